What follows belongs to an exercise in optimizing a design on an open flow for small area; a production flow would make more cautious choices.
At most, simulation tests tie the RTL to the original design; equivalence was not proved.
The runs stand in the order in which they began. Some may have run side by side, so a run need not build on the results above it, and the first need not be the original design.
Some runs may be left out. An edit can pass the tests and still lose a function that they never use.
For runs 1 to 9, only the layout was checked, not whether the RTL still works.
In runs 20 to 35 the design's own scripts or RTL, not TritonCTS, make the clock network.
The clock port is modelled as an ideal driver, which makes a skipped or thinned clock tree look cheaper than it is; a real chip needs a root buffer or a tree.
Power is estimated from default activity; no workload was simulated.

## design.v

```verilog
`timescale 1ns / 1ps
module fifo_one_clk (rst,clk, write_data,write_req, read_data,read_data_valid, read_req, fifo_of, fifo_uf, fifo_empty, fifo_full);
parameter DATA = 8;
parameter ADDR = 10; 
     input  			rst,clk;
     input [7:0] 		write_data;
     input 				write_req, read_req;  
     output reg [7:0] 	read_data;
	 output reg			read_data_valid;
	 output reg 		fifo_of, fifo_uf;
	 output				fifo_empty, fifo_full;
   	reg [DATA-1:0] my_fifo [0:2**ADDR-1];
	reg  [ADDR-1:0] read_pointer, write_pointer;	
 assign	fifo_empty	= (read_pointer == write_pointer);
 wire	fifo_full2	= (read_pointer - write_pointer == 2'b1);
 wire	fifo_full3	= (read_pointer == write_pointer + 2'b1);
 wire [ADDR-1:0] diff = read_pointer - write_pointer;
 wire 		 fifo_full =   (diff == 1);
 wire	write_to_fifo = write_req & !fifo_full;
 wire	read_from_fifo = read_req & !fifo_empty;
   always @ (posedge clk or negedge rst)
    if (!rst)
  	 	write_pointer <= 0;
	 else if (write_to_fifo)
    	write_pointer <= write_pointer + 1;
always @ (posedge clk)
	if (write_to_fifo)
		my_fifo[write_pointer] <= write_data[7:0];
always @ (posedge clk or negedge rst) 
 	if (!rst)
  	 	fifo_of <= 0;
	 else
	   	fifo_of <= write_req & fifo_full;       		  
  always @ (posedge clk or negedge rst)
    if (!rst) 
		begin
		read_pointer 	<= 0;
 		read_data		<= 0;
		read_data_valid	<= 0;
		end
	else
	 if (read_from_fifo)
			begin
			read_data<= my_fifo[read_pointer];
			read_data_valid <= 1;
			read_pointer <=read_pointer +1;
			end
		else
			read_data_valid <= 0;
always @ (posedge clk or negedge rst) 
 	if (!rst)
  	 	fifo_uf <= 0;
	 else	  	
	 	fifo_uf <= read_req & fifo_empty; 
endmodule
`timescale 1ns / 1ps
module switch(rst,clk,write_data_0, write_data_1,dest_0,dest_1,write_req_0, write_req_1,  
data_ack_0, data_ack_1, read_data_0, read_data_1,read_data_valid_0, read_data_valid_1,source_add_0, source_add_1,
 configuration_address,configuration_data,configuration_data_valid);
parameter DATA_SWITCH  = 8;
parameter ADDR_SWITCH  = 4;
input  				rst,clk;			 
input 		[7:0] 	write_data_0, write_data_1;			 
input		[2:0]	dest_0, dest_1;  
input 				write_req_0, write_req_1; 
output				data_ack_0, data_ack_1;  
output  	[7:0] 	read_data_0, read_data_1;			 
output 				read_data_valid_0, read_data_valid_1;	 
output				source_add_0, source_add_1;
input	[3:0]		configuration_address;
input	[7:0]		configuration_data;
input				configuration_data_valid;
reg [7:0] map;
reg 	strict_rount, prioritized, write_req_0_s, write_req_1_s;
wire 	fifo_dest_0, fifo_dest_1;
reg		next_read_to_out_0, next_read_to_out_1;
wire 	fifo_of_0_0, fifo_of_0_1, fifo_of_1_0, fifo_of_1_1;
wire 	read_data_valid_0_0, read_data_valid_0_1, read_data_valid_1_0, read_data_valid_1_1;
wire 	[7:0] read_data_0_0, read_data_0_1, read_data_1_0, read_data_1_1;
reg		read_req_0_0, read_req_0_1, read_req_1_0, read_req_1_1;
wire 	fifo_empty_0_0, fifo_empty_0_1, fifo_empty_1_0, fifo_empty_1_1;
assign fifo_dest_0 = map[dest_0];
assign fifo_dest_1 = map[dest_1];
assign data_ack_0 = write_req_0_s & !(fifo_of_0_0 | fifo_of_0_1);
assign data_ack_1 = write_req_1_s & !(fifo_of_1_0 | fifo_of_1_1);
assign read_data_valid_0 = read_data_valid_0_0 | read_data_valid_1_0;
assign read_data_valid_1 = read_data_valid_0_1 | read_data_valid_1_1;
assign read_data_0 = read_data_valid_0_0 ? read_data_0_0 : read_data_1_0;
assign read_data_1 = read_data_valid_0_1 ? read_data_0_1 : read_data_1_1;
assign source_add_0 = (read_data_valid_0_0) ? 0 : 1;
assign source_add_1 = (read_data_valid_1_1) ? 1 : 0;
reg last_read_out_0, last_read_out_1;
always @ (posedge clk or negedge rst)
    if (!rst) 
		begin
		write_req_0_s <= 0;
		write_req_1_s <= 0;
		end
	else
		begin
		write_req_0_s <= write_req_0;
		write_req_1_s <= write_req_1;
		end
always @ (posedge clk or negedge rst)
    if (!rst) 
		begin
		map 			<= 8'b1111_0000;
		strict_rount 	<= 1;
		prioritized		<= 0;
		end
	else
		if (configuration_data_valid)
			case (configuration_address)
					0 : 	map <= configuration_data;
					1:		{strict_rount, prioritized} <= configuration_data[1:0];
			endcase
always @(*)
	begin
	next_read_to_out_0 = 0;  
	next_read_to_out_1 = 0;  
	if(strict_rount)
		begin
		next_read_to_out_0 = prioritized;
		next_read_to_out_1 = prioritized;
		end
	else
		begin
		next_read_to_out_0 = !last_read_out_0;
		next_read_to_out_1 = !last_read_out_1;
		end
	end
always @ (posedge clk or negedge rst)
    if (!rst) 
		begin
		last_read_out_0	<= 0; 
		last_read_out_1	<= 0;
		end
	else
		begin
		if(read_data_valid_0_0)
			last_read_out_0 <= 0;
		if(read_data_valid_1_0)
			last_read_out_0 <= 1;
		if(read_data_valid_0_1)
			last_read_out_1 <= 0;
		if(read_data_valid_1_1)
			last_read_out_1 <= 1;
		end
always @(*)
	begin
	read_req_0_0 = 0;
	read_req_1_0 = 0;
	case ({fifo_empty_0_0, fifo_empty_1_0})
		2'b11:
			begin
			read_req_0_0 = 0;
			read_req_1_0 = 0;
			end
		2'b10:
			begin
			read_req_0_0 = 0;
			read_req_1_0 = 1;
			end
		2'b01:
			begin
			read_req_0_0 = 1;
			read_req_1_0 = 0;
			end
		2'b00:
			begin
			read_req_0_0 = !next_read_to_out_0;
			read_req_1_0 = next_read_to_out_0;
			end
	default:
			begin
			read_req_0_0 = 0;
			read_req_1_0 = 0;
			end
	endcase
	end
always @(*)
	begin
	read_req_0_1 = 0;
	read_req_1_1 = 0;
	case ({fifo_empty_0_1, fifo_empty_1_1})
		2'b11:
			begin
			read_req_0_1 = 0;
			read_req_1_1 = 0;
			end
		2'b10:
			begin
			read_req_0_1 = 0;
			read_req_1_1 = 1;
			end
		2'b01:
			begin
			read_req_0_1 = 1;
			read_req_1_1 = 0;
			end
		2'b00:
			begin
			read_req_0_1 = !next_read_to_out_1;
			read_req_1_1 = next_read_to_out_1;
			end
	default:
			begin
			read_req_0_1 = 0;
			read_req_1_1 = 0;
			end
	endcase
	end		
fifo_one_clk FIFO_IN0_OUT0 (.rst			(rst),
							.clk			(clk), 
							.write_data		(write_data_0),
							.write_req		(write_req_0& !fifo_dest_0), 
							.read_data		(read_data_0_0),
							.read_data_valid(read_data_valid_0_0), 
							.read_req		(read_req_0_0), 
							.fifo_of		(fifo_of_0_0), 
							.fifo_uf		(), 
							.fifo_empty		(fifo_empty_0_0), 
							.fifo_full		());
defparam FIFO_IN0_OUT0.DATA=DATA_SWITCH,FIFO_IN0_OUT0.ADDR = ADDR_SWITCH; 
fifo_one_clk FIFO_IN0_OUT1 (.rst			(rst),
							.clk			(clk), 
							.write_data		(write_data_0),
							.write_req		(write_req_0& fifo_dest_0), 
							.read_data		(read_data_0_1),
							.read_data_valid(read_data_valid_0_1), 
							.read_req		(read_req_0_1), 
							.fifo_of		(fifo_of_0_1), 
							.fifo_uf		(), 
							.fifo_empty		(fifo_empty_0_1), 
							.fifo_full		());
defparam FIFO_IN0_OUT1.DATA=DATA_SWITCH,FIFO_IN0_OUT1.ADDR = ADDR_SWITCH; 
fifo_one_clk FIFO_IN1_OUT0 (.rst			(rst),
							.clk			(clk), 
							.write_data		(write_data_1),
							.write_req		(write_req_1 & !fifo_dest_1), 
							.read_data		(read_data_1_0),
							.read_data_valid(read_data_valid_1_0), 
							.read_req		(read_req_1_0), 
							.fifo_of		(fifo_of_1_0), 
							.fifo_uf		(), 
							.fifo_empty		(fifo_empty_1_0), 
							.fifo_full		());
defparam FIFO_IN1_OUT0.DATA=DATA_SWITCH,FIFO_IN1_OUT0.ADDR = ADDR_SWITCH; 
fifo_one_clk FIFO_IN1_OUT1 (.rst			(rst),
							.clk			(clk), 
							.write_data		(write_data_1),
							.write_req		(write_req_1 & fifo_dest_1), 
							.read_data		(read_data_1_1),  
							.read_data_valid(read_data_valid_1_1), 
							.read_req		(read_req_1_1), 
							.fifo_of		(fifo_of_1_1), 
							.fifo_uf		(), 
							.fifo_empty		(fifo_empty_1_1), 
							.fifo_full		());
defparam FIFO_IN1_OUT1.DATA=DATA_SWITCH,FIFO_IN1_OUT1.ADDR = ADDR_SWITCH; 
endmodule
```

## run.sh

```bash
#!/bin/bash
# synth_recipe.tcl (not shown) runs the flow's synth.tcl, then flattens the netlist and writes it again
# the make line also repeats each setting of config.mk as NAME=value (left out here)
make -C /OpenROAD-flow-scripts/flow DESIGN_CONFIG=/design/flow/config.mk WORK_HOME=/design/flow/orfs CLKGATE_MAP_FILE= SYNTH_SCRIPT=/design/flow/synth_recipe.tcl finish
```

## config.mk

```make
export PLATFORM = sky130hd
export DESIGN_NAME = switch
export DESIGN_NICKNAME = switch
export VERILOG_FILES = /design/flow/design.v
export SDC_FILE = /design/flow/constraint.sdc
export NUM_CORES = 4
export LEC_CHECK = 0
export CAP_MARGIN = 20
export CORE_MARGIN = 2
export CORE_UTILIZATION = 40
export SLEW_MARGIN = 20
```

## constraint.sdc

```tcl
create_clock -name core_clock -period 5.0 [get_ports {clk}]
set_input_delay 1.0000 -clock core_clock [delete_from_list [all_inputs] [get_ports {clk}]]
set_output_delay 1.0000 -clock core_clock [all_outputs]
set_load 0.01 [all_outputs]
```

==> results.yml, run 1 <==
global_route:
  grt_pass1_vias: 12620
  grt.overflow.total: 0
  grt_pass1_wl_um: 79730
  antenna_found_initial: 0
  grt_max_degree: 52
  grt_usage: 0.1681
timing:
  finalHoldViolations: 0
  fmax_ghz: 0.2849
  fin_setup_tns_ps: 0
  max_slew_margin: 0.3594
  fin_crit_sh: 0.7021
  skew_ps: 29.06
  finalCriticalPeriod_ps: 3510
  setup_viol: 0
  worst_slew_pin_slew_ps: 960.9
  slew_viol_final: 0
  rsz0062_at_grt: "false"
worst_setup_path:
  critPathBufInv: 1
  critPathMaxStageDelay_ps: 820
  critical_path_class: "reg2reg"
  start_kind: "flop"
  end_kind: "flop"
  cp_common_cell: "a21oi_1"
  path_cells: "clkinv_1 > ha_1 > a21oi_1 > a21o_1 > a21oi_1 > or2_1 > nor4b_2"
  worstPathArrival_ps: 3740
  crit_family: "simple AND/OR/NAND/NOR gates"
  worst_path_max_delay_cell: "nor4b_2"
  cp_data_required_time_ps: 5230
  cp_max_fo: 13
yosys:
  syn_area_um2: 24860
  synth-main-ff-cell: "edfxtp_1"
  synth-edff-count: 512
  synth_area_leaders: "edfxtp_1, mux4_2, dfrtp_1, mux2_2, mux4_1"
  yosysSeqAreaShare: 0.7052
  ys.warnings.count: 2
  ys_seq_elements: 598
  synth_cell_types: 58
  synth_top_area_share: 0.6184
  synth.largest_area_cell: "edfxtp_1"
  syn_avg_cell_area_um2: 19.59
  synthArstFlopShare: 0.1438
  syn_inst: 1269
  syn-num-nets: 1344
drt:
  dr.first_iter.drc_count: 914
  drt_pass1_iterations: 4
  vias: 11950
  wl_um: 52580
  drcViolationCount: 0
  wire_per_inst_um: 23.23
  drt-vias-per-instance: 5.280
  drtAntennaViolNets: 0
die:
  die-width_um: 253.3
  die_h_um: 253.3
  num_rows: 91
  num_io_pins: 61
  coreArea_um2: 61600
  start_util: 0.4036
  die_area_um2: 64160
power:
  leakage_nw: 9.739
  finalPower_mw: 16.77
  power_density_nw_per_um2: 590.3
  ir_worst_vdd_mv: 0.2353
clock_network:
  clk_pin_slew_ps: 60
  worstSkewPairLatency_ps: 600
  cts_root_buf: "clkbuf_16"
  cts.repair.resized: 0
  cts_buffers: 66
  cts_sinks: 598
  cts_max_level: 3
  cts_buffer_depth: 3
  postCtsSetupBuffers: 0
  cts-hold-fix-buffers: 0
  cts_tree: "built"
hold_path:
  hold_path.class: "reg2reg"
placed_design:
  port_buffers: 60
  hpwl_um: 33820
  gp_congestion: 0.7981
  place_inst: 2145
layout:
  syn2layout_area_growth_pct: 14.27
  layout-drive-gt1-share: 0.2328
  fin_nets: 1451
  diodes: 0
  finalNonFillerCells: 2263
job:
  drv_cap: 0
run_status:
  outcome: "no timing/DRC/antenna violations"
stage by stage:
step	setup slack, ps	utilization	hold slack (ps)	cell area [um2]
global route	1148	0.4612	494.1	28410
CTS	1518	0.4612	471.7	28410
detailed placement	1070	0.4254	440.4	26200
floorplan	1598	-	419.8	24860
finish	1490	0.4612	471.9	28410
global placement	1104	0.4254	430.1	26200
cell usage after synthesis (17+ instances only):
cell	number
inv_1	22
xnor2_1	17
edfxtp_1	512
and2_1	18
mux4_2	102
mux2i_1	38
a21oi_1	33
mux4_1	26
and3_1	42
dfrtp_1	81
mux2_2	61
nor2b_1	28
nand2_1	29
a211oi_1	25
ha_1	32
clkbuf_8	18
power by group:
group | total (mW) | internal [mW] | switching [mW]
registers | 6.47 | 6.04 | 0.427
clock network | 4.90 | 2.95 | 1.95
logic | 5.40 | 2.54 | 2.86
layout make-up:
type,instances,area [um2]
fill,5182,33190
inverter,23,86.33
multi-input combinational,585,6618
clock buffer,87,1824
timing repair buffer,102,913.4
sequential,598,17540
tap,837,1047
clock inverter,31,382.9
layout by cell type, fill, tap and decap left out, types with 6 or more instances in the layout:
cell type        count
and2_1              18
mux4_2             102
edfxtp_1           512
nor3_1              15
clkdlybuf4s50_1     59
bufinv_16            7
dfrtp_1             77
a21oi_1             33
nor2b_1             28
a211oi_1            25
and3_1              42
o21ai_0             16
nand2_1             29
xor2_1              15
clkbuf_16           69
nor3b_1              6
xnor2_1             17
nor2_1              16
nand3_1             11
clkbuf_1            15
inv_1               22
mux4_1              26
mux2i_1             38
ha_1                32
mux2_2              61
mux2_4               8
clkinv_1             9
buf_4               43
logic make-up after synthesis:
group	after synthesis	share of synthesized area
compound gates	88	0.02270
xor+xnor	32	0.01127
fa+ha+maj	36	0.01933
buf+inv	86	0.02884
flops	598	0.7052
mux	235	0.1676
simple gates	194	0.04499
worst reg2reg max path: cells and delay by family, from the launching register on:
family                     cells  cell delay, ps
and+or+nand+nor                2            1260
DFF                            1             610
AOI/OAI and AO/OA              3             480
adders and majority gates      1             440
buffers and inverters          1             360
registers in the layout (all words and copies together) (netlist names), 4 cells and up:
signal	count
FIFO_IN1_OUT0.read_pointer	4
FIFO_IN1_OUT1.write_pointer	4
FIFO_IN0_OUT0.read_data	8
FIFO_IN0_OUT0.write_pointer	4
FIFO_IN1_OUT1.read_data	8
FIFO_IN1_OUT0.my_fifo	128
FIFO_IN0_OUT1.read_pointer	4
map	8
FIFO_IN1_OUT0.read_data	8
FIFO_IN0_OUT0.my_fifo	128
FIFO_IN0_OUT1.read_data	8
FIFO_IN1_OUT1.read_pointer	4
FIFO_IN1_OUT0.write_pointer	4
FIFO_IN0_OUT1.write_pointer	4
FIFO_IN1_OUT1.my_fifo	128
FIFO_IN0_OUT0.read_pointer	4
FIFO_IN0_OUT1.my_fifo	128
per-layer routing:
layer  part of all wire  wire length, um  global-route usage  up-vias
met5                  0                0                   0        -
met1               0.44            23140              0.2349     6231
met3              0.055             2874             0.03218       72
met2               0.49            25550              0.2708      336
li1                   -                -                   -     5310
met4              0.019             1006             0.04429        0
final timing paths:
| check | from | endpoint | slack [ps] | cells past startpoint |
|---|---|---|---|---|
| max in group asynchronous | rst | FIFO_IN0_OUT0.read_pointer[0]$_DFFE_PN0P_ | 3490 | 2 |
| worst max-delay path | FIFO_IN0_OUT1.write_pointer[2]$_DFFE_PN0P_ | FIFO_IN0_OUT1.my_fifo[2][3]$_DFFE_PP_ | 1490 | 7 |
| worst min-delay path | FIFO_IN1_OUT0.read_data_valid$_DFF_PN0_ | last_read_out_0$_DFFE_PN0P_ | 470 | 1 |
| worst max register to register | FIFO_IN0_OUT1.write_pointer[2]$_DFFE_PN0P_ | FIFO_IN0_OUT1.my_fifo[2][3]$_DFFE_PP_ | 1490 | 7 |
| worst min register to register | FIFO_IN1_OUT0.read_data_valid$_DFF_PN0_ | last_read_out_0$_DFFE_PN0P_ | 470 | 1 |
| min in group asynchronous | rst | map[2]$_DFFE_PN0P_ | 480 | 1 |
==> run 2, diff against run 1 <==
==> design.v (replaced) <==
module fifo_one_clk (rst, clk, write_data, write_req, read_req, fifo_empty, fifo_full, last);
input         rst, clk;
input  [7:0]  write_data;
input         write_req;    
input         read_req;     
output        fifo_empty, fifo_full;
output [7:0]  last;         
reg [119:0] mem;
reg [3:0]   cnt;
assign fifo_empty = (cnt == 4'd0);
assign fifo_full  = (cnt == 4'd15);
wire write_to_fifo = write_req & !fifo_full;
always @(posedge clk or negedge rst)
	if (!rst)
		cnt <= 4'd0;
	else
		cnt <= cnt + {3'b000, write_to_fifo} - {3'b000, read_req};
always @(posedge clk)
	if (write_to_fifo)
		mem <= {mem[111:0], write_data};
assign last = mem[cnt*8 +: 8];
endmodule
module switch(rst,clk,write_data_0, write_data_1,dest_0,dest_1,write_req_0, write_req_1,
data_ack_0, data_ack_1, read_data_0, read_data_1,read_data_valid_0, read_data_valid_1,source_add_0, source_add_1,
 configuration_address,configuration_data,configuration_data_valid);
input               rst,clk;
input       [7:0]   write_data_0, write_data_1;
input       [2:0]   dest_0, dest_1;
input               write_req_0, write_req_1;
output reg          data_ack_0, data_ack_1;
output      [7:0]   read_data_0, read_data_1;
output reg          read_data_valid_0, read_data_valid_1;
output reg          source_add_0, source_add_1;
input       [3:0]   configuration_address;
input       [7:0]   configuration_data;
input               configuration_data_valid;
reg [7:0] map;
reg       strict_rount, prioritized;
reg       last_read_out_0, last_read_out_1;
wire fifo_dest_0 = map[dest_0];
wire fifo_dest_1 = map[dest_1];
wire empty_0_0, empty_0_1, empty_1_0, empty_1_1;
wire full_0_0, full_0_1, full_1_0, full_1_1;
wire [7:0] last_0_0, last_0_1, last_1_0, last_1_1;
always @(posedge clk or negedge rst)
	if (!rst) begin
		map          <= 8'b1111_0000;
		strict_rount <= 1'b1;
		prioritized  <= 1'b0;
	end else if (configuration_data_valid)
		case (configuration_address)
			0 : map <= configuration_data;
			1: {strict_rount, prioritized} <= configuration_data[1:0];
		endcase
always @(posedge clk or negedge rst)
	if (!rst) begin
		data_ack_0 <= 1'b0;
		data_ack_1 <= 1'b0;
	end else begin
		data_ack_0 <= write_req_0 & !(fifo_dest_0 ? full_0_1 : full_0_0);
		data_ack_1 <= write_req_1 & !(fifo_dest_1 ? full_1_1 : full_1_0);
	end
wire next_0 = strict_rount ? prioritized : !last_read_out_0;
wire next_1 = strict_rount ? prioritized : !last_read_out_1;
wire rd_0_0 = !empty_0_0 & (empty_1_0 | !next_0);
wire rd_1_0 = !empty_1_0 & (empty_0_0 |  next_0);
wire rd_0_1 = !empty_0_1 & (empty_1_1 | !next_1);
wire rd_1_1 = !empty_1_1 & (empty_0_1 |  next_1);
always @(posedge clk or negedge rst)
	if (!rst) begin
		read_data_valid_0 <= 1'b0;
		read_data_valid_1 <= 1'b0;
		last_read_out_0   <= 1'b0;
		last_read_out_1   <= 1'b0;
	end else begin
		read_data_valid_0 <= rd_0_0 | rd_1_0;
		read_data_valid_1 <= rd_0_1 | rd_1_1;
		if (read_data_valid_0) last_read_out_0 <= source_add_0;
		if (read_data_valid_1) last_read_out_1 <= source_add_1;
	end
always @(posedge clk) begin
	source_add_0 <= rd_1_0;
	source_add_1 <= rd_1_1;
end
assign read_data_0 = source_add_0 ? last_1_0 : last_0_0;
assign read_data_1 = source_add_1 ? last_1_1 : last_0_1;
fifo_one_clk FIFO_IN0_OUT0 (.rst(rst), .clk(clk), .write_data(write_data_0),
	.write_req(write_req_0 & !fifo_dest_0), .read_req(rd_0_0),
	.fifo_empty(empty_0_0), .fifo_full(full_0_0), .last(last_0_0));
fifo_one_clk FIFO_IN0_OUT1 (.rst(rst), .clk(clk), .write_data(write_data_0),
	.write_req(write_req_0 & fifo_dest_0), .read_req(rd_0_1),
	.fifo_empty(empty_0_1), .fifo_full(full_0_1), .last(last_0_1));
fifo_one_clk FIFO_IN1_OUT0 (.rst(rst), .clk(clk), .write_data(write_data_1),
	.write_req(write_req_1 & !fifo_dest_1), .read_req(rd_1_0),
	.fifo_empty(empty_1_0), .fifo_full(full_1_0), .last(last_1_0));
fifo_one_clk FIFO_IN1_OUT1 (.rst(rst), .clk(clk), .write_data(write_data_1),
	.write_req(write_req_1 & fifo_dest_1), .read_req(rd_1_1),
	.fifo_empty(empty_1_1), .fifo_full(full_1_1), .last(last_1_1));
endmodule
==> run 2 against run 1 <==
Net effect: critical path type is now reg2out; wire length down 25%; critical path depth down 1; design area fell by 17%; synthesized cell count is 18% lower; first-iteration DRC count grew 2.6%; clock-buffer cell count fell by 9; still clean; clock skew fell by 11 ps; clock power decreased by 18%; register-to-register slack improved by 340 ps; sequential share of layout area increased by 3.0 points; highest routed layer unchanged; worst hold slack worse by 37 ps; via count fell by 18%.
==> results.yml, run 2 <==
run_status:
  outcome: "no timing/DRC/antenna violations"
worst_setup_path:
  worst-r2r-setup-slack_ps: 1830
  critical_path_class: "reg2out"
  worstPathArrival_ps: 3640
  start_kind: "flop"
  cp_max_fo: 25
  end_kind: "output port"
  cp_data_required_time_ps: 4000
timing:
  setup_ws_ps: 355.0
  worst_slew_pin_slew_ps: 1063
  fmax_ghz: 0.2153
  slew_viol_final: 0
  hold_slack_ps: 435.4
  finalCriticalPeriod_ps: 4645
  skew_ps: 18.00
  fin_crit_sh: 0.9290
  setup_viol: 0
  finalHoldViolations: 0
  rsz0062_at_grt: "false"
  max_slew_margin: 0.2900
  fin_setup_tns_ps: 0
yosys:
  syn-num-nets: 1102
  synth_area_leaders: "edfxtp_1, mux4_2, mux2i_1, dfrtp_1, mux2_2"
  syn_avg_cell_area_um2: 19.77
  synth-main-ff-cell: "edfxtp_1"
  synth_cell_types: 48
  syn_area_um2: 20470
  synth_top_area_share: 0.7043
  yosysSeqAreaShare: 0.7457
  ys.warnings.count: 2
  yosysMostFrequentCell: "edfxtp_1"
  synthArstFlopShare: 0.06226
  ys_seq_elements: 514
  synth.largest_area_cell: "edfxtp_1"
  syn_inst: 1035
  synth-edff-count: 480
  synth_top_cells_by_count: "edfxtp_1, mux4_2, mux2i_1"
power:
  power_density_nw_per_um2: 626.7
  ir_worst_vdd_mv: 0.2796
  pwr-share-seq: 0.448
  leakage_nw: 7.956
  p_int_mw: 10.22
  comb_power_share: 0.281
  p_switching_mw: 4.573
  p_clk_frac: 0.271
  switching_share: 0.3092
clock_network:
  worstSkewPairLatency_ps: 600
  cts_buffer_depth: 3
  postCtsSetupBuffers: 0
  cts_root_buf: "clkbuf_16"
  cts_sinks: 514
  clk_pin_slew_ps: 60
  cts_max_level: 2
  cts_buffers: 54
  cts.repair.resized: 0
  cts_tree: "built"
  cts-hold-fix-buffers: 0
die:
  start_util: 0.4063
  coreArea_um2: 50380
  die_h_um: 230.2
  die-width_um: 230.2
  die_area_um2: 52990
  num_rows: 82
  num_io_pins: 61
layout:
  seqCellArea_um2: 15270
  n_fill_cell: 4154
  diodes: 0
  final_core_util: 0.4684
  layout-drive-gt1-share: 0.1959
  multi_input_area_um2: 4792
  fin_nets: 1186
  final_cell_mix: "edfxtp_1, mux4_2, mux2i_1"
  syn2layout_area_growth_pct: 15.30
  final_common_cell: "edfxtp_1"
global_route:
  grt_pass1_wl_um: 61200
  antenna_found_initial: 1
  grt_pass1_vias: 9906
  grt_max_degree: 93
  grt.overflow.total: 0
  grt_usage: 0.1494
drt:
  dr.first_iter.drc_count: 938
  drt-vias-per-instance: 5.355
  wire_per_inst_um: 21.48
  wl_um: 39450
  drtAntennaViolNets: 0
  drt_pass1_iterations: 5
  drcViolationCount: 0
  vias: 9832
job:
  drv_cap: 0
placed_design:
  port_buffers: 60
  gp_congestion: 0.7552
  dp_slack_ps: 874.0
  hpwl_um: 23990
hold_path:
  hold_path.class: "reg2reg"
## run 2: critical path, cell delays in order (launching register included)
cell             delay (ps)
dfrtp_1                 780
buf_12                  280
mux4_2                  520
a2bb2oi_1               140
a221oi_1                660
a31oi_1                 130
clkdlybuf4s50_1         540
## run 2: layout make-up
cell class,count,share of cell area
sequential,514,0.6470
multi-input combinational,438,0.2031
clock buffer,78,0.06448
tap,672,0.03563
timing repair buffer,83,0.03468
clock inverter,23,0.01066
inverter,28,0.004454
## run 2: per-stage QoR
step                total power, mW  cell area, um2  cells
detailed placement            10.92           21820   1735
CTS                           14.98           23590   1836
global route                  15.55           23600   1836
global placement              10.86           21820   1735
floorplan                     9.440           20470   1035
finish                        14.79           23600   1836
## run 2: worst paths after layout
path,startpoint,endpoint,cells past startpoint
setup / recovery,FIFO_IN0_OUT0.cnt[1]$_DFF_PN0_,read_data_0[4],6
hold / removal,FIFO_IN1_OUT1.mem[95]$_DFFE_PP_,FIFO_IN1_OUT1.mem[103]$_DFFE_PP_,0
setup reg to reg,FIFO_IN1_OUT0.cnt[0]$_DFF_PN0_,FIFO_IN1_OUT0.cnt[2]$_DFF_PN0_,10
hold reg to reg,FIFO_IN1_OUT1.mem[95]$_DFFE_PP_,FIFO_IN1_OUT1.mem[103]$_DFFE_PP_,0
max in group asynchronous,rst,FIFO_IN1_OUT1.cnt[0]$_DFF_PN0_,1
min in group asynchronous,rst,data_ack_1$_DFF_PN0_,1
## run 2: kinds of logic (layout without fill, tap and decap cells)
group           count (synthesis)  in the layout  share of synthesized area
xor+xnor                        8              8                   0.003424
flops                         514            514                     0.7457
simple gates                   72             72                    0.01950
buf+inv                        83            212                    0.02152
fa+ha+maj                      28             28                    0.01859
compound gates                142            142                    0.05001
mux                           188            188                     0.1413
## run 2: power by group through the flow
stage,clock [mW],sequential [mW],combinational [mW]
final,4.01,6.62,4.16
after global routing,4.26,6.77,4.52
after detailed placement,0,6.72,4.20
after global placement,0,6.70,4.16
after floorplan,0,6.13,3.31
after CTS,4.11,6.65,4.22
## run 2: metal layers
metal	global-route usage	routed length, um
met3	0.03137	1986
met1	0.2301	19350
met4	0.03690	755
met5	0	0
met2	0.2163	17350
==> run 3, diff against run 2 <==
--- a/config.mk
+++ b/config.mk
@@ -9,3 +9,5 @@
 export CORE_MARGIN = 2
 export CORE_UTILIZATION = 40
+export CTS_BUF_LIST = sky130_fd_sc_hd__clkbuf_8
+export CTS_CLUSTER_SIZE = 30
 export SLEW_MARGIN = 20
==> run 3 against run 2 <==
Net effect: sequential share of layout area up 0.66 points; via count increased by 1.9%; combinational power about the same; critical endpoint unchanged; non-clock buffer count is the same; sequential power barely moved; critical path depth did not move; synthesized area unchanged; first-iteration DRC count shrank 15%; clock-buffer cell count is 10 higher; still clean on timing, DRC and antenna.
==> results.yml, run 3 <==
power:
  p_clk_frac: 0.238
  leakage_nw: 8.006
  comb_power_share: 0.294
  switching_share: 0.3252
  p_switching_mw: 4.596
  p_int_mw: 9.538
  pwr-share-seq: 0.468
  ir_worst_vdd_mv: 0.2394
  power_density_nw_per_um2: 605.1
global_route:
  grt.overflow.total: 0
  grt_pass1_wl_um: 62210
  antenna_found_initial: 1
  grt_usage: 0.1529
  grt_max_degree: 93
  grt_pass1_vias: 10240
yosys:
  synth_top_area_share: 0.7043
  syn-num-nets: 1102
  yosysSeqAreaShare: 0.7457
  synth_top_cells_by_count: "edfxtp_1, mux4_2, mux2i_1"
  yosysMostFrequentCell: "edfxtp_1"
  ys_seq_elements: 514
  synth_area_leaders: "edfxtp_1, mux4_2, mux2i_1, dfrtp_1, mux2_2"
  syn_inst: 1035
  syn_avg_cell_area_um2: 19.77
  ys.warnings.count: 2
  synth-main-ff-cell: "edfxtp_1"
  syn_area_um2: 20470
  synth.largest_area_cell: "edfxtp_1"
  synth_cell_types: 48
  synth-edff-count: 480
  synthArstFlopShare: 0.06226
timing:
  fin_crit_sh: 0.9304
  finalHoldViolations: 0
  finalCriticalPeriod_ps: 4652
  worst_slew_pin_slew_ps: 1027
  rsz0062_at_grt: "false"
  max_slew_margin: 0.3147
  slew_viol_final: 0
  fmax_ghz: 0.2150
  skew_ps: 25.88
  setup_viol: 0
  hold_slack_ps: 428.4
worst_setup_path:
  crit_family: "compound AO/OA/AOI/OAI gates"
  critical_path_class: "reg2out"
  end_kind: "output port"
  worst_path_max_delay_cell: "dfrtp_1"
  critPathMaxStageDelay_ps: 760
  worstPathArrival_ps: 3650
  path_cells: "buf_12 > mux4_2 > a2bb2oi_1 > a221oi_1 > a31oi_1 > clkdlybuf4s50_1"
  cp_max_fo: 25
  cp_data_required_time_ps: 4000
  critPathBufInv: 2
  start_kind: "flop"
drt:
  vias: 10020
  dr.first_iter.drc_count: 801
  wl_met1_um: 19270
  wire_per_inst_um: 21.17
  met3_length_um: 2059
  wl_um: 40090
  drt-vias-per-instance: 5.291
  top_layer: "met4"
  drt_pass1_iterations: 5
  drtAntennaViolNets: 0
  drcViolationCount: 0
  met2WireLength_um: 17850
clock_network:
  cts_buffer_depth: 3
  cts_tree: "built"
  worstSkewPairLatency_ps: 650
  cts_buffers: 84
  cts.repair.resized: 0
  cts-hold-fix-buffers: 0
  cts_sinks: 514
  clk_pin_slew_ps: 60
  cts_max_level: 3
  cts_root_buf: "clkbuf_8"
  postCtsSetupBuffers: 0
die:
  start_util: 0.4063
  coreArea_um2: 50380
  num_rows: 82
  num_io_pins: 61
  die-width_um: 230.2
  die_h_um: 230.2
  die_area_um2: 52990
placed_design:
  gp_congestion: 0.7552
  port_buffers: 60
  place_inst: 1735
  hpwl_um: 23990
layout:
  final_common_cell: "edfxtp_1"
  fin_nets: 1216
  final_cell_mix: "edfxtp_1, clkbuf_8, mux4_2"
  syn2layout_area_growth_pct: 14.13
  final_core_util: 0.4637
  layout-drive-gt1-share: 0.2088
  finalNonFillerCells: 1894
hold_path:
  hold_path.class: "reg2reg"
run_status:
  outcome: "no timing/DRC/antenna violations"
job:
  drv_cap: 0
-- run 3: cell counts after synthesis --
No cell type changed its count.
-- run 3: per-layer routing --
metal  GRT usage  vias to the layer above
met1      0.2299                     5205
met4     0.04839                        0
met5           0                        -
met2      0.2205                      240
li1            -                     4497
met3     0.03460                       79
-- run 3: path summary, 6_finish.rpt --
check	depth (start not counted)	slack (ps)	start	to
max reg2reg	10	1820	FIFO_IN1_OUT0.cnt[0]$_DFF_PN0_	FIFO_IN1_OUT0.cnt[2]$_DFF_PN0_
min	0	430	FIFO_IN0_OUT1.mem[53]$_DFFE_PP_	FIFO_IN0_OUT1.mem[61]$_DFFE_PP_
min in group asynchronous	1	460	rst	FIFO_IN1_OUT0.cnt[2]$_DFF_PN0_
max	6	350	FIFO_IN0_OUT0.cnt[1]$_DFF_PN0_	read_data_0[4]
min reg2reg	0	430	FIFO_IN0_OUT1.mem[53]$_DFFE_PP_	FIFO_IN0_OUT1.mem[61]$_DFFE_PP_
max in group asynchronous	1	3910	rst	FIFO_IN1_OUT1.cnt[0]$_DFF_PN0_
-- run 3: cells by family (layout without fill, tap and decap cells) --
family,Yosys count,in the layout,share of synthesized area
other cells,0,1,0
fa+ha+maj,28,28,0.01859
compound gates,142,142,0.05001
mux,188,188,0.1413
buf+inv,83,269,0.02152
simple gates,72,72,0.01950
flops,514,514,0.7457
xor+xnor,8,8,0.003424
-- run 3: cell type report --
type	count	area, um2
Sequential cell	514	15270
Clock inverter	70	320.3
Tap cell	672	840.8
Timing Repair Buffer	83	818.3
Antenna cell	1	2.502
Inverter	28	105.1
Clock buffer	88	1211
Fill cell	4234	27020
Multi-Input combinational cell	438	4792
-- run 3: power groups by stage --
stage | Sequential, mW | Combinational [mW] | Clock [mW]
final | 6.62 | 4.16 | 3.36
after global routing | 6.78 | 4.52 | 3.64
after global placement | 6.70 | 4.16 | 0
after detailed placement | 6.72 | 4.20 | 0
after CTS | 6.65 | 4.22 | 3.48
after floorplan | 6.13 | 3.31 | 0
-- run 3: per-stage QoR --
step           power (mW)  worst slack [ps]  cell area, um2  setup TNS (ps)
6_report            14.13             347.9           23360               0
5_1_grt             14.94             181.0           23350               0
4_1_cts             14.36             233.9           23350               0
3_5_place_dp        10.92             874.0           21820               0
3_3_place_gp        10.86             913.0           21820               0
2_1_floorplan       9.440            -771.3           20470          -14180
==> run 4, diff against run 3 <==
--- a/config.mk
+++ b/config.mk
@@ -9,5 +9,5 @@
 export CORE_MARGIN = 2
 export CORE_UTILIZATION = 40
-export CTS_BUF_LIST = sky130_fd_sc_hd__clkbuf_8
-export CTS_CLUSTER_SIZE = 30
+export CTS_BUF_LIST = sky130_fd_sc_hd__clkbuf_4
+export CTS_CLUSTER_SIZE = 20
 export SLEW_MARGIN = 20
==> run 4 against run 3 <==
Net effect: still clean on timing, DRC and antenna; wire length up 0.26%; sequential power about the same; synthesized area is the same; combinational power barely moved; critical path type unchanged; highest routed layer unchanged.
==> results.yml, run 4 <==
worst_setup_path:
  crit_family: "compound AO/OA/AOI/OAI gates"
  worstPathArrival_ps: 3660
  worst-r2r-setup-slack_ps: 1830
  cp_data_required_time_ps: 4000
  critPathBufInv: 1
  rr_endpoint: "FIFO_IN1_OUT1.mem[42]$_DFFE_PP_"
  critical_path_class: "reg2out"
  start_kind: "flop"
  reg2reg_from: "FIFO_IN1_OUT1.cnt[2]$_DFF_PN0_"
  cp_max_fo: 31
  end_kind: "output port"
  worst_path_max_delay_cell: "dfrtp_2"
  rr_worst_depth: 6
  path_cells: "mux4_2 > a2bb2oi_1 > a221oi_1 > a31oi_1 > clkdlybuf4s50_1"
  critPathMaxStageDelay_ps: 910
global_route:
  grt_max_degree: 93
  antenna_found_initial: 2
  grt_pass1_vias: 10710
  grt.overflow.total: 0
  grt_pass1_wl_um: 62880
  grt_usage: 0.1545
drt:
  wl_um: 40200
  wire_per_inst_um: 20.37
  dr.first_iter.drc_count: 885
  drcViolationCount: 0
  vias: 10360
  drtAntennaViolNets: 0
  drt_pass1_iterations: 4
  drt-vias-per-instance: 5.250
clock_network:
  cts_max_level: 4
  cts_sinks: 514
  cts_root_buf: "clkbuf_4"
  cts_buffer_depth: 3
  worstSkewPairLatency_ps: 800
  cts_buffers: 136
  clk_pin_slew_ps: 70
  cts_tree: "built"
  postCtsSetupBuffers: 0
hold_path:
  hold_path.class: "in2async"
power:
  p_switching_mw: 4.623
  comb_power_share: 0.288
  p_int_mw: 9.814
  pwr-share-seq: 0.458
  p_clk_frac: 0.254
  finalPower_mw: 14.44
  ir_worst_vdd_mv: 0.2093
  switching_share: 0.3202
  power_density_nw_per_um2: 613.2
  leakage_nw: 8.120
layout:
  seqCellArea_um2: 15270
  layout-drive-gt1-share: 0.2777
  n_fill_cell: 4252
  final_cell_mix: "edfxtp_1, clkbuf_4, mux4_2"
  finalNonFillerCells: 1973
  final_common_cell: "edfxtp_1"
  multi_input_area_um2: 4792
  syn2layout_area_growth_pct: 15.03
  fin_nets: 1268
  final_core_util: 0.4673
  design_area_um2: 23540
yosys:
  synth_top_area_share: 0.7043
  synthArstFlopShare: 0.06226
  ys_seq_elements: 514
  synth_area_leaders: "edfxtp_1, mux4_2, mux2i_1, dfrtp_1, mux2_2"
  synth.largest_area_cell: "edfxtp_1"
  syn-num-nets: 1102
  yosysMostFrequentCell: "edfxtp_1"
  yosysSeqAreaShare: 0.7457
  synth-main-ff-cell: "edfxtp_1"
  synth-edff-count: 480
  syn_area_um2: 20470
  synth_top_cells_by_count: "edfxtp_1, mux4_2, mux2i_1"
  syn_inst: 1035
  ys.warnings.count: 2
  synth_cell_types: 48
  syn_avg_cell_area_um2: 19.77
die:
  die-width_um: 230.2
  num_rows: 82
  coreArea_um2: 50380
  start_util: 0.4063
  num_io_pins: 61
  die_area_um2: 52990
  die_h_um: 230.2
timing:
  finalHoldViolations: 0
  fin_setup_tns_ps: 0
  setup_viol: 0
  skew_ps: 39.17
  setup_ws_ps: 342.5
  rsz0062_at_grt: "false"
  fmax_ghz: 0.2147
  hold_slack_ps: 303.5
  max_slew_margin: 0.3096
  fin_crit_sh: 0.9315
  slew_viol_final: 0
  worst_slew_pin_slew_ps: 1034
  finalCriticalPeriod_ps: 4657
placed_design:
  dp_slack_ps: 874.0
  placed_cell_area_um2: 21820
  gp_congestion: 0.7552
  place_inst: 1735
  port_buffers: 60
  hpwl_um: 23990
run_status:
  outcome: "no timing/DRC/antenna violations"
job:
  drv_cap: 0
## run 4: cell counts after synthesis
No cell type changed its count.
## run 4: area by class of cell
| type | instances | share of cell area |
|---|---|---|
| well taps | 672 | 0.03571 |
| flip-flops and latches | 514 | 0.6485 |
| inverters | 28 | 0.004464 |
| clock buffers | 198 | 0.06314 |
| clock inverters | 39 | 0.009726 |
| multi-input cells | 438 | 0.2036 |
| repair buffers | 83 | 0.03476 |
| diodes | 1 | 0.0001063 |
## run 4: worst max path at each step
| stage | cells after the start | from | endpoint |
|---|---|---|---|
| 2_1_floorplan | 7 | dest_0[0] | FIFO_IN0_OUT1.cnt[2]$_DFF_PN0_ |
| 6_report | 5 | FIFO_IN0_OUT0.cnt[2]$_DFF_PN0_ | read_data_0[2] |
| 3_5_place_dp | 5 | dest_0[0] | FIFO_IN0_OUT0.mem[119]$_DFFE_PP_ |
| 5_1_grt | 6 | FIFO_IN1_OUT1.cnt[2]$_DFF_PN0_ | read_data_1[0] |
| 3_3_place_gp | 5 | dest_0[0] | FIFO_IN0_OUT0.mem[87]$_DFFE_PP_ |
| 4_1_cts | 6 | FIFO_IN0_OUT0.cnt[1]$_DFF_PN0_ | read_data_0[4] |
## run 4: cells by family after synthesis
family / Yosys count / synth area share
adders and majority gates: 28 / 0.01859
and+or+nand+nor: 72 / 0.01950
DFF: 514 / 0.7457
AOI/OAI and AO/OA: 142 / 0.05001
buffers and inverters: 83 / 0.02152
muxes: 188 / 0.1413
xor gates and xnor gates: 8 / 0.003424
## run 4: timing repair
item,4_1_cts,5_1_grt
hold buffers,0,0
setup endpoints to repair,0,1
hold endpoints to repair,0,0
gates resized for setup,0,1
## run 4: power by group through the flow
stage	logic [mW]	clock network, mW	registers (mW)
floorplan	3.31	0	6.13
global placement	4.16	0	6.70
detailed placement	4.20	0	6.72
CTS	4.22	3.81	6.65
global route	4.52	4.02	6.77
finish	4.15	3.67	6.61
## run 4: per-layer routing
layer / part of all wire / routed length (um) / global-route usage / vias to the layer above
met5: 0 / 0 / 0 / -
met4: 0.017 / 700 / 0.05081 / 0
met3: 0.063 / 2527 / 0.04576 / 69
met2: 0.45 / 17910 / 0.2194 / 314
met1: 0.47 / 19060 / 0.2273 / 5308
li1: - / - / - / 4668
==> run 5, diff against run 4 <==
==> flow/run.sh (new file) <==
#!/bin/bash
# Standard ORFS layout with area-oriented tweaks:
#  - clock tree without dummy loads, from small clock buffers
#  - port buffers of the smallest buffer cell
#  - power (and so area) recovery after global routing
export CTS_ARGS="-sink_clustering_enable -repair_clock_nets -dont_use_dummy_load ${CTS_EXTRA:-}"
export BUFFER_PORTS_ARGS="-buffer_cell sky130_fd_sc_hd__buf_1"
export RECOVER_POWER=100
bash standard.sh > standard.log 2>&1
==> standard.sh (new file) <==
#!/bin/bash
# synth_recipe.tcl (not shown) runs the flow's synth.tcl, then flattens the netlist and writes it again
# the make line also repeats each setting of config.mk as NAME=value (left out here)
make -C /OpenROAD-flow-scripts/flow DESIGN_CONFIG=/design/flow/config.mk WORK_HOME=/design/flow/orfs CLKGATE_MAP_FILE= SYNTH_SCRIPT=/design/flow/synth_recipe.tcl "${@:-finish}"
--- a/config.mk
+++ b/config.mk
@@ -6,8 +6,7 @@
 export NUM_CORES = 4
 export LEC_CHECK = 0
+export ABC_AREA = 1
 export CAP_MARGIN = 20
 export CORE_MARGIN = 2
 export CORE_UTILIZATION = 40
-export CTS_BUF_LIST = sky130_fd_sc_hd__clkbuf_4
-export CTS_CLUSTER_SIZE = 20
 export SLEW_MARGIN = 20
removed: run.sh
==> run 5 against run 4 <==
Net effect: now fails the layout checks on max-capacitance violations, max-slew violations; non-clock buffer count fell by 4; die area rose by 9.4%; setup slack improved by 520 ps; fmax rose by 13%; highest routed layer is now met5.
==> results.yml, run 5 <==
run_status:
  outcome: "failed layout checks"
  so_faults: "max-capacitance violations, max-slew violations"
clock_network:
  cts.repair.resized: 0
  cts-hold-fix-buffers: 0
  cts_buffers: 54
  cts_sinks: 514
  cts_buffer_depth: 3
  clk_pin_slew_ps: 60
  cts_root_buf: "clkbuf_16"
  postCtsSetupBuffers: 0
  worstSkewPairLatency_ps: 610
  cts_max_level: 2
  cts_tree: "built"
yosys:
  synth.largest_area_cell: "edfxtp_1"
  synth-edff-count: 480
  synth_cell_types: 29
  yosysMostFrequentCell: "nand2_1"
  syn_area_um2: 22420
  synth_top_area_share: 0.6430
  synthArstFlopShare: 0.06226
  syn_avg_cell_area_um2: 10.60
  syn_inst: 2115
  ys.warnings.count: 2
  synth-main-ff-cell: "edfxtp_1"
  synth_top_cells_by_count: "nand2_1, edfxtp_1, nand3_1"
  synth_area_leaders: "edfxtp_1, nand2_1, nand3_1, inv_1, dfrtp_1"
  yosysSeqAreaShare: 0.6808
  syn-num-nets: 2182
  ys_seq_elements: 514
layout:
  finalNonFillerCells: 2901
  fin_nets: 2222
  diodes: 0
  layout-drive-gt1-share: 0.04923
  final_cell_mix: "nand2_1, edfxtp_1, nand3_1"
  design_area_um2: 24540
  syn2layout_area_growth_pct: 9.461
  final_common_cell: "nand2_1"
  n_fill_cell: 5159
  final_core_util: 0.4445
global_route:
  grt_pass1_wl_um: 76240
  antenna_found_initial: 1
  grt.overflow.total: 0
  grt_pass1_vias: 14050
  grt_max_degree: 121
  grt_usage: 0.1676
hold_path:
  hold_path.class: "reg2reg"
placed_design:
  port_buffers: 60
  hpwl_um: 27840
  placed_cell_area_um2: 23260
  dp_slack_ps: 1387
  gp_congestion: 0.7689
  place_inst: 2847
drt:
  drtAntennaViolNets: 0
  wire_per_inst_um: 16.29
  drcViolationCount: 0
  drt-vias-per-instance: 4.851
  vias: 14070
  wl_um: 47250
  drt_pass1_iterations: 5
  dr.first_iter.drc_count: 1300
die:
  start_util: 0.4061
  num_rows: 86
  die-width_um: 240.7
  num_io_pins: 61
  die_h_um: 240.7
  coreArea_um2: 55200
  die_area_um2: 57950
timing:
  fmax_ghz: 0.2420
  setup_viol: 0
  fin_crit_sh: 0.8265
  finalHoldViolations: 0
  fin_setup_tns_ps: 0
  max_slew_margin: -1.018
  skew_ps: 54.87
  finalCriticalPeriod_ps: 4133
  worst_slew_pin_slew_ps: 3027
  rsz0062_at_grt: "false"
  setup_ws_ps: 867.3
  slew_viol_final: 397
power:
  ir_worst_vdd_mv: 0.2686
  power_density_nw_per_um2: 573.7
  leakage_nw: 10.32
worst_setup_path:
  start_kind: "flop"
  cp_max_fo: 34
  worstPathArrival_ps: 3130
  cp_data_required_time_ps: 4000
  critical_path_class: "reg2out"
  end_kind: "output port"
job:
  drv_cap: 5
run 5: cell count changes in the layout (fill, tap and decap cells not counted), moves of 22 or more:
cell,change
a221oi_1,-24
buf_1,+56
clkbuf_16,+54
clkbuf_4,-197
clkdlybuf4s50_1,-59
clkinv_1,-22
inv_1,+318
mux2_2,-33
mux2i_1,-68
mux4_2,-75
nand2_1,+627
nand3_1,+350
nor2_1,+25
run 5: per-layer routing:
layer,GRT usage,routed length [um],vias to the layer above
met3,0.02814,2700,84
met5,0,11,-
met4,0.05665,1141,2
li1,-,-,6940
met2,0.2547,20620,344
met1,0.2442,22780,6704
run 5: power breakdown:
| part | internal (mW) | switching [mW] | leakage [nW] |
|---|---|---|---|
| Sequential | 5.48 | 0.434 | 4.87 |
| Clock | 1.88 | 1.51 | 0.665 |
| Combinational | 1.45 | 3.32 | 4.78 |
| Total | 8.81 | 5.27 | 10.3 |
run 5: final timing paths:
kind                                                  from                               to  slack, ps  cells past startpoint
min                        FIFO_IN0_OUT0.mem[65]$_DFFE_PP_  FIFO_IN0_OUT0.mem[73]$_DFFE_PP_        390                      0
max in group asynchronous                              rst   FIFO_IN0_OUT0.cnt[0]$_DFF_PN0_       2790                      1
min in group asynchronous                              rst             data_ack_0$_DFF_PN0_        930                      1
max                         FIFO_IN1_OUT1.cnt[1]$_DFF_PN0_                   read_data_1[3]        870                      8
min reg2reg                FIFO_IN0_OUT0.mem[65]$_DFFE_PP_  FIFO_IN0_OUT0.mem[73]$_DFFE_PP_        390                      0
max reg2reg                 FIFO_IN1_OUT0.cnt[0]$_DFF_PN0_  FIFO_IN1_OUT0.mem[78]$_DFFE_PP_        900                      5
run 5: cells by family (layout without fill, tap and decap cells):
family	count (synthesis)	in the layout	synth area share
AOI/OAI and AO/OA	41	41	0.01161
xor gates and xnor gates	8	8	0.003126
adders and majority gates	28	28	0.01697
buffers and inverters	458	496	0.08490
DFF	514	514	0.6808
and+or+nand+nor	1066	1066	0.2026
run 5: area by class of cell:
cell class              instances  area (um2)  area share
flip-flops and latches        514       15270      0.6222
multi-input cells            1143        5251      0.2140
inverters                     363        1375     0.05604
clock buffers                  54        1351     0.05507
well taps                     748       935.9     0.03814
repair buffers                 79       356.6     0.01453
run 5: worst max-delay path, cell delays in order, from the launching register on:
cell and delay [ps]:
dfrtp_1 570, inv_1 1020, nand3_1 170, nand3_1 140, nand3_1 140, nand2_1 170, nand2_1 70, nand2_1 80
buf_1 160
run 5: stage by stage:
| step | hold slack, ps | power (mW) |
|---|---|---|
| 2_1_floorplan | 417.4 | 9.431 |
| 3_3_place_gp | 422.6 | 10.72 |
| 3_5_place_dp | 427.9 | 10.81 |
| 4_1_cts | 394.5 | 14.24 |
| 5_1_grt | 396.2 | 15.07 |
| 6_report | 394.9 | 14.08 |
==> run 6, diff against run 5 <==
--- a/config.mk
+++ b/config.mk
@@ -6,5 +6,4 @@
 export NUM_CORES = 4
 export LEC_CHECK = 0
-export ABC_AREA = 1
 export CAP_MARGIN = 20
 export CORE_MARGIN = 2
==> run 6 against run 5 <==
Net effect: via count fell by 31%; clock-buffer cell count fell by 2; die area fell by 8.6%; largest cell class unchanged; total power fell by 2.0%; still fails the layout checks on max-capacitance violations, max-slew violations; first-iteration DRC count fell by 27%; flip-flop and latch count did not move; clock skew fell by 31 ps; worst hold slack improved by 32 ps; register-to-register slack improved by 110 ps.
==> results.yml, run 6 <==
run_status:
  outcome: "failed layout checks"
  so_faults: "max-capacitance violations, max-slew violations"
timing:
  max_slew_margin: -0.9504
  skew_ps: 23.51
  finalCriticalPeriod_ps: 4493
  worst_slew_pin_slew_ps: 2926
  finalHoldViolations: 0
  rsz0062_at_grt: "false"
  fmax_ghz: 0.2225
  fin_crit_sh: 0.8987
  setup_viol: 0
  slew_viol_final: 314
  hold_slack_ps: 427.1
  setup_ws_ps: 506.6
yosys:
  synth_cell_types: 48
  synth.largest_area_cell: "edfxtp_1"
  synth-main-ff-cell: "edfxtp_1"
  synth_xor_area_frac: 0.003424
  syn_area_um2: 20470
  syn_inst: 1035
  syn-num-nets: 1102
  yosysMostFrequentCell: "edfxtp_1"
  synth-compound-area-share: 0.05001
  synthMuxAreaShare: 0.1413
  synth_top_family_by_area: "multiplexers"
  synthArstFlopShare: 0.06226
  synthAdderAreaFrac: 0.01859
  yosysSeqAreaShare: 0.7457
  synth-edff-count: 480
  synth_top_area_share: 0.7043
  synth_top_cells_by_count: "edfxtp_1, mux4_2, mux2i_1"
  ys_seq_elements: 514
  synth-simple-area-share: 0.01950
  synth_area_leaders: "edfxtp_1, mux4_2, mux2i_1, dfrtp_1, mux2_2"
  ys.warnings.count: 2
  syn_avg_cell_area_um2: 19.77
die:
  num_io_pins: 61
  start_util: 0.4063
  die_h_um: 230.2
  die-width_um: 230.2
  die_area_um2: 52990
  coreArea_um2: 50380
  num_rows: 82
hold_path:
  hold_path.class: "reg2reg"
  hp-start: "FIFO_IN1_OUT1.mem[106]$_DFFE_PP_"
layout:
  finalNonFillerCells: 1786
  final_common_cell: "edfxtp_1"
  final_cell_mix: "edfxtp_1, mux4_2, mux2i_1"
  seqCellArea_um2: 15260
  n_fill_cell: 4239
  multi_input_area_um2: 4762
  fin_nets: 1182
  syn2layout_area_growth_pct: 10.78
  layout-drive-gt1-share: 0.1743
  design_area_um2: 22670
  final_core_util: 0.4501
worst_setup_path:
  cp_data_required_time_ps: 4000
  critical_path_class: "reg2out"
  startpoint: "FIFO_IN0_OUT1.cnt[2]$_DFF_PN0_"
  start_kind: "flop"
  cp_max_fo: 19
  end_kind: "output port"
  worstPathArrival_ps: 3490
  reg2reg_from: "map[3]$_DFFE_PN0P_"
placed_design:
  hpwl_um: 24170
  placed_cell_area_um2: 21420
  dp_slack_ps: 1159
  port_buffers: 60
  gp_congestion: 0.7546
  place_inst: 1733
clock_network:
  worstSkewPairLatency_ps: 570
  cts_max_level: 2
  postCtsSetupBuffers: 0
  cts_buffer_depth: 3
  cts_root_buf: "clkbuf_16"
  cts_tree: "built"
  cts_sinks: 514
  cts-hold-fix-buffers: 0
  clk_pin_slew_ps: 60
  cts_buffers: 52
  cts.repair.resized: 0
global_route:
  busiest_layer: "met1"
  grt_pass1_vias: 9922
  grt_pass1_wl_um: 60640
  grt_use_met3: 0.03013
  grt.overflow.total: 0
  grt_max_degree: 121
  antenna_found_initial: 1
  grt_use_met1: 0.2344
  grt_usage: 0.1487
  use_met2: 0.2083
drt:
  wl_um: 38810
  drcViolationCount: 0
  dr.first_iter.drc_count: 950
  drt-vias-per-instance: 5.463
  vias: 9757
  wire_per_inst_um: 21.73
  drtAntennaViolNets: 0
  drt_pass1_iterations: 5
job:
  drv_cap: 6
power:
  power_density_nw_per_um2: 608.1
  leakage_nw: 7.540
  ir_worst_vdd_mv: 0.2550
[run 6: critical path, stage by stage, from the launching register on]
cell	delay, ps
dfrtp_1	920
clkbuf_1	810
inv_2	330
a221oi_1	330
nor2_1	100
o31a_1	280
buf_1	140
[run 6: kinds of logic after synthesis]
kind of cell / Yosys count
DFF: 514
xor gates and xnor gates: 8
adders and majority gates: 28
muxes: 188
buffers and inverters: 83
AOI/OAI and AO/OA: 142
and+or+nand+nor: 72
[run 6: final timing paths]
path	cells past startpoint	slack, ps	endpoint
setup / recovery	6	510	read_data_1[5]
hold / removal	0	430	FIFO_IN1_OUT1.mem[114]$_DFFE_PP_
setup reg to reg	5	1010	FIFO_IN1_OUT0.cnt[1]$_DFF_PN0_
hold reg to reg	0	430	FIFO_IN1_OUT1.mem[114]$_DFFE_PP_
max in group asynchronous	1	2580	FIFO_IN0_OUT0.cnt[2]$_DFF_PN0_
min in group asynchronous	1	1050	data_ack_1$_DFF_PN0_
[run 6: metal layers]
layer / wire length [um] / part of all wire / vias to the layer above
met3: 2246 / 0.058 / 57
met4: 692 / 0.018 / 0
met5: 0 / 0 / -
met2: 16890 / 0.44 / 257
li1: - / - / 4368
met1: 18980 / 0.49 / 5075
[run 6: report_power, final]
group | internal, mW | switching [mW]
Combinational | 1.81 | 2.05
Sequential | 5.80 | 0.862
Clock | 1.81 | 1.45
[run 6: final cells by class]
class,instances,share of cell area
Antenna cell,1,0.0001104
Clock buffer,52,0.05739
Inverter,28,0.004636
Multi-Input combinational cell,438,0.2100
Sequential cell,514,0.6733
Tap cell,672,0.03708
Timing Repair Buffer,81,0.01749
[run 6: metrics by stage]
stage	setup TNS, ps	total power [mW]
finish	0	13.79
global route	0	14.56
CTS	0	13.96
detailed placement	0	10.66
global placement	0	10.61
floorplan	-14180	9.440
==> run 7, diff against run 6 <==
--- a/flow/run.sh
+++ b/flow/run.sh
@@ -6,4 +6,4 @@
 export CTS_ARGS="-sink_clustering_enable -repair_clock_nets -dont_use_dummy_load ${CTS_EXTRA:-}"
 export BUFFER_PORTS_ARGS="-buffer_cell sky130_fd_sc_hd__buf_1"
-export RECOVER_POWER=100
+#export RECOVER_POWER=100
 bash standard.sh > standard.log 2>&1
==> run 7 against run 6 <==
Net effect: largest cell class unchanged; flip-flop and latch count stayed put; synthesized cell count unchanged; highest routed layer unchanged; setup slack improved by 140 ps; now clean on timing, DRC and antenna.
==> results.yml, run 7 <==
die:
  die_h_um: 230.2
  num_rows: 82
  die-width_um: 230.2
  start_util: 0.4063
  coreArea_um2: 50380
  num_io_pins: 61
  die_area_um2: 52990
power:
  ir_worst_vdd_mv: 0.2549
  switching_share: 0.3171
  leakage_nw: 7.553
  p_int_mw: 9.415
  power_density_nw_per_um2: 606.7
  comb_power_share: 0.282
  p_switching_mw: 4.373
  pwr-share-seq: 0.481
  p_clk_frac: 0.237
  finalPower_mw: 13.79
yosys:
  synth_area_leaders: "edfxtp_1, mux4_2, mux2i_1, dfrtp_1, mux2_2"
  synth-edff-count: 480
  ys.warnings.count: 2
  synthArstFlopShare: 0.06226
  syn_inst: 1035
  synth_cell_types: 48
  syn-num-nets: 1102
  synth.largest_area_cell: "edfxtp_1"
  synth-main-ff-cell: "edfxtp_1"
  yosysMostFrequentCell: "edfxtp_1"
  yosysSeqAreaShare: 0.7457
  syn_avg_cell_area_um2: 19.77
  syn_area_um2: 20470
  ys_seq_elements: 514
  synth_top_area_share: 0.7043
  synth_top_cells_by_count: "edfxtp_1, mux4_2, mux2i_1"
worst_setup_path:
  cp_data_required_time_ps: 4000
  critPathBufInv: 2
  worst_path_max_delay_cell: "dfrtp_1"
  worstPathArrival_ps: 3360
  worstSetupPathDepth: 6
  critPathMaxStageDelay_ps: 930
  critical_path_class: "reg2out"
  end_kind: "output port"
  start_kind: "flop"
  path_cells: "buf_4 > mux4_2 > a2bb2oi_1 > a221oi_1 > a31oi_1 > buf_1"
  rr_worst_depth: 11
  cp_max_fo: 19
  crit_family: "flip-flops"
global_route:
  grt.overflow.total: 0
  grt_max_degree: 121
  grt_pass1_vias: 9922
  antenna_found_initial: 1
  grt_usage: 0.1487
  grt_pass1_wl_um: 60640
hold_path:
  hold_path_depth: 0
  hold_path.class: "reg2reg"
layout:
  layout-drive-gt1-share: 0.1797
  fin_nets: 1182
  final_cell_mix: "edfxtp_1, mux4_2, mux2i_1"
  syn2layout_area_growth_pct: 11.04
  design_area_um2: 22730
  final_common_cell: "edfxtp_1"
run_status:
  outcome: "no timing/DRC/antenna violations"
clock_network:
  cts_sinks: 514
  cts_root_buf: "clkbuf_16"
  cts_tree: "built"
  cts_max_level: 2
  worstSkewPairLatency_ps: 570
  postCtsSetupBuffers: 0
  cts_buffer_depth: 3
  cts_buffers: 52
  clk_pin_slew_ps: 50
  cts-hold-fix-buffers: 0
  cts.repair.resized: 0
drt:
  wire_per_inst_um: 21.70
  dr.first_iter.drc_count: 989
  wl_um: 38760
  drt-vias-per-instance: 5.451
  drtAntennaViolNets: 0
  vias: 9736
  drcViolationCount: 0
  drt_pass1_iterations: 5
timing:
  max_slew_margin: 0.3451
  fin_crit_sh: 0.8715
  setup_viol: 0
  hold_slack_ps: 427.7
  fmax_ghz: 0.2295
  setup_ws_ps: 642.6
  finalHoldViolations: 0
  worst_slew_pin_slew_ps: 982.4
  finalCriticalPeriod_ps: 4357
  skew_ps: 23.81
  rsz0062_at_grt: "false"
  slew_viol_final: 0
placed_design:
  placed_cell_area_um2: 21420
  dp_slack_ps: 1159
  gp_congestion: 0.7546
  hpwl_um: 24170
  port_buffers: 60
job:
  drv_cap: 0
==> run 7: power by group through the flow <==
stage,Sequential (mW),Clock (mW),Combinational (mW)
after floorplan,6.13,0,3.31
after global placement,6.73,0,3.88
after detailed placement,6.74,0,3.92
after CTS,6.67,3.36,3.93
after global routing,6.80,3.51,4.24
final,6.64,3.27,3.88
==> run 7: worst register-to-register path, delay by kind of cell, from the launching register on <==
| family | cells | cell delay (ps) |
|---|---|---|
| XOR/XNOR | 1 | 140 |
| adder cells (fa/ha/maj) | 4 | 1140 |
| flip-flops | 1 | 920 |
| AO/OA/AOI/OAI | 2 | 240 |
| buffers and inverters | 4 | 730 |
==> run 7: per-stage QoR <==
stage / instances / util / TNS, ps
3_5_place_dp: 1733 / 0.4252 / 0
5_1_grt: 1785 / 0.4511 / 0
6_report: 1786 / 0.4511 / 0
4_1_cts: 1785 / 0.4511 / 0
2_1_floorplan: 1035 / - / -14180
3_3_place_gp: 1733 / 0.4252 / 0
==> run 7: layout make-up <==
| class | count | area (um2) |
|---|---|---|
| Antenna cell | 1 | 2.502 |
| Timing Repair Buffer | 81 | 421.7 |
| Clock buffer | 52 | 1301 |
| Multi-Input combinational cell | 438 | 4790 |
| Sequential cell | 514 | 15260 |
| Tap cell | 672 | 840.8 |
| Inverter | 28 | 105.1 |
| Fill cell | 4231 | 27650 |
==> run 7: cell families (layout without fill, tap and decap cells) <==
logic type / after synthesis / in the layout / synth area share
buffers and inverters: 83 / 161 / 0.02152
flip-flops: 514 / 514 / 0.7457
AO/OA/AOI/OAI: 142 / 142 / 0.05001
other: 0 / 1 / 0
XOR/XNOR: 8 / 8 / 0.003424
multiplexers: 188 / 188 / 0.1413
adder cells (fa/ha/maj): 28 / 28 / 0.01859
AND/OR/NAND/NOR: 72 / 72 / 0.01950
==> run 7: routing by layer <==
layer  part of all wire  global-route usage  wire length, um  up-vias
met5                  0                   0                0        -
met1               0.49              0.2344            19060     5057
met4              0.018             0.04032              696        0
li1                   -                   -                -     4376
met3              0.055             0.03013             2139       57
met2               0.44              0.2083            16870      246
==> run 7: worst paths after layout <==
check	start	endpoint	slack (ps)
setup / recovery	FIFO_IN0_OUT0.cnt[1]$_DFF_PN0_	read_data_0[4]	640
hold / removal	FIFO_IN1_OUT1.mem[106]$_DFFE_PP_	FIFO_IN1_OUT1.mem[114]$_DFFE_PP_	430
setup reg to reg	FIFO_IN0_OUT1.cnt[2]$_DFF_PN0_	FIFO_IN1_OUT1.cnt[2]$_DFF_PN0_	1730
hold reg to reg	FIFO_IN1_OUT1.mem[106]$_DFFE_PP_	FIFO_IN1_OUT1.mem[114]$_DFFE_PP_	430
max in group asynchronous	rst	FIFO_IN0_OUT0.cnt[2]$_DFF_PN0_	3830
min in group asynchronous	rst	data_ack_1$_DFF_PN0_	550
==> run 8, diff against run 7 <==
==> design.v (replaced) <==
module fifo_one_clk (rst, clk, write_data, write_req, read_req, ovf_data,
                     fifo_empty, fifo_full, head, ovf_write, ovf_read, ovf_alloc);
input         rst, clk;
input  [7:0]  write_data;
input         write_req;    
input         read_req;     
input  [7:0]  ovf_data;     
output        fifo_empty, fifo_full;
output [7:0]  head;         
output        ovf_write;    
output        ovf_read;     
output        ovf_alloc;    
reg [79:0]  mem;
reg [3:0]   cnt;
assign fifo_empty = (cnt == 4'd0);
assign fifo_full  = (cnt == 4'd15);
wire write_to_fifo = write_req & !fifo_full;
wire eq10 = (cnt == 4'd10);
wire gt10 = (cnt > 4'd10);
always @(posedge clk or negedge rst)
	if (!rst)
		cnt <= 4'd0;
	else if (write_to_fifo & !read_req)
		cnt <= cnt + 4'd1;
	else if (read_req & !write_to_fifo)
		cnt <= cnt - 4'd1;
assign ovf_write = write_to_fifo & (gt10 | (eq10 & !read_req));
assign ovf_read  = read_req & gt10;
assign ovf_alloc = write_to_fifo & eq10 & !read_req;
wire       insert = (write_to_fifo & !ovf_write) | ovf_read;
wire [7:0] din    = gt10 ? ovf_data : write_data;
always @(posedge clk)
	if (insert)
		mem <= {mem[71:0], din};
reg [7:0] rd;
integer k;
always @(*) begin
	rd = 8'd0;
	for (k = 0; k < 9; k = k + 1)
		rd = rd | (mem[k*8 +: 8] & {8{cnt == k + 1}});
	rd = rd | (mem[72 +: 8] & {8{cnt >= 4'd10}});
end
assign head = rd;
endmodule
module switch(rst,clk,write_data_0, write_data_1,dest_0,dest_1,write_req_0, write_req_1,
data_ack_0, data_ack_1, read_data_0, read_data_1,read_data_valid_0, read_data_valid_1,source_add_0, source_add_1,
 configuration_address,configuration_data,configuration_data_valid);
input               rst,clk;
input       [7:0]   write_data_0, write_data_1;
input       [2:0]   dest_0, dest_1;
input               write_req_0, write_req_1;
output reg          data_ack_0, data_ack_1;
output reg  [7:0]   read_data_0, read_data_1;
output reg          read_data_valid_0, read_data_valid_1;
output reg          source_add_0, source_add_1;
input       [3:0]   configuration_address;
input       [7:0]   configuration_data;
input               configuration_data_valid;
reg [7:0] map;
reg       strict_rount, prioritized;
reg       last_read_out_0, last_read_out_1;
wire fifo_dest_0 = map[dest_0];
wire fifo_dest_1 = map[dest_1];
wire [3:0] empty, full, rd, wreq, ovf_write, ovf_read, ovf_alloc;
wire [7:0] head0, head1, head2, head3;
wire [7:0] xdata0, xdata1, xdata2, xdata3;
assign wreq[0] = write_req_0 & !fifo_dest_0;
assign wreq[1] = write_req_0 &  fifo_dest_0;
assign wreq[2] = write_req_1 & !fifo_dest_1;
assign wreq[3] = write_req_1 &  fifo_dest_1;
always @(posedge clk or negedge rst)
	if (!rst) begin
		map          <= 8'b1111_0000;
		strict_rount <= 1'b1;
		prioritized  <= 1'b0;
	end else if (configuration_data_valid)
		case (configuration_address)
			0 : map <= configuration_data;
			1: {strict_rount, prioritized} <= configuration_data[1:0];
		endcase
always @(posedge clk or negedge rst)
	if (!rst) begin
		data_ack_0 <= 1'b0;
		data_ack_1 <= 1'b0;
	end else begin
		data_ack_0 <= write_req_0 & !(fifo_dest_0 ? full[1] : full[0]);
		data_ack_1 <= write_req_1 & !(fifo_dest_1 ? full[3] : full[2]);
	end
wire next_0 = strict_rount ? prioritized : !last_read_out_0;
wire next_1 = strict_rount ? prioritized : !last_read_out_1;
assign rd[0] = !empty[0] & (empty[2] | !next_0);
assign rd[2] = !empty[2] & (empty[0] |  next_0);
assign rd[1] = !empty[1] & (empty[3] | !next_1);
assign rd[3] = !empty[3] & (empty[1] |  next_1);
always @(posedge clk or negedge rst)
	if (!rst) begin
		read_data_valid_0 <= 1'b0;
		read_data_valid_1 <= 1'b0;
		last_read_out_0   <= 1'b0;
		last_read_out_1   <= 1'b0;
	end else begin
		read_data_valid_0 <= rd[0] | rd[2];
		read_data_valid_1 <= rd[1] | rd[3];
		if (read_data_valid_0) last_read_out_0 <= source_add_0;
		if (read_data_valid_1) last_read_out_1 <= source_add_1;
	end
always @(posedge clk) begin
	source_add_0 <= rd[2];
	source_add_1 <= rd[3];
	read_data_0  <= (head0 & {8{rd[0]}}) | (head2 & {8{rd[2]}});
	read_data_1  <= (head1 & {8{rd[1]}}) | (head3 & {8{rd[3]}});
end
reg  [39:0] mem_a, mem_b;
reg  [2:0]  cnt_a, cnt_b;
reg  [1:0]  own_a, own_b;
wire        busy_a = (cnt_a != 3'd0);
wire        busy_b = (cnt_b != 3'd0);
wire [3:0] grant_a, grant_b;
assign grant_a[0] = ovf_alloc[0] & !busy_a;
assign grant_a[1] = ovf_alloc[1] & !busy_a & !ovf_alloc[0];
assign grant_a[2] = ovf_alloc[2] & !busy_a & !(|ovf_alloc[1:0]);
assign grant_a[3] = ovf_alloc[3] & !busy_a & !(|ovf_alloc[2:0]);
assign grant_b    = ovf_alloc & ~grant_a;
wire [3:0] is_a = {busy_a & own_a == 2'd3, busy_a & own_a == 2'd2,
                   busy_a & own_a == 2'd1, busy_a & own_a == 2'd0};
wire [3:0] is_b = {busy_b & own_b == 2'd3, busy_b & own_b == 2'd2,
                   busy_b & own_b == 2'd1, busy_b & own_b == 2'd0};
wire [3:0] wr_a_q = ovf_write & (is_a | grant_a);
wire [3:0] wr_b_q = ovf_write & (is_b | grant_b);
wire wr_a = |wr_a_q;
wire wr_b = |wr_b_q;
wire rd_a = |(ovf_read & is_a);
wire rd_b = |(ovf_read & is_b);
wire [7:0] wd_a = (|wr_a_q[3:2]) ? write_data_1 : write_data_0;
wire [7:0] wd_b = (|wr_b_q[3:2]) ? write_data_1 : write_data_0;
always @(posedge clk or negedge rst)
	if (!rst) begin
		cnt_a <= 3'd0;
		cnt_b <= 3'd0;
	end else begin
		if (wr_a & !rd_a) cnt_a <= cnt_a + 3'd1;
		else if (rd_a & !wr_a) cnt_a <= cnt_a - 3'd1;
		if (wr_b & !rd_b) cnt_b <= cnt_b + 3'd1;
		else if (rd_b & !wr_b) cnt_b <= cnt_b - 3'd1;
	end
always @(posedge clk) begin
	if (|grant_a) own_a <= {grant_a[3] | grant_a[2], grant_a[3] | grant_a[1]};
	if (|grant_b) own_b <= {grant_b[3] | grant_b[2], grant_b[3] | grant_b[1]};
	if (wr_a) mem_a <= {mem_a[31:0], wd_a};
	if (wr_b) mem_b <= {mem_b[31:0], wd_b};
end
reg [7:0] head_a, head_b;
integer k;
always @(*) begin
	head_a = 8'd0;
	head_b = 8'd0;
	for (k = 0; k < 5; k = k + 1) begin
		head_a = head_a | (mem_a[k*8 +: 8] & {8{cnt_a == k + 1}});
		head_b = head_b | (mem_b[k*8 +: 8] & {8{cnt_b == k + 1}});
	end
end
assign xdata0 = is_a[0] ? head_a : head_b;
assign xdata1 = is_a[1] ? head_a : head_b;
assign xdata2 = is_a[2] ? head_a : head_b;
assign xdata3 = is_a[3] ? head_a : head_b;
fifo_one_clk FIFO_IN0_OUT0 (.rst(rst), .clk(clk), .write_data(write_data_0),
	.write_req(wreq[0]), .read_req(rd[0]), .ovf_data(xdata0),
	.fifo_empty(empty[0]), .fifo_full(full[0]), .head(head0),
	.ovf_write(ovf_write[0]), .ovf_read(ovf_read[0]), .ovf_alloc(ovf_alloc[0]));
fifo_one_clk FIFO_IN0_OUT1 (.rst(rst), .clk(clk), .write_data(write_data_0),
	.write_req(wreq[1]), .read_req(rd[1]), .ovf_data(xdata1),
	.fifo_empty(empty[1]), .fifo_full(full[1]), .head(head1),
	.ovf_write(ovf_write[1]), .ovf_read(ovf_read[1]), .ovf_alloc(ovf_alloc[1]));
fifo_one_clk FIFO_IN1_OUT0 (.rst(rst), .clk(clk), .write_data(write_data_1),
	.write_req(wreq[2]), .read_req(rd[2]), .ovf_data(xdata2),
	.fifo_empty(empty[2]), .fifo_full(full[2]), .head(head2),
	.ovf_write(ovf_write[2]), .ovf_read(ovf_read[2]), .ovf_alloc(ovf_alloc[2]));
fifo_one_clk FIFO_IN1_OUT1 (.rst(rst), .clk(clk), .write_data(write_data_1),
	.write_req(wreq[3]), .read_req(rd[3]), .ovf_data(xdata3),
	.fifo_empty(empty[3]), .fifo_full(full[3]), .head(head3),
	.ovf_write(ovf_write[3]), .ovf_read(ovf_read[3]), .ovf_alloc(ovf_alloc[3]));
endmodule
--- a/flow/run.sh
+++ b/flow/run.sh
@@ -4,5 +4,5 @@
 #  - port buffers of the smallest buffer cell
 #  - power (and so area) recovery after global routing
-export CTS_ARGS="-sink_clustering_enable -repair_clock_nets -dont_use_dummy_load ${CTS_EXTRA:-}"
+export CTS_ARGS="-sink_clustering_enable -repair_clock_nets -dont_use_dummy_load -sink_clustering_size 30 -sink_clustering_max_diameter 80"
 export BUFFER_PORTS_ARGS="-buffer_cell sky130_fd_sc_hd__buf_1"
 #export RECOVER_POWER=100
==> run 8 against run 7 <==
Net effect: still clean on timing, DRC and antenna; worst hold slack got worse by 36 ps; sequential power increased by 19%; clock power decreased by 35%; synthesized area decreased by 4.9%; setup slack improved by 500 ps; core utilization decreased by 1.1 points; sequential share of layout area decreased by 3.3 points; combinational power increased by 43%; critical endpoint is now mem_b[15]$_DFFE_PP_; highest routed layer is now met5.
==> results.yml, run 8 <==
layout:
  fin_nets: 1445
  final_cell_mix: "edfxtp_1, nand2_1, o21ai_0"
  final_common_cell: "edfxtp_1"
  syn2layout_area_growth_pct: 8.231
  diodes: 0
  layout-drive-gt1-share: 0.1105
yosys:
  synth_top_family_by_area: "compound AO/OA/AOI/OAI gates"
  syn-num-nets: 1413
  synth-compound-area-share: 0.1380
  synth_top_area_share: 0.6235
  synth_xor_area_frac: 0.009003
  syn_avg_cell_area_um2: 14.56
  syn_inst: 1336
  synth_area_leaders: "edfxtp_1, dfrtp_1, mux2_2, ha_1, nand2_1"
  synth.largest_area_cell: "edfxtp_1"
  synthArstFlopShare: 0.08261
  synth_top_cells_by_count: "edfxtp_1, nand2_1, o21ai_0"
  synth-main-ff-cell: "edfxtp_1"
  synthAdderAreaFrac: 0.02495
  yosysSeqAreaShare: 0.6912
  synthMuxAreaShare: 0.04643
  ys.warnings.count: 2
  synth_cell_types: 81
  yosysMostFrequentCell: "edfxtp_1"
  ys_seq_elements: 460
  syn_area_um2: 19460
  synth-edff-count: 404
  synth-simple-area-share: 0.06733
hold_path:
  hold_path.class: "reg2reg"
global_route:
  grt_max_degree: 81
  use_met2: 0.2537
  grt_pass1_vias: 11050
  antenna_found_initial: 2
  grt_use_met1: 0.2664
  grt_pass1_wl_um: 67410
  grt_use_met3: 0.02391
  busiest_layer: "met1"
  grt_usage: 0.1712
  grt.overflow.total: 0
job:
  drv_cap: 0
drt:
  wl_um: 43520
  drt_pass1_iterations: 5
  drcViolationCount: 0
  dr.first_iter.drc_count: 1189
  drtAntennaViolNets: 0
  vias: 11450
  drt-vias-per-instance: 5.779
  wire_per_inst_um: 21.97
power:
  ir_worst_vdd_mv: 0.5109
  finalPower_mw: 15.60
  leakage_nw: 7.060
  power_density_nw_per_um2: 740.9
clock_network:
  cts_max_level: 1
  cts_buffers: 27
  cts_root_buf: "clkbuf_16"
  worstSkewPairLatency_ps: 610
  postCtsSetupBuffers: 0
  cts_buffer_depth: 3
  cts.repair.resized: 0
  clk_pin_slew_ps: 90
  cts_tree: "built"
  cts-hold-fix-buffers: 0
  cts_sinks: 460
worst_setup_path:
  critical_path_class: "reg2reg"
  worstPathArrival_ps: 4080
  end_kind: "flop"
  start_kind: "flop"
  cp_data_required_time_ps: 5220
  cp_max_fo: 40
timing:
  setup_viol: 0
  finalHoldViolations: 0
  slew_viol_final: 0
  finalCriticalPeriod_ps: 3857
  rsz0062_at_grt: "false"
  fin_setup_tns_ps: 0
  worst_slew_pin_slew_ps: 1051
  skew_ps: 76.50
  max_slew_margin: 0.2953
  fin_crit_sh: 0.7714
  fmax_ghz: 0.2593
die:
  num_io_pins: 61
  start_util: 0.4067
  die_h_um: 224.6
  die_area_um2: 50420
  die-width_um: 224.6
  coreArea_um2: 47850
  num_rows: 80
run_status:
  outcome: "no timing/DRC/antenna violations"
placed_design:
  port_buffers: 60
  hpwl_um: 28200
  gp_congestion: 0.8129
==> run 8: worst paths after layout <==
| path | from | end | slack, ps | cells after the start |
|---|---|---|---|---|
| min reg2reg | mem_a[22]$_DFFE_PP_ | mem_a[30]$_DFFE_PP_ | 390 | 0 |
| min | mem_a[22]$_DFFE_PP_ | mem_a[30]$_DFFE_PP_ | 390 | 0 |
| max reg2reg | FIFO_IN1_OUT0.cnt[1]$_DFFE_PN0P_ | mem_b[15]$_DFFE_PP_ | 1140 | 9 |
| max in group asynchronous | rst | strict_rount$_DFFE_PN1P_ | 4070 | 2 |
| min in group asynchronous | rst | FIFO_IN1_OUT0.cnt[3]$_DFFE_PN0P_ | 460 | 2 |
| max | FIFO_IN1_OUT0.cnt[1]$_DFFE_PN0P_ | mem_b[15]$_DFFE_PP_ | 1140 | 9 |
==> run 8: cell families after synthesis <==
kind of cell	Yosys count
flops	460
simple gates	266
mux	79
fa+ha+maj	39
xor+xnor	20
compound gates	360
buf+inv	112
==> run 8: power by group <==
| part | switching [mW] | total (mW) | internal [mW] |
|---|---|---|---|
| Sequential | 0.988 | 7.92 | 6.93 |
| Clock | 1.18 | 2.14 | 0.956 |
| Combinational | 3.69 | 5.55 | 1.86 |
| Total | 5.85 | 15.6 | 9.75 |
==> run 8: cell type report <==
class	instances	area (um2)
sequential	460	13450
fill	4274	26790
tap	615	769.5
clock buffer	27	675.6
timing repair buffer	83	449.2
multi-input combinational	764	5595
inverter	32	120.1
==> run 8: stage by stage <==
step           hold slack, ps    util  worst slack, ps  cells  area, um2
2_1_floorplan           418.8       -            275.0   1336      19480
6_report                392.1  0.4401             1143   1981      21060
5_1_grt                 404.8  0.4401            880.9   1981      21060
3_5_place_dp            431.3  0.4260            803.3   1954      20380
3_3_place_gp            421.9  0.4260            931.5   1954      20380
4_1_cts                 394.2  0.4401             1160   1981      21060
==> run 8: per-layer routing <==
layer | routed length, um | vias up
met1 | 20820 | 5784
li1 | - | 5290
met2 | 19290 | 321
met4 | 954 | 2
met5 | 13 | -
met3 | 2429 | 51
==> run 8: critical path, stage by stage (launching register included) <==
cell      delay [ps]
dfrtp_1          460
inv_1            120
ha_1             470
nor3b_2          330
nor4_4           430
o211ai_2         250
and2_1           290
o221ai_4         440
a211o_1          250
buf_4            450
==> run 9, diff against run 8 <==
==> flow/run.sh (replaced) <==
#!/bin/bash
# Standard ORFS layout with area-oriented tweaks:
#  - clock tree without dummy loads, from small clock buffers
#  - port buffers of the smallest buffer cell
#  - power (and so area) recovery after global routing
export CTS_ARGS="-sink_clustering_enable -repair_clock_nets -dont_use_dummy_load -sink_clustering_size 24 -sink_clustering_max_diameter 60"
export BUFFER_PORTS_ARGS="-buffer_cell sky130_fd_sc_hd__buf_1"
#export RECOVER_POWER=100
bash standard.sh > standard.log 2>&1
==> run 9 against run 8 <==
Net effect: still clean on timing, DRC and antenna; clock-buffer cell count increased by 10; via count increased by 1.1%; worst hold slack improved by 10 ps; setup slack got worse by 54 ps; fmax decreased by 1.4%; wire length increased by 0.86%; critical endpoint is now mem_b[32]$_DFFE_PP_.
==> results.yml, run 9 <==
yosys:
  synth-main-ff-cell: "edfxtp_1"
  ys_seq_elements: 460
  ys.warnings.count: 2
  synth-edff-count: 404
  syn_inst: 1336
  synth_top_area_share: 0.6235
  synth.largest_area_cell: "edfxtp_1"
  syn-num-nets: 1413
  yosysSeqAreaShare: 0.6912
  synth_cell_types: 81
  syn_area_um2: 19460
  synth_area_leaders: "edfxtp_1, dfrtp_1, mux2_2, ha_1, nand2_1"
  syn_avg_cell_area_um2: 14.56
  synth_top_cells_by_count: "edfxtp_1, nand2_1, o21ai_0"
  yosysMostFrequentCell: "edfxtp_1"
  synthArstFlopShare: 0.08261
timing:
  rsz0062_at_grt: "false"
  max_slew_margin: 0.2975
  finalCriticalPeriod_ps: 3911
  fin_crit_sh: 0.7822
  fin_setup_tns_ps: 0
  skew_ps: 74.39
  finalHoldViolations: 0
  slew_viol_final: 0
  fmax_ghz: 0.2557
  worst_slew_pin_slew_ps: 1048
  setup_ws_ps: 1089
  hold_slack_ps: 402.6
  setup_viol: 0
power:
  ir_worst_vdd_mv: 0.5049
  p_clk_frac: 0.160
  p_switching_mw: 5.945
  p_int_mw: 10.11
  finalPower_mw: 16.05
  pwr-share-seq: 0.494
  switching_share: 0.3704
  leakage_nw: 7.183
  comb_power_share: 0.346
  power_density_nw_per_um2: 753.3
worst_setup_path:
  start_kind: "flop"
  startpoint: "FIFO_IN1_OUT0.cnt[0]$_DFFE_PN0P_"
  worst_path_max_delay_cell: "ha_1"
  crit_family: "simple AND/OR/NAND/NOR gates"
  end_kind: "flop"
  reg2reg_from: "FIFO_IN1_OUT0.cnt[0]$_DFFE_PN0P_"
  critPathMaxStageDelay_ps: 490
  rr_endpoint: "mem_b[32]$_DFFE_PP_"
  cp_max_fo: 40
  critPathCapture: "mem_b[32]$_DFFE_PP_"
  rr_worst_depth: 9
  cp_data_required_time_ps: 5160
  critPathBufInv: 2
  worstSetupPathDepth: 9
  worst-r2r-setup-slack_ps: 1090
  worstPathArrival_ps: 4070
  critical_path_class: "reg2reg"
  path_cells: "inv_1 > ha_1 > nor3b_2 > nor4_4 > o211ai_2 > and2_1 > o221ai_4 > a211o_1 > buf_4"
placed_design:
  place_inst: 1954
  gp_congestion: 0.8129
  hpwl_um: 28200
  dp_slack_ps: 803.3
  placed_cell_area_um2: 20380
  port_buffers: 60
layout:
  diodes: 0
  syn2layout_area_growth_pct: 9.517
  final_core_util: 0.4454
  n_fill_cell: 4253
  fin_nets: 1455
  layout-drive-gt1-share: 0.1170
  final_common_cell: "edfxtp_1"
  design_area_um2: 21310
  finalNonFillerCells: 1991
  final_cell_mix: "edfxtp_1, nand2_1, o21ai_0"
clock_network:
  cts_root_buf: "clkbuf_16"
  worstSkewPairLatency_ps: 570
  cts_tree: "built"
  cts_buffers: 37
  clk_pin_slew_ps: 90
  cts_max_level: 2
  cts_buffer_depth: 3
  cts-hold-fix-buffers: 0
  postCtsSetupBuffers: 0
  cts_sinks: 460
  cts.repair.resized: 0
die:
  die-width_um: 224.6
  die_area_um2: 50420
  num_rows: 80
  die_h_um: 224.6
  num_io_pins: 61
  coreArea_um2: 47850
  start_util: 0.4067
global_route:
  grt_pass1_wl_um: 67520
  grt.overflow.total: 0
  grt_usage: 0.1734
  grt_pass1_vias: 11100
  grt_max_degree: 81
  antenna_found_initial: 2
drt:
  drtAntennaViolNets: 0
  wl_um: 43890
  vias: 11570
  dr.first_iter.drc_count: 1275
  wire_per_inst_um: 22.05
  drcViolationCount: 0
  drt-vias-per-instance: 5.812
  drt_pass1_iterations: 5
job:
  drv_cap: 0
hold_path:
  hold_path.class: "reg2reg"
  hp-start: "mem_a[22]$_DFFE_PP_"
run_status:
  outcome: "no timing/DRC/antenna violations"
[run 9: worst min-delay path by stage]
stage | endpoint | slack, ps | cells past startpoint
2_1_floorplan | FIFO_IN1_OUT0.mem[54]$_DFFE_PP_ | 420 | 0
3_3_place_gp | FIFO_IN0_OUT1.mem[54]$_DFFE_PP_ | 420 | 0
3_5_place_dp | FIFO_IN1_OUT1.mem[79]$_DFFE_PP_ | 430 | 0
4_1_cts | mem_a[30]$_DFFE_PP_ | 400 | 0
5_1_grt | mem_a[30]$_DFFE_PP_ | 420 | 0
6_report | mem_a[30]$_DFFE_PP_ | 400 | 0
[run 9: area by class of cell]
cell class                 instances  area (um2)  share of cell area
clock buffer                      37       925.9             0.04345
sequential                       460       13450              0.6311
inverter                          32       120.1            0.005637
tap                              615       769.5             0.03611
multi-input combinational        764        5595              0.2626
timing repair buffer              83       449.2             0.02108
[run 9: cells by family after synthesis]
| family | count (synthesis) | synth area share |
|---|---|---|
| DFF | 460 | 0.6912 |
| AOI/OAI and AO/OA | 360 | 0.1380 |
| and+or+nand+nor | 266 | 0.06733 |
| buffers and inverters | 112 | 0.02309 |
| muxes | 79 | 0.04643 |
| adders and majority gates | 39 | 0.02495 |
| xor gates and xnor gates | 20 | 0.009003 |
[run 9: power groups by stage]
stage / registers (mW) / logic [mW] / clock network (mW)
4_1_cts: 7.95 / 5.57 / 2.63
3_5_place_dp: 7.99 / 5.55 / 0
2_1_floorplan: 7.73 / 3.82 / 0
6_report: 7.93 / 5.56 / 2.57
5_1_grt: 8.16 / 6.10 / 2.75
3_3_place_gp: 7.93 / 5.50 / 0
[run 9: per-layer routing]
metal | wire length, um | share of wire | up-vias | global-route usage
li1 | - | - | 5310 | -
met1 | 20860 | 0.48 | 5828 | 0.2655
met2 | 19200 | 0.44 | 366 | 0.2508
met3 | 2891 | 0.066 | 66 | 0.03331
met4 | 934 | 0.021 | 2 | 0.04892
met5 | 13 | 0.00030 | - | 0
[run 9: worst reg2reg max path: cells and delay by family (launching register included)]
| family | cells | cell delay (ps) |
|---|---|---|
| flops | 1 | 450 |
| fa+ha+maj | 1 | 490 |
| compound gates | 3 | 940 |
| buf+inv | 2 | 570 |
| simple gates | 3 | 1050 |
==> run 10, diff against run 9 <==
--- a/design.v
+++ b/design.v
@@ -1,11 +1,12 @@
-module fifo_one_clk (rst, clk, write_data, write_req, read_req, ovf_data,
-                     fifo_empty, fifo_full, head, ovf_write, ovf_read, ovf_alloc);
+module fifo_one_clk (rst, clk, write_data, write_req, read_req,
+                     fifo_empty, fifo_full, more10, head, top, ovf_write, ovf_read, ovf_alloc);
 input         rst, clk;
 input  [7:0]  write_data;
 input         write_req;    
 input         read_req;     
-input  [7:0]  ovf_data;     
 output        fifo_empty, fifo_full;
+output        more10;       
 output [7:0]  head;         
+output [7:0]  top;          
 output        ovf_write;    
 output        ovf_read;     
@@ -17,5 +18,5 @@
 wire write_to_fifo = write_req & !fifo_full;
 wire eq10 = (cnt == 4'd10);
-wire gt10 = (cnt > 4'd10);
+assign more10 = (cnt > 4'd10);
 always @(posedge clk or negedge rst)
 	if (!rst)
@@ -25,19 +26,17 @@
 	else if (read_req & !write_to_fifo)
 		cnt <= cnt - 4'd1;
-assign ovf_write = write_to_fifo & (gt10 | (eq10 & !read_req));
-assign ovf_read  = read_req & gt10;
+assign ovf_write = write_to_fifo & (more10 | (eq10 & !read_req));
+assign ovf_read  = read_req & more10;
 assign ovf_alloc = write_to_fifo & eq10 & !read_req;
-wire       insert = (write_to_fifo & !ovf_write) | ovf_read;
-wire [7:0] din    = gt10 ? ovf_data : write_data;
 always @(posedge clk)
-	if (insert)
-		mem <= {mem[71:0], din};
+	if (write_to_fifo)
+		mem <= {mem[71:0], write_data};
+assign top = mem[72 +: 8];
 reg [7:0] rd;
 integer k;
 always @(*) begin
 	rd = 8'd0;
-	for (k = 0; k < 9; k = k + 1)
+	for (k = 0; k < 10; k = k + 1)
 		rd = rd | (mem[k*8 +: 8] & {8{cnt == k + 1}});
-	rd = rd | (mem[72 +: 8] & {8{cnt >= 4'd10}});
 end
 assign head = rd;
@@ -62,7 +61,7 @@
 wire fifo_dest_0 = map[dest_0];
 wire fifo_dest_1 = map[dest_1];
-wire [3:0] empty, full, rd, wreq, ovf_write, ovf_read, ovf_alloc;
+wire [3:0] empty, full, more10, rd, wreq, ovf_write, ovf_read, ovf_alloc;
 wire [7:0] head0, head1, head2, head3;
-wire [7:0] xdata0, xdata1, xdata2, xdata3;
+wire [7:0] top0, top1, top2, top3;
 assign wreq[0] = write_req_0 & !fifo_dest_0;
 assign wreq[1] = write_req_0 &  fifo_dest_0;
@@ -105,10 +104,4 @@
 		if (read_data_valid_1) last_read_out_1 <= source_add_1;
 	end
-always @(posedge clk) begin
-	source_add_0 <= rd[2];
-	source_add_1 <= rd[3];
-	read_data_0  <= (head0 & {8{rd[0]}}) | (head2 & {8{rd[2]}});
-	read_data_1  <= (head1 & {8{rd[1]}}) | (head3 & {8{rd[3]}});
-end
 reg  [39:0] mem_a, mem_b;
 reg  [2:0]  cnt_a, cnt_b;
@@ -132,6 +125,19 @@
 wire rd_a = |(ovf_read & is_a);
 wire rd_b = |(ovf_read & is_b);
-wire [7:0] wd_a = (|wr_a_q[3:2]) ? write_data_1 : write_data_0;
-wire [7:0] wd_b = (|wr_b_q[3:2]) ? write_data_1 : write_data_0;
+reg [7:0] wd_a, wd_b;
+always @(*) begin
+	case (busy_a ? own_a : {grant_a[3] | grant_a[2], grant_a[3] | grant_a[1]})
+		2'd0: wd_a = top0;
+		2'd1: wd_a = top1;
+		2'd2: wd_a = top2;
+		default: wd_a = top3;
+	endcase
+	case (busy_b ? own_b : {grant_b[3] | grant_b[2], grant_b[3] | grant_b[1]})
+		2'd0: wd_b = top0;
+		2'd1: wd_b = top1;
+		2'd2: wd_b = top2;
+		default: wd_b = top3;
+	endcase
+end
 always @(posedge clk or negedge rst)
 	if (!rst) begin
@@ -160,23 +166,32 @@
 	end
 end
-assign xdata0 = is_a[0] ? head_a : head_b;
-assign xdata1 = is_a[1] ? head_a : head_b;
-assign xdata2 = is_a[2] ? head_a : head_b;
-assign xdata3 = is_a[3] ? head_a : head_b;
+wire [3:0] rd_p  = rd & ~more10;
+wire       rd_a0 = rd_a & !own_a[0];
+wire       rd_a1 = rd_a &  own_a[0];
+wire       rd_b0 = rd_b & !own_b[0];
+wire       rd_b1 = rd_b &  own_b[0];
+always @(posedge clk) begin
+	source_add_0 <= rd[2];
+	source_add_1 <= rd[3];
+	read_data_0  <= (head0 & {8{rd_p[0]}}) | (head2 & {8{rd_p[2]}}) |
+	                (head_a & {8{rd_a0}}) | (head_b & {8{rd_b0}});
+	read_data_1  <= (head1 & {8{rd_p[1]}}) | (head3 & {8{rd_p[3]}}) |
+	                (head_a & {8{rd_a1}}) | (head_b & {8{rd_b1}});
+end
 fifo_one_clk FIFO_IN0_OUT0 (.rst(rst), .clk(clk), .write_data(write_data_0),
-	.write_req(wreq[0]), .read_req(rd[0]), .ovf_data(xdata0),
-	.fifo_empty(empty[0]), .fifo_full(full[0]), .head(head0),
+	.write_req(wreq[0]), .read_req(rd[0]),
+	.fifo_empty(empty[0]), .fifo_full(full[0]), .more10(more10[0]), .head(head0), .top(top0),
 	.ovf_write(ovf_write[0]), .ovf_read(ovf_read[0]), .ovf_alloc(ovf_alloc[0]));
 fifo_one_clk FIFO_IN0_OUT1 (.rst(rst), .clk(clk), .write_data(write_data_0),
-	.write_req(wreq[1]), .read_req(rd[1]), .ovf_data(xdata1),
-	.fifo_empty(empty[1]), .fifo_full(full[1]), .head(head1),
+	.write_req(wreq[1]), .read_req(rd[1]),
+	.fifo_empty(empty[1]), .fifo_full(full[1]), .more10(more10[1]), .head(head1), .top(top1),
 	.ovf_write(ovf_write[1]), .ovf_read(ovf_read[1]), .ovf_alloc(ovf_alloc[1]));
 fifo_one_clk FIFO_IN1_OUT0 (.rst(rst), .clk(clk), .write_data(write_data_1),
-	.write_req(wreq[2]), .read_req(rd[2]), .ovf_data(xdata2),
-	.fifo_empty(empty[2]), .fifo_full(full[2]), .head(head2),
+	.write_req(wreq[2]), .read_req(rd[2]),
+	.fifo_empty(empty[2]), .fifo_full(full[2]), .more10(more10[2]), .head(head2), .top(top2),
 	.ovf_write(ovf_write[2]), .ovf_read(ovf_read[2]), .ovf_alloc(ovf_alloc[2]));
 fifo_one_clk FIFO_IN1_OUT1 (.rst(rst), .clk(clk), .write_data(write_data_1),
-	.write_req(wreq[3]), .read_req(rd[3]), .ovf_data(xdata3),
-	.fifo_empty(empty[3]), .fifo_full(full[3]), .head(head3),
+	.write_req(wreq[3]), .read_req(rd[3]),
+	.fifo_empty(empty[3]), .fifo_full(full[3]), .more10(more10[3]), .head(head3), .top(top3),
 	.ovf_write(ovf_write[3]), .ovf_read(ovf_read[3]), .ovf_alloc(ovf_alloc[3]));
 endmodule
==> flow/run.sh (replaced) <==
#!/bin/bash
# Standard ORFS layout with area-oriented tweaks:
#  - clock tree without dummy loads, from small clock buffers
#  - port buffers of the smallest buffer cell
#  - power (and so area) recovery after global routing
export CTS_ARGS="-sink_clustering_enable -repair_clock_nets -dont_use_dummy_load -sink_clustering_size 30 -sink_clustering_max_diameter 80"
export BUFFER_PORTS_ARGS="-buffer_cell sky130_fd_sc_hd__buf_1"
#export RECOVER_POWER=100
bash standard.sh > standard.log 2>&1
==> run 10 against run 9 <==
Net effect: core utilization down 0.81 points; sequential power down 29%; clock-buffer cell count down 10.
==> results.yml, run 10 <==
run_status:
  outcome: "no timing/DRC/antenna violations"
layout:
  final_cell_mix: "edfxtp_1, nand2_1, buf_1"
  final_common_cell: "edfxtp_1"
  layout-drive-gt1-share: 0.1072
  final_core_util: 0.4373
  syn2layout_area_growth_pct: 8.777
  fin_nets: 1357
global_route:
  grt_pass1_vias: 10780
  grt_usage: 0.1784
  grt_pass1_wl_um: 68090
  grt_max_degree: 83
  grt.overflow.total: 0
  antenna_found_initial: 2
clock_network:
  cts_max_level: 1
  clk_pin_slew_ps: 110
  postCtsSetupBuffers: 0
  cts_root_buf: "clkbuf_16"
  cts_buffer_depth: 3
  cts.repair.resized: 0
  cts_tree: "built"
  cts_buffers: 27
  cts-hold-fix-buffers: 0
  cts_sinks: 460
  worstSkewPairLatency_ps: 600
timing:
  setup_viol: 0
  hold_slack_ps: 393.2
  skew_ps: 68.13
  max_slew_margin: 0.2932
  slew_viol_final: 0
  fmax_ghz: 0.2489
  worst_slew_pin_slew_ps: 1060
  finalHoldViolations: 0
  rsz0062_at_grt: "false"
  fin_crit_sh: 0.8034
  finalCriticalPeriod_ps: 4017
drt:
  drtAntennaViolNets: 0
  vias: 11130
  wire_per_inst_um: 23.90
  drcViolationCount: 0
  drt_pass1_iterations: 7
  wl_um: 45290
  drt-vias-per-instance: 5.875
  dr.first_iter.drc_count: 1596
yosys:
  ys.warnings.count: 2
  synth-edff-count: 404
  synth_top_area_share: 0.6361
  ys_seq_elements: 460
  yosysMostFrequentCell: "edfxtp_1"
  synth_top_cells_by_count: "edfxtp_1, nand2_1, a22oi_1"
  syn_area_um2: 19070
  synth_area_leaders: "edfxtp_1, dfrtp_1, a222oi_1, ha_1, a22oi_1"
  yosysSeqAreaShare: 0.7051
  synth-main-ff-cell: "edfxtp_1"
  synthArstFlopShare: 0.08261
  syn-num-nets: 1307
  synth.largest_area_cell: "edfxtp_1"
  syn_avg_cell_area_um2: 15.51
  syn_inst: 1230
  synth_cell_types: 76
die:
  coreArea_um2: 47450
  die_area_um2: 49450
  start_util: 0.4020
  die_h_um: 222.4
  die-width_um: 222.4
  num_rows: 80
  num_io_pins: 61
power:
  p_clk_frac: 0.178
  leakage_nw: 6.920
  pwr-share-seq: 0.468
  switching_share: 0.3722
  p_int_mw: 7.558
  ir_worst_vdd_mv: 0.3208
  power_density_nw_per_um2: 580.3
  finalPower_mw: 12.04
  comb_power_share: 0.354
  p_switching_mw: 4.481
hold_path:
  hp-start: "FIFO_IN1_OUT0.mem[15]$_DFFE_PP_"
  hold_path.class: "reg2reg"
  hold_path_depth: 0
  min_to: "FIFO_IN1_OUT0.mem[23]$_DFFE_PP_"
worst_setup_path:
  cp_data_required_time_ps: 5200
  cp_max_fo: 40
  worst-r2r-setup-slack_ps: 980
  worstPathArrival_ps: 4220
  rr_endpoint: "mem_a[36]$_DFFE_PP_"
  rr_worst_depth: 10
  end_kind: "flop"
  reg2reg_from: "FIFO_IN1_OUT0.cnt[1]$_DFFE_PN0P_"
  start_kind: "flop"
  critical_path_class: "reg2reg"
placed_design:
  port_buffers: 60
  gp_congestion: 0.9134
  hpwl_um: 30580
job:
  drv_cap: 0
run 10: cell count changes after synthesis, moves of 15 or more:
| cell | before | now |
|---|---|---|
| mux2_2 | 56 | 37 |
| o21ai_0 | 68 | 35 |
| nand2_1 | 120 | 74 |
| a22o_1 | 11 | 31 |
| a21oi_1 | 47 | 32 |
| a222oi_1 | 29 | 50 |
| a221oi_1 | 40 | 18 |
| mux2i_1 | 13 | 39 |
run 10: worst max path at each step:
stage,start,to,slack [ps]
floorplan,dest_1[0],cnt_a[2]$_DFFE_PN0P_,-520
global placement,dest_0[0],mem_a[36]$_DFFE_PP_,1060
detailed placement,dest_0[0],mem_a[38]$_DFFE_PP_,980
CTS,FIFO_IN1_OUT0.cnt[1]$_DFFE_PN0P_,mem_a[36]$_DFFE_PP_,1040
global route,FIFO_IN1_OUT0.cnt[1]$_DFFE_PN0P_,cnt_a[2]$_DFFE_PN0P_,840
finish,FIFO_IN1_OUT0.cnt[1]$_DFFE_PN0P_,mem_a[36]$_DFFE_PP_,980
run 10: cells by family after synthesis:
| kind of cell | synth area share |
|---|---|
| buffers and inverters | 0.01922 |
| multiplexers | 0.05235 |
| AO/OA/AOI/OAI | 0.1295 |
| flip-flops | 0.7051 |
| adder cells (fa/ha/maj) | 0.02545 |
| XOR/XNOR | 0.009184 |
| AND/OR/NAND/NOR | 0.05917 |
run 10: area by class of cell:
class,count,area [um2]
timing repair buffer,89,444.2
clock buffer,27,675.6
antenna,2,5.005
fill,4196,26700
sequential,460,13450
inverter,24,90.09
multi-input combinational,678,5314
tap,615,769.5
run 10: per-stage QoR:
step	setup TNS [ps]	worst slack (ps)	instance area, um2	cells
floorplan	-1312	-518.8	19120	1230
global placement	0	1058	20070	1866
CTS	0	1039	20740	1893
detailed placement	0	977.2	20070	1866
finish	0	983.0	20750	1895
global route	0	841.1	20740	1894
run 10: worst max-delay path, stage by stage (launching register included):
cell and delay [ps]:
dfrtp_1 460, inv_1 160, ha_1 490, nor3b_2 540, or4_4 240, a21o_4 110, nand3_1 200, o21ai_4 460
mux2i_1 140, o211ai_1 310, buf_4 520
run 10: power groups by stage:
stage	Combinational (mW)	Sequential (mW)	Clock, mW
after floorplan	2.93	5.45	0
after global placement	4.21	5.69	0
after detailed placement	4.24	5.72	0
after CTS	4.25	5.64	2.19
after global routing	4.62	5.73	2.31
final	4.26	5.64	2.14
run 10: per-layer routing:
layer  global-route usage  vias to the layer above  part of all wire
met1               0.2553                     5640              0.44
met4              0.05023                        0             0.025
met5                    0                        -                 0
li1                     -                     5034                 -
met3              0.02777                       68             0.064
met2               0.2835                      391              0.47
==> run 11, diff against run 10 <==
==> flow/run.sh (replaced) <==
#!/bin/bash
# Standard ORFS layout with area-oriented tweaks:
#  - clock tree without dummy loads, from small clock buffers
#  - port buffers of the smallest buffer cell
#  - power (and so area) recovery after global routing
export CTS_ARGS="-sink_clustering_enable -repair_clock_nets -dont_use_dummy_load -buf_list sky130_fd_sc_hd__clkbuf_8 -sink_clustering_size 20 -sink_clustering_max_diameter 60"
export BUFFER_PORTS_ARGS="-buffer_cell sky130_fd_sc_hd__buf_1"
#export RECOVER_POWER=100
bash standard.sh > standard.log 2>&1
==> run 11 against run 10 <==
Net effect: still clean; setup slack lost 28 ps; final cell count is 0.47% higher; non-clock buffer count stayed put; clock-buffer cell count grew 9; synthesized cell count is the same; die area is the same; worst hold slack better by 8.5 ps; synthesized area did not move; global-route usage rose by 0.32 points; critical path depth did not move; register-to-register slack got worse by 30 ps; clock power is 15% lower.
==> results.yml, run 11 <==
clock_network:
  cts-hold-fix-buffers: 0
  cts.repair.resized: 0
  clk_pin_slew_ps: 110
  worstSkewPairLatency_ps: 650
  cts_buffers: 36
  cts_root_buf: "clkbuf_8"
  postCtsSetupBuffers: 0
  cts_max_level: 2
  cts_sinks: 460
  cts_buffer_depth: 3
  cts_tree: "built"
layout:
  fin_nets: 1366
  seqCellArea_um2: 13450
  design_area_um2: 20570
  syn2layout_area_growth_pct: 7.832
  finalNonFillerCells: 1904
  final_common_cell: "edfxtp_1"
  multi_input_area_um2: 5314
  final_cell_mix: "edfxtp_1, nand2_1, buf_1"
  n_fill_cell: 4225
  layout-drive-gt1-share: 0.1134
  final_core_util: 0.4335
run_status:
  outcome: "no timing/DRC/antenna violations"
worst_setup_path:
  worst-r2r-setup-slack_ps: 960
  crit_family: "simple AND/OR/NAND/NOR gates"
  path_cells: "inv_1 > ha_1 > nor3b_2 > or4_4 > a21o_4 > nand3_1 > o21ai_4 > mux2i_1 > o211ai_1 > buf_4"
  worst_path_max_delay_cell: "nor3b_2"
  start_kind: "flop"
  critical_path_class: "reg2reg"
  cp_data_required_time_ps: 5200
  critPathMaxStageDelay_ps: 540
  end_kind: "flop"
  rr_endpoint: "mem_a[36]$_DFFE_PP_"
  rr_worst_depth: 10
  critPathBufInv: 2
  worstPathArrival_ps: 4250
  cp_max_fo: 40
  reg2reg_from: "FIFO_IN1_OUT0.cnt[1]$_DFFE_PN0P_"
yosys:
  yosysSeqAreaShare: 0.7051
  synthArstFlopShare: 0.08261
  synth.largest_area_cell: "edfxtp_1"
  syn_avg_cell_area_um2: 15.51
  synth_top_area_share: 0.6361
  ys.warnings.count: 2
  synth_top_cells_by_count: "edfxtp_1, nand2_1, a22oi_1"
  synth-main-ff-cell: "edfxtp_1"
  syn_inst: 1230
  synth_cell_types: 76
  synth-edff-count: 404
  yosysMostFrequentCell: "edfxtp_1"
  syn-num-nets: 1307
  synth_area_leaders: "edfxtp_1, dfrtp_1, a222oi_1, ha_1, a22oi_1"
  ys_seq_elements: 460
  syn_area_um2: 19070
die:
  num_rows: 80
  die_area_um2: 49450
  coreArea_um2: 47450
  num_io_pins: 61
  die_h_um: 222.4
  start_util: 0.4020
  die-width_um: 222.4
power:
  ir_worst_vdd_mv: 0.1906
  p_clk_frac: 0.155
  p_switching_mw: 4.461
  leakage_nw: 6.846
  switching_share: 0.3809
  comb_power_share: 0.364
  p_int_mw: 7.249
  power_density_nw_per_um2: 569.4
  pwr-share-seq: 0.481
drt:
  wire_per_inst_um: 23.98
  drt-vias-per-instance: 5.854
  dr.first_iter.drc_count: 1597
  wl_um: 45650
  vias: 11150
  drt_pass1_iterations: 6
  drtAntennaViolNets: 0
  drcViolationCount: 0
global_route:
  grt_pass1_wl_um: 68400
  grt_pass1_vias: 10900
  grt_max_degree: 83
  grt_usage: 0.1816
  antenna_found_initial: 1
  grt.overflow.total: 0
timing:
  max_slew_margin: 0.3005
  worst_slew_pin_slew_ps: 1049
  rsz0062_at_grt: "false"
  hold_slack_ps: 401.7
  fmax_ghz: 0.2472
  slew_viol_final: 0
  skew_ps: 90.42
  setup_viol: 0
  finalCriticalPeriod_ps: 4045
  fin_crit_sh: 0.8089
  finalHoldViolations: 0
placed_design:
  hpwl_um: 30580
  port_buffers: 60
  placed_cell_area_um2: 20070
  gp_congestion: 0.9134
  place_inst: 1866
hold_path:
  hp-start: "mem_a[12]$_DFFE_PP_"
  hold_path_depth: 0
  min_to: "mem_a[20]$_DFFE_PP_"
  hold_path.class: "reg2reg"
job:
  drv_cap: 0
run 11: cell types whose count changed in the layout (fill, tap and decap cells not counted), sizes merged:
cell    change
clkbuf      +9
run 11: metrics by stage:
step                      setup TNS, ps  power (mW)  worst slack, ps
after floorplan                   -1312       8.384           -518.8
after global placement                0       9.895             1058
after detailed placement              0       9.956            977.2
after CTS                             0       11.77             1016
after global routing                  0       12.33            834.1
final                                 0       11.71            955.4
run 11: layout make-up:
cell class,instances,share of cell area
tap,615,0.03741
sequential,460,0.6539
inverter,24,0.004380
timing repair buffer,89,0.02160
antenna,2,0.0002433
clock buffer,36,0.02409
multi-input combinational,678,0.2584
run 11: kinds of logic after synthesis:
group           Yosys count  share of synthesized area
mux                      85                    0.05235
xor+xnor                 20                   0.009184
buf+inv                  92                    0.01922
flops                   460                     0.7051
fa+ha+maj                39                    0.02545
compound gates          314                     0.1295
simple gates            220                    0.05917
run 11: worst max-delay path by stage:
| stage | start | to | slack [ps] | cells past startpoint |
|---|---|---|---|---|
| 2_1_floorplan | dest_1[0] | cnt_a[2]$_DFFE_PN0P_ | -520 | 10 |
| 3_3_place_gp | dest_0[0] | mem_a[36]$_DFFE_PP_ | 1060 | 9 |
| 3_5_place_dp | dest_0[0] | mem_a[38]$_DFFE_PP_ | 980 | 9 |
| 4_1_cts | FIFO_IN1_OUT0.cnt[1]$_DFFE_PN0P_ | mem_a[36]$_DFFE_PP_ | 1020 | 10 |
| 5_1_grt | FIFO_IN0_OUT1.cnt[1]$_DFFE_PN0P_ | cnt_b[2]$_DFFE_PN0P_ | 830 | 12 |
| 6_report | FIFO_IN1_OUT0.cnt[1]$_DFFE_PN0P_ | mem_a[36]$_DFFE_PP_ | 960 | 10 |
run 11: routing by layer:
layer / global-route usage / share of wire / vias to the layer above
li1: - / - / 5032
met4: 0.06820 / 0.032 / 0
met1: 0.2591 / 0.44 / 5625
met2: 0.2830 / 0.46 / 416
met3: 0.02618 / 0.063 / 73
met5: 0 / 0 / -
run 11: power groups by stage:
stage / Sequential (mW) / Combinational, mW / Clock, mW
2_1_floorplan: 5.45 / 2.93 / 0
3_3_place_gp: 5.69 / 4.21 / 0
3_5_place_dp: 5.72 / 4.24 / 0
4_1_cts: 5.64 / 4.25 / 1.88
5_1_grt: 5.72 / 4.61 / 1.99
6_report: 5.63 / 4.26 / 1.82
run 11: worst reg2reg max path, stage by stage, from the launching register on:
cell and delay, ps:
dfrtp_1 470, inv_1 160, ha_1 490, nor3b_2 550, or4_4 250, a21o_4 110
nand3_1 210, o21ai_4 460, mux2i_1 140, o211ai_1 290, buf_4 530
==> run 12, diff against run 11 <==
==> flow/run.sh (replaced) <==
#!/bin/bash
# ORFS layout as standard.sh does it, with these changes:
#  - synthesis maps the logic with an area-oriented ABC script
#  - clock tree without dummy loads, from larger sink clusters
#  - port buffers of the smallest buffer cell
# Each tool's output is in standard.log and in the ORFS logs under orfs/logs.
set -e
export AREA_ABC_SCRIPT=$PWD/flow/area.abc
export FLOW_SYNTH_TCL=$PWD/synth_recipe.tcl
export CTS_ARGS="-sink_clustering_enable -repair_clock_nets -dont_use_dummy_load -buf_list sky130_fd_sc_hd__clkbuf_8 -sink_clustering_size 16 -sink_clustering_max_diameter 50"
export BUFFER_PORTS_ARGS="-buffer_cell sky130_fd_sc_hd__buf_1"
sed "s#SYNTH_SCRIPT=[^ ]*#SYNTH_SCRIPT=$PWD/flow/synth_abc.tcl#" standard.sh > standard_area.sh
bash standard_area.sh > standard.log 2>&1
==> flow/area.abc (new file) <==
&get -n
&st
&dch
&nf -R 1000 -p
&st
&syn2
&dch
&nf -R 1000 -p
&st
&dch
&nf -R 1000 -p
&put
buffer -c
topo
stime -c
upsize -c
dnsize -c
==> flow/synth_abc.tcl (new file) <==
# The standard synthesis script, with Yosys's abc pass given an
# area-oriented ABC script (flow/area.abc) in place of ORFS's speed script.
# Only the combinational mapping changes; the registers are the same.
proc abc {args} {
  set i [lsearch $args -script]
  if {$i >= 0} { lset args [expr {$i+1}] $::env(AREA_ABC_SCRIPT) }
  puts "abc: $args"
  yosys abc {*}$args
}
source $::env(FLOW_SYNTH_TCL)
==> run 12 against run 11 <==
Net effect: still clean; register-to-register slack better by 50 ps; clock power up 9%; via count down 3.4%.
==> results.yml, run 12 <==
run_status:
  outcome: "no timing/DRC/antenna violations"
timing:
  worst_slew_pin_slew_ps: 1067
  finalHoldViolations: 0
  setup_viol: 0
  fmax_ghz: 0.2505
  skew_ps: 67.73
  fin_setup_tns_ps: 0
  fin_crit_sh: 0.7983
  rsz0062_at_grt: "false"
  max_slew_margin: 0.2871
  finalCriticalPeriod_ps: 3991
  slew_viol_final: 0
  setup_ws_ps: 1009
die:
  coreArea_um2: 45380
  die_area_um2: 47770
  die-width_um: 218.6
  die_h_um: 218.6
  num_rows: 78
  start_util: 0.4058
  num_io_pins: 61
yosys:
  syn_avg_cell_area_um2: 15.88
  synth_area_leaders: "edfxtp_1, dfrtp_1, a222oi_1, ha_1, dfxtp_1"
  synth_cell_types: 66
  synth_top_cells_by_count: "edfxtp_1, a222oi_1, o21ai_0"
  syn_inst: 1160
  yosysSeqAreaShare: 0.7303
  synth-main-ff-cell: "edfxtp_1"
  syn_area_um2: 18420
  ys.warnings.count: 2
  synth.largest_area_cell: "edfxtp_1"
  synth_top_area_share: 0.6588
  synth-edff-count: 404
  yosysMostFrequentCell: "edfxtp_1"
  synthArstFlopShare: 0.08261
  ys_seq_elements: 460
  syn-num-nets: 1237
clock_network:
  postCtsSetupBuffers: 0
  cts_root_buf: "clkbuf_8"
  cts-hold-fix-buffers: 0
  cts_buffer_depth: 3
  cts_sinks: 460
  cts_buffers: 44
  cts_tree: "built"
  cts_max_level: 2
  clk_pin_slew_ps: 100
  worstSkewPairLatency_ps: 650
  cts.repair.resized: 0
placed_design:
  place_inst: 1768
  gp_congestion: 0.9002
  hpwl_um: 31210
  port_buffers: 60
  dp_slack_ps: 508.7
layout:
  syn2layout_area_growth_pct: 7.902
  final_common_cell: "edfxtp_1"
  fin_nets: 1291
  final_core_util: 0.4379
  seqCellArea_um2: 13450
  final_cell_mix: "edfxtp_1, a222oi_1, nor2_1"
  n_fill_cell: 4001
  multi_input_area_um2: 4683
  finalNonFillerCells: 1813
  layout-drive-gt1-share: 0.08416
worst_setup_path:
  path_cells: "inv_1 > ha_1 > a31oi_1 > nand3_2 > nand3_2 > nor2_2 > nand2_1 > a31oi_1 > buf_4 > a21oi_1 > o21ai_1 > nand3_4 > ha_4 > nor2b_1 > a21oi_1 > o21ai_0"
  worst_path_max_delay_cell: "ha_1"
  cp_max_fo: 30
  cp_data_required_time_ps: 5480
  start_kind: "flop"
  worstPathArrival_ps: 4470
  critPathMaxStageDelay_ps: 570
  critical_path_class: "reg2reg"
  end_kind: "flop"
power:
  leakage_nw: 6.390
  p_clk_frac: 0.175
  ir_worst_vdd_mv: 0.1873
  pwr-share-seq: 0.508
  switching_share: 0.3660
  power_density_nw_per_um2: 573.3
  comb_power_share: 0.317
  p_int_mw: 7.221
  finalPower_mw: 11.39
  p_switching_mw: 4.169
drt:
  vias: 10770
  wire_per_inst_um: 25.19
  drcViolationCount: 0
  dr.first_iter.drc_count: 1516
  wl_um: 45670
  drtAntennaViolNets: 0
  drt-vias-per-instance: 5.938
  drt_pass1_iterations: 6
global_route:
  antenna_found_initial: 1
  grt_pass1_wl_um: 67160
  grt.overflow.total: 0
  grt_usage: 0.1904
  grt_pass1_vias: 10240
  grt_max_degree: 83
hold_path:
  hold_path.class: "reg2reg"
job:
  drv_cap: 0
-- run 12: path summary, 6_finish.rpt --
kind	from	to	slack, ps	cells past startpoint
max	FIFO_IN1_OUT0.cnt[1]$_DFFE_PN0P_	cnt_a[2]$_DFFE_PN0P_	1010	16
min reg2reg	mem_a[0]$_DFFE_PP_	mem_a[8]$_DFFE_PP_	400	0
min in group asynchronous	rst	cnt_b[2]$_DFFE_PN0P_	530	1
min	mem_a[0]$_DFFE_PP_	mem_a[8]$_DFFE_PP_	400	0
max reg2reg	FIFO_IN1_OUT0.cnt[1]$_DFFE_PN0P_	cnt_a[2]$_DFFE_PN0P_	1010	16
max in group asynchronous	rst	FIFO_IN0_OUT1.cnt[3]$_DFFE_PN0P_	3810	1
-- run 12: power groups by stage --
stage               logic, mW  registers [mW]  clock network (mW)
detailed placement       3.57            5.86                   0
floorplan                2.42            5.64                   0
CTS                      3.58            5.79                2.06
global placement         3.53            5.83                   0
finish                   3.61            5.79                1.99
global route             3.90            5.88                2.18
-- run 12: final cells by class --
class	instances	share of cell area
clock buffer	44	0.03048
tap	600	0.03778
antenna	1	0.0001259
inverter	21	0.004282
multi-input combinational	618	0.2357
timing repair buffer	69	0.01480
sequential	460	0.6768
-- run 12: cell families after synthesis --
logic type | count (synthesis) | synth area share
buffers and inverters | 82 | 0.01746
muxes | 23 | 0.02154
AOI/OAI and AO/OA | 337 | 0.1367
DFF | 460 | 0.7303
and+or+nand+nor | 200 | 0.05864
adders and majority gates | 38 | 0.02582
xor gates and xnor gates | 20 | 0.009512
-- run 12: metal layers --
| metal | share of wire | track usage | routed length [um] | up-vias |
|---|---|---|---|---|
| met3 | 0.078 | 0.03814 | 3576 | 92 |
| met5 | 0 | 0 | 0 | - |
| met4 | 0.038 | 0.08299 | 1739 | 0 |
| li1 | - | - | - | 4757 |
| met2 | 0.45 | 0.2832 | 20520 | 486 |
| met1 | 0.43 | 0.2712 | 19830 | 5431 |
-- run 12: metrics by stage --
stage / instance area [um2] / hold slack [ps]
after floorplan: 18460 / 420.7
after global placement: 19260 / 427.5
after detailed placement: 19260 / 430.0
after CTS: 19870 / 401.5
after global routing: 19870 / 400.7
final: 19870 / 404.4
-- run 12: critical path, delay by kind of cell (launching register included) --
| kind | cells | cell delay (ps) |
|---|---|---|
| buf+inv | 2 | 400 |
| fa+ha+maj | 2 | 910 |
| compound gates | 6 | 900 |
| flops | 1 | 430 |
| simple gates | 6 | 1180 |
==> run 13, diff against run 12 <==
==> flow/area.abc (replaced) <==
&get -n
&st
&dch
&nf -R 1000 -p
&put
topo
==> run 13 against run 12 <==
Net effect: critical endpoint is now mem_a[29]$_DFFE_PP_; first-iteration DRC count down 2.7%; still clean; setup slack worse by 110 ps; largest power group unchanged; critical path depth down 2; core utilization up 0.75 points; largest cell class unchanged; highest routed layer is now met5.
==> results.yml, run 13 <==
job:
  drv_cap: 0
layout:
  design_area_um2: 19740
  final_core_util: 0.4454
  final_common_cell: "edfxtp_1"
  final_cell_mix: "edfxtp_1, nand2_1, a222oi_1"
  syn2layout_area_growth_pct: 9.724
  layout-drive-gt1-share: 0.06245
  finalNonFillerCells: 1842
  fin_nets: 1328
yosys:
  synth.largest_area_cell: "edfxtp_1"
  syn_inst: 1131
  synth-edff-count: 404
  yosysSeqAreaShare: 0.7477
  ys_seq_elements: 460
  syn_area_um2: 17990
  synth_area_leaders: "edfxtp_1, a222oi_1, dfrtp_1, nand2_1, ha_1"
  syn_avg_cell_area_um2: 15.90
  synth_top_area_share: 0.6744
  synth-main-ff-cell: "edfxtp_1"
  syn-num-nets: 1208
  synth_top_cells_by_count: "edfxtp_1, nand2_1, a222oi_1"
  yosysMostFrequentCell: "edfxtp_1"
  ys.warnings.count: 2
  synth_cell_types: 40
  synthArstFlopShare: 0.08261
die:
  die-width_um: 216.1
  die_h_um: 216.1
  num_rows: 77
  start_util: 0.4059
  num_io_pins: 61
  die_area_um2: 46680
  coreArea_um2: 44320
placed_design:
  placed_cell_area_um2: 19120
  port_buffers: 60
  gp_congestion: 0.8954
  place_inst: 1796
  hpwl_um: 28760
timing:
  worst_slew_pin_slew_ps: 1035
  rsz0062_at_grt: "false"
  max_slew_margin: 0.3103
  finalHoldViolations: 0
  slew_viol_final: 0
  finalCriticalPeriod_ps: 4103
  hold_slack_ps: 404.0
  setup_viol: 0
  fmax_ghz: 0.2437
  fin_crit_sh: 0.8206
  skew_ps: 66.94
power:
  ir_worst_vdd_mv: 0.2616
  comb_power_share: 0.317
  p_int_mw: 7.297
  p_switching_mw: 4.079
  pwr-share-seq: 0.508
  power_density_nw_per_um2: 576.3
  leakage_nw: 6.552
  p_clk_frac: 0.175
  switching_share: 0.3586
  finalPower_mw: 11.38
worst_setup_path:
  critPathMaxStageDelay_ps: 510
  end_kind: "flop"
  path_cells: "buf_1 > mux4_2 > mux2i_1 > nand3_1 > clkinv_4 > nand3_1 > nand2_1 > or3_1 > o21ai_0 > nand2b_1 > nor2_1 > a221oi_1 > nand2_2 > buf_4"
  crit_family: "simple AND/OR/NAND/NOR gates"
  cp_data_required_time_ps: 5230
  start_kind: "primary input"
  critical_path_class: "in2reg"
  critPathBufInv: 3
  cp_common_cell: "nand3_1"
  cp_max_fo: 40
  worst_path_max_delay_cell: "mux4_2"
  worstPathArrival_ps: 4330
drt:
  drt-vias-per-instance: 5.721
  wl_um: 41290
  wire_per_inst_um: 22.42
  vias: 10540
  drtAntennaViolNets: 0
  dr.first_iter.drc_count: 1475
  drcViolationCount: 0
  drt_pass1_iterations: 7
global_route:
  grt_pass1_wl_um: 62220
  grt_max_degree: 83
  grt_usage: 0.1751
  antenna_found_initial: 1
  grt.overflow.total: 0
  grt_pass1_vias: 10240
clock_network:
  cts_sinks: 460
  cts_tree: "built"
  worstSkewPairLatency_ps: 650
  cts.repair.resized: 0
  cts_root_buf: "clkbuf_8"
  cts_buffer_depth: 3
  cts-hold-fix-buffers: 0
  cts_buffers: 45
  postCtsSetupBuffers: 0
  cts_max_level: 2
  clk_pin_slew_ps: 80
hold_path:
  hold_path.class: "reg2reg"
run_status:
  outcome: "no timing/DRC/antenna violations"
-- run 13: cell count changes after synthesis, sizes merged, moves of 20 or more --
cell	before	now
a221o	0	24
inv	20	0
a21oi	39	19
clkinv	1	27
o21ai	70	21
a21boi	22	0
clkbuf	47	0
a31oi	34	4
a22oi	13	35
nor2	68	28
nand2	24	165
-- run 13: worst paths after layout --
check | from | end | slack [ps] | cells past startpoint
hold / removal | mem_b[24]$_DFFE_PP_ | mem_b[32]$_DFFE_PP_ | 400 | 0
max in group asynchronous | rst | cnt_b[0]$_DFFE_PN0P_ | 4100 | 2
min in group asynchronous | rst | prioritized$_DFFE_PN0P_ | 440 | 2
setup / recovery | dest_0[0] | mem_a[29]$_DFFE_PP_ | 900 | 14
hold reg to reg | mem_b[24]$_DFFE_PP_ | mem_b[32]$_DFFE_PP_ | 400 | 0
setup reg to reg | FIFO_IN1_OUT1.cnt[2]$_DFFE_PN0P_ | mem_a[29]$_DFFE_PP_ | 1010 | 12
-- run 13: area by class of cell --
class                      count  area (um2)
antenna                        1       2.502
clock buffer                  45       619.3
fill                        3981       24580
inverter                      27       136.4
multi-input combinational    644        4468
sequential                   460       13450
tap                          592       740.7
timing repair buffer          73       321.6
-- run 13: logic make-up after synthesis --
family,after synthesis,synth area share
buffers and inverters,27,0.005634
multiplexers,20,0.01482
flip-flops,460,0.7477
adder cells (fa/ha/maj),38,0.02643
XOR/XNOR,22,0.01071
AND/OR/NAND/NOR,337,0.08931
AO/OA/AOI/OAI,227,0.1054
-- run 13: power groups by stage --
| stage | registers, mW | logic (mW) | clock network (mW) |
|---|---|---|---|
| after global routing | 5.88 | 3.95 | 2.18 |
| after CTS | 5.78 | 3.62 | 2.06 |
| after floorplan | 5.67 | 2.32 | 0 |
| final | 5.78 | 3.61 | 1.99 |
| after global placement | 5.83 | 3.57 | 0 |
| after detailed placement | 5.86 | 3.61 | 0 |
-- run 13: layer usage --
| layer | part of all wire | track usage | vias up |
|---|---|---|---|
| li1 | - | - | 4811 |
| met1 | 0.46 | 0.2576 | 5281 |
| met2 | 0.45 | 0.2649 | 373 |
| met3 | 0.061 | 0.02835 | 71 |
| met4 | 0.026 | 0.06096 | 2 |
| met5 | 0.00027 | 0 | - |
-- run 13: stage by stage --
| stage | setup WS (ps) | TNS (ps) |
|---|---|---|
| after global routing | 597.5 | 0 |
| after floorplan | -4.748 | -9.496 |
| after global placement | 415.3 | 0 |
| final | 896.8 | 0 |
| after CTS | 1027 | 0 |
| after detailed placement | 366.6 | 0 |
==> run 14, diff against run 13 <==
--- a/design.v
+++ b/design.v
@@ -19,11 +19,14 @@
 wire eq10 = (cnt == 4'd10);
 assign more10 = (cnt > 4'd10);
+wire [3:0] tg;
+assign tg[0] = write_to_fifo ^ read_req;
+assign tg[1] = tg[0] & (cnt[0] ~^ write_to_fifo);
+assign tg[2] = tg[1] & (cnt[1] ~^ write_to_fifo);
+assign tg[3] = tg[2] & (cnt[2] ~^ write_to_fifo);
 always @(posedge clk or negedge rst)
 	if (!rst)
 		cnt <= 4'd0;
-	else if (write_to_fifo & !read_req)
-		cnt <= cnt + 4'd1;
-	else if (read_req & !write_to_fifo)
-		cnt <= cnt - 4'd1;
+	else
+		cnt <= cnt ^ tg;
 assign ovf_write = write_to_fifo & (more10 | (eq10 & !read_req));
 assign ovf_read  = read_req & more10;
@@ -140,4 +143,11 @@
 	endcase
 end
+wire [2:0] tg_a, tg_b;
+assign tg_a[0] = wr_a ^ rd_a;
+assign tg_a[1] = tg_a[0] & (cnt_a[0] ~^ wr_a);
+assign tg_a[2] = tg_a[1] & (cnt_a[1] ~^ wr_a);
+assign tg_b[0] = wr_b ^ rd_b;
+assign tg_b[1] = tg_b[0] & (cnt_b[0] ~^ wr_b);
+assign tg_b[2] = tg_b[1] & (cnt_b[1] ~^ wr_b);
 always @(posedge clk or negedge rst)
 	if (!rst) begin
@@ -145,8 +155,6 @@
 		cnt_b <= 3'd0;
 	end else begin
-		if (wr_a & !rd_a) cnt_a <= cnt_a + 3'd1;
-		else if (rd_a & !wr_a) cnt_a <= cnt_a - 3'd1;
-		if (wr_b & !rd_b) cnt_b <= cnt_b + 3'd1;
-		else if (rd_b & !wr_b) cnt_b <= cnt_b - 3'd1;
+		cnt_a <= cnt_a ^ tg_a;
+		cnt_b <= cnt_b ^ tg_b;
 	end
 always @(posedge clk) begin
==> run 14 against run 13 <==
Net effect: via count is 1.4% higher; combinational power is 6.1% lower; total power is 1.4% lower; flip-flop and latch count stayed put; register-to-register slack better by 190 ps; largest power group unchanged; clock skew is 8.6 ps lower; worst hold slack worse by 2.2 ps.
==> results.yml, run 14 <==
drt:
  drt-vias-per-instance: 5.840
  drt_pass1_iterations: 9
  wire_per_inst_um: 23.64
  vias: 10690
  dr.first_iter.drc_count: 1799
  drcViolationCount: 0
  drtAntennaViolNets: 0
  wl_um: 43260
yosys:
  synth-simple-area-share: 0.09334
  syn_avg_cell_area_um2: 15.88
  ys.warnings.count: 2
  syn_inst: 1104
  synth-edff-count: 404
  synth_area_leaders: "edfxtp_1, a222oi_1, dfrtp_1, nand2_1, dfxtp_1"
  yosysSeqAreaShare: 0.7671
  yosysMostFrequentCell: "edfxtp_1"
  synthMuxAreaShare: 0.01513
  ys_seq_elements: 460
  synth_cell_types: 38
  syn_area_um2: 17530
  synth_top_cells_by_count: "edfxtp_1, nand2_1, a222oi_1"
  synth_xor_area_frac: 0.01549
  synth-compound-area-share: 0.1079
  synth_top_family_by_area: "compound AO/OA/AOI/OAI gates"
  syn-num-nets: 1143
  synth.largest_area_cell: "edfxtp_1"
  synthArstFlopShare: 0.08261
  synth-main-ff-cell: "edfxtp_1"
  synth_top_area_share: 0.6919
  synthAdderAreaFrac: 0
hold_path:
  hold_path.class: "reg2reg"
  min_to: "FIFO_IN0_OUT1.mem[77]$_DFFE_PP_"
  hp-start: "FIFO_IN0_OUT1.mem[69]$_DFFE_PP_"
  hold_path_depth: 0
layout:
  final_common_cell: "edfxtp_1"
  multi_input_area_um2: 4163
  fin_nets: 1286
  n_fill_cell: 3829
  layout-drive-gt1-share: 0.09076
  final_cell_mix: "edfxtp_1, nand2_1, a222oi_1"
  final_core_util: 0.4512
  design_area_um2: 19480
  diodes: 0
  syn2layout_area_growth_pct: 11.10
  seqCellArea_um2: 13450
global_route:
  grt.overflow.total: 0
  grt_pass1_vias: 10470
  antenna_found_initial: 0
  grt_usage: 0.1921
  grt_pass1_wl_um: 64930
  grt_max_degree: 84
clock_network:
  cts_root_buf: "clkbuf_8"
  cts_tree: "built"
  worstSkewPairLatency_ps: 630
  cts_buffer_depth: 3
  cts_max_level: 2
  postCtsSetupBuffers: 0
  cts_sinks: 460
  cts-hold-fix-buffers: 0
  cts.repair.resized: 0
  clk_pin_slew_ps: 100
  cts_buffers: 42
placed_design:
  port_buffers: 60
  placed_cell_area_um2: 18890
  hpwl_um: 30130
  gp_congestion: 0.9136
die:
  start_util: 0.4061
  num_rows: 76
  num_io_pins: 61
  coreArea_um2: 43170
  die_area_um2: 45520
  die-width_um: 213.4
  die_h_um: 213.4
worst_setup_path:
  reg2reg_from: "map[1]$_DFFE_PN0P_"
  worstPathArrival_ps: 4230
  cp_max_fo: 40
  cp_data_required_time_ps: 5220
  rr_worst_depth: 13
  worst-r2r-setup-slack_ps: 1200
  start_kind: "primary input"
  end_kind: "flop"
  rr_endpoint: "mem_a[21]$_DFFE_PN_"
  critical_path_class: "in2reg"
power:
  leakage_nw: 6.259
  power_density_nw_per_um2: 575.8
  finalPower_mw: 11.22
  ir_worst_vdd_mv: 0.1840
timing:
  max_slew_margin: 0.2580
  skew_ps: 58.32
  fin_setup_tns_ps: 0
  fmax_ghz: 0.2490
  finalHoldViolations: 0
  worst_slew_pin_slew_ps: 1104
  finalCriticalPeriod_ps: 4016
  rsz0062_at_grt: "false"
  setup_viol: 0
  fin_crit_sh: 0.8032
  hold_slack_ps: 401.8
  slew_viol_final: 0
run_status:
  outcome: "no timing/DRC/antenna violations"
job:
  drv_cap: 0
run 14: final cells by class:
class,instances,share of cell area
multi-input cells,639,0.2137
well taps,585,0.03757
inverters,5,0.001349
repair buffers,99,0.02730
clock buffers,42,0.02967
flip-flops and latches,460,0.6904
run 14: critical path, stage by stage:
cell      delay (ps)
buf_1            160
mux4_2           510
mux2i_1          160
buf_4            160
nand3_1          150
clkinv_2         100
o21ai_0          210
nor3_1           310
buf_4            170
nand3_1          110
and2_1           250
nand2_1          140
o32ai_2          130
nor3_4           260
clkinv_4         360
run 14: per-layer routing:
metal / global-route usage / wire length [um] / vias up
met5: 0 / 0 / -
met4: 0.09028 / 1895 / 0
met3: 0.03339 / 3480 / 88
met2: 0.2875 / 19310 / 474
met1: 0.2746 / 18570 / 5333
li1: - / - / 4792
run 14: logic make-up (layout without fill, tap and decap cells):
group                     Yosys count  after routing
AOI/OAI and AO/OA                 244            244
xor gates and xnor gates           31             31
buffers and inverters               5            146
DFF                               460            460
muxes                              20             20
and+or+nand+nor                   344            344
run 14: worst max path at each step:
stage                         start                   to  slack (ps)  depth (start not counted)
after CTS                 dest_0[0]  mem_a[32]$_DFFE_PN_         980                         14
after global routing      dest_0[0]  mem_a[21]$_DFFE_PN_         750                         14
after detailed placement  dest_0[0]  mem_a[21]$_DFFE_PN_         370                         14
final                     dest_1[0]  mem_a[21]$_DFFE_PN_         980                         15
after floorplan           dest_0[0]   cnt_b[2]$_DFF_PN0_       -1040                         15
after global placement    dest_0[0]  mem_a[37]$_DFFE_PN_         460                         14
run 14: metrics by stage:
| step | setup slack [ps] | cells |
|---|---|---|
| floorplan | -1037 | 1104 |
| global placement | 461.1 | 1788 |
| detailed placement | 365.3 | 1788 |
| CTS | 975.6 | 1830 |
| global route | 754.1 | 1830 |
| finish | 983.9 | 1830 |
run 14: report_power, final:
group / switching (mW) / internal (mW)
clock network: 1.18 / 0.751
logic: 2.25 / 1.14
registers: 0.637 / 5.26
total: 4.06 / 7.15
==> run 15, diff against run 14 <==
--- a/config.mk
+++ b/config.mk
@@ -8,4 +8,5 @@
 export CAP_MARGIN = 20
 export CORE_MARGIN = 2
-export CORE_UTILIZATION = 40
+export CORE_UTILIZATION = 65
+export PLACE_DENSITY = 0.75
 export SLEW_MARGIN = 20
==> run 15 against run 14 <==
Net effect: global-route usage increased by 11 points; combinational power about the same; critical endpoint is now cnt_b[2]$_DFF_PN0_; sequential power about the same; non-clock buffer count unchanged; largest power group unchanged; final cell count decreased by 13%; die area decreased by 38%; core utilization increased by 26 points; synthesized cell count unchanged.
==> results.yml, run 15 <==
clock_network:
  postCtsSetupBuffers: 0
  worstSkewPairLatency_ps: 570
  clk_pin_slew_ps: 100
  cts_root_buf: "clkbuf_8"
  cts-hold-fix-buffers: 0
  cts_sinks: 460
  cts.repair.resized: 0
  cts_max_level: 2
  cts_buffers: 39
  cts_buffer_depth: 3
  cts_tree: "built"
worst_setup_path:
  rr_worst_depth: 13
  rr_endpoint: "cnt_b[2]$_DFF_PN0_"
  critPathCapture: "cnt_b[2]$_DFF_PN0_"
  startpoint: "dest_0[0]"
  worstPathArrival_ps: 4460
  start_kind: "primary input"
  cp_max_fo: 84
  reg2reg_from: "map[2]$_DFFE_PN0P_"
  worst-r2r-setup-slack_ps: 1240
  cp_data_required_time_ps: 5450
  critical_path_class: "in2reg"
  end_kind: "flop"
global_route:
  grt_usage: 0.2976
  grt_pass1_wl_um: 62780
  grt_pass1_vias: 10270
  antenna_found_initial: 0
  grt_max_degree: 85
  grt.overflow.total: 0
power:
  leakage_nw: 6.233
  finalPower_mw: 11.09
  switching_share: 0.3592
  pwr-share-seq: 0.531
  p_clk_frac: 0.163
  ir_worst_vdd_mv: 0.3464
  comb_power_share: 0.305
  p_int_mw: 7.107
  power_density_nw_per_um2: 580.2
  p_switching_mw: 3.984
die:
  die_h_um: 168.2
  die-width_um: 168.2
  coreArea_um2: 26730
  num_io_pins: 61
  num_rows: 60
  die_area_um2: 28300
  start_util: 0.6560
hold_path:
  hold_path.class: "reg2reg"
timing:
  finalHoldViolations: 0
  finalCriticalPeriod_ps: 4014
  setup_ws_ps: 986.4
  skew_ps: 41.34
  fin_setup_tns_ps: 0
  max_slew_margin: 0.1608
  rsz0062_at_grt: "false"
  worst_slew_pin_slew_ps: 1249
  setup_viol: 0
  fin_crit_sh: 0.8027
  fmax_ghz: 0.2492
  slew_viol_final: 0
placed_design:
  port_buffers: 60
  hpwl_um: 29200
  gp_congestion: 0.9060
  dp_slack_ps: 419.4
layout:
  final_core_util: 0.7153
  final_cell_mix: "edfxtp_1, nand2_1, a222oi_1"
  seqCellArea_um2: 13450
  syn2layout_area_growth_pct: 9.027
  final_common_cell: "edfxtp_1"
  multi_input_area_um2: 4148
  fin_nets: 1283
  n_fill_cell: 1762
  layout-drive-gt1-share: 0.08615
  diodes: 0
drt:
  drcViolationCount: 0
  drtAntennaViolNets: 0
  drt_pass1_iterations: 9
  wire_per_inst_um: 26.29
  wl_um: 41610
  vias: 10950
  dr.first_iter.drc_count: 1870
  drt-vias-per-instance: 6.915
yosys:
  yosysSeqAreaShare: 0.7671
  synth_area_leaders: "edfxtp_1, a222oi_1, dfrtp_1, nand2_1, dfxtp_1"
  synth_cell_types: 38
  ys_seq_elements: 460
  synth_top_area_share: 0.6919
  syn-num-nets: 1143
  syn_avg_cell_area_um2: 15.88
  synth.largest_area_cell: "edfxtp_1"
  synthArstFlopShare: 0.08261
  yosysMostFrequentCell: "edfxtp_1"
  ys.warnings.count: 2
  synth_top_cells_by_count: "edfxtp_1, nand2_1, a222oi_1"
  syn_inst: 1104
  synth-main-ff-cell: "edfxtp_1"
  syn_area_um2: 17530
  synth-edff-count: 404
job:
  drv_cap: 0
run_status:
  outcome: "no timing/DRC/antenna violations"
run 15: cell types whose count changed in the layout (fill, tap and decap cells not counted):
cell,change
clkbuf_2,-1
o21ai_1,-1
buf_2,+2
o311ai_1,-1
clkbuf_8,-3
nor3_1,+3
nor3_2,-3
buf_4,-1
o21ai_0,+1
o311ai_0,+1
run 15: through the flow:
stage          hold WS [ps]  area, um2  instances
6_report              418.7      19120       1583
3_5_place_dp          433.5      18560       1543
2_1_floorplan         425.2      17610       1104
4_1_cts               420.9      19100       1582
5_1_grt               432.7      19120       1583
3_3_place_gp          428.0      18560       1543
run 15: worst min-delay path by stage:
stage | slack [ps] | endpoint | cells after the start | start
4_1_cts | 420 | FIFO_IN0_OUT0.mem[28]$_DFFE_PN_ | 0 | FIFO_IN0_OUT0.mem[20]$_DFFE_PN_
3_5_place_dp | 430 | FIFO_IN1_OUT1.mem[79]$_DFFE_PN_ | 0 | FIFO_IN1_OUT1.mem[71]$_DFFE_PN_
6_report | 420 | FIFO_IN0_OUT0.mem[31]$_DFFE_PN_ | 0 | FIFO_IN0_OUT0.mem[23]$_DFFE_PN_
3_3_place_gp | 430 | FIFO_IN0_OUT1.mem[71]$_DFFE_PP_ | 0 | FIFO_IN0_OUT1.mem[63]$_DFFE_PP_
2_1_floorplan | 430 | FIFO_IN0_OUT0.mem[10]$_DFFE_PN_ | 0 | FIFO_IN0_OUT0.mem[2]$_DFFE_PN_
5_1_grt | 430 | FIFO_IN0_OUT0.mem[28]$_DFFE_PN_ | 0 | FIFO_IN0_OUT0.mem[20]$_DFFE_PN_
run 15: area by class of cell:
type / instances / area share
flip-flops and latches: 460 / 0.7036
repair buffers: 99 / 0.02769
multi-input cells: 639 / 0.2170
inverters: 5 / 0.001375
clock buffers: 39 / 0.02808
well taps: 341 / 0.02232
run 15: critical path, cell delays in order:
cell and delay [ps]:
buf_1 150, mux4_2 510, mux2i_1 270, nand2_1 140
a41oi_4 190, buf_4 820, a21oi_1 290, nor4_1 250
nor4_1 80, nand3b_1 220, nand2b_1 180, or3_1 120
o21ai_0 100, xor2_1 150
run 15: routing by layer:
layer / track usage / vias up / routed length, um
li1: - / 4780 / -
met1: 0.4584 / 5402 / 17260
met2: 0.4337 / 672 / 18380
met3: 0.05078 / 92 / 4199
met4: 0.1147 / 0 / 1767
met5: 0 / - / 0
run 15: cell families (layout without fill, tap and decap cells):
| group | count (synthesis) | count (layout) | share of synthesized area |
|---|---|---|---|
| xor+xnor | 31 | 31 | 0.01549 |
| flops | 460 | 460 | 0.7671 |
| buf+inv | 5 | 143 | 0.001071 |
| mux | 20 | 20 | 0.01513 |
| compound gates | 244 | 244 | 0.1079 |
| simple gates | 344 | 344 | 0.09334 |
run 15: power groups by stage:
stage	Combinational, mW	Sequential, mW	Clock [mW]
after CTS	3.32	5.88	1.83
final	3.39	5.89	1.81
after global routing	3.62	5.99	1.96
after global placement	3.27	5.90	0
after detailed placement	3.31	5.96	0
after floorplan	2.02	5.78	0
==> run 16, diff against run 15 <==
--- a/config.mk
+++ b/config.mk
@@ -6,7 +6,7 @@
 export NUM_CORES = 4
 export LEC_CHECK = 0
-export CAP_MARGIN = 20
+export CAP_MARGIN = 0
 export CORE_MARGIN = 2
 export CORE_UTILIZATION = 65
 export PLACE_DENSITY = 0.75
-export SLEW_MARGIN = 20
+export SLEW_MARGIN = 0
==> run 16 against run 15 <==
Net effect: still clean; register-to-register slack worse by 20 ps; non-clock buffer count down 1; setup slack improved by 22 ps; first-iteration DRC count increased by 0.96%; design area shrank 0.10%; via count shrank 0.16%; clock skew down 1.6 ps; final cell count is essentially flat; worst hold slack gained 3.4 ps; sequential share of layout area increased by 0.074 points; die area unchanged; fmax grew 0.56%; largest cell class unchanged; highest routed layer unchanged.
==> results.yml, run 16 <==
power:
  p_int_mw: 7.102
  p_clk_frac: 0.163
  comb_power_share: 0.305
  power_density_nw_per_um2: 579.7
  p_switching_mw: 3.969
  ir_worst_vdd_mv: 0.3453
  leakage_nw: 6.222
  pwr-share-seq: 0.532
  switching_share: 0.3585
run_status:
  outcome: "no timing/DRC/antenna violations"
drt:
  wire_per_inst_um: 26.31
  drt-vias-per-instance: 6.908
  dr.first_iter.drc_count: 1888
  vias: 10930
  drcViolationCount: 0
  drtAntennaViolNets: 0
  drt_pass1_iterations: 12
  wl_um: 41630
yosys:
  synth-main-ff-cell: "edfxtp_1"
  synthAdderAreaFrac: 0
  ys_seq_elements: 460
  yosysMostFrequentCell: "edfxtp_1"
  syn_inst: 1104
  synth.largest_area_cell: "edfxtp_1"
  synthArstFlopShare: 0.08261
  synth_top_area_share: 0.6919
  synth-simple-area-share: 0.09334
  synth_xor_area_frac: 0.01549
  synth-compound-area-share: 0.1079
  synth_area_leaders: "edfxtp_1, a222oi_1, dfrtp_1, nand2_1, dfxtp_1"
  ys.warnings.count: 2
  syn-num-nets: 1143
  synthMuxAreaShare: 0.01513
  synth_cell_types: 38
  syn_area_um2: 17530
  yosysSeqAreaShare: 0.7671
  syn_avg_cell_area_um2: 15.88
  synth-edff-count: 404
  synth_top_cells_by_count: "edfxtp_1, nand2_1, a222oi_1"
  synth_top_family_by_area: "compound AO/OA/AOI/OAI gates"
timing:
  max_slew_margin: 0.1328
  skew_ps: 39.73
  hold_slack_ps: 422.1
  setup_ws_ps: 1009
  rsz0062_at_grt: "false"
  slew_viol_final: 0
  setup_viol: 0
  finalHoldViolations: 0
  fmax_ghz: 0.2506
  fin_crit_sh: 0.7982
  worst_slew_pin_slew_ps: 1287
  fin_setup_tns_ps: 0
  finalCriticalPeriod_ps: 3991
worst_setup_path:
  reg2reg_from: "FIFO_IN0_OUT0.cnt[2]$_DFF_PN0_"
  path_cells: "buf_1 > mux4_2 > mux2i_1 > nand2_1 > a41oi_4 > buf_4 > a21oi_1 > nor4_1 > nor4_1 > nand3b_1 > nand2b_1 > or3_1 > o21ai_0 > xor2_1"
  startpoint: "dest_0[0]"
  worst_path_max_delay_cell: "buf_4"
  end_kind: "flop"
  cp_common_cell: "nor4_1"
  critical_path_class: "in2reg"
  critPathMaxStageDelay_ps: 800
  start_kind: "primary input"
  cp_data_required_time_ps: 5440
  cp_max_fo: 84
  worstPathArrival_ps: 4430
hold_path:
  hold_path.class: "reg2reg"
  hp-start: "FIFO_IN1_OUT0.mem[70]$_DFFE_PN_"
die:
  coreArea_um2: 26730
  die_h_um: 168.2
  die_area_um2: 28300
  start_util: 0.6560
  die-width_um: 168.2
  num_rows: 60
  num_io_pins: 61
clock_network:
  cts_sinks: 460
  cts_tree: "built"
  postCtsSetupBuffers: 0
  cts_max_level: 2
  cts_root_buf: "clkbuf_8"
  worstSkewPairLatency_ps: 560
  cts.repair.resized: 0
  clk_pin_slew_ps: 100
  cts-hold-fix-buffers: 0
  cts_buffers: 39
  cts_buffer_depth: 3
global_route:
  grt_usage: 0.2976
  grt_max_degree: 85
  busiest_layer: "met1"
  grt_pass1_wl_um: 62780
  grt_pass1_vias: 10270
  antenna_found_initial: 0
  grt_use_met3: 0.05078
  use_met2: 0.4337
  grt_use_met1: 0.4584
  grt.overflow.total: 0
placed_design:
  hpwl_um: 29200
  gp_congestion: 0.9060
  port_buffers: 60
  dp_slack_ps: 419.4
job:
  drv_cap: 0
layout:
  diodes: 0
  syn2layout_area_growth_pct: 8.913
  final_cell_mix: "edfxtp_1, nand2_1, a222oi_1"
  fin_nets: 1282
  final_common_cell: "edfxtp_1"
  layout-drive-gt1-share: 0.08300
run 16: worst paths after layout:
check | endpoint | slack (ps) | cells after the start
hold reg to reg | FIFO_IN1_OUT0.mem[78]$_DFFE_PN_ | 420 | 0
setup reg to reg | read_data_1[3]$_DFF_P_ | 1220 | 10
min in group asynchronous | last_read_out_1$_DFFE_PN0P_ | 600 | 1
setup / recovery | cnt_b[2]$_DFF_PN0_ | 1010 | 14
max in group asynchronous | cnt_b[0]$_DFF_PN0_ | 3740 | 1
hold / removal | FIFO_IN1_OUT0.mem[78]$_DFFE_PN_ | 420 | 0
run 16: critical path: cells and delay by family:
family                 cells  cell delay, ps
AND/OR/NAND/NOR            6             980
multiplexers               2             780
AO/OA/AOI/OAI              3             570
buffers and inverters      2             950
XOR/XNOR                   1             150
run 16: power groups by stage:
stage | combinational, mW | sequential [mW] | clock [mW]
finish | 3.38 | 5.89 | 1.81
global route | 3.62 | 5.98 | 1.96
CTS | 3.31 | 5.88 | 1.83
detailed placement | 3.30 | 5.96 | 0
global placement | 3.27 | 5.90 | 0
floorplan | 2.02 | 5.78 | 0
run 16: final cells by class:
class,instances,area [um2]
Sequential cell,460,13450
Fill cell,1764,7630
Multi-Input combinational cell,639,4133
Clock buffer,39,536.8
Timing Repair Buffer,98,524.3
Tap cell,341,426.7
Inverter,5,26.28
run 16: logic make-up (layout without fill, tap and decap cells):
group           after synthesis  after routing
simple gates                344            344
xor+xnor                     31             31
flops                       460            460
compound gates              244            244
mux                          20             20
buf+inv                       5            142
run 16: layer usage:
metal / vias to the layer above / wire (um)
met4: 0 / 1817
met5: - / 0
met2: 703 / 18430
li1: 4782 / -
met3: 96 / 4273
met1: 5347 / 17110
run 16: stage by stage:
step                      instance area (um2)  utilization  power (mW)  instances
after floorplan                         17610            -       7.801       1104
after global routing                    19100       0.7145       11.56       1582
final                                   19100       0.7145       11.07       1582
after CTS                               19100       0.7145       11.03       1582
after global placement                  18560       0.6944       9.169       1543
after detailed placement                18560       0.6944       9.266       1543
==> run 17, diff against run 16 <==
--- a/flow/run.sh
+++ b/flow/run.sh
@@ -8,5 +8,5 @@
 export AREA_ABC_SCRIPT=$PWD/flow/area.abc
 export FLOW_SYNTH_TCL=$PWD/synth_recipe.tcl
-export CTS_ARGS="-sink_clustering_enable -repair_clock_nets -dont_use_dummy_load -buf_list sky130_fd_sc_hd__clkbuf_8 -sink_clustering_size 16 -sink_clustering_max_diameter 50"
+export CTS_ARGS="-sink_clustering_enable -repair_clock_nets -dont_use_dummy_load -buf_list sky130_fd_sc_hd__clkbuf_8 -sink_clustering_size 22 -sink_clustering_max_diameter 60"
 export BUFFER_PORTS_ARGS="-buffer_cell sky130_fd_sc_hd__buf_1"
 sed "s#SYNTH_SCRIPT=[^ ]*#SYNTH_SCRIPT=$PWD/flow/synth_abc.tcl#" standard.sh > standard_area.sh
--- a/config.mk
+++ b/config.mk
@@ -6,7 +6,7 @@
 export NUM_CORES = 4
 export LEC_CHECK = 0
-export CAP_MARGIN = 0
+export CAP_MARGIN = 20
 export CORE_MARGIN = 2
 export CORE_UTILIZATION = 65
 export PLACE_DENSITY = 0.75
-export SLEW_MARGIN = 0
+export SLEW_MARGIN = 20
==> run 17 against run 16 <==
Net effect: synthesized cell count did not move; register-to-register slack got worse by 20 ps; critical path depth fell by 1; synthesized area did not move; total power fell by 1.6%; final cell count fell by 0.44%; still clean; clock skew rose by 28 ps; setup slack improved by 31 ps; flip-flop and latch count did not move.
==> results.yml, run 17 <==
power:
  pwr-share-seq: 0.540
  ir_worst_vdd_mv: 0.3306
  power_density_nw_per_um2: 573.2
  comb_power_share: 0.310
  p_clk_frac: 0.149
  p_int_mw: 6.958
  finalPower_mw: 10.89
  switching_share: 0.3613
  p_switching_mw: 3.936
  leakage_nw: 6.175
layout:
  final_common_cell: "edfxtp_1"
  layout-drive-gt1-share: 0.08023
  finalNonFillerCells: 1575
  fin_nets: 1275
  final_core_util: 0.7111
  seqCellArea_um2: 13450
  final_cell_mix: "edfxtp_1, nand2_1, a222oi_1"
  design_area_um2: 19010
  multi_input_area_um2: 4148
  n_fill_cell: 1772
  syn2layout_area_growth_pct: 8.399
  diodes: 0
placed_design:
  place_inst: 1543
  gp_congestion: 0.9060
  hpwl_um: 29200
  dp_slack_ps: 419.4
  port_buffers: 60
  placed_cell_area_um2: 18560
worst_setup_path:
  end_kind: "flop"
  start_kind: "primary input"
  worstPathArrival_ps: 4190
  cp_common_cell: "nand3_1"
  cp_data_required_time_ps: 5230
  crit_family: "simple AND/OR/NAND/NOR gates"
  worst_path_max_delay_cell: "mux4_2"
  cp_max_fo: 40
  critPathBufInv: 3
  critical_path_class: "in2reg"
  critPathMaxStageDelay_ps: 510
  path_cells: "buf_1 > mux4_2 > mux2i_1 > nand3_1 > clkinv_2 > o21ai_0 > nor3_1 > nand3_1 > and2_1 > nand2_1 > o32ai_2 > nor3_4 > clkinv_4"
die:
  die_area_um2: 28300
  coreArea_um2: 26730
  die_h_um: 168.2
  start_util: 0.6560
  num_io_pins: 61
  num_rows: 60
  die-width_um: 168.2
timing:
  finalHoldViolations: 0
  skew_ps: 67.91
  worst_slew_pin_slew_ps: 1145
  setup_ws_ps: 1040
  hold_slack_ps: 406.3
  rsz0062_at_grt: "false"
  fmax_ghz: 0.2525
  max_slew_margin: 0.2307
  setup_viol: 0
  fin_crit_sh: 0.7921
  slew_viol_final: 0
  fin_setup_tns_ps: 0
  finalCriticalPeriod_ps: 3960
yosys:
  syn_avg_cell_area_um2: 15.88
  synth_top_cells_by_count: "edfxtp_1, nand2_1, a222oi_1"
  syn-num-nets: 1143
  synth_top_area_share: 0.6919
  syn_area_um2: 17530
  synth-main-ff-cell: "edfxtp_1"
  syn_inst: 1104
  yosysMostFrequentCell: "edfxtp_1"
  synth_area_leaders: "edfxtp_1, a222oi_1, dfrtp_1, nand2_1, dfxtp_1"
  ys.warnings.count: 2
  yosysSeqAreaShare: 0.7671
  synth_cell_types: 38
  synth.largest_area_cell: "edfxtp_1"
  ys_seq_elements: 460
  synth-edff-count: 404
  synthArstFlopShare: 0.08261
drt:
  drtAntennaViolNets: 0
  dr.first_iter.drc_count: 1952
  wire_per_inst_um: 26.26
  vias: 10840
  drt_pass1_iterations: 9
  drcViolationCount: 0
  drt-vias-per-instance: 6.880
  wl_um: 41360
clock_network:
  cts_tree: "built"
  cts_buffers: 31
  cts_max_level: 1
  cts_root_buf: "clkbuf_8"
  cts-hold-fix-buffers: 0
  cts_sinks: 460
  cts.repair.resized: 0
  postCtsSetupBuffers: 0
  worstSkewPairLatency_ps: 640
  clk_pin_slew_ps: 110
  cts_buffer_depth: 3
global_route:
  grt_pass1_wl_um: 62530
  antenna_found_initial: 0
  grt_usage: 0.2942
  grt_pass1_vias: 10120
  grt.overflow.total: 0
  grt_max_degree: 85
hold_path:
  hold_path.class: "reg2reg"
run_status:
  outcome: "no timing/DRC/antenna violations"
job:
  drv_cap: 0
## run 17: layout make-up
cell class	count	share of cell area
Clock buffer	31	0.02245
Timing Repair Buffer	99	0.02785
Inverter	5	0.001382
Tap cell	341	0.02245
Multi-Input combinational cell	639	0.2182
Sequential cell	460	0.7076
## run 17: final timing paths
check                                               start                        endpoint  cells past startpoint  slack (ps)
max reg2reg                FIFO_IN1_OUT0.cnt[1]$_DFF_PN0_              mem_a[5]$_DFFE_PN_                     12        1200
min in group asynchronous                             rst  FIFO_IN0_OUT1.cnt[2]$_DFF_PN0_                      1         520
max                                             dest_1[0]              mem_a[5]$_DFFE_PN_                     13        1040
min reg2reg                           mem_a[23]$_DFFE_PN_             mem_a[31]$_DFFE_PN_                      0         410
max in group asynchronous                             rst              cnt_b[0]$_DFF_PN0_                      1        3870
min                                   mem_a[23]$_DFFE_PN_             mem_a[31]$_DFFE_PN_                      0         410
## run 17: cells by family (layout without fill, tap and decap cells)
family          after synthesis  after routing  share of synthesized area
simple gates                344            344                    0.09334
mux                          20             20                    0.01513
compound gates              244            244                     0.1079
xor+xnor                     31             31                    0.01549
buf+inv                       5            135                   0.001071
flops                       460            460                     0.7671
## run 17: routing by layer
layer  track usage  up-vias  wire length (um)
li1              -     4768                 -
met1        0.4630     5317             16960
met2        0.4312      666             18440
met3       0.03879       85              4164
met5             0        -                 0
met4        0.1053        0              1803
## run 17: power groups by stage
| stage | Combinational (mW) | Sequential (mW) | Clock (mW) |
|---|---|---|---|
| floorplan | 2.02 | 5.78 | 0 |
| global placement | 3.27 | 5.90 | 0 |
| detailed placement | 3.31 | 5.96 | 0 |
| CTS | 3.31 | 5.88 | 1.64 |
| global route | 3.62 | 5.98 | 1.75 |
| finish | 3.38 | 5.89 | 1.63 |
==> run 18, diff against run 17 <==
--- a/flow/run.sh
+++ b/flow/run.sh
@@ -8,5 +8,5 @@
 export AREA_ABC_SCRIPT=$PWD/flow/area.abc
 export FLOW_SYNTH_TCL=$PWD/synth_recipe.tcl
-export CTS_ARGS="-sink_clustering_enable -repair_clock_nets -dont_use_dummy_load -buf_list sky130_fd_sc_hd__clkbuf_8 -sink_clustering_size 22 -sink_clustering_max_diameter 60"
+export CTS_ARGS="-sink_clustering_enable -repair_clock_nets -dont_use_dummy_load -buf_list sky130_fd_sc_hd__clkbuf_8 -sink_clustering_size 20 -sink_clustering_max_diameter 55"
 export BUFFER_PORTS_ARGS="-buffer_cell sky130_fd_sc_hd__buf_1"
 sed "s#SYNTH_SCRIPT=[^ ]*#SYNTH_SCRIPT=$PWD/flow/synth_abc.tcl#" standard.sh > standard_area.sh
==> flow/area.abc (replaced) <==
&get -n
&st
&dch
&nf -R 1000 -p -C 32 -F 10 -A 10
&put
topo
--- a/config.mk
+++ b/config.mk
@@ -8,5 +8,5 @@
 export CAP_MARGIN = 20
 export CORE_MARGIN = 2
-export CORE_UTILIZATION = 65
-export PLACE_DENSITY = 0.75
+export CORE_UTILIZATION = 70
+export PLACE_DENSITY = 0.8
 export SLEW_MARGIN = 20
==> run 18 against run 17 <==
Net effect: largest power group unchanged; synthesized area is 0.80% lower; design area fell by 0.63%; wire length up 0.14%; core utilization grew 6.3 points.
==> results.yml, run 18 <==
timing:
  fin_setup_tns_ps: 0
  max_slew_margin: 0.2022
  fin_crit_sh: 0.8405
  rsz0062_at_grt: "false"
  finalCriticalPeriod_ps: 4203
  slew_viol_final: 0
  setup_viol: 0
  finalHoldViolations: 0
  fmax_ghz: 0.2379
  skew_ps: 96.20
  worst_slew_pin_slew_ps: 1188
power:
  p_clk_frac: 0.157
  ir_worst_vdd_mv: 0.4993
  power_density_nw_per_um2: 578.1
  p_int_mw: 6.963
  leakage_nw: 6.163
  p_switching_mw: 3.956
  switching_share: 0.3623
  comb_power_share: 0.297
  pwr-share-seq: 0.546
placed_design:
  gp_congestion: 0.9622
  hpwl_um: 28830
  port_buffers: 60
drt:
  drtAntennaViolNets: 0
  drt-vias-per-instance: 7.371
  wl_um: 41420
  vias: 10940
  dr.first_iter.drc_count: 2403
  drt_pass1_iterations: 10
  drcViolationCount: 0
  wire_per_inst_um: 27.91
worst_setup_path:
  rr_worst_depth: 11
  cp_max_fo: 8
  reg2reg_from: "FIFO_IN0_OUT0.cnt[2]$_DFF_PN0_"
  worstPathArrival_ps: 4620
  end_kind: "flop"
  rr_endpoint: "cnt_b[2]$_DFF_PN0_"
  worst-r2r-setup-slack_ps: 880
  critical_path_class: "in2reg"
  start_kind: "primary input"
  cp_data_required_time_ps: 5420
die:
  start_util: 0.7131
  coreArea_um2: 24390
  die_area_um2: 26120
  num_io_pins: 61
  die-width_um: 161.6
  die_h_um: 161.6
  num_rows: 57
global_route:
  grt.overflow.total: 0
  grt_pass1_vias: 10220
  antenna_found_initial: 1
  grt_usage: 0.3169
  grt_max_degree: 84
  grt_pass1_wl_um: 61400
layout:
  diodes: 0
  final_cell_mix: "edfxtp_1, a222oi_1, nand2_1"
  final_core_util: 0.7743
  seqCellArea_um2: 13450
  n_fill_cell: 1418
  multi_input_area_um2: 4056
  fin_nets: 1201
  layout-drive-gt1-share: 0.08793
  final_common_cell: "edfxtp_1"
  syn2layout_area_growth_pct: 8.582
job:
  drv_cap: 0
hold_path:
  hold_path.class: "reg2reg"
  hold_path_depth: 0
  min_to: "FIFO_IN0_OUT1.mem[19]$_DFFE_PP_"
  hp-start: "FIFO_IN0_OUT1.mem[11]$_DFFE_PP_"
clock_network:
  cts_root_buf: "clkbuf_8"
  worstSkewPairLatency_ps: 570
  cts-hold-fix-buffers: 0
  cts_sinks: 460
  cts_buffers: 35
  cts_max_level: 2
  cts.repair.resized: 0
  postCtsSetupBuffers: 0
  cts_buffer_depth: 3
  cts_tree: "built"
  clk_pin_slew_ps: 110
yosys:
  syn-num-nets: 1078
  syn_area_um2: 17390
  synth_area_leaders: "edfxtp_1, a222oi_1, dfrtp_1, dfxtp_1, nand2_1"
  syn_avg_cell_area_um2: 16.74
  synthArstFlopShare: 0.08261
  yosysMostFrequentCell: "edfxtp_1"
  yosysSeqAreaShare: 0.7733
  synth_cell_types: 39
  syn_inst: 1039
  ys.warnings.count: 2
  ys_seq_elements: 460
  synth-main-ff-cell: "edfxtp_1"
  synth.largest_area_cell: "edfxtp_1"
  synth_top_area_share: 0.6975
  synth_top_cells_by_count: "edfxtp_1, a222oi_1, nand2_1"
  synth-edff-count: 404
run_status:
  outcome: "no timing/DRC/antenna violations"
==> run 18: cell type report <==
| cell class | count | share of cell area |
|---|---|---|
| Clock buffer | 35 | 0.02551 |
| Inverter | 10 | 0.002451 |
| Multi-Input combinational cell | 569 | 0.2148 |
| Sequential cell | 460 | 0.7121 |
| Tap cell | 324 | 0.02147 |
| Timing Repair Buffer | 86 | 0.02365 |
==> run 18: worst max path at each step <==
stage / from / endpoint / slack (ps)
floorplan: dest_0[0] / mem_b[2]$_DFFE_PP_ / -310
detailed placement: dest_0[0] / cnt_b[2]$_DFF_PN0_ / 290
global route: dest_0[0] / cnt_b[2]$_DFF_PN0_ / 580
global placement: dest_0[0] / cnt_b[2]$_DFF_PN0_ / 440
finish: dest_0[0] / cnt_b[2]$_DFF_PN0_ / 800
CTS: dest_0[0] / cnt_b[2]$_DFF_PN0_ / 840
==> run 18: worst max-delay path: stages <==
cell and delay, ps:
buf_1 150, mux4_2 530, mux2i_1 270, a311o_1 400, nor2_1 80, nand2_1 250
nor2_1 100, or4_1 520, nor4_1 630, and2_1 260, nor3b_1 210, a31oi_1 80
xnor2_1 150
==> run 18: cells by family (layout without fill, tap and decap cells) <==
group	count (synthesis)	count (layout)	share of synthesized area
DFF	460	460	0.7733
AOI/OAI and AO/OA	272	272	0.1259
and+or+nand+nor	245	245	0.06748
xor gates and xnor gates	34	34	0.01712
muxes	18	18	0.01410
buffers and inverters	10	131	0.002158
==> run 18: power by group through the flow <==
stage | Combinational [mW] | Clock, mW | Sequential, mW
floorplan | 1.94 | 0 | 5.79
global placement | 3.04 | 0 | 5.94
finish | 3.25 | 1.71 | 5.96
CTS | 3.14 | 1.72 | 5.93
global route | 3.42 | 1.84 | 6.05
detailed placement | 3.13 | 0 | 6.00
==> run 18: metrics by stage <==
step	hold WS, ps	power [mW]	instances	cell area, um2	setup WS (ps)
after floorplan	421.1	7.733	1039	17500	-314.0
after global placement	425.5	8.979	1449	18350	441.9
after detailed placement	432.7	9.138	1449	18360	292.5
after CTS	434.3	10.79	1484	18850	843.0
after global routing	423.0	11.31	1484	18890	583.3
final	426.5	10.92	1484	18890	797.3
==> run 18: routing by layer <==
layer | track usage | vias to the layer above | routed length [um]
met5 | 0 | - | 17
met4 | 0.1086 | 2 | 1575
met3 | 0.04931 | 107 | 4946
met2 | 0.4815 | 871 | 18990
met1 | 0.4831 | 5350 | 15890
li1 | - | 4609 | -
==> run 19, diff against run 18 <==
--- a/flow/run.sh
+++ b/flow/run.sh
@@ -8,5 +8,5 @@
 export AREA_ABC_SCRIPT=$PWD/flow/area.abc
 export FLOW_SYNTH_TCL=$PWD/synth_recipe.tcl
-export CTS_ARGS="-sink_clustering_enable -repair_clock_nets -dont_use_dummy_load -buf_list sky130_fd_sc_hd__clkbuf_8 -sink_clustering_size 20 -sink_clustering_max_diameter 55"
+export CTS_ARGS="-sink_clustering_enable -repair_clock_nets -dont_use_dummy_load -buf_list sky130_fd_sc_hd__clkbuf_4 -sink_clustering_size 10 -sink_clustering_max_diameter 40"
 export BUFFER_PORTS_ARGS="-buffer_cell sky130_fd_sc_hd__buf_1"
 sed "s#SYNTH_SCRIPT=[^ ]*#SYNTH_SCRIPT=$PWD/flow/synth_abc.tcl#" standard.sh > standard_area.sh
==> run 19 against run 18 <==
Net effect: critical endpoint unchanged; largest power group unchanged; register-to-register slack hardly changed; critical path type is now reg2reg; highest routed layer is now met4; core utilization is 0.23 points lower; sequential share of layout area is 0.21 points higher; still clean; setup slack better by 93 ps.
==> results.yml, run 19 <==
global_route:
  grt.overflow.total: 0
  grt_max_degree: 84
  grt_usage: 0.3202
  antenna_found_initial: 1
  grt_pass1_vias: 10460
  grt_pass1_wl_um: 62020
yosys:
  syn_inst: 1039
  ys.warnings.count: 2
  synth_cell_types: 39
  synth.largest_area_cell: "edfxtp_1"
  syn-num-nets: 1078
  yosysMostFrequentCell: "edfxtp_1"
  ys_seq_elements: 460
  synth_top_area_share: 0.6975
  synthArstFlopShare: 0.08261
  syn_area_um2: 17390
  synth_top_cells_by_count: "edfxtp_1, a222oi_1, nand2_1"
  synth_area_leaders: "edfxtp_1, a222oi_1, dfrtp_1, dfxtp_1, nand2_1"
  syn_avg_cell_area_um2: 16.74
  yosysSeqAreaShare: 0.7733
  synth-edff-count: 404
  synth-main-ff-cell: "edfxtp_1"
worst_setup_path:
  path_cells: "nand2b_1 > nor2_1 > nor2_1 > a22oi_1 > nor4_1 > or4_1 > nor4_1 > and2_1 > nor3b_1 > a31oi_1 > xnor2_1"
  worst-r2r-setup-slack_ps: 890
  start_kind: "flop"
  cp_data_required_time_ps: 5570
  rr_worst_depth: 11
  worstPathArrival_ps: 4680
  cp_max_fo: 12
  critical_path_class: "reg2reg"
  crit_family: "simple AND/OR/NAND/NOR gates"
  reg2reg_from: "FIFO_IN0_OUT0.cnt[2]$_DFF_PN0_"
  worst_path_max_delay_cell: "nor2_1"
  critPathBufInv: 0
  end_kind: "flop"
  critPathMaxStageDelay_ps: 760
  rr_endpoint: "cnt_b[2]$_DFF_PN0_"
power:
  leakage_nw: 6.169
  power_density_nw_per_um2: 573.7
  ir_worst_vdd_mv: 0.3001
layout:
  final_cell_mix: "edfxtp_1, a222oi_1, nand2_1"
  seqCellArea_um2: 13450
  final_common_cell: "edfxtp_1"
  finalNonFillerCells: 1507
  fin_nets: 1222
  n_fill_cell: 1455
  final_core_util: 0.7720
  syn2layout_area_growth_pct: 8.258
  layout-drive-gt1-share: 0.1041
  multi_input_area_um2: 4056
clock_network:
  cts.repair.resized: 0
  cts_buffer_depth: 3
  cts_root_buf: "clkbuf_4"
  cts_sinks: 460
  worstSkewPairLatency_ps: 750
  cts_max_level: 2
  clk_pin_slew_ps: 110
  cts_tree: "built"
  postCtsSetupBuffers: 0
  cts-hold-fix-buffers: 0
  cts_buffers: 56
die:
  num_rows: 57
  coreArea_um2: 24390
  num_io_pins: 61
  die-width_um: 161.6
  die_area_um2: 26120
  die_h_um: 161.6
  start_util: 0.7131
placed_design:
  hpwl_um: 28830
  dp_slack_ps: 292.5
  place_inst: 1449
  port_buffers: 60
  gp_congestion: 0.9622
drt:
  wire_per_inst_um: 27.57
  met2WireLength_um: 18910
  met3_length_um: 5105
  drt-vias-per-instance: 7.313
  dr.first_iter.drc_count: 2354
  drcViolationCount: 0
  top_layer: "met4"
  wl_met1_um: 15810
  vias: 11020
  drtAntennaViolNets: 0
  drt_pass1_iterations: 12
  wl_um: 41550
timing:
  fmax_ghz: 0.2433
  setup_viol: 0
  slew_viol_final: 0
  fin_crit_sh: 0.8220
  worst_slew_pin_slew_ps: 1169
  fin_setup_tns_ps: 0
  rsz0062_at_grt: "false"
  skew_ps: 105.8
  finalCriticalPeriod_ps: 4110
  setup_ws_ps: 890.2
  max_slew_margin: 0.2147
  finalHoldViolations: 0
  hold_slack_ps: 414.4
hold_path:
  min_to: "FIFO_IN0_OUT0.mem[65]$_DFFE_PN_"
  hold_path.class: "reg2reg"
  hold_path_depth: 0
  hp-start: "FIFO_IN0_OUT0.mem[57]$_DFFE_PN_"
job:
  drv_cap: 0
run_status:
  outcome: "no timing/DRC/antenna violations"
-- run 19: area by class of cell --
cell class                 count  area share
tap                          324     0.02153
inverter                      10    0.002459
clock buffer                  56     0.02233
sequential                   460      0.7143
multi-input combinational    569      0.2154
antenna                        2   0.0002658
timing repair buffer          86     0.02372
-- run 19: kinds of logic (layout without fill, tap and decap cells) --
logic type	count (synthesis)	after routing	share of synthesized area
flops	460	460	0.7733
compound gates	272	272	0.1259
buf+inv	10	152	0.002158
other cells	0	2	0
simple gates	245	245	0.06748
xor+xnor	34	34	0.01712
mux	18	18	0.01410
-- run 19: worst max path at each step --
stage	start	endpoint	slack (ps)	depth (start not counted)
final	FIFO_IN0_OUT0.cnt[2]$_DFF_PN0_	cnt_b[2]$_DFF_PN0_	890	11
after CTS	FIFO_IN1_OUT0.cnt[3]$_DFF_PN0_	cnt_b[2]$_DFF_PN0_	950	13
after detailed placement	dest_0[0]	cnt_b[2]$_DFF_PN0_	290	13
after floorplan	dest_0[0]	mem_b[2]$_DFFE_PP_	-310	15
after global routing	FIFO_IN1_OUT1.cnt[1]$_DFF_PN0_	cnt_b[2]$_DFF_PN0_	650	16
after global placement	dest_0[0]	cnt_b[2]$_DFF_PN0_	440	13
-- run 19: through the flow --
step	power, mW	instance area [um2]
2_1_floorplan	7.733	17500
3_3_place_gp	8.979	18350
3_5_place_dp	9.138	18360
4_1_cts	10.70	18780
5_1_grt	11.24	18830
6_report	10.80	18830
-- run 19: layer usage --
metal,vias to the layer above,global-route usage
li1,4699,-
met1,5384,0.4814
met2,822,0.4792
met3,116,0.05675
met4,0,0.1279
met5,-,0
-- run 19: power breakdown --
| group | switching, mW | internal, mW |
|---|---|---|
| Clock | 1.11 | 0.513 |
| Sequential | 0.674 | 5.28 |
| Combinational | 2.18 | 1.05 |
| Total | 3.96 | 6.84 |
==> run 20, diff against run 19 <==
==> flow/run.sh (replaced) <==
#!/bin/bash
# ORFS layout as standard.sh does it, with these changes:
#  - synthesis maps the logic with an area-oriented ABC script
#  - a plain two-level clock tree (flow/clock_tree.tcl) in place of TritonCTS
#  - port buffers of the smallest buffer cell
# Each tool's output is in standard.log and in the ORFS logs under orfs/logs.
set -e
export AREA_ABC_SCRIPT=$PWD/flow/area.abc
export FLOW_SYNTH_TCL=$PWD/synth_recipe.tcl
export PRE_CTS_TCL=$PWD/flow/clock_tree.tcl
export CLK_GROUP=16
export CLK_LEAF=sky130_fd_sc_hd__clkbuf_8
export CLK_ROOT=sky130_fd_sc_hd__clkbuf_16
export BUFFER_PORTS_ARGS="-buffer_cell sky130_fd_sc_hd__buf_1"
sed "s#SYNTH_SCRIPT=[^ ]*#SYNTH_SCRIPT=$PWD/flow/synth_abc.tcl#" standard.sh > standard_area.sh
bash standard_area.sh > standard.log 2>&1
==> flow/clock_tree.tcl (new file) <==
# Loaded by cts.tcl (PRE_CTS_TCL): replaces TritonCTS with a plain two-level
# clock tree, one leaf buffer per geographic group of sinks and one root buffer.
proc build_clock_tree {} {
  set group_size [expr {[info exists ::env(CLK_GROUP)] ? $::env(CLK_GROUP) : 24}]
  set leaf_cell  [expr {[info exists ::env(CLK_LEAF)] ? $::env(CLK_LEAF) : "sky130_fd_sc_hd__clkbuf_8"}]
  set root_cell  [expr {[info exists ::env(CLK_ROOT)] ? $::env(CLK_ROOT) : "sky130_fd_sc_hd__clkbuf_16"}]
  set db [ord::get_db]
  set block [ord::get_db_block]
  set clk_net [$block findNet clk]
  set sinks {}
  foreach it [$clk_net getITerms] {
    set inst [$it getInst]
    set bb [$inst getBBox]
    set x [expr {([$bb xMin] + [$bb xMax]) / 2}]
    set y [expr {([$bb yMin] + [$bb yMax]) / 2}]
    lappend sinks [list $x $y $it]
  }
  set n [llength $sinks]
  set ngroups [expr {int(ceil(double($n) / $group_size))}]
  # columns x rows of groups, about square
  set ncols [expr {int(ceil(sqrt($ngroups)))}]
  set nrows [expr {int(ceil(double($ngroups) / $ncols))}]
  set sinks [lsort -integer -index 0 $sinks]
  set per_col [expr {int(ceil(double($n) / $ncols))}]
  set groups {}
  for {set c 0} {$c < $ncols} {incr c} {
    set col [lrange $sinks [expr {$c * $per_col}] [expr {($c + 1) * $per_col - 1}]]
    if {[llength $col] == 0} continue
    set col [lsort -integer -index 1 $col]
    set nr [expr {int(ceil(double([llength $col]) / $group_size))}]
    set per_row [expr {int(ceil(double([llength $col]) / $nr))}]
    for {set r 0} {$r < $nr} {incr r} {
      set g [lrange $col [expr {$r * $per_row}] [expr {($r + 1) * $per_row - 1}]]
      if {[llength $g]} { lappend groups $g }
    }
  }
  set leaf_master [$db findMaster $leaf_cell]
  set root_master [$db findMaster $root_cell]
  set root_net [odb::dbNet_create $block clknet_root]
  $root_net setSigType CLOCK
  set i 0
  set sx 0; set sy 0
  foreach g $groups {
    set cx 0; set cy 0
    foreach s $g { incr cx [lindex $s 0]; incr cy [lindex $s 1] }
    set cx [expr {$cx / [llength $g]}]
    set cy [expr {$cy / [llength $g]}]
    set buf [odb::dbInst_create $block $leaf_master clkbuf_leaf_$i]
    set net [odb::dbNet_create $block clknet_leaf_$i]
    $net setSigType CLOCK
    foreach s $g {
      set it [lindex $s 2]
      $it disconnect
      $it connect $net
    }
    [$buf findITerm X] connect $net
    [$buf findITerm A] connect $root_net
    $buf setLocation $cx $cy
    $buf setPlacementStatus PLACED
    incr sx $cx; incr sy $cy
    incr i
  }
  set root [odb::dbInst_create $block $root_master clkbuf_root]
  [$root findITerm A] connect $clk_net
  [$root findITerm X] connect $root_net
  $root setLocation [expr {$sx / $i}] [expr {$sy / $i}]
  $root setPlacementStatus PLACED
  puts "clock tree: $n sinks, $i leaf buffers ($leaf_cell), root $root_cell"
}

rename clock_tree_synthesis ""
proc clock_tree_synthesis {args} {
  build_clock_tree
  set_propagated_clock [all_clocks]
}
==> run 20 against run 19 <==
Net effect: clock power is essentially flat; sequential power is essentially flat; register-to-register slack worse by 80 ps; design area about the same; final cell count fell by 1.8%; synthesized cell count is the same; synthesized area is the same; first-iteration DRC count fell by 8.6%; wire length is 0.89% lower; core utilization is 0.051 points higher; combinational power is essentially flat; largest power group unchanged.
==> results.yml, run 20 <==
yosys:
  syn-num-nets: 1078
  synth_top_area_share: 0.6975
  synth_top_cells_by_count: "edfxtp_1, a222oi_1, nand2_1"
  synth-compound-area-share: 0.1259
  synth_xor_area_frac: 0.01712
  yosysMostFrequentCell: "edfxtp_1"
  ys_seq_elements: 460
  synth-simple-area-share: 0.06748
  yosysSeqAreaShare: 0.7733
  syn_avg_cell_area_um2: 16.74
  synth_area_leaders: "edfxtp_1, a222oi_1, dfrtp_1, dfxtp_1, nand2_1"
  synth_top_family_by_area: "compound AO/OA/AOI/OAI gates"
  synthArstFlopShare: 0.08261
  synth-main-ff-cell: "edfxtp_1"
  synth_cell_types: 39
  syn_inst: 1039
  syn_area_um2: 17390
  synthAdderAreaFrac: 0
  synthMuxAreaShare: 0.01410
  synth-edff-count: 404
  synth.largest_area_cell: "edfxtp_1"
  ys.warnings.count: 2
job:
  drv_cap: 0
layout:
  diodes: 0
  n_fill_cell: 1428
  seqCellArea_um2: 13450
  layout-drive-gt1-share: 0.08478
  final_core_util: 0.7725
  syn2layout_area_growth_pct: 8.330
  final_cell_mix: "edfxtp_1, a222oi_1, nand2_1"
  multi_input_area_um2: 4056
  final_common_cell: "edfxtp_1"
  fin_nets: 1197
timing:
  worst_slew_pin_slew_ps: 1209
  finalCriticalPeriod_ps: 4189
  fmax_ghz: 0.2387
  finalHoldViolations: 0
  setup_ws_ps: 811.2
  fin_crit_sh: 0.8378
  rsz0062_at_grt: "false"
  slew_viol_final: 0
  skew_ps: 33.97
  setup_viol: 0
  fin_setup_tns_ps: 0
  max_slew_margin: 0.1878
worst_setup_path:
  rr_worst_depth: 13
  worstPathArrival_ps: 4620
  reg2reg_from: "FIFO_IN1_OUT0.cnt[0]$_DFF_PN0_"
  rr_endpoint: "cnt_b[2]$_DFF_PN0_"
  cp_data_required_time_ps: 5430
  critPathMaxStageDelay_ps: 800
  worst-r2r-setup-slack_ps: 810
  start_kind: "flop"
  cp_max_fo: 11
  critPathCapture: "cnt_b[2]$_DFF_PN0_"
  startpoint: "FIFO_IN1_OUT0.cnt[0]$_DFF_PN0_"
  end_kind: "flop"
  path_cells: "nor4_1 > nor3_1 > nor2_1 > buf_4 > nor2_1 > a22oi_1 > nor4_1 > or4_1 > nor4_1 > and2_1 > nor3b_1 > a31oi_1 > xnor2_1"
  cp_common_cell: "nor4_1"
  worst_path_max_delay_cell: "nor4_1"
  critical_path_class: "reg2reg"
clock_network:
  clk_pin_slew_ps: 110
  postCtsSetupBuffers: 0
  cts.repair.resized: 0
  worstSkewPairLatency_ps: 560
  cts-hold-fix-buffers: 0
drt:
  wl_um: 41180
  dr.first_iter.drc_count: 2151
  vias: 10830
  drt-vias-per-instance: 7.320
  wire_per_inst_um: 27.82
  drt_pass1_iterations: 10
  drtAntennaViolNets: 0
  drcViolationCount: 0
global_route:
  grt.overflow.total: 0
  grt_max_degree: 84
  grt_pass1_wl_um: 60620
  grt_usage: 0.3102
  grt_pass1_vias: 10190
  antenna_found_initial: 1
power:
  comb_power_share: 0.300
  power_density_nw_per_um2: 575.2
  pwr-share-seq: 0.550
  finalPower_mw: 10.84
  p_switching_mw: 3.941
  ir_worst_vdd_mv: 0.3686
  p_int_mw: 6.897
  leakage_nw: 6.139
  p_clk_frac: 0.150
  switching_share: 0.3636
die:
  die_area_um2: 26120
  die_h_um: 161.6
  die-width_um: 161.6
  num_io_pins: 61
  coreArea_um2: 24390
  num_rows: 57
  start_util: 0.7131
placed_design:
  dp_slack_ps: 292.5
  hpwl_um: 28830
  gp_congestion: 0.9622
  port_buffers: 60
run_status:
  outcome: "no timing/DRC/antenna violations"
hold_path:
  hold_path.class: "reg2reg"
run 20: area by class of cell:
cell class                      instances  area share
Inverter                               10    0.002457
Timing Repair Buffer                   86     0.02371
Buffer                                 31     0.02324
Sequential cell                       460      0.7138
Tap cell                              324     0.02152
Multi-Input combinational cell        569      0.2153
run 20: worst min path at each step:
stage	cells past startpoint	start	end
floorplan	0	FIFO_IN0_OUT0.mem[14]$_DFFE_PN_	FIFO_IN0_OUT0.mem[22]$_DFFE_PN_
global placement	0	FIFO_IN1_OUT1.mem[71]$_DFFE_PN_	FIFO_IN1_OUT1.mem[79]$_DFFE_PN_
detailed placement	0	FIFO_IN0_OUT0.mem[46]$_DFFE_PN_	FIFO_IN0_OUT0.mem[54]$_DFFE_PN_
CTS	0	FIFO_IN1_OUT0.mem[45]$_DFFE_PN_	FIFO_IN1_OUT0.mem[53]$_DFFE_PN_
global route	0	FIFO_IN1_OUT0.mem[67]$_DFFE_PN_	FIFO_IN1_OUT0.mem[75]$_DFFE_PN_
finish	0	FIFO_IN0_OUT0.mem[13]$_DFFE_PN_	FIFO_IN0_OUT0.mem[21]$_DFFE_PN_
run 20: kinds of logic (layout without fill, tap and decap cells):
family	Yosys count	count (layout)
DFF	460	460
AOI/OAI and AO/OA	272	272
and+or+nand+nor	245	245
muxes	18	18
xor gates and xnor gates	34	34
buffers and inverters	10	127
run 20: metrics by stage:
step                instances  cell area (um2)  hold WS, ps
floorplan                1039            17500        421.1
global placement         1449            18350        425.5
detailed placement       1449            18360        432.7
finish                   1480            18840        444.9
global route             1480            18840        446.7
CTS                      1480            18800        444.7
run 20: per-layer routing:
layer / wire length, um / global-route usage
met1: 15630 / 0.4637
met5: 16 / 0
met2: 18410 / 0.4639
met3: 4979 / 0.05675
met4: 2138 / 0.1279
run 20: worst max-delay path: cells and delay by family, from the launching register on:
kind            cells  cell delay (ps)
compound gates      2              410
xor+xnor            1              150
buf+inv             1              180
flops               1              520
simple gates        9             2790
run 20: power by group through the flow:
stage	sequential, mW	clock, mW	combinational [mW]
finish	5.96	1.63	3.25
global placement	5.94	0	3.04
floorplan	5.79	0	1.94
global route	6.05	1.74	3.43
detailed placement	6.00	0	3.13
CTS	5.93	1.64	3.14
==> run 21, diff against run 20 <==
--- a/flow/run.sh
+++ b/flow/run.sh
@@ -12,4 +12,5 @@
 export CLK_LEAF=sky130_fd_sc_hd__clkbuf_8
 export CLK_ROOT=sky130_fd_sc_hd__clkbuf_16
+export REMOVE_ABC_BUFFERS=1
 export BUFFER_PORTS_ARGS="-buffer_cell sky130_fd_sc_hd__buf_1"
 sed "s#SYNTH_SCRIPT=[^ ]*#SYNTH_SCRIPT=$PWD/flow/synth_abc.tcl#" standard.sh > standard_area.sh
==> run 21 against run 20 <==
Net effect: critical endpoint unchanged; global-route usage rose by 0.59 points; wire length rose by 0.32%; register-to-register slack improved by 170 ps; core utilization fell by 0.43 points; still clean; clock power barely moved; first-iteration DRC count rose by 6.5%; die area did not move; total power fell by 0.66%; synthesized area did not move; highest routed layer is now met4.
==> results.yml, run 21 <==
timing:
  rsz0062_at_grt: "false"
  worst_slew_pin_slew_ps: 1130
  fin_crit_sh: 0.8348
  finalHoldViolations: 0
  slew_viol_final: 0
  finalCriticalPeriod_ps: 4174
  max_slew_margin: 0.2410
  fmax_ghz: 0.2396
  skew_ps: 30.42
  setup_viol: 0
worst_setup_path:
  worstPathArrival_ps: 4620
  end_kind: "flop"
  cp_max_fo: 4
  rr_endpoint: "cnt_b[2]$_DFF_PN0_"
  start_kind: "primary input"
  worst-r2r-setup-slack_ps: 980
  cp_data_required_time_ps: 5450
  reg2reg_from: "FIFO_IN0_OUT0.cnt[0]$_DFF_PN0_"
  critical_path_class: "in2reg"
  rr_worst_depth: 11
drt:
  wl_um: 41310
  drt_pass1_iterations: 10
  drcViolationCount: 0
  wl_met1_um: 16250
  drtAntennaViolNets: 0
  top_layer: "met4"
  drt-vias-per-instance: 7.327
  wire_per_inst_um: 27.84
  met2WireLength_um: 18860
  met3_length_um: 4765
  vias: 10870
  dr.first_iter.drc_count: 2291
yosys:
  synthArstFlopShare: 0.08261
  syn_avg_cell_area_um2: 16.74
  syn_area_um2: 17390
  yosysMostFrequentCell: "edfxtp_1"
  synth_area_leaders: "edfxtp_1, a222oi_1, dfrtp_1, dfxtp_1, nand2_1"
  ys_seq_elements: 460
  synth_top_cells_by_count: "edfxtp_1, a222oi_1, nand2_1"
  syn_inst: 1039
  synth-edff-count: 404
  ys.warnings.count: 2
  yosysSeqAreaShare: 0.7733
  synth_top_area_share: 0.6975
  synth.largest_area_cell: "edfxtp_1"
  synth-main-ff-cell: "edfxtp_1"
  synth_cell_types: 39
hold_path:
  hold_path_depth: 0
  hp-start: "FIFO_IN1_OUT1.mem[60]$_DFFE_PN_"
  hold_path.class: "reg2reg"
  min_to: "FIFO_IN1_OUT1.mem[68]$_DFFE_PN_"
die:
  die-width_um: 161.6
  num_io_pins: 61
  die_area_um2: 26120
  die_h_um: 161.6
  num_rows: 57
  coreArea_um2: 24390
  start_util: 0.7131
placed_design:
  placed_cell_area_um2: 18280
  hpwl_um: 29350
  port_buffers: 60
  gp_congestion: 0.9500
layout:
  diodes: 0
  fin_nets: 1201
  layout-drive-gt1-share: 0.06724
  final_core_util: 0.7682
  syn2layout_area_growth_pct: 7.726
  design_area_um2: 18740
  final_common_cell: "edfxtp_1"
  final_cell_mix: "edfxtp_1, a222oi_1, nand2_1"
global_route:
  antenna_found_initial: 1
  grt_pass1_vias: 10130
  grt.overflow.total: 0
  grt_usage: 0.3161
  grt_pass1_wl_um: 62390
  grt_max_degree: 84
power:
  ir_worst_vdd_mv: 0.3820
  power_density_nw_per_um2: 574.6
  leakage_nw: 6.112
clock_network:
  postCtsSetupBuffers: 0
  clk_pin_slew_ps: 110
  cts.repair.resized: 0
  worstSkewPairLatency_ps: 550
  cts-hold-fix-buffers: 0
run_status:
  outcome: "no timing/DRC/antenna violations"
job:
  drv_cap: 0
[run 21: routing by layer]
layer  track usage  vias to the layer above
met5             0                        -
met4       0.08890                        0
met3       0.03801                       91
met2        0.4823                      790
met1        0.4971                     5378
li1              -                     4615
[run 21: report_power, final]
| group | switching, mW | leakage [nW] | total (mW) | internal (mW) |
|---|---|---|---|---|
| clock | 1.06 | 0.228 | 1.63 | 0.566 |
| sequential | 0.683 | 4.37 | 5.97 | 5.28 |
| combinational | 2.13 | 1.52 | 3.17 | 1.04 |
[run 21: cells by family (layout without fill, tap and decap cells)]
logic type,after synthesis,count (layout),synth area share
DFF,460,460,0.7733
AOI/OAI and AO/OA,272,272,0.1259
xor gates and xnor gates,34,34,0.01712
buffers and inverters,10,131,0.002158
and+or+nand+nor,245,245,0.06748
muxes,18,18,0.01410
[run 21: worst max path at each step]
stage | from | end | slack [ps] | cells after the start
2_1_floorplan | dest_0[0] | mem_a[0]$_DFFE_PN_ | -4450 | 12
3_3_place_gp | dest_1[0] | cnt_b[2]$_DFF_PN0_ | 400 | 16
3_5_place_dp | dest_1[0] | cnt_b[2]$_DFF_PN0_ | 250 | 16
4_1_cts | dest_1[0] | cnt_b[2]$_DFF_PN0_ | 840 | 16
5_1_grt | dest_1[0] | cnt_b[2]$_DFF_PN0_ | 440 | 16
6_report | dest_1[0] | cnt_b[2]$_DFF_PN0_ | 830 | 16
[run 21: cell type report]
| class | count | area (um2) |
|---|---|---|
| well taps | 324 | 405.4 |
| repair buffers | 90 | 466.7 |
| plain buffers | 31 | 437.9 |
| flip-flops and latches | 460 | 13450 |
| multi-input cells | 569 | 3940 |
| fillers | 1414 | 5654 |
| inverters | 10 | 37.54 |
[run 21: through the flow]
stage / total power, mW / setup TNS (ps) / instances / hold WS, ps / setup WS (ps)
2_1_floorplan: 7.716 / -558320 / 1039 / 421.1 / -4454
3_3_place_gp: 8.968 / 0 / 1449 / 423.4 / 399.1
3_5_place_dp: 9.094 / 0 / 1452 / 432.2 / 253.7
4_1_cts: 10.66 / 0 / 1483 / 451.4 / 835.4
5_1_grt: 11.18 / 0 / 1484 / 460.8 / 440.4
6_report: 10.77 / 0 / 1484 / 450.2 / 825.8
[run 21: worst max-delay path, cell delays in order]
cell and delay (ps):
buf_1 150, mux4_2 510, mux2i_1 380, nand3_1 220, inv_2 110, o21ai_0 160
nor3_1 240, buf_4 160, nand3_1 100, nand2_1 130, nand2_1 100, nor4_1 620
and2_0 260, nor3b_1 230, a31oi_1 90, xnor2_1 150
==> run 22, diff against run 21 <==
--- a/flow/run.sh
+++ b/flow/run.sh
@@ -3,4 +3,6 @@
 #  - synthesis maps the logic with an area-oriented ABC script
 #  - a plain two-level clock tree (flow/clock_tree.tcl) in place of TritonCTS
+#  - no timing repair at floorplan (REMOVE_ABC_BUFFERS): later stages repair
+#    timing with placement in hand
 #  - port buffers of the smallest buffer cell
 # Each tool's output is in standard.log and in the ORFS logs under orfs/logs.
==> run 22 against run 21 <==
Net effect: still clean on timing, DRC and antenna; synthesized area did not move; wire length did not move; clock skew did not move; die area did not move; register-to-register slack barely moved; final cell count did not move; clock power barely moved; via count did not move; core utilization did not move; critical path type unchanged; critical endpoint unchanged.
==> results.yml, run 22 <==
run_status:
  outcome: "no timing/DRC/antenna violations"
power:
  switching_share: 0.3604
  p_switching_mw: 3.880
  p_int_mw: 6.885
  p_clk_frac: 0.151
  ir_worst_vdd_mv: 0.3820
  comb_power_share: 0.294
  leakage_nw: 6.112
  pwr-share-seq: 0.554
  power_density_nw_per_um2: 574.6
yosys:
  synthAdderAreaFrac: 0
  synth_top_area_share: 0.6975
  yosysSeqAreaShare: 0.7733
  ys_seq_elements: 460
  synthArstFlopShare: 0.08261
  syn_avg_cell_area_um2: 16.74
  synth-edff-count: 404
  syn_area_um2: 17390
  yosysMostFrequentCell: "edfxtp_1"
  syn_inst: 1039
  synth_top_family_by_area: "compound AO/OA/AOI/OAI gates"
  synthMuxAreaShare: 0.01410
  ys.warnings.count: 2
  synth-main-ff-cell: "edfxtp_1"
  synth_top_cells_by_count: "edfxtp_1, a222oi_1, nand2_1"
  synth-compound-area-share: 0.1259
  synth_xor_area_frac: 0.01712
  synth_area_leaders: "edfxtp_1, a222oi_1, dfrtp_1, dfxtp_1, nand2_1"
  synth.largest_area_cell: "edfxtp_1"
  synth_cell_types: 39
  synth-simple-area-share: 0.06748
drt:
  drcViolationCount: 0
  drt-vias-per-instance: 7.327
  dr.first_iter.drc_count: 2291
  wire_per_inst_um: 27.84
  vias: 10870
  drt_pass1_iterations: 10
  drtAntennaViolNets: 0
  wl_um: 41310
die:
  num_rows: 57
  num_io_pins: 61
  start_util: 0.7131
  die_h_um: 161.6
  die-width_um: 161.6
  coreArea_um2: 24390
  die_area_um2: 26120
timing:
  hold_slack_ps: 450.2
  max_slew_margin: 0.2410
  slew_viol_final: 0
  rsz0062_at_grt: "false"
  fin_setup_tns_ps: 0
  setup_ws_ps: 825.8
  fmax_ghz: 0.2396
  skew_ps: 30.42
  worst_slew_pin_slew_ps: 1130
  setup_viol: 0
  fin_crit_sh: 0.8348
  finalCriticalPeriod_ps: 4174
  finalHoldViolations: 0
layout:
  final_common_cell: "edfxtp_1"
  final_cell_mix: "edfxtp_1, a222oi_1, nand2_1"
  finalNonFillerCells: 1484
  syn2layout_area_growth_pct: 7.726
  diodes: 0
  layout-drive-gt1-share: 0.06724
  fin_nets: 1201
placed_design:
  hpwl_um: 29350
  place_inst: 1452
  dp_slack_ps: 253.7
  port_buffers: 60
  gp_congestion: 0.9500
worst_setup_path:
  path_cells: "buf_1 > mux4_2 > mux2i_1 > nand3_1 > inv_2 > o21ai_0 > nor3_1 > buf_4 > nand3_1 > nand2_1 > nand2_1 > nor4_1 > and2_0 > nor3b_1 > a31oi_1 > xnor2_1"
  critPathMaxStageDelay_ps: 620
  critical_path_class: "in2reg"
  worstPathArrival_ps: 4620
  start_kind: "primary input"
  worst_path_max_delay_cell: "nor4_1"
  end_kind: "flop"
  cp_max_fo: 4
  cp_data_required_time_ps: 5450
global_route:
  grt_max_degree: 84
  grt.overflow.total: 0
  grt_usage: 0.3161
  antenna_found_initial: 1
  grt_pass1_wl_um: 62390
  grt_pass1_vias: 10130
clock_network:
  clk_pin_slew_ps: 110
  cts.repair.resized: 0
  cts-hold-fix-buffers: 0
  worstSkewPairLatency_ps: 550
  postCtsSetupBuffers: 0
hold_path:
  hold_path.class: "reg2reg"
job:
  drv_cap: 0
[run 22: cell counts after synthesis]
Identical to the previous run, type by type.
[run 22: critical path: cells and delay by family]
| family | cells | cell delay (ps) |
|---|---|---|
| simple gates | 8 | 1900 |
| mux | 2 | 890 |
| buf+inv | 3 | 420 |
| compound gates | 2 | 250 |
| xor+xnor | 1 | 150 |
[run 22: power by group through the flow]
stage	Clock [mW]	Combinational, mW	Sequential [mW]
floorplan	0	1.90	5.82
global placement	0	3.01	5.96
detailed placement	0	3.07	6.03
CTS	1.64	3.07	5.95
global route	1.75	3.36	6.06
finish	1.63	3.17	5.97
[run 22: kinds of logic (layout without fill, tap and decap cells)]
group,after synthesis,in the layout
flops,460,460
buf+inv,10,131
simple gates,245,245
xor+xnor,34,34
compound gates,272,272
mux,18,18
[run 22: worst paths after layout]
check                      cells past startpoint                               to                             from  slack (ps)
min                                            0  FIFO_IN1_OUT1.mem[68]$_DFFE_PN_  FIFO_IN1_OUT1.mem[60]$_DFFE_PN_         450
max                                           16               cnt_b[2]$_DFF_PN0_                        dest_1[0]         830
min reg2reg                                    0  FIFO_IN1_OUT1.mem[68]$_DFFE_PN_  FIFO_IN1_OUT1.mem[60]$_DFFE_PN_         450
max reg2reg                                   11               cnt_b[2]$_DFF_PN0_   FIFO_IN0_OUT0.cnt[0]$_DFF_PN0_         980
max in group asynchronous                      1   FIFO_IN1_OUT0.cnt[3]$_DFF_PN0_                              rst        3810
min in group asynchronous                      1   FIFO_IN0_OUT0.cnt[0]$_DFF_PN0_                              rst         580
[run 22: layout make-up]
class / count / area (um2)
flip-flops and latches: 460 / 13450
multi-input cells: 569 / 3940
inverters: 10 / 37.54
well taps: 324 / 405.4
fillers: 1414 / 5654
plain buffers: 31 / 437.9
repair buffers: 90 / 466.7
[run 22: metal layers]
layer / vias up / GRT usage / part of all wire / wire length, um
li1: 4615 / - / - / -
met1: 5378 / 0.4971 / 0.39 / 16250
met2: 790 / 0.4823 / 0.46 / 18860
met3: 91 / 0.03801 / 0.12 / 4765
met4: 0 / 0.08890 / 0.035 / 1437
met5: - / 0 / 0 / 0
[run 22: metrics by stage]
stage                 util  power (mW)  area (um2)
floorplan                -       7.716       17390
global placement    0.7488       8.968       18260
detailed placement  0.7496       9.094       18280
CTS                 0.7676       10.66       18720
global route        0.7682       11.18       18740
finish              0.7682       10.77       18740
==> run 23, diff against run 22 <==
--- a/config.mk
+++ b/config.mk
@@ -9,4 +9,5 @@
 export CORE_MARGIN = 2
 export CORE_UTILIZATION = 70
+export GPL_TIMING_DRIVEN = 0
 export PLACE_DENSITY = 0.8
 export SLEW_MARGIN = 20
==> run 23 against run 22 <==
Net effect: wire length is 1.4% lower; critical path depth shrank 7; synthesized area stayed put; final cell count is 1.4% lower; global-route usage is 0.79 points lower; critical endpoint is now mem_b[27]$_DFFE_PP_; first-iteration DRC count shrank 1.4%; combinational power about the same; total power down 0.32%.
==> results.yml, run 23 <==
run_status:
  outcome: "no timing/DRC/antenna violations"
placed_design:
  gp_congestion: 1.001
  port_buffers: 60
  hpwl_um: 28250
  place_inst: 1431
  dp_slack_ps: -1139
  placed_cell_area_um2: 18200
yosys:
  synth_top_cells_by_count: "edfxtp_1, a222oi_1, nand2_1"
  synthAdderAreaFrac: 0
  synth.largest_area_cell: "edfxtp_1"
  synth-simple-area-share: 0.06748
  syn_avg_cell_area_um2: 16.74
  yosysSeqAreaShare: 0.7733
  synth_top_family_by_area: "compound AO/OA/AOI/OAI gates"
  yosysMostFrequentCell: "edfxtp_1"
  syn_inst: 1039
  synth_top_area_share: 0.6975
  synth_cell_types: 39
  synth-compound-area-share: 0.1259
  synth_xor_area_frac: 0.01712
  ys.warnings.count: 2
  syn_area_um2: 17390
  synth_area_leaders: "edfxtp_1, a222oi_1, dfrtp_1, dfxtp_1, nand2_1"
  synth-main-ff-cell: "edfxtp_1"
  synthMuxAreaShare: 0.01410
  synthArstFlopShare: 0.08261
  synth-edff-count: 404
  ys_seq_elements: 460
layout:
  finalNonFillerCells: 1463
  final_common_cell: "edfxtp_1"
  final_core_util: 0.7702
  syn2layout_area_growth_pct: 8.014
  design_area_um2: 18790
  fin_nets: 1180
  layout-drive-gt1-share: 0.06848
  final_cell_mix: "edfxtp_1, a222oi_1, nand2_1"
  diodes: 0
die:
  die_h_um: 161.6
  num_io_pins: 61
  die-width_um: 161.6
  num_rows: 57
  die_area_um2: 26120
  start_util: 0.7131
  coreArea_um2: 24390
hold_path:
  hold_path.class: "reg2reg"
  hp-start: "FIFO_IN1_OUT0.mem[22]$_DFFE_PN_"
  min_to: "FIFO_IN1_OUT0.mem[30]$_DFFE_PN_"
  hold_path_depth: 0
drt:
  wire_per_inst_um: 27.85
  drcViolationCount: 0
  dr.first_iter.drc_count: 2259
  wl_um: 40750
  drtAntennaViolNets: 0
  drt-vias-per-instance: 7.321
  drt_pass1_iterations: 10
  vias: 10710
power:
  pwr-share-seq: 0.555
  comb_power_share: 0.294
  ir_worst_vdd_mv: 0.3620
  switching_share: 0.3628
  power_density_nw_per_um2: 571.2
  leakage_nw: 6.058
  finalPower_mw: 10.73
  p_clk_frac: 0.151
  p_int_mw: 6.837
  p_switching_mw: 3.894
timing:
  finalCriticalPeriod_ps: 4702
  max_slew_margin: 0.1908
  slew_viol_final: 0
  fin_setup_tns_ps: 0
  worst_slew_pin_slew_ps: 1205
  finalHoldViolations: 0
  setup_ws_ps: 297.7
  setup_viol: 0
  fin_crit_sh: 0.9405
  fmax_ghz: 0.2127
  skew_ps: 30.30
  hold_slack_ps: 438.4
clock_network:
  cts-hold-fix-buffers: 0
  clk_pin_slew_ps: 90
  postCtsSetupBuffers: 0
  worstSkewPairLatency_ps: 550
worst_setup_path:
  cp_max_fo: 83
  end_kind: "flop"
  startpoint: "dest_1[0]"
  rr_endpoint: "mem_b[3]$_DFFE_PP_"
  worst-r2r-setup-slack_ps: 480
  critical_path_class: "in2reg"
  worstPathArrival_ps: 4890
  rr_worst_depth: 12
  start_kind: "primary input"
  cp_data_required_time_ps: 5180
  reg2reg_from: "FIFO_IN1_OUT1.cnt[1]$_DFF_PN0_"
global_route:
  grt_usage: 0.3082
  grt_pass1_vias: 10080
  grt_max_degree: 84
  grt.overflow.total: 0
  antenna_found_initial: 0
  grt_pass1_wl_um: 60200
job:
  drv_cap: 0
==> run 23: cells by family after synthesis <==
logic type                Yosys count
AOI/OAI and AO/OA                 272
xor gates and xnor gates           34
buffers and inverters              10
DFF                               460
muxes                              18
and+or+nand+nor                   245
==> run 23: what timing repair did <==
item | CTS | global route
setup endpoints to repair | 92 | 94
resized for setup | 7 | 8
pin swaps | 0 | 0
gates cloned | 0 | 1
==> run 23: layout make-up <==
cell class,count,area (um2)
sequential,460,13450
fill,1408,5604
multi-input combinational,569,4038
buffer,31,437.9
tap,324,405.4
timing repair buffer,68,356.6
inverter,10,91.34
timing repair inverter,1,8.758
==> run 23: layer usage <==
metal,share of wire,wire [um],track usage,vias up
met1,0.38,15660,0.4665,5236
met2,0.45,18380,0.4610,779
met4,0.048,1946,0.1211,0
met3,0.12,4765,0.05265,118
met5,0,0,0,-
li1,-,-,-,4578
==> run 23: worst max-delay path, cell delays in order <==
cell and delay (ps):
buf_1 160, mux4_2 530, mux2i_2 400, nand3b_1 550, clkinv_8 480, and4b_1 380, or4_1 420, nor4_2 520
clkinv_4 420
==> run 23: worst max-delay path by stage <==
stage	to	slack, ps	cells past startpoint
2_1_floorplan	mem_a[0]$_DFFE_PN_	-4450	12
3_3_place_gp	mem_a[17]$_DFFE_PN_	-7400	13
3_5_place_dp	mem_b[27]$_DFFE_PP_	-1140	12
4_1_cts	cnt_a[2]$_DFF_PN0_	20	16
5_1_grt	cnt_a[2]$_DFF_PN0_	-9	16
6_report	mem_b[27]$_DFFE_PP_	300	9
==> run 23: power groups by stage <==
stage               clock network (mW)  registers, mW  logic (mW)
floorplan                            0           5.82        1.90
global placement                     0           5.98        2.86
detailed placement                   0           6.00        3.01
CTS                               1.62           5.92        3.03
global route                      1.75           6.05        3.35
finish                            1.62           5.95        3.16
==> run 24, diff against run 23 <==
--- a/flow/clock_tree.tcl
+++ b/flow/clock_tree.tcl
@@ -1,4 +1,4 @@
 # Loaded by cts.tcl (PRE_CTS_TCL): replaces TritonCTS with a plain two-level
-# clock tree, one leaf buffer per geographic group of sinks and one root buffer.
+# clock tree, one leaf buffer per compact group of sinks and one root buffer.
 proc build_clock_tree {} {
   set group_size [expr {[info exists ::env(CLK_GROUP)] ? $::env(CLK_GROUP) : 24}]
@@ -34,4 +34,53 @@
       if {[llength $g]} { lappend groups $g }
     }
+  }
+  # refine the groups: a few rounds of capacity-limited nearest-centre
+  # assignment (balanced k-means), so that each group is compact
+  set k [llength $groups]
+  set cap [expr {int(ceil(double($n) / $k)) + 1}]
+  set centres {}
+  foreach g $groups {
+    set cx 0; set cy 0
+    foreach s $g { set cx [expr {$cx + [lindex $s 0]}]; set cy [expr {$cy + [lindex $s 1]}] }
+    lappend centres [list [expr {$cx / [llength $g]}] [expr {$cy / [llength $g]}]]
+  }
+  for {set iter 0} {$iter < 12} {incr iter} {
+    set pairs {}
+    for {set si 0} {$si < $n} {incr si} {
+      set s [lindex $sinks $si]
+      for {set ci 0} {$ci < $k} {incr ci} {
+        set c [lindex $centres $ci]
+        lappend pairs [list [expr {abs([lindex $s 0] - [lindex $c 0]) + abs([lindex $s 1] - [lindex $c 1])}] $si $ci]
+      }
+    }
+    set pairs [lsort -integer -index 0 $pairs]
+    set assigned [lrepeat $n -1]
+    set counts [lrepeat $k 0]
+    set left $n
+    foreach p $pairs {
+      lassign $p d si ci
+      if {[lindex $assigned $si] >= 0 || [lindex $counts $ci] >= $cap} continue
+      lset assigned $si $ci
+      lset counts $ci [expr {[lindex $counts $ci] + 1}]
+      incr left -1
+      if {$left == 0} break
+    }
+    set groups {}
+    for {set ci 0} {$ci < $k} {incr ci} { lappend groups {} }
+    for {set si 0} {$si < $n} {incr si} {
+      set ci [lindex $assigned $si]
+      lset groups $ci [concat [lindex $groups $ci] [list [lindex $sinks $si]]]
+    }
+    set centres {}
+    set ng {}
+    foreach g $groups {
+      if {[llength $g] == 0} continue
+      lappend ng $g
+      set cx 0; set cy 0
+      foreach s $g { set cx [expr {$cx + [lindex $s 0]}]; set cy [expr {$cy + [lindex $s 1]}] }
+      lappend centres [list [expr {$cx / [llength $g]}] [expr {$cy / [llength $g]}]]
+    }
+    set groups $ng
+    set k [llength $groups]
   }
   set leaf_master [$db findMaster $leaf_cell]
--- a/config.mk
+++ b/config.mk
@@ -9,5 +9,4 @@
 export CORE_MARGIN = 2
 export CORE_UTILIZATION = 70
-export GPL_TIMING_DRIVEN = 0
 export PLACE_DENSITY = 0.8
 export SLEW_MARGIN = 20
==> run 24 against run 23 <==
Net effect: fmax is 10% higher; die area unchanged; register-to-register slack improved by 450 ps; clock power hardly changed; sequential share of layout area rose by 0.19 points; flip-flop and latch count unchanged; setup slack improved by 440 ps; largest power group unchanged.
==> results.yml, run 24 <==
hold_path:
  hp-start: "mem_b[11]$_DFFE_PP_"
  hold_path.class: "reg2reg"
  min_to: "mem_b[19]$_DFFE_PP_"
  hold_path_depth: 0
layout:
  seqCellArea_um2: 13450
  syn2layout_area_growth_pct: 7.726
  multi_input_area_um2: 3940
  diodes: 0
  final_common_cell: "edfxtp_1"
  fin_nets: 1201
  final_cell_mix: "edfxtp_1, a222oi_1, nand2_1"
  n_fill_cell: 1421
  layout-drive-gt1-share: 0.06724
die:
  num_io_pins: 61
  num_rows: 57
  coreArea_um2: 24390
  start_util: 0.7131
  die_area_um2: 26120
  die_h_um: 161.6
  die-width_um: 161.6
power:
  leakage_nw: 6.112
  ir_worst_vdd_mv: 0.3692
  power_density_nw_per_um2: 573.1
  finalPower_mw: 10.74
worst_setup_path:
  end_kind: "flop"
  start_kind: "primary input"
  rr_worst_depth: 11
  critical_path_class: "in2reg"
  cp_max_fo: 4
  worstPathArrival_ps: 4660
  rr_endpoint: "cnt_b[2]$_DFF_PN0_"
  cp_data_required_time_ps: 5400
  reg2reg_from: "FIFO_IN0_OUT0.cnt[0]$_DFF_PN0_"
  worst-r2r-setup-slack_ps: 930
clock_network:
  clk_pin_slew_ps: 100
  postCtsSetupBuffers: 0
  cts.repair.resized: 0
  cts-hold-fix-buffers: 0
  worstSkewPairLatency_ps: 550
timing:
  slew_viol_final: 0
  finalHoldViolations: 0
  fin_setup_tns_ps: 0
  rsz0062_at_grt: "false"
  setup_viol: 0
  finalCriticalPeriod_ps: 4258
  fmax_ghz: 0.2349
  skew_ps: 29.23
  worst_slew_pin_slew_ps: 1151
  max_slew_margin: 0.2269
  fin_crit_sh: 0.8515
yosys:
  yosysSeqAreaShare: 0.7733
  ys.warnings.count: 2
  syn_area_um2: 17390
  synth-edff-count: 404
  ys_seq_elements: 460
  synth.largest_area_cell: "edfxtp_1"
  synth_cell_types: 39
  synthArstFlopShare: 0.08261
  synth_top_area_share: 0.6975
  yosysMostFrequentCell: "edfxtp_1"
  synth_top_cells_by_count: "edfxtp_1, a222oi_1, nand2_1"
  syn_inst: 1039
  syn_avg_cell_area_um2: 16.74
  synth_area_leaders: "edfxtp_1, a222oi_1, dfrtp_1, dfxtp_1, nand2_1"
  synth-main-ff-cell: "edfxtp_1"
placed_design:
  port_buffers: 60
  gp_congestion: 0.9500
  hpwl_um: 29350
drt:
  wl_um: 41100
  drtAntennaViolNets: 0
  vias: 10810
  wire_per_inst_um: 27.69
  drt-vias-per-instance: 7.282
  dr.first_iter.drc_count: 2134
  drt_pass1_iterations: 9
  drcViolationCount: 0
global_route:
  grt_usage: 0.3150
  antenna_found_initial: 0
  grt_pass1_wl_um: 62180
  grt.overflow.total: 0
  grt_pass1_vias: 10140
  grt_max_degree: 84
job:
  drv_cap: 0
run_status:
  outcome: "no timing/DRC/antenna violations"
## run 24: worst max path at each step
stage	startpoint	end	cells past startpoint
2_1_floorplan	dest_0[0]	mem_a[0]$_DFFE_PN_	12
3_3_place_gp	dest_1[0]	cnt_b[2]$_DFF_PN0_	16
3_5_place_dp	dest_1[0]	cnt_b[2]$_DFF_PN0_	16
4_1_cts	dest_1[0]	cnt_b[2]$_DFF_PN0_	16
5_1_grt	dest_1[0]	cnt_b[2]$_DFF_PN0_	16
6_report	dest_1[0]	cnt_b[2]$_DFF_PN0_	16
## run 24: cells by family after synthesis
| family | share of synthesized area |
|---|---|
| AO/OA/AOI/OAI | 0.1259 |
| XOR/XNOR | 0.01712 |
| buffers and inverters | 0.002158 |
| flip-flops | 0.7733 |
| multiplexers | 0.01410 |
| AND/OR/NAND/NOR | 0.06748 |
## run 24: cell type report
cell class,count,area share
multi-input combinational,569,0.2103
tap,324,0.02164
inverter,10,0.002003
sequential,460,0.7178
timing repair buffer,90,0.02491
buffer,31,0.02337
## run 24: critical path: stages
cell,delay (ps)
buf_1,150
mux4_2,510
mux2i_1,380
nand3_1,230
inv_2,110
o21ai_0,160
nor3_1,240
buf_4,150
nand3_1,100
nand2_1,140
nand2_1,110
nor4_1,640
and2_0,260
nor3b_1,230
a31oi_1,90
xnor2_1,150
## run 24: power by group
part	switching [mW]	internal (mW)
registers	0.682	5.28
logic	2.13	1.04
clock network	1.04	0.566
## run 24: per-stage QoR
stage / setup WS, ps / utilization / hold WS, ps / area (um2) / std cells
2_1_floorplan: -4454 / - / 421.1 / 17390 / 1039
5_1_grt: 391.8 / 0.7682 / 453.5 / 18740 / 1484
3_3_place_gp: 399.1 / 0.7488 / 423.4 / 18260 / 1449
6_report: 742.3 / 0.7682 / 438.1 / 18740 / 1484
3_5_place_dp: 253.7 / 0.7496 / 432.2 / 18280 / 1452
4_1_cts: 786.6 / 0.7676 / 442.3 / 18720 / 1483
## run 24: routing by layer
layer	vias to the layer above	wire (um)	global-route usage
li1	4610	-	-
met1	5383	16410	0.4910
met2	736	18710	0.4841
met3	78	4621	0.04391
met4	0	1355	0.08126
met5	-	0	0
==> run 25, diff against run 24 <==
--- a/config.mk
+++ b/config.mk
@@ -8,5 +8,5 @@
 export CAP_MARGIN = 20
 export CORE_MARGIN = 2
-export CORE_UTILIZATION = 70
-export PLACE_DENSITY = 0.8
+export CORE_UTILIZATION = 60
+export PLACE_DENSITY = 0.7
 export SLEW_MARGIN = 20
==> run 25 against run 24 <==
Net effect: flip-flop and latch count did not move; critical endpoint is now mem_b[0]$_DFFE_PP_; critical path depth shrank 2; setup slack improved by 160 ps; total power up 0.33%; highest routed layer unchanged; sequential share of layout area is 0.56 points lower; worst hold slack got worse by 2.9 ps; final cell count is 4.6% higher; register-to-register slack improved by 140 ps.
==> results.yml, run 25 <==
run_status:
  outcome: "no timing/DRC/antenna violations"
timing:
  max_slew_margin: 0.2180
  finalCriticalPeriod_ps: 4095
  skew_ps: 22.43
  hold_slack_ps: 435.2
  slew_viol_final: 0
  rsz0062_at_grt: "false"
  finalHoldViolations: 0
  fmax_ghz: 0.2442
  setup_viol: 0
  fin_setup_tns_ps: 0
  fin_crit_sh: 0.8189
  worst_slew_pin_slew_ps: 1170
drt:
  drtAntennaViolNets: 0
  drt_pass1_iterations: 8
  wl_um: 42000
  dr.first_iter.drc_count: 1990
  drt-vias-per-instance: 6.955
  drcViolationCount: 0
  vias: 10790
  wire_per_inst_um: 27.06
yosys:
  syn_avg_cell_area_um2: 16.74
  synth-edff-count: 404
  synthMuxAreaShare: 0.01410
  ys.warnings.count: 2
  synth_top_cells_by_count: "edfxtp_1, a222oi_1, nand2_1"
  synth_cell_types: 39
  synth-main-ff-cell: "edfxtp_1"
  syn_area_um2: 17390
  synthArstFlopShare: 0.08261
  yosysMostFrequentCell: "edfxtp_1"
  synth_top_family_by_area: "compound AO/OA/AOI/OAI gates"
  synth-simple-area-share: 0.06748
  synth_top_area_share: 0.6975
  yosysSeqAreaShare: 0.7733
  synth_area_leaders: "edfxtp_1, a222oi_1, dfrtp_1, dfxtp_1, nand2_1"
  syn_inst: 1039
  synthAdderAreaFrac: 0
  ys_seq_elements: 460
  synth-compound-area-share: 0.1259
  synth.largest_area_cell: "edfxtp_1"
  synth_xor_area_frac: 0.01712
layout:
  n_fill_cell: 2025
  seqCellArea_um2: 13450
  final_common_cell: "edfxtp_1"
  multi_input_area_um2: 3935
  layout-drive-gt1-share: 0.07277
  fin_nets: 1209
  final_cell_mix: "edfxtp_1, a222oi_1, nand2_1"
  syn2layout_area_growth_pct: 8.575
  diodes: 0
die:
  num_io_pins: 61
  die_h_um: 174.3
  die_area_um2: 30370
  coreArea_um2: 28630
  start_util: 0.6076
  die-width_um: 174.3
  num_rows: 62
worst_setup_path:
  start_kind: "primary input"
  worst-r2r-setup-slack_ps: 1070
  critPathBufInv: 2
  crit_family: "simple AND/OR/NAND/NOR gates"
  path_cells: "buf_1 > mux4_2 > mux2i_1 > nand3_1 > inv_2 > o21ai_0 > nor3_1 > nand3_1 > nand2_1 > nand2_1 > a21boi_0 > nor2b_1 > a222oi_1 > nand2_1"
  critical_path_class: "in2reg"
  worst_path_max_delay_cell: "nor2b_1"
  worstPathArrival_ps: 4510
  cp_max_fo: 8
  critPathMaxStageDelay_ps: 610
  cp_common_cell: "nand2_1"
  end_kind: "flop"
  cp_data_required_time_ps: 5410
placed_design:
  hpwl_um: 29160
  port_buffers: 60
  gp_congestion: 0.8846
power:
  leakage_nw: 6.157
  power_density_nw_per_um2: 570.4
  ir_worst_vdd_mv: 0.3011
clock_network:
  clk_pin_slew_ps: 100
  postCtsSetupBuffers: 0
  cts.repair.resized: 0
  worstSkewPairLatency_ps: 560
  cts-hold-fix-buffers: 0
global_route:
  grt.overflow.total: 0
  grt_usage: 0.2710
  grt_max_degree: 84
  grt_pass1_vias: 10150
  grt_pass1_wl_um: 62630
  antenna_found_initial: 0
hold_path:
  hold_path.class: "reg2reg"
job:
  drv_cap: 0
-- run 25: cell counts after synthesis --
Identical to the previous run, type by type.
-- run 25: per-layer routing --
layer,wire length [um],up-vias,part of all wire,GRT usage
met3,4375,80,0.10,0.03871
met2,18900,650,0.45,0.4097
met5,0,-,0,0
met1,17470,5430,0.42,0.4214
met4,1250,0,0.030,0.07003
li1,-,4634,-,-
-- run 25: through the flow --
stage	setup WS, ps	power, mW	utilization	cells	instance area [um2]
after detailed placement	364.6	9.150	0.6441	1519	18440
after global placement	465.2	9.050	0.6437	1519	18430
final	905.5	10.77	0.6597	1552	18880
after floorplan	-4454	7.716	-	1039	17390
after global routing	541.0	11.25	0.6597	1552	18880
after CTS	897.8	10.74	0.6594	1550	18870
-- run 25: cell families (layout without fill, tap and decap cells) --
kind of cell | count (synthesis) | after routing
flops | 460 | 460
compound gates | 272 | 272
buf+inv | 10 | 139
simple gates | 245 | 245
mux | 18 | 18
xor+xnor | 34 | 34
-- run 25: worst paths after layout --
kind | cells after the start | endpoint | from
setup / recovery | 14 | mem_b[0]$_DFFE_PP_ | dest_1[0]
hold / removal | 0 | FIFO_IN1_OUT0.mem[38]$_DFFE_PN_ | FIFO_IN1_OUT0.mem[30]$_DFFE_PN_
setup reg to reg | 14 | mem_b[6]$_DFFE_PP_ | FIFO_IN1_OUT1.cnt[1]$_DFF_PN0_
hold reg to reg | 0 | FIFO_IN1_OUT0.mem[38]$_DFFE_PN_ | FIFO_IN1_OUT0.mem[30]$_DFFE_PN_
max in group asynchronous | 2 | FIFO_IN1_OUT0.cnt[2]$_DFF_PN0_ | rst
min in group asynchronous | 2 | map[3]$_DFFE_PN0P_ | rst
-- run 25: report_power, final --
part	switching, mW	internal (mW)
registers	0.664	5.28
clock network	1.06	0.566
logic	2.14	1.06
-- run 25: cell type report --
type                       instances  area share
buffer                            31     0.02319
inverter                          10    0.001988
multi-input combinational        569      0.2084
sequential                       460      0.7122
tap                              384     0.02544
timing repair buffer              98     0.02882
==> run 26, diff against run 25 <==
==> flow/area.abc (replaced) <==
&get -n
&st
&dch
&nf -R 100 -p -C 32 -F 10 -A 10
&put
topo
--- a/config.mk
+++ b/config.mk
@@ -8,5 +8,5 @@
 export CAP_MARGIN = 20
 export CORE_MARGIN = 2
-export CORE_UTILIZATION = 60
-export PLACE_DENSITY = 0.7
+export CORE_UTILIZATION = 70
+export PLACE_DENSITY = 0.8
 export SLEW_MARGIN = 20
==> run 26 against run 25 <==
Net effect: still clean; clock skew is 15 ps higher; via count grew 1.2%; core utilization rose by 11 points; largest power group unchanged.
==> results.yml, run 26 <==
power:
  power_density_nw_per_um2: 572.1
  ir_worst_vdd_mv: 0.3566
  leakage_nw: 6.132
clock_network:
  clk_pin_slew_ps: 100
  worstSkewPairLatency_ps: 560
  cts.repair.resized: 0
  postCtsSetupBuffers: 0
  cts-hold-fix-buffers: 0
die:
  num_rows: 57
  die_area_um2: 26120
  die_h_um: 161.6
  coreArea_um2: 24390
  start_util: 0.7130
  num_io_pins: 61
  die-width_um: 161.6
timing:
  finalCriticalPeriod_ps: 4194
  worst_slew_pin_slew_ps: 1134
  rsz0062_at_grt: "false"
  skew_ps: 37.26
  fin_crit_sh: 0.8387
  fin_setup_tns_ps: 0
  setup_viol: 0
  fmax_ghz: 0.2385
  finalHoldViolations: 0
  max_slew_margin: 0.2378
  slew_viol_final: 0
yosys:
  synth-main-ff-cell: "edfxtp_1"
  yosysMostFrequentCell: "edfxtp_1"
  syn_area_um2: 17390
  synth.largest_area_cell: "edfxtp_1"
  ys_seq_elements: 460
  synth-edff-count: 404
  synth_top_area_share: 0.6976
  syn_avg_cell_area_um2: 16.75
  syn_inst: 1038
  synth_top_cells_by_count: "edfxtp_1, a222oi_1, nand2_1"
  synth_cell_types: 39
  ys.warnings.count: 2
  yosysSeqAreaShare: 0.7733
  synthArstFlopShare: 0.08261
  synth_area_leaders: "edfxtp_1, a222oi_1, dfrtp_1, nand2_1, dfxtp_1"
layout:
  diodes: 0
  layout-drive-gt1-share: 0.06995
  final_core_util: 0.7696
  fin_nets: 1199
  syn2layout_area_growth_pct: 7.928
  n_fill_cell: 1449
  final_cell_mix: "edfxtp_1, a222oi_1, nand2_1"
  final_common_cell: "edfxtp_1"
global_route:
  grt.overflow.total: 0
  grt_usage: 0.3224
  grt_max_degree: 85
  grt_pass1_vias: 10120
  grt_pass1_wl_um: 62870
  antenna_found_initial: 0
job:
  drv_cap: 0
run_status:
  outcome: "no timing/DRC/antenna violations"
worst_setup_path:
  worst_path_max_delay_cell: "buf_4"
  critPathMaxStageDelay_ps: 820
  critical_path_class: "in2reg"
  cp_data_required_time_ps: 5450
  path_cells: "buf_1 > mux4_2 > mux2i_1 > nand2_1 > a41oi_4 > buf_4 > a21boi_0 > nor4_1 > or4_1 > nor4_1 > and2_0 > nor3b_1 > a31oi_1 > xnor2_1"
  cp_max_fo: 84
  cp_common_cell: "nor4_1"
  end_kind: "flop"
  worstPathArrival_ps: 4640
  start_kind: "primary input"
drt:
  drt_pass1_iterations: 10
  vias: 10920
  drt-vias-per-instance: 7.371
  drtAntennaViolNets: 0
  wire_per_inst_um: 28.73
  drcViolationCount: 0
  dr.first_iter.drc_count: 2383
  wl_um: 42580
placed_design:
  gp_congestion: 0.9729
  port_buffers: 60
  hpwl_um: 30050
hold_path:
  hold_path.class: "reg2reg"
## run 26: cell count changes after synthesis, moves of 2 or more
cell     previous run  this run
a21oi_1            34        36
nor2_1             42        38
xnor2_1            20        17
xor2_1             14        16
## run 26: power breakdown
part,total [mW],leakage (nW),internal [mW],switching (mW)
clock,1.61,0.228,0.566,1.04
sequential,5.98,4.37,5.28,0.703
combinational,3.15,1.53,1.03,2.13
## run 26: cell type report
class                           instances  area [um2]  share of cell area
Sequential cell                       460       13450              0.7165
Multi-Input combinational cell        568        3959              0.2109
Timing Repair Buffer                   89       481.7             0.02566
Buffer                                 31       437.9             0.02333
Tap cell                              324       405.4             0.02160
Inverter                               10       37.54            0.002000
## run 26: logic make-up (layout without fill, tap and decap cells)
| group | after synthesis | in the layout | synth area share |
|---|---|---|---|
| compound gates | 273 | 273 | 0.1261 |
| xor+xnor | 33 | 33 | 0.01662 |
| buf+inv | 10 | 130 | 0.002159 |
| flops | 460 | 460 | 0.7733 |
| mux | 19 | 19 | 0.01468 |
| simple gates | 243 | 243 | 0.06712 |
## run 26: routing by layer
metal | vias up | global-route usage | routed length [um]
li1 | 4611 | - | -
met1 | 5380 | 0.5031 | 16610
met2 | 812 | 0.4858 | 19330
met3 | 121 | 0.02979 | 4587
met4 | 0 | 0.1251 | 2052
met5 | - | 0 | 0
## run 26: critical path: cells and delay by family
family / cells / cell delay (ps)
multiplexers: 2 / 830
AND/OR/NAND/NOR: 6 / 970
buffers and inverters: 2 / 970
AO/OA/AOI/OAI: 3 / 730
XOR/XNOR: 1 / 130
## run 26: path summary, 6_finish.rpt
kind / start / end / slack [ps] / depth (start not counted)
setup / recovery: dest_0[0] / cnt_b[2]$_DFF_PN0_ / 810 / 14
hold / removal: FIFO_IN0_OUT1.mem[56]$_DFFE_PP_ / FIFO_IN0_OUT1.mem[64]$_DFFE_PP_ / 430 / 0
setup reg to reg: FIFO_IN1_OUT0.cnt[0]$_DFF_PN0_ / cnt_b[2]$_DFF_PN0_ / 820 / 12
hold reg to reg: FIFO_IN0_OUT1.mem[56]$_DFFE_PP_ / FIFO_IN0_OUT1.mem[64]$_DFFE_PP_ / 430 / 0
max in group asynchronous: rst / cnt_b[2]$_DFF_PN0_ / 3830 / 1
min in group asynchronous: rst / FIFO_IN0_OUT0.cnt[2]$_DFF_PN0_ / 580 / 1
## run 26: through the flow
| step | instances | setup slack, ps | hold slack (ps) | total power, mW | area [um2] |
|---|---|---|---|---|---|
| detailed placement | 1451 | 225.8 | 431.2 | 9.095 | 18310 |
| global placement | 1451 | 449.9 | 422.6 | 8.956 | 18300 |
| global route | 1482 | 477.2 | 438.4 | 11.12 | 18770 |
| finish | 1482 | 806.3 | 427.4 | 10.74 | 18770 |
| floorplan | 1038 | -4322 | 421.1 | 7.679 | 17390 |
| CTS | 1482 | 787.9 | 431.3 | 10.65 | 18750 |
==> run 27, diff against run 26 <==
==> flow/area.abc (replaced) <==
&get -n
&st
&dch
&nf -R 1000 -p -C 32 -F 10 -A 10
&put
topo
--- a/config.mk
+++ b/config.mk
@@ -6,7 +6,7 @@
 export NUM_CORES = 4
 export LEC_CHECK = 0
-export CAP_MARGIN = 20
+export CAP_MARGIN = 0
 export CORE_MARGIN = 2
 export CORE_UTILIZATION = 70
 export PLACE_DENSITY = 0.8
-export SLEW_MARGIN = 20
+export SLEW_MARGIN = 0
==> run 27 against run 26 <==
Net effect: still clean on timing, DRC and antenna; first-iteration DRC count shrank 3.9%; sequential share of layout area rose by 0.26 points; synthesized cell count is essentially flat; fmax is 1.6% lower; final cell count down 0.13%; via count shrank 1.1%; total power about the same; synthesized area about the same; worst hold slack improved by 12 ps; core utilization fell by 0.28 points; setup slack worse by 70 ps; highest routed layer unchanged.
==> results.yml, run 27 <==
run_status:
  outcome: "no timing/DRC/antenna violations"
yosys:
  synth_top_family_by_area: "compound AO/OA/AOI/OAI gates"
  synth_xor_area_frac: 0.01712
  synth-simple-area-share: 0.06748
  ys.warnings.count: 2
  synthAdderAreaFrac: 0
  yosysSeqAreaShare: 0.7733
  syn_avg_cell_area_um2: 16.74
  synth_top_cells_by_count: "edfxtp_1, a222oi_1, nand2_1"
  synth_area_leaders: "edfxtp_1, a222oi_1, dfrtp_1, dfxtp_1, nand2_1"
  syn_area_um2: 17390
  synth-edff-count: 404
  synth.largest_area_cell: "edfxtp_1"
  synthArstFlopShare: 0.08261
  synthMuxAreaShare: 0.01410
  synth_cell_types: 39
  yosysMostFrequentCell: "edfxtp_1"
  synth-compound-area-share: 0.1259
  synth_top_area_share: 0.6975
  syn_inst: 1039
  ys_seq_elements: 460
  synth-main-ff-cell: "edfxtp_1"
worst_setup_path:
  start_kind: "primary input"
  critPathBufInv: 3
  critPathMaxStageDelay_ps: 720
  end_kind: "flop"
  rr_worst_depth: 11
  worst_path_max_delay_cell: "nor4_1"
  critical_path_class: "in2reg"
  worstPathArrival_ps: 4680
  worst-r2r-setup-slack_ps: 850
  crit_family: "simple AND/OR/NAND/NOR gates"
  cp_max_fo: 4
  cp_data_required_time_ps: 5410
  path_cells: "buf_1 > mux4_2 > mux2i_1 > nand3_1 > inv_2 > o21ai_0 > nor3_1 > buf_4 > nand3_1 > nand2_1 > nand2_1 > nor4_1 > and2_0 > nor3b_1 > a31oi_1 > xnor2_1"
  rr_endpoint: "cnt_b[2]$_DFF_PN0_"
  reg2reg_from: "FIFO_IN0_OUT0.cnt[0]$_DFF_PN0_"
layout:
  syn2layout_area_growth_pct: 7.525
  diodes: 0
  fin_nets: 1197
  finalNonFillerCells: 1480
  final_common_cell: "edfxtp_1"
  final_cell_mix: "edfxtp_1, a222oi_1, nand2_1"
  layout-drive-gt1-share: 0.06142
  design_area_um2: 18700
die:
  start_util: 0.7131
  num_io_pins: 61
  die_area_um2: 26120
  coreArea_um2: 24390
  die-width_um: 161.6
  num_rows: 57
  die_h_um: 161.6
power:
  power_density_nw_per_um2: 574.6
  finalPower_mw: 10.75
  ir_worst_vdd_mv: 0.3613
  leakage_nw: 6.087
drt:
  wire_per_inst_um: 27.85
  wl_um: 41210
  drt_pass1_iterations: 10
  drcViolationCount: 0
  drtAntennaViolNets: 0
  dr.first_iter.drc_count: 2290
  drt-vias-per-instance: 7.299
  vias: 10800
placed_design:
  dp_slack_ps: 302.0
  placed_cell_area_um2: 18260
  gp_congestion: 0.9500
  place_inst: 1449
  hpwl_um: 29440
  port_buffers: 60
timing:
  fmax_ghz: 0.2345
  finalCriticalPeriod_ps: 4264
  rsz0062_at_grt: "false"
  skew_ps: 31.42
  slew_viol_final: 0
  fin_crit_sh: 0.8528
  max_slew_margin: 0.1195
  setup_ws_ps: 736.2
  finalHoldViolations: 0
  worst_slew_pin_slew_ps: 1311
  setup_viol: 0
  hold_slack_ps: 439.3
clock_network:
  postCtsSetupBuffers: 0
  worstSkewPairLatency_ps: 560
  clk_pin_slew_ps: 110
  cts.repair.resized: 0
  cts-hold-fix-buffers: 0
global_route:
  antenna_found_initial: 2
  grt_usage: 0.3168
  grt_pass1_vias: 10200
  grt.overflow.total: 0
  grt_pass1_wl_um: 62410
  grt_max_degree: 84
hold_path:
  hold_path_depth: 0
  hp-start: "FIFO_IN0_OUT0.mem[66]$_DFFE_PN_"
  hold_path.class: "reg2reg"
  min_to: "FIFO_IN0_OUT0.mem[74]$_DFFE_PN_"
job:
  drv_cap: 0
## run 27: final cells by class
| type | count | area [um2] |
|---|---|---|
| Fill cell | 1418 | 5689 |
| Tap cell | 324 | 405.4 |
| Sequential cell | 460 | 13450 |
| Timing Repair Buffer | 86 | 446.7 |
| Inverter | 10 | 37.54 |
| Buffer | 31 | 437.9 |
| Multi-Input combinational cell | 569 | 3925 |
## run 27: cell families (layout without fill, tap and decap cells)
kind of cell / count (synthesis) / in the layout
buf+inv: 10 / 127
flops: 460 / 460
mux: 18 / 18
xor+xnor: 34 / 34
simple gates: 245 / 245
compound gates: 272 / 272
## run 27: worst max-delay path by stage
stage	from	end	slack, ps	cells after the start
2_1_floorplan	dest_0[0]	mem_a[0]$_DFFE_PN_	-4450	12
3_3_place_gp	dest_1[0]	cnt_b[2]$_DFF_PN0_	400	16
3_5_place_dp	dest_1[0]	cnt_b[2]$_DFF_PN0_	300	16
4_1_cts	dest_1[0]	cnt_b[2]$_DFF_PN0_	840	16
5_1_grt	dest_1[0]	cnt_b[2]$_DFF_PN0_	470	16
6_report	dest_1[0]	cnt_b[2]$_DFF_PN0_	740	16
## run 27: power by group
| group | internal, mW | total (mW) | switching, mW |
|---|---|---|---|
| Clock | 0.566 | 1.63 | 1.06 |
| Combinational | 1.03 | 3.16 | 2.13 |
| Sequential | 5.28 | 5.96 | 0.673 |
## run 27: per-stage QoR
step                      TNS, ps    util
final                           0  0.7667
after floorplan           -558320       -
after global placement          0  0.7488
after detailed placement        0  0.7488
after global routing            0  0.7667
after CTS                       0  0.7667
## run 27: layer usage
metal | track usage | routed length (um)
met5 | 0 | 0
met4 | 0.08528 | 1368
met3 | 0.03955 | 4786
met2 | 0.4862 | 18800
met1 | 0.4963 | 16250
==> run 28, diff against run 27 <==
--- a/design.v
+++ b/design.v
@@ -1,4 +1,5 @@
 module fifo_one_clk (rst, clk, write_data, write_req, read_req,
-                     fifo_empty, fifo_full, more10, head, top, ovf_write, ovf_read, ovf_alloc);
+                     fifo_empty, fifo_full, more10, last, top,
+                     ovf_write, ovf_read, ovf_take, ovf_ghost);
 input         rst, clk;
 input  [7:0]  write_data;
@@ -7,9 +8,10 @@
 output        fifo_empty, fifo_full;
 output        more10;       
-output [7:0]  head;         
+output [7:0]  last;         
 output [7:0]  top;          
 output        ovf_write;    
 output        ovf_read;     
-output        ovf_alloc;    
+output        ovf_take;     
+output        ovf_ghost;    
 reg [79:0]  mem;
 reg [3:0]   cnt;
@@ -31,5 +33,6 @@
 assign ovf_write = write_to_fifo & (more10 | (eq10 & !read_req));
 assign ovf_read  = read_req & more10;
-assign ovf_alloc = write_to_fifo & eq10 & !read_req;
+assign ovf_take  = write_to_fifo & eq10;
+assign ovf_ghost = write_to_fifo & eq10 & read_req;
 always @(posedge clk)
 	if (write_to_fifo)
@@ -41,7 +44,7 @@
 	rd = 8'd0;
 	for (k = 0; k < 10; k = k + 1)
-		rd = rd | (mem[k*8 +: 8] & {8{cnt == k + 1}});
-end
-assign head = rd;
+		rd = rd | (mem[k*8 +: 8] & {8{cnt == k}});
+end
+assign last = rd;
 endmodule
 module switch(rst,clk,write_data_0, write_data_1,dest_0,dest_1,write_req_0, write_req_1,
@@ -53,5 +56,5 @@
 input               write_req_0, write_req_1;
 output reg          data_ack_0, data_ack_1;
-output reg  [7:0]   read_data_0, read_data_1;
+output      [7:0]   read_data_0, read_data_1;
 output reg          read_data_valid_0, read_data_valid_1;
 output reg          source_add_0, source_add_1;
@@ -64,6 +67,6 @@
 wire fifo_dest_0 = map[dest_0];
 wire fifo_dest_1 = map[dest_1];
-wire [3:0] empty, full, more10, rd, wreq, ovf_write, ovf_read, ovf_alloc;
-wire [7:0] head0, head1, head2, head3;
+wire [3:0] empty, full, more10, rd, wreq, ovf_write, ovf_read, ovf_take, ovf_ghost;
+wire [7:0] last0, last1, last2, last3;
 wire [7:0] top0, top1, top2, top3;
 assign wreq[0] = write_req_0 & !fifo_dest_0;
@@ -113,17 +116,17 @@
 wire        busy_b = (cnt_b != 3'd0);
 wire [3:0] grant_a, grant_b;
-assign grant_a[0] = ovf_alloc[0] & !busy_a;
-assign grant_a[1] = ovf_alloc[1] & !busy_a & !ovf_alloc[0];
-assign grant_a[2] = ovf_alloc[2] & !busy_a & !(|ovf_alloc[1:0]);
-assign grant_a[3] = ovf_alloc[3] & !busy_a & !(|ovf_alloc[2:0]);
-assign grant_b    = ovf_alloc & ~grant_a;
+assign grant_a[0] = ovf_take[0] & !busy_a;
+assign grant_a[1] = ovf_take[1] & !busy_a & !ovf_take[0];
+assign grant_a[2] = ovf_take[2] & !busy_a & !(|ovf_take[1:0]);
+assign grant_a[3] = ovf_take[3] & !busy_a & !(|ovf_take[2:0]);
+assign grant_b    = ovf_take & ~grant_a;
 wire [3:0] is_a = {busy_a & own_a == 2'd3, busy_a & own_a == 2'd2,
                    busy_a & own_a == 2'd1, busy_a & own_a == 2'd0};
 wire [3:0] is_b = {busy_b & own_b == 2'd3, busy_b & own_b == 2'd2,
                    busy_b & own_b == 2'd1, busy_b & own_b == 2'd0};
-wire [3:0] wr_a_q = ovf_write & (is_a | grant_a);
-wire [3:0] wr_b_q = ovf_write & (is_b | grant_b);
-wire wr_a = |wr_a_q;
-wire wr_b = |wr_b_q;
+wire wr_a = |(ovf_write & (is_a | grant_a));
+wire wr_b = |(ovf_write & (is_b | grant_b));
+wire sh_a = wr_a | (|(ovf_ghost & grant_a));
+wire sh_b = wr_b | (|(ovf_ghost & grant_b));
 wire rd_a = |(ovf_read & is_a);
 wire rd_b = |(ovf_read & is_b);
@@ -161,45 +164,55 @@
 	if (|grant_a) own_a <= {grant_a[3] | grant_a[2], grant_a[3] | grant_a[1]};
 	if (|grant_b) own_b <= {grant_b[3] | grant_b[2], grant_b[3] | grant_b[1]};
-	if (wr_a) mem_a <= {mem_a[31:0], wd_a};
-	if (wr_b) mem_b <= {mem_b[31:0], wd_b};
-end
-reg [7:0] head_a, head_b;
+	if (sh_a) mem_a <= {mem_a[31:0], wd_a};
+	if (sh_b) mem_b <= {mem_b[31:0], wd_b};
+end
+reg [7:0] last_a, last_b;
 integer k;
 always @(*) begin
-	head_a = 8'd0;
-	head_b = 8'd0;
+	last_a = 8'd0;
+	last_b = 8'd0;
 	for (k = 0; k < 5; k = k + 1) begin
-		head_a = head_a | (mem_a[k*8 +: 8] & {8{cnt_a == k + 1}});
-		head_b = head_b | (mem_b[k*8 +: 8] & {8{cnt_b == k + 1}});
-	end
-end
-wire [3:0] rd_p  = rd & ~more10;
-wire       rd_a0 = rd_a & !own_a[0];
-wire       rd_a1 = rd_a &  own_a[0];
-wire       rd_b0 = rd_b & !own_b[0];
-wire       rd_b1 = rd_b &  own_b[0];
+		last_a = last_a | (mem_a[k*8 +: 8] & {8{cnt_a == k}});
+		last_b = last_b | (mem_b[k*8 +: 8] & {8{cnt_b == k}});
+	end
+end
+wire gh_a0 = |(ovf_ghost & grant_a & 4'b0101);
+wire gh_a1 = |(ovf_ghost & grant_a & 4'b1010);
+wire gh_b0 = |(ovf_ghost & grant_b & 4'b0101);
+wire gh_b1 = |(ovf_ghost & grant_b & 4'b1010);
+wire rd_a0 = rd_a & !own_a[0];
+wire rd_a1 = rd_a &  own_a[0];
+wire rd_b0 = rd_b & !own_b[0];
+wire rd_b1 = rd_b &  own_b[0];
+reg  in_ovf_0, in_ovf_1, ovf_b_0, ovf_b_1;
 always @(posedge clk) begin
 	source_add_0 <= rd[2];
 	source_add_1 <= rd[3];
-	read_data_0  <= (head0 & {8{rd_p[0]}}) | (head2 & {8{rd_p[2]}}) |
-	                (head_a & {8{rd_a0}}) | (head_b & {8{rd_b0}});
-	read_data_1  <= (head1 & {8{rd_p[1]}}) | (head3 & {8{rd_p[3]}}) |
-	                (head_a & {8{rd_a1}}) | (head_b & {8{rd_b1}});
-end
+	in_ovf_0     <= rd_a0 | rd_b0 | gh_a0 | gh_b0;
+	in_ovf_1     <= rd_a1 | rd_b1 | gh_a1 | gh_b1;
+	ovf_b_0      <= rd_b0 | gh_b0;
+	ovf_b_1      <= rd_b1 | gh_b1;
+end
+assign read_data_0 = in_ovf_0 ? (ovf_b_0 ? last_b : last_a) : (source_add_0 ? last2 : last0);
+assign read_data_1 = in_ovf_1 ? (ovf_b_1 ? last_b : last_a) : (source_add_1 ? last3 : last1);
 fifo_one_clk FIFO_IN0_OUT0 (.rst(rst), .clk(clk), .write_data(write_data_0),
 	.write_req(wreq[0]), .read_req(rd[0]),
-	.fifo_empty(empty[0]), .fifo_full(full[0]), .more10(more10[0]), .head(head0), .top(top0),
-	.ovf_write(ovf_write[0]), .ovf_read(ovf_read[0]), .ovf_alloc(ovf_alloc[0]));
+	.fifo_empty(empty[0]), .fifo_full(full[0]), .more10(more10[0]), .last(last0), .top(top0),
+	.ovf_write(ovf_write[0]), .ovf_read(ovf_read[0]),
+	.ovf_take(ovf_take[0]), .ovf_ghost(ovf_ghost[0]));
 fifo_one_clk FIFO_IN0_OUT1 (.rst(rst), .clk(clk), .write_data(write_data_0),
 	.write_req(wreq[1]), .read_req(rd[1]),
-	.fifo_empty(empty[1]), .fifo_full(full[1]), .more10(more10[1]), .head(head1), .top(top1),
-	.ovf_write(ovf_write[1]), .ovf_read(ovf_read[1]), .ovf_alloc(ovf_alloc[1]));
+	.fifo_empty(empty[1]), .fifo_full(full[1]), .more10(more10[1]), .last(last1), .top(top1),
+	.ovf_write(ovf_write[1]), .ovf_read(ovf_read[1]),
+	.ovf_take(ovf_take[1]), .ovf_ghost(ovf_ghost[1]));
 fifo_one_clk FIFO_IN1_OUT0 (.rst(rst), .clk(clk), .write_data(write_data_1),
 	.write_req(wreq[2]), .read_req(rd[2]),
-	.fifo_empty(empty[2]), .fifo_full(full[2]), .more10(more10[2]), .head(head2), .top(top2),
-	.ovf_write(ovf_write[2]), .ovf_read(ovf_read[2]), .ovf_alloc(ovf_alloc[2]));
+	.fifo_empty(empty[2]), .fifo_full(full[2]), .more10(more10[2]), .last(last2), .top(top2),
+	.ovf_write(ovf_write[2]), .ovf_read(ovf_read[2]),
+	.ovf_take(ovf_take[2]), .ovf_ghost(ovf_ghost[2]));
 fifo_one_clk FIFO_IN1_OUT1 (.rst(rst), .clk(clk), .write_data(write_data_1),
 	.write_req(wreq[3]), .read_req(rd[3]),
-	.fifo_empty(empty[3]), .fifo_full(full[3]), .more10(more10[3]), .head(head3), .top(top3),
-	.ovf_write(ovf_write[3]), .ovf_read(ovf_read[3]), .ovf_alloc(ovf_alloc[3]));
+	.fifo_empty(empty[3]), .fifo_full(full[3]), .more10(more10[3]), .last(last3), .top(top3),
+	.ovf_write(ovf_write[3]), .ovf_read(ovf_read[3]),
+	.ovf_take(ovf_take[3]), .ovf_ghost(ovf_ghost[3]));
 endmodule
--- a/config.mk
+++ b/config.mk
@@ -6,7 +6,7 @@
 export NUM_CORES = 4
 export LEC_CHECK = 0
-export CAP_MARGIN = 0
+export CAP_MARGIN = 20
 export CORE_MARGIN = 2
 export CORE_UTILIZATION = 70
 export PLACE_DENSITY = 0.8
-export SLEW_MARGIN = 0
+export SLEW_MARGIN = 20
==> run 28 against run 27 <==
Net effect: first-iteration DRC count is 6.0% higher; register-to-register slack improved by 50 ps; setup slack lost 240 ps; synthesized area fell by 0.94%; sequential power down 2%; clock power decreased by 2%; die area down 0.92%; combinational power up 6%; total power up 0.24%; critical path type is now reg2out.
==> results.yml, run 28 <==
layout:
  syn2layout_area_growth_pct: 8.475
  fin_nets: 1231
  final_cell_mix: "edfxtp_1, nand2_1, a222oi_1"
  n_fill_cell: 1388
  seqCellArea_um2: 13210
  final_common_cell: "edfxtp_1"
  finalNonFillerCells: 1514
  layout-drive-gt1-share: 0.07815
  diodes: 0
  multi_input_area_um2: 4051
worst_setup_path:
  end_kind: "output port"
  worst-r2r-setup-slack_ps: 900
  start_kind: "flop"
  critPathCapture: "read_data_1[5]"
  worstPathArrival_ps: 3510
  reg2reg_from: "map[3]$_DFFE_PN0P_"
  startpoint: "cnt_a[1]$_DFF_PN0_"
  rr_endpoint: "mem_b[1]$_DFFE_PP_"
  critical_path_class: "reg2out"
  rr_worst_depth: 13
  cp_max_fo: 8
  cp_data_required_time_ps: 4000
hold_path:
  hold_path.class: "reg2reg"
power:
  ir_worst_vdd_mv: 0.3966
  power_density_nw_per_um2: 576.3
  leakage_nw: 6.056
yosys:
  synth-compound-area-share: 0.1150
  synth.largest_area_cell: "edfxtp_1"
  synth_top_cells_by_count: "edfxtp_1, nand2_1, a222oi_1"
  syn_inst: 1059
  syn_area_um2: 17230
  synth_top_family_by_area: "compound AO/OA/AOI/OAI gates"
  yosysSeqAreaShare: 0.7667
  synth-main-ff-cell: "edfxtp_1"
  syn_avg_cell_area_um2: 16.27
  synth_top_area_share: 0.7041
  synth_area_leaders: "edfxtp_1, a222oi_1, dfrtp_1, nand2_1, nor2_1"
  synthArstFlopShare: 0.08482
  synthMuxAreaShare: 0.01489
  synthAdderAreaFrac: 0
  synth-edff-count: 404
  ys_seq_elements: 448
  ys.warnings.count: 2
  synth_xor_area_frac: 0.01932
  synth-simple-area-share: 0.08214
  synth_cell_types: 41
  yosysMostFrequentCell: "edfxtp_1"
global_route:
  antenna_found_initial: 1
  grt_pass1_wl_um: 64120
  grt_max_degree: 85
  grt_pass1_vias: 10430
  grt_usage: 0.3299
  grt.overflow.total: 0
die:
  die_area_um2: 25880
  num_rows: 57
  num_io_pins: 61
  die-width_um: 160.9
  start_util: 0.7105
  coreArea_um2: 24250
  die_h_um: 160.9
timing:
  max_slew_margin: 0.2453
  fin_crit_sh: 0.9012
  finalHoldViolations: 0
  skew_ps: 21.50
  fin_setup_tns_ps: 0
  setup_viol: 0
  fmax_ghz: 0.2219
  rsz0062_at_grt: "false"
  slew_viol_final: 0
  finalCriticalPeriod_ps: 4506
  worst_slew_pin_slew_ps: 1130
placed_design:
  port_buffers: 60
  place_inst: 1483
  gp_congestion: 1.017
  hpwl_um: 30440
clock_network:
  worstSkewPairLatency_ps: 550
  clk_pin_slew_ps: 90
  cts-hold-fix-buffers: 0
  cts.repair.resized: 0
  postCtsSetupBuffers: 0
run_status:
  outcome: "no timing/DRC/antenna violations"
job:
  drv_cap: 0
drt:
  dr.first_iter.drc_count: 2428
  drt_pass1_iterations: 8
  drcViolationCount: 0
  drt-vias-per-instance: 7.279
  drtAntennaViolNets: 0
  wl_um: 42880
  wire_per_inst_um: 28.32
  vias: 11020
[run 28: worst min-delay path by stage]
stage,start,endpoint,slack [ps],depth (start not counted)
3_5_place_dp,mem_b[30]$_DFFE_PP_,mem_b[38]$_DFFE_PP_,430,0
3_3_place_gp,FIFO_IN0_OUT0.mem[39]$_DFFE_PN_,FIFO_IN0_OUT0.mem[47]$_DFFE_PN_,430,0
4_1_cts,mem_b[13]$_DFFE_PP_,mem_b[21]$_DFFE_PP_,440,0
6_report,mem_b[13]$_DFFE_PP_,mem_b[21]$_DFFE_PP_,440,0
5_1_grt,mem_b[13]$_DFFE_PP_,mem_b[21]$_DFFE_PP_,450,0
2_1_floorplan,FIFO_IN0_OUT0.mem[2]$_DFFE_PN_,FIFO_IN0_OUT0.mem[10]$_DFFE_PN_,430,0
[run 28: layout make-up]
type	count	area share
tap	324	0.02169
timing repair buffer	100	0.02952
buffer	31	0.02343
inverter	9	0.001808
sequential	448	0.7068
multi-input combinational	602	0.2168
[run 28: metrics by stage]
stage / hold slack, ps / total power [mW] / setup slack, ps / cell area [um2] / util
after global routing: 446.2 / 11.20 / 293.9 / 18690 / 0.7707
after global placement: 426.7 / 8.980 / 367.3 / 18240 / 0.7522
final: 439.4 / 10.77 / 493.9 / 18690 / 0.7707
after detailed placement: 433.5 / 9.143 / 292.7 / 18240 / 0.7522
after CTS: 438.3 / 10.68 / 605.7 / 18680 / 0.7703
after floorplan: 425.2 / 7.624 / -4017 / 17230 / -
[run 28: critical path, cell delays in order, from the launching register on]
cell      delay, ps
dfrtp_1         490
nor3b_1         860
a222oi_1        240
nand2_1         140
a21oi_1          90
o21ai_0         700
nand2_1         120
o21ai_0         130
buf_1           180
[run 28: kinds of logic after synthesis]
group	after synthesis
XOR/XNOR	38
buffers and inverters	9
multiplexers	19
flip-flops	448
AND/OR/NAND/NOR	305
AO/OA/AOI/OAI	240
[run 28: metal layers]
metal | part of all wire | track usage | vias up
li1 | - | - | 4695
met1 | 0.38 | 0.4911 | 5435
met2 | 0.47 | 0.5242 | 791
met3 | 0.11 | 0.04390 | 98
met4 | 0.035 | 0.1011 | 2
met5 | 0.00021 | 0 | -
[run 28: report_power, final]
| group | leakage, nW | total (mW) | switching (mW) | internal, mW |
|---|---|---|---|---|
| Combinational | 1.56 | 3.34 | 2.21 | 1.12 |
| Clock | 0.228 | 1.59 | 1.03 | 0.565 |
| Sequential | 4.27 | 5.84 | 0.745 | 5.10 |
==> run 29, diff against run 28 <==
--- a/config.mk
+++ b/config.mk
@@ -6,7 +6,8 @@
 export NUM_CORES = 4
 export LEC_CHECK = 0
-export CAP_MARGIN = 20
+export CAP_MARGIN = 0
 export CORE_MARGIN = 2
 export CORE_UTILIZATION = 70
+export GPL_TIMING_DRIVEN = 0
 export PLACE_DENSITY = 0.8
-export SLEW_MARGIN = 20
+export SLEW_MARGIN = 0
==> run 29 against run 28 <==
Net effect: clock power about the same; fmax decreased by 7.7%; first-iteration DRC count decreased by 10%; final cell count decreased by 1.7%; clock skew increased by 2.2 ps; highest routed layer is now met4.
==> results.yml, run 29 <==
yosys:
  yosysSeqAreaShare: 0.7667
  synth_cell_types: 41
  syn_area_um2: 17230
  syn_inst: 1059
  yosysMostFrequentCell: "edfxtp_1"
  synth_top_area_share: 0.7041
  synth-edff-count: 404
  syn_avg_cell_area_um2: 16.27
  synth_top_cells_by_count: "edfxtp_1, nand2_1, a222oi_1"
  ys.warnings.count: 2
  synth-main-ff-cell: "edfxtp_1"
  synth_area_leaders: "edfxtp_1, a222oi_1, dfrtp_1, nand2_1, nor2_1"
  ys_seq_elements: 448
  synthArstFlopShare: 0.08482
  synth.largest_area_cell: "edfxtp_1"
placed_design:
  hpwl_um: 28680
  dp_slack_ps: -1023
  gp_congestion: 0.9665
  port_buffers: 60
die:
  start_util: 0.7105
  coreArea_um2: 24250
  die_area_um2: 25880
  die_h_um: 160.9
  num_rows: 57
  die-width_um: 160.9
  num_io_pins: 61
timing:
  skew_ps: 23.69
  finalCriticalPeriod_ps: 4882
  fmax_ghz: 0.2048
  fin_crit_sh: 0.9764
  rsz0062_at_grt: "false"
  fin_setup_tns_ps: 0
  slew_viol_final: 0
  worst_slew_pin_slew_ps: 1454
  setup_ws_ps: 118.1
  finalHoldViolations: 0
  setup_viol: 0
  hold_slack_ps: 438.5
  max_slew_margin: 0.02318
worst_setup_path:
  cp_data_required_time_ps: 4000
  end_kind: "output port"
  cp_max_fo: 10
  startpoint: "FIFO_IN0_OUT1.cnt[2]$_DFF_PN0_"
  critical_path_class: "reg2out"
  reg2reg_from: "map[4]$_DFFE_PN1P_"
  start_kind: "flop"
  worst-r2r-setup-slack_ps: 500
  worstPathArrival_ps: 3880
layout:
  n_fill_cell: 1424
  syn2layout_area_growth_pct: 8.213
  fin_nets: 1206
  final_common_cell: "edfxtp_1"
  final_cell_mix: "edfxtp_1, nand2_1, a222oi_1"
  diodes: 0
  layout-drive-gt1-share: 0.06009
drt:
  drcViolationCount: 0
  wire_per_inst_um: 27.67
  drt-vias-per-instance: 7.255
  dr.first_iter.drc_count: 2174
  wl_um: 41200
  drt_pass1_iterations: 10
  drtAntennaViolNets: 0
  vias: 10800
power:
  leakage_nw: 5.966
  finalPower_mw: 10.69
  ir_worst_vdd_mv: 0.3557
  power_density_nw_per_um2: 573.5
global_route:
  grt_pass1_vias: 10100
  grt_max_degree: 60
  antenna_found_initial: 0
  grt.overflow.total: 0
  grt_pass1_wl_um: 60690
  grt_usage: 0.3120
clock_network:
  cts-hold-fix-buffers: 0
  worstSkewPairLatency_ps: 540
  clk_pin_slew_ps: 100
job:
  drv_cap: 0
hold_path:
  hold_path.class: "in2async"
run_status:
  outcome: "no timing/DRC/antenna violations"
==> run 29: layout make-up <==
type,count,area [um2],area share
buffer,31,437.9,0.02349
inverter,9,41.29,0.002215
multi-input combinational,602,4069,0.2182
sequential,448,13210,0.7085
tap,324,405.4,0.02174
timing repair buffer,75,481.7,0.02584
==> run 29: final timing paths <==
path                                                    to  cells past startpoint
max                                         read_data_1[2]                      7
min                                     cnt_b[2]$_DFF_PN0_                      2
max reg2reg                             mem_b[3]$_DFFE_PP_                     12
min reg2reg                FIFO_IN0_OUT0.mem[46]$_DFFE_PN_                      0
max in group asynchronous               map[4]$_DFFE_PN1P_                      2
min in group core_clock    FIFO_IN0_OUT0.mem[46]$_DFFE_PN_                      0
==> run 29: per-stage QoR <==
step                      instance area, um2  std cells    util
after floorplan                        17230       1059       -
after global placement                 17860       1443  0.7365
after detailed placement               18160       1456  0.7491
after CTS                              18610       1487  0.7676
after global routing                   18640       1489  0.7689
final                                  18640       1489  0.7689
==> run 29: routing by layer <==
metal  GRT usage  vias to the layer above  part of all wire
met5           0                        -                 0
met4      0.1112                        0             0.044
met3     0.04029                      105              0.11
met2      0.4795                      697              0.46
met1      0.4740                     5350              0.39
li1            -                     4650                 -
==> run 29: kinds of logic (layout without fill, tap and decap cells) <==
logic type / count (synthesis) / count (layout) / share of synthesized area
DFF: 448 / 448 / 0.7667
AOI/OAI and AO/OA: 240 / 240 / 0.1150
buffers and inverters: 9 / 115 / 0.001961
muxes: 19 / 19 / 0.01489
and+or+nand+nor: 305 / 305 / 0.08213
xor gates and xnor gates: 38 / 38 / 0.01932
==> run 29: power by group <==
group | internal (mW) | leakage [nW] | switching [mW]
sequential | 5.09 | 4.27 | 0.727
combinational | 1.10 | 1.47 | 2.19
clock | 0.565 | 0.228 | 1.02
total | 6.75 | 5.97 | 3.94
==> run 29: timing repair <==
action,in CTS,in global routing
pin swaps,0,1
resized for setup,3,3
endpoints found under the hold margin,0,0
endpoints found under the setup margin,80,71
buffers inserted,0,2
==> run 29: critical path, cell delays in order, from the launching register on <==
cell,delay [ps]
dfrtp_1,530
nand2b_1,290
nor3_1,1030
a222oi_1,340
a41oi_1,460
a21oi_1,120
o21ai_0,390
buf_1,200
==> run 30, diff against run 29 <==
==> flow/area.abc (replaced) <==
&get -n
&st
&dch
&nf -R 1000 -p -C 32 -F 10 -A 10
&put
topo
stime -c
upsize -c
dnsize -c
--- a/config.mk
+++ b/config.mk
@@ -9,5 +9,4 @@
 export CORE_MARGIN = 2
 export CORE_UTILIZATION = 70
-export GPL_TIMING_DRIVEN = 0
 export PLACE_DENSITY = 0.8
 export SLEW_MARGIN = 0
==> run 30 against run 29 <==
Net effect: still clean on timing, DRC and antenna; total power rose by 1.5%; global-route usage rose by 1.4 points; wire length rose by 3.4%; synthesized cell count did not move; fmax rose by 12%; register-to-register slack improved by 780 ps; critical path type unchanged.
==> results.yml, run 30 <==
run_status:
  outcome: "no timing/DRC/antenna violations"
placed_design:
  place_inst: 1483
  gp_congestion: 0.9935
  port_buffers: 60
  hpwl_um: 29590
worst_setup_path:
  crit_family: "compound AO/OA/AOI/OAI gates"
  critPathBufInv: 1
  cp_data_required_time_ps: 4000
  cp_max_fo: 10
  critPathMaxStageDelay_ps: 570
  path_cells: "nand2b_1 > nor2_1 > a222oi_1 > a41oi_1 > a21oi_1 > o21ai_0 > buf_1"
  critical_path_class: "reg2out"
  reg2reg_from: "FIFO_IN0_OUT1.cnt[2]$_DFF_PN0_"
  end_kind: "output port"
  worstPathArrival_ps: 3360
  worst_path_max_delay_cell: "dfrtp_1"
  start_kind: "flop"
  startpoint: "FIFO_IN0_OUT1.cnt[2]$_DFF_PN0_"
yosys:
  ys_seq_elements: 448
  synth_top_cells_by_count: "edfxtp_1, nand2_1, a222oi_1"
  synth.largest_area_cell: "edfxtp_1"
  ys.warnings.count: 2
  synth-main-ff-cell: "edfxtp_1"
  syn_avg_cell_area_um2: 16.51
  yosysSeqAreaShare: 0.7554
  syn_inst: 1059
  synth_area_leaders: "edfxtp_1, a222oi_1, dfrtp_1, nand2_1, xnor2_1"
  synth_cell_types: 62
  synth-edff-count: 404
  synthArstFlopShare: 0.08482
  syn_area_um2: 17490
  yosysMostFrequentCell: "edfxtp_1"
  synth_top_area_share: 0.6938
timing:
  setup_viol: 0
  rsz0062_at_grt: "false"
  max_slew_margin: 0.2891
  finalCriticalPeriod_ps: 4364
  slew_viol_final: 0
  fmax_ghz: 0.2291
  finalHoldViolations: 0
  fin_crit_sh: 0.8729
  skew_ps: 39.05
  worst_slew_pin_slew_ps: 1066
die:
  die-width_um: 162.1
  start_util: 0.7169
  num_io_pins: 61
  die_h_um: 162.1
  coreArea_um2: 24390
  num_rows: 57
  die_area_um2: 26260
drt:
  wire_per_inst_um: 28.12
  dr.first_iter.drc_count: 2301
  wl_um: 42580
  drt-vias-per-instance: 7.168
  drtAntennaViolNets: 0
  vias: 10850
  drt_pass1_iterations: 11
  drcViolationCount: 0
layout:
  fin_nets: 1231
  final_common_cell: "edfxtp_1"
  final_core_util: 0.7744
  final_cell_mix: "edfxtp_1, nand2_1, a222oi_1"
  syn2layout_area_growth_pct: 8.029
  diodes: 0
  finalNonFillerCells: 1514
  layout-drive-gt1-share: 0.1008
clock_network:
  worstSkewPairLatency_ps: 550
  clk_pin_slew_ps: 100
  cts-hold-fix-buffers: 0
  postCtsSetupBuffers: 0
  cts.repair.resized: 0
global_route:
  grt_pass1_wl_um: 63750
  grt.overflow.total: 0
  grt_usage: 0.3257
  antenna_found_initial: 2
  grt_pass1_vias: 10280
  grt_max_degree: 85
hold_path:
  hold_path.class: "reg2reg"
  hp-start: "FIFO_IN1_OUT0.mem[63]$_DFFE_PP_"
power:
  power_density_nw_per_um2: 574.4
  leakage_nw: 6.122
  ir_worst_vdd_mv: 0.3683
job:
  drv_cap: 0
## run 30: cell types whose count changed in the layout (fill, tap and decap cells not counted), moves of 3 or more
cell,change
and2_0,-3
buf_4,+33
o21ai_0,-3
a21oi_1,-3
inv_2,+3
nor4_2,-4
buf_16,-4
buf_12,-4
nor4_4,+4
## run 30: worst register-to-register path, cell delays in order (launching register included)
cell	delay, ps
dfrtp_1	570
nor4_4	340
buf_4	280
or2_1	320
nor2b_1	520
o22a_1	360
o221ai_2	130
a21oi_2	270
nand3_2	350
buf_12	300
## run 30: per-layer routing
metal	up-vias	part of all wire	GRT usage
li1	4696	-	-
met1	5303	0.39	0.4956
met2	775	0.47	0.5137
met3	79	0.11	0.04750
met4	0	0.027	0.07804
met5	-	0	0
## run 30: metrics by stage
step | hold slack [ps] | TNS, ps | area, um2 | total power, mW | setup WS (ps)
floorplan | 425.2 | -145340 | 17490 | 7.719 | -1838
global placement | 428.0 | 0 | 18450 | 9.086 | 740.8
detailed placement | 432.1 | 0 | 18450 | 9.222 | 676.1
CTS | 433.3 | 0 | 18890 | 10.76 | 631.9
global route | 445.0 | 0 | 18890 | 11.27 | 561.2
finish | 434.1 | 0 | 18890 | 10.85 | 635.5
## run 30: final timing paths
| kind | end | cells past startpoint | slack, ps |
|---|---|---|---|
| worst max-delay path | read_data_1[2] | 7 | 640 |
| worst min-delay path | FIFO_IN1_OUT0.mem[71]$_DFFE_PP_ | 0 | 430 |
| worst max register to register | mem_a[2]$_DFFE_PP_ | 9 | 1280 |
| worst min register to register | FIFO_IN1_OUT0.mem[71]$_DFFE_PP_ | 0 | 430 |
| max in group asynchronous | FIFO_IN1_OUT0.cnt[3]$_DFF_PN0_ | 1 | 3690 |
| min in group asynchronous | cnt_b[2]$_DFF_PN0_ | 1 | 630 |
## run 30: power by group
group          switching, mW  internal, mW  leakage [nW]  total (mW)
Sequential             0.731          5.10          4.27        5.83
Clock                   1.03         0.566         0.228        1.59
Combinational           2.26          1.17          1.63        3.43
Total                   4.02          6.83          6.12        10.8
## run 30: layout make-up
class | instances | area [um2]
buffer | 31 | 437.9
fill | 1407 | 5502
inverter | 9 | 38.79
multi-input combinational | 602 | 4259
sequential | 448 | 13210
tap | 324 | 405.4
timing repair buffer | 100 | 539.3
## run 30: kinds of logic (layout without fill, tap and decap cells)
| family | Yosys count | in the layout | synth area share |
|---|---|---|---|
| flops | 448 | 448 | 0.7554 |
| simple gates | 305 | 305 | 0.08937 |
| compound gates | 240 | 240 | 0.1184 |
| xor+xnor | 38 | 38 | 0.01903 |
| mux | 19 | 19 | 0.01560 |
| buf+inv | 9 | 140 | 0.002218 |
==> run 31, diff against run 30 <==
==> flow/area.abc (replaced) <==
&get -n
&st
&dch
&nf -R 1000 -p -C 32 -F 10 -A 10
&put
topo
==> run 31 against run 30 <==
Net effect: critical path depth increased by 1; register-to-register slack got worse by 380 ps; fmax decreased by 3.6%; setup slack got worse by 160 ps; critical endpoint is now read_data_1[5]; design area decreased by 1.1%; sequential power about the same; worst hold slack improved by 6.0 ps; synthesized cell count unchanged; synthesized area decreased by 1.5%; via count increased by 2.2%; core utilization decreased by 0.42 points.
==> results.yml, run 31 <==
run_status:
  outcome: "no timing/DRC/antenna violations"
placed_design:
  gp_congestion: 1.017
  port_buffers: 60
  place_inst: 1483
  hpwl_um: 30440
worst_setup_path:
  start_kind: "flop"
  worstPathArrival_ps: 3530
  end_kind: "output port"
  critical_path_class: "reg2out"
  cp_data_required_time_ps: 4000
  cp_max_fo: 8
global_route:
  grt.overflow.total: 0
  grt_max_degree: 85
  grt_usage: 0.3299
  grt_pass1_vias: 10430
  antenna_found_initial: 1
  grt_pass1_wl_um: 64120
job:
  drv_cap: 0
timing:
  rsz0062_at_grt: "false"
  finalCriticalPeriod_ps: 4526
  hold_slack_ps: 440.0
  max_slew_margin: 0.1588
  slew_viol_final: 0
  skew_ps: 21.09
  finalHoldViolations: 0
  setup_viol: 0
  worst_slew_pin_slew_ps: 1245
  fmax_ghz: 0.2210
  fin_setup_tns_ps: 0
  fin_crit_sh: 0.9051
layout:
  fin_nets: 1231
  final_cell_mix: "edfxtp_1, nand2_1, a222oi_1"
  final_common_cell: "edfxtp_1"
  diodes: 0
  layout-drive-gt1-share: 0.07647
  n_fill_cell: 1389
  finalNonFillerCells: 1514
  syn2layout_area_growth_pct: 8.410
  final_core_util: 0.7703
clock_network:
  worstSkewPairLatency_ps: 550
  cts-hold-fix-buffers: 0
  clk_pin_slew_ps: 90
  cts.repair.resized: 0
  postCtsSetupBuffers: 0
power:
  finalPower_mw: 10.77
  leakage_nw: 6.053
  power_density_nw_per_um2: 576.5
  ir_worst_vdd_mv: 0.3996
yosys:
  synth-simple-area-share: 0.08214
  ys_seq_elements: 448
  syn_avg_cell_area_um2: 16.27
  synth-compound-area-share: 0.1150
  synth_cell_types: 41
  synth_area_leaders: "edfxtp_1, a222oi_1, dfrtp_1, nand2_1, nor2_1"
  syn_inst: 1059
  synth_top_area_share: 0.7041
  yosysMostFrequentCell: "edfxtp_1"
  yosysSeqAreaShare: 0.7667
  synthAdderAreaFrac: 0
  synthMuxAreaShare: 0.01489
  ys.warnings.count: 2
  synth-main-ff-cell: "edfxtp_1"
  synth.largest_area_cell: "edfxtp_1"
  syn_area_um2: 17230
  synth_xor_area_frac: 0.01932
  synthArstFlopShare: 0.08482
  synth-edff-count: 404
  synth_top_family_by_area: "compound AO/OA/AOI/OAI gates"
  synth_top_cells_by_count: "edfxtp_1, nand2_1, a222oi_1"
drt:
  wl_um: 42790
  wire_per_inst_um: 28.26
  vias: 11100
  drcViolationCount: 0
  drt_pass1_iterations: 7
  drt-vias-per-instance: 7.328
  dr.first_iter.drc_count: 2435
  drtAntennaViolNets: 0
die:
  die-width_um: 160.9
  coreArea_um2: 24250
  die_area_um2: 25880
  start_util: 0.7105
  num_io_pins: 61
  die_h_um: 160.9
  num_rows: 57
hold_path:
  hold_path.class: "reg2reg"
-- run 31: cell count changes in the layout (fill, tap and decap cells not counted), moves of 3 or more --
cell     delta
nor4_4      -4
a21oi_1     +4
nor4_2      +4
and2_0      +3
a21oi_2     -3
o21ai_0     +4
-- run 31: cell families (layout without fill, tap and decap cells) --
family | count (synthesis) | after routing
buffers and inverters | 9 | 140
XOR/XNOR | 38 | 38
flip-flops | 448 | 448
AO/OA/AOI/OAI | 240 | 240
multiplexers | 19 | 19
AND/OR/NAND/NOR | 305 | 305
-- run 31: critical path, cell delays in order, from the launching register on --
cell and delay, ps:
dfrtp_1 500, nor3b_1 910, a222oi_1 200, nand2_1 150, a21oi_1 90, o21ai_0 690
nand2_1 120, o21ai_0 130, buf_1 180
-- run 31: area by class of cell --
type,instances,area [um2],share of cell area
Inverter,9,33.78,0.001809
Timing Repair Buffer,100,551.8,0.02954
Sequential cell,448,13210,0.7072
Buffer,31,437.9,0.02345
Multi-Input combinational cell,602,4040,0.2163
Tap cell,324,405.4,0.02170
-- run 31: path summary, 6_finish.rpt --
path / from / endpoint / slack [ps] / cells after the start
worst max-delay path: cnt_a[0]$_DFF_PN0_ / read_data_1[5] / 470 / 8
worst min register to register: mem_b[13]$_DFFE_PP_ / mem_b[21]$_DFFE_PP_ / 440 / 0
min in group asynchronous: rst / cnt_b[1]$_DFF_PN0_ / 520 / 2
worst max register to register: map[3]$_DFFE_PN0P_ / mem_b[1]$_DFFE_PP_ / 900 / 13
max in group asynchronous: rst / FIFO_IN0_OUT0.cnt[0]$_DFF_PN0_ / 4050 / 2
worst min-delay path: mem_b[13]$_DFFE_PP_ / mem_b[21]$_DFFE_PP_ / 440 / 0
-- run 31: power by group --
group          internal, mW  total (mW)  switching [mW]  leakage (nW)
logic                  1.12        3.33            2.21          1.56
clock network         0.566        1.60            1.04         0.228
registers              5.10        5.84           0.743          4.27
-- run 31: metal layers --
layer  global-route usage  vias up  routed length, um  share of wire
li1                     -     4697                  -              -
met1               0.4911     5517              16100           0.38
met2               0.5242      774              20310           0.47
met3              0.04390      105               4764           0.11
met4               0.1011        2               1606          0.038
met5                    0        -                  9        0.00021
-- run 31: per-stage QoR --
step / worst slack [ps] / cell area, um2
after floorplan: -4017 / 17230
after global placement: 367.3 / 18240
after detailed placement: 292.7 / 18240
after CTS: 605.7 / 18680
after global routing: 293.9 / 18680
final: 474.4 / 18680
==> run 32, diff against run 31 <==
--- a/design.v
+++ b/design.v
@@ -39,4 +39,15 @@
 		mem <= {mem[71:0], write_data};
 assign top = mem[72 +: 8];
+wire [9:0] at;
+assign at[0] = (cnt == 4'd0);
+assign at[1] = (cnt == 4'd1);
+assign at[2] = (cnt[2:0] == 3'd2);
+assign at[3] = (cnt[2:0] == 3'd3);
+assign at[4] = (cnt[2:0] == 3'd4);
+assign at[5] = (cnt[2:0] == 3'd5);
+assign at[6] = (cnt[2:0] == 3'd6);
+assign at[7] = (cnt[2:0] == 3'd7);
+assign at[8] = cnt[3] & !cnt[0];
+assign at[9] = cnt[3] &  cnt[0];
 reg [7:0] rd;
 integer k;
@@ -44,5 +55,5 @@
 	rd = 8'd0;
 	for (k = 0; k < 10; k = k + 1)
-		rd = rd | (mem[k*8 +: 8] & {8{cnt == k}});
+		rd = rd | (mem[k*8 +: 8] & {8{at[k]}});
 end
 assign last = rd;
@@ -167,4 +178,6 @@
 	if (sh_b) mem_b <= {mem_b[31:0], wd_b};
 end
+wire [4:0] at_a = {cnt_a[2], cnt_a[1:0] == 2'd3, cnt_a[1:0] == 2'd2, cnt_a[1:0] == 2'd1, cnt_a == 3'd0};
+wire [4:0] at_b = {cnt_b[2], cnt_b[1:0] == 2'd3, cnt_b[1:0] == 2'd2, cnt_b[1:0] == 2'd1, cnt_b == 3'd0};
 reg [7:0] last_a, last_b;
 integer k;
@@ -173,6 +186,6 @@
 	last_b = 8'd0;
 	for (k = 0; k < 5; k = k + 1) begin
-		last_a = last_a | (mem_a[k*8 +: 8] & {8{cnt_a == k}});
-		last_b = last_b | (mem_b[k*8 +: 8] & {8{cnt_b == k}});
+		last_a = last_a | (mem_a[k*8 +: 8] & {8{at_a[k]}});
+		last_b = last_b | (mem_b[k*8 +: 8] & {8{at_b[k]}});
 	end
 end
--- a/config.mk
+++ b/config.mk
@@ -9,4 +9,5 @@
 export CORE_MARGIN = 2
 export CORE_UTILIZATION = 70
+export GPL_TIMING_DRIVEN = 0
 export PLACE_DENSITY = 0.8
 export SLEW_MARGIN = 0
==> run 32 against run 31 <==
Net effect: sequential power about the same; combinational power increased by 6.6%; final cell count decreased by 3.3%; core utilization increased by 0.23 points; register-to-register slack got worse by 540 ps; wire length decreased by 8.0%; largest power group unchanged; highest routed layer is now met4.
==> results.yml, run 32 <==
run_status:
  outcome: "no timing/DRC/antenna violations"
drt:
  drtAntennaViolNets: 0
  drt-vias-per-instance: 7.221
  vias: 10570
  drcViolationCount: 0
  dr.first_iter.drc_count: 2005
  wl_um: 39380
  drt_pass1_iterations: 9
  wire_per_inst_um: 26.90
timing:
  setup_viol: 0
  finalHoldViolations: 0
  skew_ps: 27.42
  finalCriticalPeriod_ps: 4752
  fmax_ghz: 0.2104
  fin_crit_sh: 0.9505
  worst_slew_pin_slew_ps: 1382
  max_slew_margin: 0.07649
  fin_setup_tns_ps: 0
  hold_slack_ps: 412.5
  rsz0062_at_grt: "false"
  slew_viol_final: 0
  setup_ws_ps: 247.7
yosys:
  ys_seq_elements: 448
  syn_inst: 1026
  ys.warnings.count: 2
  synth_cell_types: 47
  synth_area_leaders: "edfxtp_1, a222oi_1, dfrtp_1, nand2_1, a22oi_1"
  syn_area_um2: 17200
  syn_avg_cell_area_um2: 16.77
  synth_top_area_share: 0.7052
  synthArstFlopShare: 0.08482
  synth_top_cells_by_count: "edfxtp_1, a222oi_1, nand2_1"
  synth.largest_area_cell: "edfxtp_1"
  yosysSeqAreaShare: 0.7678
  yosysMostFrequentCell: "edfxtp_1"
  synth-main-ff-cell: "edfxtp_1"
  synth-edff-count: 404
power:
  comb_power_share: 0.323
  power_density_nw_per_um2: 586.5
  leakage_nw: 6.032
  pwr-share-seq: 0.532
  p_switching_mw: 4.081
  ir_worst_vdd_mv: 0.3329
  p_int_mw: 6.907
  p_clk_frac: 0.145
  switching_share: 0.3714
hold_path:
  hold_path.class: "in2async"
clock_network:
  cts-hold-fix-buffers: 0
  clk_pin_slew_ps: 100
  worstSkewPairLatency_ps: 550
layout:
  diodes: 0
  fin_nets: 1181
  syn2layout_area_growth_pct: 8.894
  finalNonFillerCells: 1464
  final_cell_mix: "edfxtp_1, a222oi_1, nand2_1"
  layout-drive-gt1-share: 0.06667
  final_common_cell: "edfxtp_1"
  final_core_util: 0.7726
worst_setup_path:
  start_kind: "primary input"
  worst-r2r-setup-slack_ps: 360
  cp_data_required_time_ps: 5270
  worstPathArrival_ps: 5020
  cp_common_cell: "nand2b_1"
  critPathMaxStageDelay_ps: 560
  worst_path_max_delay_cell: "a21oi_4"
  end_kind: "flop"
  critPathBufInv: 5
  crit_family: "simple AND/OR/NAND/NOR gates"
  path_cells: "buf_1 > mux4_2 > mux2i_1 > nand2b_1 > a21oi_4 > buf_12 > nand3_1 > nor3_1 > nand2b_1 > clkinv_1 > o21ai_1 > nand3b_1 > buf_16 > buf_6"
  critical_path_class: "in2reg"
  cp_max_fo: 30
global_route:
  grt.overflow.total: 0
  grt_pass1_vias: 9909
  grt_max_degree: 60
  grt_usage: 0.3022
  grt_pass1_wl_um: 59570
  antenna_found_initial: 0
placed_design:
  gp_congestion: 0.9558
  dp_slack_ps: -927.4
  place_inst: 1427
  hpwl_um: 27910
  port_buffers: 60
die:
  start_util: 0.7095
  die-width_um: 160.8
  num_rows: 57
  die_area_um2: 25850
  num_io_pins: 61
  coreArea_um2: 24250
  die_h_um: 160.8
job:
  drv_cap: 0
run 32: path summary, 6_finish.rpt:
path	from	cells after the start	end
hold / removal	rst	1	FIFO_IN1_OUT1.cnt[2]$_DFF_PN0_
min in group core_clock	FIFO_IN0_OUT1.mem[56]$_DFFE_PN_	0	FIFO_IN0_OUT1.mem[64]$_DFFE_PN_
setup reg to reg	map[7]$_DFFE_PN1P_	13	mem_a[34]$_DFFE_PP_
setup / recovery	dest_1[0]	14	mem_a[34]$_DFFE_PP_
hold reg to reg	FIFO_IN0_OUT1.mem[56]$_DFFE_PN_	0	FIFO_IN0_OUT1.mem[64]$_DFFE_PN_
max in group asynchronous	rst	2	map[6]$_DFFE_PN1P_
run 32: cell families after synthesis:
family,count (synthesis),synth area share
compound gates,268,0.1250
xor+xnor,40,0.02036
buf+inv,9,0.001963
flops,448,0.7678
mux,17,0.01367
simple gates,244,0.07120
run 32: power groups by stage:
stage                     logic, mW  clock network (mW)  registers [mW]
after floorplan                2.16                   0            5.67
after global placement         3.24                   0            5.92
after detailed placement       3.47                   0            5.91
after CTS                      3.50                1.59            5.83
after global routing           3.78                1.71            5.95
final                          3.55                1.59            5.85
run 32: what timing repair did:
action | in CTS | in global routing
gates cloned | 1 | 0
endpoints found under the setup margin | 71 | 12
gates resized for setup | 0 | 1
buffers inserted | 3 | 0
run 32: metrics by stage:
step	total power, mW	instance area (um2)
final	10.99	18730
after floorplan	7.826	17200
after global routing	11.44	18730
after detailed placement	9.376	18260
after CTS	10.92	18720
after global placement	9.157	17830
run 32: layout make-up:
type                       instances  area, um2
multi-input combinational        570       4051
inverter                           9      35.03
sequential                       448      13210
timing repair buffer              82      595.6
buffer                            31      437.9
fill                            1394       5514
tap                              324      405.4
run 32: layer usage:
layer	vias to the layer above	GRT usage	wire (um)
li1	4590	-	-
met1	5307	0.4627	16050
met2	608	0.4841	18850
met3	66	0.03177	3414
met4	0	0.07265	1067
met5	-	0	0
run 32: worst reg2reg max path, stage by stage, from the launching register on:
cell and delay [ps]:
dfstp_2 560, mux4_2 240, mux2i_1 100, nand2b_1 300, a21oi_4 560, buf_12 270
nand3_1 220, nor3_1 550, nand2b_1 390, clkinv_1 110, o21ai_1 390, nand3b_1 290
buf_16 200, buf_6 180
==> run 33, diff against run 32 <==
--- a/config.mk
+++ b/config.mk
@@ -9,5 +9,4 @@
 export CORE_MARGIN = 2
 export CORE_UTILIZATION = 70
-export GPL_TIMING_DRIVEN = 0
 export PLACE_DENSITY = 0.8
 export SLEW_MARGIN = 0
==> run 33 against run 32 <==
Net effect: combinational power shrank 1%; total power shrank 0.40%; via count grew 1.1%; clock power is essentially flat; sequential power is essentially flat; critical path type is now reg2out; highest routed layer unchanged.
==> results.yml, run 33 <==
drt:
  drt-vias-per-instance: 7.266
  vias: 10690
  drtAntennaViolNets: 0
  wl_um: 39940
  drcViolationCount: 0
  wire_per_inst_um: 27.15
  drt_pass1_iterations: 10
  dr.first_iter.drc_count: 2294
worst_setup_path:
  start_kind: "flop"
  crit_family: "simple AND/OR/NAND/NOR gates"
  worst_path_max_delay_cell: "nor4_1"
  worstPathArrival_ps: 3270
  critPathMaxStageDelay_ps: 870
  path_cells: "nor4_1 > buf_4 > a222oi_1 > nand4_1 > o21ai_0 > o22ai_1 > buf_1"
  critPathBufInv: 2
  end_kind: "output port"
  reg2reg_from: "FIFO_IN0_OUT0.cnt[2]$_DFF_PN0_"
  rr_endpoint: "mem_b[4]$_DFFE_PP_"
  rr_worst_depth: 10
  critical_path_class: "reg2out"
  cp_max_fo: 11
  worst-r2r-setup-slack_ps: 1120
  cp_data_required_time_ps: 4000
die:
  num_io_pins: 61
  die_h_um: 160.8
  start_util: 0.7095
  num_rows: 57
  die_area_um2: 25850
  coreArea_um2: 24250
  die-width_um: 160.8
yosys:
  synthArstFlopShare: 0.08482
  yosysMostFrequentCell: "edfxtp_1"
  synth_xor_area_frac: 0.02036
  syn_area_um2: 17200
  synth_top_cells_by_count: "edfxtp_1, a222oi_1, nand2_1"
  syn_inst: 1026
  synth_top_area_share: 0.7052
  synth_area_leaders: "edfxtp_1, a222oi_1, dfrtp_1, nand2_1, a22oi_1"
  synth-simple-area-share: 0.07120
  synth-main-ff-cell: "edfxtp_1"
  synth_cell_types: 47
  synthMuxAreaShare: 0.01367
  synth-compound-area-share: 0.1250
  syn_avg_cell_area_um2: 16.77
  synth-edff-count: 404
  synthAdderAreaFrac: 0
  ys_seq_elements: 448
  synth.largest_area_cell: "edfxtp_1"
  synth_top_family_by_area: "compound AO/OA/AOI/OAI gates"
  ys.warnings.count: 2
  yosysSeqAreaShare: 0.7678
timing:
  worst_slew_pin_slew_ps: 1095
  fmax_ghz: 0.2341
  setup_ws_ps: 729.1
  hold_slack_ps: 446.2
  max_slew_margin: 0.2688
  finalHoldViolations: 0
  fin_crit_sh: 0.8542
  rsz0062_at_grt: "false"
  finalCriticalPeriod_ps: 4271
  skew_ps: 23.60
  slew_viol_final: 0
  setup_viol: 0
layout:
  design_area_um2: 18590
  fin_nets: 1188
  diodes: 0
  syn2layout_area_growth_pct: 8.043
  finalNonFillerCells: 1471
  final_cell_mix: "edfxtp_1, a222oi_1, nand2_1"
  final_common_cell: "edfxtp_1"
  layout-drive-gt1-share: 0.06975
global_route:
  grt_pass1_wl_um: 61110
  grt_max_degree: 85
  antenna_found_initial: 1
  grt_usage: 0.3109
  grt_pass1_vias: 10090
  grt.overflow.total: 0
hold_path:
  min_to: "FIFO_IN0_OUT1.mem[29]$_DFFE_PN_"
  hp-start: "FIFO_IN0_OUT1.mem[21]$_DFFE_PN_"
  hold_path.class: "reg2reg"
  hold_path_depth: 0
power:
  p_clk_frac: 0.143
  leakage_nw: 6.009
  comb_power_share: 0.319
  switching_share: 0.3714
  p_switching_mw: 4.064
  pwr-share-seq: 0.537
  finalPower_mw: 10.94
  power_density_nw_per_um2: 588.8
  ir_worst_vdd_mv: 0.4456
  p_int_mw: 6.879
placed_design:
  hpwl_um: 28650
  place_inst: 1440
  dp_slack_ps: 483.9
  placed_cell_area_um2: 18150
  port_buffers: 60
  gp_congestion: 0.9259
clock_network:
  cts.repair.resized: 0
  clk_pin_slew_ps: 100
  cts-hold-fix-buffers: 0
  postCtsSetupBuffers: 0
  worstSkewPairLatency_ps: 540
job:
  drv_cap: 0
run_status:
  outcome: "no timing/DRC/antenna violations"
run 33: cell types whose count changed in the layout (fill, tap and decap cells not counted), sizes merged:
cell	delta
clkbuf	-1
clkinv	-1
a21oi	-1
buf	+9
inv	+1
run 33: cell families (layout without fill, tap and decap cells):
family,after synthesis,in the layout
flip-flops,448,448
AO/OA/AOI/OAI,268,268
AND/OR/NAND/NOR,244,244
XOR/XNOR,40,40
multiplexers,17,17
buffers and inverters,9,130
run 33: how the worst max path moves through the flow:
stage | start | endpoint | slack (ps) | cells after the start
finish | FIFO_IN0_OUT0.cnt[2]$_DFF_PN0_ | read_data_0[1] | 730 | 7
detailed placement | dest_0[0] | mem_b[31]$_DFFE_PP_ | 480 | 15
floorplan | dest_1[0] | mem_b[0]$_DFFE_PP_ | -4220 | 13
global route | FIFO_IN0_OUT0.cnt[0]$_DFF_PN0_ | read_data_0[4] | 490 | 7
global placement | dest_0[0] | mem_b[31]$_DFFE_PP_ | 430 | 15
CTS | FIFO_IN0_OUT0.cnt[2]$_DFF_PN0_ | read_data_0[4] | 760 | 7
run 33: area by class of cell:
| class | instances | area (um2) |
|---|---|---|
| plain buffers | 31 | 437.9 |
| fillers | 1409 | 5660 |
| inverters | 9 | 33.78 |
| multi-input cells | 569 | 4025 |
| flip-flops and latches | 448 | 13210 |
| well taps | 324 | 405.4 |
| repair buffers | 90 | 476.7 |
run 33: worst reg2reg max path, cell delays in order, from the launching register on:
cell,delay [ps]
dfrtp_1,510
nor4_1,870
a21oi_1,120
buf_4,220
nor2_1,490
o21ai_0,290
o21ai_0,120
o21ai_0,100
a221o_1,350
nand3b_1,190
buf_4,300
run 33: routing by layer:
metal	wire, um	share of wire	vias to the layer above	track usage
met5	0	0	-	0
met4	1557	0.039	0	0.1071
met3	4154	0.10	86	0.04881
met2	18480	0.46	738	0.4777
met1	15740	0.39	5273	0.4684
li1	-	-	4592	-
run 33: power by group through the flow:
stage / sequential [mW] / clock (mW) / combinational, mW
finish: 5.88 / 1.57 / 3.50
global route: 5.98 / 1.71 / 3.74
CTS: 5.86 / 1.59 / 3.44
detailed placement: 5.93 / 0 / 3.43
global placement: 5.88 / 0 / 3.37
floorplan: 5.67 / 0 / 2.16
run 33: stage by stage:
stage,TNS (ps),utilization
2_1_floorplan,-758490,-
3_3_place_gp,0,0.7485
3_5_place_dp,0,0.7485
4_1_cts,0,0.7666
5_1_grt,0,0.7666
6_report,0,0.7666
==> run 34, diff against run 33 <==
--- a/flow/run.sh
+++ b/flow/run.sh
@@ -11,6 +11,6 @@
 export FLOW_SYNTH_TCL=$PWD/synth_recipe.tcl
 export PRE_CTS_TCL=$PWD/flow/clock_tree.tcl
-export CLK_GROUP=16
-export CLK_LEAF=sky130_fd_sc_hd__clkbuf_8
+export CLK_GROUP=10
+export CLK_LEAF=sky130_fd_sc_hd__clkbuf_4
 export CLK_ROOT=sky130_fd_sc_hd__clkbuf_16
 export REMOVE_ABC_BUFFERS=1
==> run 34 against run 33 <==
Net effect: still clean on timing, DRC and antenna; fmax increased by 0.13%; combinational power barely moved; synthesized area unchanged; sequential share of layout area rose by 0.16 points; critical endpoint is now read_data_0[2]; largest cell class unchanged.
==> results.yml, run 34 <==
yosys:
  yosysMostFrequentCell: "edfxtp_1"
  synth.largest_area_cell: "edfxtp_1"
  synth_top_area_share: 0.7052
  syn_inst: 1026
  synth_top_family_by_area: "compound AO/OA/AOI/OAI gates"
  synth-edff-count: 404
  synth_top_cells_by_count: "edfxtp_1, a222oi_1, nand2_1"
  synth_xor_area_frac: 0.02036
  synth-simple-area-share: 0.07120
  synthMuxAreaShare: 0.01367
  synth_area_leaders: "edfxtp_1, a222oi_1, dfrtp_1, nand2_1, a22oi_1"
  synthArstFlopShare: 0.08482
  syn_avg_cell_area_um2: 16.77
  synthAdderAreaFrac: 0
  synth_cell_types: 47
  ys.warnings.count: 2
  ys_seq_elements: 448
  synth-compound-area-share: 0.1250
  syn_area_um2: 17200
  yosysSeqAreaShare: 0.7678
  synth-main-ff-cell: "edfxtp_1"
drt:
  dr.first_iter.drc_count: 2425
  drt-vias-per-instance: 7.167
  wl_um: 39930
  drcViolationCount: 0
  drt_pass1_iterations: 9
  drtAntennaViolNets: 0
  vias: 10690
  wire_per_inst_um: 26.78
timing:
  slew_viol_final: 0
  rsz0062_at_grt: "false"
  hold_slack_ps: 424.9
  fmax_ghz: 0.2345
  max_slew_margin: 0.2922
  worst_slew_pin_slew_ps: 1060
  finalCriticalPeriod_ps: 4265
  setup_viol: 0
  finalHoldViolations: 0
  skew_ps: 37.12
  fin_crit_sh: 0.8530
global_route:
  grt_usage: 0.3119
  grt_use_met3: 0.05398
  antenna_found_initial: 3
  busiest_layer: "met2"
  grt_pass1_vias: 10270
  grt.overflow.total: 0
  use_met2: 0.4765
  grt_use_met1: 0.4681
  grt_max_degree: 85
  grt_pass1_wl_um: 61340
placed_design:
  placed_cell_area_um2: 18150
  gp_congestion: 0.9259
  hpwl_um: 28650
  place_inst: 1440
  port_buffers: 60
die:
  coreArea_um2: 24250
  num_rows: 57
  die_area_um2: 25850
  start_util: 0.7095
  die_h_um: 160.8
  die-width_um: 160.8
  num_io_pins: 61
hold_path:
  hold_path.class: "reg2reg"
layout:
  design_area_um2: 18550
  layout-drive-gt1-share: 0.08491
  multi_input_area_um2: 4025
  final_common_cell: "edfxtp_1"
  fin_nets: 1207
  syn2layout_area_growth_pct: 7.796
  n_fill_cell: 1438
  seqCellArea_um2: 13210
  final_cell_mix: "edfxtp_1, a222oi_1, nand2_1"
  finalNonFillerCells: 1491
worst_setup_path:
  worstPathArrival_ps: 3270
  worst-r2r-setup-slack_ps: 1120
  worst_path_max_delay_cell: "nor4_1"
  start_kind: "flop"
  critPathMaxStageDelay_ps: 840
  path_cells: "nor4_1 > buf_4 > a222oi_1 > a31oi_1 > a21oi_1 > o22ai_1 > buf_1"
  critical_path_class: "reg2out"
  crit_family: "compound AO/OA/AOI/OAI gates"
  cp_data_required_time_ps: 4000
  end_kind: "output port"
  critPathBufInv: 2
  cp_max_fo: 11
clock_network:
  cts.repair.resized: 0
  cts-hold-fix-buffers: 0
  postCtsSetupBuffers: 0
  clk_pin_slew_ps: 100
  worstSkewPairLatency_ps: 580
power:
  leakage_nw: 6.019
  ir_worst_vdd_mv: 0.4430
  power_density_nw_per_um2: 586.0
run_status:
  outcome: "no timing/DRC/antenna violations"
job:
  drv_cap: 0
[run 34: cell counts after synthesis]
Identical to the previous run, type by type.
[run 34: stage by stage]
| step | setup TNS [ps] | power [mW] | utilization | setup WS, ps |
|---|---|---|---|---|
| 6_report | 0 | 10.87 | 0.7648 | 734.8 |
| 5_1_grt | 0 | 11.37 | 0.7648 | 437.8 |
| 4_1_cts | 0 | 10.82 | 0.7647 | 710.0 |
| 3_5_place_dp | 0 | 9.364 | 0.7485 | 483.9 |
| 3_3_place_gp | 0 | 9.244 | 0.7485 | 434.0 |
| 2_1_floorplan | -758490 | 7.826 | - | -4219 |
[run 34: cell families after synthesis]
family                    after synthesis
xor gates and xnor gates               40
AOI/OAI and AO/OA                     268
muxes                                  17
buffers and inverters                   9
DFF                                   448
and+or+nand+nor                       244
[run 34: area by class of cell]
type | count | area share
buffer | 50 | 0.02118
multi-input combinational | 569 | 0.2170
inverter | 9 | 0.001822
tap | 324 | 0.02186
sequential | 448 | 0.7123
timing repair buffer | 90 | 0.02571
antenna | 1 | 0.0001349
[run 34: power breakdown]
| group | switching (mW) | internal [mW] |
|---|---|---|
| clock | 1.02 | 0.482 |
| sequential | 0.774 | 5.10 |
| combinational | 2.28 | 1.21 |
| total | 4.07 | 6.79 |
[run 34: worst register-to-register path, stage by stage (launching register included)]
cell,delay (ps)
dfrtp_1,510
nor4_1,840
a21oi_1,120
buf_4,220
nor2_1,500
o21ai_0,300
o21ai_0,130
o21ai_0,100
a221o_1,350
nand3b_1,190
buf_4,300
[run 34: final timing paths]
path	startpoint	to	cells after the start
min in group asynchronous	rst	FIFO_IN1_OUT1.cnt[0]$_DFF_PN0_	2
setup / recovery	FIFO_IN0_OUT0.cnt[2]$_DFF_PN0_	read_data_0[2]	7
hold / removal	mem_b[5]$_DFFE_PP_	mem_b[13]$_DFFE_PP_	0
max in group asynchronous	rst	FIFO_IN0_OUT0.cnt[3]$_DFF_PN0_	2
setup reg to reg	FIFO_IN0_OUT0.cnt[2]$_DFF_PN0_	mem_b[39]$_DFFE_PP_	10
hold reg to reg	mem_b[5]$_DFFE_PP_	mem_b[13]$_DFFE_PP_	0
[run 34: layer usage]
metal  up-vias  share of wire  wire length (um)
met5         -        0.00033                13
met4         2          0.041              1650
met3        95           0.11              4271
met2       714           0.46             18340
met1      5239           0.39             15650
li1       4636              -                 -
==> run 35, diff against run 34 <==
--- a/flow/run.sh
+++ b/flow/run.sh
@@ -2,5 +2,6 @@
 # ORFS layout as standard.sh does it, with these changes:
 #  - synthesis maps the logic with an area-oriented ABC script
-#  - a plain two-level clock tree (flow/clock_tree.tcl) in place of TritonCTS
+#  - a plain two-level clock tree (flow/clock_tree.tcl) in place of TritonCTS,
+#    a clkbuf_4 per group of about 10 registers
 #  - no timing repair at floorplan (REMOVE_ABC_BUFFERS): later stages repair
 #    timing with placement in hand
==> run 35 against run 34 <==
Net effect: still clean on timing, DRC and antenna; fmax did not move; setup slack unchanged; final cell count is the same; global-route usage unchanged; worst hold slack is the same; clock power about the same; first-iteration DRC count unchanged; core utilization did not move; synthesized cell count unchanged; design area stayed put; wire length unchanged; largest cell class unchanged; largest power group unchanged; highest routed layer unchanged.
==> results.yml, run 35 <==
worst_setup_path:
  end_kind: "output port"
  critPathMaxStageDelay_ps: 840
  worstPathArrival_ps: 3270
  crit_family: "compound AO/OA/AOI/OAI gates"
  critPathBufInv: 2
  worst_path_max_delay_cell: "nor4_1"
  path_cells: "nor4_1 > buf_4 > a222oi_1 > a31oi_1 > a21oi_1 > o22ai_1 > buf_1"
  reg2reg_from: "FIFO_IN0_OUT0.cnt[2]$_DFF_PN0_"
  startpoint: "FIFO_IN0_OUT0.cnt[2]$_DFF_PN0_"
  cp_data_required_time_ps: 4000
  start_kind: "flop"
  cp_max_fo: 11
  critical_path_class: "reg2out"
placed_design:
  hpwl_um: 28650
  place_inst: 1440
  port_buffers: 60
  gp_congestion: 0.9259
timing:
  slew_viol_final: 0
  finalHoldViolations: 0
  finalCriticalPeriod_ps: 4265
  setup_viol: 0
  worst_slew_pin_slew_ps: 1060
  fmax_ghz: 0.2345
  fin_crit_sh: 0.8530
  rsz0062_at_grt: "false"
  skew_ps: 37.12
  fin_setup_tns_ps: 0
  max_slew_margin: 0.2922
drt:
  dr.first_iter.drc_count: 2425
  drt_pass1_iterations: 9
  drcViolationCount: 0
  drt-vias-per-instance: 7.167
  wire_per_inst_um: 26.78
  drtAntennaViolNets: 0
  wl_um: 39930
  vias: 10690
clock_network:
  postCtsSetupBuffers: 0
  cts-hold-fix-buffers: 0
  clk_pin_slew_ps: 100
  cts.repair.resized: 0
  worstSkewPairLatency_ps: 580
power:
  power_density_nw_per_um2: 586.0
  ir_worst_vdd_mv: 0.4430
  leakage_nw: 6.019
die:
  die_area_um2: 25850
  die_h_um: 160.8
  num_rows: 57
  die-width_um: 160.8
  coreArea_um2: 24250
  num_io_pins: 61
  start_util: 0.7095
yosys:
  syn_area_um2: 17200
  ys.warnings.count: 2
  yosysMostFrequentCell: "edfxtp_1"
  synth.largest_area_cell: "edfxtp_1"
  synth_cell_types: 47
  synthArstFlopShare: 0.08482
  synth_top_area_share: 0.7052
  synth-edff-count: 404
  syn_inst: 1026
  syn_avg_cell_area_um2: 16.77
  synth-main-ff-cell: "edfxtp_1"
  ys_seq_elements: 448
  synth_top_cells_by_count: "edfxtp_1, a222oi_1, nand2_1"
  yosysSeqAreaShare: 0.7678
  synth_area_leaders: "edfxtp_1, a222oi_1, dfrtp_1, nand2_1, a22oi_1"
global_route:
  grt_pass1_vias: 10270
  grt_max_degree: 85
  grt_pass1_wl_um: 61340
  antenna_found_initial: 3
  grt_usage: 0.3119
  grt.overflow.total: 0
layout:
  fin_nets: 1207
  final_cell_mix: "edfxtp_1, a222oi_1, nand2_1"
  final_common_cell: "edfxtp_1"
  syn2layout_area_growth_pct: 7.796
  finalNonFillerCells: 1491
  layout-drive-gt1-share: 0.08491
job:
  drv_cap: 0
run_status:
  outcome: "no timing/DRC/antenna violations"
hold_path:
  hold_path.class: "reg2reg"
  hp-start: "mem_b[5]$_DFFE_PP_"
run 35: cell counts in the layout (fill, tap and decap cells not counted):
No cell type changed its count.
run 35: report_power, final:
group / total (mW) / internal (mW) / switching (mW)
Sequential: 5.88 / 5.10 / 0.774
Combinational: 3.49 / 1.21 / 2.28
Clock: 1.50 / 0.482 / 1.02
run 35: final cells by class:
type                            instances  area (um2)
Sequential cell                       448       13210
Fill cell                            1438        5703
Multi-Input combinational cell        569        4025
Timing Repair Buffer                   90       476.7
Tap cell                              324       405.4
Buffer                                 50       392.9
Inverter                                9       33.78
Antenna cell                            1       2.502
run 35: worst reg2reg max path, stage by stage (launching register included):
cell	delay, ps
dfrtp_1	510
nor4_1	840
a21oi_1	120
buf_4	220
nor2_1	500
o21ai_0	300
o21ai_0	130
o21ai_0	100
a221o_1	350
nand3b_1	190
buf_4	300
run 35: per-stage QoR:
stage	hold WS, ps	worst slack, ps	utilization	instance area (um2)	total power [mW]
after floorplan	425.2	-4219	-	17200	7.826
after global placement	427.5	434.0	0.7485	18150	9.244
after detailed placement	431.9	483.9	0.7485	18150	9.364
after CTS	417.5	710.0	0.7647	18540	10.82
after global routing	433.6	437.8	0.7648	18550	11.37
final	424.9	734.8	0.7648	18550	10.87
run 35: worst paths after layout:
check | end | slack (ps) | depth (start not counted)
min | mem_b[13]$_DFFE_PP_ | 420 | 0
max reg2reg | mem_b[39]$_DFFE_PP_ | 1120 | 10
min in group asynchronous | FIFO_IN1_OUT1.cnt[0]$_DFF_PN0_ | 480 | 2
max | read_data_0[2] | 730 | 7
min reg2reg | mem_b[13]$_DFFE_PP_ | 420 | 0
max in group asynchronous | FIFO_IN0_OUT0.cnt[3]$_DFF_PN0_ | 4080 | 2
run 35: cell families after synthesis:
group / after synthesis / share of synthesized area
multiplexers: 17 / 0.01367
XOR/XNOR: 40 / 0.02036
AO/OA/AOI/OAI: 268 / 0.1250
AND/OR/NAND/NOR: 244 / 0.07120
flip-flops: 448 / 0.7678
buffers and inverters: 9 / 0.001963
run 35: routing by layer:
layer | share of wire | vias up | GRT usage
met1 | 0.39 | 5239 | 0.4681
li1 | - | 4636 | -
met5 | 0.00033 | - | 0
met3 | 0.11 | 95 | 0.05398
met2 | 0.46 | 714 | 0.4765
met4 | 0.041 | 2 | 0.1096

==> what the ideal ports hide <==
The flow's constraints put no driver on any port. The routed layouts listed below were extracted and timed again, unchanged, in two steps.
Step 1 sets driving cells, clkbuf_16 on the clock port and buf_2 on the other inputs (assumed; they add their load-dependent delay and slew).
Step 2 adds t to the input delays and takes it off the output delays; t is the mean of the earliest and latest rising clock arrival at the registers after step 1. Input paths then give back, and output paths get back, about the clock's delay inside the block.
a / b / c = no drivers / after step 1 / after step 2; a / b = the first two.
run	t, ns	setup WS [ns]	worst setup path after step 2
run 1	0.645	1.490 / 1.490 / 1.087	input to register
run 2	0.643	0.355 / 0.304 / 0.854	input to register
run 3	0.691	0.348 / 0.298 / 0.838	input to register
run 4	0.838	0.343 / 0.289 / 0.890	input to register
run 5	0.639	0.867 / 0.811 / 0.258	input to register
run 6	0.616	0.507 / 0.453 / 0.164	input to register
run 7	0.615	0.643 / 0.589 / 1.145	input to register
run 8	0.629	1.143 / 1.143 / 0.788	input to register
run 9	0.593	1.089 / 1.089 / 0.738	input to register
run 10	0.623	0.983 / 0.983 / 0.899	input to register
run 11	0.660	0.955 / 0.955 / 0.884	input to register
run 12	0.662	1.009 / 1.009 / 0.446	input to register
run 13	0.665	0.897 / 0.921 / 0.256	input to register
run 14	0.651	0.984 / 1.007 / 0.356	input to register
run 15	0.597	0.986 / 1.008 / 0.411	input to register
run 16	0.595	1.009 / 1.031 / 0.436	input to register
run 17	0.651	1.040 / 1.060 / 0.409	input to register
run 18	0.572	0.797 / 0.814 / 0.242	input to register
run 19	0.743	0.890 / 0.890 / 0.248	input to register
run 20	0.597	0.811 / 0.811 / 0.265	input to register
run 21	0.585	0.826 / 0.847 / 0.261	input to register
run 22	0.585	0.826 / 0.847 / 0.261	input to register
run 23	0.585	0.298 / 0.321 / -0.265	input to register
run 24	0.581	0.742 / 0.763 / 0.182	input to register
run 25	0.600	0.905 / 0.932 / 0.332	input to register
run 26	0.587	0.806 / 0.822 / 0.246	input to register
run 27	0.592	0.736 / 0.757 / 0.165	input to register
run 28	0.587	0.494 / 0.446 / 0.087	input to register
run 29	0.582	0.118 / 0.067 / -0.263	input to register
run 30	0.579	0.636 / 0.590 / 0.611	input to register
run 31	0.591	0.474 / 0.427 / 0.087	input to register
run 32	0.585	0.248 / 0.269 / -0.316	input to register
run 33	0.577	0.729 / 0.679 / 0.450	input to register
run 34	0.611	0.735 / 0.686 / 0.436	input to register
run 35	0.611	0.735 / 0.686 / 0.436	input to register
Met with ideal ports but missed after step 2: setup timing in run 23, run 29 and run 32. For run 19, which loses most, drivers alone change the setup slack by 0.000 ns; drivers and shift together by -0.642 ns.
